Background: an optimization exercise with open tools, aiming at small area and a short achievable clock period. Do not read the settings as production practice. RTL that was checked went through simulation tests only; none was proved equivalent to the original. Order is by start time. A run may have started before the one above it ended, and the first run may already hold edits. Some runs may be left out. An edit can pass the tests and still lose a function that they never use. No functional check of the RTL was part of runs 2 to 13, 17 to 19, 21, 22 and 25. Power figures rest on the tool's default switching activity, not on a simulated workload. The clock port is modelled as an ideal driver; clocking choices that lean on that would not hold on a real chip.

==> run.sh <==
#!/bin/bash
# synth_recipe.tcl (not shown) runs the flow's synth.tcl, then flattens the netlist and writes it again
# the make line also repeats each setting of config.mk as NAME=value (left out here)
make -C /OpenROAD-flow-scripts/flow DESIGN_CONFIG=/design/flow/config.mk WORK_HOME=/design/flow/orfs CLKGATE_MAP_FILE= SYNTH_SCRIPT=/design/flow/synth_recipe.tcl finish
==> config.mk <==
export PLATFORM = sky130hd
export DESIGN_NAME = PE
export DESIGN_NICKNAME = PE
export VERILOG_FILES = /design/flow/design.v
export SDC_FILE = /design/flow/constraint.sdc
export NUM_CORES = 4
export LEC_CHECK = 0
export CAP_MARGIN = 20
export CORE_MARGIN = 2
export CORE_UTILIZATION = 40
export SLEW_MARGIN = 20
==> constraint.sdc <==
create_clock -name core_clock -period 6.5 [get_ports {clk}]
set_input_delay 1.3000 -clock core_clock [delete_from_list [all_inputs] [get_ports {clk}]]
set_output_delay 1.3000 -clock core_clock [all_outputs]
set_load 0.01 [all_outputs]
==> design.v <==
`timescale 1ns/1ps
module register #(
    parameter NUM_STAGES = 2,
    parameter DATA_WIDTH = 2
)(
    input  wire                  CLK,
    input  wire                  RESET,
    input  wire [DATA_WIDTH-1:0] DIN,
    output wire [DATA_WIDTH-1:0] DOUT
);
genvar i;
generate
if (NUM_STAGES == 0) 
begin
    assign DOUT = DIN;
end 
else if (NUM_STAGES > 0) 
begin
    reg [NUM_STAGES*DATA_WIDTH-1:0] din_delay;
    always @(posedge CLK)
    begin
        if(RESET)
        begin
            din_delay[DATA_WIDTH-1:0] <= 0;
        end else
        begin
            din_delay[DATA_WIDTH-1:0] <= DIN;
        end
    end
    for (i=1; i<NUM_STAGES; i=i+1)
    begin : REGISTER_STAGES
        always @(posedge CLK)
        begin
            if(RESET)
            begin
                din_delay[i*DATA_WIDTH+:DATA_WIDTH] <= 0;
            end else
            begin
                din_delay[i*DATA_WIDTH+:DATA_WIDTH] <= din_delay[(i-1)*DATA_WIDTH+:DATA_WIDTH];
            end
        end
    end
    assign DOUT = din_delay[(NUM_STAGES-1)*DATA_WIDTH+:DATA_WIDTH];
end
endgenerate
endmodule
`timescale 1ns/1ps
module macc #(
    parameter OP_0_WIDTH  = 16,
    parameter OP_1_WIDTH  = 16,
    parameter ACC_WIDTH   = 48,
    parameter OUT_WIDTH   = 16,
    parameter TYPE = "FIXED_POINT",
    parameter FRAC_BITS = 0,
    parameter INT_BITS = 16 - 1 - 0
) (
  input  wire                                         clk,
  input  wire                                         reset,
  input  wire                                         enable,
  input  wire                                         clear,
  input  wire   [ 3                    -1 : 0 ]       op_code,
  input  signed [ OP_0_WIDTH           -1 : 0 ]       op_0,
  input  signed [ OP_1_WIDTH           -1 : 0 ]       op_1,
  input  signed [ ACC_WIDTH            -1 : 0 ]       op_add,
  output signed [ OUT_WIDTH            -1 : 0 ]       out
);
    localparam integer OP_CODE_WIDTH = 3;
    reg  [OP_CODE_WIDTH-1:0] op_code_d;
    reg  [OP_CODE_WIDTH-1:0] op_code_dd;
    reg  signed [OP_0_WIDTH-1:0] op_0_d;
    reg  signed [OP_1_WIDTH-1:0] op_1_d;
    reg  signed [ACC_WIDTH-1:0]  op_add_d;
    reg  signed [ACC_WIDTH-1:0]  op_add_dd;
    reg  signed [ACC_WIDTH-1:0]  product;
    wire signed [ACC_WIDTH-1:0]  data_ADD;
    reg  signed [OUT_WIDTH-1:0]  out_reg;
    wire [255:0] GND = 256'd0;
    reg enable_d;
    reg enable_dd;
    reg clear_d;
    reg clear_dd;
    always @(posedge clk)
    begin
        if (reset) begin
            op_0_d <= 0;
            op_1_d <= 0;
            op_add_d <= 0;
            op_code_d <= 0;
        end else begin
            op_code_d <= op_code;
            if (enable) begin
                op_0_d <= op_0;
                op_1_d <= (op_code[0])? op_0 : op_1;
                op_add_d <= op_add;
            end else begin
                op_0_d <= 0;
                op_1_d <= 0;
                op_add_d <= 0;
            end
        end
    end
    always@(posedge clk)
      enable_d <= enable;
    always@(posedge clk)
      clear_d <= clear;
    always @(posedge clk)
    begin
        if (reset) begin
            product <= 0;
            op_code_dd <= 0;
        end else begin
            if (enable_d) begin
                product <= op_0_d * op_1_d;
            end else begin
                product <= 0;
            end
            op_code_dd <= op_code_d;
        end
    end
    always@(posedge clk)
      enable_dd <= enable_d;
    always@(posedge clk)
      clear_dd <= clear_d;
    always @(posedge clk)
      op_add_dd <= op_add_d;
    assign data_ADD = (op_code_dd[2:1] == 2'd0) ? GND[ACC_WIDTH-1:0] :
      (op_code_dd[1] == 2'd1) ? out_reg : op_add_dd;
    always @(posedge clk)
    begin
        if (reset || clear_dd) begin
            out_reg <= 0;
        end
        else if (enable_dd) begin
            out_reg <= product + (data_ADD <<< FRAC_BITS);
        end
    end
    assign out = out_reg >>> FRAC_BITS;
endmodule
module ram
#(
  parameter integer DATA_WIDTH    = 10,
  parameter integer ADDR_WIDTH    = 12,
  parameter         RAM_TYPE      = "block"
)
(
  input  wire                         clk,
  input  wire                         reset,
  input  wire                         s_read_req,
  input  wire [ ADDR_WIDTH  -1 : 0 ]  s_read_addr,
  output reg  [ DATA_WIDTH  -1 : 0 ]  s_read_data,
  input  wire                         s_write_req,
  input  wire [ ADDR_WIDTH  -1 : 0 ]  s_write_addr,
  input  wire [ DATA_WIDTH  -1 : 0 ]  s_write_data
);
  (* RAM_STYLE = RAM_TYPE *)
  reg  [ DATA_WIDTH -1 : 0 ] mem [ 0 : 1<<ADDR_WIDTH ];
  reg[ADDR_WIDTH-1:0] rd_addr;
  reg[ADDR_WIDTH-1:0] wr_addr;
  reg[DATA_WIDTH-1:0] wr_data;
  reg rd_addr_v;
  reg wr_addr_v;
  always @(posedge clk)
    if (reset)
      rd_addr_v <= 1'b0;
    else
      rd_addr_v <= s_read_req;
  always @(posedge clk)
  begin
    if (reset)
      rd_addr <= 0;
    else if (s_read_req)
      rd_addr <= s_read_addr;
  end
  always @(posedge clk)
  begin
    if (reset)
    begin
      wr_addr <= 0;
    end
    else if (s_write_req)
    begin
      wr_addr <= s_write_addr;
    end
  end
  always @(posedge clk)
    if (reset)
      wr_addr_v <= 1'b0;
    else
      wr_addr_v <= s_write_req;
  always @(posedge clk)
    if (reset)
      wr_data <= 0;
    else if (s_write_req)
      wr_data <= s_write_data;
  always @(posedge clk)
  begin: RAM_WRITE
    if (wr_addr_v)
      mem[wr_addr] <= wr_data;
  end
  always @(posedge clk)
  begin: RAM_READ
    if (reset)
      s_read_data <= 0;
    else if (rd_addr_v)
      s_read_data <= mem[rd_addr];
  end
endmodule
`timescale 1ns/1ps
module fifo
#(   
    parameter   DATA_WIDTH          = 64,
    parameter   INIT                = "init.mif",
    parameter   ADDR_WIDTH          = 4,
    parameter   RAM_DEPTH           = (1 << ADDR_WIDTH),
    parameter   INITIALIZE_FIFO     = "no",
    parameter   TYPE                = "MLAB"
)(   
    input  wire                         clk,
    input  wire                         reset,
    input  wire                         push,
    input  wire                         pop,
    input  wire [ DATA_WIDTH -1 : 0 ]   data_in,
    output reg  [ DATA_WIDTH -1 : 0 ]   data_out,
    output reg                          empty,
    output reg                          full,
    output reg  [ ADDR_WIDTH    : 0 ]   fifo_count
);
reg     [ADDR_WIDTH-1:0]        wr_pointer;              
reg     [ADDR_WIDTH-1:0]        rd_pointer;              
reg     [DATA_WIDTH-1:0]        mem[0:RAM_DEPTH-1] ;      
always @ (fifo_count)
begin : FIFO_STATUS
  empty   = (fifo_count == 0);
  full    = (fifo_count == RAM_DEPTH);
end
always @ (posedge clk)
begin : FIFO_COUNTER
  if (reset)
    fifo_count <= 0;
  else if (push && (!pop||pop&&empty) && !full)
    fifo_count <= fifo_count + 1;
  else if (pop && (!push||push&&full) && !empty)
    fifo_count <= fifo_count - 1;
end
always @ (posedge clk)
begin : WRITE_PTR
  if (reset) begin
    wr_pointer <= 0;
  end
  else if (push && !full) begin
    wr_pointer <= wr_pointer + 1;
  end
end
always @ (posedge clk)
begin : READ_PTR
  if (reset) begin
    rd_pointer <= 0;
  end
  else if (pop && !empty) begin
    rd_pointer <= rd_pointer + 1;
  end
end
always @ (posedge clk)
begin : WRITE
  if (push & !full) begin
    mem[wr_pointer] <= data_in;
  end
end
always @ (posedge clk)
begin : READ
  if (reset) begin
    data_out <= 0;
  end
  if (pop && !empty) begin
    data_out <= mem[rd_pointer];
  end
  else begin
    data_out <= data_out;
  end
end
endmodule
module activation #(
  parameter OP_WIDTH  = 16,
  parameter TYPE        = "ReLU"
) (
  input  wire                                         clk,
  input  wire                                         reset,
  input  wire                                         enable,
  input  signed [ OP_WIDTH           -1 : 0 ]         in,
  output signed [ OP_WIDTH           -1 : 0 ]         out
);
reg [OP_WIDTH-1:0] activation_data;
always @(posedge clk)
begin
  if (reset)
    activation_data <= 0;
  else begin
    if (enable)
      activation_data <= in > 0 ? in : 0;
    else
      activation_data <= in;
  end
end
assign out = activation_data;
endmodule
`timescale 1ns/1ps
module PE #(
  parameter integer PE_BUF_ADDR_WIDTH   = 5,
  parameter integer OP_WIDTH            = 16,
  parameter integer ACC_WIDTH           = 16,
  parameter         LAYER_NORM          = "NO"
)
(
  input  wire                                         clk,
  input  wire                                         reset,
  input  wire                                         mask,
  input  wire  [ 10+2*PE_BUF_ADDR_WIDTH -1 : 0 ]      ctrl,
  input  wire                                         src_2_sel,
  input  wire  [ OP_WIDTH             -1 : 0 ]        read_data_0,
  input  wire  [ OP_WIDTH             -1 : 0 ]        read_data_1,
  input  wire  [ OP_WIDTH             -1 : 0 ]        read_data_2,
  output wire  [ OP_WIDTH             -1 : 0 ]        lrn_center,
  output wire  [ OP_WIDTH             -1 : 0 ]        write_data,
  output wire  [ OP_WIDTH             -1 : 0 ]        pe_buffer_read_data,
  input  wire                                         pe_neuron_read_req,
  input  wire  [ OP_WIDTH             -1 : 0 ]        pe_neuron_write_data,
  input  wire                                         pe_neuron_write_req,
  input  wire  [ PE_BUF_ADDR_WIDTH    -1 : 0 ]        pe_neuron_write_addr,
  output wire                                         write_valid
);
  localparam integer OP_CODE_WIDTH  = 3;
  localparam integer CTRL_WIDTH     = 10+2*PE_BUF_ADDR_WIDTH;
  wire [ OP_WIDTH           -1 : 0 ]  data_in;
  wire [ OP_WIDTH           -1 : 0 ]  pe_buffer_write_data;
  wire [ OP_WIDTH           -1 : 0 ]  pe_buffer_read_data_d;
  wire                                data_valid;
  wire                                centre_data_valid;
  wire                                src_2_sel_dd;
  wire                                _pe_buffer_write_req;
  wire                                pe_buffer_write_req;
  wire                                pe_buffer_read_req;
  wire                                _pe_buffer_read_req;
  wire                                flush, flush_d;
  wire                                enable;
  wire [ OP_CODE_WIDTH      -1 : 0 ]  op_code;
  wire [ PE_BUF_ADDR_WIDTH  -1 : 0 ]  buf_rd_addr;
  wire [ PE_BUF_ADDR_WIDTH-1:0] _buf_wr_addr;
  wire [ PE_BUF_ADDR_WIDTH-1:0] buf_wr_addr;
  wire [ OP_WIDTH-1:0] conv_out;
  wire norm_fifo_push;
  wire norm_fifo_pop;
  wire norm_fifo_empty;
  wire norm_fifo_full;
  wire [OP_WIDTH-1:0] norm_fifo_data_in;
  wire [OP_WIDTH-1:0] norm_fifo_data_out;
  assign {norm_fifo_push, norm_fifo_pop,
    buf_rd_addr, _buf_wr_addr,
    flush, write_valid, _pe_buffer_write_req, _pe_buffer_read_req, enable, op_code} = ctrl;
  assign pe_buffer_read_req = _pe_buffer_read_req || pe_neuron_read_req;
  assign pe_buffer_write_req = _pe_buffer_write_req || pe_neuron_write_req;
  assign buf_wr_addr = pe_neuron_write_req ?
    pe_neuron_write_addr : _buf_wr_addr;
  wire                         macc_enable;
  wire                         macc_clear;
  wire [OP_CODE_WIDTH -1 : 0]  macc_op_code;
  wire [OP_WIDTH      -1 : 0]  macc_op_0;
  wire [OP_WIDTH      -1 : 0]  macc_op_1;
  wire [OP_WIDTH      -1 : 0]  macc_op_add;
  wire [OP_WIDTH      -1 : 0]  macc_out;
  assign macc_enable    = enable && mask;
  assign macc_clear     = !mask;
  assign macc_op_code   = op_code;
  assign macc_op_0      = read_data_0;
  assign macc_op_1      = read_data_1;
  assign macc_op_add    = src_2_sel_dd == 0 ?
    read_data_2 : pe_buffer_read_data;
  assign conv_out     = !flush_d ? macc_out : pe_buffer_read_data_d;
  register #(
    .NUM_STAGES               ( 2                        ),
    .DATA_WIDTH               ( 1                        )
  ) src_2_delay (
    .CLK                      ( clk                      ),
    .RESET                    ( reset                    ),
    .DIN                      ( src_2_sel                ),
    .DOUT                     ( src_2_sel_dd             )
  );
  register #(
    .NUM_STAGES               ( 3                        ),
    .DATA_WIDTH               ( 1                        )
  ) macc_en_delay (
    .CLK                      ( clk                      ),
    .RESET                    ( reset                    ),
    .DIN                      ( flush                    ),
    .DOUT                     ( flush_d                  )
  );
  register #(
    .NUM_STAGES               ( 3                        ),
    .DATA_WIDTH               ( OP_WIDTH                 )
  ) fifo_out_delay (
    .CLK                      ( clk                      ),
    .RESET                    ( reset                    ),
    .DIN                      ( pe_buffer_read_data      ),
    .DOUT                     ( pe_buffer_read_data_d    )
  );
  macc #(
    .OP_0_WIDTH               ( OP_WIDTH                 ),
    .OP_1_WIDTH               ( OP_WIDTH                 ),
    .ACC_WIDTH                ( OP_WIDTH                 ),
    .OUT_WIDTH                ( OP_WIDTH                 )
  ) MACC_pe (
    .clk                      ( clk                      ),   
    .reset                    ( reset                    ),   
    .enable                   ( macc_enable              ),   
    .clear                    ( macc_clear               ),   
    .op_code                  ( macc_op_code             ),   
    .op_0                     ( macc_op_0                ),   
    .op_1                     ( macc_op_1                ),   
    .op_add                   ( macc_op_add              ),   
    .out                      ( macc_out                 )    
  );
  assign pe_buffer_write_data = pe_neuron_write_req ? pe_neuron_write_data :
    !flush_d ? macc_out : pe_buffer_read_data_d;
  ram #(
    .DATA_WIDTH               ( OP_WIDTH                 ),
    .ADDR_WIDTH               ( PE_BUF_ADDR_WIDTH        )
  ) pe_buffer (
    .clk                      ( clk                      ),   
    .reset                    ( reset                    ),   
    .s_write_req              ( pe_buffer_write_req      ),   
    .s_write_data             ( pe_buffer_write_data     ),   
    .s_write_addr             ( buf_wr_addr              ),   
    .s_read_req               ( pe_buffer_read_req       ),   
    .s_read_data              ( pe_buffer_read_data      ),   
    .s_read_addr              ( buf_rd_addr              )    
  );
  wire activation_enable = 1'b0;
  activation #(
    .OP_WIDTH                 ( OP_WIDTH                 )
  ) ReLU (
    .clk                      ( clk                      ),   
    .reset                    ( reset                    ),   
    .enable                   ( activation_enable        ),   
    .in                       ( conv_out                 ),   
    .out                      ( write_data               )    
  );
  assign norm_fifo_data_in = read_data_0;
  assign lrn_center = norm_fifo_data_out;
  fifo#(
    .DATA_WIDTH               ( OP_WIDTH                 ),
    .ADDR_WIDTH               ( 4                        )
  ) norm_fifo (
    .clk                      ( clk                      ),   
    .reset                    ( reset                    ),   
    .push                     ( norm_fifo_push           ),   
    .pop                      ( norm_fifo_pop            ),   
    .data_in                  ( norm_fifo_data_in        ),   
    .data_out                 ( norm_fifo_data_out       ),   
    .full                     ( norm_fifo_full           ),   
    .empty                    ( norm_fifo_empty          ),   
    .fifo_count               (                          )    
  );
endmodule
==> results.yml, run 1 <==
drt:
  drc: 0
  drtAntennaViolNets: 0
  viasPerCell: 5.29
  drt-pass1-iter-count: 6
  routedWlPerCell_um: 23.8
  wl_mm: 97.8
  drt_iter0_markers: 1784
  dr_total_vias: 21689
placed_design:
  place_congestion: 0.856
  pre_cts_ws_ns: 1.02
  dp_hpwl_mm: 62.2
  io_buffer_count: 141
clocking:
  ctsHtreeMaxLevel: 3
  cts_buffers: 102
  clock_latency_ns: 0.69
  cts_setup_buffers: 0
  cts_tree: "built"
  cts_resized: 0
  cts_root_buf: "clkbuf_16"
  path_clk_slew_ns: 0.07
  ctsHoldBuffers: 0
  cts_sinks: 1014
  cts_buffer_depth: 3
floorplanning:
  die_h_um: 328
  die_w_um: 328
  rows: 118
  die_area_um2: 107000
  start_util_pct: 40.4
  io_pins: 144
  core_um2: 104000
global_routing:
  grt_pass1_vias: 22386
  grt_pass1_wl_mm: 145
  grt_max_degree: 71
  grtUsageTotal_pct: 18.3
  antenna_found_initial: 1
  grt_overflow: 0
synth:
  ys_seq_area_share_pct: 67.2
  ys_types: 53
  yosysWarnings: 7
  synth_flop_cell: "edfxtp_1"
  synthArstFlopShare_pct: 0
  syn_inst: 2442
  avgSynthCellArea_um2: 17.2
  syn-cell-area_um2: 41900
  synth_edf_count: 784
  syn-num-nets: 2702
  synth-seq-cells: 1014
worst_setup_path:
  r2r_end: "MACC_pe.product[15]"
  arrival_ns: 6.06
  crit_type: "reg2reg"
  worstReg2RegStart: "MACC_pe.op_1_d[1]"
  cp-start-kind: "flip-flop"
  required_ns: 7.06
  ff2ff_path_depth: 17
  critPathMaxFanout: 15
  critPathCaptureType: "flip-flop"
  rrSetupSlack_ns: 1.0
power:
  switchingPower_uw: 3350
  pwr_density_cell_nw_per_um2: 305
  switching_share_pct: 22.6
  p_leak_uw: 0.0166
  ir_drop_mv: 0.285
  power_frac_comb_pct: 9.6
  seq_power_share_pct: 49.9
  power.internal_uw: 11500
  power_uw: 14800
  p_clk_share_pct: 40.5
timing:
  finalCriticalPeriod_ns: 5.50
  fin_worst_skew_ns: 0.0497
  max_slew_margin_pct: 26.9
  finalSetupViolCount: 0
  hold_violations: 0
  rsz0062_at_grt: "false"
  fin_crit_sh_pct: 84.6
  finalMaxSlewViolations: 0
  setup_slack_ns: 0.998
  fin_setup_tns_ns: 0
  clock.fmax_mhz: 182
  tightest_slew_ns: 1.10
cells_and_area:
  drive_gt1_share_pct: 18.5
  top_regs: "pe_buffer.mem: 512 flops, norm_fifo.mem: 256 flops, fifo_out_delay.genblk1.genblk1.din_delay: 48 flops"
  most-common-layout-cells: "784 x edfxtp_1, 240 x mux4_2, 207 x dfxtp_1"
  fill_cells: 8820
  area_delta_synth_final_pct: 15.9
  final_common_cell: "edfxtp_1"
  nets: 2891
  largest_reg_flops: 512
  regMostFlops: "pe_buffer.mem"
  post-route-util_pct: 46.9
worst_hold_path:
  whs_path_depth: 0
  min_from: "MACC_pe.op_add_d[15]"
  hold_path_end: "MACC_pe.op_add_dd[15]"
  hold_class: "reg2reg"
flow_run:
  maxCapViolCount: 0
run_status:
  status: "finished clean"
routing by layer:
layer | GRT usage, % | share of wire, % | up-vias
li1 | - | - | 9566
met1 | 25.8 | 44 | 11327
met2 | 29.4 | 48 | 653
met3 | 3.10 | 6.1 | 143
met4 | 4.81 | 2.1 | 0
met5 | 0 | 0 | -
power by group through the flow:
stage          Clock [uW]  Combinational [uW]  Sequential, uW
2_1_floorplan           0                1000            7420
3_3_place_gp            0                1420            7530
3_5_place_dp            0                1440            7550
4_1_cts              6140                1440            7410
5_1_grt              6360                1520            7430
6_report             6000                1420            7400
cells in the mapped netlist, types with 8 or more instances:
| library cell | instances | area [um2] |
|---|---|---|
| edfxtp_1 | 784 | 23500 |
| mux4_2 | 240 | 5410 |
| dfxtp_1 | 230 | 4600 |
| nor2_1 | 176 | 661 |
| inv_1 | 125 | 469 |
| nand2_1 | 114 | 428 |
| ha_1 | 84 | 1050 |
| and2_1 | 81 | 507 |
| fa_1 | 81 | 1620 |
| mux2i_1 | 81 | 811 |
| clkbuf_1 | 75 | 282 |
| nor2b_1 | 63 | 394 |
| xnor2_1 | 45 | 394 |
| a21oi_1 | 31 | 155 |
| a211oi_1 | 24 | 180 |
| o21ai_0 | 23 | 115 |
| buf_1 | 22 | 82.6 |
| buf_2 | 18 | 90.1 |
| a22o_1 | 14 | 123 |
| a22oi_1 | 14 | 105 |
| xor2_1 | 14 | 123 |
| o22ai_1 | 13 | 81.3 |
| a21o_1 | 11 | 82.6 |
| nor3_1 | 10 | 50.1 |
| buf_4 | 9 | 67.6 |
| o21a_1 | 9 | 67.6 |
| nand2b_1 | 8 | 50.1 |
| nand3b_1 | 8 | 60.1 |
worst max-delay path by stage:
stage / to / start / cells after the start
CTS: MACC_pe.product[15] / MACC_pe.op_1_d[1] / 17
global placement: MACC_pe.product[15] / MACC_pe.op_1_d[1] / 17
finish: MACC_pe.product[15] / MACC_pe.op_1_d[1] / 17
floorplan: MACC_pe.product[15] / MACC_pe.op_1_d[1] / 18
detailed placement: MACC_pe.product[15] / MACC_pe.op_1_d[1] / 17
global route: MACC_pe.product[15] / MACC_pe.op_1_d[1] / 17
worst max-delay path, stage by stage, from the launching register on:
cell	delay, ns
dfxtp_1	0.68
nand2_1	0.17
fa_1	0.56
inv_1	0.05
fa_1	0.54
ha_1	0.13
inv_1	0.04
fa_1	0.47
fa_1	0.50
fa_1	0.49
inv_1	0.04
ha_1	0.30
or2_2	0.33
a31o_2	0.25
a2111oi_0	0.39
o21ai_0	0.19
xnor2_1	0.18
nor2_1	0.05
layout make-up:
| type | instances | area [um2] | share of cell area, % |
|---|---|---|---|
| flip-flops and latches | 1014 | 28200 | 58.0 |
| multi-input cells | 1178 | 12800 | 26.3 |
| clock buffers | 140 | 2820 | 5.80 |
| repair buffers | 210 | 1920 | 3.96 |
| well taps | 1380 | 1730 | 3.56 |
| clock inverters | 51 | 652 | 1.34 |
| inverters | 125 | 469 | 0.966 |
| diodes | 4 | 10.0 | 0.0206 |
per-stage QoR:
stage	cell area, um2	instances	hold slack (ns)
finish	48600	4102	0.327
global route	48600	4098	0.328
CTS	48500	4098	0.329
detailed placement	45100	3907	0.313
global placement	45100	3907	0.317
floorplan	41900	2442	0.310
cells by family after synthesis:
kind of cell               synth area share [%]
buffers and inverters                      2.39
and+or+nand+nor                            5.36
DFF                                        67.2
adders and majority gates                  6.38
muxes                                      14.8
xor gates and xnor gates                   1.29
AOI/OAI and AO/OA                          2.54
==> run 2, diff against run 1 <==
==> design.v (replaced) <==
`timescale 1ns/1ps
module register #(
    parameter NUM_STAGES = 2,
    parameter DATA_WIDTH = 2,
    parameter USE_RESET  = 1
)(
    input  wire                  CLK,
    input  wire                  RESET,
    input  wire [DATA_WIDTH-1:0] DIN,
    output wire [DATA_WIDTH-1:0] DOUT
);
genvar i;
generate
if (NUM_STAGES == 0)
begin : pass
    assign DOUT = DIN;
end
else
begin : stages
    reg [NUM_STAGES*DATA_WIDTH-1:0] din_delay;
    for (i=0; i<NUM_STAGES; i=i+1)
    begin : REGISTER_STAGES
        wire [DATA_WIDTH-1:0] prev;
        if (i == 0) begin : first
            assign prev = DIN;
        end else begin : rest
            assign prev = din_delay[(i-1)*DATA_WIDTH+:DATA_WIDTH];
        end
        always @(posedge CLK)
        begin
            if (USE_RESET && RESET)
                din_delay[i*DATA_WIDTH+:DATA_WIDTH] <= 0;
            else
                din_delay[i*DATA_WIDTH+:DATA_WIDTH] <= prev;
        end
    end
    assign DOUT = din_delay[(NUM_STAGES-1)*DATA_WIDTH+:DATA_WIDTH];
end
endgenerate
endmodule
`timescale 1ns/1ps
module macc (
  input  wire                 clk,
  input  wire                 reset,
  input  wire                 enable,
  input  wire                 clear,
  input  wire [ 2 : 0 ]       op_code,
  input  wire [ 15 : 0 ]      op_0,
  input  wire [ 15 : 0 ]      op_1,
  input  wire [ 15 : 0 ]      op_add,
  output wire [ 15 : 0 ]      out
);
  reg  [15:0] a1;
  reg  [7:0] neg1, one1, two1;
  reg  [15:0] add1;
  reg  [1:0] mode1;
  reg  en1, clr1;
  wire [15:0] b = op_code[0] ? op_0 : op_1;
  wire [16:0] bx = {b, 1'b0};
  wire [7:0] neg0, one0, two0;
  genvar g;
  generate for (g = 0; g < 8; g = g + 1) begin : booth
    assign neg0[g] = bx[2*g+2];
    assign one0[g] = bx[2*g+1] ^ bx[2*g];
    assign two0[g] = (bx[2*g+2] & ~bx[2*g+1] & ~bx[2*g]) | (~bx[2*g+2] & bx[2*g+1] & bx[2*g]);
  end endgenerate
  always @(posedge clk) begin
    a1    <= op_0;
    neg1  <= neg0;
    one1  <= one0;
    two1  <= two0;
    add1  <= op_add;
    mode1 <= op_code[2:1];
    en1   <= enable && !reset;
    clr1  <= clear;
  end
  wire pp0_0;
  wire pp0_1;
  wire pp0_2;
  wire pp0_3;
  wire pp0_4;
  wire pp0_5;
  wire pp0_6;
  wire pp0_7;
  wire pp0_8;
  wire pp0_9;
  wire pp0_10;
  wire pp0_11;
  wire pp0_12;
  wire pp0_13;
  wire pp0_14;
  wire pp0_15;
  wire pp1_0;
  wire pp1_1;
  wire pp1_2;
  wire pp1_3;
  wire pp1_4;
  wire pp1_5;
  wire pp1_6;
  wire pp1_7;
  wire pp1_8;
  wire pp1_9;
  wire pp1_10;
  wire pp1_11;
  wire pp1_12;
  wire pp1_13;
  wire pp2_0;
  wire pp2_1;
  wire pp2_2;
  wire pp2_3;
  wire pp2_4;
  wire pp2_5;
  wire pp2_6;
  wire pp2_7;
  wire pp2_8;
  wire pp2_9;
  wire pp2_10;
  wire pp2_11;
  wire pp3_0;
  wire pp3_1;
  wire pp3_2;
  wire pp3_3;
  wire pp3_4;
  wire pp3_5;
  wire pp3_6;
  wire pp3_7;
  wire pp3_8;
  wire pp3_9;
  wire pp4_0;
  wire pp4_1;
  wire pp4_2;
  wire pp4_3;
  wire pp4_4;
  wire pp4_5;
  wire pp4_6;
  wire pp4_7;
  wire pp5_0;
  wire pp5_1;
  wire pp5_2;
  wire pp5_3;
  wire pp5_4;
  wire pp5_5;
  wire pp6_0;
  wire pp6_1;
  wire pp6_2;
  wire pp6_3;
  wire pp7_0;
  wire pp7_1;
  wire t2s1;
  wire t2c2;
  wire t2s3;
  wire t2c4;
  wire t2s5;
  wire t2c6;
  wire t2s7;
  wire t2c8;
  wire t2s9;
  wire t2c10;
  wire t2s11;
  wire t2c12;
  wire t2s13;
  wire t2c14;
  wire t2s15;
  wire t2c16;
  wire t2s17;
  wire t2c18;
  wire t2s19;
  wire t2c20;
  wire t2s21;
  wire t2c22;
  wire t2s23;
  wire t2c24;
  wire t2s25;
  wire t2c26;
  wire t2s27;
  wire t2c28;
  wire t2s29;
  wire t2c30;
  wire t2s31;
  wire t2c32;
  wire t2s33;
  wire t2c34;
  wire t2s35;
  wire t2c36;
  wire t2s37;
  wire t2c38;
  wire t2s39;
  wire t2c40;
  wire t2s41;
  wire t2c42;
  wire t2s43;
  wire t2c44;
  wire t2s45;
  wire t2c46;
  wire t2s47;
  wire t2c48;
  wire t2s49;
  wire t2c50;
  wire t2s51;
  wire t2c52;
  wire t2s53;
  wire t2c54;
  wire t2s55;
  wire t2c56;
  wire t2s57;
  wire t2c58;
  wire t2s59;
  wire t2c60;
  wire t2s61;
  wire t2c62;
  wire t2s63;
  wire t2c64;
  wire t2s65;
  wire t2c66;
  wire t2s67;
  wire t2c68;
  wire t2s69;
  wire t2c70;
  wire t2s71;
  wire t2c72;
  wire t2s73;
  wire t2s74;
  wire t2s75;
  wire t2s76;
  wire t2s77;
  wire t2s78;
  assign pp0_0 = (one1[0] & a1[0]) ^ neg1[0];
  assign pp0_1 = ((one1[0] & a1[1]) | (two1[0] & a1[0])) ^ neg1[0];
  assign pp0_2 = ((one1[0] & a1[2]) | (two1[0] & a1[1])) ^ neg1[0];
  assign pp0_3 = ((one1[0] & a1[3]) | (two1[0] & a1[2])) ^ neg1[0];
  assign pp0_4 = ((one1[0] & a1[4]) | (two1[0] & a1[3])) ^ neg1[0];
  assign pp0_5 = ((one1[0] & a1[5]) | (two1[0] & a1[4])) ^ neg1[0];
  assign pp0_6 = ((one1[0] & a1[6]) | (two1[0] & a1[5])) ^ neg1[0];
  assign pp0_7 = ((one1[0] & a1[7]) | (two1[0] & a1[6])) ^ neg1[0];
  assign pp0_8 = ((one1[0] & a1[8]) | (two1[0] & a1[7])) ^ neg1[0];
  assign pp0_9 = ((one1[0] & a1[9]) | (two1[0] & a1[8])) ^ neg1[0];
  assign pp0_10 = ((one1[0] & a1[10]) | (two1[0] & a1[9])) ^ neg1[0];
  assign pp0_11 = ((one1[0] & a1[11]) | (two1[0] & a1[10])) ^ neg1[0];
  assign pp0_12 = ((one1[0] & a1[12]) | (two1[0] & a1[11])) ^ neg1[0];
  assign pp0_13 = ((one1[0] & a1[13]) | (two1[0] & a1[12])) ^ neg1[0];
  assign pp0_14 = ((one1[0] & a1[14]) | (two1[0] & a1[13])) ^ neg1[0];
  assign pp0_15 = ((one1[0] & a1[15]) | (two1[0] & a1[14])) ^ neg1[0];
  assign pp1_0 = (one1[1] & a1[0]) ^ neg1[1];
  assign pp1_1 = ((one1[1] & a1[1]) | (two1[1] & a1[0])) ^ neg1[1];
  assign pp1_2 = ((one1[1] & a1[2]) | (two1[1] & a1[1])) ^ neg1[1];
  assign pp1_3 = ((one1[1] & a1[3]) | (two1[1] & a1[2])) ^ neg1[1];
  assign pp1_4 = ((one1[1] & a1[4]) | (two1[1] & a1[3])) ^ neg1[1];
  assign pp1_5 = ((one1[1] & a1[5]) | (two1[1] & a1[4])) ^ neg1[1];
  assign pp1_6 = ((one1[1] & a1[6]) | (two1[1] & a1[5])) ^ neg1[1];
  assign pp1_7 = ((one1[1] & a1[7]) | (two1[1] & a1[6])) ^ neg1[1];
  assign pp1_8 = ((one1[1] & a1[8]) | (two1[1] & a1[7])) ^ neg1[1];
  assign pp1_9 = ((one1[1] & a1[9]) | (two1[1] & a1[8])) ^ neg1[1];
  assign pp1_10 = ((one1[1] & a1[10]) | (two1[1] & a1[9])) ^ neg1[1];
  assign pp1_11 = ((one1[1] & a1[11]) | (two1[1] & a1[10])) ^ neg1[1];
  assign pp1_12 = ((one1[1] & a1[12]) | (two1[1] & a1[11])) ^ neg1[1];
  assign pp1_13 = ((one1[1] & a1[13]) | (two1[1] & a1[12])) ^ neg1[1];
  assign pp2_0 = (one1[2] & a1[0]) ^ neg1[2];
  assign pp2_1 = ((one1[2] & a1[1]) | (two1[2] & a1[0])) ^ neg1[2];
  assign pp2_2 = ((one1[2] & a1[2]) | (two1[2] & a1[1])) ^ neg1[2];
  assign pp2_3 = ((one1[2] & a1[3]) | (two1[2] & a1[2])) ^ neg1[2];
  assign pp2_4 = ((one1[2] & a1[4]) | (two1[2] & a1[3])) ^ neg1[2];
  assign pp2_5 = ((one1[2] & a1[5]) | (two1[2] & a1[4])) ^ neg1[2];
  assign pp2_6 = ((one1[2] & a1[6]) | (two1[2] & a1[5])) ^ neg1[2];
  assign pp2_7 = ((one1[2] & a1[7]) | (two1[2] & a1[6])) ^ neg1[2];
  assign pp2_8 = ((one1[2] & a1[8]) | (two1[2] & a1[7])) ^ neg1[2];
  assign pp2_9 = ((one1[2] & a1[9]) | (two1[2] & a1[8])) ^ neg1[2];
  assign pp2_10 = ((one1[2] & a1[10]) | (two1[2] & a1[9])) ^ neg1[2];
  assign pp2_11 = ((one1[2] & a1[11]) | (two1[2] & a1[10])) ^ neg1[2];
  assign pp3_0 = (one1[3] & a1[0]) ^ neg1[3];
  assign pp3_1 = ((one1[3] & a1[1]) | (two1[3] & a1[0])) ^ neg1[3];
  assign pp3_2 = ((one1[3] & a1[2]) | (two1[3] & a1[1])) ^ neg1[3];
  assign pp3_3 = ((one1[3] & a1[3]) | (two1[3] & a1[2])) ^ neg1[3];
  assign pp3_4 = ((one1[3] & a1[4]) | (two1[3] & a1[3])) ^ neg1[3];
  assign pp3_5 = ((one1[3] & a1[5]) | (two1[3] & a1[4])) ^ neg1[3];
  assign pp3_6 = ((one1[3] & a1[6]) | (two1[3] & a1[5])) ^ neg1[3];
  assign pp3_7 = ((one1[3] & a1[7]) | (two1[3] & a1[6])) ^ neg1[3];
  assign pp3_8 = ((one1[3] & a1[8]) | (two1[3] & a1[7])) ^ neg1[3];
  assign pp3_9 = ((one1[3] & a1[9]) | (two1[3] & a1[8])) ^ neg1[3];
  assign pp4_0 = (one1[4] & a1[0]) ^ neg1[4];
  assign pp4_1 = ((one1[4] & a1[1]) | (two1[4] & a1[0])) ^ neg1[4];
  assign pp4_2 = ((one1[4] & a1[2]) | (two1[4] & a1[1])) ^ neg1[4];
  assign pp4_3 = ((one1[4] & a1[3]) | (two1[4] & a1[2])) ^ neg1[4];
  assign pp4_4 = ((one1[4] & a1[4]) | (two1[4] & a1[3])) ^ neg1[4];
  assign pp4_5 = ((one1[4] & a1[5]) | (two1[4] & a1[4])) ^ neg1[4];
  assign pp4_6 = ((one1[4] & a1[6]) | (two1[4] & a1[5])) ^ neg1[4];
  assign pp4_7 = ((one1[4] & a1[7]) | (two1[4] & a1[6])) ^ neg1[4];
  assign pp5_0 = (one1[5] & a1[0]) ^ neg1[5];
  assign pp5_1 = ((one1[5] & a1[1]) | (two1[5] & a1[0])) ^ neg1[5];
  assign pp5_2 = ((one1[5] & a1[2]) | (two1[5] & a1[1])) ^ neg1[5];
  assign pp5_3 = ((one1[5] & a1[3]) | (two1[5] & a1[2])) ^ neg1[5];
  assign pp5_4 = ((one1[5] & a1[4]) | (two1[5] & a1[3])) ^ neg1[5];
  assign pp5_5 = ((one1[5] & a1[5]) | (two1[5] & a1[4])) ^ neg1[5];
  assign pp6_0 = (one1[6] & a1[0]) ^ neg1[6];
  assign pp6_1 = ((one1[6] & a1[1]) | (two1[6] & a1[0])) ^ neg1[6];
  assign pp6_2 = ((one1[6] & a1[2]) | (two1[6] & a1[1])) ^ neg1[6];
  assign pp6_3 = ((one1[6] & a1[3]) | (two1[6] & a1[2])) ^ neg1[6];
  assign pp7_0 = (one1[7] & a1[0]) ^ neg1[7];
  assign pp7_1 = ((one1[7] & a1[1]) | (two1[7] & a1[0])) ^ neg1[7];
  assign t2s1 = neg1[2] ^ pp0_4;
  assign t2c2 = neg1[2] & pp0_4;
  assign t2s3 = pp0_5 ^ pp1_3;
  assign t2c4 = pp0_5 & pp1_3;
  assign t2s5 = neg1[3] ^ pp0_6 ^ pp1_4;
  assign t2c6 = (neg1[3] & pp0_6) | (neg1[3] & pp1_4) | (pp0_6 & pp1_4);
  assign t2s7 = pp2_2 ^ pp3_0;
  assign t2c8 = pp2_2 & pp3_0;
  assign t2s9 = pp0_7 ^ pp1_5 ^ pp2_3;
  assign t2c10 = (pp0_7 & pp1_5) | (pp0_7 & pp2_3) | (pp1_5 & pp2_3);
  assign t2s11 = pp3_1 ^ t2c8;
  assign t2c12 = pp3_1 & t2c8;
  assign t2s13 = neg1[4] ^ pp0_8 ^ pp1_6;
  assign t2c14 = (neg1[4] & pp0_8) | (neg1[4] & pp1_6) | (pp0_8 & pp1_6);
  assign t2s15 = pp2_4 ^ pp3_2 ^ pp4_0;
  assign t2c16 = (pp2_4 & pp3_2) | (pp2_4 & pp4_0) | (pp3_2 & pp4_0);
  assign t2s17 = t2c12 ^ t2c10;
  assign t2c18 = t2c12 & t2c10;
  assign t2s19 = pp0_9 ^ pp1_7 ^ pp2_5;
  assign t2c20 = (pp0_9 & pp1_7) | (pp0_9 & pp2_5) | (pp1_7 & pp2_5);
  assign t2s21 = pp3_3 ^ pp4_1 ^ t2c14;
  assign t2c22 = (pp3_3 & pp4_1) | (pp3_3 & t2c14) | (pp4_1 & t2c14);
  assign t2s23 = t2c16 ^ t2s19;
  assign t2c24 = t2c16 & t2s19;
  assign t2s25 = neg1[5] ^ pp0_10 ^ pp1_8;
  assign t2c26 = (neg1[5] & pp0_10) | (neg1[5] & pp1_8) | (pp0_10 & pp1_8);
  assign t2s27 = pp2_6 ^ pp3_4 ^ pp4_2;
  assign t2c28 = (pp2_6 & pp3_4) | (pp2_6 & pp4_2) | (pp3_4 & pp4_2);
  assign t2s29 = pp5_0 ^ t2c20 ^ t2s25;
  assign t2c30 = (pp5_0 & t2c20) | (pp5_0 & t2s25) | (t2c20 & t2s25);
  assign t2s31 = t2s27 ^ t2c24;
  assign t2c32 = t2s27 & t2c24;
  assign t2s33 = pp0_11 ^ pp1_9 ^ pp2_7;
  assign t2c34 = (pp0_11 & pp1_9) | (pp0_11 & pp2_7) | (pp1_9 & pp2_7);
  assign t2s35 = pp3_5 ^ pp4_3 ^ pp5_1;
  assign t2c36 = (pp3_5 & pp4_3) | (pp3_5 & pp5_1) | (pp4_3 & pp5_1);
  assign t2s37 = t2c26 ^ t2c28 ^ t2s33;
  assign t2c38 = (t2c26 & t2c28) | (t2c26 & t2s33) | (t2c28 & t2s33);
  assign t2s39 = t2s35 ^ t2c32;
  assign t2c40 = t2s35 & t2c32;
  assign t2s41 = neg1[6] ^ pp0_12 ^ pp1_10;
  assign t2c42 = (neg1[6] & pp0_12) | (neg1[6] & pp1_10) | (pp0_12 & pp1_10);
  assign t2s43 = pp2_8 ^ pp3_6 ^ pp4_4;
  assign t2c44 = (pp2_8 & pp3_6) | (pp2_8 & pp4_4) | (pp3_6 & pp4_4);
  assign t2s45 = pp5_2 ^ pp6_0 ^ t2c34;
  assign t2c46 = (pp5_2 & pp6_0) | (pp5_2 & t2c34) | (pp6_0 & t2c34);
  assign t2s47 = t2c36 ^ t2s41 ^ t2s43;
  assign t2c48 = (t2c36 & t2s41) | (t2c36 & t2s43) | (t2s41 & t2s43);
  assign t2s49 = t2c38 ^ t2s45;
  assign t2c50 = t2c38 & t2s45;
  assign t2s51 = pp0_13 ^ pp1_11 ^ pp2_9;
  assign t2c52 = (pp0_13 & pp1_11) | (pp0_13 & pp2_9) | (pp1_11 & pp2_9);
  assign t2s53 = pp3_7 ^ pp4_5 ^ pp5_3;
  assign t2c54 = (pp3_7 & pp4_5) | (pp3_7 & pp5_3) | (pp4_5 & pp5_3);
  assign t2s55 = pp6_1 ^ t2c42 ^ t2c44;
  assign t2c56 = (pp6_1 & t2c42) | (pp6_1 & t2c44) | (t2c42 & t2c44);
  assign t2s57 = t2s51 ^ t2s53 ^ t2c46;
  assign t2c58 = (t2s51 & t2s53) | (t2s51 & t2c46) | (t2s53 & t2c46);
  assign t2s59 = t2c48 ^ t2s55;
  assign t2c60 = t2c48 & t2s55;
  assign t2s61 = neg1[7] ^ pp0_14 ^ pp1_12;
  assign t2c62 = (neg1[7] & pp0_14) | (neg1[7] & pp1_12) | (pp0_14 & pp1_12);
  assign t2s63 = pp2_10 ^ pp3_8 ^ pp4_6;
  assign t2c64 = (pp2_10 & pp3_8) | (pp2_10 & pp4_6) | (pp3_8 & pp4_6);
  assign t2s65 = pp5_4 ^ pp6_2 ^ pp7_0;
  assign t2c66 = (pp5_4 & pp6_2) | (pp5_4 & pp7_0) | (pp6_2 & pp7_0);
  assign t2s67 = t2c52 ^ t2c54 ^ t2s61;
  assign t2c68 = (t2c52 & t2c54) | (t2c52 & t2s61) | (t2c54 & t2s61);
  assign t2s69 = t2s63 ^ t2s65 ^ t2c56;
  assign t2c70 = (t2s63 & t2s65) | (t2s63 & t2c56) | (t2s65 & t2c56);
  assign t2s71 = t2s67 ^ t2c60;
  assign t2c72 = t2s67 & t2c60;
  assign t2s73 = pp0_15 ^ pp1_13 ^ pp2_11;
  assign t2s74 = pp3_9 ^ pp4_7 ^ pp5_5;
  assign t2s75 = pp6_3 ^ pp7_1 ^ t2c62;
  assign t2s76 = t2c64 ^ t2c66 ^ t2s73;
  assign t2s77 = t2s74 ^ t2c68 ^ t2s75;
  assign t2s78 = t2s76 ^ t2c70;
  reg  p2_0_0;
  reg  p2_0_1;
  reg  p2_1_0;
  reg  p2_2_0;
  reg  p2_2_1;
  reg  p2_2_2;
  reg  p2_3_0;
  reg  p2_3_1;
  reg  p2_4_0;
  reg  p2_4_1;
  reg  p2_4_2;
  reg  p2_5_0;
  reg  p2_5_1;
  reg  p2_5_2;
  reg  p2_6_0;
  reg  p2_6_1;
  reg  p2_6_2;
  reg  p2_7_0;
  reg  p2_7_1;
  reg  p2_7_2;
  reg  p2_8_0;
  reg  p2_8_1;
  reg  p2_8_2;
  reg  p2_9_0;
  reg  p2_9_1;
  reg  p2_9_2;
  reg  p2_10_0;
  reg  p2_10_1;
  reg  p2_10_2;
  reg  p2_11_0;
  reg  p2_11_1;
  reg  p2_11_2;
  reg  p2_12_0;
  reg  p2_12_1;
  reg  p2_12_2;
  reg  p2_13_0;
  reg  p2_13_1;
  reg  p2_13_2;
  reg  p2_14_0;
  reg  p2_14_1;
  reg  p2_14_2;
  reg  p2_15_0;
  reg  p2_15_1;
  reg  p2_15_2;
  reg  [15:0] add2;
  reg  [1:0] mode2;
  reg  en2, clr2;
  always @(posedge clk) begin
    p2_0_0 <= neg1[0];
    p2_0_1 <= pp0_0;
    p2_1_0 <= pp0_1;
    p2_2_0 <= neg1[1];
    p2_2_1 <= pp0_2;
    p2_2_2 <= pp1_0;
    p2_3_0 <= pp0_3;
    p2_3_1 <= pp1_1;
    p2_4_0 <= pp1_2;
    p2_4_1 <= pp2_0;
    p2_4_2 <= t2s1;
    p2_5_0 <= pp2_1;
    p2_5_1 <= t2c2;
    p2_5_2 <= t2s3;
    p2_6_0 <= t2c4;
    p2_6_1 <= t2s7;
    p2_6_2 <= t2s5;
    p2_7_0 <= t2c6;
    p2_7_1 <= t2s11;
    p2_7_2 <= t2s9;
    p2_8_0 <= t2s13;
    p2_8_1 <= t2s15;
    p2_8_2 <= t2s17;
    p2_9_0 <= t2c18;
    p2_9_1 <= t2s23;
    p2_9_2 <= t2s21;
    p2_10_0 <= t2c22;
    p2_10_1 <= t2s29;
    p2_10_2 <= t2s31;
    p2_11_0 <= t2c30;
    p2_11_1 <= t2s37;
    p2_11_2 <= t2s39;
    p2_12_0 <= t2s47;
    p2_12_1 <= t2c40;
    p2_12_2 <= t2s49;
    p2_13_0 <= t2c50;
    p2_13_1 <= t2s59;
    p2_13_2 <= t2s57;
    p2_14_0 <= t2c58;
    p2_14_1 <= t2s69;
    p2_14_2 <= t2s71;
    p2_15_0 <= t2c72;
    p2_15_1 <= t2s77;
    p2_15_2 <= t2s78;
    add2  <= add1;
    mode2 <= mode1;
    en2   <= en1;
    clr2  <= clr1;
  end
  reg  [15:0] acc;
  wire [15:0] dadd = mode2[0] ? acc : mode2[1] ? add2 : 16'd0;
  wire t3s79;
  wire t3c80;
  wire t3s81;
  wire t3c82;
  wire t3s83;
  wire t3c84;
  wire t3s85;
  wire t3c86;
  wire t3s87;
  wire t3c88;
  wire t3s89;
  wire t3c90;
  wire t3s91;
  wire t3c92;
  wire t3s93;
  wire t3c94;
  wire t3s95;
  wire t3c96;
  wire t3s97;
  wire t3c98;
  wire t3s99;
  wire t3c100;
  wire t3s101;
  wire t3c102;
  wire t3s103;
  wire t3c104;
  wire t3s105;
  wire t3c106;
  wire t3s107;
  wire t3c108;
  wire t3s109;
  wire t3c110;
  wire t3s111;
  wire t3c112;
  wire t3s113;
  wire t3c114;
  wire t3s115;
  wire t3c116;
  wire t3s117;
  wire t3c118;
  wire t3s119;
  wire t3c120;
  wire t3s121;
  wire t3c122;
  wire t3s123;
  wire t3c124;
  wire t3s125;
  wire t3c126;
  wire t3s127;
  wire t3c128;
  wire t3s129;
  wire t3c130;
  wire t3s131;
  wire t3c132;
  wire t3s133;
  wire t3c134;
  wire t3s135;
  wire t3s136;
  assign t3s79 = p2_0_0 ^ p2_0_1;
  assign t3c80 = p2_0_0 & p2_0_1;
  assign t3s81 = p2_1_0 ^ t3c80;
  assign t3c82 = p2_1_0 & t3c80;
  assign t3s83 = p2_2_0 ^ p2_2_1 ^ p2_2_2;
  assign t3c84 = (p2_2_0 & p2_2_1) | (p2_2_0 & p2_2_2) | (p2_2_1 & p2_2_2);
  assign t3s85 = dadd[2] ^ t3c82;
  assign t3c86 = dadd[2] & t3c82;
  assign t3s87 = p2_3_0 ^ p2_3_1 ^ dadd[3];
  assign t3c88 = (p2_3_0 & p2_3_1) | (p2_3_0 & dadd[3]) | (p2_3_1 & dadd[3]);
  assign t3s89 = t3c84 ^ t3c86;
  assign t3c90 = t3c84 & t3c86;
  assign t3s91 = p2_4_0 ^ p2_4_1 ^ p2_4_2;
  assign t3c92 = (p2_4_0 & p2_4_1) | (p2_4_0 & p2_4_2) | (p2_4_1 & p2_4_2);
  assign t3s93 = dadd[4] ^ t3s91 ^ t3c88;
  assign t3c94 = (dadd[4] & t3s91) | (dadd[4] & t3c88) | (t3s91 & t3c88);
  assign t3s95 = p2_5_0 ^ p2_5_1 ^ p2_5_2;
  assign t3c96 = (p2_5_0 & p2_5_1) | (p2_5_0 & p2_5_2) | (p2_5_1 & p2_5_2);
  assign t3s97 = dadd[5] ^ t3c92 ^ t3s95;
  assign t3c98 = (dadd[5] & t3c92) | (dadd[5] & t3s95) | (t3c92 & t3s95);
  assign t3s99 = p2_6_0 ^ p2_6_1 ^ p2_6_2;
  assign t3c100 = (p2_6_0 & p2_6_1) | (p2_6_0 & p2_6_2) | (p2_6_1 & p2_6_2);
  assign t3s101 = dadd[6] ^ t3c96 ^ t3s99;
  assign t3c102 = (dadd[6] & t3c96) | (dadd[6] & t3s99) | (t3c96 & t3s99);
  assign t3s103 = p2_7_0 ^ p2_7_1 ^ p2_7_2;
  assign t3c104 = (p2_7_0 & p2_7_1) | (p2_7_0 & p2_7_2) | (p2_7_1 & p2_7_2);
  assign t3s105 = dadd[7] ^ t3c100 ^ t3s103;
  assign t3c106 = (dadd[7] & t3c100) | (dadd[7] & t3s103) | (t3c100 & t3s103);
  assign t3s107 = p2_8_0 ^ p2_8_1 ^ p2_8_2;
  assign t3c108 = (p2_8_0 & p2_8_1) | (p2_8_0 & p2_8_2) | (p2_8_1 & p2_8_2);
  assign t3s109 = dadd[8] ^ t3c104 ^ t3s107;
  assign t3c110 = (dadd[8] & t3c104) | (dadd[8] & t3s107) | (t3c104 & t3s107);
  assign t3s111 = p2_9_0 ^ p2_9_1 ^ p2_9_2;
  assign t3c112 = (p2_9_0 & p2_9_1) | (p2_9_0 & p2_9_2) | (p2_9_1 & p2_9_2);
  assign t3s113 = dadd[9] ^ t3c108 ^ t3s111;
  assign t3c114 = (dadd[9] & t3c108) | (dadd[9] & t3s111) | (t3c108 & t3s111);
  assign t3s115 = p2_10_0 ^ p2_10_1 ^ p2_10_2;
  assign t3c116 = (p2_10_0 & p2_10_1) | (p2_10_0 & p2_10_2) | (p2_10_1 & p2_10_2);
  assign t3s117 = dadd[10] ^ t3c112 ^ t3s115;
  assign t3c118 = (dadd[10] & t3c112) | (dadd[10] & t3s115) | (t3c112 & t3s115);
  assign t3s119 = p2_11_0 ^ p2_11_1 ^ p2_11_2;
  assign t3c120 = (p2_11_0 & p2_11_1) | (p2_11_0 & p2_11_2) | (p2_11_1 & p2_11_2);
  assign t3s121 = dadd[11] ^ t3c116 ^ t3s119;
  assign t3c122 = (dadd[11] & t3c116) | (dadd[11] & t3s119) | (t3c116 & t3s119);
  assign t3s123 = p2_12_0 ^ p2_12_1 ^ p2_12_2;
  assign t3c124 = (p2_12_0 & p2_12_1) | (p2_12_0 & p2_12_2) | (p2_12_1 & p2_12_2);
  assign t3s125 = dadd[12] ^ t3c120 ^ t3s123;
  assign t3c126 = (dadd[12] & t3c120) | (dadd[12] & t3s123) | (t3c120 & t3s123);
  assign t3s127 = p2_13_0 ^ p2_13_1 ^ p2_13_2;
  assign t3c128 = (p2_13_0 & p2_13_1) | (p2_13_0 & p2_13_2) | (p2_13_1 & p2_13_2);
  assign t3s129 = dadd[13] ^ t3c124 ^ t3s127;
  assign t3c130 = (dadd[13] & t3c124) | (dadd[13] & t3s127) | (t3c124 & t3s127);
  assign t3s131 = p2_14_0 ^ p2_14_1 ^ p2_14_2;
  assign t3c132 = (p2_14_0 & p2_14_1) | (p2_14_0 & p2_14_2) | (p2_14_1 & p2_14_2);
  assign t3s133 = dadd[14] ^ t3c128 ^ t3s131;
  assign t3c134 = (dadd[14] & t3c128) | (dadd[14] & t3s131) | (t3c128 & t3s131);
  assign t3s135 = p2_15_0 ^ p2_15_1 ^ p2_15_2;
  assign t3s136 = dadd[15] ^ t3c132 ^ t3s135;
  wire [15:0] rx = {t3c134, t3c130, t3c126, t3c122, t3c118, t3c114, t3c110, t3c106, t3c102, t3c98, t3s97, t3c90, t3s87, t3s83, dadd[1], dadd[0]};
  wire [15:0] ry = {t3s136, t3s133, t3s129, t3s125, t3s121, t3s117, t3s113, t3s109, t3s105, t3s101, t3c94, t3s93, t3s89, t3s85, t3s81, t3s79};
  always @(posedge clk) begin
    if (reset || clr2)
      acc <= 16'd0;
    else if (en2)
      acc <= rx + ry;
  end
  assign out = acc;
endmodule
module ram
#(
  parameter integer DATA_WIDTH    = 16,
  parameter integer ADDR_WIDTH    = 5
)
(
  input  wire                         clk,
  input  wire                         reset,
  input  wire                         s_read_req,
  input  wire [ ADDR_WIDTH  -1 : 0 ]  s_read_addr,
  output reg  [ DATA_WIDTH  -1 : 0 ]  s_read_data,
  input  wire                         s_write_req,
  input  wire [ ADDR_WIDTH  -1 : 0 ]  s_write_addr,
  input  wire [ DATA_WIDTH  -1 : 0 ]  s_write_data
);
  reg  [ DATA_WIDTH -1 : 0 ] mem [ 0 : (1<<ADDR_WIDTH)-1 ];
  reg  [ ADDR_WIDTH -1 : 0 ] rd_addr;
  reg  [ ADDR_WIDTH -1 : 0 ] wr_addr;
  reg  [ DATA_WIDTH -1 : 0 ] wr_data;
  reg                        rd_addr_v;
  reg                        wr_addr_v;
  always @(posedge clk) begin
    rd_addr_v <= s_read_req && !reset;
    wr_addr_v <= s_write_req && !reset;
    rd_addr   <= s_read_addr;
    wr_addr   <= s_write_addr;
    wr_data   <= s_write_data;
  end
  always @(posedge clk)
    if (wr_addr_v)
      mem[wr_addr] <= wr_data;
  always @(posedge clk)
    if (reset)
      s_read_data <= 0;
    else if (rd_addr_v)
      s_read_data <= mem[rd_addr];
endmodule
`timescale 1ns/1ps
module fifo
#(
    parameter   DATA_WIDTH          = 16,
    parameter   ADDR_WIDTH          = 4,
    parameter   RAM_DEPTH           = (1 << ADDR_WIDTH)
)(
    input  wire                         clk,
    input  wire                         reset,
    input  wire                         push,
    input  wire                         pop,
    input  wire [ DATA_WIDTH -1 : 0 ]   data_in,
    output reg  [ DATA_WIDTH -1 : 0 ]   data_out
);
reg     [ADDR_WIDTH-1:0]        wr_pointer;
reg     [ADDR_WIDTH-1:0]        rd_pointer;
reg     [ADDR_WIDTH  :0]        fifo_count;
reg     [DATA_WIDTH-1:0]        mem[0:RAM_DEPTH-1];
wire empty = (fifo_count == 0);
wire full  = (fifo_count == RAM_DEPTH);
wire do_push = push && !full;
wire do_pop  = pop && !empty;
always @ (posedge clk)
begin
  if (reset)
    fifo_count <= 0;
  else if (do_push && !do_pop)
    fifo_count <= fifo_count + 1;
  else if (do_pop && !do_push)
    fifo_count <= fifo_count - 1;
end
always @ (posedge clk)
begin
  if (reset)
    wr_pointer <= 0;
  else if (do_push)
    wr_pointer <= wr_pointer + 1;
end
always @ (posedge clk)
begin
  if (reset)
    rd_pointer <= 0;
  else if (do_pop)
    rd_pointer <= rd_pointer + 1;
end
always @ (posedge clk)
  if (do_push)
    mem[wr_pointer] <= data_in;
always @ (posedge clk)
  if (do_pop)
    data_out <= mem[rd_pointer];
endmodule
module activation #(
  parameter OP_WIDTH  = 16
) (
  input  wire                                         clk,
  input  wire                                         enable,
  input  wire        [ OP_WIDTH           -1 : 0 ]    in,
  output wire        [ OP_WIDTH           -1 : 0 ]    out
);
reg [OP_WIDTH-1:0] activation_data;
always @(posedge clk)
  if (enable)
    activation_data <= ($signed(in) > 0) ? in : {OP_WIDTH{1'b0}};
  else
    activation_data <= in;
assign out = activation_data;
endmodule
`timescale 1ns/1ps
module PE #(
  parameter integer PE_BUF_ADDR_WIDTH   = 5,
  parameter integer OP_WIDTH            = 16,
  parameter integer ACC_WIDTH           = 16,
  parameter         LAYER_NORM          = "NO"
)
(
  input  wire                                         clk,
  input  wire                                         reset,
  input  wire                                         mask,
  input  wire  [ 10+2*PE_BUF_ADDR_WIDTH -1 : 0 ]      ctrl,
  input  wire                                         src_2_sel,
  input  wire  [ OP_WIDTH             -1 : 0 ]        read_data_0,
  input  wire  [ OP_WIDTH             -1 : 0 ]        read_data_1,
  input  wire  [ OP_WIDTH             -1 : 0 ]        read_data_2,
  output wire  [ OP_WIDTH             -1 : 0 ]        lrn_center,
  output wire  [ OP_WIDTH             -1 : 0 ]        write_data,
  output wire  [ OP_WIDTH             -1 : 0 ]        pe_buffer_read_data,
  input  wire                                         pe_neuron_read_req,
  input  wire  [ OP_WIDTH             -1 : 0 ]        pe_neuron_write_data,
  input  wire                                         pe_neuron_write_req,
  input  wire  [ PE_BUF_ADDR_WIDTH    -1 : 0 ]        pe_neuron_write_addr,
  output wire                                         write_valid
);
  localparam integer OP_CODE_WIDTH  = 3;
  wire [ OP_WIDTH           -1 : 0 ]  pe_buffer_write_data;
  wire [ OP_WIDTH           -1 : 0 ]  pe_buffer_read_data_d;
  wire                                src_2_sel_dd;
  wire                                _pe_buffer_write_req;
  wire                                pe_buffer_write_req;
  wire                                pe_buffer_read_req;
  wire                                _pe_buffer_read_req;
  wire                                flush, flush_d;
  wire                                enable;
  wire [ OP_CODE_WIDTH      -1 : 0 ]  op_code;
  wire [ PE_BUF_ADDR_WIDTH  -1 : 0 ]  buf_rd_addr;
  wire [ PE_BUF_ADDR_WIDTH  -1 : 0 ]  _buf_wr_addr;
  wire [ PE_BUF_ADDR_WIDTH  -1 : 0 ]  buf_wr_addr;
  wire [ OP_WIDTH           -1 : 0 ]  conv_out;
  wire                                norm_fifo_push;
  wire                                norm_fifo_pop;
  wire [ OP_WIDTH           -1 : 0 ]  macc_out;
  assign {norm_fifo_push, norm_fifo_pop,
    buf_rd_addr, _buf_wr_addr,
    flush, write_valid, _pe_buffer_write_req, _pe_buffer_read_req, enable, op_code} = ctrl;
  assign pe_buffer_read_req  = _pe_buffer_read_req || pe_neuron_read_req;
  assign pe_buffer_write_req = _pe_buffer_write_req || pe_neuron_write_req;
  assign buf_wr_addr = pe_neuron_write_req ? pe_neuron_write_addr : _buf_wr_addr;
  wire [OP_WIDTH-1:0] macc_op_add = src_2_sel_dd == 0 ?
    read_data_2 : pe_buffer_read_data;
  assign conv_out = !flush_d ? macc_out : pe_buffer_read_data_d;
  register #(.NUM_STAGES(2), .DATA_WIDTH(1)) src_2_delay (
    .CLK(clk), .RESET(reset), .DIN(src_2_sel), .DOUT(src_2_sel_dd));
  register #(.NUM_STAGES(3), .DATA_WIDTH(1)) macc_en_delay (
    .CLK(clk), .RESET(reset), .DIN(flush), .DOUT(flush_d));
  register #(.NUM_STAGES(3), .DATA_WIDTH(OP_WIDTH), .USE_RESET(0)) fifo_out_delay (
    .CLK(clk), .RESET(reset), .DIN(pe_buffer_read_data), .DOUT(pe_buffer_read_data_d));
  macc MACC_pe (
    .clk      ( clk                 ),
    .reset    ( reset               ),
    .enable   ( enable && mask      ),
    .clear    ( !mask               ),
    .op_code  ( op_code             ),
    .op_0     ( read_data_0         ),
    .op_1     ( read_data_1         ),
    .op_add   ( macc_op_add         ),
    .out      ( macc_out            )
  );
  assign pe_buffer_write_data = pe_neuron_write_req ? pe_neuron_write_data : conv_out;
  ram #(
    .DATA_WIDTH               ( OP_WIDTH                 ),
    .ADDR_WIDTH               ( PE_BUF_ADDR_WIDTH        )
  ) pe_buffer (
    .clk                      ( clk                      ),
    .reset                    ( reset                    ),
    .s_write_req              ( pe_buffer_write_req      ),
    .s_write_data             ( pe_buffer_write_data     ),
    .s_write_addr             ( buf_wr_addr              ),
    .s_read_req               ( pe_buffer_read_req       ),
    .s_read_data              ( pe_buffer_read_data      ),
    .s_read_addr              ( buf_rd_addr              )
  );
  activation #(
    .OP_WIDTH                 ( OP_WIDTH                 )
  ) ReLU (
    .clk                      ( clk                      ),
    .enable                   ( 1'b0                     ),
    .in                       ( conv_out                 ),
    .out                      ( write_data               )
  );
  fifo #(
    .DATA_WIDTH               ( OP_WIDTH                 ),
    .ADDR_WIDTH               ( 4                        )
  ) norm_fifo (
    .clk                      ( clk                      ),
    .reset                    ( reset                    ),
    .push                     ( norm_fifo_push           ),
    .pop                      ( norm_fifo_pop            ),
    .data_in                  ( read_data_0              ),
    .data_out                 ( lrn_center               )
  );
endmodule
==> results.yml, run 2 <==
drt:
  drt-pass1-iter-count: 5
  routedWlPerCell_um: 25.0
  drt_iter0_markers: 1899
  dr_total_vias: 20310
  drc: 0
  wl_mm: 94.9
  viasPerCell: 5.36
  drtAntennaViolNets: 0
synth:
  syn_inst: 2136
  synth_top_family_by_area: "multiplexers"
  yosysTopAreaCell: "edfxtp_1"
  synthMuxAreaShare_pct: 15.7
  synth_xor_area_share_pct: 2.42
  yosysWarnings: 7
  synth_commonest_cells: "784 x edfxtp_1, 266 x dfxtp_1, 240 x mux4_2"
  synth_edf_count: 784
  ys_types: 46
  synth_most_common_cell: "edfxtp_1"
  avgSynthCellArea_um2: 19.0
  synthArstFlopShare_pct: 0
  syn-num-nets: 2321
  synth-simple-area-share_pct: 2.04
  syn-cell-area_um2: 40500
  synth_area_leaders: "edfxtp_1 58%, mux4_2 13%, dfxtp_1 13%, fa_1 2.5%, xnor2_1 1.8%"
  yosys.area.top_type_share_pct: 58.1
  synth-seq-cells: 1050
  synth_compound_area_share_pct: 2.97
  synthAdderAreaFrac_pct: 3.72
  ys_seq_area_share_pct: 71.2
  synth_flop_cell: "edfxtp_1"
power:
  power.internal_uw: 12800
  p_leak_uw: 0.0160
  p_clk_share_pct: 34.0
  seq_power_share_pct: 45.7
  pwr_density_cell_nw_per_um2: 374
  power_frac_comb_pct: 20.2
  switchingPower_uw: 4850
  ir_drop_mv: 0.291
  switching_share_pct: 27.4
floorplanning:
  start_util_pct: 40.4
  die_area_um2: 104000
  io_pins: 144
  die_h_um: 322
  core_um2: 100000
  rows: 116
  die_w_um: 322
global_routing:
  grt_max_degree: 99
  grt_pass1_vias: 21275
  antenna_found_initial: 3
  grt_overflow: 0
  grtUsageTotal_pct: 18.4
  grt_pass1_wl_mm: 140
clocking:
  cts_root_buf: "clkbuf_16"
  cts_buffer_depth: 3
  cts_setup_buffers: 0
  cts_resized: 0
  cts_sinks: 1050
  clock_latency_ns: 0.71
  path_clk_slew_ns: 0.06
  cts_tree: "built"
  cts_buffers: 106
  ctsHtreeMaxLevel: 3
  ctsHoldBuffers: 0
worst_setup_path:
  crit_chain: "a22oi_1, fa_1, fa_1, inv_1, ha_1, a21oi_1, o21ai_0, o21ai_0, a31oi_1, nor4b_1, a211o_1"
  required_ns: 7.13
  crit_type: "reg2reg"
  crit_slowest_cell: "dfxtp_1"
  critPathCaptureType: "flip-flop"
  cp-start-kind: "flip-flop"
  cpPeakStageDelay_ns: 0.76
  rrSetupSlack_ns: 2.44
  arrival_ns: 4.69
  critPathMaxFanout: 18
cells_and_area:
  top_regs: "pe_buffer.mem: 512 flops, norm_fifo.mem: 256 flops, fifo_out_delay.stages.din_delay: 48 flops"
  nets: 2530
  drive_gt1_share_pct: 23.3
  largest_reg_flops: 512
  regMostFlops: "pe_buffer.mem"
  post-route-util_pct: 47.2
  final_common_cell: "edfxtp_1"
  area_delta_synth_final_pct: 16.7
  final_cells: 3791
  most-common-layout-cells: "784 x edfxtp_1, 252 x dfxtp_1, 240 x mux4_2"
run_status:
  status: "finished clean"
placed_design:
  dp_hpwl_mm: 58.0
  dp.cells: 3593
  io_buffer_count: 141
  place_congestion: 0.837
worst_hold_path:
  hold_class: "reg2reg"
timing:
  finalMaxSlewViolations: 0
  fin_worst_skew_ns: 0.0359
  rsz0062_at_grt: "false"
  clock.fmax_mhz: 246
  tightest_slew_ns: 1.14
  hold_ws_ns: 0.325
  max_slew_margin_pct: 23.6
  fin_setup_tns_ns: 0
  hold_violations: 0
  finalCriticalPeriod_ns: 4.06
  fin_crit_sh_pct: 62.5
  finalSetupViolCount: 0
flow_run:
  maxCapViolCount: 0
==> run 2: cell types whose count changed after synthesis, sizes merged, moves of 14 or more <==
cell,delta
mux2i,-46
fa,-30
ha,-45
xnor2,+36
nor2,-77
nand2,-73
dfxtp,+36
xor2,+17
clkbuf,-14
a22oi,+59
inv,-44
and2,-81
mux2,+55
nor2b,-56
==> run 2: final timing paths <==
kind,end,cells past startpoint,start
worst min register to register,fifo_out_delay.stages.din_delay[46],0,fifo_out_delay.stages.din_delay[30]
worst max-delay path,MACC_pe.acc[13],11,MACC_pe.mode2[0]
worst min-delay path,fifo_out_delay.stages.din_delay[46],0,fifo_out_delay.stages.din_delay[30]
worst max register to register,MACC_pe.acc[13],11,MACC_pe.mode2[0]
==> run 2: power groups by stage <==
stage / registers (uW) / logic, uW / clock network, uW
after floorplan: 8030 / 2570 / 0
after global placement: 8220 / 3540 / 0
after detailed placement: 8240 / 3560 / 0
after CTS: 8100 / 3590 / 6150
after global routing: 8150 / 3930 / 6400
final: 8090 / 3580 / 6020
==> run 2: final cells by class <==
| cell class | instances | area (um2) |
|---|---|---|
| Tap cell | 1357 | 1700 |
| Antenna cell | 1 | 2.50 |
| Inverter | 82 | 308 |
| Timing Repair Buffer | 211 | 1950 |
| Clock inverter | 56 | 608 |
| Clock buffer | 140 | 2850 |
| Multi-Input combinational cell | 894 | 11000 |
| Sequential cell | 1050 | 28900 |
| Fill cell | 8349 | 53000 |
==> run 2: metal layers <==
metal | track usage, % | up-vias | routed length, um
li1 | - | 8750 | -
met1 | 26.3 | 10752 | 41600
met2 | 29.8 | 691 | 45900
met3 | 2.91 | 117 | 5790
met4 | 4.42 | 0 | 1590
met5 | 0 | - | 0
==> run 2: logic make-up (layout without fill, tap and decap cells) <==
logic type,count (synthesis),count (layout)
buffers and inverters,192,489
flip-flops,1050,1050
AND/OR/NAND/NOR,190,190
multiplexers,330,330
other,0,1
adder cells (fa/ha/maj),90,90
XOR/XNOR,112,112
AO/OA/AOI/OAI,172,172
==> run 2: worst max-delay path: cells and delay by family, from the launching register on <==
family                   cells  cell delay (ns)
AO/OA/AOI/OAI                6             1.54
adder cells (fa/ha/maj)      3             1.32
buffers and inverters        1             0.05
flip-flops                   1             0.76
AND/OR/NAND/NOR              1             0.33
==> run 2: per-stage QoR <==
stage	cell area (um2)	power, uW	worst slack (ns)
6_report	47300	17700	2.44
3_3_place_gp	43800	11800	2.54
3_5_place_dp	43800	11800	2.47
4_1_cts	47300	17800	2.47
2_1_floorplan	40500	10600	2.85
5_1_grt	47300	18500	2.21
==> run 3, diff against run 2 <==
--- a/design.v
+++ b/design.v
@@ -220,9 +220,36 @@
   wire t2c72;
   wire t2s73;
-  wire t2s74;
+  wire t2c74;
   wire t2s75;
-  wire t2s76;
+  wire t2c76;
   wire t2s77;
-  wire t2s78;
+  wire t2c78;
+  wire t2s79;
+  wire t2c80;
+  wire t2s81;
+  wire t2c82;
+  wire t2s83;
+  wire t2c84;
+  wire t2s85;
+  wire t2c86;
+  wire t2s87;
+  wire t2c88;
+  wire t2s89;
+  wire t2c90;
+  wire t2s91;
+  wire t2c92;
+  wire t2s93;
+  wire t2c94;
+  wire t2s95;
+  wire t2c96;
+  wire t2s97;
+  wire t2c98;
+  wire t2s99;
+  wire t2s100;
+  wire t2s101;
+  wire t2s102;
+  wire t2s103;
+  wire t2s104;
+  wire t2s105;
   assign pp0_0 = (one1[0] & a1[0]) ^ neg1[0];
   assign pp0_1 = ((one1[0] & a1[1]) | (two1[0] & a1[0])) ^ neg1[0];
@@ -297,82 +324,109 @@
   assign pp7_0 = (one1[7] & a1[0]) ^ neg1[7];
   assign pp7_1 = ((one1[7] & a1[1]) | (two1[7] & a1[0])) ^ neg1[7];
-  assign t2s1 = neg1[2] ^ pp0_4;
-  assign t2c2 = neg1[2] & pp0_4;
-  assign t2s3 = pp0_5 ^ pp1_3;
-  assign t2c4 = pp0_5 & pp1_3;
-  assign t2s5 = neg1[3] ^ pp0_6 ^ pp1_4;
-  assign t2c6 = (neg1[3] & pp0_6) | (neg1[3] & pp1_4) | (pp0_6 & pp1_4);
-  assign t2s7 = pp2_2 ^ pp3_0;
-  assign t2c8 = pp2_2 & pp3_0;
-  assign t2s9 = pp0_7 ^ pp1_5 ^ pp2_3;
-  assign t2c10 = (pp0_7 & pp1_5) | (pp0_7 & pp2_3) | (pp1_5 & pp2_3);
-  assign t2s11 = pp3_1 ^ t2c8;
-  assign t2c12 = pp3_1 & t2c8;
-  assign t2s13 = neg1[4] ^ pp0_8 ^ pp1_6;
-  assign t2c14 = (neg1[4] & pp0_8) | (neg1[4] & pp1_6) | (pp0_8 & pp1_6);
-  assign t2s15 = pp2_4 ^ pp3_2 ^ pp4_0;
-  assign t2c16 = (pp2_4 & pp3_2) | (pp2_4 & pp4_0) | (pp3_2 & pp4_0);
-  assign t2s17 = t2c12 ^ t2c10;
-  assign t2c18 = t2c12 & t2c10;
-  assign t2s19 = pp0_9 ^ pp1_7 ^ pp2_5;
-  assign t2c20 = (pp0_9 & pp1_7) | (pp0_9 & pp2_5) | (pp1_7 & pp2_5);
-  assign t2s21 = pp3_3 ^ pp4_1 ^ t2c14;
-  assign t2c22 = (pp3_3 & pp4_1) | (pp3_3 & t2c14) | (pp4_1 & t2c14);
-  assign t2s23 = t2c16 ^ t2s19;
-  assign t2c24 = t2c16 & t2s19;
-  assign t2s25 = neg1[5] ^ pp0_10 ^ pp1_8;
-  assign t2c26 = (neg1[5] & pp0_10) | (neg1[5] & pp1_8) | (pp0_10 & pp1_8);
-  assign t2s27 = pp2_6 ^ pp3_4 ^ pp4_2;
-  assign t2c28 = (pp2_6 & pp3_4) | (pp2_6 & pp4_2) | (pp3_4 & pp4_2);
-  assign t2s29 = pp5_0 ^ t2c20 ^ t2s25;
-  assign t2c30 = (pp5_0 & t2c20) | (pp5_0 & t2s25) | (t2c20 & t2s25);
-  assign t2s31 = t2s27 ^ t2c24;
-  assign t2c32 = t2s27 & t2c24;
-  assign t2s33 = pp0_11 ^ pp1_9 ^ pp2_7;
-  assign t2c34 = (pp0_11 & pp1_9) | (pp0_11 & pp2_7) | (pp1_9 & pp2_7);
-  assign t2s35 = pp3_5 ^ pp4_3 ^ pp5_1;
-  assign t2c36 = (pp3_5 & pp4_3) | (pp3_5 & pp5_1) | (pp4_3 & pp5_1);
-  assign t2s37 = t2c26 ^ t2c28 ^ t2s33;
-  assign t2c38 = (t2c26 & t2c28) | (t2c26 & t2s33) | (t2c28 & t2s33);
+  assign t2s1 = neg1[1] ^ pp0_2;
+  assign t2c2 = neg1[1] & pp0_2;
+  assign t2s3 = pp0_3 ^ pp1_1;
+  assign t2c4 = pp0_3 & pp1_1;
+  assign t2s5 = neg1[2] ^ pp0_4 ^ pp1_2;
+  assign t2c6 = (neg1[2] & pp0_4) | (neg1[2] & pp1_2) | (pp0_4 & pp1_2);
+  assign t2s7 = pp2_0 ^ t2c4;
+  assign t2c8 = pp2_0 & t2c4;
+  assign t2s9 = pp0_5 ^ pp1_3 ^ pp2_1;
+  assign t2c10 = (pp0_5 & pp1_3) | (pp0_5 & pp2_1) | (pp1_3 & pp2_1);
+  assign t2s11 = t2c8 ^ t2c6;
+  assign t2c12 = t2c8 & t2c6;
+  assign t2s13 = neg1[3] ^ pp0_6 ^ pp1_4;
+  assign t2c14 = (neg1[3] & pp0_6) | (neg1[3] & pp1_4) | (pp0_6 & pp1_4);
+  assign t2s15 = pp2_2 ^ pp3_0 ^ t2c10;
+  assign t2c16 = (pp2_2 & pp3_0) | (pp2_2 & t2c10) | (pp3_0 & t2c10);
+  assign t2s17 = t2s13 ^ t2c12;
+  assign t2c18 = t2s13 & t2c12;
+  assign t2s19 = pp0_7 ^ pp1_5 ^ pp2_3;
+  assign t2c20 = (pp0_7 & pp1_5) | (pp0_7 & pp2_3) | (pp1_5 & pp2_3);
+  assign t2s21 = pp3_1 ^ t2c14 ^ t2s19;
+  assign t2c22 = (pp3_1 & t2c14) | (pp3_1 & t2s19) | (t2c14 & t2s19);
+  assign t2s23 = t2c18 ^ t2c16;
+  assign t2c24 = t2c18 & t2c16;
+  assign t2s25 = neg1[4] ^ pp0_8 ^ pp1_6;
+  assign t2c26 = (neg1[4] & pp0_8) | (neg1[4] & pp1_6) | (pp0_8 & pp1_6);
+  assign t2s27 = pp2_4 ^ pp3_2 ^ pp4_0;
+  assign t2c28 = (pp2_4 & pp3_2) | (pp2_4 & pp4_0) | (pp3_2 & pp4_0);
+  assign t2s29 = t2c20 ^ t2s25 ^ t2s27;
+  assign t2c30 = (t2c20 & t2s25) | (t2c20 & t2s27) | (t2s25 & t2s27);
+  assign t2s31 = t2c22 ^ t2s29;
+  assign t2c32 = t2c22 & t2s29;
+  assign t2s33 = pp0_9 ^ pp1_7 ^ pp2_5;
+  assign t2c34 = (pp0_9 & pp1_7) | (pp0_9 & pp2_5) | (pp1_7 & pp2_5);
+  assign t2s35 = pp3_3 ^ pp4_1 ^ t2c26;
+  assign t2c36 = (pp3_3 & pp4_1) | (pp3_3 & t2c26) | (pp4_1 & t2c26);
+  assign t2s37 = t2c28 ^ t2s33 ^ t2c30;
+  assign t2c38 = (t2c28 & t2s33) | (t2c28 & t2c30) | (t2s33 & t2c30);
   assign t2s39 = t2s35 ^ t2c32;
   assign t2c40 = t2s35 & t2c32;
-  assign t2s41 = neg1[6] ^ pp0_12 ^ pp1_10;
-  assign t2c42 = (neg1[6] & pp0_12) | (neg1[6] & pp1_10) | (pp0_12 & pp1_10);
-  assign t2s43 = pp2_8 ^ pp3_6 ^ pp4_4;
-  assign t2c44 = (pp2_8 & pp3_6) | (pp2_8 & pp4_4) | (pp3_6 & pp4_4);
-  assign t2s45 = pp5_2 ^ pp6_0 ^ t2c34;
-  assign t2c46 = (pp5_2 & pp6_0) | (pp5_2 & t2c34) | (pp6_0 & t2c34);
-  assign t2s47 = t2c36 ^ t2s41 ^ t2s43;
-  assign t2c48 = (t2c36 & t2s41) | (t2c36 & t2s43) | (t2s41 & t2s43);
-  assign t2s49 = t2c38 ^ t2s45;
-  assign t2c50 = t2c38 & t2s45;
-  assign t2s51 = pp0_13 ^ pp1_11 ^ pp2_9;
-  assign t2c52 = (pp0_13 & pp1_11) | (pp0_13 & pp2_9) | (pp1_11 & pp2_9);
-  assign t2s53 = pp3_7 ^ pp4_5 ^ pp5_3;
-  assign t2c54 = (pp3_7 & pp4_5) | (pp3_7 & pp5_3) | (pp4_5 & pp5_3);
-  assign t2s55 = pp6_1 ^ t2c42 ^ t2c44;
-  assign t2c56 = (pp6_1 & t2c42) | (pp6_1 & t2c44) | (t2c42 & t2c44);
-  assign t2s57 = t2s51 ^ t2s53 ^ t2c46;
-  assign t2c58 = (t2s51 & t2s53) | (t2s51 & t2c46) | (t2s53 & t2c46);
-  assign t2s59 = t2c48 ^ t2s55;
-  assign t2c60 = t2c48 & t2s55;
-  assign t2s61 = neg1[7] ^ pp0_14 ^ pp1_12;
-  assign t2c62 = (neg1[7] & pp0_14) | (neg1[7] & pp1_12) | (pp0_14 & pp1_12);
-  assign t2s63 = pp2_10 ^ pp3_8 ^ pp4_6;
-  assign t2c64 = (pp2_10 & pp3_8) | (pp2_10 & pp4_6) | (pp3_8 & pp4_6);
-  assign t2s65 = pp5_4 ^ pp6_2 ^ pp7_0;
-  assign t2c66 = (pp5_4 & pp6_2) | (pp5_4 & pp7_0) | (pp6_2 & pp7_0);
-  assign t2s67 = t2c52 ^ t2c54 ^ t2s61;
-  assign t2c68 = (t2c52 & t2c54) | (t2c52 & t2s61) | (t2c54 & t2s61);
-  assign t2s69 = t2s63 ^ t2s65 ^ t2c56;
-  assign t2c70 = (t2s63 & t2s65) | (t2s63 & t2c56) | (t2s65 & t2c56);
-  assign t2s71 = t2s67 ^ t2c60;
-  assign t2c72 = t2s67 & t2c60;
-  assign t2s73 = pp0_15 ^ pp1_13 ^ pp2_11;
-  assign t2s74 = pp3_9 ^ pp4_7 ^ pp5_5;
-  assign t2s75 = pp6_3 ^ pp7_1 ^ t2c62;
-  assign t2s76 = t2c64 ^ t2c66 ^ t2s73;
-  assign t2s77 = t2s74 ^ t2c68 ^ t2s75;
-  assign t2s78 = t2s76 ^ t2c70;
+  assign t2s41 = neg1[5] ^ pp0_10 ^ pp1_8;
+  assign t2c42 = (neg1[5] & pp0_10) | (neg1[5] & pp1_8) | (pp0_10 & pp1_8);
+  assign t2s43 = pp2_6 ^ pp3_4 ^ pp4_2;
+  assign t2c44 = (pp2_6 & pp3_4) | (pp2_6 & pp4_2) | (pp3_4 & pp4_2);
+  assign t2s45 = pp5_0 ^ t2c34 ^ t2s41;
+  assign t2c46 = (pp5_0 & t2c34) | (pp5_0 & t2s41) | (t2c34 & t2s41);
+  assign t2s47 = t2s43 ^ t2c36 ^ t2s45;
+  assign t2c48 = (t2s43 & t2c36) | (t2s43 & t2s45) | (t2c36 & t2s45);
+  assign t2s49 = t2c38 ^ t2c40;
+  assign t2c50 = t2c38 & t2c40;
+  assign t2s51 = pp0_11 ^ pp1_9 ^ pp2_7;
+  assign t2c52 = (pp0_11 & pp1_9) | (pp0_11 & pp2_7) | (pp1_9 & pp2_7);
+  assign t2s53 = pp3_5 ^ pp4_3 ^ pp5_1;
+  assign t2c54 = (pp3_5 & pp4_3) | (pp3_5 & pp5_1) | (pp4_3 & pp5_1);
+  assign t2s55 = t2c42 ^ t2c44 ^ t2s51;
+  assign t2c56 = (t2c42 & t2c44) | (t2c42 & t2s51) | (t2c44 & t2s51);
+  assign t2s57 = t2s53 ^ t2c46 ^ t2s55;
+  assign t2c58 = (t2s53 & t2c46) | (t2s53 & t2s55) | (t2c46 & t2s55);
+  assign t2s59 = t2c48 ^ t2s57;
+  assign t2c60 = t2c48 & t2s57;
+  assign t2s61 = neg1[6] ^ pp0_12 ^ pp1_10;
+  assign t2c62 = (neg1[6] & pp0_12) | (neg1[6] & pp1_10) | (pp0_12 & pp1_10);
+  assign t2s63 = pp2_8 ^ pp3_6 ^ pp4_4;
+  assign t2c64 = (pp2_8 & pp3_6) | (pp2_8 & pp4_4) | (pp3_6 & pp4_4);
+  assign t2s65 = pp5_2 ^ pp6_0 ^ t2c52;
+  assign t2c66 = (pp5_2 & pp6_0) | (pp5_2 & t2c52) | (pp6_0 & t2c52);
+  assign t2s67 = t2c54 ^ t2s61 ^ t2s63;
+  assign t2c68 = (t2c54 & t2s61) | (t2c54 & t2s63) | (t2s61 & t2s63);
+  assign t2s69 = t2c56 ^ t2s65 ^ t2s67;
+  assign t2c70 = (t2c56 & t2s65) | (t2c56 & t2s67) | (t2s65 & t2s67);
+  assign t2s71 = t2c58 ^ t2s69;
+  assign t2c72 = t2c58 & t2s69;
+  assign t2s73 = pp0_13 ^ pp1_11 ^ pp2_9;
+  assign t2c74 = (pp0_13 & pp1_11) | (pp0_13 & pp2_9) | (pp1_11 & pp2_9);
+  assign t2s75 = pp3_7 ^ pp4_5 ^ pp5_3;
+  assign t2c76 = (pp3_7 & pp4_5) | (pp3_7 & pp5_3) | (pp4_5 & pp5_3);
+  assign t2s77 = pp6_1 ^ t2c62 ^ t2c64;
+  assign t2c78 = (pp6_1 & t2c62) | (pp6_1 & t2c64) | (t2c62 & t2c64);
+  assign t2s79 = t2s73 ^ t2s75 ^ t2c66;
+  assign t2c80 = (t2s73 & t2s75) | (t2s73 & t2c66) | (t2s75 & t2c66);
+  assign t2s81 = t2c68 ^ t2s77 ^ t2s79;
+  assign t2c82 = (t2c68 & t2s77) | (t2c68 & t2s79) | (t2s77 & t2s79);
+  assign t2s83 = t2c70 ^ t2c72;
+  assign t2c84 = t2c70 & t2c72;
+  assign t2s85 = neg1[7] ^ pp0_14 ^ pp1_12;
+  assign t2c86 = (neg1[7] & pp0_14) | (neg1[7] & pp1_12) | (pp0_14 & pp1_12);
+  assign t2s87 = pp2_10 ^ pp3_8 ^ pp4_6;
+  assign t2c88 = (pp2_10 & pp3_8) | (pp2_10 & pp4_6) | (pp3_8 & pp4_6);
+  assign t2s89 = pp5_4 ^ pp6_2 ^ pp7_0;
+  assign t2c90 = (pp5_4 & pp6_2) | (pp5_4 & pp7_0) | (pp6_2 & pp7_0);
+  assign t2s91 = t2c74 ^ t2c76 ^ t2s85;
+  assign t2c92 = (t2c74 & t2c76) | (t2c74 & t2s85) | (t2c76 & t2s85);
+  assign t2s93 = t2s87 ^ t2s89 ^ t2c78;
+  assign t2c94 = (t2s87 & t2s89) | (t2s87 & t2c78) | (t2s89 & t2c78);
+  assign t2s95 = t2s91 ^ t2c80 ^ t2s93;
+  assign t2c96 = (t2s91 & t2c80) | (t2s91 & t2s93) | (t2c80 & t2s93);
+  assign t2s97 = t2c82 ^ t2s95;
+  assign t2c98 = t2c82 & t2s95;
+  assign t2s99 = pp0_15 ^ pp1_13 ^ pp2_11;
+  assign t2s100 = pp3_9 ^ pp4_7 ^ pp5_5;
+  assign t2s101 = pp6_3 ^ pp7_1 ^ t2c86;
+  assign t2s102 = t2c88 ^ t2c90 ^ t2s100;
+  assign t2s103 = t2s99 ^ t2c92 ^ t2s101;
+  assign t2s104 = t2s102 ^ t2c94 ^ t2s103;
+  assign t2s105 = t2c96 ^ t2s104;
   reg  p2_0_0;
   reg  p2_0_1;
@@ -380,43 +434,30 @@
   reg  p2_2_0;
   reg  p2_2_1;
-  reg  p2_2_2;
   reg  p2_3_0;
   reg  p2_3_1;
   reg  p2_4_0;
   reg  p2_4_1;
-  reg  p2_4_2;
   reg  p2_5_0;
   reg  p2_5_1;
-  reg  p2_5_2;
   reg  p2_6_0;
   reg  p2_6_1;
-  reg  p2_6_2;
   reg  p2_7_0;
   reg  p2_7_1;
-  reg  p2_7_2;
   reg  p2_8_0;
   reg  p2_8_1;
-  reg  p2_8_2;
   reg  p2_9_0;
   reg  p2_9_1;
-  reg  p2_9_2;
   reg  p2_10_0;
   reg  p2_10_1;
-  reg  p2_10_2;
   reg  p2_11_0;
   reg  p2_11_1;
-  reg  p2_11_2;
   reg  p2_12_0;
   reg  p2_12_1;
-  reg  p2_12_2;
   reg  p2_13_0;
   reg  p2_13_1;
-  reg  p2_13_2;
   reg  p2_14_0;
   reg  p2_14_1;
-  reg  p2_14_2;
   reg  p2_15_0;
   reg  p2_15_1;
-  reg  p2_15_2;
   reg  [15:0] add2;
   reg  [1:0] mode2;
@@ -426,45 +467,32 @@
     p2_0_1 <= pp0_0;
     p2_1_0 <= pp0_1;
-    p2_2_0 <= neg1[1];
-    p2_2_1 <= pp0_2;
-    p2_2_2 <= pp1_0;
-    p2_3_0 <= pp0_3;
-    p2_3_1 <= pp1_1;
-    p2_4_0 <= pp1_2;
-    p2_4_1 <= pp2_0;
-    p2_4_2 <= t2s1;
-    p2_5_0 <= pp2_1;
-    p2_5_1 <= t2c2;
-    p2_5_2 <= t2s3;
-    p2_6_0 <= t2c4;
-    p2_6_1 <= t2s7;
-    p2_6_2 <= t2s5;
-    p2_7_0 <= t2c6;
-    p2_7_1 <= t2s11;
-    p2_7_2 <= t2s9;
-    p2_8_0 <= t2s13;
-    p2_8_1 <= t2s15;
-    p2_8_2 <= t2s17;
-    p2_9_0 <= t2c18;
-    p2_9_1 <= t2s23;
-    p2_9_2 <= t2s21;
-    p2_10_0 <= t2c22;
-    p2_10_1 <= t2s29;
-    p2_10_2 <= t2s31;
-    p2_11_0 <= t2c30;
-    p2_11_1 <= t2s37;
-    p2_11_2 <= t2s39;
-    p2_12_0 <= t2s47;
-    p2_12_1 <= t2c40;
-    p2_12_2 <= t2s49;
-    p2_13_0 <= t2c50;
-    p2_13_1 <= t2s59;
-    p2_13_2 <= t2s57;
-    p2_14_0 <= t2c58;
-    p2_14_1 <= t2s69;
-    p2_14_2 <= t2s71;
-    p2_15_0 <= t2c72;
-    p2_15_1 <= t2s77;
-    p2_15_2 <= t2s78;
+    p2_2_0 <= pp1_0;
+    p2_2_1 <= t2s1;
+    p2_3_0 <= t2c2;
+    p2_3_1 <= t2s3;
+    p2_4_0 <= t2s5;
+    p2_4_1 <= t2s7;
+    p2_5_0 <= t2s9;
+    p2_5_1 <= t2s11;
+    p2_6_0 <= t2s15;
+    p2_6_1 <= t2s17;
+    p2_7_0 <= t2s21;
+    p2_7_1 <= t2s23;
+    p2_8_0 <= t2c24;
+    p2_8_1 <= t2s31;
+    p2_9_0 <= t2s37;
+    p2_9_1 <= t2s39;
+    p2_10_0 <= t2s47;
+    p2_10_1 <= t2s49;
+    p2_11_0 <= t2c50;
+    p2_11_1 <= t2s59;
+    p2_12_0 <= t2c60;
+    p2_12_1 <= t2s71;
+    p2_13_0 <= t2s81;
+    p2_13_1 <= t2s83;
+    p2_14_0 <= t2c84;
+    p2_14_1 <= t2s97;
+    p2_15_0 <= t2c98;
+    p2_15_1 <= t2s105;
     add2  <= add1;
     mode2 <= mode1;
@@ -474,122 +502,68 @@
   reg  [15:0] acc;
   wire [15:0] dadd = mode2[0] ? acc : mode2[1] ? add2 : 16'd0;
-  wire t3s79;
-  wire t3c80;
-  wire t3s81;
-  wire t3c82;
-  wire t3s83;
-  wire t3c84;
-  wire t3s85;
-  wire t3c86;
-  wire t3s87;
-  wire t3c88;
-  wire t3s89;
-  wire t3c90;
-  wire t3s91;
-  wire t3c92;
-  wire t3s93;
-  wire t3c94;
-  wire t3s95;
-  wire t3c96;
-  wire t3s97;
-  wire t3c98;
-  wire t3s99;
-  wire t3c100;
-  wire t3s101;
-  wire t3c102;
-  wire t3s103;
-  wire t3c104;
-  wire t3s105;
-  wire t3c106;
-  wire t3s107;
-  wire t3c108;
-  wire t3s109;
-  wire t3c110;
-  wire t3s111;
-  wire t3c112;
-  wire t3s113;
-  wire t3c114;
-  wire t3s115;
-  wire t3c116;
-  wire t3s117;
-  wire t3c118;
-  wire t3s119;
-  wire t3c120;
-  wire t3s121;
-  wire t3c122;
-  wire t3s123;
-  wire t3c124;
-  wire t3s125;
-  wire t3c126;
-  wire t3s127;
-  wire t3c128;
-  wire t3s129;
-  wire t3c130;
-  wire t3s131;
-  wire t3c132;
-  wire t3s133;
-  wire t3c134;
-  wire t3s135;
+  wire t3s106;
+  wire t3c107;
+  wire t3s108;
+  wire t3c109;
+  wire t3s110;
+  wire t3c111;
+  wire t3s112;
+  wire t3c113;
+  wire t3s114;
+  wire t3c115;
+  wire t3s116;
+  wire t3c117;
+  wire t3s118;
+  wire t3c119;
+  wire t3s120;
+  wire t3c121;
+  wire t3s122;
+  wire t3c123;
+  wire t3s124;
+  wire t3c125;
+  wire t3s126;
+  wire t3c127;
+  wire t3s128;
+  wire t3c129;
+  wire t3s130;
+  wire t3c131;
+  wire t3s132;
+  wire t3c133;
+  wire t3s134;
+  wire t3c135;
   wire t3s136;
-  assign t3s79 = p2_0_0 ^ p2_0_1;
-  assign t3c80 = p2_0_0 & p2_0_1;
-  assign t3s81 = p2_1_0 ^ t3c80;
-  assign t3c82 = p2_1_0 & t3c80;
-  assign t3s83 = p2_2_0 ^ p2_2_1 ^ p2_2_2;
-  assign t3c84 = (p2_2_0 & p2_2_1) | (p2_2_0 & p2_2_2) | (p2_2_1 & p2_2_2);
-  assign t3s85 = dadd[2] ^ t3c82;
-  assign t3c86 = dadd[2] & t3c82;
-  assign t3s87 = p2_3_0 ^ p2_3_1 ^ dadd[3];
-  assign t3c88 = (p2_3_0 & p2_3_1) | (p2_3_0 & dadd[3]) | (p2_3_1 & dadd[3]);
-  assign t3s89 = t3c84 ^ t3c86;
-  assign t3c90 = t3c84 & t3c86;
-  assign t3s91 = p2_4_0 ^ p2_4_1 ^ p2_4_2;
-  assign t3c92 = (p2_4_0 & p2_4_1) | (p2_4_0 & p2_4_2) | (p2_4_1 & p2_4_2);
-  assign t3s93 = dadd[4] ^ t3s91 ^ t3c88;
-  assign t3c94 = (dadd[4] & t3s91) | (dadd[4] & t3c88) | (t3s91 & t3c88);
-  assign t3s95 = p2_5_0 ^ p2_5_1 ^ p2_5_2;
-  assign t3c96 = (p2_5_0 & p2_5_1) | (p2_5_0 & p2_5_2) | (p2_5_1 & p2_5_2);
-  assign t3s97 = dadd[5] ^ t3c92 ^ t3s95;
-  assign t3c98 = (dadd[5] & t3c92) | (dadd[5] & t3s95) | (t3c92 & t3s95);
-  assign t3s99 = p2_6_0 ^ p2_6_1 ^ p2_6_2;
-  assign t3c100 = (p2_6_0 & p2_6_1) | (p2_6_0 & p2_6_2) | (p2_6_1 & p2_6_2);
-  assign t3s101 = dadd[6] ^ t3c96 ^ t3s99;
-  assign t3c102 = (dadd[6] & t3c96) | (dadd[6] & t3s99) | (t3c96 & t3s99);
-  assign t3s103 = p2_7_0 ^ p2_7_1 ^ p2_7_2;
-  assign t3c104 = (p2_7_0 & p2_7_1) | (p2_7_0 & p2_7_2) | (p2_7_1 & p2_7_2);
-  assign t3s105 = dadd[7] ^ t3c100 ^ t3s103;
-  assign t3c106 = (dadd[7] & t3c100) | (dadd[7] & t3s103) | (t3c100 & t3s103);
-  assign t3s107 = p2_8_0 ^ p2_8_1 ^ p2_8_2;
-  assign t3c108 = (p2_8_0 & p2_8_1) | (p2_8_0 & p2_8_2) | (p2_8_1 & p2_8_2);
-  assign t3s109 = dadd[8] ^ t3c104 ^ t3s107;
-  assign t3c110 = (dadd[8] & t3c104) | (dadd[8] & t3s107) | (t3c104 & t3s107);
-  assign t3s111 = p2_9_0 ^ p2_9_1 ^ p2_9_2;
-  assign t3c112 = (p2_9_0 & p2_9_1) | (p2_9_0 & p2_9_2) | (p2_9_1 & p2_9_2);
-  assign t3s113 = dadd[9] ^ t3c108 ^ t3s111;
-  assign t3c114 = (dadd[9] & t3c108) | (dadd[9] & t3s111) | (t3c108 & t3s111);
-  assign t3s115 = p2_10_0 ^ p2_10_1 ^ p2_10_2;
-  assign t3c116 = (p2_10_0 & p2_10_1) | (p2_10_0 & p2_10_2) | (p2_10_1 & p2_10_2);
-  assign t3s117 = dadd[10] ^ t3c112 ^ t3s115;
-  assign t3c118 = (dadd[10] & t3c112) | (dadd[10] & t3s115) | (t3c112 & t3s115);
-  assign t3s119 = p2_11_0 ^ p2_11_1 ^ p2_11_2;
-  assign t3c120 = (p2_11_0 & p2_11_1) | (p2_11_0 & p2_11_2) | (p2_11_1 & p2_11_2);
-  assign t3s121 = dadd[11] ^ t3c116 ^ t3s119;
-  assign t3c122 = (dadd[11] & t3c116) | (dadd[11] & t3s119) | (t3c116 & t3s119);
-  assign t3s123 = p2_12_0 ^ p2_12_1 ^ p2_12_2;
-  assign t3c124 = (p2_12_0 & p2_12_1) | (p2_12_0 & p2_12_2) | (p2_12_1 & p2_12_2);
-  assign t3s125 = dadd[12] ^ t3c120 ^ t3s123;
-  assign t3c126 = (dadd[12] & t3c120) | (dadd[12] & t3s123) | (t3c120 & t3s123);
-  assign t3s127 = p2_13_0 ^ p2_13_1 ^ p2_13_2;
-  assign t3c128 = (p2_13_0 & p2_13_1) | (p2_13_0 & p2_13_2) | (p2_13_1 & p2_13_2);
-  assign t3s129 = dadd[13] ^ t3c124 ^ t3s127;
-  assign t3c130 = (dadd[13] & t3c124) | (dadd[13] & t3s127) | (t3c124 & t3s127);
-  assign t3s131 = p2_14_0 ^ p2_14_1 ^ p2_14_2;
-  assign t3c132 = (p2_14_0 & p2_14_1) | (p2_14_0 & p2_14_2) | (p2_14_1 & p2_14_2);
-  assign t3s133 = dadd[14] ^ t3c128 ^ t3s131;
-  assign t3c134 = (dadd[14] & t3c128) | (dadd[14] & t3s131) | (t3c128 & t3s131);
-  assign t3s135 = p2_15_0 ^ p2_15_1 ^ p2_15_2;
-  assign t3s136 = dadd[15] ^ t3c132 ^ t3s135;
-  wire [15:0] rx = {t3c134, t3c130, t3c126, t3c122, t3c118, t3c114, t3c110, t3c106, t3c102, t3c98, t3s97, t3c90, t3s87, t3s83, dadd[1], dadd[0]};
-  wire [15:0] ry = {t3s136, t3s133, t3s129, t3s125, t3s121, t3s117, t3s113, t3s109, t3s105, t3s101, t3c94, t3s93, t3s89, t3s85, t3s81, t3s79};
+  assign t3s106 = p2_0_0 ^ p2_0_1;
+  assign t3c107 = p2_0_0 & p2_0_1;
+  assign t3s108 = p2_1_0 ^ t3c107;
+  assign t3c109 = p2_1_0 & t3c107;
+  assign t3s110 = p2_2_0 ^ p2_2_1 ^ dadd[2];
+  assign t3c111 = (p2_2_0 & p2_2_1) | (p2_2_0 & dadd[2]) | (p2_2_1 & dadd[2]);
+  assign t3s112 = p2_3_0 ^ p2_3_1 ^ dadd[3];
+  assign t3c113 = (p2_3_0 & p2_3_1) | (p2_3_0 & dadd[3]) | (p2_3_1 & dadd[3]);
+  assign t3s114 = p2_4_0 ^ p2_4_1 ^ dadd[4];
+  assign t3c115 = (p2_4_0 & p2_4_1) | (p2_4_0 & dadd[4]) | (p2_4_1 & dadd[4]);
+  assign t3s116 = p2_5_0 ^ p2_5_1 ^ dadd[5];
+  assign t3c117 = (p2_5_0 & p2_5_1) | (p2_5_0 & dadd[5]) | (p2_5_1 & dadd[5]);
+  assign t3s118 = p2_6_0 ^ p2_6_1 ^ dadd[6];
+  assign t3c119 = (p2_6_0 & p2_6_1) | (p2_6_0 & dadd[6]) | (p2_6_1 & dadd[6]);
+  assign t3s120 = p2_7_0 ^ p2_7_1 ^ dadd[7];
+  assign t3c121 = (p2_7_0 & p2_7_1) | (p2_7_0 & dadd[7]) | (p2_7_1 & dadd[7]);
+  assign t3s122 = p2_8_0 ^ p2_8_1 ^ dadd[8];
+  assign t3c123 = (p2_8_0 & p2_8_1) | (p2_8_0 & dadd[8]) | (p2_8_1 & dadd[8]);
+  assign t3s124 = p2_9_0 ^ p2_9_1 ^ dadd[9];
+  assign t3c125 = (p2_9_0 & p2_9_1) | (p2_9_0 & dadd[9]) | (p2_9_1 & dadd[9]);
+  assign t3s126 = p2_10_0 ^ p2_10_1 ^ dadd[10];
+  assign t3c127 = (p2_10_0 & p2_10_1) | (p2_10_0 & dadd[10]) | (p2_10_1 & dadd[10]);
+  assign t3s128 = p2_11_0 ^ p2_11_1 ^ dadd[11];
+  assign t3c129 = (p2_11_0 & p2_11_1) | (p2_11_0 & dadd[11]) | (p2_11_1 & dadd[11]);
+  assign t3s130 = p2_12_0 ^ p2_12_1 ^ dadd[12];
+  assign t3c131 = (p2_12_0 & p2_12_1) | (p2_12_0 & dadd[12]) | (p2_12_1 & dadd[12]);
+  assign t3s132 = p2_13_0 ^ p2_13_1 ^ dadd[13];
+  assign t3c133 = (p2_13_0 & p2_13_1) | (p2_13_0 & dadd[13]) | (p2_13_1 & dadd[13]);
+  assign t3s134 = p2_14_0 ^ p2_14_1 ^ dadd[14];
+  assign t3c135 = (p2_14_0 & p2_14_1) | (p2_14_0 & dadd[14]) | (p2_14_1 & dadd[14]);
+  assign t3s136 = p2_15_0 ^ p2_15_1 ^ dadd[15];
+  wire [15:0] rx = {t3c135, t3c133, t3c131, t3c129, t3c127, t3c125, t3c123, t3c121, t3c119, t3c117, t3c115, t3c113, t3c111, t3c109, dadd[1], dadd[0]};
+  wire [15:0] ry = {t3s136, t3s134, t3s132, t3s130, t3s128, t3s126, t3s124, t3s122, t3s120, t3s118, t3s116, t3s114, t3s112, t3s110, t3s108, t3s106};
   always @(posedge clk) begin
     if (reset || clr2)
==> results.yml, run 3 <==
worst_setup_path:
  critPathMaxFanout: 13
  crit_type: "reg2reg"
  worstReg2RegStart: "MACC_pe.a1[3]"
  critPathCaptureType: "flip-flop"
  rrSetupSlack_ns: 2.76
  cp-start-kind: "flip-flop"
  required_ns: 7.11
  ff2ff_path_depth: 11
  r2r_end: "MACC_pe.p2_15_1"
  arrival_ns: 4.35
power:
  pwr_density_cell_nw_per_um2: 362
  p_leak_uw: 0.0160
  ir_drop_mv: 0.256
synth:
  synth-seq-cells: 1037
  yosys.area.top_type_share_pct: 58.3
  avgSynthCellArea_um2: 18.2
  syn-cell-area_um2: 40400
  synth_edf_count: 784
  syn_inst: 2221
  synth_commonest_cells: "784 x edfxtp_1, 253 x dfxtp_1, 208 x mux4_2"
  synthArstFlopShare_pct: 0
  syn-num-nets: 2406
  synth_flop_cell: "edfxtp_1"
  yosysTopAreaCell: "edfxtp_1"
  synth_area_leaders: "edfxtp_1 58%, dfxtp_1 13%, mux4_2 12%, fa_1 2.5%, xnor2_1 1.6%"
  ys_types: 53
  ys_seq_area_share_pct: 70.8
  synth_most_common_cell: "edfxtp_1"
  yosysWarnings: 7
timing:
  tightest_slew_ns: 1.14
  rsz0062_at_grt: "false"
  fin_setup_tns_ns: 0
  setup_slack_ns: 2.76
  max_slew_margin_pct: 23.6
  clock.fmax_mhz: 267
  finalSetupViolCount: 0
  fin_worst_skew_ns: 0.0758
  hold_violations: 0
  fin_crit_sh_pct: 57.6
  finalCriticalPeriod_ns: 3.74
  finalMaxSlewViolations: 0
floorplanning:
  rows: 116
  die_h_um: 322
  die_area_um2: 104000
  core_um2: 100000
  die_w_um: 322
  start_util_pct: 40.4
  io_pins: 144
clocking:
  cts_resized: 0
  cts_tree: "built"
  ctsHtreeMaxLevel: 3
  cts_sinks: 1037
  ctsHoldBuffers: 0
  cts_buffers: 106
  cts_root_buf: "clkbuf_16"
  path_clk_slew_ns: 0.06
  cts_buffer_depth: 3
  cts_setup_buffers: 0
  clock_latency_ns: 0.71
drt:
  dr_total_vias: 20735
  drt-pass1-iter-count: 6
  drc: 0
  drtAntennaViolNets: 0
  routedWlPerCell_um: 25.1
  drt_iter0_markers: 2039
  wl_mm: 95.7
  viasPerCell: 5.44
placed_design:
  place_congestion: 0.849
  dp_hpwl_mm: 60.3
  io_buffer_count: 141
  pre_cts_ws_ns: 2.67
global_routing:
  grt_pass1_vias: 21417
  antenna_found_initial: 5
  grt_pass1_wl_mm: 141
  grtUsageTotal_pct: 18.6
  grt_max_degree: 65
  grt_overflow: 0
cells_and_area:
  regMostFlops: "pe_buffer.mem"
  drive_gt1_share_pct: 20.9
  most-common-layout-cells: "784 x edfxtp_1, 234 x dfxtp_1, 208 x mux4_2"
  largest_reg_flops: 512
  final_common_cell: "edfxtp_1"
  fill_cells: 8334
  top_regs: "pe_buffer.mem: 512 flops, norm_fifo.mem: 256 flops, fifo_out_delay.stages.din_delay: 48 flops"
  area_delta_synth_final_pct: 16.2
  nets: 2607
worst_hold_path:
  min_from: "fifo_out_delay.stages.din_delay[2]"
  hold_class: "reg2reg"
  whs_path_depth: 0
  hold_path_end: "fifo_out_delay.stages.din_delay[18]"
flow_run:
  maxCapViolCount: 0
run_status:
  status: "finished clean"
-- run 3: cell count changes in the layout (fill, tap and decap cells not counted), sizes merged, moves of 7 or more --
cell / previous run / this run
a211oi: 20 / 29
a21oi: 20 / 49
dfxtp: 266 / 253
inv: 85 / 103
mux2i: 35 / 44
mux4: 240 / 208
nor2: 99 / 106
o21a: 9 / 1
o22ai: 2 / 43
xor2: 31 / 38
-- run 3: how the worst max path moves through the flow --
| stage | to | cells after the start | slack, ns | start |
|---|---|---|---|---|
| after floorplan | MACC_pe.p2_15_1 | 13 | 3.01 | MACC_pe.neg1[1] |
| after global placement | norm_fifo.fifo_count[4] | 10 | 2.62 | ctrl[19] |
| after detailed placement | norm_fifo.fifo_count[4] | 10 | 2.67 | ctrl[19] |
| after CTS | MACC_pe.acc[10] | 11 | 2.66 | MACC_pe.mode2[0] |
| after global routing | MACC_pe.acc[13] | 11 | 2.64 | MACC_pe.mode2[0] |
| final | MACC_pe.p2_15_1 | 11 | 2.76 | MACC_pe.a1[3] |
-- run 3: cell families (layout without fill, tap and decap cells) --
kind of cell / count (synthesis) / after routing / synth area share [%]
and+or+nand+nor: 219 / 219 / 2.47
other: 0 / 1 / 0
muxes: 307 / 307 / 14.2
adders and majority gates: 90 / 90 / 3.73
AOI/OAI and AO/OA: 240 / 240 / 3.96
xor gates and xnor gates: 113 / 113 / 2.45
buffers and inverters: 215 / 505 / 2.40
DFF: 1037 / 1037 / 70.8
-- run 3: power by group --
part           switching [uW]  total, uW  internal [uW]
clock                    2540       6070           3530
combinational            1620       3060           1440
sequential                349       7890           7550
total                    4510      17000          12500
-- run 3: cell type report --
class                   count  area, um2  share of cell area, %
clock buffers             142       2960                   6.31
multi-input cells         969      10900                   23.1
well taps                1298       1620                   3.46
diodes                      1       2.50                0.00533
inverters                  98        368                  0.783
clock inverters            55        567                   1.21
flip-flops and latches   1037      28600                   61.0
repair buffers            210       1960                   4.17
-- run 3: routing by layer --
layer / vias up / wire length, um / track usage, %
li1: 9011 / - / -
met1: 10897 / 42500 / 26.6
met2: 690 / 44500 / 28.9
met3: 137 / 6330 / 3.48
met4: 0 / 2350 / 5.57
met5: - / 0 / 0
-- run 3: worst max-delay path: stages, from the launching register on --
cell and delay (ns):
dfxtp_1 0.68, a22oi_1 0.17, xor2_1 0.19, fa_1 0.48
fa_1 0.45, fa_1 0.47, fa_1 0.39, xor2_1 0.16
xnor2_1 0.22, xnor2_1 0.17, xnor2_1 0.15, xnor2_1 0.13
-- run 3: through the flow --
step / cell area [um2] / util [%] / instances / hold WS (ns) / power [uW]
global route: 47000 / 46.9 / 3809 / 0.329 / 17800
floorplan: 40400 / - / 2221 / 0.310 / 10000
global placement: 43400 / 43.3 / 3611 / 0.310 / 11100
detailed placement: 43400 / 43.4 / 3612 / 0.312 / 11100
CTS: 47000 / 46.9 / 3809 / 0.309 / 17200
finish: 47000 / 46.9 / 3810 / 0.314 / 17000
==> run 4, diff against run 3 <==
--- a/config.mk
+++ b/config.mk
@@ -6,6 +6,8 @@
 export NUM_CORES = 4
 export LEC_CHECK = 0
+export ABC_CLOCK_PERIOD_IN_PS = 2800
 export CAP_MARGIN = 20
 export CORE_MARGIN = 2
 export CORE_UTILIZATION = 40
+export SETUP_SLACK_MARGIN = 3.6
 export SLEW_MARGIN = 20
==> results.yml, run 4 <==
synth:
  synth_area_leaders: "edfxtp_1 58%, dfxtp_1 13%, mux4_2 12%, fa_1 2.5%, xnor2_1 1.6%"
  yosysTopAreaCell: "edfxtp_1"
  synthArstFlopShare_pct: 0
  synthAdderAreaFrac_pct: 3.73
  synth_edf_count: 784
  avgSynthCellArea_um2: 18.2
  synth_flop_cell: "edfxtp_1"
  synth_top_family_by_area: "multiplexers"
  synthMuxAreaShare_pct: 14.2
  synth_commonest_cells: "784 x edfxtp_1, 253 x dfxtp_1, 208 x mux4_2"
  synth-seq-cells: 1037
  syn_inst: 2221
  synth_most_common_cell: "edfxtp_1"
  synth_compound_area_share_pct: 3.96
  yosys.area.top_type_share_pct: 58.3
  ys_seq_area_share_pct: 70.8
  syn-num-nets: 2406
  synth-simple-area-share_pct: 2.47
  ys_types: 53
  synth_xor_area_share_pct: 2.45
  yosysWarnings: 7
  syn-cell-area_um2: 40400
floorplanning:
  die_h_um: 322
  start_util_pct: 40.4
  core_um2: 100000
  die_w_um: 322
  rows: 116
  io_pins: 144
  die_area_um2: 104000
worst_setup_path:
  required_ns: 7.05
  critPathCaptureType: "flip-flop"
  arrival_ns: 3.72
  crit_type: "reg2reg"
  critPathMaxFanout: 2
  ff2ff_path_depth: 11
  cp-start-kind: "flip-flop"
clocking:
  cts_root_buf: "clkbuf_16"
  ctsHtreeMaxLevel: 3
  clock_latency_ns: 0.69
  cts_buffers: 105
  cts_sinks: 1037
  cts_tree: "built"
  path_clk_slew_ns: 0.06
  cts_buffer_depth: 3
flow_run:
  maxCapViolCount: 0
placed_design:
  place_congestion: 0.835
  io_buffer_count: 141
  dp_hpwl_mm: 60.8
  dp.cells: 3609
timing:
  fin_crit_sh_pct: 48.7
  finalSetupViolCount: 0
  finalMaxSlewViolations: 0
  max_slew_margin_pct: 24.9
  finalCriticalPeriod_ns: 3.17
  tightest_slew_ns: 1.12
  clock.fmax_mhz: 316
  rsz0062_at_grt: "true"
  fin_setup_tns_ns: 0
  hold_violations: 0
  fin_worst_skew_ns: 0.0343
drt:
  drt_iter0_markers: 1945
  drc: 0
  wl_mm: 97.5
  drt-pass1-iter-count: 5
  routedWlPerCell_um: 25.4
  drtAntennaViolNets: 0
  viasPerCell: 5.44
  dr_total_vias: 20879
run_status:
  status: "finished clean"
cells_and_area:
  regArea_um2: 28800
  final_common_cell: "edfxtp_1"
  largest_reg_flops: 512
  most-common-layout-cells: "784 x edfxtp_1, 208 x mux4_2, 193 x dfxtp_1"
  regMostFlops: "pe_buffer.mem"
  nets: 2633
  drive_gt1_share_pct: 26.5
  final_cells: 3838
  fill_cells: 8286
  top_regs: "pe_buffer.mem: 512 flops, norm_fifo.mem: 256 flops, fifo_out_delay.stages.din_delay: 48 flops"
  area_delta_synth_final_pct: 18.7
  multiInputGateArea_um2: 11200
power:
  p_leak_uw: 0.0163
  pwr_density_cell_nw_per_um2: 369
  ir_drop_mv: 0.208
global_routing:
  antenna_found_initial: 0
  grt_max_degree: 66
  grtUsageTotal_pct: 18.7
  grt_overflow: 0
  grt_pass1_vias: 21313
  grt_pass1_wl_mm: 142
worst_hold_path:
  whs_path_depth: 0
  hold_class: "reg2reg"
run 4: cell counts after synthesis:
Identical to the previous run, type by type.
run 4: repair_timing:
action	CTS	global route
gates resized for setup	112	62
gates cloned	1	1
buffers inserted	18	10
hold buffers	0	0
pin swaps	11	27
setup endpoints to repair	88	51
run 4: area by class of cell:
| class | instances | share of cell area, % |
|---|---|---|
| diodes | 1 | 0.00522 |
| clock buffers | 154 | 6.49 |
| clock inverters | 44 | 1.35 |
| inverters | 98 | 0.769 |
| multi-input cells | 970 | 23.4 |
| flip-flops and latches | 1037 | 60.0 |
| well taps | 1298 | 3.39 |
| repair buffers | 236 | 4.65 |
run 4: power breakdown:
group,internal [uW],switching [uW],total (uW),leakage [uW]
Clock,3880,2540,6420,0.00184
Combinational,1610,1760,3370,0.00520
Sequential,7550,339,7890,0.00930
Total,13000,4640,17700,0.0163
run 4: per-stage QoR:
step	setup WS, ns	area [um2]	power (uW)	util [%]	hold slack, ns
floorplan	3.31	40500	10100	-	0.310
global placement	2.76	43400	11100	43.4	0.311
detailed placement	2.80	43400	11100	43.4	0.312
CTS	3.31	47500	17700	47.5	0.316
global route	3.23	48000	18500	47.9	0.325
finish	3.33	48000	17700	47.9	0.321
run 4: critical path: stages (launching register included):
cell	delay [ns]
dfxtp_4	0.35
a22oi_2	0.19
xor2_1	0.11
fa_2	0.41
fa_2	0.40
fa_1	0.49
fa_2	0.36
xor2_1	0.15
xnor2_1	0.13
xnor2_1	0.14
xnor2_1	0.21
xnor2_1	0.10
run 4: worst paths after layout:
path / startpoint / end / slack [ns]
worst max-delay path: MACC_pe.a1[4] / MACC_pe.p2_15_1 / 3.33
worst min-delay path: fifo_out_delay.stages.din_delay[5] / fifo_out_delay.stages.din_delay[21] / 0.32
worst max register to register: MACC_pe.a1[4] / MACC_pe.p2_15_1 / 3.33
worst min register to register: fifo_out_delay.stages.din_delay[5] / fifo_out_delay.stages.din_delay[21] / 0.32
run 4: cell families after synthesis:
kind of cell,after synthesis
compound gates,240
simple gates,219
fa+ha+maj,90
xor+xnor,113
buf+inv,215
flops,1037
mux,307
run 4: layer usage:
layer | vias up | routed length (um) | track usage, %
met1 | 10983 | 41700 | 26.0
met2 | 694 | 47900 | 30.5
met5 | - | 0 | 0
met4 | 0 | 1940 | 5.18
li1 | 9078 | - | -
met3 | 124 | 6030 | 3.17
==> run 5, diff against run 4 <==
--- a/config.mk
+++ b/config.mk
@@ -9,5 +9,5 @@
 export CAP_MARGIN = 20
 export CORE_MARGIN = 2
-export CORE_UTILIZATION = 40
+export CORE_UTILIZATION = 60
 export SETUP_SLACK_MARGIN = 3.6
 export SLEW_MARGIN = 20
==> results.yml, run 5 <==
timing:
  max_slew_margin_pct: 25.4
  finalSetupViolCount: 0
  finalMaxSlewViolations: 0
  fin_setup_tns_ns: 0
  finalCriticalPeriod_ns: 3.10
  tightest_slew_ns: 1.12
  hold_violations: 0
  fin_crit_sh_pct: 47.7
  clock.fmax_mhz: 323
  rsz0062_at_grt: "true"
  hold_ws_ns: 0.323
  fin_worst_skew_ns: 0.0257
synth:
  yosysTopAreaCell: "edfxtp_1"
  synth_area_leaders: "edfxtp_1 58%, dfxtp_1 13%, mux4_2 12%, fa_1 2.5%, xnor2_1 1.6%"
  yosysWarnings: 7
  ys_types: 53
  synth_flop_cell: "edfxtp_1"
  synthArstFlopShare_pct: 0
  synth_edf_count: 784
  syn-cell-area_um2: 40400
  synth-seq-cells: 1037
  synth_compound_area_share_pct: 3.96
  synth_commonest_cells: "784 x edfxtp_1, 253 x dfxtp_1, 208 x mux4_2"
  yosys.area.top_type_share_pct: 58.3
  syn-num-nets: 2406
  synth-simple-area-share_pct: 2.47
  synth_xor_area_share_pct: 2.45
  synthMuxAreaShare_pct: 14.2
  syn_inst: 2221
  synth_top_family_by_area: "multiplexers"
  avgSynthCellArea_um2: 18.2
  synth_most_common_cell: "edfxtp_1"
  synthAdderAreaFrac_pct: 3.73
  ys_seq_area_share_pct: 70.8
drt:
  drt-pass1-iter-count: 5
  drt_iter0_markers: 1801
  routedWlPerCell_um: 27.8
  viasPerCell: 6.11
  drc: 0
  drtAntennaViolNets: 0
  dr_total_vias: 20921
  wl_mm: 95.2
placed_design:
  dp_hpwl_mm: 59.3
  io_buffer_count: 141
  place_congestion: 0.847
worst_setup_path:
  crit_top_cell: "xnor2_1"
  crit_slowest_cell: "fa_1"
  rrSetupSlack_ns: 3.40
  worstReg2RegStart: "MACC_pe.two1[4]"
  required_ns: 7.04
  ff2ff_path_depth: 11
  r2r_end: "MACC_pe.p2_15_1"
  cp-start-kind: "flip-flop"
  arrival_ns: 3.64
  critPathCaptureType: "flip-flop"
  crit_chain: "a22oi_2, xor2_2, fa_2, fa_2, fa_1, fa_2, xor2_1, xnor2_1, xnor2_1, xnor2_1, xnor2_1"
  cp-startpoint: "MACC_pe.two1[4]"
  cp.buffers_inverters: 0
  critPathMaxFanout: 7
  crit_family: "adder cells"
  crit_type: "reg2reg"
  cpPeakStageDelay_ns: 0.46
floorplanning:
  rows: 95
  die_w_um: 264
  io_pins: 144
  core_um2: 66900
  start_util_pct: 60.4
  die_h_um: 264
  die_area_um2: 69500
global_routing:
  grtUsageTotal_pct: 27.7
  grt_pass1_vias: 21148
  grt_max_degree: 51
  grt_overflow: 0
  grt_pass1_wl_mm: 139
  antenna_found_initial: 10
clocking:
  cts_sinks: 1037
  path_clk_slew_ns: 0.06
  cts_tree: "built"
  clock_latency_ns: 0.66
  ctsHtreeMaxLevel: 3
  cts_buffer_depth: 3
  cts_buffers: 101
  cts_root_buf: "clkbuf_16"
cells_and_area:
  most-common-layout-cells: "784 x edfxtp_1, 208 x mux4_2, 197 x dfxtp_1"
  top_regs: "pe_buffer.mem: 512 flops, norm_fifo.mem: 256 flops, fifo_out_delay.stages.din_delay: 48 flops"
  drive_gt1_share_pct: 27.5
  largest_reg_flops: 512
  final_common_cell: "edfxtp_1"
  area_delta_synth_final_pct: 17.0
  regMostFlops: "pe_buffer.mem"
  nets: 2647
worst_hold_path:
  hold_path_end: "fifo_out_delay.stages.din_delay[24]"
  whs_path_depth: 0
  min_from: "fifo_out_delay.stages.din_delay[8]"
  hold_class: "reg2reg"
power:
  pwr_density_cell_nw_per_um2: 364
  p_leak_uw: 0.0163
  ir_drop_mv: 0.244
run_status:
  status: "finished clean"
flow_run:
  maxCapViolCount: 0
==> run 5: cell counts after synthesis <==
No cell type changed its count.
==> run 5: kinds of logic after synthesis <==
kind of cell,count (synthesis)
simple gates,219
buf+inv,215
xor+xnor,113
fa+ha+maj,90
compound gates,240
mux,307
flops,1037
==> run 5: worst reg2reg max path: stages, from the launching register on <==
cell,delay [ns]
dfxtp_2,0.44
a22oi_2,0.11
xor2_2,0.17
fa_2,0.39
fa_2,0.37
fa_1,0.46
fa_2,0.35
xor2_1,0.15
xnor2_1,0.14
xnor2_1,0.19
xnor2_1,0.15
xnor2_1,0.09
==> run 5: repair_timing <==
action / CTS / global route
cloned: 1 / 0
hold buffers: 0 / 0
setup endpoints to repair: 167 / 47
pin swaps: 7 / 33
endpoints found under the hold margin: 0 / 0
buffers inserted: 25 / 24
resized for setup: 98 / 86
==> run 5: metal layers <==
metal  global-route usage, %  share of wire [%]  up-vias
met5                       0              0.037        -
met3                    4.12                6.3      172
met1                    38.5                 40    10850
met2                    45.7                 50      795
li1                        -                  -     9098
met4                    8.94                3.1        6
==> run 5: how the worst max path moves through the flow <==
stage	slack, ns	cells after the start	to
5_1_grt	3.29	11	MACC_pe.p2_15_1
3_5_place_dp	2.81	10	norm_fifo.fifo_count[4]
3_3_place_gp	2.79	10	norm_fifo.fifo_count[4]
4_1_cts	3.38	11	MACC_pe.p2_15_1
6_report	3.40	11	MACC_pe.p2_15_1
2_1_floorplan	3.31	12	MACC_pe.p2_15_1
==> run 5: area by class of cell <==
cell class	instances	area, um2
inverters	98	369
flip-flops and latches	1037	28700
fillers	4287	19600
clock inverters	63	648
clock buffers	125	2740
repair buffers	254	2330
diodes	3	7.51
well taps	873	1090
multi-input cells	970	11400
==> run 5: power by group <==
group          leakage, uW  switching, uW  internal [uW]  total (uW)
Sequential         0.00930            324           7550        7870
Clock              0.00166           2480           3410        5890
Combinational      0.00534           1800           1630        3430
==> run 5: per-stage QoR <==
| stage | total power (uW) | utilization (%) | setup WS (ns) | cell area, um2 | std cells |
|---|---|---|---|---|---|
| floorplan | 10100 | - | 3.31 | 40500 | 2221 |
| global placement | 11000 | 64.1 | 2.79 | 42900 | 3181 |
| detailed placement | 11100 | 64.1 | 2.81 | 42900 | 3182 |
| CTS | 17000 | 69.8 | 3.38 | 46700 | 3396 |
| global route | 17900 | 70.7 | 3.29 | 47300 | 3423 |
| finish | 17200 | 70.7 | 3.40 | 47300 | 3423 |
==> run 6, diff against run 5 <==
--- a/design.v
+++ b/design.v
@@ -245,11 +245,17 @@
   wire t2s97;
   wire t2c98;
-  wire t2s99;
-  wire t2s100;
-  wire t2s101;
-  wire t2s102;
-  wire t2s103;
-  wire t2s104;
-  wire t2s105;
+  wire t2x99;
+  wire t2x100;
+  wire t2x101;
+  wire t2x102;
+  wire t2x103;
+  wire t2x104;
+  wire t2x105;
+  wire t2x106;
+  wire t2x107;
+  wire t2x108;
+  wire t2x109;
+  wire t2x110;
+  wire t2x111;
   assign pp0_0 = (one1[0] & a1[0]) ^ neg1[0];
   assign pp0_1 = ((one1[0] & a1[1]) | (two1[0] & a1[0])) ^ neg1[0];
@@ -422,11 +428,17 @@
   assign t2s97 = t2c82 ^ t2s95;
   assign t2c98 = t2c82 & t2s95;
-  assign t2s99 = pp0_15 ^ pp1_13 ^ pp2_11;
-  assign t2s100 = pp3_9 ^ pp4_7 ^ pp5_5;
-  assign t2s101 = pp6_3 ^ pp7_1 ^ t2c86;
-  assign t2s102 = t2c88 ^ t2c90 ^ t2s100;
-  assign t2s103 = t2s99 ^ t2c92 ^ t2s101;
-  assign t2s104 = t2s102 ^ t2c94 ^ t2s103;
-  assign t2s105 = t2c96 ^ t2s104;
+  assign t2x99 = pp0_15 ^ pp1_13;
+  assign t2x100 = pp2_11 ^ pp3_9;
+  assign t2x101 = pp4_7 ^ pp5_5;
+  assign t2x102 = pp6_3 ^ pp7_1;
+  assign t2x103 = t2x100 ^ t2x101;
+  assign t2x104 = t2x102 ^ t2x99;
+  assign t2x105 = t2x103 ^ t2x104;
+  assign t2x106 = t2c86 ^ t2c88;
+  assign t2x107 = t2c90 ^ t2x105;
+  assign t2x108 = t2x106 ^ t2x107;
+  assign t2x109 = t2c92 ^ t2x108;
+  assign t2x110 = t2x109 ^ t2c94;
+  assign t2x111 = t2x110 ^ t2c96;
   reg  p2_0_0;
   reg  p2_0_1;
@@ -493,6 +505,6 @@
     p2_14_0 <= t2c84;
     p2_14_1 <= t2s97;
-    p2_15_0 <= t2c98;
-    p2_15_1 <= t2s105;
+    p2_15_0 <= t2x111;
+    p2_15_1 <= t2c98;
     add2  <= add1;
     mode2 <= mode1;
@@ -502,10 +514,4 @@
   reg  [15:0] acc;
   wire [15:0] dadd = mode2[0] ? acc : mode2[1] ? add2 : 16'd0;
-  wire t3s106;
-  wire t3c107;
-  wire t3s108;
-  wire t3c109;
-  wire t3s110;
-  wire t3c111;
   wire t3s112;
   wire t3c113;
@@ -533,37 +539,45 @@
   wire t3c135;
   wire t3s136;
-  assign t3s106 = p2_0_0 ^ p2_0_1;
-  assign t3c107 = p2_0_0 & p2_0_1;
-  assign t3s108 = p2_1_0 ^ t3c107;
-  assign t3c109 = p2_1_0 & t3c107;
-  assign t3s110 = p2_2_0 ^ p2_2_1 ^ dadd[2];
-  assign t3c111 = (p2_2_0 & p2_2_1) | (p2_2_0 & dadd[2]) | (p2_2_1 & dadd[2]);
-  assign t3s112 = p2_3_0 ^ p2_3_1 ^ dadd[3];
-  assign t3c113 = (p2_3_0 & p2_3_1) | (p2_3_0 & dadd[3]) | (p2_3_1 & dadd[3]);
-  assign t3s114 = p2_4_0 ^ p2_4_1 ^ dadd[4];
-  assign t3c115 = (p2_4_0 & p2_4_1) | (p2_4_0 & dadd[4]) | (p2_4_1 & dadd[4]);
-  assign t3s116 = p2_5_0 ^ p2_5_1 ^ dadd[5];
-  assign t3c117 = (p2_5_0 & p2_5_1) | (p2_5_0 & dadd[5]) | (p2_5_1 & dadd[5]);
-  assign t3s118 = p2_6_0 ^ p2_6_1 ^ dadd[6];
-  assign t3c119 = (p2_6_0 & p2_6_1) | (p2_6_0 & dadd[6]) | (p2_6_1 & dadd[6]);
-  assign t3s120 = p2_7_0 ^ p2_7_1 ^ dadd[7];
-  assign t3c121 = (p2_7_0 & p2_7_1) | (p2_7_0 & dadd[7]) | (p2_7_1 & dadd[7]);
-  assign t3s122 = p2_8_0 ^ p2_8_1 ^ dadd[8];
-  assign t3c123 = (p2_8_0 & p2_8_1) | (p2_8_0 & dadd[8]) | (p2_8_1 & dadd[8]);
-  assign t3s124 = p2_9_0 ^ p2_9_1 ^ dadd[9];
-  assign t3c125 = (p2_9_0 & p2_9_1) | (p2_9_0 & dadd[9]) | (p2_9_1 & dadd[9]);
-  assign t3s126 = p2_10_0 ^ p2_10_1 ^ dadd[10];
-  assign t3c127 = (p2_10_0 & p2_10_1) | (p2_10_0 & dadd[10]) | (p2_10_1 & dadd[10]);
-  assign t3s128 = p2_11_0 ^ p2_11_1 ^ dadd[11];
-  assign t3c129 = (p2_11_0 & p2_11_1) | (p2_11_0 & dadd[11]) | (p2_11_1 & dadd[11]);
-  assign t3s130 = p2_12_0 ^ p2_12_1 ^ dadd[12];
-  assign t3c131 = (p2_12_0 & p2_12_1) | (p2_12_0 & dadd[12]) | (p2_12_1 & dadd[12]);
-  assign t3s132 = p2_13_0 ^ p2_13_1 ^ dadd[13];
-  assign t3c133 = (p2_13_0 & p2_13_1) | (p2_13_0 & dadd[13]) | (p2_13_1 & dadd[13]);
-  assign t3s134 = p2_14_0 ^ p2_14_1 ^ dadd[14];
-  assign t3c135 = (p2_14_0 & p2_14_1) | (p2_14_0 & dadd[14]) | (p2_14_1 & dadd[14]);
-  assign t3s136 = p2_15_0 ^ p2_15_1 ^ dadd[15];
-  wire [15:0] rx = {t3c135, t3c133, t3c131, t3c129, t3c127, t3c125, t3c123, t3c121, t3c119, t3c117, t3c115, t3c113, t3c111, t3c109, dadd[1], dadd[0]};
-  wire [15:0] ry = {t3s136, t3s134, t3s132, t3s130, t3s128, t3s126, t3s124, t3s122, t3s120, t3s118, t3s116, t3s114, t3s112, t3s110, t3s108, t3s106};
+  wire t3c137;
+  wire t3s138;
+  wire t3c139;
+  wire t3s140;
+  wire t3c141;
+  wire t3x142;
+  wire t3x143;
+  assign t3s112 = p2_0_0 ^ p2_0_1;
+  assign t3c113 = p2_0_0 & p2_0_1;
+  assign t3s114 = p2_1_0 ^ t3c113;
+  assign t3c115 = p2_1_0 & t3c113;
+  assign t3s116 = p2_2_0 ^ p2_2_1 ^ dadd[2];
+  assign t3c117 = (p2_2_0 & p2_2_1) | (p2_2_0 & dadd[2]) | (p2_2_1 & dadd[2]);
+  assign t3s118 = p2_3_0 ^ p2_3_1 ^ dadd[3];
+  assign t3c119 = (p2_3_0 & p2_3_1) | (p2_3_0 & dadd[3]) | (p2_3_1 & dadd[3]);
+  assign t3s120 = p2_4_0 ^ p2_4_1 ^ dadd[4];
+  assign t3c121 = (p2_4_0 & p2_4_1) | (p2_4_0 & dadd[4]) | (p2_4_1 & dadd[4]);
+  assign t3s122 = p2_5_0 ^ p2_5_1 ^ dadd[5];
+  assign t3c123 = (p2_5_0 & p2_5_1) | (p2_5_0 & dadd[5]) | (p2_5_1 & dadd[5]);
+  assign t3s124 = p2_6_0 ^ p2_6_1 ^ dadd[6];
+  assign t3c125 = (p2_6_0 & p2_6_1) | (p2_6_0 & dadd[6]) | (p2_6_1 & dadd[6]);
+  assign t3s126 = p2_7_0 ^ p2_7_1 ^ dadd[7];
+  assign t3c127 = (p2_7_0 & p2_7_1) | (p2_7_0 & dadd[7]) | (p2_7_1 & dadd[7]);
+  assign t3s128 = p2_8_0 ^ p2_8_1 ^ dadd[8];
+  assign t3c129 = (p2_8_0 & p2_8_1) | (p2_8_0 & dadd[8]) | (p2_8_1 & dadd[8]);
+  assign t3s130 = p2_9_0 ^ p2_9_1 ^ dadd[9];
+  assign t3c131 = (p2_9_0 & p2_9_1) | (p2_9_0 & dadd[9]) | (p2_9_1 & dadd[9]);
+  assign t3s132 = p2_10_0 ^ p2_10_1 ^ dadd[10];
+  assign t3c133 = (p2_10_0 & p2_10_1) | (p2_10_0 & dadd[10]) | (p2_10_1 & dadd[10]);
+  assign t3s134 = p2_11_0 ^ p2_11_1 ^ dadd[11];
+  assign t3c135 = (p2_11_0 & p2_11_1) | (p2_11_0 & dadd[11]) | (p2_11_1 & dadd[11]);
+  assign t3s136 = p2_12_0 ^ p2_12_1 ^ dadd[12];
+  assign t3c137 = (p2_12_0 & p2_12_1) | (p2_12_0 & dadd[12]) | (p2_12_1 & dadd[12]);
+  assign t3s138 = p2_13_0 ^ p2_13_1 ^ dadd[13];
+  assign t3c139 = (p2_13_0 & p2_13_1) | (p2_13_0 & dadd[13]) | (p2_13_1 & dadd[13]);
+  assign t3s140 = p2_14_0 ^ p2_14_1 ^ dadd[14];
+  assign t3c141 = (p2_14_0 & p2_14_1) | (p2_14_0 & dadd[14]) | (p2_14_1 & dadd[14]);
+  assign t3x142 = p2_15_0 ^ p2_15_1;
+  assign t3x143 = t3x142 ^ dadd[15];
+  wire [15:0] rx = {t3x143, t3c139, t3c137, t3c135, t3c133, t3c131, t3c129, t3c127, t3c125, t3c123, t3c121, t3c119, t3c117, t3c115, dadd[1], dadd[0]};
+  wire [15:0] ry = {t3c141, t3s140, t3s138, t3s136, t3s134, t3s132, t3s130, t3s128, t3s126, t3s124, t3s122, t3s120, t3s118, t3s116, t3s114, t3s112};
   always @(posedge clk) begin
     if (reset || clr2)
--- a/config.mk
+++ b/config.mk
@@ -10,4 +10,4 @@
 export CORE_MARGIN = 2
 export CORE_UTILIZATION = 60
-export SETUP_SLACK_MARGIN = 3.6
+export SETUP_SLACK_MARGIN = 3.9
 export SLEW_MARGIN = 20
==> results.yml, run 6 <==
run_status:
  status: "finished clean"
synth:
  synthArstFlopShare_pct: 0
  yosysWarnings: 7
  yosysTopAreaCell: "edfxtp_1"
  synth_area_leaders: "edfxtp_1 58%, mux4_2 13%, dfxtp_1 13%, fa_1 2.5%, xnor2_1 1.8%"
  yosys.area.top_type_share_pct: 58.5
  synth_compound_area_share_pct: 2.72
  synth-seq-cells: 1037
  synth_most_common_cell: "edfxtp_1"
  syn-num-nets: 2315
  synthMuxAreaShare_pct: 15.9
  synthAdderAreaFrac_pct: 3.75
  synth_xor_area_share_pct: 2.52
  synth_edf_count: 784
  syn-cell-area_um2: 40300
  ys_types: 42
  synth_top_family_by_area: "multiplexers"
  synth_flop_cell: "edfxtp_1"
  avgSynthCellArea_um2: 18.9
  synth_commonest_cells: "784 x edfxtp_1, 253 x dfxtp_1, 240 x mux4_2"
  ys_seq_area_share_pct: 71.0
  synth-simple-area-share_pct: 2.08
  syn_inst: 2130
drt:
  routedWlPerCell_um: 28.4
  drt_iter0_markers: 1998
  dr_total_vias: 20369
  drc: 0
  wl_mm: 94.6
  drt-pass1-iter-count: 5
  drtAntennaViolNets: 0
  viasPerCell: 6.11
cells_and_area:
  area_delta_synth_final_pct: 18.0
  drive_gt1_share_pct: 31.8
  multiInputGateArea_um2: 11500
  largest_reg_flops: 512
  regMostFlops: "pe_buffer.mem"
  nets: 2572
  most-common-layout-cells: "784 x edfxtp_1, 240 x mux4_2, 187 x dfxtp_1"
  fill_cells: 4041
  top_regs: "pe_buffer.mem: 512 flops, norm_fifo.mem: 256 flops, fifo_out_delay.stages.din_delay: 48 flops"
  post-route-util_pct: 71.9
  regArea_um2: 28800
  final_common_cell: "edfxtp_1"
worst_setup_path:
  crit_chain: "a22oi_2, xnor2_2, fa_2, fa_2, fa_1, fa_2, xnor2_2, xnor2_2, xnor2_2, xnor2_1, xnor2_1"
  ff2ff_path_depth: 11
  rrSetupSlack_ns: 3.33
  cp-start-kind: "flip-flop"
  crit_family: "adder cells"
  arrival_ns: 3.72
  r2r_end: "MACC_pe.p2_15_0"
  cp.buffers_inverters: 0
  crit_type: "reg2reg"
  cpPeakStageDelay_ns: 0.47
  crit_top_cell: "xnor2_2"
  required_ns: 7.05
  crit_slowest_cell: "fa_1"
  worstReg2RegStart: "MACC_pe.a1[8]"
  critPathMaxFanout: 7
  critPathCaptureType: "flip-flop"
floorplanning:
  die_w_um: 263
  start_util_pct: 60.9
  core_um2: 66100
  die_area_um2: 69200
  rows: 94
  die_h_um: 263
  io_pins: 144
timing:
  fin_crit_sh_pct: 48.8
  clock.fmax_mhz: 315
  hold_violations: 0
  fin_worst_skew_ns: 0.0394
  rsz0062_at_grt: "true"
  finalSetupViolCount: 0
  finalMaxSlewViolations: 0
  fin_setup_tns_ns: 0
  finalCriticalPeriod_ns: 3.17
  max_slew_margin_pct: 23.1
  tightest_slew_ns: 1.15
flow_run:
  maxCapViolCount: 0
power:
  pwr_density_cell_nw_per_um2: 360
  power_uw: 17100
  p_leak_uw: 0.0163
  ir_drop_mv: 0.224
clocking:
  clock_latency_ns: 0.67
  path_clk_slew_ns: 0.06
  cts_buffer_depth: 3
  cts_sinks: 1037
  ctsHoldBuffers: 0
  cts_buffers: 100
  cts_root_buf: "clkbuf_16"
  ctsHtreeMaxLevel: 3
  cts_tree: "built"
global_routing:
  antenna_found_initial: 6
  grt_pass1_wl_mm: 138
  grt_pass1_vias: 20955
  top_usage_layer: "met2"
  grtUsageTotal_pct: 27.7
  grt_max_degree: 54
  met3_usage_pct: 3.90
  grt_overflow: 0
  met2_usage_pct: 45.6
  grtUsageMet1_pct: 38.2
worst_hold_path:
  whs_path_depth: 0
  min_from: "MACC_pe.clr1"
  hold_path_end: "MACC_pe.clr2"
  hold_class: "reg2reg"
placed_design:
  io_buffer_count: 141
  place_congestion: 0.820
  dp_hpwl_mm: 57.1
## run 6: final cells by class
type	count	share of cell area (%)
tap	864	2.27
clock inverter	42	0.892
inverter	96	0.769
timing repair buffer	265	5.28
clock buffer	141	5.91
antenna	2	0.0105
multi-input combinational	887	24.3
sequential	1037	60.6
## run 6: cell families after synthesis
logic type | after synthesis
and+or+nand+nor | 191
AOI/OAI and AO/OA | 158
buffers and inverters | 207
adders and majority gates | 90
xor gates and xnor gates | 116
DFF | 1037
muxes | 331
## run 6: metal layers
metal / wire length (um) / share of wire [%]
met1: 37600 / 40
met2: 47100 / 50
met3: 6200 / 6.6
met4: 3700 / 3.9
met5: 25 / 0.026
## run 6: what timing repair did
item,CTS,global route
resized for setup,260,56
cloned,3,2
setup endpoints to repair,377,73
pin swaps,42,60
buffers inserted,55,16
## run 6: stage by stage
step	setup WS [ns]	std cells	instance area, um2	hold WS [ns]
6_report	3.33	3334	47500	0.310
5_1_grt	3.18	3334	47500	0.323
4_1_cts	3.30	3313	47100	0.316
3_5_place_dp	2.81	3072	43000	0.312
3_3_place_gp	2.82	3072	43000	0.310
2_1_floorplan	3.34	2130	40800	0.310
## run 6: worst register-to-register path, delay by kind of cell, from the launching register on
family | cells | cell delay [ns]
AO/OA/AOI/OAI | 1 | 0.25
XOR/XNOR | 6 | 0.87
adder cells (fa/ha/maj) | 4 | 1.58
flip-flops | 1 | 0.38
## run 6: worst max-delay path by stage
stage | from | end | slack (ns) | cells after the start
floorplan | MACC_pe.one1[2] | MACC_pe.p2_15_0 | 3.34 | 12
global placement | ctrl[19] | norm_fifo.fifo_count[4] | 2.82 | 10
detailed placement | ctrl[19] | norm_fifo.mem[15][12] | 2.81 | 4
CTS | MACC_pe.one1[4] | MACC_pe.p2_15_0 | 3.30 | 11
global route | MACC_pe.a1[8] | MACC_pe.p2_15_0 | 3.18 | 11
finish | MACC_pe.a1[8] | MACC_pe.p2_15_0 | 3.33 | 11
## run 6: power by group
| group | switching [uW] | internal, uW |
|---|---|---|
| clock network | 2420 | 3260 |
| logic | 1830 | 1760 |
| registers | 324 | 7540 |
==> run 7: too many edits to list; what changed since run 6 <==
design.v: 797 -> 875 lines; modules unchanged: 5
  macc: edited, 548 -> 626 lines, not shown
==> results.yml, run 7 <==
drt:
  drt_iter0_markers: 2103
  drtAntennaViolNets: 0
  routedWlPerCell_um: 27.1
  drt-pass1-iter-count: 7
  drc: 0
  dr_total_vias: 21004
  viasPerCell: 5.99
  wl_mm: 95.2
floorplanning:
  die_area_um2: 71600
  die_w_um: 268
  rows: 96
  die_h_um: 268
  start_util_pct: 60.6
  io_pins: 144
  core_um2: 68700
global_routing:
  antenna_found_initial: 6
  grt_pass1_vias: 21534
  grt_max_degree: 68
  grt_pass1_wl_mm: 141
  grt_overflow: 0
  grtUsageTotal_pct: 27.4
timing:
  tightest_slew_ns: 0.978
  fin_crit_sh_pct: 40.0
  fin_setup_tns_ns: 0
  finalSetupViolCount: 0
  finalCriticalPeriod_ns: 2.60
  setup_slack_ns: 3.90
  max_slew_margin_pct: 34.8
  hold_violations: 0
  hold_ws_ns: 0.322
  rsz0062_at_grt: "true"
  finalMaxSlewViolations: 0
  fin_worst_skew_ns: 0.0177
  clock.fmax_mhz: 385
power:
  ir_drop_mv: 0.250
  power_uw: 16700
  pwr_density_cell_nw_per_um2: 346
  p_leak_uw: 0.0168
clocking:
  path_clk_slew_ns: 0.06
  cts_buffer_depth: 3
  ctsHtreeMaxLevel: 3
  cts_sinks: 1066
  ctsHoldBuffers: 0
  clock_latency_ns: 0.67
  cts_tree: "built"
  cts_root_buf: "clkbuf_16"
  cts_buffers: 103
synth:
  synth_commonest_cells: "784 x edfxtp_1, 282 x dfxtp_1, 224 x mux4_2"
  syn-num-nets: 2467
  yosysTopAreaCell: "edfxtp_1"
  avgSynthCellArea_um2: 18.3
  synth_flop_cell: "edfxtp_1"
  synth-seq-cells: 1066
  yosysWarnings: 7
  synth_area_leaders: "edfxtp_1 57%, dfxtp_1 14%, mux4_2 12%, fa_1 3.1%, mux2i_1 2.5%"
  synthArstFlopShare_pct: 0
  synth_most_common_cell: "edfxtp_1"
  syn_inst: 2271
  synth_edf_count: 784
  yosys.area.top_type_share_pct: 56.5
  syn-cell-area_um2: 41700
  ys_types: 51
  ys_seq_area_share_pct: 70.0
placed_design:
  dp.cells: 3282
  io_buffer_count: 141
  dp_hpwl_mm: 59.4
  place_congestion: 0.830
  pre_cts_ws_ns: 2.72
worst_setup_path:
  critPathCaptureType: "output pin"
  required_ns: 5.20
  cp-start-kind: "primary input"
  crit_type: "in2out"
  arrival_ns: 1.30
  critPathMaxFanout: 1
cells_and_area:
  largest_reg_flops: 512
  area_delta_synth_final_pct: 16.0
  final_cells: 3507
  nets: 2676
  regMostFlops: "pe_buffer.mem"
  most-common-layout-cells: "784 x edfxtp_1, 224 x mux4_2, 221 x dfxtp_1"
  drive_gt1_share_pct: 25.8
  top_regs: "pe_buffer.mem: 512 flops, norm_fifo.mem: 256 flops, fifo_out_delay.stages.din_delay: 48 flops"
  final_common_cell: "edfxtp_1"
flow_run:
  maxCapViolCount: 0
worst_hold_path:
  hold_class: "reg2reg"
run_status:
  status: "finished clean"
## run 7: cell count changes after synthesis, sizes merged, moves of 6 or more
cell    before  now
mux2        55   37
mux2i       36  104
o21ai       18   27
and2         0   11
fa          51   65
a22o         4   10
mux4       240  224
dfxtp      253  282
clkbuf      65   77
nor2       104  116
nand2       36   52
## run 7: routing by layer
layer / track usage [%] / wire (um)
met1: 38.2 / 39100
met2: 45.6 / 47300
met3: 4.22 / 6110
met4: 8.05 / 2660
met5: 0 / 40
## run 7: logic make-up after synthesis
logic type	synth area share [%]
buffers and inverters	2.19
adders and majority gates	4.20
and+or+nand+nor	2.47
xor gates and xnor gates	2.50
DFF	70.0
AOI/OAI and AO/OA	2.98
muxes	15.6
## run 7: layout make-up
type	instances	area (um2)
tap	931	1160
multi-input combinational	987	11800
clock buffer	140	2880
fill	4444	20400
inverter	94	355
sequential	1066	29300
clock inverter	56	703
timing repair buffer	228	2100
antenna	5	12.5
## run 7: timing repair
action,in CTS,in global routing
resized for setup,199,43
endpoints found under the setup margin,350,54
cloned,1,0
endpoints found under the hold margin,0,0
setup buffers,19,4
pin swaps,10,5
## run 7: worst paths after layout
path | from | depth (start not counted) | end | slack [ns]
max | ctrl[6] | 0 | write_valid | 3.90
min reg2reg | MACC_pe.add1[0] | 0 | MACC_pe.add2[0] | 0.32
min | MACC_pe.add1[0] | 0 | MACC_pe.add2[0] | 0.32
max reg2reg | norm_fifo.fifo_count[3] | 10 | norm_fifo.fifo_count[4] | 3.90
## run 7: where the power goes
part / total [uW] / switching [uW] / leakage [uW] / internal (uW)
registers: 8060 / 309 / 0.00950 / 7750
logic: 2450 / 1290 / 0.00554 / 1160
clock network: 6210 / 2490 / 0.00176 / 3720
total: 16700 / 4100 / 0.0168 / 12600
## run 7: per-stage QoR
| step | util (%) | area (um2) |
|---|---|---|
| 2_1_floorplan | - | 41800 |
| 3_3_place_gp | 64.5 | 44300 |
| 3_5_place_dp | 64.5 | 44300 |
| 4_1_cts | 70.3 | 48300 |
| 5_1_grt | 70.3 | 48300 |
| 6_report | 70.4 | 48300 |
==> run 8, diff against run 7 <==
--- a/config.mk
+++ b/config.mk
@@ -10,4 +10,6 @@
 export CORE_MARGIN = 2
 export CORE_UTILIZATION = 60
+export CTS_CLUSTER_DIAMETER = 80
+export CTS_CLUSTER_SIZE = 28
 export SETUP_SLACK_MARGIN = 3.9
 export SLEW_MARGIN = 20
==> results.yml, run 8 <==
clocking:
  ctsHoldBuffers: 0
  cts_buffer_depth: 3
  cts_sinks: 1066
  clock_latency_ns: 0.63
  cts_root_buf: "clkbuf_16"
  cts_buffers: 46
  ctsHtreeMaxLevel: 2
  cts_tree: "built"
  path_clk_slew_ns: 0.11
synth:
  avgSynthCellArea_um2: 18.3
  synth-seq-cells: 1066
  syn-num-nets: 2467
  synth_commonest_cells: "784 x edfxtp_1, 282 x dfxtp_1, 224 x mux4_2"
  yosysTopAreaCell: "edfxtp_1"
  yosys.area.top_type_share_pct: 56.5
  synthArstFlopShare_pct: 0
  ys_types: 51
  syn-cell-area_um2: 41700
  synth_area_leaders: "edfxtp_1 57%, dfxtp_1 14%, mux4_2 12%, fa_1 3.1%, mux2i_1 2.5%"
  synth_most_common_cell: "edfxtp_1"
  ys_seq_area_share_pct: 70.0
  yosysWarnings: 7
  synth_edf_count: 784
  synth_flop_cell: "edfxtp_1"
  syn_inst: 2271
timing:
  fin_setup_tns_ns: 0
  finalCriticalPeriod_ns: 2.60
  finalMaxSlewViolations: 0
  rsz0062_at_grt: "true"
  fin_worst_skew_ns: 0.0230
  clock.fmax_mhz: 385
  max_slew_margin_pct: 33.7
  finalSetupViolCount: 0
  hold_violations: 0
  fin_crit_sh_pct: 40.0
  tightest_slew_ns: 0.993
cells_and_area:
  drive_gt1_share_pct: 22.7
  top_regs: "pe_buffer.mem: 512 flops, norm_fifo.mem: 256 flops, fifo_out_delay.stages.din_delay: 48 flops"
  final_common_cell: "edfxtp_1"
  most-common-layout-cells: "784 x edfxtp_1, 224 x mux4_2, 218 x dfxtp_1"
  largest_reg_flops: 512
  area_delta_synth_final_pct: 11.1
  nets: 2626
  regMostFlops: "pe_buffer.mem"
power:
  ir_drop_mv: 0.266
  p_leak_uw: 0.0158
  pwr_density_cell_nw_per_um2: 302
  power_uw: 14000
placed_design:
  place_congestion: 0.830
  io_buffer_count: 141
  dp_hpwl_mm: 59.4
drt:
  viasPerCell: 6.05
  drtAntennaViolNets: 0
  dr_total_vias: 20566
  routedWlPerCell_um: 27.6
  wl_mm: 94.0
  drc: 0
  drt-pass1-iter-count: 7
  drt_iter0_markers: 1749
floorplanning:
  rows: 96
  core_um2: 68700
  die_area_um2: 71600
  die_h_um: 268
  die_w_um: 268
  io_pins: 144
  start_util_pct: 60.6
global_routing:
  antenna_found_initial: 9
  grt_pass1_vias: 20904
  grt_pass1_wl_mm: 139
  grtUsageTotal_pct: 26.9
  grt_overflow: 0
  grt_max_degree: 68
worst_setup_path:
  crit_type: "in2out"
  critPathCaptureType: "output pin"
  arrival_ns: 1.30
  required_ns: 5.20
  critPathMaxFanout: 1
  cp-start-kind: "primary input"
flow_run:
  maxCapViolCount: 0
run_status:
  status: "finished clean"
worst_hold_path:
  hold_class: "reg2reg"
==> run 8: cell counts after synthesis <==
Identical to the previous run, type by type.
==> run 8: per-stage QoR <==
stage | setup slack (ns) | instances | instance area (um2) | hold WS (ns) | utilization [%]
2_1_floorplan | 3.57 | 2271 | 41800 | 0.310 | -
3_3_place_gp | 2.81 | 3282 | 44300 | 0.310 | 64.5
3_5_place_dp | 2.72 | 3282 | 44300 | 0.312 | 64.5
4_1_cts | 3.84 | 3383 | 46100 | 0.308 | 67.1
5_1_grt | 3.79 | 3399 | 46300 | 0.331 | 67.4
6_report | 3.90 | 3400 | 46300 | 0.322 | 67.4
==> run 8: timing repair <==
| action | in CTS | in global routing |
|---|---|---|
| pin swaps | 9 | 11 |
| buffers inserted | 16 | 14 |
| gates resized for setup | 179 | 41 |
| endpoints found under the setup margin | 350 | 41 |
| cloned | 1 | 0 |
==> run 8: layout make-up <==
cell class                      count  area (um2)
Clock inverter                     12         105
Multi-Input combinational cell    987       11800
Antenna cell                        3        7.51
Clock buffer                       72        1290
Tap cell                          931        1160
Timing Repair Buffer              235        2240
Inverter                           94         355
Sequential cell                  1066       29300
Fill cell                        4637       22400
==> run 8: logic make-up after synthesis <==
family                   Yosys count  synth area share, %
XOR/XNOR                         119                 2.50
adder cells (fa/ha/maj)          101                 4.20
AND/OR/NAND/NOR                  231                 2.47
buffers and inverters            218                 2.19
AO/OA/AOI/OAI                    171                 2.98
flip-flops                      1066                 70.0
multiplexers                     365                 15.6
==> run 8: path summary, 6_finish.rpt <==
kind / startpoint / to / slack [ns] / depth (start not counted)
max: ctrl[6] / write_valid / 3.90 / 0
min: MACC_pe.add1[5] / MACC_pe.add2[5] / 0.32 / 0
max reg2reg: norm_fifo.fifo_count[1] / norm_fifo.fifo_count[4] / 3.92 / 10
min reg2reg: MACC_pe.add1[5] / MACC_pe.add2[5] / 0.32 / 0
==> run 8: metal layers <==
metal / up-vias / GRT usage (%) / part of all wire [%]
li1: 8966 / - / -
met1: 10822 / 37.6 / 41
met2: 652 / 45.4 / 50
met3: 120 / 3.46 / 5.7
met4: 6 / 6.72 / 2.4
met5: - / 0 / 0.043
==> run 8: report_power, final <==
group          internal [uW]  switching (uW)  total, uW
Clock                   1420            2030       3450
Combinational           1180            1300       2480
Sequential              7740             304       8050
## Run 9: large edit since run 8, in outline
design.v: 875 -> 959 lines; modules unchanged: 3
  macc: edited, 626 -> 702 lines, shown in part
  ram: edited, 37 -> 38 lines, not shown
  fifo: edited, 51 -> 58 lines
==> module macc, changes in run 9, first 64 of 601 lines <==
@@ -29,5 +29,5 @@
     one1  <= one0;
     two1  <= two0;
-    add1  <= op_add;
+    add1  <= (op_code[2:1] == 2'b10) ? op_add : 16'd0;
     mode1 <= op_code[2:1];
     en1   <= enable && !reset;
@@ -178,15 +178,43 @@
   wire t2s71;
   wire t2c72;
-  wire t2x73;
-  wire t2x74;
-  wire t2x75;
-  wire t2x76;
-  wire t2x77;
-  wire t2x78;
-  wire t2x79;
-  wire t2x80;
-  wire t2x81;
-  wire t2x82;
-  wire t2x83;
+  wire t2s73;
+  wire t2c74;
+  wire t2s75;
+  wire t2c76;
+  wire t2s77;
+  wire t2c78;
+  wire t2s79;
+  wire t2c80;
+  wire t2s81;
+  wire t2c82;
+  wire t2s83;
+  wire t2c84;
+  wire t2s85;
+  wire t2c86;
+  wire t2s87;
+  wire t2c88;
+  wire t2s89;
+  wire t2c90;
+  wire t2s91;
+  wire t2c92;
+  wire t2s93;
+  wire t2c94;
+  wire t2s95;
+  wire t2c96;
+  wire t2s97;
+  wire t2c98;
+  wire t2x99;
+  wire t2x100;
+  wire t2x101;
+  wire t2x102;
+  wire t2x103;
+  wire t2x104;
+  wire t2x105;
+  wire t2x106;
+  wire t2x107;
+  wire t2x108;
+  wire t2x109;
+  wire t2x110;
+  wire t2x111;
   assign pp0_0 = (one1[0] & a1[0]) ^ neg1[0];
   assign pp0_1 = ((one1[0] & a1[1]) | (two1[0] & a1[0])) ^ neg1[0];
@@ -261,70 +289,70 @@
   assign pp7_0 = (one1[7] & a1[0]) ^ neg1[7];
==> module fifo, changes in run 9 <==
@@ -46,6 +46,13 @@
   if (do_push)
     mem[wr_pointer] <= data_in;
+reg [DATA_WIDTH-1:0] rd_mux;
+integer k;
+always @(*) begin
+  rd_mux = {DATA_WIDTH{1'b0}};
+  for (k = 0; k < RAM_DEPTH; k = k + 1)
+    rd_mux = rd_mux | (mem[k] & {DATA_WIDTH{rd_pointer == k}});
+end
 always @ (posedge clk)
   if (do_pop)
-    data_out <= mem[rd_pointer];
+    data_out <= rd_mux;
 endmodule
==> results.yml, run 9 <==
synth:
  avgSynthCellArea_um2: 14.9
  ys_types: 64
  syn_inst: 2709
  synth_most_common_cell: "edfxtp_1"
  synth_flop_cell: "edfxtp_1"
  yosys.area.top_type_share_pct: 58.3
  synth_area_leaders: "edfxtp_1 58%, dfxtp_1 13%, a22oi_1 6.6%, fa_1 3.9%, mux2i_1 2.3%"
  syn-num-nets: 2925
  ys_seq_area_share_pct: 71.0
  yosysTopAreaCell: "edfxtp_1"
  synth_commonest_cells: "784 x edfxtp_1, 356 x a22oi_1, 256 x dfxtp_1"
  syn-cell-area_um2: 40400
  synth-seq-cells: 1040
  synth_edf_count: 784
  yosysWarnings: 7
  synthArstFlopShare_pct: 0
placed_design:
  dp.cells: 3655
  dp_hpwl_mm: 76.6
  pre_cts_ws_ns: 2.40
  dpl_cell_area_um2: 43500
  place_congestion: 0.930
  io_buffer_count: 141
cells_and_area:
  final_cells: 3916
  regMostFlops: "pe_buffer.mem"
  top_regs: "pe_buffer.mem: 512 flops, norm_fifo.mem: 256 flops, fifo_out_delay.stages.din_delay: 48 flops"
  area_delta_synth_final_pct: 18.7
  largest_reg_flops: 512
  most-common-layout-cells: "784 x edfxtp_1, 338 x a22oi_1, 191 x dfxtp_1"
  drive_gt1_share_pct: 19.3
  nets: 3220
  fin_area_um2: 47900
  final_common_cell: "edfxtp_1"
worst_hold_path:
  hold_class: "reg2reg"
  whs_path_depth: 0
  hold_path_end: "MACC_pe.en2"
  min_from: "MACC_pe.en1"
global_routing:
  antenna_found_initial: 8
  grt_max_degree: 40
  grt_overflow: 0
  grtUsageTotal_pct: 37.1
  grt_pass1_wl_mm: 182
  grt_pass1_vias: 25321
floorplanning:
  core_um2: 66900
  start_util_pct: 60.3
  rows: 95
  die_w_um: 263
  die_h_um: 263
  die_area_um2: 69400
  io_pins: 144
flow_run:
  maxCapViolCount: 0
timing:
  tightest_slew_ns: 1.05
  finalMaxSlewViolations: 0
  finalSetupViolCount: 0
  setup_slack_ns: 3.79
  fin_setup_tns_ns: 0
  fin_worst_skew_ns: 0.0316
  max_slew_margin_pct: 29.7
  rsz0062_at_grt: "true"
  finalCriticalPeriod_ns: 2.71
  hold_violations: 0
  clock.fmax_mhz: 368
  fin_crit_sh_pct: 41.8
clocking:
  cts_sinks: 1040
  ctsHtreeMaxLevel: 2
  cts_tree: "built"
  cts_buffers: 45
  cts_root_buf: "clkbuf_16"
  cts_buffer_depth: 3
  clock_latency_ns: 0.64
  path_clk_slew_ns: 0.11
  ctsHoldBuffers: 0
drt:
  dr_total_vias: 25872
  routedWlPerCell_um: 33.5
  drtAntennaViolNets: 0
  drt_iter0_markers: 4011
  wl_mm: 131
  viasPerCell: 6.61
  drc: 0
  drt-pass1-iter-count: 6
worst_setup_path:
  critPathMaxFanout: 16
  cp-start-kind: "flip-flop"
  crit_type: "reg2reg"
  arrival_ns: 3.09
  required_ns: 6.88
  crit_slowest_cell: "dfxtp_2"
  cpPeakStageDelay_ns: 0.37
  cp.buffers_inverters: 4
  crit_family: "compound AO/OA/AOI/OAI gates"
  ff2ff_path_depth: 12
  critPathCaptureType: "flip-flop"
  rrSetupSlack_ns: 3.79
  r2r_end: "pe_buffer.mem[5][14]"
  crit_chain: "ha_4, inv_2, fa_2, nand2b_4, a21o_4, a32oi_4, buf_6, o31ai_4, mux2i_2, nor3_4, buf_4, buf_12"
  worstReg2RegStart: "MACC_pe.accc[0]"
power:
  ir_drop_mv: 0.257
  power_uw: 13800
  p_leak_uw: 0.0167
  pwr_density_cell_nw_per_um2: 289
run_status:
  status: "finished clean"
run 9: cell type report:
class,instances,area [um2]
flip-flops and latches,1040,28800
fillers,4362,19000
multi-input cells,1414,12100
repair buffers,360,3900
clock buffers,73,1290
well taps,873,1090
inverters,143,548
clock inverters,9,110
diodes,4,10.0
run 9: routing by layer:
layer | vias to the layer above | wire length (um) | global-route usage, %
met5 | - | 13 | 0
met4 | 2 | 7590 | 16.6
met3 | 359 | 13500 | 5.79
met2 | 1789 | 61800 | 60.4
met1 | 12947 | 48200 | 50.1
li1 | 10775 | - | -
run 9: worst register-to-register path, stage by stage (launching register included):
cell and delay, ns:
dfxtp_2 0.37, ha_4 0.15, inv_2 0.04, fa_2 0.33
nand2b_4 0.16, a21o_4 0.23, a32oi_4 0.29, buf_6 0.15
o31ai_4 0.07, mux2i_2 0.26, nor3_4 0.09, buf_4 0.15
buf_12 0.15
run 9: kinds of logic after synthesis:
logic type | after synthesis | synth area share, %
compound gates | 528 | 9.73
xor+xnor | 116 | 2.52
flops | 1040 | 71.0
mux | 116 | 2.98
buf+inv | 269 | 2.62
fa+ha+maj | 121 | 5.22
simple gates | 519 | 5.91
run 9: timing repair:
item | in CTS | in global routing
pin swaps | 85 | 31
gates resized for setup | 324 | 91
endpoints found under the setup margin | 1283 | 724
cloned | 15 | 8
setup buffers | 115 | 35
run 9: power breakdown:
part / switching, uW / leakage (uW) / internal [uW]
clock: 2060 / 0.000668 / 1420
combinational: 1500 / 0.00673 / 1080
sequential: 205 / 0.00928 / 7560
total: 3770 / 0.0167 / 10100
run 9: how the worst max path moves through the flow:
stage | start | to | slack (ns) | cells past startpoint
after detailed placement | pe_neuron_write_req | pe_buffer.mem[21][13] | 2.40 | 8
final | MACC_pe.accc[0] | pe_buffer.mem[5][14] | 3.79 | 12
after CTS | MACC_pe.accs[0] | pe_buffer.mem[18][15] | 3.74 | 11
after global placement | ctrl[15] | pe_buffer.rd_data[11] | 2.25 | 7
after floorplan | ctrl[19] | norm_fifo.fifo_count[4] | 3.58 | 10
after global routing | MACC_pe.accs[7] | pe_buffer.mem[18][14] | 3.72 | 10
run 9: stage by stage:
step / hold slack, ns / utilization, %
floorplan: 0.310 / -
global placement: 0.310 / 64.9
detailed placement: 0.312 / 64.9
CTS: 0.326 / 70.6
global route: 0.331 / 71.6
finish: 0.321 / 71.6
==> run 10, diff against run 9 <==
==> flow/run.sh (new file) <==
#!/bin/bash
set -e
export BUFFER_PORTS_ARGS="-buffer_cell sky130_fd_sc_hd__buf_1"
export CTS_ARGS="-sink_clustering_enable -repair_clock_nets -sink_clustering_size 28 -sink_clustering_max_diameter 80 -dont_use_dummy_load"
bash standard.sh > standard.log 2>&1
==> standard.sh (new file) <==
#!/bin/bash
# synth_recipe.tcl (not shown) runs the flow's synth.tcl, then flattens the netlist and writes it again
# the make line also repeats each setting of config.mk as NAME=value (left out here)
make -C /OpenROAD-flow-scripts/flow DESIGN_CONFIG=/design/flow/config.mk WORK_HOME=/design/flow/orfs CLKGATE_MAP_FILE= SYNTH_SCRIPT=/design/flow/synth_recipe.tcl "${@:-finish}"
--- a/config.mk
+++ b/config.mk
@@ -10,6 +10,4 @@
 export CORE_MARGIN = 2
 export CORE_UTILIZATION = 60
-export CTS_CLUSTER_DIAMETER = 80
-export CTS_CLUSTER_SIZE = 28
 export SETUP_SLACK_MARGIN = 3.9
 export SLEW_MARGIN = 20
removed: run.sh
==> results.yml, run 10 <==
run_status:
  status: "finished clean"
synth:
  synth_flop_cell: "edfxtp_1"
  syn_inst: 2709
  synth_area_leaders: "edfxtp_1 58%, dfxtp_1 13%, a22oi_1 6.6%, fa_1 3.9%, mux2i_1 2.3%"
  ys_seq_area_share_pct: 71.0
  synth_edf_count: 784
  synth_commonest_cells: "784 x edfxtp_1, 356 x a22oi_1, 256 x dfxtp_1"
  yosysWarnings: 7
  yosys.area.top_type_share_pct: 58.3
  ys_types: 64
  synth_most_common_cell: "edfxtp_1"
  synth-seq-cells: 1040
  syn-cell-area_um2: 40400
  avgSynthCellArea_um2: 14.9
  yosysTopAreaCell: "edfxtp_1"
  syn-num-nets: 2925
  synthArstFlopShare_pct: 0
timing:
  tightest_slew_ns: 1.12
  fin_setup_tns_ns: 0
  clock.fmax_mhz: 370
  finalCriticalPeriod_ns: 2.71
  finalSetupViolCount: 0
  setup_slack_ns: 3.79
  hold_ws_ns: 0.335
  hold_violations: 0
  fin_crit_sh_pct: 41.6
  fin_worst_skew_ns: 0.0700
  finalMaxSlewViolations: 0
  max_slew_margin_pct: 25.5
  rsz0062_at_grt: "true"
drt:
  wl_mm: 125
  routedWlPerCell_um: 32.5
  maxUsedRoutingLayer: "met5"
  wl_met2_mm: 59.4
  drt-pass1-iter-count: 6
  drc: 0
  viasPerCell: 6.63
  wl_met1_mm: 45.6
  dr_total_vias: 25479
  wl_met3_mm: 13.5
  drtAntennaViolNets: 0
  drt_iter0_markers: 3691
placed_design:
  pre_cts_ws_ns: 2.21
  io_buffer_count: 141
  dp_hpwl_mm: 76.2
  place_congestion: 0.940
clocking:
  cts_buffers: 45
  ctsHoldBuffers: 0
  cts_root_buf: "clkbuf_16"
  cts_buffer_depth: 3
  cts_tree: "built"
  path_clk_slew_ns: 0.10
  cts_sinks: 1040
  clock_latency_ns: 0.64
  ctsHtreeMaxLevel: 2
power:
  seq_power_share_pct: 58.3
  power.internal_uw: 9760
  switching_share_pct: 26.8
  power_frac_comb_pct: 18.0
  switchingPower_uw: 3580
  pwr_density_cell_nw_per_um2: 287
  p_leak_uw: 0.0159
  ir_drop_mv: 0.267
  p_clk_share_pct: 23.7
cells_and_area:
  fill_cells: 4460
  largest_reg_flops: 512
  area_delta_synth_final_pct: 15.0
  nets: 3187
  drive_gt1_share_pct: 17.5
  most-common-layout-cells: "784 x edfxtp_1, 335 x a22oi_1, 206 x dfxtp_1"
  final_common_cell: "edfxtp_1"
  regMostFlops: "pe_buffer.mem"
  top_regs: "pe_buffer.mem: 512 flops, norm_fifo.mem: 256 flops, fifo_out_delay.stages.din_delay: 48 flops"
worst_hold_path:
  hold_class: "reg2reg"
  hold_path_end: "MACC_pe.en2"
  min_from: "MACC_pe.en1"
  whs_path_depth: 0
worst_setup_path:
  critPathCaptureType: "flip-flop"
  cp.buffers_inverters: 3
  crit_family: "compound AO/OA/AOI/OAI gates"
  crit_slowest_cell: "dfxtp_2"
  worstReg2RegStart: "MACC_pe.accc[0]"
  ff2ff_path_depth: 11
  arrival_ns: 3.06
  critPathMaxFanout: 8
  crit_chain: "ha_4, inv_2, fa_2, nand2b_4, a21o_4, a32oi_4, buf_4, o21ba_2, o31ai_4, buf_12, mux2_4"
  cpPeakStageDelay_ns: 0.38
  rrSetupSlack_ns: 3.79
  required_ns: 6.86
  r2r_end: "pe_buffer.mem[12][10]"
  crit_type: "reg2reg"
  cp-start-kind: "flip-flop"
floorplanning:
  core_um2: 66900
  io_pins: 144
  rows: 95
  die_w_um: 263
  die_area_um2: 69400
  start_util_pct: 60.3
  die_h_um: 263
global_routing:
  grt_overflow: 0
  grt_pass1_vias: 24570
  antenna_found_initial: 4
  grt_pass1_wl_mm: 173
  grtUsageTotal_pct: 35.2
  grt_max_degree: 40
flow_run:
  maxCapViolCount: 0
==> run 10: cell counts after synthesis <==
Identical to the previous run, type by type.
==> run 10: cells by family after synthesis <==
family,synth area share (%)
adder cells (fa/ha/maj),5.22
AND/OR/NAND/NOR,5.91
XOR/XNOR,2.52
AO/OA/AOI/OAI,9.73
flip-flops,71.0
multiplexers,2.98
buffers and inverters,2.62
==> run 10: metrics by stage <==
| step | cell area (um2) | utilization (%) | std cells | power [uW] |
|---|---|---|---|---|
| 2_1_floorplan | 41100 | - | 2709 | 9300 |
| 3_3_place_gp | 42500 | 63.6 | 3652 | 10000 |
| 3_5_place_dp | 42600 | 63.6 | 3652 | 10100 |
| 4_1_cts | 45500 | 68.0 | 3796 | 13300 |
| 5_1_grt | 46400 | 69.3 | 3842 | 13900 |
| 6_report | 46400 | 69.3 | 3844 | 13300 |
==> run 10: how the worst max path moves through the flow <==
stage	slack, ns	start	cells past startpoint	to
after floorplan	3.58	ctrl[19]	10	norm_fifo.fifo_count[4]
after global placement	2.20	pe_neuron_write_req	6	pe_buffer.mem[22][5]
after detailed placement	2.21	pe_neuron_write_req	6	pe_buffer.mem[22][5]
after CTS	3.58	MACC_pe.accc[0]	9	pe_buffer.mem[27][10]
after global routing	3.71	MACC_pe.accc[1]	9	pe_buffer.mem[20][15]
final	3.79	MACC_pe.accc[0]	11	pe_buffer.mem[12][10]
==> run 10: power by group through the flow <==
stage / Sequential [uW] / Clock [uW] / Combinational (uW)
2_1_floorplan: 7850 / 0 / 1460
3_3_place_gp: 7920 / 0 / 2110
3_5_place_dp: 7930 / 0 / 2180
4_1_cts: 7770 / 3160 / 2320
5_1_grt: 7800 / 3380 / 2670
6_report: 7770 / 3160 / 2400
==> run 10: layout make-up <==
| type | instances | area, um2 | area share (%) |
|---|---|---|---|
| multi-input combinational | 1412 | 12100 | 26.1 |
| antenna | 2 | 5.00 | 0.0108 |
| sequential | 1040 | 28800 | 62.0 |
| tap | 873 | 1090 | 2.35 |
| timing repair buffer | 329 | 2710 | 5.84 |
| clock buffer | 45 | 1130 | 2.43 |
| inverter | 143 | 571 | 1.23 |
==> run 10: what timing repair did <==
action / CTS / global route
buffers inserted: 92 / 36
gates resized for setup: 176 / 102
pin swaps: 46 / 28
endpoints found under the hold margin: 0 / 0
cloned: 7 / 8
setup endpoints to repair: 1146 / 892
==> run 10: per-layer routing <==
| layer | GRT usage, % | up-vias |
|---|---|---|
| met5 | 0 | - |
| met4 | 15.8 | 2 |
| met3 | 5.72 | 295 |
| met2 | 57.4 | 1698 |
| met1 | 47.1 | 12818 |
| li1 | - | 10666 |
==> run 10: worst register-to-register path: stages, from the launching register on <==
cell	delay, ns
dfxtp_2	0.38
ha_4	0.15
inv_2	0.04
fa_2	0.34
nand2b_4	0.16
a21o_4	0.23
a32oi_4	0.23
buf_4	0.18
o21ba_2	0.15
o31ai_4	0.08
buf_12	0.16
mux2_4	0.36
==> run 11, diff against run 10 <==
--- a/design.v
+++ b/design.v
@@ -758,6 +758,19 @@
 );
   reg  [ DATA_WIDTH -1 : 0 ] mem [ 0 : (1<<ADDR_WIDTH)-1 ];
-  reg  [ DATA_WIDTH -1 : 0 ] rd_data;
-  reg                        rd_v;
+  reg  [ ADDR_WIDTH -1 : 0 ] rd_addr;
+  reg  [ ADDR_WIDTH -1 : 0 ] wr_addr;
+  reg  [ DATA_WIDTH -1 : 0 ] wr_data;
+  reg                        rd_addr_v;
+  reg                        wr_addr_v;
+  always @(posedge clk) begin
+    rd_addr_v <= s_read_req && !reset;
+    wr_addr_v <= s_write_req && !reset;
+    rd_addr   <= s_read_addr;
+    wr_addr   <= s_write_addr;
+    wr_data   <= s_write_data;
+  end
+  always @(posedge clk)
+    if (wr_addr_v)
+      mem[wr_addr] <= wr_data;
   reg  [ DATA_WIDTH -1 : 0 ] rd_mux;
   integer k;
@@ -765,18 +778,11 @@
     rd_mux = {DATA_WIDTH{1'b0}};
     for (k = 0; k < (1<<ADDR_WIDTH); k = k + 1)
-      rd_mux = rd_mux | (mem[k] & {DATA_WIDTH{s_read_addr == k}});
-  end
-  always @(posedge clk) begin
-    rd_v    <= s_read_req && !reset;
-    rd_data <= rd_mux;
+      rd_mux = rd_mux | (mem[k] & {DATA_WIDTH{rd_addr == k}});
   end
   always @(posedge clk)
-    if (s_write_req && !reset)
-      mem[s_write_addr] <= s_write_data;
-  always @(posedge clk)
     if (reset)
       s_read_data <= 0;
-    else if (rd_v)
-      s_read_data <= rd_data;
+    else if (rd_addr_v)
+      s_read_data <= rd_mux;
 endmodule
 `timescale 1ns/1ps
@@ -794,10 +800,9 @@
     output reg  [ DATA_WIDTH -1 : 0 ]   data_out
 );
-reg     [ADDR_WIDTH-1:0]        wr_pointer;
-reg     [ADDR_WIDTH-1:0]        rd_pointer;
-reg     [ADDR_WIDTH  :0]        fifo_count;
+reg     [ADDR_WIDTH  :0]        wr_pointer;
+reg     [ADDR_WIDTH  :0]        rd_pointer;
 reg     [DATA_WIDTH-1:0]        mem[0:RAM_DEPTH-1];
-wire empty = (fifo_count == 0);
-wire full  = (fifo_count == RAM_DEPTH);
+wire empty = (wr_pointer == rd_pointer);
+wire full  = (wr_pointer == {~rd_pointer[ADDR_WIDTH], rd_pointer[ADDR_WIDTH-1:0]});
 wire do_push = push && !full;
 wire do_pop  = pop && !empty;
@@ -805,13 +810,4 @@
 begin
   if (reset)
-    fifo_count <= 0;
-  else if (do_push && !do_pop)
-    fifo_count <= fifo_count + 1;
-  else if (do_pop && !do_push)
-    fifo_count <= fifo_count - 1;
-end
-always @ (posedge clk)
-begin
-  if (reset)
     wr_pointer <= 0;
   else if (do_push)
@@ -827,5 +823,5 @@
 always @ (posedge clk)
   if (do_push)
-    mem[wr_pointer] <= data_in;
+    mem[wr_pointer[ADDR_WIDTH-1:0]] <= data_in;
 reg [DATA_WIDTH-1:0] rd_mux;
 integer k;
@@ -833,5 +829,5 @@
   rd_mux = {DATA_WIDTH{1'b0}};
   for (k = 0; k < RAM_DEPTH; k = k + 1)
-    rd_mux = rd_mux | (mem[k] & {DATA_WIDTH{rd_pointer == k}});
+    rd_mux = rd_mux | (mem[k] & {DATA_WIDTH{rd_pointer[ADDR_WIDTH-1:0] == k}});
 end
 always @ (posedge clk)
==> run.sh (new file) <==
#!/bin/bash
# synth_recipe.tcl (not shown) runs the flow's synth.tcl, then flattens the netlist and writes it again
# the make line also repeats each setting of config.mk as NAME=value (left out here)
make -C /OpenROAD-flow-scripts/flow DESIGN_CONFIG=/design/flow/config.mk WORK_HOME=/design/flow/orfs CLKGATE_MAP_FILE= SYNTH_SCRIPT=/design/flow/synth_recipe.tcl finish
--- a/config.mk
+++ b/config.mk
@@ -10,4 +10,6 @@
 export CORE_MARGIN = 2
 export CORE_UTILIZATION = 60
+export CTS_CLUSTER_DIAMETER = 80
+export CTS_CLUSTER_SIZE = 28
 export SETUP_SLACK_MARGIN = 3.9
 export SLEW_MARGIN = 20
removed: flow/run.sh
removed: standard.sh
==> results.yml, run 11 <==
timing:
  fin_worst_skew_ns: 0.0309
  clock.fmax_mhz: 385
  fin_setup_tns_ns: 0
  finalMaxSlewViolations: 0
  finalSetupViolCount: 0
  rsz0062_at_grt: "true"
  finalCriticalPeriod_ns: 2.60
  max_slew_margin_pct: 24.5
  hold_violations: 0
  tightest_slew_ns: 1.13
  fin_crit_sh_pct: 40.0
worst_hold_path:
  min_from: "fifo_out_delay.stages.din_delay[16]"
  whs_path_depth: 0
  hold_class: "reg2reg"
  hold_path_end: "fifo_out_delay.stages.din_delay[32]"
floorplanning:
  core_um2: 67300
  start_util_pct: 60.8
  die_area_um2: 70300
  io_pins: 144
  rows: 95
  die_w_um: 265
  die_h_um: 265
worst_setup_path:
  worstReg2RegStart: "MACC_pe.one1[0]"
  r2r_end: "MACC_pe.p2_15_0"
  critPathMaxFanout: 1
  crit_type: "in2out"
  cp-start-kind: "primary input"
  ff2ff_path_depth: 10
  arrival_ns: 1.30
  cp-startpoint: "ctrl[6]"
  critPathCaptureType: "output pin"
  required_ns: 5.20
  rrSetupSlack_ns: 3.90
placed_design:
  place_congestion: 0.912
  dp_hpwl_mm: 70.9
  dp.cells: 3640
  io_buffer_count: 141
drt:
  viasPerCell: 6.53
  wl_mm: 120
  routedWlPerCell_um: 31.7
  drc: 0
  drt_iter0_markers: 3301
  drt-pass1-iter-count: 6
  drtAntennaViolNets: 0
  dr_total_vias: 24675
synth:
  synth_area_leaders: "edfxtp_1 58%, dfxtp_1 13%, a22oi_1 6.1%, fa_1 3.8%, mux2i_1 1.7%"
  synth-seq-cells: 1048
  syn-num-nets: 2921
  yosys.area.top_type_share_pct: 57.6
  synth_edf_count: 784
  syn_inst: 2710
  synthArstFlopShare_pct: 0
  syn-cell-area_um2: 40900
  synth_flop_cell: "edfxtp_1"
  synth_most_common_cell: "edfxtp_1"
  yosysWarnings: 7
  ys_seq_area_share_pct: 70.5
  ys_types: 73
  avgSynthCellArea_um2: 15.1
  yosysTopAreaCell: "edfxtp_1"
  synth_commonest_cells: "784 x edfxtp_1, 330 x a22oi_1, 264 x dfxtp_1"
clocking:
  cts_buffer_depth: 3
  ctsHoldBuffers: 0
  cts_root_buf: "clkbuf_16"
  path_clk_slew_ns: 0.11
  ctsHtreeMaxLevel: 2
  cts_sinks: 1048
  cts_buffers: 45
  clock_latency_ns: 0.65
  cts_tree: "built"
global_routing:
  grt_pass1_vias: 23865
  grt_max_degree: 40
  grt_overflow: 0
  antenna_found_initial: 5
  grt_pass1_wl_mm: 170
  grtUsageTotal_pct: 34.0
cells_and_area:
  final_cells: 3781
  largest_reg_flops: 512
  drive_gt1_share_pct: 14.3
  nets: 3079
  post-route-util_pct: 67.9
  regMostFlops: "pe_buffer.mem"
  final_common_cell: "edfxtp_1"
  area_delta_synth_final_pct: 11.7
  top_regs: "pe_buffer.mem: 512 flops, norm_fifo.mem: 256 flops, fifo_out_delay.stages.din_delay: 48 flops"
  most-common-layout-cells: "784 x edfxtp_1, 321 x a22oi_1, 201 x dfxtp_1"
flow_run:
  maxCapViolCount: 0
power:
  ir_drop_mv: 0.252
  p_leak_uw: 0.0158
  pwr_density_cell_nw_per_um2: 290
run_status:
  status: "finished clean"
-- run 11: cell count changes in the layout (fill, tap and decap cells not counted), sizes merged, moves of 11 or more --
cell | previous run | this run
a222oi | 12 | 25
a22oi | 356 | 333
buf | 324 | 113
clkbuf | 50 | 73
clkdlybuf4s15 | 0 | 25
clkdlybuf4s50 | 0 | 90
dlygate4sd2 | 0 | 12
mux2i | 93 | 70
nand2 | 165 | 148
nand3 | 18 | 29
nor3 | 17 | 29
-- run 11: worst max-delay path by stage --
stage | slack (ns) | end | cells after the start
after floorplan | 3.66 | norm_fifo.mem[11][0] | 3
after global placement | 2.95 | norm_fifo.mem[14][7] | 4
after detailed placement | 2.90 | norm_fifo.mem[11][11] | 4
after CTS | 3.60 | norm_fifo.mem[13][11] | 4
after global routing | 3.78 | MACC_pe.p2_15_0 | 9
final | 3.90 | write_valid | 0
-- run 11: cell families (layout without fill, tap and decap cells) --
group / count (synthesis) / after routing / share of synthesized area (%)
DFF: 1048 / 1048 / 70.5
and+or+nand+nor: 537 / 537 / 6.85
xor gates and xnor gates: 119 / 119 / 2.55
adders and majority gates: 116 / 116 / 4.98
muxes: 96 / 96 / 2.43
buffers and inverters: 275 / 469 / 3.01
AOI/OAI and AO/OA: 519 / 519 / 9.67
other: 0 / 4 / 0
-- run 11: per-layer routing --
metal  vias up  GRT usage, %  wire length, um  share of wire [%]
met1     12430          45.7            45100                 38
met3       299          5.49            11300                9.4
li1      10489             -                -                  -
met4         6          12.8             5150                4.3
met5         -             0               40              0.033
met2      1451          56.5            58100                 49
-- run 11: what timing repair did --
action / CTS / global route
setup buffers: 32 / 22
pin swaps: 9 / 15
gates resized for setup: 202 / 74
setup endpoints to repair: 239 / 101
-- run 11: cell type report --
class	count	area, um2
Antenna cell	4	10.0
Clock buffer	68	1210
Clock inverter	15	224
Fill cell	4631	21600
Inverter	140	527
Multi-Input combinational cell	1387	11300
Sequential cell	1048	29000
Tap cell	873	1090
Timing Repair Buffer	246	2310
-- run 11: power breakdown --
group | leakage, uW | switching [uW] | internal, uW
registers | 0.00934 | 265 | 7540
clock network | 0.000688 | 2070 | 1480
logic | 0.00573 | 1080 | 791
-- run 11: through the flow --
step | hold WS [ns] | worst slack [ns] | power, uW | area (um2)
2_1_floorplan | 0.310 | 3.66 | 9020 | 41000
3_3_place_gp | 0.310 | 2.95 | 9720 | 43300
3_5_place_dp | 0.312 | 2.90 | 9770 | 43300
4_1_cts | 0.335 | 3.60 | 13200 | 45200
5_1_grt | 0.341 | 3.78 | 13700 | 45700
6_report | 0.334 | 3.90 | 13200 | 45700
==> run 12, diff against run 11 <==
==> flow/run.sh (new file) <==
#!/bin/bash
set -e
export BUFFER_PORTS_ARGS="-buffer_cell sky130_fd_sc_hd__buf_1"
export CTS_ARGS="-sink_clustering_enable -repair_clock_nets -sink_clustering_size 28 -sink_clustering_max_diameter 80 -dont_use_dummy_load"
bash standard.sh > standard.log 2>&1
==> standard.sh (new file) <==
#!/bin/bash
# synth_recipe.tcl (not shown) runs the flow's synth.tcl, then flattens the netlist and writes it again
# the make line also repeats each setting of config.mk as NAME=value (left out here)
make -C /OpenROAD-flow-scripts/flow DESIGN_CONFIG=/design/flow/config.mk WORK_HOME=/design/flow/orfs CLKGATE_MAP_FILE= SYNTH_SCRIPT=/design/flow/synth_recipe.tcl "${@:-finish}"
--- a/config.mk
+++ b/config.mk
@@ -10,6 +10,4 @@
 export CORE_MARGIN = 2
 export CORE_UTILIZATION = 60
-export CTS_CLUSTER_DIAMETER = 80
-export CTS_CLUSTER_SIZE = 28
 export SETUP_SLACK_MARGIN = 3.9
 export SLEW_MARGIN = 20
removed: run.sh
==> results.yml, run 12 <==
worst_setup_path:
  crit_type: "reg2reg"
  cp-start-kind: "flip-flop"
  critPathMaxFanout: 36
  arrival_ns: 2.98
  ff2ff_path_depth: 7
  rrSetupSlack_ns: 3.87
  required_ns: 6.85
  r2r_end: "norm_fifo.data_out[15]"
  critPathCaptureType: "flip-flop"
  worstReg2RegStart: "norm_fifo.rd_pointer[2]"
worst_hold_path:
  min_from: "fifo_out_delay.stages.din_delay[26]"
  hold_class: "reg2reg"
  hold_path_end: "fifo_out_delay.stages.din_delay[42]"
  whs_path_depth: 0
synth:
  syn-num-nets: 2921
  ys_seq_area_share_pct: 70.5
  synth-seq-cells: 1048
  ys_types: 73
  synth_most_common_cell: "edfxtp_1"
  yosysWarnings: 7
  yosys.area.top_type_share_pct: 57.6
  synth_area_leaders: "edfxtp_1 58%, dfxtp_1 13%, a22oi_1 6.1%, fa_1 3.8%, mux2i_1 1.7%"
  syn-cell-area_um2: 40900
  synth_flop_cell: "edfxtp_1"
  yosysTopAreaCell: "edfxtp_1"
  syn_inst: 2710
  synth_commonest_cells: "784 x edfxtp_1, 330 x a22oi_1, 264 x dfxtp_1"
  synthArstFlopShare_pct: 0
  avgSynthCellArea_um2: 15.1
  synth_edf_count: 784
drt:
  drc: 0
  wl_met1_mm: 45.0
  maxUsedRoutingLayer: "met5"
  wl_met3_mm: 11.3
  dr_total_vias: 24709
  routedWlPerCell_um: 32.4
  drtAntennaViolNets: 0
  viasPerCell: 6.61
  wl_mm: 121
  drt-pass1-iter-count: 6
  drt_iter0_markers: 3421
  wl_met2_mm: 58.7
cells_and_area:
  regMostFlops: "pe_buffer.mem"
  final_common_cell: "edfxtp_1"
  drive_gt1_share_pct: 13.0
  most-common-layout-cells: "784 x edfxtp_1, 323 x a22oi_1, 209 x dfxtp_1"
  top_regs: "pe_buffer.mem: 512 flops, norm_fifo.mem: 256 flops, fifo_out_delay.stages.din_delay: 48 flops"
  largest_reg_flops: 512
  nets: 3074
  area_delta_synth_final_pct: 9.17
global_routing:
  antenna_found_initial: 8
  grt_overflow: 0
  grtUsageTotal_pct: 34.3
  grt_pass1_vias: 24046
  grt_max_degree: 37
  grt_pass1_wl_mm: 170
placed_design:
  pre_cts_ws_ns: 3.09
  dp_hpwl_mm: 72.8
  place_congestion: 0.889
  io_buffer_count: 141
clocking:
  cts_tree: "built"
  cts_sinks: 1048
  path_clk_slew_ns: 0.10
  ctsHoldBuffers: 0
  cts_buffer_depth: 3
  clock_latency_ns: 0.65
  cts_buffers: 45
  cts_root_buf: "clkbuf_16"
  ctsHtreeMaxLevel: 2
power:
  p_leak_uw: 0.0152
  ir_drop_mv: 0.294
  pwr_density_cell_nw_per_um2: 287
floorplanning:
  io_pins: 144
  rows: 95
  core_um2: 67300
  die_w_um: 265
  die_area_um2: 70300
  die_h_um: 265
  start_util_pct: 60.8
timing:
  hold_violations: 0
  rsz0062_at_grt: "true"
  tightest_slew_ns: 1.10
  fin_crit_sh_pct: 40.4
  fin_worst_skew_ns: 0.0813
  fin_setup_tns_ns: 0
  finalCriticalPeriod_ns: 2.63
  finalMaxSlewViolations: 0
  clock.fmax_mhz: 380
  setup_slack_ns: 3.87
  finalSetupViolCount: 0
  max_slew_margin_pct: 26.8
run_status:
  status: "finished clean"
flow_run:
  maxCapViolCount: 0
==> run 12: cell counts after synthesis <==
Identical to the previous run, type by type.
==> run 12: layer usage <==
| layer | up-vias | track usage (%) |
|---|---|---|
| li1 | 10441 | - |
| met3 | 291 | 5.31 |
| met4 | 6 | 14.4 |
| met5 | - | 0 |
| met1 | 12448 | 45.5 |
| met2 | 1523 | 57.2 |
==> run 12: stage by stage <==
step	total power (uW)	cell area, um2	utilization (%)	hold WS, ns	instances
floorplan	9020	41000	-	0.310	2710
finish	12800	44600	66.4	0.329	3736
CTS	12800	44100	65.6	0.332	3706
detailed placement	9720	42400	63.0	0.312	3635
global route	13300	44600	66.3	0.329	3735
global placement	9670	42400	63.0	0.310	3635
==> run 12: logic make-up (layout without fill, tap and decap cells) <==
| family | after synthesis | in the layout | synth area share [%] |
|---|---|---|---|
| mux | 96 | 96 | 2.43 |
| other cells | 0 | 2 | 0 |
| simple gates | 537 | 537 | 6.85 |
| fa+ha+maj | 116 | 116 | 4.98 |
| xor+xnor | 119 | 119 | 2.55 |
| flops | 1048 | 1048 | 70.5 |
| buf+inv | 275 | 426 | 3.01 |
| compound gates | 519 | 519 | 9.67 |
==> run 12: report_power, final <==
| group | leakage [uW] | internal [uW] | switching (uW) |
|---|---|---|---|
| clock network | 0.000555 | 1250 | 1950 |
| logic | 0.00530 | 736 | 1090 |
| registers | 0.00934 | 7540 | 274 |
==> run 12: worst max path at each step <==
stage | end | slack, ns | from
after CTS | pe_buffer.s_read_data[5] | 3.68 | pe_buffer.rd_addr[1]
after detailed placement | pe_buffer.s_read_data[5] | 3.09 | pe_buffer.rd_addr[1]
after global routing | norm_fifo.data_out[15] | 3.76 | norm_fifo.rd_pointer[2]
after global placement | pe_buffer.s_read_data[5] | 3.02 | pe_buffer.rd_addr[1]
after floorplan | norm_fifo.mem[11][0] | 3.66 | ctrl[19]
final | norm_fifo.data_out[15] | 3.87 | norm_fifo.rd_pointer[2]
==> run 12: worst max-delay path, cell delays in order (launching register included) <==
cell and delay [ns]:
dfxtp_1 0.37, clkbuf_8 0.32, nor2_1 0.25, and2_2 0.38, a222oi_1 0.47, nand3_1 0.22
a21oi_1 0.18, nand4_1 0.10
==> run 12: repair_timing <==
action                                  4_1_cts  5_1_grt
gates resized for setup                      98       54
hold endpoints to repair                      0        0
endpoints found under the setup margin      291      190
pin swaps                                     6       12
buffers inserted                             26       28
gates cloned                                  0        0
==> run 12: final cells by class <==
cell class                 count  area (um2)
antenna                        2        5.00
clock buffer                  45        1130
fill                        4757       22600
inverter                     140         527
multi-input combinational   1387       11300
sequential                  1048       29000
tap                          873        1090
timing repair buffer         241        1590
==> run 13, diff against run 12 <==
--- a/design.v
+++ b/design.v
@@ -237,25 +237,15 @@
   wire t2s89;
   wire t2c90;
-  wire t2s91;
-  wire t2c92;
-  wire t2s93;
-  wire t2c94;
-  wire t2s95;
-  wire t2c96;
-  wire t2s97;
-  wire t2c98;
+  wire t2x91;
+  wire t2x92;
+  wire t2x93;
+  wire t2x94;
+  wire t2x95;
+  wire t2x96;
+  wire t2x97;
+  wire t2x98;
   wire t2x99;
   wire t2x100;
   wire t2x101;
-  wire t2x102;
-  wire t2x103;
-  wire t2x104;
-  wire t2x105;
-  wire t2x106;
-  wire t2x107;
-  wire t2x108;
-  wire t2x109;
-  wire t2x110;
-  wire t2x111;
   assign pp0_0 = (one1[0] & a1[0]) ^ neg1[0];
   assign pp0_1 = ((one1[0] & a1[1]) | (two1[0] & a1[0])) ^ neg1[0];
@@ -380,65 +370,55 @@
   assign t2s49 = t2c38 ^ t2s45;
   assign t2c50 = t2c38 & t2s45;
-  assign t2s51 = add1[11] ^ pp0_11 ^ pp1_9;
-  assign t2c52 = (add1[11] & pp0_11) | (add1[11] & pp1_9) | (pp0_11 & pp1_9);
-  assign t2s53 = pp2_7 ^ pp3_5 ^ pp4_3;
-  assign t2c54 = (pp2_7 & pp3_5) | (pp2_7 & pp4_3) | (pp3_5 & pp4_3);
-  assign t2s55 = pp5_1 ^ t2c42 ^ t2c44;
-  assign t2c56 = (pp5_1 & t2c42) | (pp5_1 & t2c44) | (t2c42 & t2c44);
-  assign t2s57 = t2s51 ^ t2s53 ^ t2c46;
-  assign t2c58 = (t2s51 & t2s53) | (t2s51 & t2c46) | (t2s53 & t2c46);
-  assign t2s59 = t2c48 ^ t2s55;
-  assign t2c60 = t2c48 & t2s55;
-  assign t2s61 = add1[12] ^ neg1[6] ^ pp0_12;
-  assign t2c62 = (add1[12] & neg1[6]) | (add1[12] & pp0_12) | (neg1[6] & pp0_12);
-  assign t2s63 = pp1_10 ^ pp2_8 ^ pp3_6;
-  assign t2c64 = (pp1_10 & pp2_8) | (pp1_10 & pp3_6) | (pp2_8 & pp3_6);
-  assign t2s65 = pp4_4 ^ pp5_2 ^ pp6_0;
-  assign t2c66 = (pp4_4 & pp5_2) | (pp4_4 & pp6_0) | (pp5_2 & pp6_0);
-  assign t2s67 = t2c52 ^ t2c54 ^ t2s61;
-  assign t2c68 = (t2c52 & t2c54) | (t2c52 & t2s61) | (t2c54 & t2s61);
-  assign t2s69 = t2s63 ^ t2s65 ^ t2c56;
-  assign t2c70 = (t2s63 & t2s65) | (t2s63 & t2c56) | (t2s65 & t2c56);
-  assign t2s71 = t2s67 ^ t2c60;
-  assign t2c72 = t2s67 & t2c60;
-  assign t2s73 = add1[13] ^ pp0_13 ^ pp1_11;
-  assign t2c74 = (add1[13] & pp0_13) | (add1[13] & pp1_11) | (pp0_13 & pp1_11);
-  assign t2s75 = pp2_9 ^ pp3_7 ^ pp4_5;
-  assign t2c76 = (pp2_9 & pp3_7) | (pp2_9 & pp4_5) | (pp3_7 & pp4_5);
-  assign t2s77 = pp5_3 ^ pp6_1 ^ t2c62;
-  assign t2c78 = (pp5_3 & pp6_1) | (pp5_3 & t2c62) | (pp6_1 & t2c62);
-  assign t2s79 = t2c64 ^ t2c66 ^ t2s73;
-  assign t2c80 = (t2c64 & t2c66) | (t2c64 & t2s73) | (t2c66 & t2s73);
-  assign t2s81 = t2s75 ^ t2c68 ^ t2s77;
-  assign t2c82 = (t2s75 & t2c68) | (t2s75 & t2s77) | (t2c68 & t2s77);
-  assign t2s83 = t2s79 ^ t2c70;
-  assign t2c84 = t2s79 & t2c70;
-  assign t2s85 = add1[14] ^ neg1[7] ^ pp0_14;
-  assign t2c86 = (add1[14] & neg1[7]) | (add1[14] & pp0_14) | (neg1[7] & pp0_14);
-  assign t2s87 = pp1_12 ^ pp2_10 ^ pp3_8;
-  assign t2c88 = (pp1_12 & pp2_10) | (pp1_12 & pp3_8) | (pp2_10 & pp3_8);
-  assign t2s89 = pp4_6 ^ pp5_4 ^ pp6_2;
-  assign t2c90 = (pp4_6 & pp5_4) | (pp4_6 & pp6_2) | (pp5_4 & pp6_2);
-  assign t2s91 = pp7_0 ^ t2c74 ^ t2c76;
-  assign t2c92 = (pp7_0 & t2c74) | (pp7_0 & t2c76) | (t2c74 & t2c76);
-  assign t2s93 = t2s85 ^ t2s87 ^ t2s89;
-  assign t2c94 = (t2s85 & t2s87) | (t2s85 & t2s89) | (t2s87 & t2s89);
-  assign t2s95 = t2c78 ^ t2c80 ^ t2s91;
-  assign t2c96 = (t2c78 & t2c80) | (t2c78 & t2s91) | (t2c80 & t2s91);
-  assign t2s97 = t2s93 ^ t2c82;
-  assign t2c98 = t2s93 & t2c82;
-  assign t2x99 = add1[15] ^ pp0_15;
-  assign t2x100 = pp1_13 ^ pp2_11;
-  assign t2x101 = pp3_9 ^ pp4_7;
-  assign t2x102 = pp5_5 ^ pp6_3;
-  assign t2x103 = pp7_1 ^ t2x100;
-  assign t2x104 = t2x101 ^ t2x102;
-  assign t2x105 = t2x99 ^ t2x103;
-  assign t2x106 = t2x104 ^ t2c86;
-  assign t2x107 = t2c88 ^ t2c90;
-  assign t2x108 = t2x105 ^ t2x106;
-  assign t2x109 = t2x107 ^ t2x108;
-  assign t2x110 = t2c92 ^ t2c94;
-  assign t2x111 = t2x109 ^ t2x110;
+  assign t2s51 = pp0_11 ^ pp1_9 ^ pp2_7;
+  assign t2c52 = (pp0_11 & pp1_9) | (pp0_11 & pp2_7) | (pp1_9 & pp2_7);
+  assign t2s53 = pp3_5 ^ pp4_3 ^ pp5_1;
+  assign t2c54 = (pp3_5 & pp4_3) | (pp3_5 & pp5_1) | (pp4_3 & pp5_1);
+  assign t2s55 = t2c42 ^ t2c44 ^ t2s51;
+  assign t2c56 = (t2c42 & t2c44) | (t2c42 & t2s51) | (t2c44 & t2s51);
+  assign t2s57 = t2s53 ^ t2c46 ^ t2c48;
+  assign t2c58 = (t2s53 & t2c46) | (t2s53 & t2c48) | (t2c46 & t2c48);
+  assign t2s59 = neg1[6] ^ pp0_12 ^ pp1_10;
+  assign t2c60 = (neg1[6] & pp0_12) | (neg1[6] & pp1_10) | (pp0_12 & pp1_10);
+  assign t2s61 = pp2_8 ^ pp3_6 ^ pp4_4;
+  assign t2c62 = (pp2_8 & pp3_6) | (pp2_8 & pp4_4) | (pp3_6 & pp4_4);
+  assign t2s63 = pp5_2 ^ pp6_0 ^ t2c52;
+  assign t2c64 = (pp5_2 & pp6_0) | (pp5_2 & t2c52) | (pp6_0 & t2c52);
+  assign t2s65 = t2c54 ^ t2s59 ^ t2s61;
+  assign t2c66 = (t2c54 & t2s59) | (t2c54 & t2s61) | (t2s59 & t2s61);
+  assign t2s67 = t2c56 ^ t2s63;
+  assign t2c68 = t2c56 & t2s63;
+  assign t2s69 = pp0_13 ^ pp1_11 ^ pp2_9;
+  assign t2c70 = (pp0_13 & pp1_11) | (pp0_13 & pp2_9) | (pp1_11 & pp2_9);
+  assign t2s71 = pp3_7 ^ pp4_5 ^ pp5_3;
+  assign t2c72 = (pp3_7 & pp4_5) | (pp3_7 & pp5_3) | (pp4_5 & pp5_3);
+  assign t2s73 = pp6_1 ^ t2c60 ^ t2c62;
+  assign t2c74 = (pp6_1 & t2c60) | (pp6_1 & t2c62) | (t2c60 & t2c62);
+  assign t2s75 = t2s69 ^ t2s71 ^ t2c64;
+  assign t2c76 = (t2s69 & t2s71) | (t2s69 & t2c64) | (t2s71 & t2c64);
+  assign t2s77 = t2c66 ^ t2s73;
+  assign t2c78 = t2c66 & t2s73;
+  assign t2s79 = neg1[7] ^ pp0_14 ^ pp1_12;
+  assign t2c80 = (neg1[7] & pp0_14) | (neg1[7] & pp1_12) | (pp0_14 & pp1_12);
+  assign t2s81 = pp2_10 ^ pp3_8 ^ pp4_6;
+  assign t2c82 = (pp2_10 & pp3_8) | (pp2_10 & pp4_6) | (pp3_8 & pp4_6);
+  assign t2s83 = pp5_4 ^ pp6_2 ^ pp7_0;
+  assign t2c84 = (pp5_4 & pp6_2) | (pp5_4 & pp7_0) | (pp6_2 & pp7_0);
+  assign t2s85 = t2c70 ^ t2c72 ^ t2s79;
+  assign t2c86 = (t2c70 & t2c72) | (t2c70 & t2s79) | (t2c72 & t2s79);
+  assign t2s87 = t2s81 ^ t2s83 ^ t2c74;
+  assign t2c88 = (t2s81 & t2s83) | (t2s81 & t2c74) | (t2s83 & t2c74);
+  assign t2s89 = t2s85 ^ t2c78;
+  assign t2c90 = t2s85 & t2c78;
+  assign t2x91 = pp0_15 ^ pp1_13;
+  assign t2x92 = pp2_11 ^ pp3_9;
+  assign t2x93 = pp4_7 ^ pp5_5;
+  assign t2x94 = pp6_3 ^ pp7_1;
+  assign t2x95 = t2x91 ^ t2x92;
+  assign t2x96 = t2x93 ^ t2x94;
+  assign t2x97 = t2x95 ^ t2x96;
+  assign t2x98 = t2c80 ^ t2c82;
+  assign t2x99 = t2c84 ^ t2x97;
+  assign t2x100 = t2x98 ^ t2x99;
+  assign t2x101 = t2c86 ^ t2x100;
   reg  p2_0_0;
   reg  p2_0_1;
@@ -490,4 +470,5 @@
   reg  [1:0] mode2;
   reg  en2, clr2;
+  reg  [15:11] add2;
   always @(posedge clk) begin
     p2_0_0 <= add1[0];
@@ -523,19 +504,20 @@
     p2_10_1 <= t2c40;
     p2_10_2 <= t2s49;
-    p2_11_0 <= t2c50;
-    p2_11_1 <= t2s59;
+    p2_11_0 <= t2s55;
+    p2_11_1 <= t2c50;
     p2_11_2 <= t2s57;
-    p2_12_0 <= t2c58;
-    p2_12_1 <= t2s69;
-    p2_12_2 <= t2s71;
-    p2_13_0 <= t2c72;
-    p2_13_1 <= t2s81;
-    p2_13_2 <= t2s83;
-    p2_14_0 <= t2s95;
-    p2_14_1 <= t2c84;
-    p2_14_2 <= t2s97;
-    p2_15_0 <= t2x111;
-    p2_15_1 <= t2c96;
-    p2_15_2 <= t2c98;
+    p2_12_0 <= t2s65;
+    p2_12_1 <= t2s67;
+    p2_12_2 <= t2c58;
+    p2_13_0 <= t2c68;
+    p2_13_1 <= t2s77;
+    p2_13_2 <= t2s75;
+    p2_14_0 <= t2c76;
+    p2_14_1 <= t2s87;
+    p2_14_2 <= t2s89;
+    p2_15_0 <= t2x101;
+    p2_15_1 <= t2c88;
+    p2_15_2 <= t2c90;
+    add2  <= add1[15:11];
     mode2 <= mode1;
     en2   <= en1;
@@ -543,6 +525,16 @@
   end
   reg  [15:0] accs, accc;
-  wire [15:0] dadd_s = mode2[0] ? accs : 16'd0;
+  wire [15:0] dadd_s = mode2[0] ? accs : {add2, 11'd0};
   wire [15:0] dadd_c = mode2[0] ? accc : 16'd0;
+  wire t3s102;
+  wire t3c103;
+  wire t3s104;
+  wire t3c105;
+  wire t3s106;
+  wire t3c107;
+  wire t3s108;
+  wire t3c109;
+  wire t3s110;
+  wire t3c111;
   wire t3s112;
   wire t3c113;
@@ -621,114 +613,104 @@
   wire t3s186;
   wire t3c187;
-  wire t3s188;
-  wire t3c189;
-  wire t3s190;
-  wire t3c191;
-  wire t3s192;
-  wire t3c193;
-  wire t3s194;
-  wire t3c195;
-  wire t3s196;
-  wire t3c197;
-  wire t3x198;
-  wire t3x199;
-  wire t3x200;
-  wire t3x201;
-  wire t3x202;
-  wire t3x203;
-  assign t3s112 = p2_0_0 ^ p2_0_1 ^ p2_0_2;
-  assign t3c113 = (p2_0_0 & p2_0_1) | (p2_0_0 & p2_0_2) | (p2_0_1 & p2_0_2);
-  assign t3s114 = dadd_c[0] ^ dadd_s[0];
-  assign t3c115 = dadd_c[0] & dadd_s[0];
-  assign t3s116 = p2_1_0 ^ p2_1_1 ^ dadd_c[1];
-  assign t3c117 = (p2_1_0 & p2_1_1) | (p2_1_0 & dadd_c[1]) | (p2_1_1 & dadd_c[1]);
-  assign t3s118 = dadd_s[1] ^ t3c113 ^ t3c115;
-  assign t3c119 = (dadd_s[1] & t3c113) | (dadd_s[1] & t3c115) | (t3c113 & t3c115);
-  assign t3s120 = p2_2_0 ^ p2_2_1 ^ p2_2_2;
-  assign t3c121 = (p2_2_0 & p2_2_1) | (p2_2_0 & p2_2_2) | (p2_2_1 & p2_2_2);
-  assign t3s122 = dadd_c[2] ^ dadd_s[2] ^ t3s120;
-  assign t3c123 = (dadd_c[2] & dadd_s[2]) | (dadd_c[2] & t3s120) | (dadd_s[2] & t3s120);
-  assign t3s124 = t3c117 ^ t3c119;
-  assign t3c125 = t3c117 & t3c119;
-  assign t3s126 = p2_3_0 ^ p2_3_1 ^ p2_3_2;
-  assign t3c127 = (p2_3_0 & p2_3_1) | (p2_3_0 & p2_3_2) | (p2_3_1 & p2_3_2);
-  assign t3s128 = dadd_c[3] ^ dadd_s[3] ^ t3c121;
-  assign t3c129 = (dadd_c[3] & dadd_s[3]) | (dadd_c[3] & t3c121) | (dadd_s[3] & t3c121);
-  assign t3s130 = t3s126 ^ t3c123 ^ t3s128;
-  assign t3c131 = (t3s126 & t3c123) | (t3s126 & t3s128) | (t3c123 & t3s128);
-  assign t3s132 = p2_4_0 ^ p2_4_1 ^ p2_4_2;
-  assign t3c133 = (p2_4_0 & p2_4_1) | (p2_4_0 & p2_4_2) | (p2_4_1 & p2_4_2);
-  assign t3s134 = dadd_c[4] ^ dadd_s[4] ^ t3c127;
-  assign t3c135 = (dadd_c[4] & dadd_s[4]) | (dadd_c[4] & t3c127) | (dadd_s[4] & t3c127);
-  assign t3s136 = t3s132 ^ t3c129 ^ t3s134;
-  assign t3c137 = (t3s132 & t3c129) | (t3s132 & t3s134) | (t3c129 & t3s134);
-  assign t3s138 = p2_5_0 ^ p2_5_1 ^ p2_5_2;
-  assign t3c139 = (p2_5_0 & p2_5_1) | (p2_5_0 & p2_5_2) | (p2_5_1 & p2_5_2);
-  assign t3s140 = dadd_c[5] ^ dadd_s[5] ^ t3c133;
-  assign t3c141 = (dadd_c[5] & dadd_s[5]) | (dadd_c[5] & t3c133) | (dadd_s[5] & t3c133);
-  assign t3s142 = t3s138 ^ t3c135 ^ t3s140;
-  assign t3c143 = (t3s138 & t3c135) | (t3s138 & t3s140) | (t3c135 & t3s140);
-  assign t3s144 = p2_6_0 ^ p2_6_1 ^ p2_6_2;
-  assign t3c145 = (p2_6_0 & p2_6_1) | (p2_6_0 & p2_6_2) | (p2_6_1 & p2_6_2);
-  assign t3s146 = dadd_c[6] ^ dadd_s[6] ^ t3c139;
-  assign t3c147 = (dadd_c[6] & dadd_s[6]) | (dadd_c[6] & t3c139) | (dadd_s[6] & t3c139);
-  assign t3s148 = t3s144 ^ t3c141 ^ t3s146;
-  assign t3c149 = (t3s144 & t3c141) | (t3s144 & t3s146) | (t3c141 & t3s146);
-  assign t3s150 = p2_7_0 ^ p2_7_1 ^ p2_7_2;
-  assign t3c151 = (p2_7_0 & p2_7_1) | (p2_7_0 & p2_7_2) | (p2_7_1 & p2_7_2);
-  assign t3s152 = dadd_c[7] ^ dadd_s[7] ^ t3c145;
-  assign t3c153 = (dadd_c[7] & dadd_s[7]) | (dadd_c[7] & t3c145) | (dadd_s[7] & t3c145);
-  assign t3s154 = t3s150 ^ t3c147 ^ t3s152;
-  assign t3c155 = (t3s150 & t3c147) | (t3s150 & t3s152) | (t3c147 & t3s152);
-  assign t3s156 = p2_8_0 ^ p2_8_1 ^ p2_8_2;
-  assign t3c157 = (p2_8_0 & p2_8_1) | (p2_8_0 & p2_8_2) | (p2_8_1 & p2_8_2);
-  assign t3s158 = dadd_c[8] ^ dadd_s[8] ^ t3c151;
-  assign t3c159 = (dadd_c[8] & dadd_s[8]) | (dadd_c[8] & t3c151) | (dadd_s[8] & t3c151);
-  assign t3s160 = t3s156 ^ t3c153 ^ t3s158;
-  assign t3c161 = (t3s156 & t3c153) | (t3s156 & t3s158) | (t3c153 & t3s158);
-  assign t3s162 = p2_9_0 ^ p2_9_1 ^ p2_9_2;
-  assign t3c163 = (p2_9_0 & p2_9_1) | (p2_9_0 & p2_9_2) | (p2_9_1 & p2_9_2);
-  assign t3s164 = dadd_c[9] ^ dadd_s[9] ^ t3c157;
-  assign t3c165 = (dadd_c[9] & dadd_s[9]) | (dadd_c[9] & t3c157) | (dadd_s[9] & t3c157);
-  assign t3s166 = t3s162 ^ t3c159 ^ t3s164;
-  assign t3c167 = (t3s162 & t3c159) | (t3s162 & t3s164) | (t3c159 & t3s164);
-  assign t3s168 = p2_10_0 ^ p2_10_1 ^ p2_10_2;
-  assign t3c169 = (p2_10_0 & p2_10_1) | (p2_10_0 & p2_10_2) | (p2_10_1 & p2_10_2);
-  assign t3s170 = dadd_c[10] ^ dadd_s[10] ^ t3c163;
-  assign t3c171 = (dadd_c[10] & dadd_s[10]) | (dadd_c[10] & t3c163) | (dadd_s[10] & t3c163);
-  assign t3s172 = t3s168 ^ t3c165 ^ t3s170;
-  assign t3c173 = (t3s168 & t3c165) | (t3s168 & t3s170) | (t3c165 & t3s170);
-  assign t3s174 = p2_11_0 ^ p2_11_1 ^ p2_11_2;
-  assign t3c175 = (p2_11_0 & p2_11_1) | (p2_11_0 & p2_11_2) | (p2_11_1 & p2_11_2);
-  assign t3s176 = dadd_c[11] ^ dadd_s[11] ^ t3c169;
-  assign t3c177 = (dadd_c[11] & dadd_s[11]) | (dadd_c[11] & t3c169) | (dadd_s[11] & t3c169);
-  assign t3s178 = t3s174 ^ t3c171 ^ t3s176;
-  assign t3c179 = (t3s174 & t3c171) | (t3s174 & t3s176) | (t3c171 & t3s176);
-  assign t3s180 = p2_12_0 ^ p2_12_1 ^ p2_12_2;
-  assign t3c181 = (p2_12_0 & p2_12_1) | (p2_12_0 & p2_12_2) | (p2_12_1 & p2_12_2);
-  assign t3s182 = dadd_c[12] ^ dadd_s[12] ^ t3c175;
-  assign t3c183 = (dadd_c[12] & dadd_s[12]) | (dadd_c[12] & t3c175) | (dadd_s[12] & t3c175);
-  assign t3s184 = t3s180 ^ t3c177 ^ t3s182;
-  assign t3c185 = (t3s180 & t3c177) | (t3s180 & t3s182) | (t3c177 & t3s182);
-  assign t3s186 = p2_13_0 ^ p2_13_1 ^ p2_13_2;
-  assign t3c187 = (p2_13_0 & p2_13_1) | (p2_13_0 & p2_13_2) | (p2_13_1 & p2_13_2);
-  assign t3s188 = dadd_c[13] ^ dadd_s[13] ^ t3c181;
-  assign t3c189 = (dadd_c[13] & dadd_s[13]) | (dadd_c[13] & t3c181) | (dadd_s[13] & t3c181);
-  assign t3s190 = t3s186 ^ t3c183 ^ t3s188;
-  assign t3c191 = (t3s186 & t3c183) | (t3s186 & t3s188) | (t3c183 & t3s188);
-  assign t3s192 = p2_14_0 ^ p2_14_1 ^ p2_14_2;
-  assign t3c193 = (p2_14_0 & p2_14_1) | (p2_14_0 & p2_14_2) | (p2_14_1 & p2_14_2);
-  assign t3s194 = dadd_c[14] ^ dadd_s[14] ^ t3c187;
-  assign t3c195 = (dadd_c[14] & dadd_s[14]) | (dadd_c[14] & t3c187) | (dadd_s[14] & t3c187);
-  assign t3s196 = t3s192 ^ t3c189 ^ t3s194;
-  assign t3c197 = (t3s192 & t3c189) | (t3s192 & t3s194) | (t3c189 & t3s194);
-  assign t3x198 = p2_15_0 ^ p2_15_1;
-  assign t3x199 = p2_15_2 ^ t3x198;
-  assign t3x200 = dadd_c[15] ^ dadd_s[15];
-  assign t3x201 = t3x199 ^ t3c193;
-  assign t3x202 = t3x200 ^ t3x201;
-  assign t3x203 = t3x202 ^ t3c195;
-  wire [15:0] rx = {t3x203, t3c191, t3c185, t3c179, t3c173, t3c167, t3c161, t3c155, t3c149, t3c143, t3c137, t3c131, t3c125, t3s122, t3s116, t3s112};
-  wire [15:0] ry = {t3c197, t3s196, t3s190, t3s184, t3s178, t3s172, t3s166, t3s160, t3s154, t3s148, t3s142, t3s136, t3s130, t3s124, t3s118, t3s114};
+  wire t3x188;
+  wire t3x189;
+  wire t3x190;
+  wire t3x191;
+  wire t3x192;
+  wire t3x193;
+  assign t3s102 = p2_0_0 ^ p2_0_1 ^ p2_0_2;
+  assign t3c103 = (p2_0_0 & p2_0_1) | (p2_0_0 & p2_0_2) | (p2_0_1 & p2_0_2);
+  assign t3s104 = dadd_c[0] ^ dadd_s[0];
+  assign t3c105 = dadd_c[0] & dadd_s[0];
+  assign t3s106 = p2_1_0 ^ p2_1_1 ^ dadd_c[1];
+  assign t3c107 = (p2_1_0 & p2_1_1) | (p2_1_0 & dadd_c[1]) | (p2_1_1 & dadd_c[1]);
+  assign t3s108 = dadd_s[1] ^ t3c103 ^ t3c105;
+  assign t3c109 = (dadd_s[1] & t3c103) | (dadd_s[1] & t3c105) | (t3c103 & t3c105);
+  assign t3s110 = p2_2_0 ^ p2_2_1 ^ p2_2_2;
+  assign t3c111 = (p2_2_0 & p2_2_1) | (p2_2_0 & p2_2_2) | (p2_2_1 & p2_2_2);
+  assign t3s112 = dadd_c[2] ^ dadd_s[2] ^ t3s110;
+  assign t3c113 = (dadd_c[2] & dadd_s[2]) | (dadd_c[2] & t3s110) | (dadd_s[2] & t3s110);
+  assign t3s114 = t3c107 ^ t3c109;
+  assign t3c115 = t3c107 & t3c109;
+  assign t3s116 = p2_3_0 ^ p2_3_1 ^ p2_3_2;
+  assign t3c117 = (p2_3_0 & p2_3_1) | (p2_3_0 & p2_3_2) | (p2_3_1 & p2_3_2);
+  assign t3s118 = dadd_c[3] ^ dadd_s[3] ^ t3c111;
+  assign t3c119 = (dadd_c[3] & dadd_s[3]) | (dadd_c[3] & t3c111) | (dadd_s[3] & t3c111);
+  assign t3s120 = t3s116 ^ t3c113 ^ t3s118;
+  assign t3c121 = (t3s116 & t3c113) | (t3s116 & t3s118) | (t3c113 & t3s118);
+  assign t3s122 = p2_4_0 ^ p2_4_1 ^ p2_4_2;
+  assign t3c123 = (p2_4_0 & p2_4_1) | (p2_4_0 & p2_4_2) | (p2_4_1 & p2_4_2);
+  assign t3s124 = dadd_c[4] ^ dadd_s[4] ^ t3c117;
+  assign t3c125 = (dadd_c[4] & dadd_s[4]) | (dadd_c[4] & t3c117) | (dadd_s[4] & t3c117);
+  assign t3s126 = t3s122 ^ t3c119 ^ t3s124;
+  assign t3c127 = (t3s122 & t3c119) | (t3s122 & t3s124) | (t3c119 & t3s124);
+  assign t3s128 = p2_5_0 ^ p2_5_1 ^ p2_5_2;
+  assign t3c129 = (p2_5_0 & p2_5_1) | (p2_5_0 & p2_5_2) | (p2_5_1 & p2_5_2);
+  assign t3s130 = dadd_c[5] ^ dadd_s[5] ^ t3c123;
+  assign t3c131 = (dadd_c[5] & dadd_s[5]) | (dadd_c[5] & t3c123) | (dadd_s[5] & t3c123);
+  assign t3s132 = t3s128 ^ t3c125 ^ t3s130;
+  assign t3c133 = (t3s128 & t3c125) | (t3s128 & t3s130) | (t3c125 & t3s130);
+  assign t3s134 = p2_6_0 ^ p2_6_1 ^ p2_6_2;
+  assign t3c135 = (p2_6_0 & p2_6_1) | (p2_6_0 & p2_6_2) | (p2_6_1 & p2_6_2);
+  assign t3s136 = dadd_c[6] ^ dadd_s[6] ^ t3c129;
+  assign t3c137 = (dadd_c[6] & dadd_s[6]) | (dadd_c[6] & t3c129) | (dadd_s[6] & t3c129);
+  assign t3s138 = t3s134 ^ t3c131 ^ t3s136;
+  assign t3c139 = (t3s134 & t3c131) | (t3s134 & t3s136) | (t3c131 & t3s136);
+  assign t3s140 = p2_7_0 ^ p2_7_1 ^ p2_7_2;
+  assign t3c141 = (p2_7_0 & p2_7_1) | (p2_7_0 & p2_7_2) | (p2_7_1 & p2_7_2);
+  assign t3s142 = dadd_c[7] ^ dadd_s[7] ^ t3c135;
+  assign t3c143 = (dadd_c[7] & dadd_s[7]) | (dadd_c[7] & t3c135) | (dadd_s[7] & t3c135);
+  assign t3s144 = t3s140 ^ t3c137 ^ t3s142;
+  assign t3c145 = (t3s140 & t3c137) | (t3s140 & t3s142) | (t3c137 & t3s142);
+  assign t3s146 = p2_8_0 ^ p2_8_1 ^ p2_8_2;
+  assign t3c147 = (p2_8_0 & p2_8_1) | (p2_8_0 & p2_8_2) | (p2_8_1 & p2_8_2);
+  assign t3s148 = dadd_c[8] ^ dadd_s[8] ^ t3c141;
+  assign t3c149 = (dadd_c[8] & dadd_s[8]) | (dadd_c[8] & t3c141) | (dadd_s[8] & t3c141);
+  assign t3s150 = t3s146 ^ t3c143 ^ t3s148;
+  assign t3c151 = (t3s146 & t3c143) | (t3s146 & t3s148) | (t3c143 & t3s148);
+  assign t3s152 = p2_9_0 ^ p2_9_1 ^ p2_9_2;
+  assign t3c153 = (p2_9_0 & p2_9_1) | (p2_9_0 & p2_9_2) | (p2_9_1 & p2_9_2);
+  assign t3s154 = dadd_c[9] ^ dadd_s[9] ^ t3c147;
+  assign t3c155 = (dadd_c[9] & dadd_s[9]) | (dadd_c[9] & t3c147) | (dadd_s[9] & t3c147);
+  assign t3s156 = t3s152 ^ t3c149 ^ t3s154;
+  assign t3c157 = (t3s152 & t3c149) | (t3s152 & t3s154) | (t3c149 & t3s154);
+  assign t3s158 = p2_10_0 ^ p2_10_1 ^ p2_10_2;
+  assign t3c159 = (p2_10_0 & p2_10_1) | (p2_10_0 & p2_10_2) | (p2_10_1 & p2_10_2);
+  assign t3s160 = dadd_c[10] ^ dadd_s[10] ^ t3c153;
+  assign t3c161 = (dadd_c[10] & dadd_s[10]) | (dadd_c[10] & t3c153) | (dadd_s[10] & t3c153);
+  assign t3s162 = t3s158 ^ t3c155 ^ t3s160;
+  assign t3c163 = (t3s158 & t3c155) | (t3s158 & t3s160) | (t3c155 & t3s160);
+  assign t3s164 = p2_11_0 ^ p2_11_1 ^ p2_11_2;
+  assign t3c165 = (p2_11_0 & p2_11_1) | (p2_11_0 & p2_11_2) | (p2_11_1 & p2_11_2);
+  assign t3s166 = dadd_c[11] ^ dadd_s[11] ^ t3c159;
+  assign t3c167 = (dadd_c[11] & dadd_s[11]) | (dadd_c[11] & t3c159) | (dadd_s[11] & t3c159);
+  assign t3s168 = t3s164 ^ t3c161 ^ t3s166;
+  assign t3c169 = (t3s164 & t3c161) | (t3s164 & t3s166) | (t3c161 & t3s166);
+  assign t3s170 = p2_12_0 ^ p2_12_1 ^ p2_12_2;
+  assign t3c171 = (p2_12_0 & p2_12_1) | (p2_12_0 & p2_12_2) | (p2_12_1 & p2_12_2);
+  assign t3s172 = dadd_c[12] ^ dadd_s[12] ^ t3c165;
+  assign t3c173 = (dadd_c[12] & dadd_s[12]) | (dadd_c[12] & t3c165) | (dadd_s[12] & t3c165);
+  assign t3s174 = t3s170 ^ t3c167 ^ t3s172;
+  assign t3c175 = (t3s170 & t3c167) | (t3s170 & t3s172) | (t3c167 & t3s172);
+  assign t3s176 = p2_13_0 ^ p2_13_1 ^ p2_13_2;
+  assign t3c177 = (p2_13_0 & p2_13_1) | (p2_13_0 & p2_13_2) | (p2_13_1 & p2_13_2);
+  assign t3s178 = dadd_c[13] ^ dadd_s[13] ^ t3c171;
+  assign t3c179 = (dadd_c[13] & dadd_s[13]) | (dadd_c[13] & t3c171) | (dadd_s[13] & t3c171);
+  assign t3s180 = t3s176 ^ t3c173 ^ t3s178;
+  assign t3c181 = (t3s176 & t3c173) | (t3s176 & t3s178) | (t3c173 & t3s178);
+  assign t3s182 = p2_14_0 ^ p2_14_1 ^ p2_14_2;
+  assign t3c183 = (p2_14_0 & p2_14_1) | (p2_14_0 & p2_14_2) | (p2_14_1 & p2_14_2);
+  assign t3s184 = dadd_c[14] ^ dadd_s[14] ^ t3c177;
+  assign t3c185 = (dadd_c[14] & dadd_s[14]) | (dadd_c[14] & t3c177) | (dadd_s[14] & t3c177);
+  assign t3s186 = t3s182 ^ t3c179 ^ t3s184;
+  assign t3c187 = (t3s182 & t3c179) | (t3s182 & t3s184) | (t3c179 & t3s184);
+  assign t3x188 = p2_15_0 ^ p2_15_1;
+  assign t3x189 = p2_15_2 ^ t3x188;
+  assign t3x190 = dadd_c[15] ^ dadd_s[15];
+  assign t3x191 = t3x189 ^ t3c183;
+  assign t3x192 = t3x190 ^ t3x191;
+  assign t3x193 = t3x192 ^ t3c185;
+  wire [15:0] rx = {t3x193, t3c181, t3c175, t3c169, t3c163, t3c157, t3c151, t3c145, t3c139, t3c133, t3c127, t3c121, t3c115, t3s112, t3s106, t3s102};
+  wire [15:0] ry = {t3c187, t3s186, t3s180, t3s174, t3s168, t3s162, t3s156, t3s150, t3s144, t3s138, t3s132, t3s126, t3s120, t3s114, t3s108, t3s104};
   always @(posedge clk) begin
     if (reset || clr2) begin
--- a/config.mk
+++ b/config.mk
@@ -10,4 +10,4 @@
 export CORE_MARGIN = 2
 export CORE_UTILIZATION = 60
-export SETUP_SLACK_MARGIN = 3.9
+export SETUP_SLACK_MARGIN = 4.0
 export SLEW_MARGIN = 20
==> results.yml, run 13 <==
timing:
  clock.fmax_mhz: 385
  fin_setup_tns_ns: 0
  setup_slack_ns: 3.90
  finalCriticalPeriod_ns: 2.60
  hold_ws_ns: 0.316
  finalSetupViolCount: 0
  finalMaxSlewViolations: 0
  fin_crit_sh_pct: 40.0
  tightest_slew_ns: 1.19
  max_slew_margin_pct: 20.9
  hold_violations: 0
  fin_worst_skew_ns: 0.0563
  rsz0062_at_grt: "true"
clocking:
  cts_sinks: 1053
  ctsHtreeMaxLevel: 2
  path_clk_slew_ns: 0.09
  cts_buffer_depth: 3
  clock_latency_ns: 0.65
  cts_root_buf: "clkbuf_16"
  cts_tree: "built"
  cts_buffers: 46
placed_design:
  pre_cts_ws_ns: 3.27
  io_buffer_count: 141
  dp_hpwl_mm: 72.8
  place_congestion: 0.911
  dp.cells: 3626
worst_setup_path:
  cp-start-kind: "primary input"
  required_ns: 5.20
  crit_type: "in2out"
  critPathCaptureType: "output pin"
  critPathMaxFanout: 1
  arrival_ns: 1.30
cells_and_area:
  regArea_um2: 29100
  top_regs: "pe_buffer.mem: 512 flops, norm_fifo.mem: 256 flops, fifo_out_delay.stages.din_delay: 48 flops"
  drive_gt1_share_pct: 14.8
  largest_reg_flops: 512
  area_delta_synth_final_pct: 10.5
  multiInputGateArea_um2: 11200
  final_common_cell: "edfxtp_1"
  most-common-layout-cells: "784 x edfxtp_1, 288 x a22oi_1, 211 x dfxtp_1"
  fill_cells: 4746
  final_cells: 3747
  regMostFlops: "pe_buffer.mem"
  nets: 3081
floorplanning:
  core_um2: 67200
  die_w_um: 264
  die_area_um2: 69900
  die_h_um: 264
  rows: 95
  io_pins: 144
  start_util_pct: 60.5
global_routing:
  grtUsageMet1_pct: 45.9
  grt_overflow: 0
  grt_max_degree: 40
  met2_usage_pct: 58.1
  met3_usage_pct: 5.72
  grtUsageTotal_pct: 34.7
  antenna_found_initial: 5
  top_usage_layer: "met2"
  grt_pass1_wl_mm: 172
  grt_pass1_vias: 24130
synth:
  synth_flop_cell: "edfxtp_1"
  synth_area_leaders: "edfxtp_1 58%, dfxtp_1 13%, a22oi_1 5.4%, fa_1 3.7%, mux2i_1 1.8%"
  syn-cell-area_um2: 40700
  synth-seq-cells: 1053
  yosys.area.top_type_share_pct: 57.9
  avgSynthCellArea_um2: 15.1
  yosysWarnings: 7
  ys_types: 76
  yosysTopAreaCell: "edfxtp_1"
  syn-num-nets: 2892
  synth_edf_count: 784
  synth_commonest_cells: "784 x edfxtp_1, 294 x a22oi_1, 269 x dfxtp_1"
  syn_inst: 2685
  ys_seq_area_share_pct: 71.1
  synth_most_common_cell: "edfxtp_1"
  synthArstFlopShare_pct: 0
run_status:
  status: "finished clean"
drt:
  drt_iter0_markers: 3348
  routedWlPerCell_um: 32.5
  wl_mm: 122
  drtAntennaViolNets: 0
  viasPerCell: 6.60
  drc: 0
  drt-pass1-iter-count: 8
  dr_total_vias: 24740
worst_hold_path:
  hold_class: "reg2reg"
power:
  p_leak_uw: 0.0152
  power_uw: 12900
  ir_drop_mv: 0.289
  pwr_density_cell_nw_per_um2: 288
flow_run:
  maxCapViolCount: 0
[run 13: changes by cell type after synthesis, sizes merged, moves of 9 or more]
| cell | change |
|---|---|
| inv | -9 |
| a22o | +24 |
| nand2 | -9 |
| a221oi | +23 |
| nor3 | -13 |
| a22oi | -39 |
[run 13: kinds of logic after synthesis]
family	Yosys count	synth area share (%)
AO/OA/AOI/OAI	536	10.0
XOR/XNOR	122	2.66
AND/OR/NAND/NOR	498	6.07
flip-flops	1053	71.1
adder cells (fa/ha/maj)	112	4.83
multiplexers	99	2.55
buffers and inverters	265	2.72
[run 13: cell type report]
| class | count | share of cell area [%] |
|---|---|---|
| repair buffers | 275 | 4.36 |
| well taps | 873 | 2.43 |
| flip-flops and latches | 1053 | 64.7 |
| clock buffers | 46 | 2.56 |
| multi-input cells | 1367 | 24.8 |
| diodes | 2 | 0.0111 |
| inverters | 131 | 1.10 |
[run 13: through the flow]
stage | area (um2) | util (%)
floorplan | 40700 | -
global route | 44900 | 66.9
global placement | 42400 | 63.1
detailed placement | 42400 | 63.1
finish | 44900 | 66.9
CTS | 44600 | 66.4
[run 13: timing repair]
item | in CTS | in global routing
setup endpoints to repair | 319 | 144
hold endpoints to repair | 0 | 0
resized for setup | 129 | 55
pin swaps | 21 | 10
buffers inserted | 61 | 11
hold buffers | 0 | 0
[run 13: worst paths after layout]
kind	depth (start not counted)	to	slack [ns]	startpoint
worst min register to register	0	fifo_out_delay.stages.din_delay[39]	0.32	fifo_out_delay.stages.din_delay[23]
worst max-delay path	0	write_valid	3.90	ctrl[6]
worst min-delay path	0	fifo_out_delay.stages.din_delay[39]	0.32	fifo_out_delay.stages.din_delay[23]
worst max register to register	9	MACC_pe.p2_15_0	4.04	MACC_pe.a1[11]
[run 13: layer usage]
layer	wire, um	vias up
met2	59300	1398
met1	45900	12584
met5	0	-
li1	-	10470
met4	5250	0
met3	11200	288
[run 13: where the power goes]
group          switching, uW  total (uW)  internal [uW]  leakage (uW)
registers                258        7830           7570       0.00938
clock network           1970        3240           1270      0.000567
logic                   1110        1870            764       0.00529
total                   3330       12900           9600        0.0152
--- run 14: outline of the changes from run 13 ---
design.v: 937 -> 956 lines; modules unchanged: 4
  macc: edited, 684 -> 702 lines, not shown
  activation: edited, 16 -> 17 lines
==> module activation, changes in run 14 <==
@@ -8,7 +8,8 @@
 );
 reg [OP_WIDTH-1:0] activation_data;
+wire signed [OP_WIDTH-1:0] in_s = in;
 always @(posedge clk)
   if (enable)
-    activation_data <= ($signed(in) > 0) ? in : {OP_WIDTH{1'b0}};
+    activation_data <= (in_s > 0) ? in : {OP_WIDTH{1'b0}};
   else
     activation_data <= in;
removed: flow/run.sh
removed: standard.sh
==> run.sh (new file) <==
#!/bin/bash
# synth_recipe.tcl (not shown) runs the flow's synth.tcl, then flattens the netlist and writes it again
# the make line also repeats each setting of config.mk as NAME=value (left out here)
make -C /OpenROAD-flow-scripts/flow DESIGN_CONFIG=/design/flow/config.mk WORK_HOME=/design/flow/orfs CLKGATE_MAP_FILE= SYNTH_SCRIPT=/design/flow/synth_recipe.tcl finish
--- a/config.mk
+++ b/config.mk
@@ -10,4 +10,6 @@
 export CORE_MARGIN = 2
 export CORE_UTILIZATION = 60
-export SETUP_SLACK_MARGIN = 4.0
+export CTS_CLUSTER_DIAMETER = 80
+export CTS_CLUSTER_SIZE = 28
+export SETUP_SLACK_MARGIN = 3.9
 export SLEW_MARGIN = 20
==> results.yml, run 14 <==
synth:
  syn-cell-area_um2: 40900
  ys_seq_area_share_pct: 70.5
  synthArstFlopShare_pct: 0
  synth_edf_count: 784
  yosys.area.top_type_share_pct: 57.6
  synth_commonest_cells: "784 x edfxtp_1, 330 x a22oi_1, 264 x dfxtp_1"
  synth_area_leaders: "edfxtp_1 58%, dfxtp_1 13%, a22oi_1 6.1%, fa_1 3.8%, mux2i_1 1.7%"
  ys_types: 73
  syn-num-nets: 2921
  syn_inst: 2710
  yosysWarnings: 7
  synth_flop_cell: "edfxtp_1"
  yosysTopAreaCell: "edfxtp_1"
  avgSynthCellArea_um2: 15.1
  synth-seq-cells: 1048
  synth_most_common_cell: "edfxtp_1"
clocking:
  clock_latency_ns: 0.65
  cts_buffers: 45
  ctsHtreeMaxLevel: 2
  cts_root_buf: "clkbuf_16"
  ctsHoldBuffers: 0
  path_clk_slew_ns: 0.11
  cts_tree: "built"
  cts_buffer_depth: 3
  cts_sinks: 1048
timing:
  finalMaxSlewViolations: 0
  rsz0062_at_grt: "true"
  max_slew_margin_pct: 24.5
  finalCriticalPeriod_ns: 2.60
  fin_worst_skew_ns: 0.0309
  finalSetupViolCount: 0
  clock.fmax_mhz: 385
  fin_setup_tns_ns: 0
  tightest_slew_ns: 1.13
  fin_crit_sh_pct: 40.0
  hold_violations: 0
global_routing:
  grt_max_degree: 40
  grtUsageTotal_pct: 34.0
  met2_usage_pct: 56.5
  grtUsageMet1_pct: 45.7
  top_usage_layer: "met2"
  grt_pass1_wl_mm: 170
  grt_overflow: 0
  antenna_found_initial: 5
  grt_pass1_vias: 23865
  met3_usage_pct: 5.49
drt:
  dr_total_vias: 24675
  drtAntennaViolNets: 0
  viasPerCell: 6.53
  drc: 0
  drt_iter0_markers: 3301
  drt-pass1-iter-count: 6
  wl_mm: 120
  routedWlPerCell_um: 31.7
placed_design:
  place_congestion: 0.912
  dp.cells: 3640
  dp_hpwl_mm: 70.9
  dpl_cell_area_um2: 43300
  io_buffer_count: 141
floorplanning:
  start_util_pct: 60.8
  die_w_um: 265
  core_um2: 67300
  rows: 95
  io_pins: 144
  die_area_um2: 70300
  die_h_um: 265
cells_and_area:
  most-common-layout-cells: "784 x edfxtp_1, 321 x a22oi_1, 201 x dfxtp_1"
  area_delta_synth_final_pct: 11.7
  top_regs: "pe_buffer.mem: 512 flops, norm_fifo.mem: 256 flops, fifo_out_delay.stages.din_delay: 48 flops"
  fin_area_um2: 45700
  post-route-util_pct: 67.9
  nets: 3079
  final_cells: 3781
  final_common_cell: "edfxtp_1"
  regMostFlops: "pe_buffer.mem"
  drive_gt1_share_pct: 14.3
  largest_reg_flops: 512
worst_setup_path:
  critPathMaxFanout: 1
  required_ns: 5.20
  arrival_ns: 1.30
  cp-start-kind: "primary input"
  critPathCaptureType: "output pin"
  crit_type: "in2out"
power:
  ir_drop_mv: 0.252
  pwr_density_cell_nw_per_um2: 290
  p_leak_uw: 0.0158
worst_hold_path:
  hold_class: "reg2reg"
run_status:
  status: "finished clean"
flow_run:
  maxCapViolCount: 0
## run 14: changes by cell type after synthesis, moves of 8 or more
cell / previous run / this run
a22oi_1: 294 / 330
a22o_1: 48 / 24
a221oi_1: 40 / 17
buf_6: 2 / 16
nor3_1: 16 / 29
nand2_1: 138 / 148
inv_1: 130 / 138
o21ai_0: 32 / 24
## run 14: layer usage
metal / routed length (um) / vias up
li1: - / 10489
met1: 45100 / 12430
met2: 58100 / 1451
met3: 11300 / 299
met4: 5150 / 6
met5: 40 / -
## run 14: logic make-up (layout without fill, tap and decap cells)
group           Yosys count  after routing  share of synthesized area [%]
flops                  1048           1048                           70.5
simple gates            537            537                           6.85
compound gates          519            519                           9.67
buf+inv                 275            469                           3.01
xor+xnor                119            119                           2.55
fa+ha+maj               116            116                           4.98
mux                      96             96                           2.43
other cells               0              4                              0
## run 14: path summary, 6_finish.rpt
path	slack (ns)	endpoint	depth (start not counted)	start
setup / recovery	3.90	write_valid	0	ctrl[6]
hold / removal	0.33	fifo_out_delay.stages.din_delay[32]	0	fifo_out_delay.stages.din_delay[16]
setup reg to reg	3.90	MACC_pe.p2_15_0	10	MACC_pe.one1[0]
hold reg to reg	0.33	fifo_out_delay.stages.din_delay[32]	0	fifo_out_delay.stages.din_delay[16]
## run 14: timing repair
item / CTS / global route
buffers inserted: 32 / 22
gates resized for setup: 202 / 74
pin swaps: 9 / 15
setup endpoints to repair: 239 / 101
## run 14: final cells by class
type | instances | area, um2
sequential | 1048 | 29000
tap | 873 | 1090
clock buffer | 68 | 1210
fill | 4631 | 21600
clock inverter | 15 | 224
antenna | 4 | 10.0
timing repair buffer | 246 | 2310
inverter | 140 | 527
multi-input combinational | 1387 | 11300
## run 14: per-stage QoR
step / setup WS [ns] / hold slack, ns / total power [uW]
after floorplan: 3.66 / 0.310 / 9020
after global placement: 2.95 / 0.310 / 9720
after detailed placement: 2.90 / 0.312 / 9770
after CTS: 3.60 / 0.335 / 13200
after global routing: 3.78 / 0.341 / 13700
final: 3.90 / 0.334 / 13200
## run 14: where the power goes
group	switching, uW	internal [uW]
Combinational	1080	791
Sequential	265	7540
Clock	2070	1480
==> run 15: too many edits to list; what changed since run 14 <==
design.v: 956 -> 938 lines; modules unchanged: 5
  macc: edited, 702 -> 684 lines, not shown
removed: run.sh
==> flow/run.sh (new file) <==
#!/bin/bash
set -e
export BUFFER_PORTS_ARGS="-buffer_cell sky130_fd_sc_hd__buf_1"
export CTS_ARGS="-sink_clustering_enable -repair_clock_nets -sink_clustering_size 28 -sink_clustering_max_diameter 80 -dont_use_dummy_load"
bash standard.sh > standard.log 2>&1
==> standard.sh (new file) <==
#!/bin/bash
# synth_recipe.tcl (not shown) runs the flow's synth.tcl, then flattens the netlist and writes it again
# the make line also repeats each setting of config.mk as NAME=value (left out here)
make -C /OpenROAD-flow-scripts/flow DESIGN_CONFIG=/design/flow/config.mk WORK_HOME=/design/flow/orfs CLKGATE_MAP_FILE= SYNTH_SCRIPT=/design/flow/synth_recipe.tcl "${@:-finish}"
--- a/config.mk
+++ b/config.mk
@@ -10,6 +10,4 @@
 export CORE_MARGIN = 2
 export CORE_UTILIZATION = 60
-export CTS_CLUSTER_DIAMETER = 80
-export CTS_CLUSTER_SIZE = 28
-export SETUP_SLACK_MARGIN = 3.9
+export SETUP_SLACK_MARGIN = 4.0
 export SLEW_MARGIN = 20
==> results.yml, run 15 <==
run_status:
  status: "finished clean"
floorplanning:
  die_h_um: 264
  io_pins: 144
  core_um2: 67200
  rows: 95
  start_util_pct: 60.5
  die_w_um: 264
  die_area_um2: 69900
cells_and_area:
  largest_reg_flops: 512
  final_common_cell: "edfxtp_1"
  fill_cells: 4746
  multiInputGateArea_um2: 11200
  final_cells: 3747
  most-common-layout-cells: "784 x edfxtp_1, 288 x a22oi_1, 211 x dfxtp_1"
  regMostFlops: "pe_buffer.mem"
  top_regs: "pe_buffer.mem: 512 flops, norm_fifo.mem: 256 flops, fifo_out_delay.stages.din_delay: 48 flops"
  regArea_um2: 29100
  nets: 3081
  area_delta_synth_final_pct: 10.5
  drive_gt1_share_pct: 14.8
placed_design:
  dp.cells: 3626
  io_buffer_count: 141
  dp_hpwl_mm: 72.8
  place_congestion: 0.911
  pre_cts_ws_ns: 3.27
drt:
  wl_mm: 122
  drt_iter0_markers: 3348
  drtAntennaViolNets: 0
  viasPerCell: 6.60
  routedWlPerCell_um: 32.5
  drc: 0
  drt-pass1-iter-count: 8
  dr_total_vias: 24740
worst_setup_path:
  crit_type: "in2out"
  critPathMaxFanout: 1
  critPathCaptureType: "output pin"
  arrival_ns: 1.30
  cp-start-kind: "primary input"
  required_ns: 5.20
timing:
  hold_ws_ns: 0.316
  rsz0062_at_grt: "true"
  finalCriticalPeriod_ns: 2.60
  finalMaxSlewViolations: 0
  setup_slack_ns: 3.90
  hold_violations: 0
  tightest_slew_ns: 1.19
  fin_worst_skew_ns: 0.0563
  fin_crit_sh_pct: 40.0
  finalSetupViolCount: 0
  fin_setup_tns_ns: 0
  max_slew_margin_pct: 20.9
  clock.fmax_mhz: 385
power:
  power_uw: 12900
  ir_drop_mv: 0.289
  pwr_density_cell_nw_per_um2: 288
  p_leak_uw: 0.0152
global_routing:
  grtUsageTotal_pct: 34.7
  grt_overflow: 0
  antenna_found_initial: 5
  grt_max_degree: 40
  grt_pass1_wl_mm: 172
  grt_pass1_vias: 24130
synth:
  synth_edf_count: 784
  synth_area_leaders: "edfxtp_1 58%, dfxtp_1 13%, a22oi_1 5.4%, fa_1 3.7%, mux2i_1 1.8%"
  ys_types: 76
  synth_most_common_cell: "edfxtp_1"
  syn-cell-area_um2: 40700
  synthArstFlopShare_pct: 0
  synth_commonest_cells: "784 x edfxtp_1, 294 x a22oi_1, 269 x dfxtp_1"
  synth_flop_cell: "edfxtp_1"
  syn_inst: 2685
  ys_seq_area_share_pct: 71.1
  syn-num-nets: 2892
  yosysTopAreaCell: "edfxtp_1"
  avgSynthCellArea_um2: 15.1
  synth-seq-cells: 1053
  yosysWarnings: 7
  yosys.area.top_type_share_pct: 57.9
clocking:
  cts_root_buf: "clkbuf_16"
  cts_sinks: 1053
  ctsHtreeMaxLevel: 2
  cts_buffers: 46
  cts_tree: "built"
  cts_buffer_depth: 3
  path_clk_slew_ns: 0.09
  clock_latency_ns: 0.65
worst_hold_path:
  hold_class: "reg2reg"
flow_run:
  maxCapViolCount: 0
-- run 15: cell count changes after synthesis, sizes merged, moves of 7 or more --
cell | previous run | this run
a22o | 24 | 48
and3 | 20 | 13
a221oi | 17 | 40
inv | 139 | 130
nand2 | 148 | 139
o21ai | 24 | 32
nor2b | 15 | 8
a22oi | 333 | 294
nor3 | 29 | 16
-- run 15: worst paths after layout --
kind                                                           from                                   to  slack (ns)  cells past startpoint
worst max-delay path                                        ctrl[6]                          write_valid        3.90                      0
worst min-delay path            fifo_out_delay.stages.din_delay[23]  fifo_out_delay.stages.din_delay[39]        0.32                      0
worst max register to register                       MACC_pe.a1[11]                      MACC_pe.p2_15_0        4.04                      9
worst min register to register  fifo_out_delay.stages.din_delay[23]  fifo_out_delay.stages.din_delay[39]        0.32                      0
-- run 15: stage by stage --
stage	area, um2	utilization, %
detailed placement	42400	63.1
global route	44900	66.9
finish	44900	66.9
global placement	42400	63.1
CTS	44600	66.4
floorplan	40700	-
-- run 15: final cells by class --
class / count / share of cell area (%)
Antenna cell: 2 / 0.0111
Sequential cell: 1053 / 64.7
Timing Repair Buffer: 275 / 4.36
Clock buffer: 46 / 2.56
Multi-Input combinational cell: 1367 / 24.8
Tap cell: 873 / 2.43
Inverter: 131 / 1.10
-- run 15: worst reg2reg max path: stages (launching register included) --
cell and delay, ns:
dfxtp_2 0.37, a22oi_2 0.23, xnor2_2 0.15, fa_1 0.45
fa_2 0.37, xor2_2 0.16, xnor2_1 0.16, xnor2_1 0.16
xnor2_1 0.15, xnor2_1 0.14
-- run 15: layer usage --
| layer | up-vias | wire [um] | part of all wire (%) | track usage [%] |
|---|---|---|---|---|
| li1 | 10470 | - | - | - |
| met5 | - | 0 | 0 | 0 |
| met2 | 1398 | 59300 | 49 | 58.1 |
| met3 | 288 | 11200 | 9.2 | 5.72 |
| met1 | 12584 | 45900 | 38 | 45.9 |
| met4 | 0 | 5250 | 4.3 | 13.3 |
-- run 15: repair_timing --
item                                    4_1_cts  5_1_grt
resized for setup                           129       55
setup buffers                                61       11
endpoints found under the setup margin      319      144
hold buffers                                  0        0
pin swaps                                    21       10
-- run 15: report_power, final --
| part | internal, uW | total (uW) | switching, uW |
|---|---|---|---|
| clock | 1270 | 3240 | 1970 |
| sequential | 7570 | 7830 | 258 |
| combinational | 764 | 1870 | 1110 |
| total | 9600 | 12900 | 3330 |
-- run 15: kinds of logic after synthesis --
family | synth area share (%)
flops | 71.1
fa+ha+maj | 4.83
compound gates | 10.0
xor+xnor | 2.66
buf+inv | 2.72
mux | 2.55
simple gates | 6.07
==> run 16, diff against run 15 <==
--- a/config.mk
+++ b/config.mk
@@ -9,5 +9,5 @@
 export CAP_MARGIN = 20
 export CORE_MARGIN = 2
-export CORE_UTILIZATION = 60
+export CORE_UTILIZATION = 70
 export SETUP_SLACK_MARGIN = 4.0
 export SLEW_MARGIN = 20
==> results.yml, run 16 <==
run_status:
  status: "finished clean"
cells_and_area:
  final_common_cell: "edfxtp_1"
  area_delta_synth_final_pct: 9.08
  nets: 3071
  fin_area_um2: 44400
  top_regs: "pe_buffer.mem: 512 flops, norm_fifo.mem: 256 flops, fifo_out_delay.stages.din_delay: 48 flops"
  regMostFlops: "pe_buffer.mem"
  largest_reg_flops: 512
  drive_gt1_share_pct: 13.8
  most-common-layout-cells: "784 x edfxtp_1, 290 x a22oi_1, 211 x dfxtp_1"
timing:
  finalMaxSlewViolations: 0
  clock.fmax_mhz: 384
  fin_setup_tns_ns: 0
  fin_crit_sh_pct: 40.1
  fin_worst_skew_ns: 0.0429
  tightest_slew_ns: 1.16
  hold_ws_ns: 0.323
  hold_violations: 0
  max_slew_margin_pct: 22.8
  finalCriticalPeriod_ns: 2.61
  finalSetupViolCount: 0
  rsz0062_at_grt: "true"
worst_setup_path:
  critPathCaptureType: "flip-flop"
  required_ns: 6.98
  rrSetupSlack_ns: 3.89
  arrival_ns: 3.09
  r2r_end: "pe_buffer.s_read_data[1]"
  critPathMaxFanout: 16
  worstReg2RegStart: "pe_buffer.rd_addr[3]"
  crit_type: "reg2reg"
  ff2ff_path_depth: 6
  cp-start-kind: "flip-flop"
synth:
  yosysWarnings: 7
  syn_inst: 2685
  synth_area_leaders: "edfxtp_1 58%, dfxtp_1 13%, a22oi_1 5.4%, fa_1 3.7%, mux2i_1 1.8%"
  synth_commonest_cells: "784 x edfxtp_1, 294 x a22oi_1, 269 x dfxtp_1"
  synth_flop_cell: "edfxtp_1"
  synth_most_common_cell: "edfxtp_1"
  syn-num-nets: 2892
  syn-cell-area_um2: 40700
  synth-seq-cells: 1053
  ys_seq_area_share_pct: 71.1
  synth_edf_count: 784
  avgSynthCellArea_um2: 15.1
  ys_types: 76
  synthArstFlopShare_pct: 0
  yosysTopAreaCell: "edfxtp_1"
  yosys.area.top_type_share_pct: 57.9
placed_design:
  io_buffer_count: 141
  dp_hpwl_mm: 68.5
  place_congestion: 0.917
  dpl_cell_area_um2: 42200
flow_run:
  maxCapViolCount: 0
global_routing:
  grtUsageTotal_pct: 38.5
  grt_pass1_wl_mm: 163
  top_usage_layer: "met2"
  grt_overflow: 0
  grt_max_degree: 40
  grt_pass1_vias: 24107
  met3_usage_pct: 7.53
  grtUsageMet1_pct: 49.9
  antenna_found_initial: 3
  met2_usage_pct: 62.3
power:
  power.internal_uw: 9580
  switching_share_pct: 25.3
  switchingPower_uw: 3240
  power_uw: 12800
  p_clk_share_pct: 24.6
  p_leak_uw: 0.0151
  pwr_density_cell_nw_per_um2: 289
  seq_power_share_pct: 61.1
  power_frac_comb_pct: 14.3
  ir_drop_mv: 0.294
worst_hold_path:
  whs_path_depth: 0
  min_from: "MACC_pe.clr1"
  hold_class: "reg2reg"
  hold_path_end: "MACC_pe.clr2"
drt:
  drt-pass1-iter-count: 8
  drt_iter0_markers: 3914
  drtAntennaViolNets: 0
  drc: 0
  dr_total_vias: 25135
  routedWlPerCell_um: 31.8
  viasPerCell: 6.93
  wl_mm: 115
floorplanning:
  die_area_um2: 60000
  die_w_um: 245
  rows: 88
  core_um2: 57600
  start_util_pct: 70.6
  die_h_um: 245
  io_pins: 144
clocking:
  clock_latency_ns: 0.63
  cts_sinks: 1053
  cts_root_buf: "clkbuf_16"
  cts_buffers: 45
  cts_tree: "built"
  ctsHtreeMaxLevel: 2
  cts_buffer_depth: 3
  path_clk_slew_ns: 0.10
[run 16: what timing repair did]
item | CTS | global route
gates resized for setup | 107 | 51
hold buffers | 0 | 0
pin swaps | 6 | 17
setup buffers | 34 | 28
setup endpoints to repair | 324 | 254
[run 16: cell families after synthesis]
family / count (synthesis) / synth area share, %
multiplexers: 99 / 2.55
buffers and inverters: 265 / 2.72
AO/OA/AOI/OAI: 536 / 10.0
XOR/XNOR: 122 / 2.66
AND/OR/NAND/NOR: 498 / 6.07
flip-flops: 1053 / 71.1
adder cells (fa/ha/maj): 112 / 4.83
[run 16: area by class of cell]
type | instances | area [um2]
Sequential cell | 1053 | 29100
Fill cell | 3433 | 13200
Multi-Input combinational cell | 1367 | 11000
Timing Repair Buffer | 266 | 1700
Clock buffer | 45 | 1130
Tap cell | 765 | 957
Inverter | 131 | 493
Antenna cell | 2 | 5.00
[run 16: worst max path at each step]
stage          depth (start not counted)                       end  slack (ns)                  from
6_report                               6  pe_buffer.s_read_data[1]        3.89  pe_buffer.rd_addr[3]
5_1_grt                                6  pe_buffer.s_read_data[1]        3.85  pe_buffer.rd_addr[3]
4_1_cts                                0               write_valid        3.90               ctrl[6]
3_5_place_dp                           5      norm_fifo.mem[9][14]        3.35              ctrl[19]
3_3_place_gp                           5      norm_fifo.mem[9][14]        3.38              ctrl[19]
2_1_floorplan                          3      norm_fifo.mem[11][0]        3.69              ctrl[19]
[run 16: power by group through the flow]
stage,logic (uW),registers (uW),clock network [uW]
floorplan,1200,7860,0
global placement,1680,7970,0
detailed placement,1730,7980,0
CTS,1790,7830,3150
global route,2060,7860,3360
finish,1840,7830,3150
[run 16: per-stage QoR]
step,cells,util (%),setup slack (ns)
floorplan,2685,-,3.69
global placement,3520,73.3,3.38
detailed placement,3520,73.3,3.35
CTS,3599,76.3,3.90
global route,3627,77.0,3.85
finish,3629,77.0,3.89
[run 16: worst max-delay path: stages, from the launching register on]
cell and delay (ns):
dfxtp_1 0.59, or3_4 0.29, nor2_4 0.17, a2111oi_0 0.55, nand3_1 0.20, nor4_1 0.49
a311oi_1 0.16
[run 16: per-layer routing]
metal  wire (um)  vias to the layer above
met4        7340                        4
met3       13400                      449
met1       39800                    12339
met5          26                        -
met2       54800                     1904
li1            -                    10439
==> run 17, diff against run 16 <==
--- a/design.v
+++ b/design.v
@@ -246,6 +246,4 @@
   wire t2x98;
   wire t2x99;
-  wire t2x100;
-  wire t2x101;
   assign pp0_0 = (one1[0] & a1[0]) ^ neg1[0];
   assign pp0_1 = ((one1[0] & a1[1]) | (two1[0] & a1[0])) ^ neg1[0];
@@ -419,6 +417,4 @@
   assign t2x98 = t2c80 ^ t2c82;
   assign t2x99 = t2c84 ^ t2x97;
-  assign t2x100 = t2x98 ^ t2x99;
-  assign t2x101 = t2c86 ^ t2x100;
   reg  p2_0_0;
   reg  p2_0_1;
@@ -468,4 +464,6 @@
   reg  p2_15_1;
   reg  p2_15_2;
+  reg  p2_15_3;
+  reg  p2_15_4;
   reg  [1:0] mode2;
   reg  en2, clr2;
@@ -516,7 +514,9 @@
     p2_14_1 <= t2s87;
     p2_14_2 <= t2s89;
-    p2_15_0 <= t2x101;
-    p2_15_1 <= t2c88;
-    p2_15_2 <= t2c90;
+    p2_15_0 <= t2x98;
+    p2_15_1 <= t2x99;
+    p2_15_2 <= t2c86;
+    p2_15_3 <= t2c88;
+    p2_15_4 <= t2c90;
     add2  <= add1[15:11];
     mode2 <= mode1;
@@ -527,4 +527,6 @@
   wire [15:0] dadd_s = mode2[0] ? accs : {add2, 11'd0};
   wire [15:0] dadd_c = mode2[0] ? accc : 16'd0;
+  wire t3s100;
+  wire t3c101;
   wire t3s102;
   wire t3c103;
@@ -611,6 +613,6 @@
   wire t3s184;
   wire t3c185;
-  wire t3s186;
-  wire t3c187;
+  wire t3x186;
+  wire t3x187;
   wire t3x188;
   wire t3x189;
@@ -619,98 +621,100 @@
   wire t3x192;
   wire t3x193;
-  assign t3s102 = p2_0_0 ^ p2_0_1 ^ p2_0_2;
-  assign t3c103 = (p2_0_0 & p2_0_1) | (p2_0_0 & p2_0_2) | (p2_0_1 & p2_0_2);
-  assign t3s104 = dadd_c[0] ^ dadd_s[0];
-  assign t3c105 = dadd_c[0] & dadd_s[0];
-  assign t3s106 = p2_1_0 ^ p2_1_1 ^ dadd_c[1];
-  assign t3c107 = (p2_1_0 & p2_1_1) | (p2_1_0 & dadd_c[1]) | (p2_1_1 & dadd_c[1]);
-  assign t3s108 = dadd_s[1] ^ t3c103 ^ t3c105;
-  assign t3c109 = (dadd_s[1] & t3c103) | (dadd_s[1] & t3c105) | (t3c103 & t3c105);
-  assign t3s110 = p2_2_0 ^ p2_2_1 ^ p2_2_2;
-  assign t3c111 = (p2_2_0 & p2_2_1) | (p2_2_0 & p2_2_2) | (p2_2_1 & p2_2_2);
-  assign t3s112 = dadd_c[2] ^ dadd_s[2] ^ t3s110;
-  assign t3c113 = (dadd_c[2] & dadd_s[2]) | (dadd_c[2] & t3s110) | (dadd_s[2] & t3s110);
-  assign t3s114 = t3c107 ^ t3c109;
-  assign t3c115 = t3c107 & t3c109;
-  assign t3s116 = p2_3_0 ^ p2_3_1 ^ p2_3_2;
-  assign t3c117 = (p2_3_0 & p2_3_1) | (p2_3_0 & p2_3_2) | (p2_3_1 & p2_3_2);
-  assign t3s118 = dadd_c[3] ^ dadd_s[3] ^ t3c111;
-  assign t3c119 = (dadd_c[3] & dadd_s[3]) | (dadd_c[3] & t3c111) | (dadd_s[3] & t3c111);
-  assign t3s120 = t3s116 ^ t3c113 ^ t3s118;
-  assign t3c121 = (t3s116 & t3c113) | (t3s116 & t3s118) | (t3c113 & t3s118);
-  assign t3s122 = p2_4_0 ^ p2_4_1 ^ p2_4_2;
-  assign t3c123 = (p2_4_0 & p2_4_1) | (p2_4_0 & p2_4_2) | (p2_4_1 & p2_4_2);
-  assign t3s124 = dadd_c[4] ^ dadd_s[4] ^ t3c117;
-  assign t3c125 = (dadd_c[4] & dadd_s[4]) | (dadd_c[4] & t3c117) | (dadd_s[4] & t3c117);
-  assign t3s126 = t3s122 ^ t3c119 ^ t3s124;
-  assign t3c127 = (t3s122 & t3c119) | (t3s122 & t3s124) | (t3c119 & t3s124);
-  assign t3s128 = p2_5_0 ^ p2_5_1 ^ p2_5_2;
-  assign t3c129 = (p2_5_0 & p2_5_1) | (p2_5_0 & p2_5_2) | (p2_5_1 & p2_5_2);
-  assign t3s130 = dadd_c[5] ^ dadd_s[5] ^ t3c123;
-  assign t3c131 = (dadd_c[5] & dadd_s[5]) | (dadd_c[5] & t3c123) | (dadd_s[5] & t3c123);
-  assign t3s132 = t3s128 ^ t3c125 ^ t3s130;
-  assign t3c133 = (t3s128 & t3c125) | (t3s128 & t3s130) | (t3c125 & t3s130);
-  assign t3s134 = p2_6_0 ^ p2_6_1 ^ p2_6_2;
-  assign t3c135 = (p2_6_0 & p2_6_1) | (p2_6_0 & p2_6_2) | (p2_6_1 & p2_6_2);
-  assign t3s136 = dadd_c[6] ^ dadd_s[6] ^ t3c129;
-  assign t3c137 = (dadd_c[6] & dadd_s[6]) | (dadd_c[6] & t3c129) | (dadd_s[6] & t3c129);
-  assign t3s138 = t3s134 ^ t3c131 ^ t3s136;
-  assign t3c139 = (t3s134 & t3c131) | (t3s134 & t3s136) | (t3c131 & t3s136);
-  assign t3s140 = p2_7_0 ^ p2_7_1 ^ p2_7_2;
-  assign t3c141 = (p2_7_0 & p2_7_1) | (p2_7_0 & p2_7_2) | (p2_7_1 & p2_7_2);
-  assign t3s142 = dadd_c[7] ^ dadd_s[7] ^ t3c135;
-  assign t3c143 = (dadd_c[7] & dadd_s[7]) | (dadd_c[7] & t3c135) | (dadd_s[7] & t3c135);
-  assign t3s144 = t3s140 ^ t3c137 ^ t3s142;
-  assign t3c145 = (t3s140 & t3c137) | (t3s140 & t3s142) | (t3c137 & t3s142);
-  assign t3s146 = p2_8_0 ^ p2_8_1 ^ p2_8_2;
-  assign t3c147 = (p2_8_0 & p2_8_1) | (p2_8_0 & p2_8_2) | (p2_8_1 & p2_8_2);
-  assign t3s148 = dadd_c[8] ^ dadd_s[8] ^ t3c141;
-  assign t3c149 = (dadd_c[8] & dadd_s[8]) | (dadd_c[8] & t3c141) | (dadd_s[8] & t3c141);
-  assign t3s150 = t3s146 ^ t3c143 ^ t3s148;
-  assign t3c151 = (t3s146 & t3c143) | (t3s146 & t3s148) | (t3c143 & t3s148);
-  assign t3s152 = p2_9_0 ^ p2_9_1 ^ p2_9_2;
-  assign t3c153 = (p2_9_0 & p2_9_1) | (p2_9_0 & p2_9_2) | (p2_9_1 & p2_9_2);
-  assign t3s154 = dadd_c[9] ^ dadd_s[9] ^ t3c147;
-  assign t3c155 = (dadd_c[9] & dadd_s[9]) | (dadd_c[9] & t3c147) | (dadd_s[9] & t3c147);
-  assign t3s156 = t3s152 ^ t3c149 ^ t3s154;
-  assign t3c157 = (t3s152 & t3c149) | (t3s152 & t3s154) | (t3c149 & t3s154);
-  assign t3s158 = p2_10_0 ^ p2_10_1 ^ p2_10_2;
-  assign t3c159 = (p2_10_0 & p2_10_1) | (p2_10_0 & p2_10_2) | (p2_10_1 & p2_10_2);
-  assign t3s160 = dadd_c[10] ^ dadd_s[10] ^ t3c153;
-  assign t3c161 = (dadd_c[10] & dadd_s[10]) | (dadd_c[10] & t3c153) | (dadd_s[10] & t3c153);
-  assign t3s162 = t3s158 ^ t3c155 ^ t3s160;
-  assign t3c163 = (t3s158 & t3c155) | (t3s158 & t3s160) | (t3c155 & t3s160);
-  assign t3s164 = p2_11_0 ^ p2_11_1 ^ p2_11_2;
-  assign t3c165 = (p2_11_0 & p2_11_1) | (p2_11_0 & p2_11_2) | (p2_11_1 & p2_11_2);
-  assign t3s166 = dadd_c[11] ^ dadd_s[11] ^ t3c159;
-  assign t3c167 = (dadd_c[11] & dadd_s[11]) | (dadd_c[11] & t3c159) | (dadd_s[11] & t3c159);
-  assign t3s168 = t3s164 ^ t3c161 ^ t3s166;
-  assign t3c169 = (t3s164 & t3c161) | (t3s164 & t3s166) | (t3c161 & t3s166);
-  assign t3s170 = p2_12_0 ^ p2_12_1 ^ p2_12_2;
-  assign t3c171 = (p2_12_0 & p2_12_1) | (p2_12_0 & p2_12_2) | (p2_12_1 & p2_12_2);
-  assign t3s172 = dadd_c[12] ^ dadd_s[12] ^ t3c165;
-  assign t3c173 = (dadd_c[12] & dadd_s[12]) | (dadd_c[12] & t3c165) | (dadd_s[12] & t3c165);
-  assign t3s174 = t3s170 ^ t3c167 ^ t3s172;
-  assign t3c175 = (t3s170 & t3c167) | (t3s170 & t3s172) | (t3c167 & t3s172);
-  assign t3s176 = p2_13_0 ^ p2_13_1 ^ p2_13_2;
-  assign t3c177 = (p2_13_0 & p2_13_1) | (p2_13_0 & p2_13_2) | (p2_13_1 & p2_13_2);
-  assign t3s178 = dadd_c[13] ^ dadd_s[13] ^ t3c171;
-  assign t3c179 = (dadd_c[13] & dadd_s[13]) | (dadd_c[13] & t3c171) | (dadd_s[13] & t3c171);
-  assign t3s180 = t3s176 ^ t3c173 ^ t3s178;
-  assign t3c181 = (t3s176 & t3c173) | (t3s176 & t3s178) | (t3c173 & t3s178);
-  assign t3s182 = p2_14_0 ^ p2_14_1 ^ p2_14_2;
-  assign t3c183 = (p2_14_0 & p2_14_1) | (p2_14_0 & p2_14_2) | (p2_14_1 & p2_14_2);
-  assign t3s184 = dadd_c[14] ^ dadd_s[14] ^ t3c177;
-  assign t3c185 = (dadd_c[14] & dadd_s[14]) | (dadd_c[14] & t3c177) | (dadd_s[14] & t3c177);
-  assign t3s186 = t3s182 ^ t3c179 ^ t3s184;
-  assign t3c187 = (t3s182 & t3c179) | (t3s182 & t3s184) | (t3c179 & t3s184);
-  assign t3x188 = p2_15_0 ^ p2_15_1;
-  assign t3x189 = p2_15_2 ^ t3x188;
-  assign t3x190 = dadd_c[15] ^ dadd_s[15];
-  assign t3x191 = t3x189 ^ t3c183;
+  assign t3s100 = p2_0_0 ^ p2_0_1 ^ p2_0_2;
+  assign t3c101 = (p2_0_0 & p2_0_1) | (p2_0_0 & p2_0_2) | (p2_0_1 & p2_0_2);
+  assign t3s102 = dadd_c[0] ^ dadd_s[0];
+  assign t3c103 = dadd_c[0] & dadd_s[0];
+  assign t3s104 = p2_1_0 ^ p2_1_1 ^ dadd_c[1];
+  assign t3c105 = (p2_1_0 & p2_1_1) | (p2_1_0 & dadd_c[1]) | (p2_1_1 & dadd_c[1]);
+  assign t3s106 = dadd_s[1] ^ t3c101 ^ t3c103;
+  assign t3c107 = (dadd_s[1] & t3c101) | (dadd_s[1] & t3c103) | (t3c101 & t3c103);
+  assign t3s108 = p2_2_0 ^ p2_2_1 ^ p2_2_2;
+  assign t3c109 = (p2_2_0 & p2_2_1) | (p2_2_0 & p2_2_2) | (p2_2_1 & p2_2_2);
+  assign t3s110 = dadd_c[2] ^ dadd_s[2] ^ t3s108;
+  assign t3c111 = (dadd_c[2] & dadd_s[2]) | (dadd_c[2] & t3s108) | (dadd_s[2] & t3s108);
+  assign t3s112 = t3c105 ^ t3c107;
+  assign t3c113 = t3c105 & t3c107;
+  assign t3s114 = p2_3_0 ^ p2_3_1 ^ p2_3_2;
+  assign t3c115 = (p2_3_0 & p2_3_1) | (p2_3_0 & p2_3_2) | (p2_3_1 & p2_3_2);
+  assign t3s116 = dadd_c[3] ^ dadd_s[3] ^ t3c109;
+  assign t3c117 = (dadd_c[3] & dadd_s[3]) | (dadd_c[3] & t3c109) | (dadd_s[3] & t3c109);
+  assign t3s118 = t3s114 ^ t3c111 ^ t3s116;
+  assign t3c119 = (t3s114 & t3c111) | (t3s114 & t3s116) | (t3c111 & t3s116);
+  assign t3s120 = p2_4_0 ^ p2_4_1 ^ p2_4_2;
+  assign t3c121 = (p2_4_0 & p2_4_1) | (p2_4_0 & p2_4_2) | (p2_4_1 & p2_4_2);
+  assign t3s122 = dadd_c[4] ^ dadd_s[4] ^ t3c115;
+  assign t3c123 = (dadd_c[4] & dadd_s[4]) | (dadd_c[4] & t3c115) | (dadd_s[4] & t3c115);
+  assign t3s124 = t3s120 ^ t3c117 ^ t3s122;
+  assign t3c125 = (t3s120 & t3c117) | (t3s120 & t3s122) | (t3c117 & t3s122);
+  assign t3s126 = p2_5_0 ^ p2_5_1 ^ p2_5_2;
+  assign t3c127 = (p2_5_0 & p2_5_1) | (p2_5_0 & p2_5_2) | (p2_5_1 & p2_5_2);
+  assign t3s128 = dadd_c[5] ^ dadd_s[5] ^ t3c121;
+  assign t3c129 = (dadd_c[5] & dadd_s[5]) | (dadd_c[5] & t3c121) | (dadd_s[5] & t3c121);
+  assign t3s130 = t3s126 ^ t3c123 ^ t3s128;
+  assign t3c131 = (t3s126 & t3c123) | (t3s126 & t3s128) | (t3c123 & t3s128);
+  assign t3s132 = p2_6_0 ^ p2_6_1 ^ p2_6_2;
+  assign t3c133 = (p2_6_0 & p2_6_1) | (p2_6_0 & p2_6_2) | (p2_6_1 & p2_6_2);
+  assign t3s134 = dadd_c[6] ^ dadd_s[6] ^ t3c127;
+  assign t3c135 = (dadd_c[6] & dadd_s[6]) | (dadd_c[6] & t3c127) | (dadd_s[6] & t3c127);
+  assign t3s136 = t3s132 ^ t3c129 ^ t3s134;
+  assign t3c137 = (t3s132 & t3c129) | (t3s132 & t3s134) | (t3c129 & t3s134);
+  assign t3s138 = p2_7_0 ^ p2_7_1 ^ p2_7_2;
+  assign t3c139 = (p2_7_0 & p2_7_1) | (p2_7_0 & p2_7_2) | (p2_7_1 & p2_7_2);
+  assign t3s140 = dadd_c[7] ^ dadd_s[7] ^ t3c133;
+  assign t3c141 = (dadd_c[7] & dadd_s[7]) | (dadd_c[7] & t3c133) | (dadd_s[7] & t3c133);
+  assign t3s142 = t3s138 ^ t3c135 ^ t3s140;
+  assign t3c143 = (t3s138 & t3c135) | (t3s138 & t3s140) | (t3c135 & t3s140);
+  assign t3s144 = p2_8_0 ^ p2_8_1 ^ p2_8_2;
+  assign t3c145 = (p2_8_0 & p2_8_1) | (p2_8_0 & p2_8_2) | (p2_8_1 & p2_8_2);
+  assign t3s146 = dadd_c[8] ^ dadd_s[8] ^ t3c139;
+  assign t3c147 = (dadd_c[8] & dadd_s[8]) | (dadd_c[8] & t3c139) | (dadd_s[8] & t3c139);
+  assign t3s148 = t3s144 ^ t3c141 ^ t3s146;
+  assign t3c149 = (t3s144 & t3c141) | (t3s144 & t3s146) | (t3c141 & t3s146);
+  assign t3s150 = p2_9_0 ^ p2_9_1 ^ p2_9_2;
+  assign t3c151 = (p2_9_0 & p2_9_1) | (p2_9_0 & p2_9_2) | (p2_9_1 & p2_9_2);
+  assign t3s152 = dadd_c[9] ^ dadd_s[9] ^ t3c145;
+  assign t3c153 = (dadd_c[9] & dadd_s[9]) | (dadd_c[9] & t3c145) | (dadd_s[9] & t3c145);
+  assign t3s154 = t3s150 ^ t3c147 ^ t3s152;
+  assign t3c155 = (t3s150 & t3c147) | (t3s150 & t3s152) | (t3c147 & t3s152);
+  assign t3s156 = p2_10_0 ^ p2_10_1 ^ p2_10_2;
+  assign t3c157 = (p2_10_0 & p2_10_1) | (p2_10_0 & p2_10_2) | (p2_10_1 & p2_10_2);
+  assign t3s158 = dadd_c[10] ^ dadd_s[10] ^ t3c151;
+  assign t3c159 = (dadd_c[10] & dadd_s[10]) | (dadd_c[10] & t3c151) | (dadd_s[10] & t3c151);
+  assign t3s160 = t3s156 ^ t3c153 ^ t3s158;
+  assign t3c161 = (t3s156 & t3c153) | (t3s156 & t3s158) | (t3c153 & t3s158);
+  assign t3s162 = p2_11_0 ^ p2_11_1 ^ p2_11_2;
+  assign t3c163 = (p2_11_0 & p2_11_1) | (p2_11_0 & p2_11_2) | (p2_11_1 & p2_11_2);
+  assign t3s164 = dadd_c[11] ^ dadd_s[11] ^ t3c157;
+  assign t3c165 = (dadd_c[11] & dadd_s[11]) | (dadd_c[11] & t3c157) | (dadd_s[11] & t3c157);
+  assign t3s166 = t3s162 ^ t3c159 ^ t3s164;
+  assign t3c167 = (t3s162 & t3c159) | (t3s162 & t3s164) | (t3c159 & t3s164);
+  assign t3s168 = p2_12_0 ^ p2_12_1 ^ p2_12_2;
+  assign t3c169 = (p2_12_0 & p2_12_1) | (p2_12_0 & p2_12_2) | (p2_12_1 & p2_12_2);
+  assign t3s170 = dadd_c[12] ^ dadd_s[12] ^ t3c163;
+  assign t3c171 = (dadd_c[12] & dadd_s[12]) | (dadd_c[12] & t3c163) | (dadd_s[12] & t3c163);
+  assign t3s172 = t3s168 ^ t3c165 ^ t3s170;
+  assign t3c173 = (t3s168 & t3c165) | (t3s168 & t3s170) | (t3c165 & t3s170);
+  assign t3s174 = p2_13_0 ^ p2_13_1 ^ p2_13_2;
+  assign t3c175 = (p2_13_0 & p2_13_1) | (p2_13_0 & p2_13_2) | (p2_13_1 & p2_13_2);
+  assign t3s176 = dadd_c[13] ^ dadd_s[13] ^ t3c169;
+  assign t3c177 = (dadd_c[13] & dadd_s[13]) | (dadd_c[13] & t3c169) | (dadd_s[13] & t3c169);
+  assign t3s178 = t3s174 ^ t3c171 ^ t3s176;
+  assign t3c179 = (t3s174 & t3c171) | (t3s174 & t3s176) | (t3c171 & t3s176);
+  assign t3s180 = p2_14_0 ^ p2_14_1 ^ p2_14_2;
+  assign t3c181 = (p2_14_0 & p2_14_1) | (p2_14_0 & p2_14_2) | (p2_14_1 & p2_14_2);
+  assign t3s182 = dadd_c[14] ^ dadd_s[14] ^ t3c175;
+  assign t3c183 = (dadd_c[14] & dadd_s[14]) | (dadd_c[14] & t3c175) | (dadd_s[14] & t3c175);
+  assign t3s184 = t3s180 ^ t3c177 ^ t3s182;
+  assign t3c185 = (t3s180 & t3c177) | (t3s180 & t3s182) | (t3c177 & t3s182);
+  assign t3x186 = p2_15_0 ^ p2_15_1;
+  assign t3x187 = p2_15_2 ^ p2_15_3;
+  assign t3x188 = p2_15_4 ^ t3x186;
+  assign t3x189 = t3x187 ^ dadd_c[15];
+  assign t3x190 = dadd_s[15] ^ t3x188;
+  assign t3x191 = t3c181 ^ t3x189;
   assign t3x192 = t3x190 ^ t3x191;
-  assign t3x193 = t3x192 ^ t3c185;
-  wire [15:0] rx = {t3x193, t3c181, t3c175, t3c169, t3c163, t3c157, t3c151, t3c145, t3c139, t3c133, t3c127, t3c121, t3c115, t3s112, t3s106, t3s102};
-  wire [15:0] ry = {t3c187, t3s186, t3s180, t3s174, t3s168, t3s162, t3s156, t3s150, t3s144, t3s138, t3s132, t3s126, t3s120, t3s114, t3s108, t3s104};
+  assign t3x193 = t3c183 ^ t3x192;
+  wire [15:0] rx = {t3x193, t3c179, t3c173, t3c167, t3c161, t3c155, t3c149, t3c143, t3c137, t3c131, t3c125, t3c119, t3c113, t3s110, t3s104, t3s100};
+  wire [15:0] ry = {t3c185, t3s184, t3s178, t3s172, t3s166, t3s160, t3s154, t3s148, t3s142, t3s136, t3s130, t3s124, t3s118, t3s112, t3s106, t3s102};
   always @(posedge clk) begin
     if (reset || clr2) begin
--- a/config.mk
+++ b/config.mk
@@ -9,5 +9,5 @@
 export CAP_MARGIN = 20
 export CORE_MARGIN = 2
-export CORE_UTILIZATION = 70
+export CORE_UTILIZATION = 60
 export SETUP_SLACK_MARGIN = 4.0
 export SLEW_MARGIN = 20
==> results.yml, run 17 <==
synth:
  synth_area_leaders: "edfxtp_1 57%, dfxtp_1 13%, a22oi_1 5.6%, fa_1 3.7%, mux2i_1 2.2%"
  synth_flop_cell: "edfxtp_1"
  yosys.area.top_type_share_pct: 57.3
  synth-seq-cells: 1055
  syn-num-nets: 2987
  ys_seq_area_share_pct: 70.5
  synth_edf_count: 784
  synth_commonest_cells: "784 x edfxtp_1, 304 x a22oi_1, 271 x dfxtp_1"
  yosysWarnings: 7
  syn-cell-area_um2: 41100
  syn_inst: 2780
  synthArstFlopShare_pct: 0
  avgSynthCellArea_um2: 14.8
  yosysTopAreaCell: "edfxtp_1"
  ys_types: 77
  synth_most_common_cell: "edfxtp_1"
timing:
  rsz0062_at_grt: "true"
  fin_crit_sh_pct: 40.0
  clock.fmax_mhz: 385
  finalMaxSlewViolations: 0
  finalCriticalPeriod_ns: 2.60
  hold_violations: 0
  max_slew_margin_pct: 20.4
  finalSetupViolCount: 0
  setup_slack_ns: 3.90
  fin_worst_skew_ns: 0.0684
  fin_setup_tns_ns: 0
  tightest_slew_ns: 1.18
drt:
  viasPerCell: 6.62
  drc: 0
  wl_mm: 123
  drtAntennaViolNets: 0
  dr_total_vias: 25364
  drt-pass1-iter-count: 8
  drt_iter0_markers: 3565
  routedWlPerCell_um: 32.1
global_routing:
  antenna_found_initial: 5
  grt_overflow: 0
  grt_max_degree: 45
  grtUsageTotal_pct: 35.0
  grt_pass1_wl_mm: 175
  grt_pass1_vias: 24633
cells_and_area:
  largest_reg_flops: 512
  final_common_cell: "edfxtp_1"
  nets: 3165
  drive_gt1_share_pct: 13.9
  regMostFlops: "pe_buffer.mem"
  fill_cells: 4795
  top_regs: "pe_buffer.mem: 512 flops, norm_fifo.mem: 256 flops, fifo_out_delay.stages.din_delay: 48 flops"
  area_delta_synth_final_pct: 9.98
  most-common-layout-cells: "784 x edfxtp_1, 303 x a22oi_1, 209 x dfxtp_1"
placed_design:
  place_congestion: 0.935
  io_buffer_count: 141
  pre_cts_ws_ns: 3.22
  dp_hpwl_mm: 75.6
floorplanning:
  rows: 95
  die_area_um2: 70600
  die_w_um: 266
  io_pins: 144
  start_util_pct: 60.8
  die_h_um: 266
  core_um2: 67500
clocking:
  path_clk_slew_ns: 0.10
  cts_tree: "built"
  cts_sinks: 1055
  clock_latency_ns: 0.64
  cts_buffer_depth: 3
  cts_root_buf: "clkbuf_16"
  cts_buffers: 47
  ctsHtreeMaxLevel: 2
worst_setup_path:
  crit_type: "in2out"
  cp-start-kind: "primary input"
  required_ns: 5.20
  arrival_ns: 1.30
  critPathCaptureType: "output pin"
  critPathMaxFanout: 1
flow_run:
  maxCapViolCount: 0
power:
  ir_drop_mv: 0.228
  pwr_density_cell_nw_per_um2: 287
  p_leak_uw: 0.0154
run_status:
  status: "finished clean"
worst_hold_path:
  hold_class: "reg2reg"
run 17: worst register-to-register path: cells and delay by family, from the launching register on:
family / cells / cell delay [ns]
DFF: 1 / 0.31
AOI/OAI and AO/OA: 3 / 0.56
buffers and inverters: 2 / 0.60
and+or+nand+nor: 3 / 0.92
run 17: worst paths after layout:
kind         slack (ns)                        to  cells after the start                 start
max                3.90               write_valid                      0               ctrl[6]
min                0.32              MACC_pe.clr2                      0          MACC_pe.clr1
max reg2reg        4.02  pe_buffer.s_read_data[4]                      8  pe_buffer.rd_addr[0]
min reg2reg        0.32              MACC_pe.clr2                      0          MACC_pe.clr1
run 17: metrics by stage:
stage / area, um2 / power (uW) / hold WS (ns) / cells / utilization (%)
2_1_floorplan: 41100 / 9070 / 0.310 / 2780 / -
3_3_place_gp: 42800 / 9750 / 0.310 / 3716 / 63.4
3_5_place_dp: 42800 / 9790 / 0.312 / 3717 / 63.4
4_1_cts: 44800 / 13000 / 0.323 / 3808 / 66.4
5_1_grt: 45200 / 13400 / 0.321 / 3829 / 66.9
6_report: 45200 / 13000 / 0.324 / 3832 / 66.9
run 17: cells by family (layout without fill, tap and decap cells):
group           after synthesis  after routing  share of synthesized area [%]
flops                      1055           1055                           70.5
simple gates                573            573                           6.87
compound gates              534            534                           9.63
buf+inv                     274            450                           2.80
xor+xnor                    119            119                           2.54
mux                         113            113                           2.85
fa+ha+maj                   112            112                           4.78
other cells                   0              3                              0
run 17: final cells by class:
class | count | area, um2 | area share [%]
Antenna cell | 3 | 7.51 | 0.0166
Sequential cell | 1055 | 29100 | 64.5
Clock buffer | 47 | 1180 | 2.60
Timing Repair Buffer | 274 | 1840 | 4.08
Tap cell | 873 | 1090 | 2.42
Multi-Input combinational cell | 1451 | 11400 | 25.3
Inverter | 129 | 485 | 1.07
run 17: repair_timing:
item,4_1_cts,5_1_grt
buffers inserted,44,20
gates resized for setup,136,42
gates cloned,0,0
hold endpoints to repair,0,0
hold buffers,0,0
setup endpoints to repair,330,128
pin swaps,15,11
run 17: where the power goes:
| part | leakage [uW] | internal [uW] | switching, uW |
|---|---|---|---|
| sequential | 0.00940 | 7590 | 256 |
| clock | 0.000579 | 1300 | 1950 |
| combinational | 0.00540 | 735 | 1130 |
run 17: metal layers:
metal	vias up	share of wire [%]	track usage (%)
met3	333	9.5	5.33
met5	-	0.011	0
met1	12715	37	46.7
met2	1604	47	56.3
met4	2	5.9	18.0
li1	10710	-	-
==> run 18, diff against run 17 <==
==> flow/run.sh (replaced) <==
#!/bin/bash
set -e
export BUFFER_PORTS_ARGS="-buffer_cell sky130_fd_sc_hd__buf_1"
export CTS_ARGS="-sink_clustering_enable -repair_clock_nets -sink_clustering_size 18 -sink_clustering_max_diameter 60 -buf_list sky130_fd_sc_hd__clkbuf_8 -dont_use_dummy_load"
bash standard.sh > standard.log 2>&1
==> results.yml, run 18 <==
drt:
  drtAntennaViolNets: 0
  drt-pass1-iter-count: 6
  routedWlPerCell_um: 32.2
  wl_mm: 124
  drt_iter0_markers: 3720
  viasPerCell: 6.64
  dr_total_vias: 25559
  drc: 0
clocking:
  cts_buffer_depth: 3
  ctsHtreeMaxLevel: 3
  clock_latency_ns: 0.72
  cts_buffers: 74
  path_clk_slew_ns: 0.11
  cts_root_buf: "clkbuf_8"
  cts_sinks: 1055
  cts_tree: "built"
  ctsHoldBuffers: 0
floorplanning:
  rows: 95
  die_area_um2: 70600
  die_h_um: 266
  io_pins: 144
  die_w_um: 266
  core_um2: 67500
  start_util_pct: 60.8
synth:
  synth-seq-cells: 1055
  syn_inst: 2780
  synth_flop_cell: "edfxtp_1"
  ys_types: 77
  synthArstFlopShare_pct: 0
  ys_seq_area_share_pct: 70.5
  yosys.area.top_type_share_pct: 57.3
  synth_edf_count: 784
  syn-cell-area_um2: 41100
  avgSynthCellArea_um2: 14.8
  synth_area_leaders: "edfxtp_1 57%, dfxtp_1 13%, a22oi_1 5.6%, fa_1 3.7%, mux2i_1 2.2%"
  synth_most_common_cell: "edfxtp_1"
  syn-num-nets: 2987
  yosysWarnings: 7
  synth_commonest_cells: "784 x edfxtp_1, 304 x a22oi_1, 271 x dfxtp_1"
  yosysTopAreaCell: "edfxtp_1"
global_routing:
  met3_usage_pct: 5.87
  grt_overflow: 0
  top_usage_layer: "met2"
  grtUsageTotal_pct: 35.3
  met2_usage_pct: 56.8
  grt_max_degree: 45
  grtUsageMet1_pct: 46.8
  grt_pass1_wl_mm: 176
  grt_pass1_vias: 24944
  antenna_found_initial: 4
cells_and_area:
  drive_gt1_share_pct: 15.6
  fin_area_um2: 45100
  area_delta_synth_final_pct: 9.89
  regMostFlops: "pe_buffer.mem"
  most-common-layout-cells: "784 x edfxtp_1, 303 x a22oi_1, 207 x dfxtp_1"
  fill_cells: 4847
  nets: 3184
  largest_reg_flops: 512
  final_common_cell: "edfxtp_1"
  top_regs: "pe_buffer.mem: 512 flops, norm_fifo.mem: 256 flops, fifo_out_delay.stages.din_delay: 48 flops"
worst_setup_path:
  required_ns: 5.20
  crit_chain: "clkbuf_2"
  cp.buffers_inverters: 1
  r2r_end: "pe_buffer.s_read_data[1]"
  ff2ff_path_depth: 8
  cp-start-kind: "flip-flop"
  rrSetupSlack_ns: 4.03
  cpPeakStageDelay_ns: 0.46
  critPathMaxFanout: 1
  crit_slowest_cell: "edfxtp_1"
  worstReg2RegStart: "pe_buffer.rd_addr[0]"
  critPathCaptureType: "output pin"
  arrival_ns: 1.32
  crit_family: "flip-flops"
  crit_type: "reg2out"
worst_hold_path:
  min_from: "fifo_out_delay.stages.din_delay[12]"
  hold_class: "reg2reg"
  hold_path_end: "fifo_out_delay.stages.din_delay[28]"
  whs_path_depth: 0
flow_run:
  maxCapViolCount: 0
timing:
  fin_setup_tns_ns: 0
  tightest_slew_ns: 1.09
  max_slew_margin_pct: 27.5
  fin_worst_skew_ns: 0.0894
  clock.fmax_mhz: 381
  fin_crit_sh_pct: 40.4
  hold_violations: 0
  finalSetupViolCount: 0
  rsz0062_at_grt: "true"
  finalMaxSlewViolations: 0
  finalCriticalPeriod_ns: 2.62
placed_design:
  dpl_cell_area_um2: 42800
  dp_hpwl_mm: 75.6
  io_buffer_count: 141
  place_congestion: 0.935
power:
  pwr_density_cell_nw_per_um2: 282
  p_leak_uw: 0.0154
  ir_drop_mv: 0.192
run_status:
  status: "finished clean"
run 18: area by class of cell:
type	instances	area, um2	area share (%)
inverter	129	485	1.08
tap	873	1090	2.42
antenna	2	5.00	0.0111
sequential	1055	29100	64.6
clock buffer	74	1020	2.26
multi-input combinational	1451	11500	25.4
timing repair buffer	266	1940	4.30
run 18: worst max-delay path by stage:
stage | startpoint | end | slack [ns] | depth (start not counted)
global route | norm_fifo.data_out[5] | lrn_center[5] | 3.82 | 1
CTS | norm_fifo.data_out[5] | lrn_center[5] | 3.82 | 1
finish | norm_fifo.data_out[5] | lrn_center[5] | 3.88 | 1
floorplan | ctrl[19] | norm_fifo.mem[11][0] | 3.69 | 3
global placement | ctrl[19] | norm_fifo.mem[6][0] | 3.28 | 4
detailed placement | pe_buffer.rd_addr[1] | pe_buffer.s_read_data[7] | 3.22 | 6
run 18: layer usage:
layer | part of all wire (%) | up-vias | wire (um)
met5 | 0 | - | 0
met1 | 37 | 12762 | 46100
met4 | 6.1 | 0 | 7570
met3 | 9.5 | 367 | 11800
met2 | 47 | 1682 | 58400
li1 | - | 10748 | -
run 18: cells by family after synthesis:
family	Yosys count	share of synthesized area (%)
AO/OA/AOI/OAI	534	9.63
XOR/XNOR	119	2.54
adder cells (fa/ha/maj)	112	4.78
buffers and inverters	274	2.80
flip-flops	1055	70.5
multiplexers	113	2.85
AND/OR/NAND/NOR	573	6.87
run 18: report_power, final:
part | total (uW) | internal (uW) | switching (uW)
Sequential | 7850 | 7590 | 260
Clock | 3000 | 1030 | 1970
Combinational | 1870 | 746 | 1130
run 18: repair_timing:
item                                    4_1_cts  5_1_grt
pin swaps                                    16       10
endpoints found under the setup margin      358      114
buffers inserted                             44       13
cloned                                        0        0
gates resized for setup                     172       59
run 18: through the flow:
stage	setup WS [ns]	utilization, %	cells	hold WS [ns]	total power [uW]
floorplan	3.69	-	2780	0.310	9070
CTS	3.82	66.3	3835	0.336	12700
finish	3.88	66.9	3850	0.333	12700
global route	3.82	66.9	3849	0.342	13200
global placement	3.28	63.4	3716	0.310	9750
detailed placement	3.22	63.4	3717	0.312	9790
## Run 19: large edit since run 18, in outline
design.v: 942 -> 896 lines; modules unchanged: 5
  macc: edited, 688 -> 642 lines, not shown
==> flow/run.sh (replaced) <==
#!/bin/bash
set -e
export BUFFER_PORTS_ARGS="-buffer_cell sky130_fd_sc_hd__buf_1"
export CTS_ARGS="-sink_clustering_enable -repair_clock_nets -sink_clustering_size 28 -sink_clustering_max_diameter 80 -dont_use_dummy_load"
bash standard.sh > standard.log 2>&1
==> results.yml, run 19 <==
drt:
  drc: 0
  drtAntennaViolNets: 0
  drt-pass1-iter-count: 6
  routedWlPerCell_um: 31.7
  dr_total_vias: 24597
  wl_mm: 118
  viasPerCell: 6.62
  drt_iter0_markers: 3392
worst_setup_path:
  required_ns: 5.20
  cp-start-kind: "primary input"
  critPathCaptureType: "output pin"
  worstReg2RegStart: "norm_fifo.rd_pointer[1]"
  critPathMaxFanout: 1
  cp-startpoint: "ctrl[6]"
  arrival_ns: 1.30
  crit_type: "in2out"
floorplanning:
  io_pins: 144
  die_h_um: 263
  die_w_um: 263
  rows: 94
  die_area_um2: 69100
  core_um2: 66100
  start_util_pct: 60.8
cells_and_area:
  most-common-layout-cells: "784 x edfxtp_1, 319 x a22oi_1, 197 x dfxtp_1"
  area_delta_synth_final_pct: 10.4
  final_common_cell: "edfxtp_1"
  post-route-util_pct: 67.2
  top_regs: "pe_buffer.mem: 512 flops, norm_fifo.mem: 256 flops, fifo_out_delay.stages.din_delay: 48 flops"
  largest_reg_flops: 512
  nets: 3049
  fin_area_um2: 44400
  regMostFlops: "pe_buffer.mem"
  drive_gt1_share_pct: 15.0
  fill_cells: 4634
timing:
  tightest_slew_ns: 1.14
  hold_ws_ns: 0.317
  fin_worst_skew_ns: 0.0648
  max_slew_margin_pct: 23.9
  finalCriticalPeriod_ns: 2.60
  finalSetupViolCount: 0
  finalMaxSlewViolations: 0
  fin_crit_sh_pct: 40.0
  clock.fmax_mhz: 385
  fin_setup_tns_ns: 0
  hold_violations: 0
  rsz0062_at_grt: "true"
synth:
  synth_commonest_cells: "784 x edfxtp_1, 327 x a22oi_1, 259 x dfxtp_1"
  syn-cell-area_um2: 40200
  synth_edf_count: 784
  ys_types: 78
  yosys.area.top_type_share_pct: 58.6
  avgSynthCellArea_um2: 15.1
  synthArstFlopShare_pct: 0
  synth-seq-cells: 1043
  syn_inst: 2659
  syn-num-nets: 2858
  synth_area_leaders: "edfxtp_1 59%, dfxtp_1 13%, a22oi_1 6.1%, fa_1 3.7%, mux2i_1 1.7%"
  yosysTopAreaCell: "edfxtp_1"
  synth_flop_cell: "edfxtp_1"
  ys_seq_area_share_pct: 71.5
  yosysWarnings: 7
  synth_most_common_cell: "edfxtp_1"
power:
  power_frac_comb_pct: 14.4
  power.internal_uw: 9520
  power_uw: 12800
  ir_drop_mv: 0.231
  pwr_density_cell_nw_per_um2: 288
  seq_power_share_pct: 60.9
  switching_share_pct: 25.6
  p_clk_share_pct: 24.7
  p_leak_uw: 0.0151
  switchingPower_uw: 3270
placed_design:
  io_buffer_count: 141
  dpl_cell_area_um2: 42000
  place_congestion: 0.908
  dp_hpwl_mm: 71.6
clocking:
  cts_tree: "built"
  path_clk_slew_ns: 0.10
  clock_latency_ns: 0.64
  ctsHtreeMaxLevel: 2
  cts_buffer_depth: 3
  cts_root_buf: "clkbuf_16"
  ctsHoldBuffers: 0
  cts_sinks: 1043
  cts_buffers: 45
global_routing:
  antenna_found_initial: 5
  grt_pass1_vias: 23905
  grt_overflow: 0
  grt_pass1_wl_mm: 167
  grtUsageTotal_pct: 33.8
  grt_max_degree: 42
worst_hold_path:
  min_from: "fifo_out_delay.stages.din_delay[0]"
  hold_class: "reg2reg"
flow_run:
  maxCapViolCount: 0
run_status:
  status: "finished clean"
[run 19: kinds of logic after synthesis]
family	synth area share [%]
xor+xnor	2.52
simple gates	6.49
mux	2.51
fa+ha+maj	4.62
buf+inv	2.38
flops	71.5
compound gates	10.0
[run 19: what timing repair did]
item	in CTS	in global routing
pin swaps	16	6
setup buffers	39	28
resized for setup	143	54
endpoints found under the setup margin	387	121
[run 19: area by class of cell]
type	count	area, um2	share of cell area, %
antenna	4	10.0	0.0225
clock buffer	45	1130	2.54
inverter	100	377	0.848
multi-input combinational	1384	11000	24.9
sequential	1043	28900	65.1
tap	864	1080	2.44
timing repair buffer	276	1880	4.24
[run 19: layer usage]
layer / vias up / share of wire [%] / GRT usage, %
met4: 2 / 5.8 / 16.6
met1: 12374 / 37 / 44.6
li1: 10411 / - / -
met3: 333 / 9.6 / 5.10
met5: - / 0.011 / 0
met2: 1477 / 48 / 55.4
[run 19: metrics by stage]
stage          cells  setup WS, ns
6_report        3716          3.90
5_1_grt         3713          3.90
4_1_cts         3682          3.89
3_5_place_dp    3598          3.32
3_3_place_gp    3598          3.40
2_1_floorplan   2659          3.69
[run 19: path summary, 6_finish.rpt]
check	to	cells past startpoint	slack (ns)
max	write_valid	0	3.90
min	fifo_out_delay.stages.din_delay[16]	0	0.32
max reg2reg	norm_fifo.data_out[12]	8	3.93
min reg2reg	fifo_out_delay.stages.din_delay[16]	0	0.32
[run 19: power groups by stage]
| stage | Combinational [uW] | Sequential, uW | Clock [uW] |
|---|---|---|---|
| after floorplan | 1190 | 7820 | 0 |
| after global placement | 1700 | 7950 | 0 |
| after detailed placement | 1730 | 7950 | 0 |
| after CTS | 1800 | 7800 | 3160 |
| after global routing | 2100 | 7820 | 3380 |
| final | 1850 | 7790 | 3150 |
==> run 20, diff against run 19 <==
--- a/design.v
+++ b/design.v
@@ -252,6 +252,4 @@
   wire t2x104;
   wire t2x105;
-  wire t2x106;
-  wire t2x107;
   assign pp0_0 = (one1[0] & a1[0]) ^ neg1[0];
   assign pp0_1 = ((one1[0] & a1[1]) | (two1[0] & a1[0])) ^ neg1[0];
@@ -431,6 +429,4 @@
   assign t2x104 = t2c86 ^ t2c88;
   assign t2x105 = t2c90 ^ t2x103;
-  assign t2x106 = t2x104 ^ t2x105;
-  assign t2x107 = t2c92 ^ t2x106;
   reg  p2_0_0;
   reg  p2_1_0;
@@ -471,4 +467,6 @@
   reg  p2_15_1;
   reg  p2_15_2;
+  reg  p2_15_3;
+  reg  p2_15_4;
   reg  [1:0] mode2;
   reg  en2, clr2;
@@ -510,7 +508,9 @@
     p2_14_1 <= t2s93;
     p2_14_2 <= t2s95;
-    p2_15_0 <= t2x107;
-    p2_15_1 <= t2c94;
-    p2_15_2 <= t2c96;
+    p2_15_0 <= t2x104;
+    p2_15_1 <= t2x105;
+    p2_15_2 <= t2c92;
+    p2_15_3 <= t2c94;
+    p2_15_4 <= t2c96;
     add2  <= add1[15:11];
     mode2 <= mode1;
@@ -521,4 +521,6 @@
   wire [15:0] dadd_s = mode2[0] ? accs : {add2, 11'd0};
   wire [15:0] dadd_c = mode2[0] ? accc : 16'd0;
+  wire t3s106;
+  wire t3c107;
   wire t3s108;
   wire t3c109;
@@ -587,6 +589,6 @@
   wire t3s172;
   wire t3c173;
-  wire t3s174;
-  wire t3c175;
+  wire t3x174;
+  wire t3x175;
   wire t3x176;
   wire t3x177;
@@ -595,80 +597,82 @@
   wire t3x180;
   wire t3x181;
-  assign t3s108 = p2_0_0 ^ dadd_c[0];
-  assign t3c109 = p2_0_0 & dadd_c[0];
-  assign t3s110 = p2_1_0 ^ dadd_c[1] ^ dadd_s[1];
-  assign t3c111 = (p2_1_0 & dadd_c[1]) | (p2_1_0 & dadd_s[1]) | (dadd_c[1] & dadd_s[1]);
-  assign t3s112 = p2_2_0 ^ dadd_c[2] ^ dadd_s[2];
-  assign t3c113 = (p2_2_0 & dadd_c[2]) | (p2_2_0 & dadd_s[2]) | (dadd_c[2] & dadd_s[2]);
-  assign t3s114 = p2_3_0 ^ p2_3_1 ^ p2_3_2;
-  assign t3c115 = (p2_3_0 & p2_3_1) | (p2_3_0 & p2_3_2) | (p2_3_1 & p2_3_2);
-  assign t3s116 = dadd_c[3] ^ dadd_s[3] ^ t3s114;
-  assign t3c117 = (dadd_c[3] & dadd_s[3]) | (dadd_c[3] & t3s114) | (dadd_s[3] & t3s114);
-  assign t3s118 = p2_4_0 ^ p2_4_1 ^ dadd_c[4];
-  assign t3c119 = (p2_4_0 & p2_4_1) | (p2_4_0 & dadd_c[4]) | (p2_4_1 & dadd_c[4]);
-  assign t3s120 = dadd_s[4] ^ t3c115 ^ t3s118;
-  assign t3c121 = (dadd_s[4] & t3c115) | (dadd_s[4] & t3s118) | (t3c115 & t3s118);
-  assign t3s122 = p2_5_0 ^ p2_5_1 ^ dadd_c[5];
-  assign t3c123 = (p2_5_0 & p2_5_1) | (p2_5_0 & dadd_c[5]) | (p2_5_1 & dadd_c[5]);
-  assign t3s124 = dadd_s[5] ^ t3c119 ^ t3s122;
-  assign t3c125 = (dadd_s[5] & t3c119) | (dadd_s[5] & t3s122) | (t3c119 & t3s122);
-  assign t3s126 = p2_6_0 ^ p2_6_1 ^ dadd_c[6];
-  assign t3c127 = (p2_6_0 & p2_6_1) | (p2_6_0 & dadd_c[6]) | (p2_6_1 & dadd_c[6]);
-  assign t3s128 = dadd_s[6] ^ t3c123 ^ t3s126;
-  assign t3c129 = (dadd_s[6] & t3c123) | (dadd_s[6] & t3s126) | (t3c123 & t3s126);
-  assign t3s130 = p2_7_0 ^ p2_7_1 ^ dadd_c[7];
-  assign t3c131 = (p2_7_0 & p2_7_1) | (p2_7_0 & dadd_c[7]) | (p2_7_1 & dadd_c[7]);
-  assign t3s132 = dadd_s[7] ^ t3c127 ^ t3s130;
-  assign t3c133 = (dadd_s[7] & t3c127) | (dadd_s[7] & t3s130) | (t3c127 & t3s130);
-  assign t3s134 = p2_8_0 ^ p2_8_1 ^ p2_8_2;
-  assign t3c135 = (p2_8_0 & p2_8_1) | (p2_8_0 & p2_8_2) | (p2_8_1 & p2_8_2);
-  assign t3s136 = dadd_c[8] ^ dadd_s[8] ^ t3s134;
-  assign t3c137 = (dadd_c[8] & dadd_s[8]) | (dadd_c[8] & t3s134) | (dadd_s[8] & t3s134);
-  assign t3s138 = t3c131 ^ t3s136;
-  assign t3c139 = t3c131 & t3s136;
-  assign t3s140 = p2_9_0 ^ p2_9_1 ^ p2_9_2;
-  assign t3c141 = (p2_9_0 & p2_9_1) | (p2_9_0 & p2_9_2) | (p2_9_1 & p2_9_2);
-  assign t3s142 = dadd_c[9] ^ dadd_s[9] ^ t3c135;
-  assign t3c143 = (dadd_c[9] & dadd_s[9]) | (dadd_c[9] & t3c135) | (dadd_s[9] & t3c135);
-  assign t3s144 = t3s140 ^ t3c137 ^ t3s142;
-  assign t3c145 = (t3s140 & t3c137) | (t3s140 & t3s142) | (t3c137 & t3s142);
-  assign t3s146 = p2_10_0 ^ p2_10_1 ^ p2_10_2;
-  assign t3c147 = (p2_10_0 & p2_10_1) | (p2_10_0 & p2_10_2) | (p2_10_1 & p2_10_2);
-  assign t3s148 = dadd_c[10] ^ dadd_s[10] ^ t3c141;
-  assign t3c149 = (dadd_c[10] & dadd_s[10]) | (dadd_c[10] & t3c141) | (dadd_s[10] & t3c141);
-  assign t3s150 = t3s146 ^ t3c143 ^ t3s148;
-  assign t3c151 = (t3s146 & t3c143) | (t3s146 & t3s148) | (t3c143 & t3s148);
-  assign t3s152 = p2_11_0 ^ p2_11_1 ^ p2_11_2;
-  assign t3c153 = (p2_11_0 & p2_11_1) | (p2_11_0 & p2_11_2) | (p2_11_1 & p2_11_2);
-  assign t3s154 = dadd_c[11] ^ dadd_s[11] ^ t3c147;
-  assign t3c155 = (dadd_c[11] & dadd_s[11]) | (dadd_c[11] & t3c147) | (dadd_s[11] & t3c147);
-  assign t3s156 = t3s152 ^ t3c149 ^ t3s154;
-  assign t3c157 = (t3s152 & t3c149) | (t3s152 & t3s154) | (t3c149 & t3s154);
-  assign t3s158 = p2_12_0 ^ p2_12_1 ^ p2_12_2;
-  assign t3c159 = (p2_12_0 & p2_12_1) | (p2_12_0 & p2_12_2) | (p2_12_1 & p2_12_2);
-  assign t3s160 = dadd_c[12] ^ dadd_s[12] ^ t3c153;
-  assign t3c161 = (dadd_c[12] & dadd_s[12]) | (dadd_c[12] & t3c153) | (dadd_s[12] & t3c153);
-  assign t3s162 = t3s158 ^ t3c155 ^ t3s160;
-  assign t3c163 = (t3s158 & t3c155) | (t3s158 & t3s160) | (t3c155 & t3s160);
-  assign t3s164 = p2_13_0 ^ p2_13_1 ^ p2_13_2;
-  assign t3c165 = (p2_13_0 & p2_13_1) | (p2_13_0 & p2_13_2) | (p2_13_1 & p2_13_2);
-  assign t3s166 = dadd_c[13] ^ dadd_s[13] ^ t3c159;
-  assign t3c167 = (dadd_c[13] & dadd_s[13]) | (dadd_c[13] & t3c159) | (dadd_s[13] & t3c159);
-  assign t3s168 = t3s164 ^ t3c161 ^ t3s166;
-  assign t3c169 = (t3s164 & t3c161) | (t3s164 & t3s166) | (t3c161 & t3s166);
-  assign t3s170 = p2_14_0 ^ p2_14_1 ^ p2_14_2;
-  assign t3c171 = (p2_14_0 & p2_14_1) | (p2_14_0 & p2_14_2) | (p2_14_1 & p2_14_2);
-  assign t3s172 = dadd_c[14] ^ dadd_s[14] ^ t3c165;
-  assign t3c173 = (dadd_c[14] & dadd_s[14]) | (dadd_c[14] & t3c165) | (dadd_s[14] & t3c165);
-  assign t3s174 = t3s170 ^ t3c167 ^ t3s172;
-  assign t3c175 = (t3s170 & t3c167) | (t3s170 & t3s172) | (t3c167 & t3s172);
-  assign t3x176 = p2_15_0 ^ p2_15_1;
-  assign t3x177 = p2_15_2 ^ t3x176;
-  assign t3x178 = dadd_c[15] ^ dadd_s[15];
-  assign t3x179 = t3x177 ^ t3c171;
+  assign t3s106 = p2_0_0 ^ dadd_c[0];
+  assign t3c107 = p2_0_0 & dadd_c[0];
+  assign t3s108 = p2_1_0 ^ dadd_c[1] ^ dadd_s[1];
+  assign t3c109 = (p2_1_0 & dadd_c[1]) | (p2_1_0 & dadd_s[1]) | (dadd_c[1] & dadd_s[1]);
+  assign t3s110 = p2_2_0 ^ dadd_c[2] ^ dadd_s[2];
+  assign t3c111 = (p2_2_0 & dadd_c[2]) | (p2_2_0 & dadd_s[2]) | (dadd_c[2] & dadd_s[2]);
+  assign t3s112 = p2_3_0 ^ p2_3_1 ^ p2_3_2;
+  assign t3c113 = (p2_3_0 & p2_3_1) | (p2_3_0 & p2_3_2) | (p2_3_1 & p2_3_2);
+  assign t3s114 = dadd_c[3] ^ dadd_s[3] ^ t3s112;
+  assign t3c115 = (dadd_c[3] & dadd_s[3]) | (dadd_c[3] & t3s112) | (dadd_s[3] & t3s112);
+  assign t3s116 = p2_4_0 ^ p2_4_1 ^ dadd_c[4];
+  assign t3c117 = (p2_4_0 & p2_4_1) | (p2_4_0 & dadd_c[4]) | (p2_4_1 & dadd_c[4]);
+  assign t3s118 = dadd_s[4] ^ t3c113 ^ t3s116;
+  assign t3c119 = (dadd_s[4] & t3c113) | (dadd_s[4] & t3s116) | (t3c113 & t3s116);
+  assign t3s120 = p2_5_0 ^ p2_5_1 ^ dadd_c[5];
+  assign t3c121 = (p2_5_0 & p2_5_1) | (p2_5_0 & dadd_c[5]) | (p2_5_1 & dadd_c[5]);
+  assign t3s122 = dadd_s[5] ^ t3c117 ^ t3s120;
+  assign t3c123 = (dadd_s[5] & t3c117) | (dadd_s[5] & t3s120) | (t3c117 & t3s120);
+  assign t3s124 = p2_6_0 ^ p2_6_1 ^ dadd_c[6];
+  assign t3c125 = (p2_6_0 & p2_6_1) | (p2_6_0 & dadd_c[6]) | (p2_6_1 & dadd_c[6]);
+  assign t3s126 = dadd_s[6] ^ t3c121 ^ t3s124;
+  assign t3c127 = (dadd_s[6] & t3c121) | (dadd_s[6] & t3s124) | (t3c121 & t3s124);
+  assign t3s128 = p2_7_0 ^ p2_7_1 ^ dadd_c[7];
+  assign t3c129 = (p2_7_0 & p2_7_1) | (p2_7_0 & dadd_c[7]) | (p2_7_1 & dadd_c[7]);
+  assign t3s130 = dadd_s[7] ^ t3c125 ^ t3s128;
+  assign t3c131 = (dadd_s[7] & t3c125) | (dadd_s[7] & t3s128) | (t3c125 & t3s128);
+  assign t3s132 = p2_8_0 ^ p2_8_1 ^ p2_8_2;
+  assign t3c133 = (p2_8_0 & p2_8_1) | (p2_8_0 & p2_8_2) | (p2_8_1 & p2_8_2);
+  assign t3s134 = dadd_c[8] ^ dadd_s[8] ^ t3s132;
+  assign t3c135 = (dadd_c[8] & dadd_s[8]) | (dadd_c[8] & t3s132) | (dadd_s[8] & t3s132);
+  assign t3s136 = t3c129 ^ t3s134;
+  assign t3c137 = t3c129 & t3s134;
+  assign t3s138 = p2_9_0 ^ p2_9_1 ^ p2_9_2;
+  assign t3c139 = (p2_9_0 & p2_9_1) | (p2_9_0 & p2_9_2) | (p2_9_1 & p2_9_2);
+  assign t3s140 = dadd_c[9] ^ dadd_s[9] ^ t3c133;
+  assign t3c141 = (dadd_c[9] & dadd_s[9]) | (dadd_c[9] & t3c133) | (dadd_s[9] & t3c133);
+  assign t3s142 = t3s138 ^ t3c135 ^ t3s140;
+  assign t3c143 = (t3s138 & t3c135) | (t3s138 & t3s140) | (t3c135 & t3s140);
+  assign t3s144 = p2_10_0 ^ p2_10_1 ^ p2_10_2;
+  assign t3c145 = (p2_10_0 & p2_10_1) | (p2_10_0 & p2_10_2) | (p2_10_1 & p2_10_2);
+  assign t3s146 = dadd_c[10] ^ dadd_s[10] ^ t3c139;
+  assign t3c147 = (dadd_c[10] & dadd_s[10]) | (dadd_c[10] & t3c139) | (dadd_s[10] & t3c139);
+  assign t3s148 = t3s144 ^ t3c141 ^ t3s146;
+  assign t3c149 = (t3s144 & t3c141) | (t3s144 & t3s146) | (t3c141 & t3s146);
+  assign t3s150 = p2_11_0 ^ p2_11_1 ^ p2_11_2;
+  assign t3c151 = (p2_11_0 & p2_11_1) | (p2_11_0 & p2_11_2) | (p2_11_1 & p2_11_2);
+  assign t3s152 = dadd_c[11] ^ dadd_s[11] ^ t3c145;
+  assign t3c153 = (dadd_c[11] & dadd_s[11]) | (dadd_c[11] & t3c145) | (dadd_s[11] & t3c145);
+  assign t3s154 = t3s150 ^ t3c147 ^ t3s152;
+  assign t3c155 = (t3s150 & t3c147) | (t3s150 & t3s152) | (t3c147 & t3s152);
+  assign t3s156 = p2_12_0 ^ p2_12_1 ^ p2_12_2;
+  assign t3c157 = (p2_12_0 & p2_12_1) | (p2_12_0 & p2_12_2) | (p2_12_1 & p2_12_2);
+  assign t3s158 = dadd_c[12] ^ dadd_s[12] ^ t3c151;
+  assign t3c159 = (dadd_c[12] & dadd_s[12]) | (dadd_c[12] & t3c151) | (dadd_s[12] & t3c151);
+  assign t3s160 = t3s156 ^ t3c153 ^ t3s158;
+  assign t3c161 = (t3s156 & t3c153) | (t3s156 & t3s158) | (t3c153 & t3s158);
+  assign t3s162 = p2_13_0 ^ p2_13_1 ^ p2_13_2;
+  assign t3c163 = (p2_13_0 & p2_13_1) | (p2_13_0 & p2_13_2) | (p2_13_1 & p2_13_2);
+  assign t3s164 = dadd_c[13] ^ dadd_s[13] ^ t3c157;
+  assign t3c165 = (dadd_c[13] & dadd_s[13]) | (dadd_c[13] & t3c157) | (dadd_s[13] & t3c157);
+  assign t3s166 = t3s162 ^ t3c159 ^ t3s164;
+  assign t3c167 = (t3s162 & t3c159) | (t3s162 & t3s164) | (t3c159 & t3s164);
+  assign t3s168 = p2_14_0 ^ p2_14_1 ^ p2_14_2;
+  assign t3c169 = (p2_14_0 & p2_14_1) | (p2_14_0 & p2_14_2) | (p2_14_1 & p2_14_2);
+  assign t3s170 = dadd_c[14] ^ dadd_s[14] ^ t3c163;
+  assign t3c171 = (dadd_c[14] & dadd_s[14]) | (dadd_c[14] & t3c163) | (dadd_s[14] & t3c163);
+  assign t3s172 = t3s168 ^ t3c165 ^ t3s170;
+  assign t3c173 = (t3s168 & t3c165) | (t3s168 & t3s170) | (t3c165 & t3s170);
+  assign t3x174 = p2_15_0 ^ p2_15_1;
+  assign t3x175 = p2_15_2 ^ p2_15_3;
+  assign t3x176 = p2_15_4 ^ t3x174;
+  assign t3x177 = t3x175 ^ dadd_c[15];
+  assign t3x178 = dadd_s[15] ^ t3x176;
+  assign t3x179 = t3c169 ^ t3x177;
   assign t3x180 = t3x178 ^ t3x179;
-  assign t3x181 = t3x180 ^ t3c173;
-  wire [15:0] rx = {t3x181, t3c169, t3c163, t3c157, t3c151, t3c145, t3c139, t3c133, t3c129, t3c125, t3c121, t3c117, t3c113, t3c111, t3c109, dadd_s[0]};
-  wire [15:0] ry = {t3c175, t3s174, t3s168, t3s162, t3s156, t3s150, t3s144, t3s138, t3s132, t3s128, t3s124, t3s120, t3s116, t3s112, t3s110, t3s108};
+  assign t3x181 = t3c171 ^ t3x180;
+  wire [15:0] rx = {t3x181, t3c167, t3c161, t3c155, t3c149, t3c143, t3c137, t3c131, t3c127, t3c123, t3c119, t3c115, t3c111, t3c109, t3c107, dadd_s[0]};
+  wire [15:0] ry = {t3c173, t3s172, t3s166, t3s160, t3s154, t3s148, t3s142, t3s136, t3s130, t3s126, t3s122, t3s118, t3s114, t3s110, t3s108, t3s106};
   always @(posedge clk) begin
     if (reset || clr2) begin
==> results.yml, run 20 <==
timing:
  max_slew_margin_pct: 22.4
  fin_worst_skew_ns: 0.0717
  clock.fmax_mhz: 385
  finalCriticalPeriod_ns: 2.60
  fin_crit_sh_pct: 40.0
  finalMaxSlewViolations: 0
  rsz0062_at_grt: "true"
  hold_violations: 0
  finalSetupViolCount: 0
  tightest_slew_ns: 1.16
  fin_setup_tns_ns: 0
  setup_slack_ns: 3.90
floorplanning:
  die_h_um: 264
  die_area_um2: 69800
  start_util_pct: 60.5
  die_w_um: 264
  io_pins: 144
  core_um2: 67200
  rows: 95
drt:
  wl_met3_mm: 12.4
  drt_iter0_markers: 3491
  drtAntennaViolNets: 0
  maxUsedRoutingLayer: "met5"
  routedWlPerCell_um: 32.7
  drt-pass1-iter-count: 8
  wl_met1_mm: 46.3
  wl_mm: 123
  wl_met2_mm: 58.1
  drc: 0
  viasPerCell: 6.65
  dr_total_vias: 24920
synth:
  synth_area_leaders: "edfxtp_1 58%, dfxtp_1 13%, a22oi_1 5.9%, fa_1 3.6%, mux2i_1 1.7%"
  synthArstFlopShare_pct: 0
  synth_edf_count: 784
  synth-seq-cells: 1045
  synth_flop_cell: "edfxtp_1"
  ys_types: 80
  yosysTopAreaCell: "edfxtp_1"
  synth_most_common_cell: "edfxtp_1"
  ys_seq_area_share_pct: 70.8
  yosys.area.top_type_share_pct: 57.9
  synth_commonest_cells: "784 x edfxtp_1, 320 x a22oi_1, 261 x dfxtp_1"
  syn-cell-area_um2: 40600
  avgSynthCellArea_um2: 15.0
  syn-num-nets: 2899
  yosysWarnings: 7
  syn_inst: 2700
worst_setup_path:
  required_ns: 5.20
  cp-start-kind: "primary input"
  crit_type: "in2out"
  arrival_ns: 1.30
  critPathCaptureType: "output pin"
  critPathMaxFanout: 1
power:
  p_clk_share_pct: 25.1
  p_leak_uw: 0.0152
  switching_share_pct: 25.8
  pwr_density_cell_nw_per_um2: 289
  seq_power_share_pct: 60.6
  switchingPower_uw: 3330
  power_uw: 12900
  power_frac_comb_pct: 14.3
  power.internal_uw: 9570
  ir_drop_mv: 0.319
cells_and_area:
  multiInputGateArea_um2: 11300
  largest_reg_flops: 512
  top_regs: "pe_buffer.mem: 512 flops, norm_fifo.mem: 256 flops, fifo_out_delay.stages.din_delay: 48 flops"
  final_common_cell: "edfxtp_1"
  fin_area_um2: 44700
  fill_cells: 4742
  post-route-util_pct: 66.5
  most-common-layout-cells: "784 x edfxtp_1, 318 x a22oi_1, 199 x dfxtp_1"
  drive_gt1_share_pct: 14.3
  regArea_um2: 28900
  regMostFlops: "pe_buffer.mem"
  nets: 3069
  area_delta_synth_final_pct: 9.97
clocking:
  cts_buffer_depth: 3
  cts_root_buf: "clkbuf_16"
  clock_latency_ns: 0.66
  path_clk_slew_ns: 0.10
  cts_tree: "built"
  cts_buffers: 47
  cts_sinks: 1045
  ctsHtreeMaxLevel: 2
placed_design:
  pre_cts_ws_ns: 3.24
  dp_hpwl_mm: 74.1
  io_buffer_count: 141
  dpl_cell_area_um2: 42300
  place_congestion: 0.883
worst_hold_path:
  hold_class: "reg2reg"
global_routing:
  grt_max_degree: 38
  grt_pass1_wl_mm: 173
  grt_pass1_vias: 23998
  antenna_found_initial: 8
  grtUsageTotal_pct: 35.1
  grt_overflow: 0
run_status:
  status: "finished clean"
flow_run:
  maxCapViolCount: 0
run 20: changes by cell type in the layout (fill, tap and decap cells not counted), sizes merged, moves of 4 or more:
| cell | previous run | this run |
|---|---|---|
| a211oi | 15 | 19 |
| a22o | 33 | 22 |
| a22oi | 327 | 320 |
| a32oi | 2 | 7 |
| and3 | 19 | 15 |
| buf | 267 | 253 |
| mux2i | 67 | 71 |
| nand2 | 155 | 168 |
| nand3 | 32 | 39 |
| nand4 | 42 | 35 |
| nor2 | 169 | 175 |
| nor4 | 12 | 20 |
| o21ai | 25 | 32 |
| xor2 | 42 | 46 |
run 20: layout make-up:
class / instances / area share, %
sequential: 1045 / 64.7
timing repair buffer: 261 / 4.07
tap: 873 / 2.44
antenna: 4 / 0.0224
multi-input combinational: 1417 / 25.3
inverter: 98 / 0.832
clock buffer: 47 / 2.63
run 20: per-layer routing:
layer | up-vias | GRT usage (%)
met5 | - | 0
met4 | 2 | 14.3
met3 | 282 | 6.59
met2 | 1597 | 56.7
met1 | 12530 | 47.5
li1 | 10509 | -
run 20: final timing paths:
| kind | from | to | slack (ns) | depth (start not counted) |
|---|---|---|---|---|
| worst max register to register | MACC_pe.accs[2] | pe_buffer.wr_data[12] | 4.04 | 8 |
| worst min-delay path | fifo_out_delay.stages.din_delay[5] | fifo_out_delay.stages.din_delay[21] | 0.30 | 0 |
| worst min register to register | fifo_out_delay.stages.din_delay[5] | fifo_out_delay.stages.din_delay[21] | 0.30 | 0 |
| worst max-delay path | ctrl[6] | write_valid | 3.90 | 0 |
run 20: repair_timing:
| item | in CTS | in global routing |
|---|---|---|
| setup buffers | 49 | 6 |
| hold buffers | 0 | 0 |
| pin swaps | 18 | 4 |
| resized for setup | 140 | 46 |
| endpoints found under the setup margin | 351 | 122 |
run 20: power groups by stage:
stage / Sequential, uW / Clock, uW / Combinational, uW
detailed placement: 7980 / 0 / 1770
floorplan: 7850 / 0 / 1170
CTS: 7820 / 3260 / 1850
finish: 7820 / 3240 / 1840
global placement: 7980 / 0 / 1760
global route: 7860 / 3470 / 2060
run 20: cells by family after synthesis:
family,count (synthesis),share of synthesized area [%]
buffers and inverters,238,2.62
DFF,1045,70.8
and+or+nand+nor,569,7.14
AOI/OAI and AO/OA,533,9.94
adders and majority gates,104,4.57
xor gates and xnor gates,114,2.46
muxes,97,2.47
run 20: per-stage QoR:
step	std cells	hold WS, ns
global placement	3637	0.310
finish	3745	0.302
global route	3742	0.306
CTS	3734	0.304
floorplan	2700	0.310
detailed placement	3638	0.312
==> run 21, diff against run 20 <==
--- a/design.v
+++ b/design.v
@@ -252,4 +252,6 @@
   wire t2x104;
   wire t2x105;
+  wire t2x106;
+  wire t2x107;
   assign pp0_0 = (one1[0] & a1[0]) ^ neg1[0];
   assign pp0_1 = ((one1[0] & a1[1]) | (two1[0] & a1[0])) ^ neg1[0];
@@ -429,4 +431,6 @@
   assign t2x104 = t2c86 ^ t2c88;
   assign t2x105 = t2c90 ^ t2x103;
+  assign t2x106 = t2x104 ^ t2x105;
+  assign t2x107 = t2c92 ^ t2x106;
   reg  p2_0_0;
   reg  p2_1_0;
@@ -467,6 +471,4 @@
   reg  p2_15_1;
   reg  p2_15_2;
-  reg  p2_15_3;
-  reg  p2_15_4;
   reg  [1:0] mode2;
   reg  en2, clr2;
@@ -508,9 +510,7 @@
     p2_14_1 <= t2s93;
     p2_14_2 <= t2s95;
-    p2_15_0 <= t2x104;
-    p2_15_1 <= t2x105;
-    p2_15_2 <= t2c92;
-    p2_15_3 <= t2c94;
-    p2_15_4 <= t2c96;
+    p2_15_0 <= t2x107;
+    p2_15_1 <= t2c94;
+    p2_15_2 <= t2c96;
     add2  <= add1[15:11];
     mode2 <= mode1;
@@ -521,6 +521,4 @@
   wire [15:0] dadd_s = mode2[0] ? accs : {add2, 11'd0};
   wire [15:0] dadd_c = mode2[0] ? accc : 16'd0;
-  wire t3s106;
-  wire t3c107;
   wire t3s108;
   wire t3c109;
@@ -589,6 +587,6 @@
   wire t3s172;
   wire t3c173;
-  wire t3x174;
-  wire t3x175;
+  wire t3s174;
+  wire t3c175;
   wire t3x176;
   wire t3x177;
@@ -597,82 +595,80 @@
   wire t3x180;
   wire t3x181;
-  assign t3s106 = p2_0_0 ^ dadd_c[0];
-  assign t3c107 = p2_0_0 & dadd_c[0];
-  assign t3s108 = p2_1_0 ^ dadd_c[1] ^ dadd_s[1];
-  assign t3c109 = (p2_1_0 & dadd_c[1]) | (p2_1_0 & dadd_s[1]) | (dadd_c[1] & dadd_s[1]);
-  assign t3s110 = p2_2_0 ^ dadd_c[2] ^ dadd_s[2];
-  assign t3c111 = (p2_2_0 & dadd_c[2]) | (p2_2_0 & dadd_s[2]) | (dadd_c[2] & dadd_s[2]);
-  assign t3s112 = p2_3_0 ^ p2_3_1 ^ p2_3_2;
-  assign t3c113 = (p2_3_0 & p2_3_1) | (p2_3_0 & p2_3_2) | (p2_3_1 & p2_3_2);
-  assign t3s114 = dadd_c[3] ^ dadd_s[3] ^ t3s112;
-  assign t3c115 = (dadd_c[3] & dadd_s[3]) | (dadd_c[3] & t3s112) | (dadd_s[3] & t3s112);
-  assign t3s116 = p2_4_0 ^ p2_4_1 ^ dadd_c[4];
-  assign t3c117 = (p2_4_0 & p2_4_1) | (p2_4_0 & dadd_c[4]) | (p2_4_1 & dadd_c[4]);
-  assign t3s118 = dadd_s[4] ^ t3c113 ^ t3s116;
-  assign t3c119 = (dadd_s[4] & t3c113) | (dadd_s[4] & t3s116) | (t3c113 & t3s116);
-  assign t3s120 = p2_5_0 ^ p2_5_1 ^ dadd_c[5];
-  assign t3c121 = (p2_5_0 & p2_5_1) | (p2_5_0 & dadd_c[5]) | (p2_5_1 & dadd_c[5]);
-  assign t3s122 = dadd_s[5] ^ t3c117 ^ t3s120;
-  assign t3c123 = (dadd_s[5] & t3c117) | (dadd_s[5] & t3s120) | (t3c117 & t3s120);
-  assign t3s124 = p2_6_0 ^ p2_6_1 ^ dadd_c[6];
-  assign t3c125 = (p2_6_0 & p2_6_1) | (p2_6_0 & dadd_c[6]) | (p2_6_1 & dadd_c[6]);
-  assign t3s126 = dadd_s[6] ^ t3c121 ^ t3s124;
-  assign t3c127 = (dadd_s[6] & t3c121) | (dadd_s[6] & t3s124) | (t3c121 & t3s124);
-  assign t3s128 = p2_7_0 ^ p2_7_1 ^ dadd_c[7];
-  assign t3c129 = (p2_7_0 & p2_7_1) | (p2_7_0 & dadd_c[7]) | (p2_7_1 & dadd_c[7]);
-  assign t3s130 = dadd_s[7] ^ t3c125 ^ t3s128;
-  assign t3c131 = (dadd_s[7] & t3c125) | (dadd_s[7] & t3s128) | (t3c125 & t3s128);
-  assign t3s132 = p2_8_0 ^ p2_8_1 ^ p2_8_2;
-  assign t3c133 = (p2_8_0 & p2_8_1) | (p2_8_0 & p2_8_2) | (p2_8_1 & p2_8_2);
-  assign t3s134 = dadd_c[8] ^ dadd_s[8] ^ t3s132;
-  assign t3c135 = (dadd_c[8] & dadd_s[8]) | (dadd_c[8] & t3s132) | (dadd_s[8] & t3s132);
-  assign t3s136 = t3c129 ^ t3s134;
-  assign t3c137 = t3c129 & t3s134;
-  assign t3s138 = p2_9_0 ^ p2_9_1 ^ p2_9_2;
-  assign t3c139 = (p2_9_0 & p2_9_1) | (p2_9_0 & p2_9_2) | (p2_9_1 & p2_9_2);
-  assign t3s140 = dadd_c[9] ^ dadd_s[9] ^ t3c133;
-  assign t3c141 = (dadd_c[9] & dadd_s[9]) | (dadd_c[9] & t3c133) | (dadd_s[9] & t3c133);
-  assign t3s142 = t3s138 ^ t3c135 ^ t3s140;
-  assign t3c143 = (t3s138 & t3c135) | (t3s138 & t3s140) | (t3c135 & t3s140);
-  assign t3s144 = p2_10_0 ^ p2_10_1 ^ p2_10_2;
-  assign t3c145 = (p2_10_0 & p2_10_1) | (p2_10_0 & p2_10_2) | (p2_10_1 & p2_10_2);
-  assign t3s146 = dadd_c[10] ^ dadd_s[10] ^ t3c139;
-  assign t3c147 = (dadd_c[10] & dadd_s[10]) | (dadd_c[10] & t3c139) | (dadd_s[10] & t3c139);
-  assign t3s148 = t3s144 ^ t3c141 ^ t3s146;
-  assign t3c149 = (t3s144 & t3c141) | (t3s144 & t3s146) | (t3c141 & t3s146);
-  assign t3s150 = p2_11_0 ^ p2_11_1 ^ p2_11_2;
-  assign t3c151 = (p2_11_0 & p2_11_1) | (p2_11_0 & p2_11_2) | (p2_11_1 & p2_11_2);
-  assign t3s152 = dadd_c[11] ^ dadd_s[11] ^ t3c145;
-  assign t3c153 = (dadd_c[11] & dadd_s[11]) | (dadd_c[11] & t3c145) | (dadd_s[11] & t3c145);
-  assign t3s154 = t3s150 ^ t3c147 ^ t3s152;
-  assign t3c155 = (t3s150 & t3c147) | (t3s150 & t3s152) | (t3c147 & t3s152);
-  assign t3s156 = p2_12_0 ^ p2_12_1 ^ p2_12_2;
-  assign t3c157 = (p2_12_0 & p2_12_1) | (p2_12_0 & p2_12_2) | (p2_12_1 & p2_12_2);
-  assign t3s158 = dadd_c[12] ^ dadd_s[12] ^ t3c151;
-  assign t3c159 = (dadd_c[12] & dadd_s[12]) | (dadd_c[12] & t3c151) | (dadd_s[12] & t3c151);
-  assign t3s160 = t3s156 ^ t3c153 ^ t3s158;
-  assign t3c161 = (t3s156 & t3c153) | (t3s156 & t3s158) | (t3c153 & t3s158);
-  assign t3s162 = p2_13_0 ^ p2_13_1 ^ p2_13_2;
-  assign t3c163 = (p2_13_0 & p2_13_1) | (p2_13_0 & p2_13_2) | (p2_13_1 & p2_13_2);
-  assign t3s164 = dadd_c[13] ^ dadd_s[13] ^ t3c157;
-  assign t3c165 = (dadd_c[13] & dadd_s[13]) | (dadd_c[13] & t3c157) | (dadd_s[13] & t3c157);
-  assign t3s166 = t3s162 ^ t3c159 ^ t3s164;
-  assign t3c167 = (t3s162 & t3c159) | (t3s162 & t3s164) | (t3c159 & t3s164);
-  assign t3s168 = p2_14_0 ^ p2_14_1 ^ p2_14_2;
-  assign t3c169 = (p2_14_0 & p2_14_1) | (p2_14_0 & p2_14_2) | (p2_14_1 & p2_14_2);
-  assign t3s170 = dadd_c[14] ^ dadd_s[14] ^ t3c163;
-  assign t3c171 = (dadd_c[14] & dadd_s[14]) | (dadd_c[14] & t3c163) | (dadd_s[14] & t3c163);
-  assign t3s172 = t3s168 ^ t3c165 ^ t3s170;
-  assign t3c173 = (t3s168 & t3c165) | (t3s168 & t3s170) | (t3c165 & t3s170);
-  assign t3x174 = p2_15_0 ^ p2_15_1;
-  assign t3x175 = p2_15_2 ^ p2_15_3;
-  assign t3x176 = p2_15_4 ^ t3x174;
-  assign t3x177 = t3x175 ^ dadd_c[15];
-  assign t3x178 = dadd_s[15] ^ t3x176;
-  assign t3x179 = t3c169 ^ t3x177;
+  assign t3s108 = p2_0_0 ^ dadd_c[0];
+  assign t3c109 = p2_0_0 & dadd_c[0];
+  assign t3s110 = p2_1_0 ^ dadd_c[1] ^ dadd_s[1];
+  assign t3c111 = (p2_1_0 & dadd_c[1]) | (p2_1_0 & dadd_s[1]) | (dadd_c[1] & dadd_s[1]);
+  assign t3s112 = p2_2_0 ^ dadd_c[2] ^ dadd_s[2];
+  assign t3c113 = (p2_2_0 & dadd_c[2]) | (p2_2_0 & dadd_s[2]) | (dadd_c[2] & dadd_s[2]);
+  assign t3s114 = p2_3_0 ^ p2_3_1 ^ p2_3_2;
+  assign t3c115 = (p2_3_0 & p2_3_1) | (p2_3_0 & p2_3_2) | (p2_3_1 & p2_3_2);
+  assign t3s116 = dadd_c[3] ^ dadd_s[3] ^ t3s114;
+  assign t3c117 = (dadd_c[3] & dadd_s[3]) | (dadd_c[3] & t3s114) | (dadd_s[3] & t3s114);
+  assign t3s118 = p2_4_0 ^ p2_4_1 ^ dadd_c[4];
+  assign t3c119 = (p2_4_0 & p2_4_1) | (p2_4_0 & dadd_c[4]) | (p2_4_1 & dadd_c[4]);
+  assign t3s120 = dadd_s[4] ^ t3c115 ^ t3s118;
+  assign t3c121 = (dadd_s[4] & t3c115) | (dadd_s[4] & t3s118) | (t3c115 & t3s118);
+  assign t3s122 = p2_5_0 ^ p2_5_1 ^ dadd_c[5];
+  assign t3c123 = (p2_5_0 & p2_5_1) | (p2_5_0 & dadd_c[5]) | (p2_5_1 & dadd_c[5]);
+  assign t3s124 = dadd_s[5] ^ t3c119 ^ t3s122;
+  assign t3c125 = (dadd_s[5] & t3c119) | (dadd_s[5] & t3s122) | (t3c119 & t3s122);
+  assign t3s126 = p2_6_0 ^ p2_6_1 ^ dadd_c[6];
+  assign t3c127 = (p2_6_0 & p2_6_1) | (p2_6_0 & dadd_c[6]) | (p2_6_1 & dadd_c[6]);
+  assign t3s128 = dadd_s[6] ^ t3c123 ^ t3s126;
+  assign t3c129 = (dadd_s[6] & t3c123) | (dadd_s[6] & t3s126) | (t3c123 & t3s126);
+  assign t3s130 = p2_7_0 ^ p2_7_1 ^ dadd_c[7];
+  assign t3c131 = (p2_7_0 & p2_7_1) | (p2_7_0 & dadd_c[7]) | (p2_7_1 & dadd_c[7]);
+  assign t3s132 = dadd_s[7] ^ t3c127 ^ t3s130;
+  assign t3c133 = (dadd_s[7] & t3c127) | (dadd_s[7] & t3s130) | (t3c127 & t3s130);
+  assign t3s134 = p2_8_0 ^ p2_8_1 ^ p2_8_2;
+  assign t3c135 = (p2_8_0 & p2_8_1) | (p2_8_0 & p2_8_2) | (p2_8_1 & p2_8_2);
+  assign t3s136 = dadd_c[8] ^ dadd_s[8] ^ t3s134;
+  assign t3c137 = (dadd_c[8] & dadd_s[8]) | (dadd_c[8] & t3s134) | (dadd_s[8] & t3s134);
+  assign t3s138 = t3c131 ^ t3s136;
+  assign t3c139 = t3c131 & t3s136;
+  assign t3s140 = p2_9_0 ^ p2_9_1 ^ p2_9_2;
+  assign t3c141 = (p2_9_0 & p2_9_1) | (p2_9_0 & p2_9_2) | (p2_9_1 & p2_9_2);
+  assign t3s142 = dadd_c[9] ^ dadd_s[9] ^ t3c135;
+  assign t3c143 = (dadd_c[9] & dadd_s[9]) | (dadd_c[9] & t3c135) | (dadd_s[9] & t3c135);
+  assign t3s144 = t3s140 ^ t3c137 ^ t3s142;
+  assign t3c145 = (t3s140 & t3c137) | (t3s140 & t3s142) | (t3c137 & t3s142);
+  assign t3s146 = p2_10_0 ^ p2_10_1 ^ p2_10_2;
+  assign t3c147 = (p2_10_0 & p2_10_1) | (p2_10_0 & p2_10_2) | (p2_10_1 & p2_10_2);
+  assign t3s148 = dadd_c[10] ^ dadd_s[10] ^ t3c141;
+  assign t3c149 = (dadd_c[10] & dadd_s[10]) | (dadd_c[10] & t3c141) | (dadd_s[10] & t3c141);
+  assign t3s150 = t3s146 ^ t3c143 ^ t3s148;
+  assign t3c151 = (t3s146 & t3c143) | (t3s146 & t3s148) | (t3c143 & t3s148);
+  assign t3s152 = p2_11_0 ^ p2_11_1 ^ p2_11_2;
+  assign t3c153 = (p2_11_0 & p2_11_1) | (p2_11_0 & p2_11_2) | (p2_11_1 & p2_11_2);
+  assign t3s154 = dadd_c[11] ^ dadd_s[11] ^ t3c147;
+  assign t3c155 = (dadd_c[11] & dadd_s[11]) | (dadd_c[11] & t3c147) | (dadd_s[11] & t3c147);
+  assign t3s156 = t3s152 ^ t3c149 ^ t3s154;
+  assign t3c157 = (t3s152 & t3c149) | (t3s152 & t3s154) | (t3c149 & t3s154);
+  assign t3s158 = p2_12_0 ^ p2_12_1 ^ p2_12_2;
+  assign t3c159 = (p2_12_0 & p2_12_1) | (p2_12_0 & p2_12_2) | (p2_12_1 & p2_12_2);
+  assign t3s160 = dadd_c[12] ^ dadd_s[12] ^ t3c153;
+  assign t3c161 = (dadd_c[12] & dadd_s[12]) | (dadd_c[12] & t3c153) | (dadd_s[12] & t3c153);
+  assign t3s162 = t3s158 ^ t3c155 ^ t3s160;
+  assign t3c163 = (t3s158 & t3c155) | (t3s158 & t3s160) | (t3c155 & t3s160);
+  assign t3s164 = p2_13_0 ^ p2_13_1 ^ p2_13_2;
+  assign t3c165 = (p2_13_0 & p2_13_1) | (p2_13_0 & p2_13_2) | (p2_13_1 & p2_13_2);
+  assign t3s166 = dadd_c[13] ^ dadd_s[13] ^ t3c159;
+  assign t3c167 = (dadd_c[13] & dadd_s[13]) | (dadd_c[13] & t3c159) | (dadd_s[13] & t3c159);
+  assign t3s168 = t3s164 ^ t3c161 ^ t3s166;
+  assign t3c169 = (t3s164 & t3c161) | (t3s164 & t3s166) | (t3c161 & t3s166);
+  assign t3s170 = p2_14_0 ^ p2_14_1 ^ p2_14_2;
+  assign t3c171 = (p2_14_0 & p2_14_1) | (p2_14_0 & p2_14_2) | (p2_14_1 & p2_14_2);
+  assign t3s172 = dadd_c[14] ^ dadd_s[14] ^ t3c165;
+  assign t3c173 = (dadd_c[14] & dadd_s[14]) | (dadd_c[14] & t3c165) | (dadd_s[14] & t3c165);
+  assign t3s174 = t3s170 ^ t3c167 ^ t3s172;
+  assign t3c175 = (t3s170 & t3c167) | (t3s170 & t3s172) | (t3c167 & t3s172);
+  assign t3x176 = p2_15_0 ^ p2_15_1;
+  assign t3x177 = p2_15_2 ^ t3x176;
+  assign t3x178 = dadd_c[15] ^ dadd_s[15];
+  assign t3x179 = t3x177 ^ t3c171;
   assign t3x180 = t3x178 ^ t3x179;
-  assign t3x181 = t3c171 ^ t3x180;
-  wire [15:0] rx = {t3x181, t3c167, t3c161, t3c155, t3c149, t3c143, t3c137, t3c131, t3c127, t3c123, t3c119, t3c115, t3c111, t3c109, t3c107, dadd_s[0]};
-  wire [15:0] ry = {t3c173, t3s172, t3s166, t3s160, t3s154, t3s148, t3s142, t3s136, t3s130, t3s126, t3s122, t3s118, t3s114, t3s110, t3s108, t3s106};
+  assign t3x181 = t3x180 ^ t3c173;
+  wire [15:0] rx = {t3x181, t3c169, t3c163, t3c157, t3c151, t3c145, t3c139, t3c133, t3c129, t3c125, t3c121, t3c117, t3c113, t3c111, t3c109, dadd_s[0]};
+  wire [15:0] ry = {t3c175, t3s174, t3s168, t3s162, t3s156, t3s150, t3s144, t3s138, t3s132, t3s128, t3s124, t3s120, t3s116, t3s112, t3s110, t3s108};
   always @(posedge clk) begin
     if (reset || clr2) begin
@@ -744,9 +740,8 @@
     output reg  [ DATA_WIDTH -1 : 0 ]   data_out
 );
-reg     [ADDR_WIDTH  :0]        wr_pointer;
-reg     [ADDR_WIDTH  :0]        rd_pointer;
+reg     [ADDR_WIDTH  :0]        head;
 reg     [DATA_WIDTH-1:0]        mem[0:RAM_DEPTH-1];
-wire empty = (wr_pointer == rd_pointer);
-wire full  = (wr_pointer == {~rd_pointer[ADDR_WIDTH], rd_pointer[ADDR_WIDTH-1:0]});
+wire empty = head[ADDR_WIDTH];
+wire full  = (head == RAM_DEPTH - 1);
 wire do_push = push && !full;
 wire do_pop  = pop && !empty;
@@ -754,18 +749,17 @@
 begin
   if (reset)
-    wr_pointer <= 0;
-  else if (do_push)
-    wr_pointer <= wr_pointer + 1;
+    head <= {(ADDR_WIDTH+1){1'b1}};
+  else if (do_push && !do_pop)
+    head <= head + 1;
+  else if (do_pop && !do_push)
+    head <= head - 1;
 end
+integer i;
 always @ (posedge clk)
-begin
-  if (reset)
-    rd_pointer <= 0;
-  else if (do_pop)
-    rd_pointer <= rd_pointer + 1;
-end
-always @ (posedge clk)
-  if (do_push)
-    mem[wr_pointer[ADDR_WIDTH-1:0]] <= data_in;
+  if (do_push) begin
+    mem[0] <= data_in;
+    for (i = 1; i < RAM_DEPTH; i = i + 1)
+      mem[i] <= mem[i-1];
+  end
 reg [DATA_WIDTH-1:0] rd_mux;
 integer k;
@@ -773,5 +767,5 @@
   rd_mux = {DATA_WIDTH{1'b0}};
   for (k = 0; k < RAM_DEPTH; k = k + 1)
-    rd_mux = rd_mux | (mem[k] & {DATA_WIDTH{rd_pointer[ADDR_WIDTH-1:0] == k}});
+    rd_mux = rd_mux | (mem[k] & {DATA_WIDTH{head[ADDR_WIDTH-1:0] == k}});
 end
 always @ (posedge clk)
==> results.yml, run 21 <==
run_status:
  status: "finished clean"
global_routing:
  grt_overflow: 0
  grtUsageTotal_pct: 34.4
  grt_max_degree: 190
  grt_pass1_wl_mm: 171
  grt_pass1_vias: 24097
  antenna_found_initial: 6
power:
  p_leak_uw: 0.0153
  ir_drop_mv: 0.290
  power_uw: 14700
  pwr_density_cell_nw_per_um2: 331
clocking:
  cts_buffer_depth: 3
  cts_tree: "built"
  cts_buffers: 46
  path_clk_slew_ns: 0.10
  ctsHoldBuffers: 0
  cts_root_buf: "clkbuf_16"
  ctsHtreeMaxLevel: 2
  clock_latency_ns: 0.65
  cts_sinks: 1038
drt:
  drt-pass1-iter-count: 6
  routedWlPerCell_um: 32.3
  viasPerCell: 6.64
  drtAntennaViolNets: 0
  drt_iter0_markers: 3413
  dr_total_vias: 24555
  drc: 0
  wl_mm: 119
worst_setup_path:
  worstReg2RegStart: "MACC_pe.a1[13]"
  cp-startpoint: "ctrl[6]"
  cp-start-kind: "primary input"
  arrival_ns: 1.30
  critPathMaxFanout: 1
  ff2ff_path_depth: 9
  crit_type: "in2out"
  rrSetupSlack_ns: 3.98
  required_ns: 5.20
  crit_cells: 0
  endpoint: "write_valid"
  r2r_end: "MACC_pe.p2_15_0"
  critPathCaptureType: "output pin"
floorplanning:
  io_pins: 144
  core_um2: 66900
  die_area_um2: 69300
  start_util_pct: 60.3
  die_w_um: 263
  rows: 95
  die_h_um: 263
synth:
  synth_edf_count: 784
  yosysTopAreaCell: "edfxtp_1"
  synthArstFlopShare_pct: 0
  ys_seq_area_share_pct: 70.9
  yosys.area.top_type_share_pct: 58.3
  synth_commonest_cells: "784 x edfxtp_1, 298 x a22oi_1, 254 x dfxtp_1"
  ys_types: 87
  syn_inst: 2630
  syn-num-nets: 2826
  synth-seq-cells: 1038
  synth_flop_cell: "edfxtp_1"
  avgSynthCellArea_um2: 15.3
  synth_area_leaders: "edfxtp_1 58%, dfxtp_1 13%, a22oi_1 5.5%, fa_1 3.7%, mux2i_1 1.8%"
  yosysWarnings: 8
  syn-cell-area_um2: 40400
  synth_most_common_cell: "edfxtp_1"
cells_and_area:
  nets: 3019
  top_regs: "pe_buffer.mem: 512 flops, norm_fifo.mem: 256 flops, fifo_out_delay.stages.din_delay: 48 flops"
  drive_gt1_share_pct: 15.5
  most-common-layout-cells: "784 x edfxtp_1, 291 x a22oi_1, 195 x dfxtp_1"
  largest_reg_flops: 512
  final_common_cell: "edfxtp_1"
  post-route-util_pct: 66.6
  area_delta_synth_final_pct: 10.4
  regMostFlops: "pe_buffer.mem"
timing:
  hold_violations: 0
  fin_setup_tns_ns: 0
  clock.fmax_mhz: 385
  finalSetupViolCount: 0
  finalCriticalPeriod_ns: 2.60
  fin_crit_sh_pct: 40.0
  finalMaxSlewViolations: 0
  rsz0062_at_grt: "true"
  fin_worst_skew_ns: 0.0597
  tightest_slew_ns: 1.17
  max_slew_margin_pct: 21.8
placed_design:
  place_congestion: 0.874
  io_buffer_count: 141
  dp_hpwl_mm: 72.2
worst_hold_path:
  hold_class: "reg2reg"
flow_run:
  maxCapViolCount: 0
## run 21: changes by cell type after synthesis, moves of 8 or more
cell      previous run  this run
a211oi_1            18        10
a22o_1              22        33
nor2_1             156       143
xor2_1              46        35
and2_1              23        11
a22oi_1            320       298
clkbuf_1            69        53
nand2_1            167       132
nor4_1              20         7
## run 21: timing repair
item / CTS / global route
resized for setup: 141 / 49
pin swaps: 20 / 12
endpoints found under the setup margin: 279 / 172
buffers inserted: 64 / 11
cloned: 5 / 1
## run 21: where the power goes
part           leakage (uW)  internal, uW  switching (uW)
clock network      0.000567          1270            1950
registers           0.00944          7950             459
logic               0.00529          1230            1880
total                0.0153         10500            4290
## run 21: final cells by class
cell class	instances	area, um2
Multi-Input combinational cell	1369	11300
Inverter	97	368
Tap cell	873	1090
Timing Repair Buffer	271	1860
Sequential cell	1038	28800
Fill cell	4709	22400
Clock buffer	46	1150
Antenna cell	4	10.0
## run 21: per-layer routing
layer  GRT usage, %  routed length, um  vias up
met5              0                 27        -
met1           45.3              44400    12397
li1               -                  -    10410
met4           15.7               6310        4
met3           5.28              10600      302
met2           57.1              58100     1442
## run 21: worst min path at each step
| stage | start | to | slack [ns] | cells after the start |
|---|---|---|---|---|
| after global placement | MACC_pe.mode1[0] | MACC_pe.mode2[0] | 0.31 | 0 |
| after global routing | fifo_out_delay.stages.din_delay[11] | fifo_out_delay.stages.din_delay[27] | 0.32 | 0 |
| after detailed placement | MACC_pe.mode1[0] | MACC_pe.mode2[0] | 0.31 | 0 |
| after floorplan | MACC_pe.add1[11] | MACC_pe.add2[11] | 0.31 | 0 |
| final | MACC_pe.mode1[0] | MACC_pe.mode2[0] | 0.31 | 0 |
| after CTS | MACC_pe.mode1[0] | MACC_pe.mode2[0] | 0.30 | 0 |
## run 21: logic make-up (layout without fill, tap and decap cells)
family	after synthesis	count (layout)	synth area share, %
DFF	1038	1038	70.9
adders and majority gates	101	101	4.53
AOI/OAI and AO/OA	542	544	10.3
buffers and inverters	226	414	2.48
and+or+nand+nor	513	514	6.70
other	0	4	0
xor gates and xnor gates	105	105	2.31
muxes	105	105	2.70
## run 21: metrics by stage
step	cells	hold WS, ns	setup slack [ns]	instance area [um2]
2_1_floorplan	2630	0.310	1.52	40400
3_3_place_gp	3565	0.310	2.44	42000
3_5_place_dp	3567	0.312	2.41	42000
4_1_cts	3682	0.304	3.90	44300
5_1_grt	3695	0.319	3.88	44600
6_report	3698	0.312	3.90	44600
==> run 22, diff against run 21 <==
--- a/design.v
+++ b/design.v
@@ -518,7 +518,8 @@
     clr2  <= clr1;
   end
-  reg  [15:0] accs, accc;
+  reg  [15:0] accs;
+  reg  [2:0] accc;
   wire [15:0] dadd_s = mode2[0] ? accs : {add2, 11'd0};
-  wire [15:0] dadd_c = mode2[0] ? accc : 16'd0;
+  wire [2:0] dadd_c = mode2[0] ? accc : 3'd0;
   wire t3s108;
   wire t3c109;
@@ -581,104 +582,95 @@
   wire t3s166;
   wire t3c167;
-  wire t3s168;
-  wire t3c169;
-  wire t3s170;
-  wire t3c171;
-  wire t3s172;
-  wire t3c173;
-  wire t3s174;
-  wire t3c175;
-  wire t3x176;
-  wire t3x177;
-  wire t3x178;
-  wire t3x179;
-  wire t3x180;
-  wire t3x181;
-  assign t3s108 = p2_0_0 ^ dadd_c[0];
-  assign t3c109 = p2_0_0 & dadd_c[0];
-  assign t3s110 = p2_1_0 ^ dadd_c[1] ^ dadd_s[1];
-  assign t3c111 = (p2_1_0 & dadd_c[1]) | (p2_1_0 & dadd_s[1]) | (dadd_c[1] & dadd_s[1]);
-  assign t3s112 = p2_2_0 ^ dadd_c[2] ^ dadd_s[2];
-  assign t3c113 = (p2_2_0 & dadd_c[2]) | (p2_2_0 & dadd_s[2]) | (dadd_c[2] & dadd_s[2]);
-  assign t3s114 = p2_3_0 ^ p2_3_1 ^ p2_3_2;
-  assign t3c115 = (p2_3_0 & p2_3_1) | (p2_3_0 & p2_3_2) | (p2_3_1 & p2_3_2);
-  assign t3s116 = dadd_c[3] ^ dadd_s[3] ^ t3s114;
-  assign t3c117 = (dadd_c[3] & dadd_s[3]) | (dadd_c[3] & t3s114) | (dadd_s[3] & t3s114);
-  assign t3s118 = p2_4_0 ^ p2_4_1 ^ dadd_c[4];
-  assign t3c119 = (p2_4_0 & p2_4_1) | (p2_4_0 & dadd_c[4]) | (p2_4_1 & dadd_c[4]);
-  assign t3s120 = dadd_s[4] ^ t3c115 ^ t3s118;
-  assign t3c121 = (dadd_s[4] & t3c115) | (dadd_s[4] & t3s118) | (t3c115 & t3s118);
-  assign t3s122 = p2_5_0 ^ p2_5_1 ^ dadd_c[5];
-  assign t3c123 = (p2_5_0 & p2_5_1) | (p2_5_0 & dadd_c[5]) | (p2_5_1 & dadd_c[5]);
-  assign t3s124 = dadd_s[5] ^ t3c119 ^ t3s122;
-  assign t3c125 = (dadd_s[5] & t3c119) | (dadd_s[5] & t3s122) | (t3c119 & t3s122);
-  assign t3s126 = p2_6_0 ^ p2_6_1 ^ dadd_c[6];
-  assign t3c127 = (p2_6_0 & p2_6_1) | (p2_6_0 & dadd_c[6]) | (p2_6_1 & dadd_c[6]);
-  assign t3s128 = dadd_s[6] ^ t3c123 ^ t3s126;
-  assign t3c129 = (dadd_s[6] & t3c123) | (dadd_s[6] & t3s126) | (t3c123 & t3s126);
-  assign t3s130 = p2_7_0 ^ p2_7_1 ^ dadd_c[7];
-  assign t3c131 = (p2_7_0 & p2_7_1) | (p2_7_0 & dadd_c[7]) | (p2_7_1 & dadd_c[7]);
-  assign t3s132 = dadd_s[7] ^ t3c127 ^ t3s130;
-  assign t3c133 = (dadd_s[7] & t3c127) | (dadd_s[7] & t3s130) | (t3c127 & t3s130);
-  assign t3s134 = p2_8_0 ^ p2_8_1 ^ p2_8_2;
-  assign t3c135 = (p2_8_0 & p2_8_1) | (p2_8_0 & p2_8_2) | (p2_8_1 & p2_8_2);
-  assign t3s136 = dadd_c[8] ^ dadd_s[8] ^ t3s134;
-  assign t3c137 = (dadd_c[8] & dadd_s[8]) | (dadd_c[8] & t3s134) | (dadd_s[8] & t3s134);
-  assign t3s138 = t3c131 ^ t3s136;
-  assign t3c139 = t3c131 & t3s136;
-  assign t3s140 = p2_9_0 ^ p2_9_1 ^ p2_9_2;
-  assign t3c141 = (p2_9_0 & p2_9_1) | (p2_9_0 & p2_9_2) | (p2_9_1 & p2_9_2);
-  assign t3s142 = dadd_c[9] ^ dadd_s[9] ^ t3c135;
-  assign t3c143 = (dadd_c[9] & dadd_s[9]) | (dadd_c[9] & t3c135) | (dadd_s[9] & t3c135);
-  assign t3s144 = t3s140 ^ t3c137 ^ t3s142;
-  assign t3c145 = (t3s140 & t3c137) | (t3s140 & t3s142) | (t3c137 & t3s142);
-  assign t3s146 = p2_10_0 ^ p2_10_1 ^ p2_10_2;
-  assign t3c147 = (p2_10_0 & p2_10_1) | (p2_10_0 & p2_10_2) | (p2_10_1 & p2_10_2);
-  assign t3s148 = dadd_c[10] ^ dadd_s[10] ^ t3c141;
-  assign t3c149 = (dadd_c[10] & dadd_s[10]) | (dadd_c[10] & t3c141) | (dadd_s[10] & t3c141);
-  assign t3s150 = t3s146 ^ t3c143 ^ t3s148;
-  assign t3c151 = (t3s146 & t3c143) | (t3s146 & t3s148) | (t3c143 & t3s148);
-  assign t3s152 = p2_11_0 ^ p2_11_1 ^ p2_11_2;
-  assign t3c153 = (p2_11_0 & p2_11_1) | (p2_11_0 & p2_11_2) | (p2_11_1 & p2_11_2);
-  assign t3s154 = dadd_c[11] ^ dadd_s[11] ^ t3c147;
-  assign t3c155 = (dadd_c[11] & dadd_s[11]) | (dadd_c[11] & t3c147) | (dadd_s[11] & t3c147);
-  assign t3s156 = t3s152 ^ t3c149 ^ t3s154;
-  assign t3c157 = (t3s152 & t3c149) | (t3s152 & t3s154) | (t3c149 & t3s154);
-  assign t3s158 = p2_12_0 ^ p2_12_1 ^ p2_12_2;
-  assign t3c159 = (p2_12_0 & p2_12_1) | (p2_12_0 & p2_12_2) | (p2_12_1 & p2_12_2);
-  assign t3s160 = dadd_c[12] ^ dadd_s[12] ^ t3c153;
-  assign t3c161 = (dadd_c[12] & dadd_s[12]) | (dadd_c[12] & t3c153) | (dadd_s[12] & t3c153);
-  assign t3s162 = t3s158 ^ t3c155 ^ t3s160;
-  assign t3c163 = (t3s158 & t3c155) | (t3s158 & t3s160) | (t3c155 & t3s160);
-  assign t3s164 = p2_13_0 ^ p2_13_1 ^ p2_13_2;
-  assign t3c165 = (p2_13_0 & p2_13_1) | (p2_13_0 & p2_13_2) | (p2_13_1 & p2_13_2);
-  assign t3s166 = dadd_c[13] ^ dadd_s[13] ^ t3c159;
-  assign t3c167 = (dadd_c[13] & dadd_s[13]) | (dadd_c[13] & t3c159) | (dadd_s[13] & t3c159);
-  assign t3s168 = t3s164 ^ t3c161 ^ t3s166;
-  assign t3c169 = (t3s164 & t3c161) | (t3s164 & t3s166) | (t3c161 & t3s166);
-  assign t3s170 = p2_14_0 ^ p2_14_1 ^ p2_14_2;
-  assign t3c171 = (p2_14_0 & p2_14_1) | (p2_14_0 & p2_14_2) | (p2_14_1 & p2_14_2);
-  assign t3s172 = dadd_c[14] ^ dadd_s[14] ^ t3c165;
-  assign t3c173 = (dadd_c[14] & dadd_s[14]) | (dadd_c[14] & t3c165) | (dadd_s[14] & t3c165);
-  assign t3s174 = t3s170 ^ t3c167 ^ t3s172;
-  assign t3c175 = (t3s170 & t3c167) | (t3s170 & t3s172) | (t3c167 & t3s172);
-  assign t3x176 = p2_15_0 ^ p2_15_1;
-  assign t3x177 = p2_15_2 ^ t3x176;
-  assign t3x178 = dadd_c[15] ^ dadd_s[15];
-  assign t3x179 = t3x177 ^ t3c171;
-  assign t3x180 = t3x178 ^ t3x179;
-  assign t3x181 = t3x180 ^ t3c173;
-  wire [15:0] rx = {t3x181, t3c169, t3c163, t3c157, t3c151, t3c145, t3c139, t3c133, t3c129, t3c125, t3c121, t3c117, t3c113, t3c111, t3c109, dadd_s[0]};
-  wire [15:0] ry = {t3c175, t3s174, t3s168, t3s162, t3s156, t3s150, t3s144, t3s138, t3s132, t3s128, t3s124, t3s120, t3s116, t3s112, t3s110, t3s108};
+  wire t3x168;
+  wire t3x169;
+  wire t3x170;
+  wire t3x171;
+  wire t3x172;
+  assign t3s108 = p2_3_0 ^ p2_3_1 ^ p2_3_2;
+  assign t3c109 = (p2_3_0 & p2_3_1) | (p2_3_0 & p2_3_2) | (p2_3_1 & p2_3_2);
+  assign t3s110 = p2_4_0 ^ p2_4_1 ^ dadd_c[0];
+  assign t3c111 = (p2_4_0 & p2_4_1) | (p2_4_0 & dadd_c[0]) | (p2_4_1 & dadd_c[0]);
+  assign t3s112 = dadd_s[4] ^ t3c109;
+  assign t3c113 = dadd_s[4] & t3c109;
+  assign t3s114 = p2_5_0 ^ p2_5_1 ^ dadd_s[5];
+  assign t3c115 = (p2_5_0 & p2_5_1) | (p2_5_0 & dadd_s[5]) | (p2_5_1 & dadd_s[5]);
+  assign t3s116 = t3c113 ^ t3c111;
+  assign t3c117 = t3c113 & t3c111;
+  assign t3s118 = p2_6_0 ^ p2_6_1 ^ dadd_s[6];
+  assign t3c119 = (p2_6_0 & p2_6_1) | (p2_6_0 & dadd_s[6]) | (p2_6_1 & dadd_s[6]);
+  assign t3s120 = t3c115 ^ t3s118;
+  assign t3c121 = t3c115 & t3s118;
+  assign t3s122 = p2_7_0 ^ p2_7_1 ^ dadd_s[7];
+  assign t3c123 = (p2_7_0 & p2_7_1) | (p2_7_0 & dadd_s[7]) | (p2_7_1 & dadd_s[7]);
+  assign t3s124 = t3c119 ^ t3s122;
+  assign t3c125 = t3c119 & t3s122;
+  assign t3s126 = p2_8_0 ^ p2_8_1 ^ p2_8_2;
+  assign t3c127 = (p2_8_0 & p2_8_1) | (p2_8_0 & p2_8_2) | (p2_8_1 & p2_8_2);
+  assign t3s128 = dadd_c[1] ^ dadd_s[8] ^ t3s126;
+  assign t3c129 = (dadd_c[1] & dadd_s[8]) | (dadd_c[1] & t3s126) | (dadd_s[8] & t3s126);
+  assign t3s130 = t3c123 ^ t3c125;
+  assign t3c131 = t3c123 & t3c125;
+  assign t3s132 = p2_9_0 ^ p2_9_1 ^ p2_9_2;
+  assign t3c133 = (p2_9_0 & p2_9_1) | (p2_9_0 & p2_9_2) | (p2_9_1 & p2_9_2);
+  assign t3s134 = dadd_s[9] ^ t3c127 ^ t3s132;
+  assign t3c135 = (dadd_s[9] & t3c127) | (dadd_s[9] & t3s132) | (t3c127 & t3s132);
+  assign t3s136 = t3c129 ^ t3s134;
+  assign t3c137 = t3c129 & t3s134;
+  assign t3s138 = p2_10_0 ^ p2_10_1 ^ p2_10_2;
+  assign t3c139 = (p2_10_0 & p2_10_1) | (p2_10_0 & p2_10_2) | (p2_10_1 & p2_10_2);
+  assign t3s140 = dadd_s[10] ^ t3c133 ^ t3s138;
+  assign t3c141 = (dadd_s[10] & t3c133) | (dadd_s[10] & t3s138) | (t3c133 & t3s138);
+  assign t3s142 = t3c135 ^ t3s140;
+  assign t3c143 = t3c135 & t3s140;
+  assign t3s144 = p2_11_0 ^ p2_11_1 ^ p2_11_2;
+  assign t3c145 = (p2_11_0 & p2_11_1) | (p2_11_0 & p2_11_2) | (p2_11_1 & p2_11_2);
+  assign t3s146 = dadd_s[11] ^ t3c139 ^ t3s144;
+  assign t3c147 = (dadd_s[11] & t3c139) | (dadd_s[11] & t3s144) | (t3c139 & t3s144);
+  assign t3s148 = t3c141 ^ t3s146;
+  assign t3c149 = t3c141 & t3s146;
+  assign t3s150 = p2_12_0 ^ p2_12_1 ^ p2_12_2;
+  assign t3c151 = (p2_12_0 & p2_12_1) | (p2_12_0 & p2_12_2) | (p2_12_1 & p2_12_2);
+  assign t3s152 = dadd_c[2] ^ dadd_s[12] ^ t3c145;
+  assign t3c153 = (dadd_c[2] & dadd_s[12]) | (dadd_c[2] & t3c145) | (dadd_s[12] & t3c145);
+  assign t3s154 = t3s150 ^ t3c147 ^ t3s152;
+  assign t3c155 = (t3s150 & t3c147) | (t3s150 & t3s152) | (t3c147 & t3s152);
+  assign t3s156 = p2_13_0 ^ p2_13_1 ^ p2_13_2;
+  assign t3c157 = (p2_13_0 & p2_13_1) | (p2_13_0 & p2_13_2) | (p2_13_1 & p2_13_2);
+  assign t3s158 = dadd_s[13] ^ t3c151 ^ t3s156;
+  assign t3c159 = (dadd_s[13] & t3c151) | (dadd_s[13] & t3s156) | (t3c151 & t3s156);
+  assign t3s160 = t3c153 ^ t3s158;
+  assign t3c161 = t3c153 & t3s158;
+  assign t3s162 = p2_14_0 ^ p2_14_1 ^ p2_14_2;
+  assign t3c163 = (p2_14_0 & p2_14_1) | (p2_14_0 & p2_14_2) | (p2_14_1 & p2_14_2);
+  assign t3s164 = dadd_s[14] ^ t3c157 ^ t3s162;
+  assign t3c165 = (dadd_s[14] & t3c157) | (dadd_s[14] & t3s162) | (t3c157 & t3s162);
+  assign t3s166 = t3c159 ^ t3s164;
+  assign t3c167 = t3c159 & t3s164;
+  assign t3x168 = p2_15_0 ^ p2_15_1;
+  assign t3x169 = p2_15_2 ^ t3x168;
+  assign t3x170 = dadd_s[15] ^ t3x169;
+  assign t3x171 = t3c163 ^ t3x170;
+  assign t3x172 = t3x171 ^ t3c165;
+  wire [15:0] rx = {t3x172, t3c161, t3s160, t3c149, t3c143, t3c137, t3c131, t3s128, t3c121, t3c117, t3s114, t3s112, dadd_s[3], p2_2_0, p2_1_0, p2_0_0};
+  wire [15:0] ry = {t3c167, t3s166, t3c155, t3s154, t3s148, t3s142, t3s136, t3s130, t3s124, t3s120, t3s116, t3s110, t3s108, dadd_s[2], dadd_s[1], dadd_s[0]};
+  wire [4:0] blk0 = rx[3:0] + ry[3:0];
+  wire [4:0] blk1 = rx[7:4] + ry[7:4];
+  wire [4:0] blk2 = rx[11:8] + ry[11:8];
+  wire [4:0] blk3 = rx[15:12] + ry[15:12];
   always @(posedge clk) begin
     if (reset || clr2) begin
       accs <= 16'd0;
-      accc <= 16'd0;
+      accc <= 3'd0;
     end else if (en2) begin
-      accs <= rx;
-      accc <= ry;
+      accs[3:0] <= blk0[3:0];
+      accc[0] <= blk0[4];
+      accs[7:4] <= blk1[3:0];
+      accc[1] <= blk1[4];
+      accs[11:8] <= blk2[3:0];
+      accc[2] <= blk2[4];
+      accs[15:12] <= blk3[3:0];
     end
   end
-  assign out = accs + accc;
+  assign out = accs + {accc[0], 4'd0} + {accc[1], 8'd0} + {accc[2], 12'd0};
 endmodule
 module ram
@@ -740,8 +732,8 @@
     output reg  [ DATA_WIDTH -1 : 0 ]   data_out
 );
-reg     [ADDR_WIDTH  :0]        head;
+reg     [ADDR_WIDTH  :0]        fifo_count;
 reg     [DATA_WIDTH-1:0]        mem[0:RAM_DEPTH-1];
-wire empty = head[ADDR_WIDTH];
-wire full  = (head == RAM_DEPTH - 1);
+wire empty = (fifo_count == 0);
+wire full  = fifo_count[ADDR_WIDTH];
 wire do_push = push && !full;
 wire do_pop  = pop && !empty;
@@ -749,9 +741,9 @@
 begin
   if (reset)
-    head <= {(ADDR_WIDTH+1){1'b1}};
+    fifo_count <= 0;
   else if (do_push && !do_pop)
-    head <= head + 1;
+    fifo_count <= fifo_count + 1;
   else if (do_pop && !do_push)
-    head <= head - 1;
+    fifo_count <= fifo_count - 1;
 end
 integer i;
@@ -767,5 +759,5 @@
   rd_mux = {DATA_WIDTH{1'b0}};
   for (k = 0; k < RAM_DEPTH; k = k + 1)
-    rd_mux = rd_mux | (mem[k] & {DATA_WIDTH{head[ADDR_WIDTH-1:0] == k}});
+    rd_mux = rd_mux | (mem[k] & {DATA_WIDTH{fifo_count == k + 1}});
 end
 always @ (posedge clk)
==> results.yml, run 22 <==
worst_setup_path:
  rrSetupSlack_ns: 3.74
  critPathMaxFanout: 3
  cp-start-kind: "flip-flop"
  arrival_ns: 3.23
  critPathCaptureType: "flip-flop"
  crit_type: "reg2reg"
  required_ns: 6.97
placed_design:
  io_buffer_count: 141
  dp.cells: 3456
  place_congestion: 0.898
  dp_hpwl_mm: 71.2
clocking:
  cts_tree: "built"
  cts_sinks: 1026
  clock_latency_ns: 0.64
  path_clk_slew_ns: 0.11
  cts_buffer_depth: 3
  ctsHtreeMaxLevel: 2
  cts_root_buf: "clkbuf_16"
  cts_buffers: 43
timing:
  tightest_slew_ns: 1.17
  hold_ws_ns: 0.323
  rsz0062_at_grt: "true"
  finalSetupViolCount: 0
  clock.fmax_mhz: 362
  max_slew_margin_pct: 22.0
  hold_violations: 0
  fin_worst_skew_ns: 0.0581
  fin_crit_sh_pct: 42.5
  finalMaxSlewViolations: 0
  fin_setup_tns_ns: 0
  finalCriticalPeriod_ns: 2.76
cells_and_area:
  final_cells: 3572
  nets: 2911
  largest_reg_flops: 512
  most-common-layout-cells: "784 x edfxtp_1, 286 x a22oi_1, 177 x dfxtp_1"
  final_common_cell: "edfxtp_1"
  drive_gt1_share_pct: 16.4
  area_delta_synth_final_pct: 10.3
  regMostFlops: "pe_buffer.mem"
  top_regs: "pe_buffer.mem: 512 flops, norm_fifo.mem: 256 flops, fifo_out_delay.stages.din_delay: 48 flops"
floorplanning:
  rows: 94
  start_util_pct: 60.4
  die_w_um: 261
  core_um2: 65500
  die_h_um: 261
  io_pins: 144
  die_area_um2: 68000
power:
  ir_drop_mv: 0.261
  power_uw: 14800
  pwr_density_cell_nw_per_um2: 339
  p_leak_uw: 0.0147
drt:
  wl_mm: 117
  dr_total_vias: 24043
  routedWlPerCell_um: 32.6
  viasPerCell: 6.73
  drtAntennaViolNets: 0
  drc: 0
  drt-pass1-iter-count: 7
  drt_iter0_markers: 3225
global_routing:
  antenna_found_initial: 4
  grtUsageTotal_pct: 34.1
  grt_pass1_vias: 23337
  grt_max_degree: 102
  grt_pass1_wl_mm: 164
  grt_overflow: 0
synth:
  synth_edf_count: 784
  synth-seq-cells: 1026
  ys_seq_area_share_pct: 71.8
  avgSynthCellArea_um2: 15.6
  yosys.area.top_type_share_pct: 59.5
  synth_commonest_cells: "784 x edfxtp_1, 292 x a22oi_1, 242 x dfxtp_1"
  syn_inst: 2532
  yosysTopAreaCell: "edfxtp_1"
  ys_types: 76
  syn-cell-area_um2: 39500
  synth_most_common_cell: "edfxtp_1"
  synth_flop_cell: "edfxtp_1"
  syn-num-nets: 2734
  synth_area_leaders: "edfxtp_1 60%, dfxtp_1 12%, a22oi_1 5.5%, fa_1 3.3%, xnor2_1 1.8%"
  synthArstFlopShare_pct: 0
  yosysWarnings: 8
flow_run:
  maxCapViolCount: 0
run_status:
  status: "finished clean"
worst_hold_path:
  hold_class: "reg2reg"
-- run 22: cell count changes after synthesis, sizes merged, moves of 8 or more --
cell and change:
nand2 -40, ha +16, xnor2 +14, inv -13, dfxtp -12, nand4 +12
a222oi -10, fa -10, nor3 -10, a31oi -9, mux2 +9, a221oi +8
a32oi +8, nand2b -8
-- run 22: worst max-delay path, cell delays in order (launching register included) --
cell     delay (ns)
dfxtp_4        0.37
buf_12         0.13
mux2_4         0.30
fa_1           0.46
fa_2           0.57
ha_4           0.14
inv_2          0.03
fa_2           0.32
xnor2_1        0.13
mux2i_1        0.14
nor2_1         0.05
-- run 22: cell families after synthesis --
logic type | Yosys count | synth area share [%]
flip-flops | 1026 | 71.8
AO/OA/AOI/OAI | 506 | 9.76
AND/OR/NAND/NOR | 458 | 5.99
buffers and inverters | 211 | 2.41
XOR/XNOR | 116 | 2.57
multiplexers | 108 | 2.86
adder cells (fa/ha/maj) | 107 | 4.62
-- run 22: path summary, 6_finish.rpt --
path / start / end / depth (start not counted)
min reg2reg: MACC_pe.mode1[0] / MACC_pe.mode2[0] / 0
min: MACC_pe.mode1[0] / MACC_pe.mode2[0] / 0
max: MACC_pe.mode2[0] / MACC_pe.accs[14] / 10
max reg2reg: MACC_pe.mode2[0] / MACC_pe.accs[14] / 10
-- run 22: where the power goes --
| part | leakage [uW] | total (uW) | switching, uW | internal (uW) |
|---|---|---|---|---|
| sequential | 0.00935 | 8370 | 481 | 7890 |
| clock | 0.000530 | 3080 | 1890 | 1190 |
| combinational | 0.00481 | 3310 | 1900 | 1410 |
-- run 22: per-stage QoR --
| step | worst slack, ns | area (um2) | util, % |
|---|---|---|---|
| 6_report | 3.74 | 43600 | 66.6 |
| 5_1_grt | 3.64 | 43600 | 66.6 |
| 4_1_cts | 3.73 | 43200 | 66.0 |
| 3_5_place_dp | 3.03 | 41300 | 63.0 |
| 3_3_place_gp | 3.13 | 41200 | 63.0 |
| 2_1_floorplan | 0.127 | 39700 | - |
-- run 22: repair_timing --
action,in CTS,in global routing
hold buffers,0,0
gates cloned,1,1
pin swaps,29,21
buffers inserted,50,20
endpoints found under the setup margin,292,156
resized for setup,128,50
-- run 22: metal layers --
metal	global-route usage, %	part of all wire [%]	vias to the layer above
li1	-	-	10002
met1	44.9	37	12179
met2	55.0	48	1510
met3	5.95	9.4	348
met4	17.7	6.0	4
met5	0	0.026	-
-- run 22: area by class of cell --
| class | instances | area [um2] |
|---|---|---|
| Tap cell | 864 | 1080 |
| Fill cell | 4519 | 21900 |
| Inverter | 82 | 308 |
| Antenna cell | 1 | 2.50 |
| Multi-Input combinational cell | 1296 | 10900 |
| Clock buffer | 43 | 1080 |
| Sequential cell | 1026 | 28500 |
| Timing Repair Buffer | 260 | 1720 |
==> run 23, diff against run 22 <==
--- a/design.v
+++ b/design.v
@@ -518,8 +518,7 @@
     clr2  <= clr1;
   end
-  reg  [15:0] accs;
-  reg  [2:0] accc;
+  reg  [15:0] accs, accc;
   wire [15:0] dadd_s = mode2[0] ? accs : {add2, 11'd0};
-  wire [2:0] dadd_c = mode2[0] ? accc : 3'd0;
+  wire [15:0] dadd_c = mode2[0] ? accc : 16'd0;
   wire t3s108;
   wire t3c109;
@@ -582,95 +581,104 @@
   wire t3s166;
   wire t3c167;
-  wire t3x168;
-  wire t3x169;
-  wire t3x170;
-  wire t3x171;
-  wire t3x172;
-  assign t3s108 = p2_3_0 ^ p2_3_1 ^ p2_3_2;
-  assign t3c109 = (p2_3_0 & p2_3_1) | (p2_3_0 & p2_3_2) | (p2_3_1 & p2_3_2);
-  assign t3s110 = p2_4_0 ^ p2_4_1 ^ dadd_c[0];
-  assign t3c111 = (p2_4_0 & p2_4_1) | (p2_4_0 & dadd_c[0]) | (p2_4_1 & dadd_c[0]);
-  assign t3s112 = dadd_s[4] ^ t3c109;
-  assign t3c113 = dadd_s[4] & t3c109;
-  assign t3s114 = p2_5_0 ^ p2_5_1 ^ dadd_s[5];
-  assign t3c115 = (p2_5_0 & p2_5_1) | (p2_5_0 & dadd_s[5]) | (p2_5_1 & dadd_s[5]);
-  assign t3s116 = t3c113 ^ t3c111;
-  assign t3c117 = t3c113 & t3c111;
-  assign t3s118 = p2_6_0 ^ p2_6_1 ^ dadd_s[6];
-  assign t3c119 = (p2_6_0 & p2_6_1) | (p2_6_0 & dadd_s[6]) | (p2_6_1 & dadd_s[6]);
-  assign t3s120 = t3c115 ^ t3s118;
-  assign t3c121 = t3c115 & t3s118;
-  assign t3s122 = p2_7_0 ^ p2_7_1 ^ dadd_s[7];
-  assign t3c123 = (p2_7_0 & p2_7_1) | (p2_7_0 & dadd_s[7]) | (p2_7_1 & dadd_s[7]);
-  assign t3s124 = t3c119 ^ t3s122;
-  assign t3c125 = t3c119 & t3s122;
-  assign t3s126 = p2_8_0 ^ p2_8_1 ^ p2_8_2;
-  assign t3c127 = (p2_8_0 & p2_8_1) | (p2_8_0 & p2_8_2) | (p2_8_1 & p2_8_2);
-  assign t3s128 = dadd_c[1] ^ dadd_s[8] ^ t3s126;
-  assign t3c129 = (dadd_c[1] & dadd_s[8]) | (dadd_c[1] & t3s126) | (dadd_s[8] & t3s126);
-  assign t3s130 = t3c123 ^ t3c125;
-  assign t3c131 = t3c123 & t3c125;
-  assign t3s132 = p2_9_0 ^ p2_9_1 ^ p2_9_2;
-  assign t3c133 = (p2_9_0 & p2_9_1) | (p2_9_0 & p2_9_2) | (p2_9_1 & p2_9_2);
-  assign t3s134 = dadd_s[9] ^ t3c127 ^ t3s132;
-  assign t3c135 = (dadd_s[9] & t3c127) | (dadd_s[9] & t3s132) | (t3c127 & t3s132);
-  assign t3s136 = t3c129 ^ t3s134;
-  assign t3c137 = t3c129 & t3s134;
-  assign t3s138 = p2_10_0 ^ p2_10_1 ^ p2_10_2;
-  assign t3c139 = (p2_10_0 & p2_10_1) | (p2_10_0 & p2_10_2) | (p2_10_1 & p2_10_2);
-  assign t3s140 = dadd_s[10] ^ t3c133 ^ t3s138;
-  assign t3c141 = (dadd_s[10] & t3c133) | (dadd_s[10] & t3s138) | (t3c133 & t3s138);
-  assign t3s142 = t3c135 ^ t3s140;
-  assign t3c143 = t3c135 & t3s140;
-  assign t3s144 = p2_11_0 ^ p2_11_1 ^ p2_11_2;
-  assign t3c145 = (p2_11_0 & p2_11_1) | (p2_11_0 & p2_11_2) | (p2_11_1 & p2_11_2);
-  assign t3s146 = dadd_s[11] ^ t3c139 ^ t3s144;
-  assign t3c147 = (dadd_s[11] & t3c139) | (dadd_s[11] & t3s144) | (t3c139 & t3s144);
-  assign t3s148 = t3c141 ^ t3s146;
-  assign t3c149 = t3c141 & t3s146;
-  assign t3s150 = p2_12_0 ^ p2_12_1 ^ p2_12_2;
-  assign t3c151 = (p2_12_0 & p2_12_1) | (p2_12_0 & p2_12_2) | (p2_12_1 & p2_12_2);
-  assign t3s152 = dadd_c[2] ^ dadd_s[12] ^ t3c145;
-  assign t3c153 = (dadd_c[2] & dadd_s[12]) | (dadd_c[2] & t3c145) | (dadd_s[12] & t3c145);
-  assign t3s154 = t3s150 ^ t3c147 ^ t3s152;
-  assign t3c155 = (t3s150 & t3c147) | (t3s150 & t3s152) | (t3c147 & t3s152);
-  assign t3s156 = p2_13_0 ^ p2_13_1 ^ p2_13_2;
-  assign t3c157 = (p2_13_0 & p2_13_1) | (p2_13_0 & p2_13_2) | (p2_13_1 & p2_13_2);
-  assign t3s158 = dadd_s[13] ^ t3c151 ^ t3s156;
-  assign t3c159 = (dadd_s[13] & t3c151) | (dadd_s[13] & t3s156) | (t3c151 & t3s156);
-  assign t3s160 = t3c153 ^ t3s158;
-  assign t3c161 = t3c153 & t3s158;
-  assign t3s162 = p2_14_0 ^ p2_14_1 ^ p2_14_2;
-  assign t3c163 = (p2_14_0 & p2_14_1) | (p2_14_0 & p2_14_2) | (p2_14_1 & p2_14_2);
-  assign t3s164 = dadd_s[14] ^ t3c157 ^ t3s162;
-  assign t3c165 = (dadd_s[14] & t3c157) | (dadd_s[14] & t3s162) | (t3c157 & t3s162);
-  assign t3s166 = t3c159 ^ t3s164;
-  assign t3c167 = t3c159 & t3s164;
-  assign t3x168 = p2_15_0 ^ p2_15_1;
-  assign t3x169 = p2_15_2 ^ t3x168;
-  assign t3x170 = dadd_s[15] ^ t3x169;
-  assign t3x171 = t3c163 ^ t3x170;
-  assign t3x172 = t3x171 ^ t3c165;
-  wire [15:0] rx = {t3x172, t3c161, t3s160, t3c149, t3c143, t3c137, t3c131, t3s128, t3c121, t3c117, t3s114, t3s112, dadd_s[3], p2_2_0, p2_1_0, p2_0_0};
-  wire [15:0] ry = {t3c167, t3s166, t3c155, t3s154, t3s148, t3s142, t3s136, t3s130, t3s124, t3s120, t3s116, t3s110, t3s108, dadd_s[2], dadd_s[1], dadd_s[0]};
-  wire [4:0] blk0 = rx[3:0] + ry[3:0];
-  wire [4:0] blk1 = rx[7:4] + ry[7:4];
-  wire [4:0] blk2 = rx[11:8] + ry[11:8];
-  wire [4:0] blk3 = rx[15:12] + ry[15:12];
+  wire t3s168;
+  wire t3c169;
+  wire t3s170;
+  wire t3c171;
+  wire t3s172;
+  wire t3c173;
+  wire t3s174;
+  wire t3c175;
+  wire t3x176;
+  wire t3x177;
+  wire t3x178;
+  wire t3x179;
+  wire t3x180;
+  wire t3x181;
+  assign t3s108 = p2_0_0 ^ dadd_c[0];
+  assign t3c109 = p2_0_0 & dadd_c[0];
+  assign t3s110 = p2_1_0 ^ dadd_c[1] ^ dadd_s[1];
+  assign t3c111 = (p2_1_0 & dadd_c[1]) | (p2_1_0 & dadd_s[1]) | (dadd_c[1] & dadd_s[1]);
+  assign t3s112 = p2_2_0 ^ dadd_c[2] ^ dadd_s[2];
+  assign t3c113 = (p2_2_0 & dadd_c[2]) | (p2_2_0 & dadd_s[2]) | (dadd_c[2] & dadd_s[2]);
+  assign t3s114 = p2_3_0 ^ p2_3_1 ^ p2_3_2;
+  assign t3c115 = (p2_3_0 & p2_3_1) | (p2_3_0 & p2_3_2) | (p2_3_1 & p2_3_2);
+  assign t3s116 = dadd_c[3] ^ dadd_s[3] ^ t3s114;
+  assign t3c117 = (dadd_c[3] & dadd_s[3]) | (dadd_c[3] & t3s114) | (dadd_s[3] & t3s114);
+  assign t3s118 = p2_4_0 ^ p2_4_1 ^ dadd_c[4];
+  assign t3c119 = (p2_4_0 & p2_4_1) | (p2_4_0 & dadd_c[4]) | (p2_4_1 & dadd_c[4]);
+  assign t3s120 = dadd_s[4] ^ t3c115 ^ t3s118;
+  assign t3c121 = (dadd_s[4] & t3c115) | (dadd_s[4] & t3s118) | (t3c115 & t3s118);
+  assign t3s122 = p2_5_0 ^ p2_5_1 ^ dadd_c[5];
+  assign t3c123 = (p2_5_0 & p2_5_1) | (p2_5_0 & dadd_c[5]) | (p2_5_1 & dadd_c[5]);
+  assign t3s124 = dadd_s[5] ^ t3c119 ^ t3s122;
+  assign t3c125 = (dadd_s[5] & t3c119) | (dadd_s[5] & t3s122) | (t3c119 & t3s122);
+  assign t3s126 = p2_6_0 ^ p2_6_1 ^ dadd_c[6];
+  assign t3c127 = (p2_6_0 & p2_6_1) | (p2_6_0 & dadd_c[6]) | (p2_6_1 & dadd_c[6]);
+  assign t3s128 = dadd_s[6] ^ t3c123 ^ t3s126;
+  assign t3c129 = (dadd_s[6] & t3c123) | (dadd_s[6] & t3s126) | (t3c123 & t3s126);
+  assign t3s130 = p2_7_0 ^ p2_7_1 ^ dadd_c[7];
+  assign t3c131 = (p2_7_0 & p2_7_1) | (p2_7_0 & dadd_c[7]) | (p2_7_1 & dadd_c[7]);
+  assign t3s132 = dadd_s[7] ^ t3c127 ^ t3s130;
+  assign t3c133 = (dadd_s[7] & t3c127) | (dadd_s[7] & t3s130) | (t3c127 & t3s130);
+  assign t3s134 = p2_8_0 ^ p2_8_1 ^ p2_8_2;
+  assign t3c135 = (p2_8_0 & p2_8_1) | (p2_8_0 & p2_8_2) | (p2_8_1 & p2_8_2);
+  assign t3s136 = dadd_c[8] ^ dadd_s[8] ^ t3s134;
+  assign t3c137 = (dadd_c[8] & dadd_s[8]) | (dadd_c[8] & t3s134) | (dadd_s[8] & t3s134);
+  assign t3s138 = t3c131 ^ t3s136;
+  assign t3c139 = t3c131 & t3s136;
+  assign t3s140 = p2_9_0 ^ p2_9_1 ^ p2_9_2;
+  assign t3c141 = (p2_9_0 & p2_9_1) | (p2_9_0 & p2_9_2) | (p2_9_1 & p2_9_2);
+  assign t3s142 = dadd_c[9] ^ dadd_s[9] ^ t3c135;
+  assign t3c143 = (dadd_c[9] & dadd_s[9]) | (dadd_c[9] & t3c135) | (dadd_s[9] & t3c135);
+  assign t3s144 = t3s140 ^ t3c137 ^ t3s142;
+  assign t3c145 = (t3s140 & t3c137) | (t3s140 & t3s142) | (t3c137 & t3s142);
+  assign t3s146 = p2_10_0 ^ p2_10_1 ^ p2_10_2;
+  assign t3c147 = (p2_10_0 & p2_10_1) | (p2_10_0 & p2_10_2) | (p2_10_1 & p2_10_2);
+  assign t3s148 = dadd_c[10] ^ dadd_s[10] ^ t3c141;
+  assign t3c149 = (dadd_c[10] & dadd_s[10]) | (dadd_c[10] & t3c141) | (dadd_s[10] & t3c141);
+  assign t3s150 = t3s146 ^ t3c143 ^ t3s148;
+  assign t3c151 = (t3s146 & t3c143) | (t3s146 & t3s148) | (t3c143 & t3s148);
+  assign t3s152 = p2_11_0 ^ p2_11_1 ^ p2_11_2;
+  assign t3c153 = (p2_11_0 & p2_11_1) | (p2_11_0 & p2_11_2) | (p2_11_1 & p2_11_2);
+  assign t3s154 = dadd_c[11] ^ dadd_s[11] ^ t3c147;
+  assign t3c155 = (dadd_c[11] & dadd_s[11]) | (dadd_c[11] & t3c147) | (dadd_s[11] & t3c147);
+  assign t3s156 = t3s152 ^ t3c149 ^ t3s154;
+  assign t3c157 = (t3s152 & t3c149) | (t3s152 & t3s154) | (t3c149 & t3s154);
+  assign t3s158 = p2_12_0 ^ p2_12_1 ^ p2_12_2;
+  assign t3c159 = (p2_12_0 & p2_12_1) | (p2_12_0 & p2_12_2) | (p2_12_1 & p2_12_2);
+  assign t3s160 = dadd_c[12] ^ dadd_s[12] ^ t3c153;
+  assign t3c161 = (dadd_c[12] & dadd_s[12]) | (dadd_c[12] & t3c153) | (dadd_s[12] & t3c153);
+  assign t3s162 = t3s158 ^ t3c155 ^ t3s160;
+  assign t3c163 = (t3s158 & t3c155) | (t3s158 & t3s160) | (t3c155 & t3s160);
+  assign t3s164 = p2_13_0 ^ p2_13_1 ^ p2_13_2;
+  assign t3c165 = (p2_13_0 & p2_13_1) | (p2_13_0 & p2_13_2) | (p2_13_1 & p2_13_2);
+  assign t3s166 = dadd_c[13] ^ dadd_s[13] ^ t3c159;
+  assign t3c167 = (dadd_c[13] & dadd_s[13]) | (dadd_c[13] & t3c159) | (dadd_s[13] & t3c159);
+  assign t3s168 = t3s164 ^ t3c161 ^ t3s166;
+  assign t3c169 = (t3s164 & t3c161) | (t3s164 & t3s166) | (t3c161 & t3s166);
+  assign t3s170 = p2_14_0 ^ p2_14_1 ^ p2_14_2;
+  assign t3c171 = (p2_14_0 & p2_14_1) | (p2_14_0 & p2_14_2) | (p2_14_1 & p2_14_2);
+  assign t3s172 = dadd_c[14] ^ dadd_s[14] ^ t3c165;
+  assign t3c173 = (dadd_c[14] & dadd_s[14]) | (dadd_c[14] & t3c165) | (dadd_s[14] & t3c165);
+  assign t3s174 = t3s170 ^ t3c167 ^ t3s172;
+  assign t3c175 = (t3s170 & t3c167) | (t3s170 & t3s172) | (t3c167 & t3s172);
+  assign t3x176 = p2_15_0 ^ p2_15_1;
+  assign t3x177 = p2_15_2 ^ t3x176;
+  assign t3x178 = dadd_c[15] ^ dadd_s[15];
+  assign t3x179 = t3x177 ^ t3c171;
+  assign t3x180 = t3x178 ^ t3x179;
+  assign t3x181 = t3x180 ^ t3c173;
+  wire [15:0] rx = {t3x181, t3c169, t3c163, t3c157, t3c151, t3c145, t3c139, t3c133, t3c129, t3c125, t3c121, t3c117, t3c113, t3c111, t3c109, dadd_s[0]};
+  wire [15:0] ry = {t3c175, t3s174, t3s168, t3s162, t3s156, t3s150, t3s144, t3s138, t3s132, t3s128, t3s124, t3s120, t3s116, t3s112, t3s110, t3s108};
   always @(posedge clk) begin
     if (reset || clr2) begin
       accs <= 16'd0;
-      accc <= 3'd0;
+      accc <= 16'd0;
     end else if (en2) begin
-      accs[3:0] <= blk0[3:0];
-      accc[0] <= blk0[4];
-      accs[7:4] <= blk1[3:0];
-      accc[1] <= blk1[4];
-      accs[11:8] <= blk2[3:0];
-      accc[2] <= blk2[4];
-      accs[15:12] <= blk3[3:0];
+      accs <= rx;
+      accc <= ry;
     end
   end
-  assign out = accs + {accc[0], 4'd0} + {accc[1], 8'd0} + {accc[2], 12'd0};
+  assign out = accs + accc;
 endmodule
 module ram
==> results.yml, run 23 <==
run_status:
  status: "finished clean"
global_routing:
  met3_usage_pct: 4.55
  top_usage_layer: "met2"
  grtUsageMet1_pct: 43.6
  met2_usage_pct: 55.2
  grt_overflow: 0
  grt_pass1_vias: 23325
  antenna_found_initial: 3
  grt_max_degree: 152
  grt_pass1_wl_mm: 161
  grtUsageTotal_pct: 33.2
clocking:
  cts_buffers: 45
  cts_buffer_depth: 3
  ctsHoldBuffers: 0
  path_clk_slew_ns: 0.11
  ctsHtreeMaxLevel: 2
  clock_latency_ns: 0.65
  cts_root_buf: "clkbuf_16"
  cts_tree: "built"
  cts_sinks: 1038
drt:
  viasPerCell: 6.58
  drt_iter0_markers: 3300
  wl_mm: 115
  routedWlPerCell_um: 31.4
  drt-pass1-iter-count: 6
  drc: 0
  drtAntennaViolNets: 0
  dr_total_vias: 23982
timing:
  hold_violations: 0
  hold_ws_ns: 0.332
  finalSetupViolCount: 0
  clock.fmax_mhz: 385
  rsz0062_at_grt: "true"
  tightest_slew_ns: 1.05
  fin_setup_tns_ns: 0
  fin_crit_sh_pct: 40.0
  fin_worst_skew_ns: 0.0641
  finalMaxSlewViolations: 0
  max_slew_margin_pct: 29.7
  setup_slack_ns: 3.90
  finalCriticalPeriod_ns: 2.60
placed_design:
  io_buffer_count: 141
  pre_cts_ws_ns: 3.02
  place_congestion: 0.880
  dp_hpwl_mm: 70.3
cells_and_area:
  area_delta_synth_final_pct: 9.22
  largest_reg_flops: 512
  top_regs: "pe_buffer.mem: 512 flops, norm_fifo.mem: 256 flops, fifo_out_delay.stages.din_delay: 48 flops"
  nets: 2978
  fill_cells: 4682
  most-common-layout-cells: "784 x edfxtp_1, 315 x a22oi_1, 189 x dfxtp_1"
  regMostFlops: "pe_buffer.mem"
  drive_gt1_share_pct: 13.3
  final_common_cell: "edfxtp_1"
synth:
  avgSynthCellArea_um2: 15.2
  synth-seq-cells: 1038
  synth_commonest_cells: "784 x edfxtp_1, 319 x a22oi_1, 254 x dfxtp_1"
  ys_types: 71
  synth_area_leaders: "edfxtp_1 59%, dfxtp_1 13%, a22oi_1 6.0%, fa_1 3.7%, mux2i_1 1.8%"
  syn_inst: 2620
  ys_seq_area_share_pct: 71.8
  synth_flop_cell: "edfxtp_1"
  syn-num-nets: 2818
  synthArstFlopShare_pct: 0
  synth_edf_count: 784
  yosysTopAreaCell: "edfxtp_1"
  yosys.area.top_type_share_pct: 59.1
  syn-cell-area_um2: 39900
  synth_most_common_cell: "edfxtp_1"
  yosysWarnings: 8
floorplanning:
  die_h_um: 262
  rows: 94
  die_w_um: 262
  io_pins: 144
  die_area_um2: 68500
  start_util_pct: 60.6
  core_um2: 65700
worst_setup_path:
  arrival_ns: 1.30
  cp-start-kind: "primary input"
  required_ns: 5.20
  crit_type: "in2out"
  critPathCaptureType: "output pin"
  critPathMaxFanout: 1
power:
  p_leak_uw: 0.0149
  ir_drop_mv: 0.332
  pwr_density_cell_nw_per_um2: 323
worst_hold_path:
  hold_class: "reg2reg"
flow_run:
  maxCapViolCount: 0
## run 23: power breakdown
group          internal (uW)  leakage [uW]  switching, uW
Combinational            942       0.00496           1450
Sequential              8020       0.00942            520
Clock                   1240      0.000555           1910
## run 23: final cells by class
cell class / count / area, um2 / area share, %
Clock buffer: 45 / 1130 / 2.59
Tap cell: 864 / 1080 / 2.48
Antenna cell: 3 / 7.51 / 0.0172
Multi-Input combinational cell: 1348 / 10700 / 24.6
Sequential cell: 1038 / 28800 / 66.1
Timing Repair Buffer: 243 / 1440 / 3.30
Inverter: 104 / 390 / 0.897
## run 23: metal layers
metal,vias up,part of all wire (%)
li1,10222,-
met1,12124,37
met2,1371,49
met3,261,8.7
met4,4,5.0
met5,-,0.020
## run 23: stage by stage
step / util, % / total power, uW / cells / instance area [um2]
finish: 66.2 / 14100 / 3645 / 43500
global route: 66.2 / 14700 / 3643 / 43500
global placement: 63.3 / 10900 / 3551 / 41600
detailed placement: 63.3 / 10900 / 3551 / 41600
CTS: 65.8 / 14100 / 3623 / 43200
floorplan: - / 10000 / 2620 / 39900
## run 23: cell families (layout without fill, tap and decap cells)
family                   after synthesis  count (layout)  synth area share [%]
buffers and inverters                235             392                  2.41
adder cells (fa/ha/maj)              103             103                  4.63
other                                  0               3                     0
flip-flops                          1038            1038                  71.8
multiplexers                          92              92                  2.38
AND/OR/NAND/NOR                      517             518                  6.44
XOR/XNOR                             104             104                  2.32
AO/OA/AOI/OAI                        531             531                  10.0
## run 23: worst register-to-register path, cell delays in order, from the launching register on
cell	delay, ns
dfxtp_1	0.48
a22oi_1	0.15
xnor2_1	0.17
fa_2	0.40
fa_2	0.39
xor2_1	0.18
xnor2_1	0.20
xnor2_1	0.16
xnor2_1	0.15
xnor2_1	0.16
## run 23: worst paths after layout
kind / slack (ns) / depth (start not counted) / start / to
setup reg to reg: 3.96 / 9 / MACC_pe.a1[10] / MACC_pe.p2_15_0
hold reg to reg: 0.33 / 0 / fifo_out_delay.stages.din_delay[8] / fifo_out_delay.stages.din_delay[24]
setup / recovery: 3.90 / 0 / ctrl[6] / write_valid
hold / removal: 0.33 / 0 / fifo_out_delay.stages.din_delay[8] / fifo_out_delay.stages.din_delay[24]
## run 23: repair_timing
item	4_1_cts	5_1_grt
buffers inserted	26	19
gates resized for setup	128	34
endpoints found under the setup margin	297	75
gates cloned	1	0
pin swaps	3	11
==> run 24, diff against run 23 <==
--- a/config.mk
+++ b/config.mk
@@ -9,5 +9,5 @@
 export CAP_MARGIN = 20
 export CORE_MARGIN = 2
-export CORE_UTILIZATION = 60
+export CORE_UTILIZATION = 70
 export SETUP_SLACK_MARGIN = 4.0
 export SLEW_MARGIN = 20
==> results.yml, run 24 <==
run_status:
  status: "finished clean"
timing:
  finalMaxSlewViolations: 0
  clock.fmax_mhz: 385
  finalCriticalPeriod_ns: 2.60
  rsz0062_at_grt: "true"
  max_slew_margin_pct: 23.1
  finalSetupViolCount: 0
  fin_setup_tns_ns: 0
  fin_worst_skew_ns: 0.0631
  hold_violations: 0
  tightest_slew_ns: 1.15
  fin_crit_sh_pct: 40.0
floorplanning:
  die_h_um: 243
  die_area_um2: 58900
  die_w_um: 243
  start_util_pct: 70.7
  rows: 87
  io_pins: 144
  core_um2: 56400
worst_setup_path:
  arrival_ns: 1.30
  critPathCaptureType: "output pin"
  required_ns: 5.20
  critPathMaxFanout: 1
  rrSetupSlack_ns: 3.96
  cp-start-kind: "primary input"
  crit_type: "in2out"
placed_design:
  place_congestion: 0.947
  io_buffer_count: 141
  dp.cells: 3449
  dp_hpwl_mm: 67.0
drt:
  wl_mm: 109
  drtAntennaViolNets: 0
  routedWlPerCell_um: 30.7
  drt_iter0_markers: 3845
  dr_total_vias: 24323
  drc: 0
  viasPerCell: 6.87
  drt-pass1-iter-count: 6
cells_and_area:
  regMostFlops: "pe_buffer.mem"
  post-route-util_pct: 76.9
  drive_gt1_share_pct: 12.9
  top_regs: "pe_buffer.mem: 512 flops, norm_fifo.mem: 256 flops, fifo_out_delay.stages.din_delay: 48 flops"
  most-common-layout-cells: "784 x edfxtp_1, 312 x a22oi_1, 188 x dfxtp_1"
  final_common_cell: "edfxtp_1"
  largest_reg_flops: 512
  area_delta_synth_final_pct: 8.78
  nets: 2977
  final_cells: 3538
power:
  p_clk_share_pct: 22.0
  pwr_density_cell_nw_per_um2: 323
  power.internal_uw: 10200
  p_leak_uw: 0.0149
  power_frac_comb_pct: 17.0
  ir_drop_mv: 0.274
  switchingPower_uw: 3820
  switching_share_pct: 27.3
  seq_power_share_pct: 61.0
flow_run:
  maxCapViolCount: 0
synth:
  synth_area_leaders: "edfxtp_1 59%, dfxtp_1 13%, a22oi_1 6.0%, fa_1 3.7%, mux2i_1 1.8%"
  synth-seq-cells: 1038
  synthMuxAreaShare_pct: 2.38
  synthAdderAreaFrac_pct: 4.63
  synth_compound_area_share_pct: 10.0
  yosys.area.top_type_share_pct: 59.1
  synth_commonest_cells: "784 x edfxtp_1, 319 x a22oi_1, 254 x dfxtp_1"
  ys_types: 71
  synth_edf_count: 784
  syn_inst: 2620
  syn-cell-area_um2: 39900
  ys_seq_area_share_pct: 71.8
  yosysTopAreaCell: "edfxtp_1"
  synth_most_common_cell: "edfxtp_1"
  synthArstFlopShare_pct: 0
  synth_flop_cell: "edfxtp_1"
  synth_top_family_by_area: "compound AO/OA/AOI/OAI gates"
  yosysWarnings: 8
  synth_xor_area_share_pct: 2.32
  syn-num-nets: 2818
  avgSynthCellArea_um2: 15.2
  synth-simple-area-share_pct: 6.44
clocking:
  cts_buffer_depth: 3
  cts_tree: "built"
  clock_latency_ns: 0.63
  cts_root_buf: "clkbuf_16"
  path_clk_slew_ns: 0.11
  cts_buffers: 44
  ctsHtreeMaxLevel: 2
  cts_sinks: 1038
  ctsHoldBuffers: 0
global_routing:
  grtUsageTotal_pct: 36.7
  grt_max_degree: 99
  grt_pass1_vias: 23452
  grt_pass1_wl_mm: 156
  antenna_found_initial: 3
  grt_overflow: 0
worst_hold_path:
  hold_class: "reg2reg"
-- run 24: cell type report --
| class | instances | area (um2) |
|---|---|---|
| clock buffers | 44 | 1100 |
| well taps | 756 | 946 |
| diodes | 5 | 12.5 |
| inverters | 104 | 390 |
| fillers | 3382 | 13000 |
| repair buffers | 244 | 1460 |
| multi-input cells | 1347 | 10700 |
| flip-flops and latches | 1038 | 28800 |
-- run 24: path summary, 6_finish.rpt --
path | from | cells after the start | to
worst min register to register | fifo_out_delay.stages.din_delay[25] | 0 | fifo_out_delay.stages.din_delay[41]
worst min-delay path | fifo_out_delay.stages.din_delay[25] | 0 | fifo_out_delay.stages.din_delay[41]
worst max register to register | MACC_pe.a1[10] | 9 | MACC_pe.p2_15_0
worst max-delay path | ctrl[6] | 0 | write_valid
-- run 24: power by group through the flow --
| stage | registers, uW | logic, uW | clock network [uW] |
|---|---|---|---|
| after floorplan | 8460 | 1560 | 0 |
| after global routing | 8600 | 2660 | 3310 |
| after global placement | 8640 | 2160 | 0 |
| final | 8540 | 2380 | 3080 |
| after CTS | 8520 | 2310 | 3080 |
| after detailed placement | 8670 | 2230 | 0 |
-- run 24: through the flow --
| step | total power (uW) | hold slack, ns | worst slack, ns | area (um2) |
|---|---|---|---|---|
| after detailed placement | 10900 | 0.312 | 3.08 | 41500 |
| after global routing | 14600 | 0.330 | 3.86 | 43400 |
| final | 14000 | 0.323 | 3.90 | 43400 |
| after global placement | 10800 | 0.310 | 3.09 | 41400 |
| after CTS | 13900 | 0.333 | 3.90 | 42900 |
| after floorplan | 10000 | 0.310 | 0.115 | 39900 |
-- run 24: kinds of logic after synthesis --
| group | after synthesis |
|---|---|
| mux | 92 |
| compound gates | 531 |
| xor+xnor | 104 |
| buf+inv | 235 |
| flops | 1038 |
| fa+ha+maj | 103 |
| simple gates | 517 |
-- run 24: repair_timing --
| item | CTS | global route |
|---|---|---|
| resized for setup | 106 | 58 |
| pin swaps | 1 | 10 |
| endpoints found under the setup margin | 265 | 147 |
| buffers inserted | 10 | 29 |
| gates cloned | 1 | 0 |
-- run 24: routing by layer --
layer | wire (um) | global-route usage [%] | part of all wire, % | vias to the layer above
met1 | 39100 | 49.9 | 36 | 11994
met2 | 51400 | 59.3 | 47 | 1728
li1 | - | - | - | 10229
met5 | 18 | 0 | 0.017 | -
met3 | 12000 | 6.17 | 11 | 370
met4 | 6090 | 16.4 | 5.6 | 2
==> run 25, diff against run 24 <==
--- a/design.v
+++ b/design.v
@@ -362,6 +362,6 @@
   assign t2s35 = pp4_0 ^ t2c26 ^ t2s31;
   assign t2c36 = (pp4_0 & t2c26) | (pp4_0 & t2s31) | (t2c26 & t2s31);
-  assign t2s37 = t2s33 ^ t2c28;
-  assign t2c38 = t2s33 & t2c28;
+  assign t2s37 = t2s33 ^ t2c28 ^ t2s35;
+  assign t2c38 = (t2s33 & t2c28) | (t2s33 & t2s35) | (t2c28 & t2s35);
   assign t2s39 = add1[9] ^ pp0_9 ^ pp1_7;
   assign t2c40 = (add1[9] & pp0_9) | (add1[9] & pp1_7) | (pp0_9 & pp1_7);
@@ -370,6 +370,6 @@
   assign t2s43 = t2c32 ^ t2c34 ^ t2s39;
   assign t2c44 = (t2c32 & t2c34) | (t2c32 & t2s39) | (t2c34 & t2s39);
-  assign t2s45 = t2s41 ^ t2c36;
-  assign t2c46 = t2s41 & t2c36;
+  assign t2s45 = t2s41 ^ t2c36 ^ t2s43;
+  assign t2c46 = (t2s41 & t2c36) | (t2s41 & t2s43) | (t2c36 & t2s43);
   assign t2s47 = add1[10] ^ neg1[5] ^ pp0_10;
   assign t2c48 = (add1[10] & neg1[5]) | (add1[10] & pp0_10) | (neg1[5] & pp0_10);
@@ -380,6 +380,6 @@
   assign t2s53 = t2c42 ^ t2s47 ^ t2s49;
   assign t2c54 = (t2c42 & t2s47) | (t2c42 & t2s49) | (t2s47 & t2s49);
-  assign t2s55 = t2c44 ^ t2s51;
-  assign t2c56 = t2c44 & t2s51;
+  assign t2s55 = t2c44 ^ t2s51 ^ t2s53;
+  assign t2c56 = (t2c44 & t2s51) | (t2c44 & t2s53) | (t2s51 & t2s53);
   assign t2s57 = pp0_11 ^ pp1_9 ^ pp2_7;
   assign t2c58 = (pp0_11 & pp1_9) | (pp0_11 & pp2_7) | (pp1_9 & pp2_7);
@@ -398,6 +398,6 @@
   assign t2s71 = t2c60 ^ t2s65 ^ t2s67;
   assign t2c72 = (t2c60 & t2s65) | (t2c60 & t2s67) | (t2s65 & t2s67);
-  assign t2s73 = t2c62 ^ t2s69;
-  assign t2c74 = t2c62 & t2s69;
+  assign t2s73 = t2c62 ^ t2s69 ^ t2s71;
+  assign t2c74 = (t2c62 & t2s69) | (t2c62 & t2s71) | (t2s69 & t2s71);
   assign t2s75 = pp0_13 ^ pp1_11 ^ pp2_9;
   assign t2c76 = (pp0_13 & pp1_11) | (pp0_13 & pp2_9) | (pp1_11 & pp2_9);
@@ -449,11 +449,8 @@
   reg  p2_8_0;
   reg  p2_8_1;
-  reg  p2_8_2;
   reg  p2_9_0;
   reg  p2_9_1;
-  reg  p2_9_2;
   reg  p2_10_0;
   reg  p2_10_1;
-  reg  p2_10_2;
   reg  p2_11_0;
   reg  p2_11_1;
@@ -461,5 +458,4 @@
   reg  p2_12_0;
   reg  p2_12_1;
-  reg  p2_12_2;
   reg  p2_13_0;
   reg  p2_13_1;
@@ -489,22 +485,18 @@
     p2_7_0 <= t2s27;
     p2_7_1 <= t2s29;
-    p2_8_0 <= t2s35;
+    p2_8_0 <= t2c30;
     p2_8_1 <= t2s37;
-    p2_8_2 <= t2c30;
-    p2_9_0 <= t2s43;
-    p2_9_1 <= t2c38;
-    p2_9_2 <= t2s45;
-    p2_10_0 <= t2s53;
-    p2_10_1 <= t2c46;
-    p2_10_2 <= t2s55;
+    p2_9_0 <= t2c38;
+    p2_9_1 <= t2s45;
+    p2_10_0 <= t2c46;
+    p2_10_1 <= t2s55;
     p2_11_0 <= t2s61;
     p2_11_1 <= t2c56;
     p2_11_2 <= t2s63;
-    p2_12_0 <= t2s71;
+    p2_12_0 <= t2c64;
     p2_12_1 <= t2s73;
-    p2_12_2 <= t2c64;
-    p2_13_0 <= t2c74;
-    p2_13_1 <= t2s83;
-    p2_13_2 <= t2s81;
+    p2_13_0 <= t2s83;
+    p2_13_1 <= t2s81;
+    p2_13_2 <= t2c74;
     p2_14_0 <= t2c82;
     p2_14_1 <= t2s93;
@@ -583,16 +575,10 @@
   wire t3s168;
   wire t3c169;
-  wire t3s170;
-  wire t3c171;
-  wire t3s172;
-  wire t3c173;
-  wire t3s174;
-  wire t3c175;
-  wire t3x176;
-  wire t3x177;
-  wire t3x178;
-  wire t3x179;
-  wire t3x180;
-  wire t3x181;
+  wire t3x170;
+  wire t3x171;
+  wire t3x172;
+  wire t3x173;
+  wire t3x174;
+  wire t3x175;
   assign t3s108 = p2_0_0 ^ dadd_c[0];
   assign t3c109 = p2_0_0 & dadd_c[0];
@@ -621,54 +607,48 @@
   assign t3s132 = dadd_s[7] ^ t3c127 ^ t3s130;
   assign t3c133 = (dadd_s[7] & t3c127) | (dadd_s[7] & t3s130) | (t3c127 & t3s130);
-  assign t3s134 = p2_8_0 ^ p2_8_1 ^ p2_8_2;
-  assign t3c135 = (p2_8_0 & p2_8_1) | (p2_8_0 & p2_8_2) | (p2_8_1 & p2_8_2);
-  assign t3s136 = dadd_c[8] ^ dadd_s[8] ^ t3s134;
-  assign t3c137 = (dadd_c[8] & dadd_s[8]) | (dadd_c[8] & t3s134) | (dadd_s[8] & t3s134);
-  assign t3s138 = t3c131 ^ t3s136;
-  assign t3c139 = t3c131 & t3s136;
-  assign t3s140 = p2_9_0 ^ p2_9_1 ^ p2_9_2;
-  assign t3c141 = (p2_9_0 & p2_9_1) | (p2_9_0 & p2_9_2) | (p2_9_1 & p2_9_2);
-  assign t3s142 = dadd_c[9] ^ dadd_s[9] ^ t3c135;
-  assign t3c143 = (dadd_c[9] & dadd_s[9]) | (dadd_c[9] & t3c135) | (dadd_s[9] & t3c135);
-  assign t3s144 = t3s140 ^ t3c137 ^ t3s142;
-  assign t3c145 = (t3s140 & t3c137) | (t3s140 & t3s142) | (t3c137 & t3s142);
-  assign t3s146 = p2_10_0 ^ p2_10_1 ^ p2_10_2;
-  assign t3c147 = (p2_10_0 & p2_10_1) | (p2_10_0 & p2_10_2) | (p2_10_1 & p2_10_2);
-  assign t3s148 = dadd_c[10] ^ dadd_s[10] ^ t3c141;
-  assign t3c149 = (dadd_c[10] & dadd_s[10]) | (dadd_c[10] & t3c141) | (dadd_s[10] & t3c141);
-  assign t3s150 = t3s146 ^ t3c143 ^ t3s148;
-  assign t3c151 = (t3s146 & t3c143) | (t3s146 & t3s148) | (t3c143 & t3s148);
-  assign t3s152 = p2_11_0 ^ p2_11_1 ^ p2_11_2;
-  assign t3c153 = (p2_11_0 & p2_11_1) | (p2_11_0 & p2_11_2) | (p2_11_1 & p2_11_2);
-  assign t3s154 = dadd_c[11] ^ dadd_s[11] ^ t3c147;
-  assign t3c155 = (dadd_c[11] & dadd_s[11]) | (dadd_c[11] & t3c147) | (dadd_s[11] & t3c147);
-  assign t3s156 = t3s152 ^ t3c149 ^ t3s154;
-  assign t3c157 = (t3s152 & t3c149) | (t3s152 & t3s154) | (t3c149 & t3s154);
-  assign t3s158 = p2_12_0 ^ p2_12_1 ^ p2_12_2;
-  assign t3c159 = (p2_12_0 & p2_12_1) | (p2_12_0 & p2_12_2) | (p2_12_1 & p2_12_2);
-  assign t3s160 = dadd_c[12] ^ dadd_s[12] ^ t3c153;
-  assign t3c161 = (dadd_c[12] & dadd_s[12]) | (dadd_c[12] & t3c153) | (dadd_s[12] & t3c153);
-  assign t3s162 = t3s158 ^ t3c155 ^ t3s160;
-  assign t3c163 = (t3s158 & t3c155) | (t3s158 & t3s160) | (t3c155 & t3s160);
-  assign t3s164 = p2_13_0 ^ p2_13_1 ^ p2_13_2;
-  assign t3c165 = (p2_13_0 & p2_13_1) | (p2_13_0 & p2_13_2) | (p2_13_1 & p2_13_2);
-  assign t3s166 = dadd_c[13] ^ dadd_s[13] ^ t3c159;
-  assign t3c167 = (dadd_c[13] & dadd_s[13]) | (dadd_c[13] & t3c159) | (dadd_s[13] & t3c159);
+  assign t3s134 = p2_8_0 ^ p2_8_1 ^ dadd_c[8];
+  assign t3c135 = (p2_8_0 & p2_8_1) | (p2_8_0 & dadd_c[8]) | (p2_8_1 & dadd_c[8]);
+  assign t3s136 = dadd_s[8] ^ t3c131 ^ t3s134;
+  assign t3c137 = (dadd_s[8] & t3c131) | (dadd_s[8] & t3s134) | (t3c131 & t3s134);
+  assign t3s138 = p2_9_0 ^ p2_9_1 ^ dadd_c[9];
+  assign t3c139 = (p2_9_0 & p2_9_1) | (p2_9_0 & dadd_c[9]) | (p2_9_1 & dadd_c[9]);
+  assign t3s140 = dadd_s[9] ^ t3c135 ^ t3s138;
+  assign t3c141 = (dadd_s[9] & t3c135) | (dadd_s[9] & t3s138) | (t3c135 & t3s138);
+  assign t3s142 = p2_10_0 ^ p2_10_1 ^ dadd_c[10];
+  assign t3c143 = (p2_10_0 & p2_10_1) | (p2_10_0 & dadd_c[10]) | (p2_10_1 & dadd_c[10]);
+  assign t3s144 = dadd_s[10] ^ t3c139 ^ t3s142;
+  assign t3c145 = (dadd_s[10] & t3c139) | (dadd_s[10] & t3s142) | (t3c139 & t3s142);
+  assign t3s146 = p2_11_0 ^ p2_11_1 ^ p2_11_2;
+  assign t3c147 = (p2_11_0 & p2_11_1) | (p2_11_0 & p2_11_2) | (p2_11_1 & p2_11_2);
+  assign t3s148 = dadd_c[11] ^ dadd_s[11] ^ t3s146;
+  assign t3c149 = (dadd_c[11] & dadd_s[11]) | (dadd_c[11] & t3s146) | (dadd_s[11] & t3s146);
+  assign t3s150 = t3c143 ^ t3s148;
+  assign t3c151 = t3c143 & t3s148;
+  assign t3s152 = p2_12_0 ^ p2_12_1 ^ dadd_c[12];
+  assign t3c153 = (p2_12_0 & p2_12_1) | (p2_12_0 & dadd_c[12]) | (p2_12_1 & dadd_c[12]);
+  assign t3s154 = dadd_s[12] ^ t3c147 ^ t3s152;
+  assign t3c155 = (dadd_s[12] & t3c147) | (dadd_s[12] & t3s152) | (t3c147 & t3s152);
+  assign t3s156 = t3c149 ^ t3c151;
+  assign t3c157 = t3c149 & t3c151;
+  assign t3s158 = p2_13_0 ^ p2_13_1 ^ p2_13_2;
+  assign t3c159 = (p2_13_0 & p2_13_1) | (p2_13_0 & p2_13_2) | (p2_13_1 & p2_13_2);
+  assign t3s160 = dadd_c[13] ^ dadd_s[13] ^ t3s158;
+  assign t3c161 = (dadd_c[13] & dadd_s[13]) | (dadd_c[13] & t3s158) | (dadd_s[13] & t3s158);
+  assign t3s162 = t3c153 ^ t3s160 ^ t3c155;
+  assign t3c163 = (t3c153 & t3s160) | (t3c153 & t3c155) | (t3s160 & t3c155);
+  assign t3s164 = p2_14_0 ^ p2_14_1 ^ p2_14_2;
+  assign t3c165 = (p2_14_0 & p2_14_1) | (p2_14_0 & p2_14_2) | (p2_14_1 & p2_14_2);
+  assign t3s166 = dadd_c[14] ^ dadd_s[14] ^ t3c159;
+  assign t3c167 = (dadd_c[14] & dadd_s[14]) | (dadd_c[14] & t3c159) | (dadd_s[14] & t3c159);
   assign t3s168 = t3s164 ^ t3c161 ^ t3s166;
   assign t3c169 = (t3s164 & t3c161) | (t3s164 & t3s166) | (t3c161 & t3s166);
-  assign t3s170 = p2_14_0 ^ p2_14_1 ^ p2_14_2;
-  assign t3c171 = (p2_14_0 & p2_14_1) | (p2_14_0 & p2_14_2) | (p2_14_1 & p2_14_2);
-  assign t3s172 = dadd_c[14] ^ dadd_s[14] ^ t3c165;
-  assign t3c173 = (dadd_c[14] & dadd_s[14]) | (dadd_c[14] & t3c165) | (dadd_s[14] & t3c165);
-  assign t3s174 = t3s170 ^ t3c167 ^ t3s172;
-  assign t3c175 = (t3s170 & t3c167) | (t3s170 & t3s172) | (t3c167 & t3s172);
-  assign t3x176 = p2_15_0 ^ p2_15_1;
-  assign t3x177 = p2_15_2 ^ t3x176;
-  assign t3x178 = dadd_c[15] ^ dadd_s[15];
-  assign t3x179 = t3x177 ^ t3c171;
-  assign t3x180 = t3x178 ^ t3x179;
-  assign t3x181 = t3x180 ^ t3c173;
-  wire [15:0] rx = {t3x181, t3c169, t3c163, t3c157, t3c151, t3c145, t3c139, t3c133, t3c129, t3c125, t3c121, t3c117, t3c113, t3c111, t3c109, dadd_s[0]};
-  wire [15:0] ry = {t3c175, t3s174, t3s168, t3s162, t3s156, t3s150, t3s144, t3s138, t3s132, t3s128, t3s124, t3s120, t3s116, t3s112, t3s110, t3s108};
+  assign t3x170 = p2_15_0 ^ p2_15_1;
+  assign t3x171 = p2_15_2 ^ t3x170;
+  assign t3x172 = dadd_c[15] ^ dadd_s[15];
+  assign t3x173 = t3x171 ^ t3c165;
+  assign t3x174 = t3x172 ^ t3x173;
+  assign t3x175 = t3x174 ^ t3c167;
+  wire [15:0] rx = {t3x175, t3s168, t3c157, t3s154, t3c145, t3c141, t3c137, t3c133, t3c129, t3c125, t3c121, t3c117, t3c113, t3c111, t3c109, dadd_s[0]};
+  wire [15:0] ry = {t3c169, t3c163, t3s162, t3s156, t3s150, t3s144, t3s140, t3s136, t3s132, t3s128, t3s124, t3s120, t3s116, t3s112, t3s110, t3s108};
   always @(posedge clk) begin
     if (reset || clr2) begin
--- a/config.mk
+++ b/config.mk
@@ -9,5 +9,5 @@
 export CAP_MARGIN = 20
 export CORE_MARGIN = 2
-export CORE_UTILIZATION = 70
+export CORE_UTILIZATION = 60
 export SETUP_SLACK_MARGIN = 4.0
 export SLEW_MARGIN = 20
==> results.yml, run 25 <==
worst_setup_path:
  required_ns: 5.20
  cp-startpoint: "ctrl[6]"
  r2r_end: "MACC_pe.p2_15_0"
  cp-start-kind: "primary input"
  endpoint: "write_valid"
  critPathCaptureType: "output pin"
  worstReg2RegStart: "MACC_pe.two1[0]"
  crit_type: "in2out"
  crit_cells: 0
  rrSetupSlack_ns: 3.92
  arrival_ns: 1.30
  ff2ff_path_depth: 9
  critPathMaxFanout: 1
drt:
  drt_iter0_markers: 3012
  dr_total_vias: 23918
  wl_mm: 113
  drt-pass1-iter-count: 8
  viasPerCell: 6.61
  routedWlPerCell_um: 31.3
  drtAntennaViolNets: 0
  drc: 0
synth:
  yosysWarnings: 8
  synth_commonest_cells: "784 x edfxtp_1, 331 x a22oi_1, 250 x dfxtp_1"
  synth_area_leaders: "edfxtp_1 59%, dfxtp_1 13%, a22oi_1 6.2%, fa_1 3.7%, mux2i_1 1.7%"
  yosysTopAreaCell: "edfxtp_1"
  synthArstFlopShare_pct: 0
  ys_seq_area_share_pct: 71.7
  avgSynthCellArea_um2: 15.5
  syn_inst: 2575
  synth-seq-cells: 1034
  ys_types: 72
  yosys.area.top_type_share_pct: 59.1
  synth_flop_cell: "edfxtp_1"
  synth_edf_count: 784
  syn-cell-area_um2: 39800
  syn-num-nets: 2770
  synth_most_common_cell: "edfxtp_1"
cells_and_area:
  nets: 2950
  drive_gt1_share_pct: 14.6
  final_common_cell: "edfxtp_1"
  top_regs: "pe_buffer.mem: 512 flops, norm_fifo.mem: 256 flops, fifo_out_delay.stages.din_delay: 48 flops"
  largest_reg_flops: 512
  regMostFlops: "pe_buffer.mem"
  final_cells: 3618
  most-common-layout-cells: "784 x edfxtp_1, 323 x a22oi_1, 192 x dfxtp_1"
  area_delta_synth_final_pct: 10.0
clocking:
  cts_buffer_depth: 3
  ctsHtreeMaxLevel: 2
  ctsHoldBuffers: 0
  cts_sinks: 1034
  cts_tree: "built"
  cts_root_buf: "clkbuf_16"
  path_clk_slew_ns: 0.10
  clock_latency_ns: 0.65
  cts_buffers: 45
timing:
  finalSetupViolCount: 0
  tightest_slew_ns: 1.17
  hold_ws_ns: 0.326
  fin_setup_tns_ns: 0
  fin_worst_skew_ns: 0.0855
  rsz0062_at_grt: "true"
  finalMaxSlewViolations: 0
  clock.fmax_mhz: 385
  finalCriticalPeriod_ns: 2.60
  max_slew_margin_pct: 21.8
  hold_violations: 0
  fin_crit_sh_pct: 40.0
floorplanning:
  core_um2: 65700
  die_w_um: 262
  io_pins: 144
  rows: 94
  die_h_um: 262
  die_area_um2: 68500
  start_util_pct: 60.6
placed_design:
  io_buffer_count: 141
  dp_hpwl_mm: 69.1
  place_congestion: 0.889
  dp.cells: 3499
worst_hold_path:
  hold_class: "reg2reg"
global_routing:
  grt_pass1_vias: 23065
  grt_overflow: 0
  grt_max_degree: 92
  grt_pass1_wl_mm: 160
  antenna_found_initial: 0
  grtUsageTotal_pct: 33.0
power:
  switching_share_pct: 27.8
  ir_drop_mv: 0.285
  switchingPower_uw: 3950
  seq_power_share_pct: 59.5
  pwr_density_cell_nw_per_um2: 324
  power_frac_comb_pct: 18.3
  p_clk_share_pct: 22.2
  power.internal_uw: 10300
  p_leak_uw: 0.0148
run_status:
  status: "finished clean"
flow_run:
  maxCapViolCount: 0
run 25: cell types whose count changed in the layout (fill, tap and decap cells not counted), sizes merged, moves of 5 or more:
cell	delta
nand2	-27
a22oi	+12
inv	-34
nor3	-10
xor2	-6
nor2	+14
buf	+5
mux2	+6
and2	+9
clkbuf	+6
xnor2	+6
a222oi	-13
run 25: metal layers:
layer / vias up / routed length [um] / GRT usage (%)
met5: - / 0 / 0
met4: 0 / 5150 / 13.9
met3: 256 / 10000 / 5.13
met2: 1338 / 55100 / 54.1
met1: 12147 / 42900 / 44.4
li1: 10177 / - / -
run 25: worst min path at each step:
stage,cells after the start,endpoint,from
after detailed placement,0,fifo_out_delay.stages.din_delay[26],fifo_out_delay.stages.din_delay[10]
after CTS,0,fifo_out_delay.stages.din_delay[37],fifo_out_delay.stages.din_delay[21]
after floorplan,0,MACC_pe.add2[11],MACC_pe.add1[11]
after global placement,0,fifo_out_delay.stages.din_delay[22],fifo_out_delay.stages.din_delay[6]
final,0,fifo_out_delay.stages.din_delay[24],fifo_out_delay.stages.din_delay[8]
after global routing,0,fifo_out_delay.stages.din_delay[24],fifo_out_delay.stages.din_delay[8]
run 25: cell type report:
type / count / area, um2
flip-flops and latches: 1034 / 28700
fillers: 4576 / 21900
multi-input cells: 1346 / 10900
repair buffers: 255 / 1770
clock buffers: 45 / 1130
well taps: 864 / 1080
inverters: 73 / 279
diodes: 1 / 2.50
run 25: power by group through the flow:
stage	combinational (uW)	sequential [uW]	clock, uW
3_3_place_gp	2370	8570	0
2_1_floorplan	1670	8410	0
5_1_grt	2880	8520	3400
4_1_cts	2540	8440	3190
6_report	2600	8450	3160
3_5_place_dp	2400	8590	0
run 25: kinds of logic (layout without fill, tap and decap cells):
family | count (synthesis) | after routing | synth area share (%)
xor+xnor | 104 | 104 | 2.32
flops | 1034 | 1034 | 71.7
mux | 95 | 95 | 2.47
compound gates | 544 | 544 | 10.3
other cells | 0 | 1 | 0
buf+inv | 195 | 373 | 2.20
fa+ha+maj | 100 | 100 | 4.54
simple gates | 503 | 503 | 6.50
run 25: metrics by stage:
step,power (uW),cell area (um2),utilization [%],setup WS [ns]
final,14200,43800,66.7,3.90
after global placement,10900,41400,62.9,2.98
after detailed placement,11000,41400,62.9,2.92
after floorplan,10100,39900,-,0.112
after CTS,14200,43300,65.8,3.85
after global routing,14800,43800,66.7,3.84
run 25: repair_timing:
item,CTS,global route
gates resized for setup,134,54
pin swaps,7,14
hold endpoints to repair,0,0
endpoints found under the setup margin,183,89
gates cloned,1,0
buffers inserted,40,32
==> run 26, diff against run 25 <==
==> design.v: back to that of run 23 <==
==> flow/run.sh (replaced) <==
#!/bin/bash
set -e
export BUFFER_PORTS_ARGS="-buffer_cell sky130_fd_sc_hd__buf_1"
export CTS_ARGS="-sink_clustering_enable -repair_clock_nets -sink_clustering_size 31 -sink_clustering_max_diameter 80 -dont_use_dummy_load"
bash standard.sh > standard.log 2>&1
--- a/config.mk
+++ b/config.mk
@@ -9,5 +9,5 @@
 export CAP_MARGIN = 20
 export CORE_MARGIN = 2
-export CORE_UTILIZATION = 60
+export CORE_UTILIZATION = 70
 export SETUP_SLACK_MARGIN = 4.0
 export SLEW_MARGIN = 20
==> results.yml, run 26 <==
global_routing:
  grt_overflow: 0
  grt_pass1_vias: 23497
  grt_pass1_wl_mm: 157
  grtUsageTotal_pct: 36.7
  antenna_found_initial: 2
  grt_max_degree: 99
run_status:
  status: "finished clean"
timing:
  clock.fmax_mhz: 385
  finalCriticalPeriod_ns: 2.60
  max_slew_margin_pct: 23.1
  finalSetupViolCount: 0
  rsz0062_at_grt: "true"
  fin_setup_tns_ns: 0
  fin_worst_skew_ns: 0.0361
  finalMaxSlewViolations: 0
  fin_crit_sh_pct: 40.0
  tightest_slew_ns: 1.15
  hold_violations: 0
floorplanning:
  io_pins: 144
  core_um2: 56400
  die_w_um: 243
  rows: 87
  die_h_um: 243
  die_area_um2: 58900
  start_util_pct: 70.7
cells_and_area:
  fill_cells: 3387
  top_regs: "pe_buffer.mem: 512 flops, norm_fifo.mem: 256 flops, fifo_out_delay.stages.din_delay: 48 flops"
  most-common-layout-cells: "784 x edfxtp_1, 310 x a22oi_1, 190 x dfxtp_1"
  largest_reg_flops: 512
  drive_gt1_share_pct: 12.8
  multiInputGateArea_um2: 10700
  regArea_um2: 28800
  fin_area_um2: 43300
  regMostFlops: "pe_buffer.mem"
  nets: 2968
  area_delta_synth_final_pct: 8.52
  final_common_cell: "edfxtp_1"
worst_setup_path:
  cp-start-kind: "primary input"
  required_ns: 5.20
  arrival_ns: 1.30
  crit_type: "in2out"
  critPathCaptureType: "output pin"
  critPathMaxFanout: 1
placed_design:
  io_buffer_count: 141
  place_congestion: 0.947
  dpl_cell_area_um2: 41500
  dp_hpwl_mm: 67.0
drt:
  routedWlPerCell_um: 30.8
  viasPerCell: 6.88
  dr_total_vias: 24259
  drt_iter0_markers: 4158
  wl_met3_mm: 12.2
  drtAntennaViolNets: 0
  maxUsedRoutingLayer: "met5"
  wl_met2_mm: 52.1
  drc: 0
  wl_met1_mm: 38.7
  wl_mm: 109
  drt-pass1-iter-count: 8
synth:
  avgSynthCellArea_um2: 15.2
  yosysWarnings: 8
  yosysTopAreaCell: "edfxtp_1"
  synthArstFlopShare_pct: 0
  synth_area_leaders: "edfxtp_1 59%, dfxtp_1 13%, a22oi_1 6.0%, fa_1 3.7%, mux2i_1 1.8%"
  ys_seq_area_share_pct: 71.8
  ys_types: 71
  synth-seq-cells: 1038
  syn_inst: 2620
  synth_flop_cell: "edfxtp_1"
  synth_commonest_cells: "784 x edfxtp_1, 319 x a22oi_1, 254 x dfxtp_1"
  syn-cell-area_um2: 39900
  synth_edf_count: 784
  yosys.area.top_type_share_pct: 59.1
  syn-num-nets: 2818
  synth_most_common_cell: "edfxtp_1"
flow_run:
  maxCapViolCount: 0
power:
  power_uw: 13900
  p_leak_uw: 0.0148
  ir_drop_mv: 0.257
  pwr_density_cell_nw_per_um2: 321
clocking:
  cts_buffers: 40
  ctsHtreeMaxLevel: 2
  ctsHoldBuffers: 0
  path_clk_slew_ns: 0.11
  clock_latency_ns: 0.61
  cts_root_buf: "clkbuf_16"
  cts_tree: "built"
  cts_buffer_depth: 3
  cts_sinks: 1038
worst_hold_path:
  hold_class: "reg2reg"
run 26: changes by cell type after synthesis, sizes merged, moves of 6 or more:
| cell | before | now |
|---|---|---|
| a222oi | 20 | 33 |
| a22oi | 331 | 319 |
| and2 | 19 | 10 |
| clkbuf | 64 | 71 |
| inv | 69 | 104 |
| mux2 | 28 | 22 |
| nand2 | 121 | 148 |
| nor2 | 178 | 164 |
| nor3 | 21 | 31 |
| xnor2 | 75 | 69 |
| xor2 | 28 | 34 |
run 26: area by class of cell:
class                      count  area share [%]
antenna                        2          0.0116
multi-input combinational   1347            24.8
sequential                  1038            66.5
inverter                     104           0.911
tap                          756            2.19
clock buffer                  40            2.31
timing repair buffer         239            3.28
run 26: repair_timing:
item / CTS / global route
pin swaps: 1 / 13
resized for setup: 108 / 62
setup endpoints to repair: 269 / 146
gates cloned: 1 / 0
setup buffers: 14 / 20
run 26: cells by family (layout without fill, tap and decap cells):
kind of cell               after synthesis  count (layout)  share of synthesized area, %
DFF                                   1038            1038                          71.8
AOI/OAI and AO/OA                      531             531                          10.0
xor gates and xnor gates               104             104                          2.32
muxes                                   92              92                          2.38
buffers and inverters                  235             383                          2.41
adders and majority gates              103             103                          4.63
other                                    0               2                             0
and+or+nand+nor                        517             517                          6.44
run 26: layer usage:
layer  vias to the layer above  GRT usage [%]
li1                      10207              -
met1                     12013           49.9
met2                      1731           59.7
met3                       306           5.51
met4                         2           16.8
met5                         -              0
run 26: worst register-to-register path, stage by stage, from the launching register on:
cell and delay, ns:
dfxtp_4 0.55, xnor2_1 0.18, fa_1 0.52, fa_2 0.37
xor2_2 0.18, xnor2_1 0.19, xnor2_1 0.17, xnor2_1 0.16
xnor2_1 0.15
run 26: worst paths after layout:
path / cells after the start / slack, ns / from / to
setup reg to reg: 8 / 3.96 / MACC_pe.neg1[1] / MACC_pe.p2_15_0
setup / recovery: 0 / 3.90 / ctrl[6] / write_valid
hold / removal: 0 / 0.31 / fifo_out_delay.stages.din_delay[25] / fifo_out_delay.stages.din_delay[41]
hold reg to reg: 0 / 0.31 / fifo_out_delay.stages.din_delay[25] / fifo_out_delay.stages.din_delay[41]
run 26: power breakdown:
group          internal, uW  switching [uW]
registers              8020             526
clock network          1120            1830
logic                   959            1440
run 26: per-stage QoR:
stage,cells,utilization (%),hold WS (ns),setup slack [ns]
CTS,3504,76.0,0.310,3.90
global route,3525,76.7,0.309,3.85
finish,3526,76.7,0.310,3.90
detailed placement,3449,73.5,0.312,3.08
global placement,3448,73.5,0.310,3.09
floorplan,2620,-,0.310,0.115
==> run 27, diff against run 26 <==
==> flow/run.sh (replaced) <==
#!/bin/bash
set -e
export BUFFER_PORTS_ARGS="-buffer_cell sky130_fd_sc_hd__buf_1"
export CTS_ARGS="-sink_clustering_enable -repair_clock_nets -sink_clustering_size 28 -sink_clustering_max_diameter 80 -dont_use_dummy_load"
bash standard.sh > standard.log 2>&1
--- a/config.mk
+++ b/config.mk
@@ -9,5 +9,5 @@
 export CAP_MARGIN = 20
 export CORE_MARGIN = 2
-export CORE_UTILIZATION = 70
+export CORE_UTILIZATION = 78
 export SETUP_SLACK_MARGIN = 4.0
 export SLEW_MARGIN = 20
==> results.yml, run 27 <==
cells_and_area:
  drive_gt1_share_pct: 13.6
  nets: 2994
  regMostFlops: "pe_buffer.mem"
  final_common_cell: "edfxtp_1"
  fill_cells: 2182
  area_delta_synth_final_pct: 9.13
  post-route-util_pct: 86.5
  top_regs: "pe_buffer.mem: 512 flops, norm_fifo.mem: 256 flops, fifo_out_delay.stages.din_delay: 48 flops"
  largest_reg_flops: 512
  multiInputGateArea_um2: 10700
  regArea_um2: 28800
  most-common-layout-cells: "784 x edfxtp_1, 314 x a22oi_1, 190 x dfxtp_1"
  fin_area_um2: 43500
clocking:
  cts_root_buf: "clkbuf_16"
  ctsHtreeMaxLevel: 2
  clock_latency_ns: 0.65
  path_clk_slew_ns: 0.11
  cts_tree: "built"
  cts_buffer_depth: 3
  cts_buffers: 43
  cts_sinks: 1038
floorplanning:
  die_h_um: 230
  die_w_um: 230
  core_um2: 50300
  die_area_um2: 52900
  start_util_pct: 79.3
  io_pins: 144
  rows: 82
power:
  seq_power_share_pct: 61.1
  power_frac_comb_pct: 17.0
  power_uw: 14100
  pwr_density_cell_nw_per_um2: 324
  ir_drop_mv: 0.300
  p_leak_uw: 0.0150
  p_clk_share_pct: 21.9
  switchingPower_uw: 3920
  switching_share_pct: 27.8
  power.internal_uw: 10200
drt:
  dr_total_vias: 25829
  drt_iter0_markers: 5076
  drt-pass1-iter-count: 8
  drc: 0
  wl_mm: 115
  drtAntennaViolNets: 0
  routedWlPerCell_um: 33.3
  viasPerCell: 7.44
worst_setup_path:
  crit_type: "reg2reg"
  crit_family: "simple AND/OR/NAND/NOR gates"
  critPathMaxFanout: 27
  cpPeakStageDelay_ns: 0.60
  crit_cells: 7
  cp-start-kind: "flip-flop"
  ff2ff_path_depth: 7
  cp.buffers_inverters: 1
  crit_chain: "nand3_2, nor2_4, buf_4, a22oi_1, nand2_1, nor3_1, a311oi_1"
  required_ns: 7.00
  crit_slowest_cell: "dfxtp_4"
  arrival_ns: 3.13
  critPathCaptureType: "flip-flop"
timing:
  finalCriticalPeriod_ns: 2.63
  finalSetupViolCount: 0
  tightest_slew_ns: 1.16
  clock.fmax_mhz: 380
  hold_violations: 0
  finalMaxSlewViolations: 0
  setup_slack_ns: 3.87
  fin_worst_skew_ns: 0.0636
  fin_crit_sh_pct: 40.4
  fin_setup_tns_ns: 0
  rsz0062_at_grt: "true"
  max_slew_margin_pct: 22.7
synth:
  synth_edf_count: 784
  synth_flop_cell: "edfxtp_1"
  syn-cell-area_um2: 39900
  synth_commonest_cells: "784 x edfxtp_1, 319 x a22oi_1, 254 x dfxtp_1"
  synth-seq-cells: 1038
  syn_inst: 2620
  yosys.area.top_type_share_pct: 59.1
  avgSynthCellArea_um2: 15.2
  synthArstFlopShare_pct: 0
  syn-num-nets: 2818
  ys_seq_area_share_pct: 71.8
  yosysTopAreaCell: "edfxtp_1"
  synth_most_common_cell: "edfxtp_1"
  yosysWarnings: 8
  ys_types: 71
  synth_area_leaders: "edfxtp_1 59%, dfxtp_1 13%, a22oi_1 6.0%, fa_1 3.7%, mux2i_1 1.8%"
worst_hold_path:
  whs_path_depth: 0
  hold_class: "reg2reg"
global_routing:
  grtUsageTotal_pct: 43.4
  grt_max_degree: 99
  grtUsageMet1_pct: 55.4
  antenna_found_initial: 9
  grt_pass1_vias: 25228
  grt_overflow: 0
  met2_usage_pct: 67.2
  top_usage_layer: "met2"
  grt_pass1_wl_mm: 165
  met3_usage_pct: 11.1
placed_design:
  pre_cts_ws_ns: 2.70
  place_congestion: 0.913
  dp_hpwl_mm: 69.0
  dpl_cell_area_um2: 41300
  io_buffer_count: 141
run_status:
  status: "finished clean"
flow_run:
  maxCapViolCount: 0
-- run 27: power groups by stage --
stage                     logic, uW  clock network, uW  registers, uW
after global routing           2640               3240           8650
after CTS                      2290               3040           8570
after detailed placement       2210                  0           8710
after floorplan                1560                  0           8460
after global placement         2100                  0           8660
final                          2400               3080           8600
-- run 27: worst paths after layout --
kind,from,end,slack [ns]
max,pe_buffer.rd_addr[4],pe_buffer.s_read_data[1],3.87
min,fifo_out_delay.stages.din_delay[29],fifo_out_delay.stages.din_delay[45],0.34
max reg2reg,pe_buffer.rd_addr[4],pe_buffer.s_read_data[1],3.87
min reg2reg,fifo_out_delay.stages.din_delay[29],fifo_out_delay.stages.din_delay[45],0.34
-- run 27: cell families after synthesis --
kind of cell	Yosys count	synth area share, %
buf+inv	235	2.41
mux	92	2.38
flops	1038	71.8
xor+xnor	104	2.32
compound gates	531	10.0
simple gates	517	6.44
fa+ha+maj	103	4.63
-- run 27: repair_timing --
item                                   in CTS  in global routing
endpoints found under the hold margin       0                  0
setup buffers                              27                 32
gates resized for setup                   127                 61
pin swaps                                   8                 11
setup endpoints to repair                 286                248
hold buffers                                0                  0
-- run 27: worst register-to-register path, stage by stage, from the launching register on --
cell,delay [ns]
dfxtp_4,0.60
nand3_2,0.25
nor2_4,0.48
buf_4,0.36
a22oi_1,0.16
nand2_1,0.20
nor3_1,0.09
a311oi_1,0.34
-- run 27: cell type report --
cell class	count	share of cell area, %
sequential	1038	66.2
timing repair buffer	262	3.91
multi-input combinational	1347	24.6
inverter	104	0.897
clock buffer	43	2.47
tap	672	1.93
antenna	4	0.0230
-- run 27: stage by stage --
stage / hold WS (ns) / instances
floorplan: 0.310 / 2620
global placement: 0.310 / 3362
detailed placement: 0.312 / 3364
CTS: 0.337 / 3434
global route: 0.340 / 3468
finish: 0.336 / 3470
-- run 27: per-layer routing --
layer	part of all wire, %	wire length (um)
met3	14	16700
met2	46	53000
met5	0.029	34
met1	32	36500
met4	8.0	9220
==> run 28, diff against run 27 <==
==> flow/run.sh (replaced) <==
#!/bin/bash
set -e
export BUFFER_PORTS_ARGS="-buffer_cell sky130_fd_sc_hd__buf_1"
export CTS_ARGS="-sink_clustering_enable -repair_clock_nets -sink_clustering_size 31 -sink_clustering_max_diameter 80 -dont_use_dummy_load"
bash standard.sh > standard.log 2>&1
--- a/config.mk
+++ b/config.mk
@@ -9,5 +9,5 @@
 export CAP_MARGIN = 20
 export CORE_MARGIN = 2
-export CORE_UTILIZATION = 78
+export CORE_UTILIZATION = 70
 export SETUP_SLACK_MARGIN = 4.0
 export SLEW_MARGIN = 20
==> results.yml, run 28 <==
drt:
  wl_met1_mm: 38.7
  drt_iter0_markers: 4158
  dr_total_vias: 24259
  drtAntennaViolNets: 0
  wl_mm: 109
  drc: 0
  routedWlPerCell_um: 30.8
  drt-pass1-iter-count: 8
  wl_met2_mm: 52.1
  wl_met3_mm: 12.2
  maxUsedRoutingLayer: "met5"
  viasPerCell: 6.88
synth:
  yosysWarnings: 8
  syn-num-nets: 2818
  synthArstFlopShare_pct: 0
  yosysTopAreaCell: "edfxtp_1"
  syn-cell-area_um2: 39900
  yosys.area.top_type_share_pct: 59.1
  ys_seq_area_share_pct: 71.8
  syn_inst: 2620
  ys_types: 71
  synth_commonest_cells: "784 x edfxtp_1, 319 x a22oi_1, 254 x dfxtp_1"
  synth_most_common_cell: "edfxtp_1"
  synth-seq-cells: 1038
  synth_flop_cell: "edfxtp_1"
  synth_area_leaders: "edfxtp_1 59%, dfxtp_1 13%, a22oi_1 6.0%, fa_1 3.7%, mux2i_1 1.8%"
  synth_edf_count: 784
  avgSynthCellArea_um2: 15.2
cells_and_area:
  final_common_cell: "edfxtp_1"
  area_delta_synth_final_pct: 8.52
  regMostFlops: "pe_buffer.mem"
  nets: 2968
  largest_reg_flops: 512
  drive_gt1_share_pct: 12.8
  top_regs: "pe_buffer.mem: 512 flops, norm_fifo.mem: 256 flops, fifo_out_delay.stages.din_delay: 48 flops"
  most-common-layout-cells: "784 x edfxtp_1, 310 x a22oi_1, 190 x dfxtp_1"
floorplanning:
  start_util_pct: 70.7
  rows: 87
  die_h_um: 243
  io_pins: 144
  die_w_um: 243
  die_area_um2: 58900
  core_um2: 56400
worst_setup_path:
  required_ns: 5.20
  cp-start-kind: "primary input"
  worstReg2RegStart: "MACC_pe.neg1[1]"
  r2r_end: "MACC_pe.p2_15_0"
  crit_type: "in2out"
  ff2ff_path_depth: 8
  critPathMaxFanout: 1
  rrSetupSlack_ns: 3.96
  arrival_ns: 1.30
  cp-startpoint: "ctrl[6]"
  critPathCaptureType: "output pin"
global_routing:
  grtUsageTotal_pct: 36.7
  grt_overflow: 0
  grt_pass1_vias: 23497
  grt_max_degree: 99
  antenna_found_initial: 2
  grt_pass1_wl_mm: 157
timing:
  max_slew_margin_pct: 23.1
  finalMaxSlewViolations: 0
  tightest_slew_ns: 1.15
  fin_crit_sh_pct: 40.0
  clock.fmax_mhz: 385
  fin_worst_skew_ns: 0.0361
  rsz0062_at_grt: "true"
  hold_ws_ns: 0.310
  finalCriticalPeriod_ns: 2.60
  finalSetupViolCount: 0
  fin_setup_tns_ns: 0
  hold_violations: 0
run_status:
  status: "finished clean"
clocking:
  path_clk_slew_ns: 0.11
  cts_root_buf: "clkbuf_16"
  cts_sinks: 1038
  cts_buffer_depth: 3
  clock_latency_ns: 0.61
  cts_tree: "built"
  cts_buffers: 40
  ctsHtreeMaxLevel: 2
power:
  switching_share_pct: 27.4
  power_uw: 13900
  ir_drop_mv: 0.257
  seq_power_share_pct: 61.5
  p_clk_share_pct: 21.2
  p_leak_uw: 0.0148
  power.internal_uw: 10100
  switchingPower_uw: 3800
  power_frac_comb_pct: 17.3
  pwr_density_cell_nw_per_um2: 321
worst_hold_path:
  min_from: "fifo_out_delay.stages.din_delay[25]"
  whs_path_depth: 0
  hold_class: "reg2reg"
  hold_path_end: "fifo_out_delay.stages.din_delay[41]"
placed_design:
  dp_hpwl_mm: 67.0
  place_congestion: 0.947
  io_buffer_count: 141
flow_run:
  maxCapViolCount: 0
[run 28: cell counts after synthesis]
Identical to the previous run, type by type.
[run 28: final cells by class]
cell class                 count  area, um2
sequential                  1038      28800
fill                        3387      13100
multi-input combinational   1347      10700
timing repair buffer         239       1420
clock buffer                  40       1000
tap                          756        946
inverter                     104        394
antenna                        2       5.00
[run 28: cell families after synthesis]
group	share of synthesized area [%]
AOI/OAI and AO/OA	10.0
xor gates and xnor gates	2.32
adders and majority gates	4.63
buffers and inverters	2.41
DFF	71.8
muxes	2.38
and+or+nand+nor	6.44
[run 28: stage by stage]
step                util, %  setup WS [ns]  std cells  cell area, um2
detailed placement     73.5           3.08       3449           41500
finish                 76.7           3.90       3526           43300
global route           76.7           3.85       3525           43300
global placement       73.5           3.09       3448           41400
floorplan                 -          0.115       2620           39900
CTS                    76.0           3.90       3504           42800
[run 28: timing repair]
action / 4_1_cts / 5_1_grt
gates resized for setup: 108 / 62
endpoints found under the hold margin: 0 / 0
hold buffers: 0 / 0
pin swaps: 1 / 13
buffers inserted: 14 / 20
gates cloned: 1 / 0
endpoints found under the setup margin: 269 / 146
[run 28: worst max-delay path by stage]
stage	endpoint	cells after the start
floorplan	norm_fifo.fifo_count[2]	5
global placement	norm_fifo.mem[5][12]	4
detailed placement	norm_fifo.mem[0][8]	4
CTS	write_valid	0
global route	MACC_pe.p2_15_0	9
finish	write_valid	0
[run 28: per-layer routing]
metal	global-route usage [%]	vias up
li1	-	10207
met1	49.9	12013
met2	59.7	1731
met3	5.51	306
met4	16.8	2
met5	0	-
[run 28: power by group through the flow]
| stage | clock network (uW) | registers, uW | logic, uW |
|---|---|---|---|
| after floorplan | 0 | 8460 | 1560 |
| after global placement | 0 | 8640 | 2160 |
| after detailed placement | 0 | 8670 | 2230 |
| after CTS | 2960 | 8530 | 2320 |
| after global routing | 3170 | 8610 | 2670 |
| final | 2950 | 8540 | 2400 |
==> run 29, diff against run 28 <==
--- a/config.mk
+++ b/config.mk
@@ -10,4 +10,4 @@
 export CORE_MARGIN = 2
 export CORE_UTILIZATION = 70
-export SETUP_SLACK_MARGIN = 4.0
+export SETUP_SLACK_MARGIN = 3.95
 export SLEW_MARGIN = 20
==> results.yml, run 29 <==
placed_design:
  dp_hpwl_mm: 66.4
  place_congestion: 0.937
  io_buffer_count: 141
floorplanning:
  io_pins: 144
  core_um2: 56400
  die_h_um: 243
  die_area_um2: 58900
  start_util_pct: 70.7
  die_w_um: 243
  rows: 87
cells_and_area:
  drive_gt1_share_pct: 11.4
  regMostFlops: "pe_buffer.mem"
  area_delta_synth_final_pct: 8.01
  largest_reg_flops: 512
  nets: 2955
  most-common-layout-cells: "784 x edfxtp_1, 315 x a22oi_1, 191 x dfxtp_1"
  final_common_cell: "edfxtp_1"
  top_regs: "pe_buffer.mem: 512 flops, norm_fifo.mem: 256 flops, fifo_out_delay.stages.din_delay: 48 flops"
synth:
  syn_inst: 2620
  synth_area_leaders: "edfxtp_1 59%, dfxtp_1 13%, a22oi_1 6.0%, fa_1 3.7%, mux2i_1 1.8%"
  syn-num-nets: 2818
  yosysTopAreaCell: "edfxtp_1"
  synth_commonest_cells: "784 x edfxtp_1, 319 x a22oi_1, 254 x dfxtp_1"
  synthArstFlopShare_pct: 0
  synth_edf_count: 784
  synth_most_common_cell: "edfxtp_1"
  ys_types: 71
  synth_flop_cell: "edfxtp_1"
  avgSynthCellArea_um2: 15.2
  yosys.area.top_type_share_pct: 59.1
  syn-cell-area_um2: 39900
  yosysWarnings: 8
  synth-seq-cells: 1038
  ys_seq_area_share_pct: 71.8
clocking:
  cts_buffer_depth: 3
  cts_sinks: 1038
  clock_latency_ns: 0.64
  path_clk_slew_ns: 0.11
  ctsHtreeMaxLevel: 2
  cts_tree: "built"
  cts_root_buf: "clkbuf_16"
  cts_buffers: 41
drt:
  drtAntennaViolNets: 0
  wl_mm: 108
  viasPerCell: 6.89
  dr_total_vias: 24214
  drc: 0
  routedWlPerCell_um: 30.6
  drt_iter0_markers: 3546
  drt-pass1-iter-count: 9
timing:
  tightest_slew_ns: 1.12
  rsz0062_at_grt: "true"
  fin_crit_sh_pct: 40.1
  hold_violations: 0
  max_slew_margin_pct: 25.1
  fin_worst_skew_ns: 0.0732
  clock.fmax_mhz: 384
  finalMaxSlewViolations: 0
  finalCriticalPeriod_ns: 2.60
  hold_ws_ns: 0.334
  fin_setup_tns_ns: 0
  finalSetupViolCount: 0
global_routing:
  grt_pass1_wl_mm: 155
  grt_overflow: 0
  grtUsageTotal_pct: 36.5
  grt_max_degree: 102
  grt_pass1_vias: 23531
  antenna_found_initial: 5
power:
  p_leak_uw: 0.0147
  ir_drop_mv: 0.290
  pwr_density_cell_nw_per_um2: 321
worst_setup_path:
  crit_type: "reg2reg"
  critPathMaxFanout: 16
  cp-startpoint: "pe_buffer.rd_addr[0]"
  arrival_ns: 3.08
  cp-start-kind: "flip-flop"
  critPathCaptureType: "flip-flop"
  required_ns: 6.98
  worstReg2RegStart: "pe_buffer.rd_addr[0]"
flow_run:
  maxCapViolCount: 0
worst_hold_path:
  hold_class: "reg2reg"
  min_from: "MACC_pe.en1"
run_status:
  status: "finished clean"
[run 29: path summary, 6_finish.rpt]
path	cells past startpoint	endpoint	slack, ns
setup / recovery	7	pe_buffer.s_read_data[4]	3.90
hold / removal	0	MACC_pe.en2	0.33
setup reg to reg	7	pe_buffer.s_read_data[4]	3.90
hold reg to reg	0	MACC_pe.en2	0.33
[run 29: timing repair]
action / 4_1_cts / 5_1_grt
setup endpoints to repair: 263 / 50
hold buffers: 0 / 0
gates resized for setup: 76 / 50
buffers inserted: 7 / 14
pin swaps: 1 / 6
gates cloned: 1 / 0
[run 29: per-stage QoR]
step / utilization (%) / std cells / setup WS [ns] / instance area, um2 / total power, uW
6_report: 76.4 / 3515 / 3.90 / 43100 / 13800
5_1_grt: 76.4 / 3514 / 3.90 / 43100 / 14400
4_1_cts: 75.8 / 3497 / 3.81 / 42700 / 13800
3_5_place_dp: 73.5 / 3448 / 3.09 / 41500 / 10900
3_3_place_gp: 73.5 / 3447 / 3.12 / 41400 / 10800
2_1_floorplan: - / 2620 / 0.115 / 39900 / 10000
[run 29: cell families (layout without fill, tap and decap cells)]
kind of cell | count (synthesis) | in the layout | share of synthesized area (%)
flops | 1038 | 1038 | 71.8
compound gates | 531 | 531 | 10.0
simple gates | 517 | 517 | 6.44
buf+inv | 235 | 370 | 2.41
xor+xnor | 104 | 104 | 2.32
fa+ha+maj | 103 | 103 | 4.63
mux | 92 | 92 | 2.38
other cells | 0 | 4 | 0
[run 29: layout make-up]
type | instances | area [um2]
diodes | 4 | 10.0
clock buffers | 41 | 1030
fillers | 3443 | 13300
inverters | 104 | 390
multi-input cells | 1347 | 10600
flip-flops and latches | 1038 | 28800
well taps | 756 | 946
repair buffers | 225 | 1280
[run 29: power breakdown]
group	switching (uW)	leakage, uW	internal [uW]
Sequential	519	0.00942	8020
Combinational	1400	0.00480	907
Clock	1850	0.000505	1140
[run 29: routing by layer]
metal  part of all wire [%]  GRT usage (%)  wire, um  up-vias
met2                     47           58.7     50700     1667
met3                     11           6.87     12000      373
li1                       -              -         -    10180
met5                  0.011              0        12        -
met4                    6.5           20.4      6990        2
met1                     35           47.7     37900    11992
[run 29: worst max-delay path, cell delays in order, from the launching register on]
cell and delay, ns:
dfxtp_2 0.51, nand2b_2 0.39, nor2_2 0.07, buf_4 0.26, a222oi_1 0.52, nand3_1 0.19
nor4_2 0.37, a211oi_1 0.13
==> run 30, diff against run 29 <==
--- a/config.mk
+++ b/config.mk
@@ -7,7 +7,7 @@
 export LEC_CHECK = 0
 export ABC_CLOCK_PERIOD_IN_PS = 2800
-export CAP_MARGIN = 20
+export CAP_MARGIN = 5
 export CORE_MARGIN = 2
 export CORE_UTILIZATION = 70
-export SETUP_SLACK_MARGIN = 3.95
-export SLEW_MARGIN = 20
+export SETUP_SLACK_MARGIN = 4.0
+export SLEW_MARGIN = 5
==> results.yml, run 30 <==
timing:
  max_slew_margin_pct: 10.4
  tightest_slew_ns: 1.34
  finalMaxSlewViolations: 0
  fin_worst_skew_ns: 0.0405
  clock.fmax_mhz: 385
  finalSetupViolCount: 0
  fin_setup_tns_ns: 0
  hold_ws_ns: 0.334
  rsz0062_at_grt: "true"
  fin_crit_sh_pct: 40.0
  hold_violations: 0
  finalCriticalPeriod_ns: 2.60
  setup_slack_ns: 3.90
cells_and_area:
  nets: 2966
  drive_gt1_share_pct: 12.2
  top_regs: "pe_buffer.mem: 512 flops, norm_fifo.mem: 256 flops, fifo_out_delay.stages.din_delay: 48 flops"
  most-common-layout-cells: "784 x edfxtp_1, 313 x a22oi_1, 196 x dfxtp_1"
  largest_reg_flops: 512
  final_common_cell: "edfxtp_1"
  fin_area_um2: 43200
  regMostFlops: "pe_buffer.mem"
  post-route-util_pct: 76.6
  area_delta_synth_final_pct: 8.37
drt:
  drc: 0
  drtAntennaViolNets: 0
  viasPerCell: 6.87
  wl_mm: 108
  drt-pass1-iter-count: 6
  dr_total_vias: 24215
  routedWlPerCell_um: 30.7
  drt_iter0_markers: 3671
synth:
  syn_inst: 2620
  synth_area_leaders: "edfxtp_1 59%, dfxtp_1 13%, a22oi_1 6.0%, fa_1 3.7%, mux2i_1 1.8%"
  synth_commonest_cells: "784 x edfxtp_1, 319 x a22oi_1, 254 x dfxtp_1"
  syn-cell-area_um2: 39900
  synth-seq-cells: 1038
  synth_flop_cell: "edfxtp_1"
  synth_most_common_cell: "edfxtp_1"
  synth_edf_count: 784
  syn-num-nets: 2818
  ys_types: 71
  yosysWarnings: 8
  avgSynthCellArea_um2: 15.2
  ys_seq_area_share_pct: 71.8
  yosys.area.top_type_share_pct: 59.1
  yosysTopAreaCell: "edfxtp_1"
  synthArstFlopShare_pct: 0
worst_hold_path:
  whs_path_depth: 0
  hold_path_end: "MACC_pe.en2"
  min_from: "MACC_pe.en1"
  hold_class: "reg2reg"
floorplanning:
  die_h_um: 243
  die_w_um: 243
  core_um2: 56400
  io_pins: 144
  rows: 87
  die_area_um2: 58900
  start_util_pct: 70.7
clocking:
  cts_buffer_depth: 3
  cts_root_buf: "clkbuf_16"
  clock_latency_ns: 0.61
  cts_tree: "built"
  path_clk_slew_ns: 0.10
  cts_sinks: 1038
  ctsHoldBuffers: 0
  cts_buffers: 40
  ctsHtreeMaxLevel: 2
global_routing:
  antenna_found_initial: 4
  grt_pass1_wl_mm: 156
  grt_pass1_vias: 23606
  grt_overflow: 0
  grt_max_degree: 99
  grtUsageTotal_pct: 36.8
worst_setup_path:
  required_ns: 5.20
  ff2ff_path_depth: 9
  cp-start-kind: "primary input"
  arrival_ns: 1.30
  r2r_end: "MACC_pe.p2_15_0"
  rrSetupSlack_ns: 4.00
  worstReg2RegStart: "MACC_pe.two1[0]"
  crit_type: "in2out"
  critPathMaxFanout: 1
  critPathCaptureType: "output pin"
placed_design:
  pre_cts_ws_ns: 3.08
  dp_hpwl_mm: 66.9
  dpl_cell_area_um2: 41400
  place_congestion: 0.947
  io_buffer_count: 141
flow_run:
  maxCapViolCount: 0
power:
  pwr_density_cell_nw_per_um2: 321
  p_leak_uw: 0.0148
  ir_drop_mv: 0.269
run_status:
  status: "finished clean"
run 30: cell counts after synthesis:
No cell type changed its count.
run 30: where the power goes:
group	internal, uW	switching, uW
sequential	8020	523
clock	1120	1840
combinational	940	1420
run 30: how the worst max path moves through the flow:
stage	startpoint	slack (ns)	depth (start not counted)	endpoint
floorplan	ctrl[19]	0.11	5	norm_fifo.fifo_count[2]
global placement	ctrl[19]	3.09	4	norm_fifo.mem[5][12]
detailed placement	ctrl[19]	3.08	4	norm_fifo.mem[4][12]
CTS	ctrl[6]	3.90	0	write_valid
global route	ctrl[6]	3.90	0	write_valid
finish	ctrl[6]	3.90	0	write_valid
run 30: kinds of logic (layout without fill, tap and decap cells):
family	after synthesis	count (layout)	synth area share [%]
DFF	1038	1038	71.8
AOI/OAI and AO/OA	531	531	10.0
and+or+nand+nor	517	517	6.44
buffers and inverters	235	381	2.41
xor gates and xnor gates	104	104	2.32
adders and majority gates	103	103	4.63
muxes	92	92	2.38
other	0	5	0
run 30: layout make-up:
type	instances	area, um2
fillers	3418	13200
diodes	5	12.5
well taps	756	946
repair buffers	237	1410
flip-flops and latches	1038	28800
inverters	104	390
multi-input cells	1347	10700
clock buffers	40	1000
run 30: through the flow:
stage          cells  power, uW
6_report        3527      13900
5_1_grt         3525      14400
4_1_cts         3503      13800
3_5_place_dp    3448      10900
3_3_place_gp    3448      10800
2_1_floorplan   2620      10000
run 30: layer usage:
metal	wire (um)	GRT usage, %
met5	10	0
met4	6790	19.8
met3	12000	6.62
met2	51600	58.9
met1	38000	48.7
run 30: timing repair:
item,in CTS,in global routing
buffers inserted,14,19
setup endpoints to repair,271,146
pin swaps,3,7
cloned,1,0
gates resized for setup,118,48
hold endpoints to repair,0,0
==> run 31, diff against run 30 <==
--- a/config.mk
+++ b/config.mk
@@ -7,7 +7,7 @@
 export LEC_CHECK = 0
 export ABC_CLOCK_PERIOD_IN_PS = 2800
-export CAP_MARGIN = 5
+export CAP_MARGIN = 0
 export CORE_MARGIN = 2
 export CORE_UTILIZATION = 70
 export SETUP_SLACK_MARGIN = 4.0
-export SLEW_MARGIN = 5
+export SLEW_MARGIN = 0
==> results.yml, run 31 <==
timing:
  clock.fmax_mhz: 385
  fin_crit_sh_pct: 40.0
  hold_violations: 0
  finalCriticalPeriod_ns: 2.60
  fin_worst_skew_ns: 0.0405
  rsz0062_at_grt: "true"
  setup_slack_ns: 3.90
  finalSetupViolCount: 0
  max_slew_margin_pct: 10.4
  fin_setup_tns_ns: 0
  tightest_slew_ns: 1.34
  finalMaxSlewViolations: 0
run_status:
  status: "finished clean"
worst_setup_path:
  cp-start-kind: "primary input"
  crit_cells: 0
  cp-startpoint: "ctrl[6]"
  worstReg2RegStart: "MACC_pe.two1[0]"
  critPathCaptureType: "output pin"
  crit_type: "in2out"
  r2r_end: "MACC_pe.p2_15_0"
  required_ns: 5.20
  arrival_ns: 1.30
  rrSetupSlack_ns: 4.00
  critPathMaxFanout: 1
  ff2ff_path_depth: 9
global_routing:
  grt_pass1_vias: 23606
  grt_max_degree: 99
  antenna_found_initial: 4
  grt_pass1_wl_mm: 156
  grtUsageTotal_pct: 36.8
  grt_overflow: 0
clocking:
  ctsHtreeMaxLevel: 2
  cts_tree: "built"
  cts_sinks: 1038
  path_clk_slew_ns: 0.10
  ctsHoldBuffers: 0
  cts_root_buf: "clkbuf_16"
  clock_latency_ns: 0.61
  cts_buffer_depth: 3
  cts_buffers: 40
worst_hold_path:
  whs_path_depth: 0
  min_from: "MACC_pe.en1"
  hold_class: "reg2reg"
  hold_path_end: "MACC_pe.en2"
floorplanning:
  die_w_um: 243
  io_pins: 144
  core_um2: 56400
  die_area_um2: 58900
  start_util_pct: 70.7
  die_h_um: 243
  rows: 87
power:
  ir_drop_mv: 0.269
  p_leak_uw: 0.0148
  pwr_density_cell_nw_per_um2: 321
cells_and_area:
  nets: 2966
  area_delta_synth_final_pct: 8.37
  final_common_cell: "edfxtp_1"
  largest_reg_flops: 512
  most-common-layout-cells: "784 x edfxtp_1, 313 x a22oi_1, 196 x dfxtp_1"
  regMostFlops: "pe_buffer.mem"
  multiInputGateArea_um2: 10700
  fill_cells: 3418
  regArea_um2: 28800
  drive_gt1_share_pct: 12.2
  top_regs: "pe_buffer.mem: 512 flops, norm_fifo.mem: 256 flops, fifo_out_delay.stages.din_delay: 48 flops"
synth:
  ys_seq_area_share_pct: 71.8
  syn_inst: 2620
  avgSynthCellArea_um2: 15.2
  yosysTopAreaCell: "edfxtp_1"
  synthMuxAreaShare_pct: 2.38
  synth_top_family_by_area: "compound AO/OA/AOI/OAI gates"
  synth_commonest_cells: "784 x edfxtp_1, 319 x a22oi_1, 254 x dfxtp_1"
  yosysWarnings: 8
  ys_types: 71
  synth_most_common_cell: "edfxtp_1"
  synth-simple-area-share_pct: 6.44
  syn-num-nets: 2818
  synth_xor_area_share_pct: 2.32
  yosys.area.top_type_share_pct: 59.1
  syn-cell-area_um2: 39900
  synthAdderAreaFrac_pct: 4.63
  synth-seq-cells: 1038
  synthArstFlopShare_pct: 0
  synth_compound_area_share_pct: 10.0
  synth_area_leaders: "edfxtp_1 59%, dfxtp_1 13%, a22oi_1 6.0%, fa_1 3.7%, mux2i_1 1.8%"
  synth_flop_cell: "edfxtp_1"
  synth_edf_count: 784
drt:
  drt_iter0_markers: 3671
  drtAntennaViolNets: 0
  routedWlPerCell_um: 30.7
  dr_total_vias: 24215
  drt-pass1-iter-count: 6
  drc: 0
  viasPerCell: 6.87
  wl_mm: 108
placed_design:
  io_buffer_count: 141
  pre_cts_ws_ns: 3.08
  dp_hpwl_mm: 66.9
  place_congestion: 0.947
flow_run:
  maxCapViolCount: 0
==> run 31: cell counts in the layout (fill, tap and decap cells not counted) <==
Identical to the previous run, type by type.
==> run 31: layout make-up <==
| class | count | share of cell area [%] |
|---|---|---|
| diodes | 5 | 0.0290 |
| clock buffers | 40 | 2.32 |
| inverters | 104 | 0.904 |
| multi-input cells | 1347 | 24.7 |
| flip-flops and latches | 1038 | 66.6 |
| well taps | 756 | 2.19 |
| repair buffers | 237 | 3.27 |
==> run 31: timing repair <==
action	in CTS	in global routing
pin swaps	3	7
endpoints found under the setup margin	271	146
gates resized for setup	118	48
cloned	1	0
setup buffers	14	19
==> run 31: where the power goes <==
part	switching, uW	internal, uW	leakage [uW]
Combinational	1420	940	0.00490
Sequential	523	8020	0.00942
Clock	1840	1120	0.000493
Total	3780	10100	0.0148
==> run 31: through the flow <==
| step | hold WS (ns) | std cells | area [um2] | power, uW | util, % |
|---|---|---|---|---|---|
| floorplan | 0.310 | 2620 | 39900 | 10000 | - |
| global placement | 0.310 | 3448 | 41400 | 10800 | 73.5 |
| detailed placement | 0.312 | 3448 | 41400 | 10900 | 73.5 |
| CTS | 0.334 | 3503 | 42800 | 13800 | 76.0 |
| global route | 0.342 | 3525 | 43200 | 14400 | 76.6 |
| finish | 0.334 | 3527 | 43200 | 13900 | 76.6 |
==> run 31: worst register-to-register path, delay by kind of cell, from the launching register on <==
family | cells | cell delay [ns]
XOR/XNOR | 6 | 0.92
adder cells (fa/ha/maj) | 2 | 0.86
flip-flops | 1 | 0.39
AO/OA/AOI/OAI | 1 | 0.25
==> run 31: metal layers <==
metal	wire length (um)	track usage [%]
met5	10	0
met4	6790	19.8
met2	51600	58.9
met1	38000	48.7
met3	12000	6.62
==> run 31: worst max-delay path by stage <==
stage / end / slack, ns
3_3_place_gp: norm_fifo.mem[5][12] / 3.09
6_report: write_valid / 3.90
3_5_place_dp: norm_fifo.mem[4][12] / 3.08
5_1_grt: write_valid / 3.90
4_1_cts: write_valid / 3.90
2_1_floorplan: norm_fifo.fifo_count[2] / 0.11
==> run 31: cell families (layout without fill, tap and decap cells) <==
kind of cell | after synthesis | after routing
AOI/OAI and AO/OA | 531 | 531
xor gates and xnor gates | 104 | 104
adders and majority gates | 103 | 103
buffers and inverters | 235 | 381
DFF | 1038 | 1038
muxes | 92 | 92
other | 0 | 5
and+or+nand+nor | 517 | 517

[afterwards: timing with drivers on the ports]
The flow's constraints put no driver on any port. The routed layouts listed below were extracted and timed again, unchanged, in two steps.
Step 1 sets driving cells, clkbuf_16 on the clock port and buf_2 on the other inputs (assumed; they add their load-dependent delay and slew).
Step 2 adds t to the input delays and takes it off the output delays; t is the mean of the earliest and latest rising clock arrival at the registers after step 1. Input paths then give back, and output paths get back, about the clock's delay inside the block.
Three values: no drivers, after step 1, after step 2; two values: the first two.
run	t, ns	setup slack, ns	clock arrival spread, ns	worst register clock-pin slew, ns	worst slew at a driven data input, ns
run 1	0.730	0.998 / 0.998 / 0.998	0.053 / 0.052	0.07 / 0.07	0.08
run 2	0.754	2.439 / 2.439 / 2.439	0.039 / 0.039	0.07 / 0.07	0.06
run 3	0.736	2.759 / 2.759 / 2.670	0.076 / 0.076	0.07 / 0.07	0.07
run 4	0.741	3.333 / 3.333 / 2.982	0.042 / 0.042	0.06 / 0.06	0.06
run 5	0.712	3.402 / 3.402 / 3.007	0.026 / 0.027	0.07 / 0.07	0.11
run 6	0.714	3.328 / 3.328 / 3.160	0.045 / 0.045	0.07 / 0.07	0.08
run 7	0.728	3.900 / 3.859 / 3.290	0.021 / 0.020	0.07 / 0.07	0.13
run 8	0.687	3.900 / 3.859 / 3.313	0.030 / 0.030	0.11 / 0.11	0.14
run 9	0.693	3.786 / 3.786 / 3.260	0.037 / 0.037	0.11 / 0.11	0.09
run 10	0.673	3.795 / 3.795 / 3.229	0.072 / 0.071	0.11 / 0.11	0.08
run 11	0.700	3.900 / 3.851 / 3.275	0.042 / 0.042	0.11 / 0.11	0.12
run 12	0.676	3.872 / 3.857 / 3.448	0.088 / 0.088	0.11 / 0.11	0.12
run 13	0.686	3.900 / 3.859 / 3.461	0.060 / 0.060	0.11 / 0.11	0.06
run 14	0.700	3.900 / 3.851 / 3.275	0.042 / 0.042	0.11 / 0.11	0.12
run 15	0.686	3.900 / 3.859 / 3.461	0.060 / 0.060	0.11 / 0.11	0.06
run 16	0.675	3.895 / 3.859 / 3.451	0.050 / 0.050	0.11 / 0.11	0.06
run 17	0.678	3.900 / 3.859 / 3.526	0.072 / 0.072	0.11 / 0.11	0.08
run 18	0.744	3.876 / 3.812 / 3.522	0.095 / 0.096	0.12 / 0.12	0.09
run 19	0.660	3.900 / 3.859 / 3.501	0.094 / 0.094	0.11 / 0.11	0.13
run 20	0.688	3.900 / 3.857 / 3.429	0.080 / 0.080	0.11 / 0.11	0.11
run 21	0.682	3.900 / 3.859 / 3.311	0.070 / 0.070	0.11 / 0.11	0.12
run 22	0.679	3.737 / 3.737 / 3.520	0.064 / 0.064	0.11 / 0.11	0.06
run 23	0.681	3.900 / 3.859 / 3.380	0.075 / 0.074	0.11 / 0.11	0.11
run 24	0.667	3.900 / 3.859 / 3.435	0.070 / 0.070	0.11 / 0.11	0.10
run 25	0.669	3.900 / 3.859 / 3.489	0.088 / 0.089	0.11 / 0.11	0.09
run 26	0.657	3.900 / 3.859 / 3.441	0.054 / 0.053	0.12 / 0.12	0.11
run 27	0.684	3.871 / 3.859 / 3.404	0.075 / 0.076	0.11 / 0.11	0.11
run 28	0.657	3.900 / 3.859 / 3.441	0.054 / 0.053	0.12 / 0.12	0.11
run 29	0.664	3.895 / 3.859 / 3.338	0.081 / 0.082	0.12 / 0.12	0.12
run 30	0.661	3.900 / 3.859 / 3.416	0.056 / 0.057	0.12 / 0.12	0.13
run 31	0.661	3.900 / 3.859 / 3.416	0.056 / 0.057	0.12 / 0.12	0.13
After both steps setup and hold are still met in every run listed.
